What follows belongs to an exercise in optimizing a design on an open flow for small area; a production flow would make more cautious choices. The RTL was checked by simulation tests, not by an equivalence proof against the original design. Order is by start time. A run may have started before the one above it ended, and the first run may already hold edits. Not every run is shown, and edits may drop behaviour that the tests do not exercise.

==> flow/design.v <==
module VGA_Controller(clk, rst, xCount, yCount, ScreenArea, hsync, vsync, blank_n);
input clk, rst;
output reg [9:0]xCount, yCount; 
output reg ScreenArea;  
output hsync, vsync, blank_n;
reg p_hSync, p_vSync; 
localparam porchHF = 10'd640;  
localparam syncH = 10'd655; 
localparam porchHB = 10'd747;  
localparam maxH = 10'd793;  
localparam porchVF = 10'd480;  
localparam syncV = 10'd490;  
localparam porchVB = 10'd492;  
localparam maxV = 10'd525;  
always@(posedge clk)
	begin
		if(rst == 1'b1)
			xCount <= 10'd0;
		else if(xCount === maxH)
			xCount <= 10'd0;
		else
			xCount <= xCount + 10'd1;
	end
always@(posedge clk)
	begin
		if(rst == 1'b1)
			yCount <= 10'd0;
		else if(xCount === maxH)
			begin
				if(yCount === maxV)
					yCount <= 10'd0;
				else
					yCount <= yCount + 10'd1;
			end
	end
always@(posedge clk)  
	begin
		ScreenArea <= ((xCount < porchHF) && (yCount < porchVF)); 
	end
always@(posedge clk)  
	begin
		p_hSync <= ((xCount >= syncH) && (xCount < porchHB)); 
		p_vSync <= ((yCount >= syncV) && (yCount < porchVB)); 
	end
assign vsync = ~p_vSync; 
assign hsync = ~p_hSync;
assign blank_n = ScreenArea;
endmodule	
module player_frog (clk,rst,up,down,left,right,update,xCount,yCount,frog);
input clk,rst,up,down,left,right,update;
input [9:0]xCount;
input [9:0]yCount;
output frog;
reg frog;
wire rst;
reg [9:0] frogX[0:31];
reg [8:0] frogY[0:31];
wire [9:0] xCount;
wire [9:0] yCount;
always@(posedge clk) 
	begin	
		frog <= (xCount > frogX[0] && xCount < (frogX[0]+10'd15)) && (yCount > frogY[0] && yCount < (frogY[0]+10'd15));
	end
reg [2:0]S; 
reg [2:0]NS;
localparam move_up = 3'd0, move_down = 3'd1, move_left = 3'd2, move_right = 3'd3, dont_move = 3'd4;
always @(posedge clk) if (rst == 1'b1 || update == 1'b1) 
	begin
		if (rst == 1'b1)
			S <= dont_move;
		else
			S <= NS;
	end
always @(*) 
	case (S)
		move_up:
			begin
				if(up == 1'b0)
					NS = move_up;
				else
					NS = dont_move;
			end
		move_down:
			begin
				if(down == 1'b0)
					NS = move_down;
				else
					NS = dont_move;
			end
		move_left:
			begin
				if(left == 1'b0)
					NS = move_left;
				else
					NS = dont_move;
			end
		move_right:
			begin
				if(right == 1'b0)
					NS = move_right;
				else
					NS = dont_move;
			end
		dont_move: 
			begin
				if(up == 1'b0)
					NS = move_up;
				else if (down == 1'b0)
					NS = move_down;
				else if (left == 1'b0)
					NS = move_left;
				else if (right == 1'b0)
					NS = move_right;
				else
					NS = dont_move;
			end
		default:
			NS = dont_move;
	endcase
always @(posedge clk) if (rst == 1'b1 || update == 1'b1) 
	begin
	if (rst == 1'b1)
		begin  
			frogX[0] <= 10'd300;
			frogY[0] <= 9'd449;
		end
	else
		case(S)
			move_up:
				frogY[0] <= (frogY[0] - 9'd2);
			move_down:
				frogY[0] <= (frogY[0] + 9'd2);
			move_left:
				frogX[0] <= (frogX[0] - 10'd2);
			move_right:
				frogX[0] <= (frogX[0] + 10'd2);
			dont_move:
				begin
					frogX[0] <= frogX[0];
					frogY[0] <= frogY[0];
				end
		endcase
	end
endmodule 
module lv1car_generator (clk,update,rst,xCount,yCount,traffic);	 
input clk,rst,update;
input [9:0]xCount;
input [9:0]yCount;
wire [9:0] xCount;
wire [9:0] yCount;
output [114:0]traffic;  
assign traffic[0] = lane1c0;
assign traffic[1] = lane1c1;
assign traffic[2] = lane1c2;
assign traffic[3] = lane1c3;
assign traffic[4] = lane1c4;
assign traffic[5] = lane1c5;
assign traffic[6] = lane1c6;
assign traffic[7] = lane1c7;
assign traffic[8] = lane1c8;
assign traffic[9] = lane1c9;
assign traffic[10] = lane2c0;
assign traffic[11] = 1'b0;
assign traffic[12] = lane2c2;
assign traffic[13] = 1'b0;
assign traffic[14] = lane2c4;
assign traffic[15] = 1'b0;
assign traffic[16] = lane2c6;
assign traffic[10'd17] = 1'b0;
assign traffic[18] = lane2c8;
assign traffic[19] = 1'b0;
assign traffic[20] = 1'b0;
assign traffic[21] = lane3c0;
assign traffic[22] = lane3c1;
assign traffic[23] = 1'b0;
assign traffic[24] = lane3c3;
assign traffic[25] = lane3c4;
assign traffic[26] = 1'b0;
assign traffic[27] = lane3c6;
assign traffic[28] = lane3c7;
assign traffic[29] = 1'b0;
assign traffic[30] = 1'b0;
assign traffic[31] = 1'b0;
assign traffic[32] = 1'b0;
assign traffic[33] = 1'b0;
assign traffic[34] = 1'b0;
assign traffic[35] = 1'b0;
assign traffic[36] = 1'b0;
assign traffic[37] = lane5c1;
assign traffic[38] = lane5c2;
assign traffic[39] = 1'b0;
assign traffic[40] = lane5c4;
assign traffic[41] = lane5c5;
assign traffic[42] = 1'b0;
assign traffic[43] = lane5c7;
assign traffic[44] = lane5c8;
assign traffic[45] = lane6c0;
assign traffic[46] = 1'b0;
assign traffic[47] = lane6c2;
assign traffic[48] = lane6c3;
assign traffic[49] = 1'b0;
assign traffic[50] = lane6c5;
assign traffic[51] = lane6c6;
assign traffic[52] = 1'b0;
assign traffic[53] = lane6c8;
assign traffic[54] = lane6c9;
assign traffic[55] = lane6c10;
assign traffic[56] = 1'b0;
assign traffic[57] = lane6c12;
assign traffic[58] = lane7c0;
assign traffic[59] = lane7c1;
assign traffic[60] = lane7c2;
assign traffic[61] = lane7c3;
assign traffic[62] = lane7c4;
assign traffic[63] = lane7c5;
assign traffic[64] = lane7c6;
assign traffic[65] = 1'b0;
assign traffic[66] = lane9c0;
assign traffic[67] = lane9c1;
assign traffic[68] = lane9c2;
assign traffic[69] = lane9c3;
assign traffic[70] = lane9c4;
assign traffic[71] = lane9c5;
assign traffic[72] = lane10c0;
assign traffic[73] = 1'b0;
assign traffic[74] = lane10c2;
assign traffic[75] = lane10c3;
assign traffic[76] = lane10c4;
assign traffic[77] = lane10c5;
assign traffic[78] = 1'b0;
assign traffic[79] = lane10c7;
assign traffic[80] = lane10c8;
assign traffic[81] = 1'b0;
assign traffic[82] = lane11c0;
assign traffic[83] = lane11c1;
assign traffic[84] = lane11c2;
assign traffic[85] = lane11c3;
assign traffic[86] = lane11c4;
assign traffic[87] = lane11c5;
assign traffic[88] = lane11c6;
assign traffic[89] = lane11c7;
assign traffic[90] = lane11c8;
assign traffic[91] = lane12c0;
assign traffic[92] = lane12c1;
assign traffic[93] = lane12c2;
assign traffic[94] = lane12c3;
assign traffic[95] = lane12c4;
assign traffic[96] = lane12c5;
assign traffic[97] = 1'b0;
assign traffic[98] = 1'b0;
assign traffic[99] = 1'b0;
assign traffic[100] = 1'b0;
assign traffic[101] = 1'b0;
assign traffic[102] = 1'b0;
assign traffic[103] = lane14c0;
assign traffic[104] = lane14c1;
assign traffic[105] = lane14c2;
assign traffic[106] = lane14c3;
assign traffic[107] = lane14c4;
assign traffic[108] = lane15c0;
assign traffic[109] = 1'b0;
assign traffic[110] = lane15c2;
assign traffic[111] = lane15c3;
assign traffic[112] = lane15c4;
assign traffic[113] = 1'b0;
assign traffic[114] = lane15c6;
reg lane1c0;
reg lane1c1;
reg lane1c2;
reg lane1c3;
reg lane1c4;
reg lane1c5;
reg lane1c6;
reg lane1c7;
reg lane1c8;
reg lane1c9;
reg lane2c0;
reg lane2c2;
reg lane2c4;
reg lane2c6;
reg lane2c8;
reg lane3c0;
reg lane3c1;
reg lane3c3;
reg lane3c4;
reg lane3c6;
reg lane3c7;
reg lane5c1;
reg lane5c2;
reg lane5c4;
reg lane5c5;
reg lane5c7;
reg lane5c8;
reg lane6c0;
reg lane6c2;
reg lane6c3;
reg lane6c5;
reg lane6c6;
reg lane6c8;
reg lane6c9;
reg lane6c10;
reg lane6c12;
reg lane7c0;
reg lane7c1;
reg lane7c2;
reg lane7c3;
reg lane7c4;
reg lane7c5;
reg lane7c6;
reg lane9c0;
reg lane9c1;
reg lane9c2;
reg lane9c3;
reg lane9c4;
reg lane9c5;
reg lane10c0;
reg lane10c2;
reg lane10c3;
reg lane10c4;
reg lane10c5;
reg lane10c7;
reg lane10c8;
reg lane11c0;
reg lane11c1;
reg lane11c2;
reg lane11c3;
reg lane11c4;
reg lane11c5;
reg lane11c6;
reg lane11c7;
reg lane11c8;
reg lane12c0;
reg lane12c1;
reg lane12c2;
reg lane12c3;
reg lane12c4;
reg lane12c5;
reg lane14c0;
reg lane14c1;
reg lane14c2;
reg lane14c3;
reg lane14c4;
reg lane15c0;
reg lane15c2;
reg lane15c3;
reg lane15c4;
reg lane15c6;
reg [9:0] lane1c0X [0:31];
reg [8:0] lane1c0Y [0:31];
reg [9:0] lane1c1X [0:31];
reg [8:0] lane1c1Y [0:31];
reg [9:0] lane1c2X [0:31];
reg [8:0] lane1c2Y [0:31];
reg [9:0] lane1c3X [0:31];
reg [8:0] lane1c3Y [0:31];
reg [9:0] lane1c4X [0:31];
reg [8:0] lane1c4Y [0:31];
reg [9:0] lane1c5X [0:31];
reg [8:0] lane1c5Y [0:31];
reg [9:0] lane1c6X [0:31];
reg [8:0] lane1c6Y [0:31];
reg [9:0] lane1c7X [0:31];
reg [8:0] lane1c7Y [0:31];
reg [9:0] lane1c8X [0:31];
reg [8:0] lane1c8Y [0:31];
reg [9:0] lane1c9X [0:31];
reg [8:0] lane1c9Y [0:31];
reg [9:0] lane2c0X [0:31];
reg [8:0] lane2c0Y [0:31];
reg [9:0] lane2c2X [0:31];
reg [8:0] lane2c2Y [0:31];
reg [9:0] lane2c4X [0:31];
reg [8:0] lane2c4Y [0:31];
reg [9:0] lane2c6X [0:31];
reg [8:0] lane2c6Y [0:31];
reg [9:0] lane2c8X [0:31];
reg [8:0] lane2c8Y [0:31];
reg [9:0] lane3c0X [0:31];
reg [8:0] lane3c0Y [0:31];
reg [9:0] lane3c1X [0:31];
reg [8:0] lane3c1Y [0:31];
reg [9:0] lane3c3X [0:31];
reg [8:0] lane3c3Y [0:31];
reg [9:0] lane3c4X [0:31];
reg [8:0] lane3c4Y [0:31];
reg [9:0] lane3c6X [0:31];
reg [8:0] lane3c6Y [0:31];
reg [9:0] lane3c7X [0:31];
reg [8:0] lane3c7Y [0:31];
reg [9:0] lane5c1X [0:31];
reg [8:0] lane5c1Y [0:31];
reg [9:0] lane5c2X [0:31];
reg [8:0] lane5c2Y [0:31];
reg [9:0] lane5c4X [0:31];
reg [8:0] lane5c4Y [0:31];
reg [9:0] lane5c5X [0:31];
reg [8:0] lane5c5Y [0:31];
reg [9:0] lane5c7X [0:31];
reg [8:0] lane5c7Y [0:31];
reg [9:0] lane5c8X [0:31];
reg [8:0] lane5c8Y [0:31];
reg [9:0] lane6c0X [0:31];
reg [8:0] lane6c0Y [0:31];
reg [9:0] lane6c2X [0:31];
reg [8:0] lane6c2Y [0:31];
reg [9:0] lane6c3X [0:31];
reg [8:0] lane6c3Y [0:31];
reg [9:0] lane6c5X [0:31];
reg [8:0] lane6c5Y [0:31];
reg [9:0] lane6c6X [0:31];
reg [8:0] lane6c6Y [0:31];
reg [9:0] lane6c8X [0:31];
reg [8:0] lane6c8Y [0:31];
reg [9:0] lane6c9X [0:31];
reg [8:0] lane6c9Y [0:31];
reg [9:0] lane6c10X [0:31];
reg [8:0] lane6c10Y [0:31];
reg [9:0] lane6c12X [0:31];
reg [8:0] lane6c12Y [0:31];
reg [9:0] lane7c0X [0:31];
reg [8:0] lane7c0Y [0:31];
reg [9:0] lane7c1X [0:31];
reg [8:0] lane7c1Y [0:31];
reg [9:0] lane7c2X [0:31];
reg [8:0] lane7c2Y [0:31];
reg [9:0] lane7c3X [0:31];
reg [8:0] lane7c3Y [0:31];
reg [9:0] lane7c4X [0:31];
reg [8:0] lane7c4Y [0:31];
reg [9:0] lane7c5X [0:31];
reg [8:0] lane7c5Y [0:31];
reg [9:0] lane7c6X [0:31];
reg [8:0] lane7c6Y [0:31];
reg [9:0] lane9c0X [0:31];
reg [8:0] lane9c0Y [0:31];
reg [9:0] lane9c1X [0:31];
reg [8:0] lane9c1Y [0:31];
reg [9:0] lane9c2X [0:31];
reg [8:0] lane9c2Y [0:31];
reg [9:0] lane9c3X [0:31];
reg [8:0] lane9c3Y [0:31];
reg [9:0] lane9c4X [0:31];
reg [8:0] lane9c4Y [0:31];
reg [9:0] lane9c5X [0:31];
reg [8:0] lane9c5Y [0:31];
reg [9:0] lane10c0X [0:31];
reg [8:0] lane10c0Y [0:31];
reg [9:0] lane10c2X [0:31];
reg [8:0] lane10c2Y [0:31];
reg [9:0] lane10c3X [0:31];
reg [8:0] lane10c3Y [0:31];
reg [9:0] lane10c4X [0:31];
reg [8:0] lane10c4Y [0:31];
reg [9:0] lane10c5X [0:31];
reg [8:0] lane10c5Y [0:31];
reg [9:0] lane10c7X [0:31];
reg [8:0] lane10c7Y [0:31];
reg [9:0] lane10c8X [0:31];
reg [8:0] lane10c8Y [0:31];
reg [9:0] lane11c0X [0:31];
reg [8:0] lane11c0Y [0:31];
reg [9:0] lane11c1X [0:31];
reg [8:0] lane11c1Y [0:31];
reg [9:0] lane11c2X [0:31];
reg [8:0] lane11c2Y [0:31];
reg [9:0] lane11c3X [0:31];
reg [8:0] lane11c3Y [0:31];
reg [9:0] lane11c4X [0:31];
reg [8:0] lane11c4Y [0:31];
reg [9:0] lane11c5X [0:31];
reg [8:0] lane11c5Y [0:31];
reg [9:0] lane11c6X [0:31];
reg [8:0] lane11c6Y [0:31];
reg [9:0] lane11c7X [0:31];
reg [8:0] lane11c7Y [0:31];
reg [9:0] lane11c8X [0:31];
reg [8:0] lane11c8Y [0:31];
reg [9:0] lane12c0X [0:31];
reg [8:0] lane12c0Y [0:31];
reg [9:0] lane12c1X [0:31];
reg [8:0] lane12c1Y [0:31];
reg [9:0] lane12c2X [0:31];
reg [8:0] lane12c2Y [0:31];
reg [9:0] lane12c3X [0:31];
reg [8:0] lane12c3Y [0:31];
reg [9:0] lane12c4X [0:31];
reg [8:0] lane12c4Y [0:31];
reg [9:0] lane12c5X [0:31];
reg [8:0] lane12c5Y [0:31];
reg [9:0] lane14c0X [0:31];
reg [8:0] lane14c0Y [0:31];
reg [9:0] lane14c1X [0:31];
reg [8:0] lane14c1Y [0:31];
reg [9:0] lane14c2X [0:31];
reg [8:0] lane14c2Y [0:31];
reg [9:0] lane14c3X [0:31];
reg [8:0] lane14c3Y [0:31];
reg [9:0] lane14c4X [0:31];
reg [8:0] lane14c4Y [0:31];
reg [9:0] lane15c0X [0:31];
reg [8:0] lane15c0Y [0:31];
reg [9:0] lane15c2X [0:31];
reg [8:0] lane15c2Y [0:31];
reg [9:0] lane15c3X [0:31];
reg [8:0] lane15c3Y [0:31];
reg [9:0] lane15c4X [0:31];
reg [8:0] lane15c4Y [0:31];
reg [9:0] lane15c6X [0:31];
reg [8:0] lane15c6Y [0:31];
always@(posedge clk) 
	begin	
		lane1c0 <= (xCount > lane1c0X[0] && xCount < (lane1c0X[0]+10'd17)) && (yCount > lane1c0Y[0] && yCount < (lane1c0Y[0]+10'd17));
		lane1c1 <= (xCount > lane1c1X[0] && xCount < (lane1c1X[0]+10'd17)) && (yCount > lane1c1Y[0] && yCount < (lane1c1Y[0]+10'd17));
		lane1c2 <= (xCount > lane1c2X[0] && xCount < (lane1c2X[0]+10'd17)) && (yCount > lane1c2Y[0] && yCount < (lane1c2Y[0]+10'd17));
		lane1c3 <= (xCount > lane1c3X[0] && xCount < (lane1c3X[0]+10'd17)) && (yCount > lane1c3Y[0] && yCount < (lane1c3Y[0]+10'd17));
		lane1c4 <= (xCount > lane1c4X[0] && xCount < (lane1c4X[0]+10'd17)) && (yCount > lane1c4Y[0] && yCount < (lane1c4Y[0]+10'd17));
		lane1c5 <= (xCount > lane1c5X[0] && xCount < (lane1c5X[0]+10'd17)) && (yCount > lane1c5Y[0] && yCount < (lane1c5Y[0]+10'd17));
		lane1c6 <= (xCount > lane1c6X[0] && xCount < (lane1c6X[0]+10'd17)) && (yCount > lane1c6Y[0] && yCount < (lane1c6Y[0]+10'd17));
		lane1c7 <= (xCount > lane1c7X[0] && xCount < (lane1c7X[0]+10'd17)) && (yCount > lane1c7Y[0] && yCount < (lane1c7Y[0]+10'd17));
		lane1c8 <= (xCount > lane1c8X[0] && xCount < (lane1c8X[0]+10'd17)) && (yCount > lane1c8Y[0] && yCount < (lane1c8Y[0]+10'd17));
		lane1c9 <= (xCount > lane1c9X[0] && xCount < (lane1c9X[0]+10'd17)) && (yCount > lane1c9Y[0] && yCount < (lane1c9Y[0]+10'd17));
		lane2c0 <= (xCount > lane2c0X[0] && xCount < (lane2c0X[0]+10'd17)) && (yCount > lane2c0Y[0] && yCount < (lane2c0Y[0]+10'd17));
		lane2c2 <= (xCount > lane2c2X[0] && xCount < (lane2c2X[0]+10'd17)) && (yCount > lane2c2Y[0] && yCount < (lane2c2Y[0]+10'd17));
		lane2c4 <= (xCount > lane2c4X[0] && xCount < (lane2c4X[0]+10'd17)) && (yCount > lane2c4Y[0] && yCount < (lane2c4Y[0]+10'd17));
		lane2c6 <= (xCount > lane2c6X[0] && xCount < (lane2c6X[0]+10'd17)) && (yCount > lane2c6Y[0] && yCount < (lane2c6Y[0]+10'd17));
		lane2c8 <= (xCount > lane2c8X[0] && xCount < (lane2c8X[0]+10'd17)) && (yCount > lane2c8Y[0] && yCount < (lane2c8Y[0]+10'd17));
		lane3c0 <= (xCount > lane3c0X[0] && xCount < (lane3c0X[0]+10'd17)) && (yCount > lane3c0Y[0] && yCount < (lane3c0Y[0]+10'd17));
		lane3c1 <= (xCount > lane3c1X[0] && xCount < (lane3c1X[0]+10'd17)) && (yCount > lane3c1Y[0] && yCount < (lane3c1Y[0]+10'd17));
		lane3c3 <= (xCount > lane3c3X[0] && xCount < (lane3c3X[0]+10'd17)) && (yCount > lane3c3Y[0] && yCount < (lane3c3Y[0]+10'd17));
		lane3c4 <= (xCount > lane3c4X[0] && xCount < (lane3c4X[0]+10'd17)) && (yCount > lane3c4Y[0] && yCount < (lane3c4Y[0]+10'd17));
		lane3c6 <= (xCount > lane3c6X[0] && xCount < (lane3c6X[0]+10'd17)) && (yCount > lane3c6Y[0] && yCount < (lane3c6Y[0]+10'd17));
		lane3c7 <= (xCount > lane3c7X[0] && xCount < (lane3c7X[0]+10'd17)) && (yCount > lane3c7Y[0] && yCount < (lane3c7Y[0]+10'd17));
		lane5c1 <= (xCount > lane5c1X[0] && xCount < (lane5c1X[0]+10'd17)) && (yCount > lane5c1Y[0] && yCount < (lane5c1Y[0]+10'd17));
		lane5c2 <= (xCount > lane5c2X[0] && xCount < (lane5c2X[0]+10'd17)) && (yCount > lane5c2Y[0] && yCount < (lane5c2Y[0]+10'd17));
		lane5c4 <= (xCount > lane5c4X[0] && xCount < (lane5c4X[0]+10'd17)) && (yCount > lane5c4Y[0] && yCount < (lane5c4Y[0]+10'd17));
		lane5c5 <= (xCount > lane5c5X[0] && xCount < (lane5c5X[0]+10'd17)) && (yCount > lane5c5Y[0] && yCount < (lane5c5Y[0]+10'd17));
		lane5c7 <= (xCount > lane5c7X[0] && xCount < (lane5c7X[0]+10'd17)) && (yCount > lane5c7Y[0] && yCount < (lane5c7Y[0]+10'd17));
		lane5c8 <= (xCount > lane5c8X[0] && xCount < (lane5c8X[0]+10'd17)) && (yCount > lane5c8Y[0] && yCount < (lane5c8Y[0]+10'd17));
		lane6c0 <= (xCount > lane6c0X[0] && xCount < (lane6c0X[0]+10'd17)) && (yCount > lane6c0Y[0] && yCount < (lane6c0Y[0]+10'd17));
		lane6c2 <= (xCount > lane6c2X[0] && xCount < (lane6c2X[0]+10'd17)) && (yCount > lane6c2Y[0] && yCount < (lane6c2Y[0]+10'd17));
		lane6c3 <= (xCount > lane6c3X[0] && xCount < (lane6c3X[0]+10'd17)) && (yCount > lane6c3Y[0] && yCount < (lane6c3Y[0]+10'd17));
		lane6c5 <= (xCount > lane6c5X[0] && xCount < (lane6c5X[0]+10'd17)) && (yCount > lane6c5Y[0] && yCount < (lane6c5Y[0]+10'd17));
		lane6c6 <= (xCount > lane6c6X[0] && xCount < (lane6c6X[0]+10'd17)) && (yCount > lane6c6Y[0] && yCount < (lane6c6Y[0]+10'd17));
		lane6c8 <= (xCount > lane6c8X[0] && xCount < (lane6c8X[0]+10'd17)) && (yCount > lane6c8Y[0] && yCount < (lane6c8Y[0]+10'd17));
		lane6c9 <= (xCount > lane6c9X[0] && xCount < (lane6c9X[0]+10'd17)) && (yCount > lane6c9Y[0] && yCount < (lane6c9Y[0]+10'd17));
		lane6c10 <= (xCount > lane6c10X[0] && xCount < (lane6c10X[0]+10'd17)) && (yCount > lane6c10Y[0] && yCount < (lane6c10Y[0]+10'd17));
		lane6c12 <= (xCount > lane6c12X[0] && xCount < (lane6c12X[0]+10'd17)) && (yCount > lane6c12Y[0] && yCount < (lane6c12Y[0]+10'd17));
		lane7c0 <= (xCount > lane7c0X[0] && xCount < (lane7c0X[0]+10'd17)) && (yCount > lane7c0Y[0] && yCount < (lane7c0Y[0]+10'd17));
		lane7c1 <= (xCount > lane7c1X[0] && xCount < (lane7c1X[0]+10'd17)) && (yCount > lane7c1Y[0] && yCount < (lane7c1Y[0]+10'd17));
		lane7c2 <= (xCount > lane7c2X[0] && xCount < (lane7c2X[0]+10'd17)) && (yCount > lane7c2Y[0] && yCount < (lane7c2Y[0]+10'd17));
		lane7c3 <= (xCount > lane7c3X[0] && xCount < (lane7c3X[0]+10'd17)) && (yCount > lane7c3Y[0] && yCount < (lane7c3Y[0]+10'd17));
		lane7c4 <= (xCount > lane7c4X[0] && xCount < (lane7c4X[0]+10'd17)) && (yCount > lane7c4Y[0] && yCount < (lane7c4Y[0]+10'd17));
		lane7c5 <= (xCount > lane7c5X[0] && xCount < (lane7c5X[0]+10'd17)) && (yCount > lane7c5Y[0] && yCount < (lane7c5Y[0]+10'd17));
		lane7c6 <= (xCount > lane7c6X[0] && xCount < (lane7c6X[0]+10'd17)) && (yCount > lane7c6Y[0] && yCount < (lane7c6Y[0]+10'd17));
		lane9c0 <= (xCount > lane9c0X[0] && xCount < (lane9c0X[0]+10'd17)) && (yCount > lane9c0Y[0] && yCount < (lane9c0Y[0]+10'd17));
		lane9c1 <= (xCount > lane9c1X[0] && xCount < (lane9c1X[0]+10'd17)) && (yCount > lane9c1Y[0] && yCount < (lane9c1Y[0]+10'd17));
		lane9c2 <= (xCount > lane9c2X[0] && xCount < (lane9c2X[0]+10'd17)) && (yCount > lane9c2Y[0] && yCount < (lane9c2Y[0]+10'd17));
		lane9c3 <= (xCount > lane9c3X[0] && xCount < (lane9c3X[0]+10'd17)) && (yCount > lane9c3Y[0] && yCount < (lane9c3Y[0]+10'd17));
		lane9c4 <= (xCount > lane9c4X[0] && xCount < (lane9c4X[0]+10'd17)) && (yCount > lane9c4Y[0] && yCount < (lane9c4Y[0]+10'd17));
		lane9c5 <= (xCount > lane9c5X[0] && xCount < (lane9c5X[0]+10'd17)) && (yCount > lane9c5Y[0] && yCount < (lane9c5Y[0]+10'd17));
		lane10c0 <= (xCount > lane10c0X[0] && xCount < (lane10c0X[0]+10'd17)) && (yCount > lane10c0Y[0] && yCount < (lane10c0Y[0]+10'd17));
		lane10c2 <= (xCount > lane10c2X[0] && xCount < (lane10c2X[0]+10'd17)) && (yCount > lane10c2Y[0] && yCount < (lane10c2Y[0]+10'd17));
		lane10c3 <= (xCount > lane10c3X[0] && xCount < (lane10c3X[0]+10'd17)) && (yCount > lane10c3Y[0] && yCount < (lane10c3Y[0]+10'd17));
		lane10c4 <= (xCount > lane10c4X[0] && xCount < (lane10c4X[0]+10'd17)) && (yCount > lane10c4Y[0] && yCount < (lane10c4Y[0]+10'd17));
		lane10c5 <= (xCount > lane10c5X[0] && xCount < (lane10c5X[0]+10'd17)) && (yCount > lane10c5Y[0] && yCount < (lane10c5Y[0]+10'd17));
		lane10c7 <= (xCount > lane10c7X[0] && xCount < (lane10c7X[0]+10'd17)) && (yCount > lane10c7Y[0] && yCount < (lane10c7Y[0]+10'd17));
		lane10c8 <= (xCount > lane10c8X[0] && xCount < (lane10c8X[0]+10'd17)) && (yCount > lane10c8Y[0] && yCount < (lane10c8Y[0]+10'd17));
		lane11c0 <= (xCount > lane11c0X[0] && xCount < (lane11c0X[0]+10'd17)) && (yCount > lane11c0Y[0] && yCount < (lane11c0Y[0]+10'd17));
		lane11c1 <= (xCount > lane11c1X[0] && xCount < (lane11c1X[0]+10'd17)) && (yCount > lane11c1Y[0] && yCount < (lane11c1Y[0]+10'd17));
		lane11c2 <= (xCount > lane11c2X[0] && xCount < (lane11c2X[0]+10'd17)) && (yCount > lane11c2Y[0] && yCount < (lane11c2Y[0]+10'd17));
		lane11c3 <= (xCount > lane11c3X[0] && xCount < (lane11c3X[0]+10'd17)) && (yCount > lane11c3Y[0] && yCount < (lane11c3Y[0]+10'd17));
		lane11c4 <= (xCount > lane11c4X[0] && xCount < (lane11c4X[0]+10'd17)) && (yCount > lane11c4Y[0] && yCount < (lane11c4Y[0]+10'd17));
		lane11c5 <= (xCount > lane11c5X[0] && xCount < (lane11c5X[0]+10'd17)) && (yCount > lane11c5Y[0] && yCount < (lane11c5Y[0]+10'd17));
		lane11c6 <= (xCount > lane11c6X[0] && xCount < (lane11c6X[0]+10'd17)) && (yCount > lane11c6Y[0] && yCount < (lane11c6Y[0]+10'd17));
		lane11c7 <= (xCount > lane11c7X[0] && xCount < (lane11c7X[0]+10'd17)) && (yCount > lane11c7Y[0] && yCount < (lane11c7Y[0]+10'd17));
		lane11c8 <= (xCount > lane11c8X[0] && xCount < (lane11c8X[0]+10'd17)) && (yCount > lane11c8Y[0] && yCount < (lane11c8Y[0]+10'd17));
		lane12c0 <= (xCount > lane12c0X[0] && xCount < (lane12c0X[0]+10'd17)) && (yCount > lane12c0Y[0] && yCount < (lane12c0Y[0]+10'd17));
		lane12c1 <= (xCount > lane12c1X[0] && xCount < (lane12c1X[0]+10'd17)) && (yCount > lane12c1Y[0] && yCount < (lane12c1Y[0]+10'd17));
		lane12c2 <= (xCount > lane12c2X[0] && xCount < (lane12c2X[0]+10'd17)) && (yCount > lane12c2Y[0] && yCount < (lane12c2Y[0]+10'd17));
		lane12c3 <= (xCount > lane12c3X[0] && xCount < (lane12c3X[0]+10'd17)) && (yCount > lane12c3Y[0] && yCount < (lane12c3Y[0]+10'd17));
		lane12c4 <= (xCount > lane12c4X[0] && xCount < (lane12c4X[0]+10'd17)) && (yCount > lane12c4Y[0] && yCount < (lane12c4Y[0]+10'd17));
		lane12c5 <= (xCount > lane12c5X[0] && xCount < (lane12c5X[0]+10'd17)) && (yCount > lane12c5Y[0] && yCount < (lane12c5Y[0]+10'd17));
		lane14c0 <= (xCount > lane14c0X[0] && xCount < (lane14c0X[0]+10'd17)) && (yCount > lane14c0Y[0] && yCount < (lane14c0Y[0]+10'd17));
		lane14c1 <= (xCount > lane14c1X[0] && xCount < (lane14c1X[0]+10'd17)) && (yCount > lane14c1Y[0] && yCount < (lane14c1Y[0]+10'd17));
		lane14c2 <= (xCount > lane14c2X[0] && xCount < (lane14c2X[0]+10'd17)) && (yCount > lane14c2Y[0] && yCount < (lane14c2Y[0]+10'd17));
		lane14c3 <= (xCount > lane14c3X[0] && xCount < (lane14c3X[0]+10'd17)) && (yCount > lane14c3Y[0] && yCount < (lane14c3Y[0]+10'd17));
		lane14c4 <= (xCount > lane14c4X[0] && xCount < (lane14c4X[0]+10'd17)) && (yCount > lane14c4Y[0] && yCount < (lane14c4Y[0]+10'd17));
		lane15c0 <= (xCount > lane15c0X[0] && xCount < (lane15c0X[0]+10'd17)) && (yCount > lane15c0Y[0] && yCount < (lane15c0Y[0]+10'd17));
		lane15c2 <= (xCount > lane15c2X[0] && xCount < (lane15c2X[0]+10'd17)) && (yCount > lane15c2Y[0] && yCount < (lane15c2Y[0]+10'd17));
		lane15c3 <= (xCount > lane15c3X[0] && xCount < (lane15c3X[0]+10'd17)) && (yCount > lane15c3Y[0] && yCount < (lane15c3Y[0]+10'd17));
		lane15c4 <= (xCount > lane15c4X[0] && xCount < (lane15c4X[0]+10'd17)) && (yCount > lane15c4Y[0] && yCount < (lane15c4Y[0]+10'd17));
		lane15c6 <= (xCount > lane15c6X[0] && xCount < (lane15c6X[0]+10'd17)) && (yCount > lane15c6Y[0] && yCount < (lane15c6Y[0]+10'd17));
	end
always @(posedge clk) if (rst == 1'b1 || update == 1'b1)
	begin
		if (rst == 1'b1)
			begin  
				lane1c0X[0] <= 10'd20;
				lane1c0Y[0] <= 9'd74;
				lane1c1X[0] <= 10'd90;
				lane1c1Y[0] <= 9'd74;
				lane1c2X[0] <= 10'd160;
				lane1c2Y[0] <= 9'd74;
				lane1c3X[0] <= 10'd230;
				lane1c3Y[0] <= 9'd74;
				lane1c4X[0] <= 10'd300;
				lane1c4Y[0] <= 9'd74;
				lane1c5X[0] <= 10'd370;
				lane1c5Y[0] <= 9'd74;
				lane1c6X[0] <= 10'd440;
				lane1c6Y[0] <= 9'd74;
				lane1c7X[0] <= 10'd510;
				lane1c7Y[0] <= 9'd74;
				lane1c8X[0] <= 10'd580;
				lane1c8Y[0] <= 9'd74;
				lane1c9X[0] <= 10'd610;
				lane1c9Y[0] <= 9'd74;
			end
		else if (lane1c0X[0] >= 10'd640)
			lane1c0X[0] <= 10'd0;
		else if (lane1c1X[0] >= 10'd640)
			lane1c1X[0] <= 10'd0;
		else if (lane1c2X[0] >= 10'd640)
			lane1c2X[0] <= 10'd0;
		else if (lane1c3X[0] >= 10'd640)
			lane1c3X[0] <= 10'd0;
		else if (lane1c4X[0] >= 10'd640)
			lane1c4X[0] <= 10'd0;
		else if (lane1c5X[0] >= 10'd640)
			lane1c5X[0] <= 10'd0;
		else if (lane1c6X[0] >= 10'd640)
			lane1c6X[0] <= 10'd0;
		else if (lane1c7X[0] >= 10'd640)
			lane1c7X[0] <= 10'd0;
		else if (lane1c8X[0] >= 10'd640)
			lane1c8X[0] <= 10'd0;
		else if (lane1c9X[0] >= 10'd640)
			lane1c9X[0] <= 10'd0;
		else
			begin  
				lane1c0X[0] <= lane1c0X[0] + 10'd1;
				lane1c1X[0] <= lane1c1X[0] + 10'd1;
				lane1c2X[0] <= lane1c2X[0] + 10'd1;
				lane1c3X[0] <= lane1c3X[0] + 10'd1;
				lane1c4X[0] <= lane1c4X[0] + 10'd1;
				lane1c5X[0] <= lane1c5X[0] + 10'd1;
				lane1c6X[0] <= lane1c6X[0] + 10'd1;
				lane1c7X[0] <= lane1c7X[0] + 10'd1;
				lane1c8X[0] <= lane1c8X[0] + 10'd1;
				lane1c9X[0] <= lane1c9X[0] + 10'd1;	
			end
	end
always @(posedge clk) if (rst == 1'b1 || update == 1'b1)
	begin
		if (rst == 1'b1)  
			begin
				lane2c0X[0] <= 10'd20;
				lane2c0Y[0] <= 9'd99;
				lane2c2X[0] <= 10'd160;
				lane2c2Y[0] <= 9'd99;
				lane2c4X[0] <= 10'd300;
				lane2c4Y[0] <= 9'd99;
				lane2c6X[0] <= 10'd440;
				lane2c6Y[0] <= 9'd99;
				lane2c8X[0] <= 10'd580;
				lane2c8Y[0] <= 9'd99;
			end
		else if (lane2c0X[0] >= 10'd640)
			lane2c0X[0] <= 10'd0;
		else if (lane2c2X[0] >= 10'd640)
			lane2c2X[0] <= 10'd0;
		else if (lane2c4X[0] >= 10'd640)
			lane2c4X[0] <= 10'd0;
		else if (lane2c6X[0] >= 10'd640)
			lane2c6X[0] <= 10'd0;
		else if (lane2c8X[0] >= 10'd640)
			lane2c8X[0] <= 10'd0;
		else  
			begin
				lane2c0X[0] <= lane2c0X[0] + 10'd2;
				lane2c2X[0] <= lane2c2X[0] + 10'd2;
				lane2c4X[0] <= lane2c4X[0] + 10'd2;
				lane2c6X[0] <= lane2c6X[0] + 10'd2;
				lane2c8X[0] <= lane2c8X[0] + 10'd2;
			end
		end
always @(posedge clk) if (rst == 1'b1 || update == 1'b1)
	begin
		if (rst == 1'b1)
			begin  
				lane3c0X[0] <= 10'd30;
				lane3c0Y[0] <= 9'd124;
				lane3c1X[0] <= 10'd100;
				lane3c1Y[0] <= 9'd124;
				lane3c3X[0] <= 10'd240;
				lane3c3Y[0] <= 9'd124;
				lane3c4X[0] <= 10'd310;
				lane3c4Y[0] <= 9'd124;
				lane3c6X[0] <= 10'd450;
				lane3c6Y[0] <= 9'd124;
				lane3c7X[0] <= 10'd520;
				lane3c7Y[0] <= 9'd124;
			end
		else if (lane3c0X[0] == 10'd0)
			lane3c0X[0] <= 10'd640;
		else if (lane3c1X[0] == 10'd0)
			lane3c1X[0] <= 10'd640;
		else if (lane3c3X[0] == 10'd0)
			lane3c3X[0] <= 10'd640;
		else if (lane3c4X[0] == 10'd0)
			lane3c4X[0] <= 10'd640;
		else if (lane3c6X[0] == 10'd0)
			lane3c6X[0] <= 10'd640;
		else if (lane3c7X[0] == 10'd0)
			lane3c7X[0] <= 10'd640;
		else
			begin  
				lane3c0X[0] <= lane3c0X[0] - 10'd2;
				lane3c1X[0] <= lane3c1X[0] - 10'd2;
				lane3c3X[0] <= lane3c3X[0] - 10'd2;
				lane3c4X[0] <= lane3c4X[0] - 10'd2;
				lane3c6X[0] <= lane3c6X[0] - 10'd2;
				lane3c7X[0] <= lane3c7X[0] - 10'd2;
			end
	end
always @(posedge clk) if (rst == 1'b1 || update == 1'b1)
	begin
		if (rst == 1'b1)
			begin  
				lane5c1X[0] <= 10'd90;
				lane5c1Y[0] <= 9'd174;
				lane5c2X[0] <= 10'd160;
				lane5c2Y[0] <= 9'd174;
				lane5c4X[0] <= 10'd300;
				lane5c4Y[0] <= 9'd174;
				lane5c5X[0] <= 10'd370;
				lane5c5Y[0] <= 9'd174;
				lane5c7X[0] <= 10'd510;
				lane5c7Y[0] <= 9'd174;
				lane5c8X[0] <= 10'd580;
				lane5c8Y[0] <= 9'd174;
			end
		else if (lane5c1X[0] == 10'd0)
			lane5c1X[0] <= 10'd640;
		else if (lane5c2X[0] == 10'd0)
			lane5c2X[0] <= 10'd640;
		else if (lane5c4X[0] == 10'd0)
			lane5c4X[0] <= 10'd640;
		else if (lane5c5X[0] == 10'd0)
			lane5c5X[0] <= 10'd640;
		else if (lane5c7X[0] == 10'd0)
			lane5c7X[0] <= 10'd640;
		else if (lane5c8X[0] == 10'd0)
			lane5c8X[0] <= 10'd640;
		else
			begin  
				lane5c1X[0] <= lane5c1X[0] - 10'd1;
				lane5c2X[0] <= lane5c2X[0] - 10'd1;
				lane5c4X[0] <= lane5c4X[0] - 10'd1;
				lane5c5X[0] <= lane5c5X[0] - 10'd1;
				lane5c7X[0] <= lane5c7X[0] - 10'd1;
				lane5c8X[0] <= lane5c8X[0] - 10'd1;
			end
	end
always @(posedge clk) if (rst == 1'b1 || update == 1'b1)
	begin
		if (rst == 1'b1)
			begin  
				lane6c0X[0] <= 10'd20;
				lane6c0Y[0] <= 9'd199;
				lane6c2X[0] <= 10'd160;
				lane6c2Y[0] <= 9'd199;
				lane6c3X[0] <= 10'd230;
				lane6c3Y[0] <= 9'd199;
				lane6c5X[0] <= 10'd370;
				lane6c5Y[0] <= 9'd199;
				lane6c6X[0] <= 10'd440;
				lane6c6Y[0] <= 9'd199;
				lane6c8X[0] <= 10'd580;
				lane6c8Y[0] <= 9'd199;
				lane6c9X[0] <= 10'd610;
				lane6c9Y[0] <= 9'd199;
				lane6c10X[0] <= 10'd470;
				lane6c10Y[0] <= 9'd199;
				lane6c12X[0] <= 10'd130;
				lane6c12Y[0] <= 9'd199;
			end
		else if (lane6c0X[0] == 10'd0)
			lane6c0X[0] <= 10'd640;
		else if (lane6c2X[0] == 10'd0)
			lane6c2X[0] <= 10'd640;
		else if (lane6c3X[0] == 10'd0)
			lane6c3X[0] <= 10'd640;
		else if (lane6c5X[0] == 10'd0)
			lane6c5X[0] <= 10'd640;
		else if (lane6c6X[0] == 10'd0)
			lane6c6X[0] <= 10'd640;
		else if (lane6c8X[0] == 10'd0)
			lane6c8X[0] <= 10'd640;
		else if (lane6c9X[0] == 10'd0)
			lane6c9X[0] <= 10'd640;
		else if (lane6c10X[0] == 10'd0)
			lane6c10X[0] <= 10'd640;
		else if (lane6c12X[0] == 10'd0)
			lane6c12X[0] <= 10'd640;
		else
			begin  
				lane6c0X[0] <= lane6c0X[0] - 10'd2;
				lane6c2X[0] <= lane6c2X[0] - 10'd2;
				lane6c3X[0] <= lane6c3X[0] - 10'd2;
				lane6c5X[0] <= lane6c5X[0] - 10'd2;
				lane6c6X[0] <= lane6c6X[0] - 10'd2;
				lane6c8X[0] <= lane6c8X[0] - 10'd2;
				lane6c9X[0] <= lane6c9X[0] - 10'd2;
				lane6c10X[0] <= lane6c10X[0] - 10'd2;
				lane6c12X[0] <= lane6c12X[0] - 10'd2;
			end
	end
always @(posedge clk) if (rst == 1'b1 || update == 1'b1)
	begin
		if (rst == 1'b1)
			begin  
				lane7c0X[0] <= 10'd20;
				lane7c0Y[0] <= 9'd224;
				lane7c1X[0] <= 10'd115;
				lane7c1Y[0] <= 9'd224;
				lane7c2X[0] <= 10'd200;
				lane7c2Y[0] <= 9'd224;
				lane7c3X[0] <= 10'd310;
				lane7c3Y[0] <= 9'd224;
				lane7c4X[0] <= 10'd415;
				lane7c4Y[0] <= 9'd224;
				lane7c5X[0] <= 10'd570;
				lane7c5Y[0] <= 9'd224;
				lane7c6X[0] <= 10'd495;
				lane7c6Y[0] <= 9'd224;
			end
		else if (lane7c0X[0] >= 10'd640)
			lane7c0X[0] <= 10'd0;
		else if (lane7c1X[0] >= 10'd640)
			lane7c1X[0] <= 10'd0;
		else if (lane7c2X[0] >= 10'd640)
			lane7c2X[0] <= 10'd0;
		else if (lane7c3X[0] >= 10'd640)
			lane7c3X[0] <= 10'd0;
		else if (lane7c4X[0] >= 10'd640)
			lane7c4X[0] <= 10'd0;
		else if (lane7c5X[0] >= 10'd640)
			lane7c5X[0] <= 10'd0;
		else if (lane7c6X[0] >= 10'd640)
			lane7c6X[0] <= 10'd0;
		else
			begin  
				lane7c0X[0] <= lane7c0X[0] + 10'd1;
				lane7c1X[0] <= lane7c1X[0] + 10'd1;
				lane7c2X[0] <= lane7c2X[0] + 10'd1;
				lane7c3X[0] <= lane7c3X[0] + 10'd1;
				lane7c4X[0] <= lane7c4X[0] + 10'd1;
				lane7c5X[0] <= lane7c5X[0] + 10'd1;
				lane7c6X[0] <= lane7c6X[0] + 10'd1;
			end
	end
always @(posedge clk) if (rst == 1'b1 || update == 1'b1)
	begin
		if (rst == 1'b1)
			begin  
				lane9c0X[0] <= 10'd30;
				lane9c0Y[0] <= 9'd274;
				lane9c1X[0] <= 10'd150;
				lane9c1Y[0] <= 9'd274;
				lane9c2X[0] <= 10'd255;
				lane9c2Y[0] <= 9'd274;
				lane9c3X[0] <= 10'd365;
				lane9c3Y[0] <= 9'd274;
				lane9c4X[0] <= 10'd465;
				lane9c4Y[0] <= 9'd274;
				lane9c5X[0] <= 10'd570;
				lane9c5Y[0] <= 9'd274;
			end
		else if (lane9c0X[0] >= 10'd640)
			lane9c0X[0] <= 10'd0;
		else if (lane9c1X[0] >= 10'd640)
			lane9c1X[0] <= 10'd0;
		else if (lane9c2X[0] >= 10'd640)
			lane9c2X[0] <= 10'd0;
		else if (lane9c3X[0] >= 10'd640)
			lane9c3X[0] <= 10'd0;
		else if (lane9c4X[0] >= 10'd640)
			lane9c4X[0] <= 10'd0;
		else if (lane9c5X[0] >= 10'd640)
			lane9c5X[0] <= 10'd0;
		else
			begin  
				lane9c0X[0] <= lane9c0X[0] + 10'd1;
				lane9c1X[0] <= lane9c1X[0] + 10'd1;
				lane9c2X[0] <= lane9c2X[0] + 10'd1;
				lane9c3X[0] <= lane9c3X[0] + 10'd1;
				lane9c4X[0] <= lane9c4X[0] + 10'd1;
				lane9c5X[0] <= lane9c5X[0] + 10'd1;
			end
	end
always @(posedge clk) if (rst == 1'b1 || update == 1'b1)
	begin
		if (rst == 1'b1)
			begin  
				lane10c0X[0] <= 10'd10;
				lane10c0Y[0] <= 9'd299;
				lane10c2X[0] <= 10'd130;
				lane10c2Y[0] <= 9'd299;
				lane10c3X[0] <= 10'd190;
				lane10c3Y[0] <= 9'd299;
				lane10c4X[0] <= 10'd250;
				lane10c4Y[0] <= 9'd299;
				lane10c5X[0] <= 10'd315;
				lane10c5Y[0] <= 9'd299;
				lane10c7X[0] <= 10'd440;
				lane10c7Y[0] <= 9'd299;
				lane10c8X[0] <= 10'd510;
				lane10c8Y[0] <= 9'd299;
			end
		else if (lane10c0X[0] >= 10'd640)
			lane10c0X[0] <= 10'd0;
		else if (lane10c2X[0] >= 10'd640)
			lane10c2X[0] <= 10'd0;
		else if (lane10c3X[0] >= 10'd640)
			lane10c3X[0] <= 10'd0;
		else if (lane10c4X[0] >= 10'd640)
			lane10c4X[0] <= 10'd0;
		else if (lane10c5X[0] >= 10'd640)
			lane10c5X[0] <= 10'd0;
		else if (lane10c7X[0] >= 10'd640)
			lane10c7X[0] <= 10'd0;
		else if (lane10c8X[0] >= 10'd640)
			lane10c8X[0] <= 10'd0;
		else
			begin  
				lane10c0X[0] <= lane10c0X[0] + 10'd2;
				lane10c2X[0] <= lane10c2X[0] + 10'd2;
				lane10c3X[0] <= lane10c3X[0] + 10'd2;
				lane10c4X[0] <= lane10c4X[0] + 10'd2;
				lane10c5X[0] <= lane10c5X[0] + 10'd2;
				lane10c7X[0] <= lane10c7X[0] + 10'd2;
				lane10c8X[0] <= lane10c8X[0] + 10'd2;
			end
	end
always @(posedge clk) if (rst == 1'b1 || update == 1'b1)
	begin
		if (rst == 1'b1)
			begin  
				lane11c0X[0] <= 10'd30;
				lane11c0Y[0] <= 9'd324;
				lane11c1X[0] <= 10'd100;
				lane11c1Y[0] <= 9'd324;
				lane11c2X[0] <= 10'd170;
				lane11c2Y[0] <= 9'd324;
				lane11c3X[0] <= 10'd240;
				lane11c3Y[0] <= 9'd324;
				lane11c4X[0] <= 10'd310;
				lane11c4Y[0] <= 9'd324;
				lane11c5X[0] <= 10'd385;
				lane11c5Y[0] <= 9'd324;
				lane11c6X[0] <= 10'd450;
				lane11c6Y[0] <= 9'd324;
				lane11c7X[0] <= 10'd520;
				lane11c7Y[0] <= 9'd324;
				lane11c8X[0] <= 10'd580;
				lane11c8Y[0] <= 9'd324;
			end
		else if (lane11c0X[0] == 10'd0)
			lane11c0X[0] <= 10'd640;
		else if (lane11c1X[0] == 10'd0)
			lane11c1X[0] <= 10'd640;
		else if (lane11c2X[0] == 10'd0)
			lane11c2X[0] <= 10'd640;
		else if (lane11c3X[0] == 10'd0)
			lane11c3X[0] <= 10'd640;
		else if (lane11c4X[0] == 10'd0)
			lane11c4X[0] <= 10'd640;
		else if (lane11c5X[0] == 10'd0)
			lane11c5X[0] <= 10'd640;
		else if (lane11c6X[0] == 10'd0)
			lane11c6X[0] <= 10'd640;
		else if (lane11c7X[0] == 10'd0)
			lane11c7X[0] <= 10'd640;
		else if (lane11c8X[0] == 10'd0)
			lane11c8X[0] <= 10'd640;
		else
			begin  
				lane11c0X[0] <= lane11c0X[0] - 10'd1;
				lane11c1X[0] <= lane11c1X[0] - 10'd1;
				lane11c2X[0] <= lane11c2X[0] - 10'd1;
				lane11c3X[0] <= lane11c3X[0] - 10'd1;
				lane11c4X[0] <= lane11c4X[0] - 10'd1;
				lane11c5X[0] <= lane11c5X[0] - 10'd1;
				lane11c6X[0] <= lane11c6X[0] - 10'd1;
				lane11c7X[0] <= lane11c7X[0] - 10'd1;
				lane11c8X[0] <= lane11c8X[0] - 10'd1;
			end
	end
always @(posedge clk) if (rst == 1'b1 || update == 1'b1)
	begin
		if (rst == 1'b1)
			begin  
				lane12c0X[0] <= 10'd20;
				lane12c0Y[0] <= 9'd349;
				lane12c1X[0] <= 10'd110;
				lane12c1Y[0] <= 9'd349;
				lane12c2X[0] <= 10'd210;
				lane12c2Y[0] <= 9'd349;
				lane12c3X[0] <= 10'd330;
				lane12c3Y[0] <= 9'd349;
				lane12c4X[0] <= 10'd450;
				lane12c4Y[0] <= 9'd349;
				lane12c5X[0] <= 10'd570;
				lane12c5Y[0] <= 9'd349;			
			end
		else if (lane12c0X[0] == 10'd0)
			lane12c0X[0] <= 10'd640;
		else if (lane12c1X[0] == 10'd0)
			lane12c1X[0] <= 10'd640;
		else if (lane12c2X[0] == 10'd0)
			lane12c2X[0] <= 10'd640;
		else if (lane12c3X[0] == 10'd0)
			lane12c3X[0] <= 10'd640;
		else if (lane12c4X[0] == 10'd0)
			lane12c4X[0] <= 10'd640;
		else if (lane12c5X[0] == 10'd0)
			lane12c5X[0] <= 10'd640;			
		else
			begin  
				lane12c0X[0] <= lane12c0X[0] - 10'd2;
				lane12c1X[0] <= lane12c1X[0] - 10'd2;
				lane12c2X[0] <= lane12c2X[0] - 10'd2;
				lane12c3X[0] <= lane12c3X[0] - 10'd2;
				lane12c4X[0] <= lane12c4X[0] - 10'd2;
				lane12c5X[0] <= lane12c5X[0] - 10'd2;
			end
	end
always @(posedge clk) if (rst == 1'b1 || update == 1'b1)
	begin
		if (rst == 1'b1)
			begin  
				lane14c0X[0] <= 10'd24;
				lane14c0Y[0] <= 9'd399;
				lane14c1X[0] <= 10'd150;
				lane14c1Y[0] <= 9'd399;
				lane14c2X[0] <= 10'd290;
				lane14c2Y[0] <= 9'd399;
				lane14c3X[0] <= 10'd440;
				lane14c3Y[0] <= 9'd399;
				lane14c4X[0] <= 10'd570;
				lane14c4Y[0] <= 9'd399;
			end
		else if (lane14c0X[0] == 10'd0)
			lane14c0X[0] <= 10'd640;
		else if (lane14c1X[0] == 10'd0)
			lane14c1X[0] <= 10'd640;
		else if (lane14c2X[0] == 10'd0)
			lane14c2X[0] <= 10'd640;
		else if (lane14c3X[0] == 10'd0)
			lane14c3X[0] <= 10'd640;
		else if (lane14c4X[0] == 10'd0)
			lane14c4X[0] <= 10'd640;
		else
			begin  
				lane14c0X[0] <= lane14c0X[0] - 10'd2;
				lane14c1X[0] <= lane14c1X[0] - 10'd2;
				lane14c2X[0] <= lane14c2X[0] - 10'd2;
				lane14c3X[0] <= lane14c3X[0] - 10'd2;
				lane14c4X[0] <= lane14c4X[0] - 10'd2;
			end
	end
always @(posedge clk) if (rst == 1'b1 || update == 1'b1)
	begin
		if (rst == 1'b1)
			begin  
				lane15c0X[0] <= 10'd20;
				lane15c0Y[0] <= 9'd424;
				lane15c2X[0] <= 10'd200;
				lane15c2Y[0] <= 9'd424;
				lane15c3X[0] <= 10'd310;
				lane15c3Y[0] <= 9'd424;
				lane15c4X[0] <= 10'd415;
				lane15c4Y[0] <= 9'd424;
				lane15c6X[0] <= 10'd495;
				lane15c6Y[0] <= 9'd424;
			end
		else if (lane15c0X[0] == 10'd0)
			lane15c0X[0] <= 10'd640;
		else if (lane15c2X[0] == 10'd0)
			lane15c2X[0] <= 10'd640;
		else if (lane15c3X[0] == 10'd0)
			lane15c3X[0] <= 10'd640;
		else if (lane15c4X[0] == 10'd0)
			lane15c4X[0] <= 10'd640;
		else if (lane15c6X[0] == 10'd0)
			lane15c6X[0] <= 10'd640;
		else
			begin  
				lane15c0X[0] <= lane15c0X[0] - 10'd1;
				lane15c2X[0] <= lane15c2X[0] - 10'd1;
				lane15c3X[0] <= lane15c3X[0] - 10'd1;
				lane15c4X[0] <= lane15c4X[0] - 10'd1;
				lane15c6X[0] <= lane15c6X[0] - 10'd1;
			end
	end
endmodule 
module lv2car_generator (clk,update,rst,xCount,yCount,traffic);	 
input clk,rst,update;
input [9:0]xCount;
input [9:0]yCount;
wire [9:0] xCount;
wire [9:0] yCount;
output [114:0]traffic; 
assign traffic[0] = lane1c0;
assign traffic[1] = lane1c1;
assign traffic[2] = lane1c2;
assign traffic[3] = lane1c3;
assign traffic[4] = lane1c4;
assign traffic[5] = lane1c5;
assign traffic[6] = lane1c6;
assign traffic[7] = lane1c7;
assign traffic[8] = lane1c8;
assign traffic[9] = lane1c9;
assign traffic[10] = lane2c0;
assign traffic[11] = lane2c1;
assign traffic[12] = lane2c2;
assign traffic[13] = lane2c3;
assign traffic[14] = lane2c4;
assign traffic[15] = lane2c5;
assign traffic[16] = lane2c6;
assign traffic[17] = lane2c7;
assign traffic[18] = lane2c8;
assign traffic[19] = lane2c9;
assign traffic[20] = lane2c10;
assign traffic[21] = lane3c0;
assign traffic[22] = lane3c1;
assign traffic[23] = lane3c2;
assign traffic[24] = lane3c3;
assign traffic[25] = lane3c4;
assign traffic[26] = lane3c5;
assign traffic[27] = lane3c6;
assign traffic[28] = lane3c7;
assign traffic[29] = lane3c8;
assign traffic[30] = lane4c0;
assign traffic[31] = lane4c1;
assign traffic[32] = lane4c2;
assign traffic[33] = lane4c3;
assign traffic[34] = lane4c4;
assign traffic[35] = lane4c5;
assign traffic[36] = lane5c0;
assign traffic[37] = lane5c1;
assign traffic[38] = lane5c2;
assign traffic[39] = lane5c3;
assign traffic[40] = lane5c4;
assign traffic[41] = lane5c5;
assign traffic[42] = lane5c6;
assign traffic[43] = lane5c7;
assign traffic[44] = lane5c8;
assign traffic[45] = lane6c0;
assign traffic[46] = lane6c1;
assign traffic[47] = lane6c2;
assign traffic[48] = lane6c3;
assign traffic[49] = lane6c4;
assign traffic[50] = lane6c5;
assign traffic[51] = lane6c6;
assign traffic[52] = lane6c7;
assign traffic[53] = lane6c8;
assign traffic[54] = lane6c9;
assign traffic[55] = lane6c10;
assign traffic[56] = lane6c11;
assign traffic[57] = lane6c12;
assign traffic[58] = lane7c0;
assign traffic[59] = lane7c1;
assign traffic[60] = lane7c2;
assign traffic[61] = lane7c3;
assign traffic[62] = lane7c4;
assign traffic[63] = lane7c5;
assign traffic[64] = lane7c6;
assign traffic[65] = lane8c0;
assign traffic[66] = lane9c0;
assign traffic[67] = lane9c1;
assign traffic[68] = lane9c2;
assign traffic[69] = lane9c3;
assign traffic[70] = lane9c4;
assign traffic[71] = lane9c5;
assign traffic[72] = lane10c0;
assign traffic[73] = lane10c1;
assign traffic[74] = lane10c2;
assign traffic[75] = lane10c3;
assign traffic[76] = lane10c4;
assign traffic[77] = lane10c5;
assign traffic[78] = lane10c6;
assign traffic[79] = lane10c7;
assign traffic[80] = lane10c8;
assign traffic[81] = lane10c9;
assign traffic[82] = lane11c0;
assign traffic[83] = lane11c1;
assign traffic[84] = lane11c2;
assign traffic[85] = lane11c3;
assign traffic[86] = lane11c4;
assign traffic[87] = lane11c5;
assign traffic[88] = lane11c6;
assign traffic[89] = lane11c7;
assign traffic[90] = lane11c8;
assign traffic[91] = lane12c0;
assign traffic[92] = lane12c1;
assign traffic[93] = lane12c2;
assign traffic[94] = lane12c3;
assign traffic[95] = lane12c4;
assign traffic[96] = lane12c5;
assign traffic[97] = lane13c0;
assign traffic[98] = lane13c1;
assign traffic[99] = lane13c2;
assign traffic[100] = lane13c3;
assign traffic[101] = lane13c4;
assign traffic[102] = lane13c5;
assign traffic[103] = lane14c0;
assign traffic[104] = lane14c1;
assign traffic[105] = lane14c2;
assign traffic[106] = lane14c3;
assign traffic[107] = lane14c4;
assign traffic[108] = lane15c0;
assign traffic[109] = lane15c1;
assign traffic[110] = lane15c2;
assign traffic[111] = lane15c3;
assign traffic[112] = lane15c4;
assign traffic[113] = lane15c5;
assign traffic[114] = lane15c6;
reg lane1c0;
reg lane1c1;
reg lane1c2;
reg lane1c3;
reg lane1c4;
reg lane1c5;
reg lane1c6;
reg lane1c7;
reg lane1c8;
reg lane1c9;
reg lane2c0;
reg lane2c1;
reg lane2c2;
reg lane2c3;
reg lane2c4;
reg lane2c5;
reg lane2c6;
reg lane2c7;
reg lane2c8;
reg lane2c9;
reg lane2c10;
reg lane3c0;
reg lane3c1;
reg lane3c2;
reg lane3c3;
reg lane3c4;
reg lane3c5;
reg lane3c6;
reg lane3c7;
reg lane3c8;
reg lane4c0;
reg lane4c1;
reg lane4c2;
reg lane4c3;
reg lane4c4;
reg lane4c5;
reg lane5c0;
reg lane5c1;
reg lane5c2;
reg lane5c3;
reg lane5c4;
reg lane5c5;
reg lane5c6;
reg lane5c7;
reg lane5c8;
reg lane6c0;
reg lane6c1;
reg lane6c2;
reg lane6c3;
reg lane6c4;
reg lane6c5;
reg lane6c6;
reg lane6c7;
reg lane6c8;
reg lane6c9;
reg lane6c10;
reg lane6c11;
reg lane6c12;
reg lane7c0;
reg lane7c1;
reg lane7c2;
reg lane7c3;
reg lane7c4;
reg lane7c5;
reg lane7c6;
reg lane8c0;
reg lane9c0;
reg lane9c1;
reg lane9c2;
reg lane9c3;
reg lane9c4;
reg lane9c5;
reg lane10c0;
reg lane10c1;
reg lane10c2;
reg lane10c3;
reg lane10c4;
reg lane10c5;
reg lane10c6;
reg lane10c7;
reg lane10c8;
reg lane10c9;
reg lane11c0;
reg lane11c1;
reg lane11c2;
reg lane11c3;
reg lane11c4;
reg lane11c5;
reg lane11c6;
reg lane11c7;
reg lane11c8;
reg lane12c0;
reg lane12c1;
reg lane12c2;
reg lane12c3;
reg lane12c4;
reg lane12c5;
reg lane13c0;
reg lane13c1;
reg lane13c2;
reg lane13c3;
reg lane13c4;
reg lane13c5;
reg lane14c0;
reg lane14c1;
reg lane14c2;
reg lane14c3;
reg lane14c4;
reg lane15c0;
reg lane15c1;
reg lane15c2;
reg lane15c3;
reg lane15c4;
reg lane15c5;
reg lane15c6;
reg [9:0] lane1c0X [0:31];
reg [8:0] lane1c0Y [0:31];
reg [9:0] lane1c1X [0:31];
reg [8:0] lane1c1Y [0:31];
reg [9:0] lane1c2X [0:31];
reg [8:0] lane1c2Y [0:31];
reg [9:0] lane1c3X [0:31];
reg [8:0] lane1c3Y [0:31];
reg [9:0] lane1c4X [0:31];
reg [8:0] lane1c4Y [0:31];
reg [9:0] lane1c5X [0:31];
reg [8:0] lane1c5Y [0:31];
reg [9:0] lane1c6X [0:31];
reg [8:0] lane1c6Y [0:31];
reg [9:0] lane1c7X [0:31];
reg [8:0] lane1c7Y [0:31];
reg [9:0] lane1c8X [0:31];
reg [8:0] lane1c8Y [0:31];
reg [9:0] lane1c9X [0:31];
reg [8:0] lane1c9Y [0:31];
reg [9:0] lane2c0X [0:31];
reg [8:0] lane2c0Y [0:31];
reg [9:0] lane2c1X [0:31];
reg [8:0] lane2c1Y [0:31];
reg [9:0] lane2c2X [0:31];
reg [8:0] lane2c2Y [0:31];
reg [9:0] lane2c3X [0:31];
reg [8:0] lane2c3Y [0:31];
reg [9:0] lane2c4X [0:31];
reg [8:0] lane2c4Y [0:31];
reg [9:0] lane2c5X [0:31];
reg [8:0] lane2c5Y [0:31];
reg [9:0] lane2c6X [0:31];
reg [8:0] lane2c6Y [0:31];
reg [9:0] lane2c7X [0:31];
reg [8:0] lane2c7Y [0:31];
reg [9:0] lane2c8X [0:31];
reg [8:0] lane2c8Y [0:31];
reg [9:0] lane2c9X [0:31];
reg [8:0] lane2c9Y [0:31];
reg [9:0] lane2c10X [0:31];
reg [8:0] lane2c10Y [0:31];
reg [9:0] lane3c0X [0:31];
reg [8:0] lane3c0Y [0:31];
reg [9:0] lane3c1X [0:31];
reg [8:0] lane3c1Y [0:31];
reg [9:0] lane3c2X [0:31];
reg [8:0] lane3c2Y [0:31];
reg [9:0] lane3c3X [0:31];
reg [8:0] lane3c3Y [0:31];
reg [9:0] lane3c4X [0:31];
reg [8:0] lane3c4Y [0:31];
reg [9:0] lane3c5X [0:31];
reg [8:0] lane3c5Y [0:31];
reg [9:0] lane3c6X [0:31];
reg [8:0] lane3c6Y [0:31];
reg [9:0] lane3c7X [0:31];
reg [8:0] lane3c7Y [0:31];
reg [9:0] lane3c8X [0:31];
reg [8:0] lane3c8Y [0:31];
reg [9:0] lane4c0X [0:31];
reg [8:0] lane4c0Y [0:31];
reg [9:0] lane4c1X [0:31];
reg [8:0] lane4c1Y [0:31];
reg [9:0] lane4c2X [0:31];
reg [8:0] lane4c2Y [0:31];
reg [9:0] lane4c3X [0:31];
reg [8:0] lane4c3Y [0:31];
reg [9:0] lane4c4X [0:31];
reg [8:0] lane4c4Y [0:31];
reg [9:0] lane4c5X [0:31];
reg [8:0] lane4c5Y [0:31];
reg [9:0] lane5c0X [0:31];
reg [8:0] lane5c0Y [0:31];
reg [9:0] lane5c1X [0:31];
reg [8:0] lane5c1Y [0:31];
reg [9:0] lane5c2X [0:31];
reg [8:0] lane5c2Y [0:31];
reg [9:0] lane5c3X [0:31];
reg [8:0] lane5c3Y [0:31];
reg [9:0] lane5c4X [0:31];
reg [8:0] lane5c4Y [0:31];
reg [9:0] lane5c5X [0:31];
reg [8:0] lane5c5Y [0:31];
reg [9:0] lane5c6X [0:31];
reg [8:0] lane5c6Y [0:31];
reg [9:0] lane5c7X [0:31];
reg [8:0] lane5c7Y [0:31];
reg [9:0] lane5c8X [0:31];
reg [8:0] lane5c8Y [0:31];
reg [9:0] lane6c0X [0:31];
reg [8:0] lane6c0Y [0:31];
reg [9:0] lane6c1X [0:31];
reg [8:0] lane6c1Y [0:31];
reg [9:0] lane6c2X [0:31];
reg [8:0] lane6c2Y [0:31];
reg [9:0] lane6c3X [0:31];
reg [8:0] lane6c3Y [0:31];
reg [9:0] lane6c4X [0:31];
reg [8:0] lane6c4Y [0:31];
reg [9:0] lane6c5X [0:31];
reg [8:0] lane6c5Y [0:31];
reg [9:0] lane6c6X [0:31];
reg [8:0] lane6c6Y [0:31];
reg [9:0] lane6c7X [0:31];
reg [8:0] lane6c7Y [0:31];
reg [9:0] lane6c8X [0:31];
reg [8:0] lane6c8Y [0:31];
reg [9:0] lane6c9X [0:31];
reg [8:0] lane6c9Y [0:31];
reg [9:0] lane6c10X [0:31];
reg [8:0] lane6c10Y [0:31];
reg [9:0] lane6c11X [0:31];
reg [8:0] lane6c11Y [0:31];
reg [9:0] lane6c12X [0:31];
reg [8:0] lane6c12Y [0:31];
reg [9:0] lane7c0X [0:31];
reg [8:0] lane7c0Y [0:31];
reg [9:0] lane7c1X [0:31];
reg [8:0] lane7c1Y [0:31];
reg [9:0] lane7c2X [0:31];
reg [8:0] lane7c2Y [0:31];
reg [9:0] lane7c3X [0:31];
reg [8:0] lane7c3Y [0:31];
reg [9:0] lane7c4X [0:31];
reg [8:0] lane7c4Y [0:31];
reg [9:0] lane7c5X [0:31];
reg [8:0] lane7c5Y [0:31];
reg [9:0] lane7c6X [0:31];
reg [8:0] lane7c6Y [0:31];
reg [9:0] lane8c0X [0:31];
reg [8:0] lane8c0Y [0:31];
reg [9:0] lane9c0X [0:31];
reg [8:0] lane9c0Y [0:31];
reg [9:0] lane9c1X [0:31];
reg [8:0] lane9c1Y [0:31];
reg [9:0] lane9c2X [0:31];
reg [8:0] lane9c2Y [0:31];
reg [9:0] lane9c3X [0:31];
reg [8:0] lane9c3Y [0:31];
reg [9:0] lane9c4X [0:31];
reg [8:0] lane9c4Y [0:31];
reg [9:0] lane9c5X [0:31];
reg [8:0] lane9c5Y [0:31];
reg [9:0] lane10c0X [0:31];
reg [8:0] lane10c0Y [0:31];
reg [9:0] lane10c1X [0:31];
reg [8:0] lane10c1Y [0:31];
reg [9:0] lane10c2X [0:31];
reg [8:0] lane10c2Y [0:31];
reg [9:0] lane10c3X [0:31];
reg [8:0] lane10c3Y [0:31];
reg [9:0] lane10c4X [0:31];
reg [8:0] lane10c4Y [0:31];
reg [9:0] lane10c5X [0:31];
reg [8:0] lane10c5Y [0:31];
reg [9:0] lane10c6X [0:31];
reg [8:0] lane10c6Y [0:31];
reg [9:0] lane10c7X [0:31];
reg [8:0] lane10c7Y [0:31];
reg [9:0] lane10c8X [0:31];
reg [8:0] lane10c8Y [0:31];
reg [9:0] lane10c9X [0:31];
reg [8:0] lane10c9Y [0:31];
reg [9:0] lane11c0X [0:31];
reg [8:0] lane11c0Y [0:31];
reg [9:0] lane11c1X [0:31];
reg [8:0] lane11c1Y [0:31];
reg [9:0] lane11c2X [0:31];
reg [8:0] lane11c2Y [0:31];
reg [9:0] lane11c3X [0:31];
reg [8:0] lane11c3Y [0:31];
reg [9:0] lane11c4X [0:31];
reg [8:0] lane11c4Y [0:31];
reg [9:0] lane11c5X [0:31];
reg [8:0] lane11c5Y [0:31];
reg [9:0] lane11c6X [0:31];
reg [8:0] lane11c6Y [0:31];
reg [9:0] lane11c7X [0:31];
reg [8:0] lane11c7Y [0:31];
reg [9:0] lane11c8X [0:31];
reg [8:0] lane11c8Y [0:31];
reg [9:0] lane12c0X [0:31];
reg [8:0] lane12c0Y [0:31];
reg [9:0] lane12c1X [0:31];
reg [8:0] lane12c1Y [0:31];
reg [9:0] lane12c2X [0:31];
reg [8:0] lane12c2Y [0:31];
reg [9:0] lane12c3X [0:31];
reg [8:0] lane12c3Y [0:31];
reg [9:0] lane12c4X [0:31];
reg [8:0] lane12c4Y [0:31];
reg [9:0] lane12c5X [0:31];
reg [8:0] lane12c5Y [0:31];
reg [9:0] lane13c0X [0:31];
reg [8:0] lane13c0Y [0:31];
reg [9:0] lane13c1X [0:31];
reg [8:0] lane13c1Y [0:31];
reg [9:0] lane13c2X [0:31];
reg [8:0] lane13c2Y [0:31];
reg [9:0] lane13c3X [0:31];
reg [8:0] lane13c3Y [0:31];
reg [9:0] lane13c4X [0:31];
reg [8:0] lane13c4Y [0:31];
reg [9:0] lane13c5X [0:31];
reg [8:0] lane13c5Y [0:31];
reg [9:0] lane14c0X [0:31];
reg [8:0] lane14c0Y [0:31];
reg [9:0] lane14c1X [0:31];
reg [8:0] lane14c1Y [0:31];
reg [9:0] lane14c2X [0:31];
reg [8:0] lane14c2Y [0:31];
reg [9:0] lane14c3X [0:31];
reg [8:0] lane14c3Y [0:31];
reg [9:0] lane14c4X [0:31];
reg [8:0] lane14c4Y [0:31];
reg [9:0] lane15c0X [0:31];
reg [8:0] lane15c0Y [0:31];
reg [9:0] lane15c1X [0:31];
reg [8:0] lane15c1Y [0:31];
reg [9:0] lane15c2X [0:31];
reg [8:0] lane15c2Y [0:31];
reg [9:0] lane15c3X [0:31];
reg [8:0] lane15c3Y [0:31];
reg [9:0] lane15c4X [0:31];
reg [8:0] lane15c4Y [0:31];
reg [9:0] lane15c5X [0:31];
reg [8:0] lane15c5Y [0:31];
reg [9:0] lane15c6X [0:31];
reg [8:0] lane15c6Y [0:31];
always@(posedge clk) 
	begin	
		lane1c0 <= (xCount > lane1c0X[0] && xCount < (lane1c0X[0]+10'd17)) && (yCount > lane1c0Y[0] && yCount < (lane1c0Y[0]+10'd17));
		lane1c1 <= (xCount > lane1c1X[0] && xCount < (lane1c1X[0]+10'd30)) && (yCount > lane1c1Y[0] && yCount < (lane1c1Y[0]+10'd17));
		lane1c2 <= (xCount > lane1c2X[0] && xCount < (lane1c2X[0]+10'd17)) && (yCount > lane1c2Y[0] && yCount < (lane1c2Y[0]+10'd17));
		lane1c3 <= (xCount > lane1c3X[0] && xCount < (lane1c3X[0]+10'd25)) && (yCount > lane1c3Y[0] && yCount < (lane1c3Y[0]+10'd17));
		lane1c4 <= (xCount > lane1c4X[0] && xCount < (lane1c4X[0]+10'd17)) && (yCount > lane1c4Y[0] && yCount < (lane1c4Y[0]+10'd17));
		lane1c5 <= (xCount > lane1c5X[0] && xCount < (lane1c5X[0]+10'd27)) && (yCount > lane1c5Y[0] && yCount < (lane1c5Y[0]+10'd17));
		lane1c6 <= (xCount > lane1c6X[0] && xCount < (lane1c6X[0]+10'd17)) && (yCount > lane1c6Y[0] && yCount < (lane1c6Y[0]+10'd17));
		lane1c7 <= (xCount > lane1c7X[0] && xCount < (lane1c7X[0]+10'd33)) && (yCount > lane1c7Y[0] && yCount < (lane1c7Y[0]+10'd17));
		lane1c8 <= (xCount > lane1c8X[0] && xCount < (lane1c8X[0]+10'd17)) && (yCount > lane1c8Y[0] && yCount < (lane1c8Y[0]+10'd17));
		lane1c9 <= (xCount > lane1c9X[0] && xCount < (lane1c9X[0]+10'd31)) && (yCount > lane1c9Y[0] && yCount < (lane1c9Y[0]+10'd17));
		lane2c0 <= (xCount > lane2c0X[0] && xCount < (lane2c0X[0]+10'd17)) && (yCount > lane2c0Y[0] && yCount < (lane2c0Y[0]+10'd17));
		lane2c1 <= (xCount > lane2c1X[0] && xCount < (lane2c1X[0]+10'd17)) && (yCount > lane2c1Y[0] && yCount < (lane2c1Y[0]+10'd17));
		lane2c2 <= (xCount > lane2c2X[0] && xCount < (lane2c2X[0]+10'd26)) && (yCount > lane2c2Y[0] && yCount < (lane2c2Y[0]+10'd17));
		lane2c3 <= (xCount > lane2c3X[0] && xCount < (lane2c3X[0]+10'd17)) && (yCount > lane2c3Y[0] && yCount < (lane2c3Y[0]+10'd17));
		lane2c4 <= (xCount > lane2c4X[0] && xCount < (lane2c4X[0]+10'd17)) && (yCount > lane2c4Y[0] && yCount < (lane2c4Y[0]+10'd17));
		lane2c5 <= (xCount > lane2c5X[0] && xCount < (lane2c5X[0]+10'd17)) && (yCount > lane2c5Y[0] && yCount < (lane2c5Y[0]+10'd17));
		lane2c6 <= (xCount > lane2c6X[0] && xCount < (lane2c6X[0]+10'd17)) && (yCount > lane2c6Y[0] && yCount < (lane2c6Y[0]+10'd17));
		lane2c7 <= (xCount > lane2c7X[0] && xCount < (lane2c7X[0]+10'd17)) && (yCount > lane2c7Y[0] && yCount < (lane2c7Y[0]+10'd17));
		lane2c8 <= (xCount > lane2c8X[0] && xCount < (lane2c8X[0]+10'd17)) && (yCount > lane2c8Y[0] && yCount < (lane2c8Y[0]+10'd17));
		lane2c9 <= (xCount > lane2c9X[0] && xCount < (lane2c9X[0]+10'd17)) && (yCount > lane2c9Y[0] && yCount < (lane2c9Y[0]+10'd17));
		lane2c10 <= (xCount > lane2c10X[0] && xCount < (lane2c10X[0]+10'd17)) && (yCount > lane2c10Y[0] && yCount < (lane2c10Y[0]+10'd17));
		lane3c0 <= (xCount > lane3c0X[0] && xCount < (lane3c0X[0]+10'd17)) && (yCount > lane3c0Y[0] && yCount < (lane3c0Y[0]+10'd17));
		lane3c1 <= (xCount > lane3c1X[0] && xCount < (lane3c1X[0]+10'd17)) && (yCount > lane3c1Y[0] && yCount < (lane3c1Y[0]+10'd17));
		lane3c2 <= (xCount > lane3c2X[0] && xCount < (lane3c2X[0]+10'd17)) && (yCount > lane3c2Y[0] && yCount < (lane3c2Y[0]+10'd17));
		lane3c3 <= (xCount > lane3c3X[0] && xCount < (lane3c3X[0]+10'd17)) && (yCount > lane3c3Y[0] && yCount < (lane3c3Y[0]+10'd17));
		lane3c4 <= (xCount > lane3c4X[0] && xCount < (lane3c4X[0]+10'd17)) && (yCount > lane3c4Y[0] && yCount < (lane3c4Y[0]+10'd17));
		lane3c5 <= (xCount > lane3c5X[0] && xCount < (lane3c5X[0]+10'd17)) && (yCount > lane3c5Y[0] && yCount < (lane3c5Y[0]+10'd17));
		lane3c6 <= (xCount > lane3c6X[0] && xCount < (lane3c6X[0]+10'd17)) && (yCount > lane3c6Y[0] && yCount < (lane3c6Y[0]+10'd17));
		lane3c7 <= (xCount > lane3c7X[0] && xCount < (lane3c7X[0]+10'd17)) && (yCount > lane3c7Y[0] && yCount < (lane3c7Y[0]+10'd17));
		lane3c8 <= (xCount > lane3c8X[0] && xCount < (lane3c8X[0]+10'd17)) && (yCount > lane3c8Y[0] && yCount < (lane3c8Y[0]+10'd17));
		lane4c0 <= (xCount > lane4c0X[0] && xCount < (lane4c0X[0]+10'd17)) && (yCount > lane4c0Y[0] && yCount < (lane4c0Y[0]+10'd17));
		lane4c1 <= (xCount > lane4c1X[0] && xCount < (lane4c1X[0]+10'd40)) && (yCount > lane4c1Y[0] && yCount < (lane4c1Y[0]+10'd17));
		lane4c2 <= (xCount > lane4c2X[0] && xCount < (lane4c2X[0]+10'd35)) && (yCount > lane4c2Y[0] && yCount < (lane4c2Y[0]+10'd17));
		lane4c3 <= (xCount > lane4c3X[0] && xCount < (lane4c3X[0]+10'd25)) && (yCount > lane4c3Y[0] && yCount < (lane4c3Y[0]+10'd17));
		lane4c4 <= (xCount > lane4c4X[0] && xCount < (lane4c4X[0]+10'd17)) && (yCount > lane4c4Y[0] && yCount < (lane4c4Y[0]+10'd17));
		lane4c5 <= (xCount > lane4c5X[0] && xCount < (lane4c5X[0]+10'd30)) && (yCount > lane4c5Y[0] && yCount < (lane4c5Y[0]+10'd17));
		lane5c0 <= (xCount > lane5c0X[0] && xCount < (lane5c0X[0]+10'd17)) && (yCount > lane5c0Y[0] && yCount < (lane5c0Y[0]+10'd17));
		lane5c1 <= (xCount > lane5c1X[0] && xCount < (lane5c1X[0]+10'd17)) && (yCount > lane5c1Y[0] && yCount < (lane5c1Y[0]+10'd17));
		lane5c2 <= (xCount > lane5c2X[0] && xCount < (lane5c2X[0]+10'd17)) && (yCount > lane5c2Y[0] && yCount < (lane5c2Y[0]+10'd17));
		lane5c3 <= (xCount > lane5c3X[0] && xCount < (lane5c3X[0]+10'd17)) && (yCount > lane5c3Y[0] && yCount < (lane5c3Y[0]+10'd17));
		lane5c4 <= (xCount > lane5c4X[0] && xCount < (lane5c4X[0]+10'd17)) && (yCount > lane5c4Y[0] && yCount < (lane5c4Y[0]+10'd17));
		lane5c5 <= (xCount > lane5c5X[0] && xCount < (lane5c5X[0]+10'd17)) && (yCount > lane5c5Y[0] && yCount < (lane5c5Y[0]+10'd17));
		lane5c6 <= (xCount > lane5c6X[0] && xCount < (lane5c6X[0]+10'd17)) && (yCount > lane5c6Y[0] && yCount < (lane5c6Y[0]+10'd17));
		lane5c7 <= (xCount > lane5c7X[0] && xCount < (lane5c7X[0]+10'd17)) && (yCount > lane5c7Y[0] && yCount < (lane5c7Y[0]+10'd17));
		lane5c8 <= (xCount > lane5c8X[0] && xCount < (lane5c8X[0]+10'd17)) && (yCount > lane5c8Y[0] && yCount < (lane5c8Y[0]+10'd17));
		lane6c0 <= (xCount > lane6c0X[0] && xCount < (lane6c0X[0]+10'd17)) && (yCount > lane6c0Y[0] && yCount < (lane6c0Y[0]+10'd17));
		lane6c1 <= (xCount > lane6c1X[0] && xCount < (lane6c1X[0]+10'd17)) && (yCount > lane6c1Y[0] && yCount < (lane6c1Y[0]+10'd17));
		lane6c2 <= (xCount > lane6c2X[0] && xCount < (lane6c2X[0]+10'd17)) && (yCount > lane6c2Y[0] && yCount < (lane6c2Y[0]+10'd17));
		lane6c3 <= (xCount > lane6c3X[0] && xCount < (lane6c3X[0]+10'd17)) && (yCount > lane6c3Y[0] && yCount < (lane6c3Y[0]+10'd17));
		lane6c4 <= (xCount > lane6c4X[0] && xCount < (lane6c4X[0]+10'd17)) && (yCount > lane6c4Y[0] && yCount < (lane6c4Y[0]+10'd17));
		lane6c5 <= (xCount > lane6c5X[0] && xCount < (lane6c5X[0]+10'd17)) && (yCount > lane6c5Y[0] && yCount < (lane6c5Y[0]+10'd17));
		lane6c6 <= (xCount > lane6c6X[0] && xCount < (lane6c6X[0]+10'd17)) && (yCount > lane6c6Y[0] && yCount < (lane6c6Y[0]+10'd17));
		lane6c7 <= (xCount > lane6c7X[0] && xCount < (lane6c7X[0]+10'd17)) && (yCount > lane6c7Y[0] && yCount < (lane6c7Y[0]+10'd17));
		lane6c8 <= (xCount > lane6c8X[0] && xCount < (lane6c8X[0]+10'd17)) && (yCount > lane6c8Y[0] && yCount < (lane6c8Y[0]+10'd17));
		lane6c9 <= (xCount > lane6c9X[0] && xCount < (lane6c9X[0]+10'd17)) && (yCount > lane6c9Y[0] && yCount < (lane6c9Y[0]+10'd17));
		lane6c10 <= (xCount > lane6c10X[0] && xCount < (lane6c10X[0]+10'd17)) && (yCount > lane6c10Y[0] && yCount < (lane6c10Y[0]+10'd17));
		lane6c11 <= (xCount > lane6c11X[0] && xCount < (lane6c11X[0]+10'd17)) && (yCount > lane6c11Y[0] && yCount < (lane6c11Y[0]+10'd17));
		lane6c12 <= (xCount > lane6c12X[0] && xCount < (lane6c12X[0]+10'd17)) && (yCount > lane6c12Y[0] && yCount < (lane6c12Y[0]+10'd17));
		lane7c0 <= (xCount > lane7c0X[0] && xCount < (lane7c0X[0]+10'd25)) && (yCount > lane7c0Y[0] && yCount < (lane7c0Y[0]+10'd17));
		lane7c1 <= (xCount > lane7c1X[0] && xCount < (lane7c1X[0]+10'd25)) && (yCount > lane7c1Y[0] && yCount < (lane7c1Y[0]+10'd17));
		lane7c2 <= (xCount > lane7c2X[0] && xCount < (lane7c2X[0]+10'd25)) && (yCount > lane7c2Y[0] && yCount < (lane7c2Y[0]+10'd17));
		lane7c3 <= (xCount > lane7c3X[0] && xCount < (lane7c3X[0]+10'd25)) && (yCount > lane7c3Y[0] && yCount < (lane7c3Y[0]+10'd17));
		lane7c4 <= (xCount > lane7c4X[0] && xCount < (lane7c4X[0]+10'd25)) && (yCount > lane7c4Y[0] && yCount < (lane7c4Y[0]+10'd17));
		lane7c5 <= (xCount > lane7c5X[0] && xCount < (lane7c5X[0]+10'd25)) && (yCount > lane7c5Y[0] && yCount < (lane7c5Y[0]+10'd17));
		lane7c6 <= (xCount > lane7c6X[0] && xCount < (lane7c6X[0]+10'd25)) && (yCount > lane7c6Y[0] && yCount < (lane7c6Y[0]+10'd17));
		lane8c0 <= (xCount > lane8c0X[0] && xCount < (lane8c0X[0]+10'd17)) && (yCount > lane8c0Y[0] && yCount < (lane8c0Y[0]+10'd17));
		lane9c0 <= (xCount > lane9c0X[0] && xCount < (lane9c0X[0]+10'd20)) && (yCount > lane9c0Y[0] && yCount < (lane9c0Y[0]+10'd17));
		lane9c1 <= (xCount > lane9c1X[0] && xCount < (lane9c1X[0]+10'd20)) && (yCount > lane9c1Y[0] && yCount < (lane9c1Y[0]+10'd17));
		lane9c2 <= (xCount > lane9c2X[0] && xCount < (lane9c2X[0]+10'd20)) && (yCount > lane9c2Y[0] && yCount < (lane9c2Y[0]+10'd17));
		lane9c3 <= (xCount > lane9c3X[0] && xCount < (lane9c3X[0]+10'd20)) && (yCount > lane9c3Y[0] && yCount < (lane9c3Y[0]+10'd17));
		lane9c4 <= (xCount > lane9c4X[0] && xCount < (lane9c4X[0]+10'd20)) && (yCount > lane9c4Y[0] && yCount < (lane9c4Y[0]+10'd17));
		lane9c5 <= (xCount > lane9c5X[0] && xCount < (lane9c5X[0]+10'd20)) && (yCount > lane9c5Y[0] && yCount < (lane9c5Y[0]+10'd17));
		lane10c0 <= (xCount > lane10c0X[0] && xCount < (lane10c0X[0]+10'd17)) && (yCount > lane10c0Y[0] && yCount < (lane10c0Y[0]+10'd17));
		lane10c1 <= (xCount > lane10c1X[0] && xCount < (lane10c1X[0]+10'd17)) && (yCount > lane10c1Y[0] && yCount < (lane10c1Y[0]+10'd17));
		lane10c2 <= (xCount > lane10c2X[0] && xCount < (lane10c2X[0]+10'd17)) && (yCount > lane10c2Y[0] && yCount < (lane10c2Y[0]+10'd17));
		lane10c3 <= (xCount > lane10c3X[0] && xCount < (lane10c3X[0]+10'd17)) && (yCount > lane10c3Y[0] && yCount < (lane10c3Y[0]+10'd17));
		lane10c4 <= (xCount > lane10c4X[0] && xCount < (lane10c4X[0]+10'd17)) && (yCount > lane10c4Y[0] && yCount < (lane10c4Y[0]+10'd17));
		lane10c5 <= (xCount > lane10c5X[0] && xCount < (lane10c5X[0]+10'd17)) && (yCount > lane10c5Y[0] && yCount < (lane10c5Y[0]+10'd17));
		lane10c6 <= (xCount > lane10c6X[0] && xCount < (lane10c6X[0]+10'd17)) && (yCount > lane10c6Y[0] && yCount < (lane10c6Y[0]+10'd17));
		lane10c7 <= (xCount > lane10c7X[0] && xCount < (lane10c7X[0]+10'd17)) && (yCount > lane10c7Y[0] && yCount < (lane10c7Y[0]+10'd17));
		lane10c8 <= (xCount > lane10c8X[0] && xCount < (lane10c8X[0]+10'd17)) && (yCount > lane10c8Y[0] && yCount < (lane10c8Y[0]+10'd17));
		lane10c9 <= (xCount > lane10c9X[0] && xCount < (lane10c9X[0]+10'd17)) && (yCount > lane10c9Y[0] && yCount < (lane10c9Y[0]+10'd17));
		lane11c0 <= (xCount > lane11c0X[0] && xCount < (lane11c0X[0]+10'd17)) && (yCount > lane11c0Y[0] && yCount < (lane11c0Y[0]+10'd17));
		lane11c1 <= (xCount > lane11c1X[0] && xCount < (lane11c1X[0]+10'd17)) && (yCount > lane11c1Y[0] && yCount < (lane11c1Y[0]+10'd17));
		lane11c2 <= (xCount > lane11c2X[0] && xCount < (lane11c2X[0]+10'd17)) && (yCount > lane11c2Y[0] && yCount < (lane11c2Y[0]+10'd17));
		lane11c3 <= (xCount > lane11c3X[0] && xCount < (lane11c3X[0]+10'd17)) && (yCount > lane11c3Y[0] && yCount < (lane11c3Y[0]+10'd17));
		lane11c4 <= (xCount > lane11c4X[0] && xCount < (lane11c4X[0]+10'd17)) && (yCount > lane11c4Y[0] && yCount < (lane11c4Y[0]+10'd17));
		lane11c5 <= (xCount > lane11c5X[0] && xCount < (lane11c5X[0]+10'd17)) && (yCount > lane11c5Y[0] && yCount < (lane11c5Y[0]+10'd17));
		lane11c6 <= (xCount > lane11c6X[0] && xCount < (lane11c6X[0]+10'd17)) && (yCount > lane11c6Y[0] && yCount < (lane11c6Y[0]+10'd17));
		lane11c7 <= (xCount > lane11c7X[0] && xCount < (lane11c7X[0]+10'd17)) && (yCount > lane11c7Y[0] && yCount < (lane11c7Y[0]+10'd17));
		lane11c8 <= (xCount > lane11c8X[0] && xCount < (lane11c8X[0]+10'd17)) && (yCount > lane11c8Y[0] && yCount < (lane11c8Y[0]+10'd17));
		lane12c0 <= (xCount > lane12c0X[0] && xCount < (lane12c0X[0]+10'd17)) && (yCount > lane12c0Y[0] && yCount < (lane12c0Y[0]+10'd17));
		lane12c1 <= (xCount > lane12c1X[0] && xCount < (lane12c1X[0]+10'd17)) && (yCount > lane12c1Y[0] && yCount < (lane12c1Y[0]+10'd17));
		lane12c2 <= (xCount > lane12c2X[0] && xCount < (lane12c2X[0]+10'd17)) && (yCount > lane12c2Y[0] && yCount < (lane12c2Y[0]+10'd17));
		lane12c3 <= (xCount > lane12c3X[0] && xCount < (lane12c3X[0]+10'd17)) && (yCount > lane12c3Y[0] && yCount < (lane12c3Y[0]+10'd17));
		lane12c4 <= (xCount > lane12c4X[0] && xCount < (lane12c4X[0]+10'd17)) && (yCount > lane12c4Y[0] && yCount < (lane12c4Y[0]+10'd17));
		lane12c5 <= (xCount > lane12c5X[0] && xCount < (lane12c5X[0]+10'd17)) && (yCount > lane12c5Y[0] && yCount < (lane12c5Y[0]+10'd17));
		lane13c0 <= (xCount > lane13c0X[0] && xCount < (lane13c0X[0]+10'd22)) && (yCount > lane13c0Y[0] && yCount < (lane13c0Y[0]+10'd17));
		lane13c1 <= (xCount > lane13c1X[0] && xCount < (lane13c1X[0]+10'd22)) && (yCount > lane13c1Y[0] && yCount < (lane13c1Y[0]+10'd17));
		lane13c2 <= (xCount > lane13c2X[0] && xCount < (lane13c2X[0]+10'd22)) && (yCount > lane13c2Y[0] && yCount < (lane13c2Y[0]+10'd17));
		lane13c3 <= (xCount > lane13c3X[0] && xCount < (lane13c3X[0]+10'd22)) && (yCount > lane13c3Y[0] && yCount < (lane13c3Y[0]+10'd17));
		lane13c4 <= (xCount > lane13c4X[0] && xCount < (lane13c4X[0]+10'd22)) && (yCount > lane13c4Y[0] && yCount < (lane13c4Y[0]+10'd17));
		lane13c5 <= (xCount > lane13c5X[0] && xCount < (lane13c5X[0]+10'd22)) && (yCount > lane13c5Y[0] && yCount < (lane13c5Y[0]+10'd17));
		lane14c0 <= (xCount > lane14c0X[0] && xCount < (lane14c0X[0]+10'd30)) && (yCount > lane14c0Y[0] && yCount < (lane14c0Y[0]+10'd17));
		lane14c1 <= (xCount > lane14c1X[0] && xCount < (lane14c1X[0]+10'd30)) && (yCount > lane14c1Y[0] && yCount < (lane14c1Y[0]+10'd17));
		lane14c2 <= (xCount > lane14c2X[0] && xCount < (lane14c2X[0]+10'd30)) && (yCount > lane14c2Y[0] && yCount < (lane14c2Y[0]+10'd17));
		lane14c3 <= (xCount > lane14c3X[0] && xCount < (lane14c3X[0]+10'd30)) && (yCount > lane14c3Y[0] && yCount < (lane14c3Y[0]+10'd17));
		lane14c4 <= (xCount > lane14c4X[0] && xCount < (lane14c4X[0]+10'd30)) && (yCount > lane14c4Y[0] && yCount < (lane14c4Y[0]+10'd17));
		lane15c0 <= (xCount > lane15c0X[0] && xCount < (lane15c0X[0]+10'd17)) && (yCount > lane15c0Y[0] && yCount < (lane15c0Y[0]+10'd17));
		lane15c1 <= (xCount > lane15c1X[0] && xCount < (lane15c1X[0]+10'd17)) && (yCount > lane15c1Y[0] && yCount < (lane15c1Y[0]+10'd17));
		lane15c2 <= (xCount > lane15c2X[0] && xCount < (lane15c2X[0]+10'd17)) && (yCount > lane15c2Y[0] && yCount < (lane15c2Y[0]+10'd17));
		lane15c3 <= (xCount > lane15c3X[0] && xCount < (lane15c3X[0]+10'd17)) && (yCount > lane15c3Y[0] && yCount < (lane15c3Y[0]+10'd17));
		lane15c4 <= (xCount > lane15c4X[0] && xCount < (lane15c4X[0]+10'd17)) && (yCount > lane15c4Y[0] && yCount < (lane15c4Y[0]+10'd17));
		lane15c5 <= (xCount > lane15c5X[0] && xCount < (lane15c5X[0]+10'd17)) && (yCount > lane15c5Y[0] && yCount < (lane15c5Y[0]+10'd17));
		lane15c6 <= (xCount > lane15c6X[0] && xCount < (lane15c6X[0]+10'd17)) && (yCount > lane15c6Y[0] && yCount < (lane15c6Y[0]+10'd17));
	end
always @(posedge clk) if (rst == 1'b1 || update == 1'b1)
	begin
		if (rst == 1'b1)
			begin  
				lane1c0X[0] <= 10'd20;
				lane1c0Y[0] <= 9'd74;
				lane1c1X[0] <= 10'd90;
				lane1c1Y[0] <= 9'd74;
				lane1c2X[0] <= 10'd160;
				lane1c2Y[0] <= 9'd74;
				lane1c3X[0] <= 10'd230;
				lane1c3Y[0] <= 9'd74;
				lane1c4X[0] <= 10'd300;
				lane1c4Y[0] <= 9'd74;
				lane1c5X[0] <= 10'd370;
				lane1c5Y[0] <= 9'd74;
				lane1c6X[0] <= 10'd440;
				lane1c6Y[0] <= 9'd74;
				lane1c7X[0] <= 10'd510;
				lane1c7Y[0] <= 9'd74;
				lane1c8X[0] <= 10'd580;
				lane1c8Y[0] <= 9'd74;
				lane1c9X[0] <= 10'd610;
				lane1c9Y[0] <= 9'd74;
			end
		else if (lane1c0X[0] >= 10'd640)
			lane1c0X[0] <= 10'd0;
		else if (lane1c1X[0] >= 10'd640)
			lane1c1X[0] <= 10'd0;
		else if (lane1c2X[0] >= 10'd640)
			lane1c2X[0] <= 10'd0;
		else if (lane1c3X[0] >= 10'd640)
			lane1c3X[0] <= 10'd0;
		else if (lane1c4X[0] >= 10'd640)
			lane1c4X[0] <= 10'd0;
		else if (lane1c5X[0] >= 10'd640)
			lane1c5X[0] <= 10'd0;
		else if (lane1c6X[0] >= 10'd640)
			lane1c6X[0] <= 10'd0;
		else if (lane1c7X[0] >= 10'd640)
			lane1c7X[0] <= 10'd0;
		else if (lane1c8X[0] >= 10'd640)
			lane1c8X[0] <= 10'd0;
		else if (lane1c9X[0] >= 10'd640)
			lane1c9X[0] <= 10'd0;
		else
			begin  
				lane1c0X[0] <= lane1c0X[0] + 10'd2;
				lane1c1X[0] <= lane1c1X[0] + 10'd2;
				lane1c2X[0] <= lane1c2X[0] + 10'd2;
				lane1c3X[0] <= lane1c3X[0] + 10'd2;
				lane1c4X[0] <= lane1c4X[0] + 10'd2;
				lane1c5X[0] <= lane1c5X[0] + 10'd2;
				lane1c6X[0] <= lane1c6X[0] + 10'd2;
				lane1c7X[0] <= lane1c7X[0] + 10'd2;
				lane1c8X[0] <= lane1c8X[0] + 10'd2;
				lane1c9X[0] <= lane1c9X[0] + 10'd2;	
			end
	end
always @(posedge clk) if (rst == 1'b1 || update == 1'b1)
	begin
		if (rst == 1'b1)  
			begin
				lane2c0X[0] <= 10'd20;
				lane2c0Y[0] <= 9'd99;
				lane2c1X[0] <= 10'd90;
				lane2c1Y[0] <= 9'd99;
				lane2c2X[0] <= 10'd160;
				lane2c2Y[0] <= 9'd99;
				lane2c3X[0] <= 10'd230;
				lane2c3Y[0] <= 9'd99;
				lane2c4X[0] <= 10'd300;
				lane2c4Y[0] <= 9'd99;
				lane2c5X[0] <= 10'd370;
				lane2c5Y[0] <= 9'd99;
				lane2c6X[0] <= 10'd440;
				lane2c6Y[0] <= 9'd99;
				lane2c7X[0] <= 10'd510;
				lane2c7Y[0] <= 9'd99;
				lane2c8X[0] <= 10'd580;
				lane2c8Y[0] <= 9'd99;
				lane2c9X[0] <= 10'd610;
				lane2c9Y[0] <= 9'd99;
				lane2c10X[0] <= 10'd470;
				lane2c10Y[0] <= 9'd99;
			end
		else if (lane2c0X[0] >= 10'd640)
			lane2c0X[0] <= 10'd0;
		else if (lane2c1X[0] >= 10'd640)
			lane2c1X[0] <= 10'd0;
		else if (lane2c2X[0] >= 10'd640)
			lane2c2X[0] <= 10'd0;
		else if (lane2c3X[0] >= 10'd640)
			lane2c3X[0] <= 10'd0;
		else if (lane2c4X[0] >= 10'd640)
			lane2c4X[0] <= 10'd0;
		else if (lane2c5X[0] >= 10'd640)
			lane2c5X[0] <= 10'd0;
		else if (lane2c6X[0] >= 10'd640)
			lane2c6X[0] <= 10'd0;
		else if (lane2c7X[0] >= 10'd640)
			lane2c7X[0] <= 10'd0;
		else if (lane2c8X[0] >= 10'd640)
			lane2c8X[0] <= 10'd0;
		else if (lane2c9X[0] >= 10'd640)
			lane2c9X[0] <= 10'd0;
		else if (lane2c10X[0] >= 10'd640)
			lane2c10X[0] <= 10'd0;
		else  
			begin
				lane2c0X[0] <= lane2c0X[0] + 10'd1;
				lane2c1X[0] <= lane2c1X[0] + 10'd1;
				lane2c2X[0] <= lane2c2X[0] + 10'd1;
				lane2c3X[0] <= lane2c3X[0] + 10'd1;
				lane2c4X[0] <= lane2c4X[0] + 10'd1;
				lane2c5X[0] <= lane2c5X[0] + 10'd1;
				lane2c6X[0] <= lane2c6X[0] + 10'd1;
				lane2c7X[0] <= lane2c7X[0] + 10'd1;
				lane2c8X[0] <= lane2c8X[0] + 10'd1;
				lane2c9X[0] <= lane2c9X[0] + 10'd1;
				lane2c10X[0] <= lane2c10X[0] + 10'd1;
			end
		end
always @(posedge clk) if (rst == 1'b1 || update == 1'b1)
	begin
		if (rst == 1'b1)
			begin  
				lane3c0X[0] <= 10'd30;
				lane3c0Y[0] <= 9'd124;
				lane3c1X[0] <= 10'd100;
				lane3c1Y[0] <= 9'd124;
				lane3c2X[0] <= 10'd170;
				lane3c2Y[0] <= 9'd124;
				lane3c3X[0] <= 10'd240;
				lane3c3Y[0] <= 9'd124;
				lane3c4X[0] <= 10'd310;
				lane3c4Y[0] <= 9'd124;
				lane3c5X[0] <= 10'd380;
				lane3c5Y[0] <= 9'd124;
				lane3c6X[0] <= 10'd450;
				lane3c6Y[0] <= 9'd124;
				lane3c7X[0] <= 10'd520;
				lane3c7Y[0] <= 9'd124;
				lane3c8X[0] <= 10'd580;
				lane3c8Y[0] <= 9'd124;
			end
		else if (lane3c0X[0] == 10'd0)
			lane3c0X[0] <= 10'd640;
		else if (lane3c1X[0] == 10'd0)
			lane3c1X[0] <= 10'd640;
		else if (lane3c2X[0] == 10'd0)
			lane3c2X[0] <= 10'd640;
		else if (lane3c3X[0] == 10'd0)
			lane3c3X[0] <= 10'd640;
		else if (lane3c4X[0] == 10'd0)
			lane3c4X[0] <= 10'd640;
		else if (lane3c5X[0] == 10'd0)
			lane3c5X[0] <= 10'd640;
		else if (lane3c6X[0] == 10'd0)
			lane3c6X[0] <= 10'd640;
		else if (lane3c7X[0] == 10'd0)
			lane3c7X[0] <= 10'd640;
		else if (lane3c8X[0] == 10'd0)
			lane3c8X[0] <= 10'd640;
		else
			begin  
				lane3c0X[0] <= lane3c0X[0] - 10'd1;
				lane3c1X[0] <= lane3c1X[0] - 10'd1;
				lane3c2X[0] <= lane3c2X[0] - 10'd1;
				lane3c3X[0] <= lane3c3X[0] - 10'd1;
				lane3c4X[0] <= lane3c4X[0] - 10'd1;
				lane3c5X[0] <= lane3c5X[0] - 10'd1;
				lane3c6X[0] <= lane3c6X[0] - 10'd1;
				lane3c7X[0] <= lane3c7X[0] - 10'd1;
				lane3c8X[0] <= lane3c8X[0] - 10'd1;
			end
	end
always @(posedge clk) if (rst == 1'b1 || update == 1'b1)
	begin
		if (rst == 1'b1)
			begin  
				lane4c0X[0] <= 10'd20;
				lane4c0Y[0] <= 9'd149;
				lane4c1X[0] <= 10'd90;
				lane4c1Y[0] <= 9'd149;
				lane4c2X[0] <= 10'd210;
				lane4c2Y[0] <= 9'd149;
				lane4c3X[0] <= 10'd330;
				lane4c3Y[0] <= 9'd149;
				lane4c4X[0] <= 10'd450;
				lane4c4Y[0] <= 9'd149;
				lane4c5X[0] <= 10'd570;
				lane4c5Y[0] <= 9'd149;
			end
		else if (lane4c0X[0] >= 10'd640)
			lane4c0X[0] <= 10'd0;
		else if (lane4c1X[0] >= 10'd640)
			lane4c1X[0] <= 10'd0;
		else if (lane4c2X[0] >= 10'd640)
			lane4c2X[0] <= 10'd0;
		else if (lane4c3X[0] >= 10'd640)
			lane4c3X[0] <= 10'd0;
		else if (lane4c4X[0] >= 10'd640)
			lane4c4X[0] <= 10'd0;
		else if (lane4c5X[0] >= 10'd640)
			lane4c5X[0] <= 10'd0;
		else
			begin  
				lane4c0X[0] <= lane4c0X[0] + 10'd3;
				lane4c1X[0] <= lane4c1X[0] + 10'd3;
				lane4c2X[0] <= lane4c2X[0] + 10'd3;
				lane4c3X[0] <= lane4c3X[0] + 10'd3;
				lane4c4X[0] <= lane4c4X[0] + 10'd3;
				lane4c5X[0] <= lane4c5X[0] + 10'd3;
			end
	end
always @(posedge clk) if (rst == 1'b1 || update == 1'b1)
	begin
		if (rst == 1'b1)
			begin  
				lane5c0X[0] <= 10'd20;
				lane5c0Y[0] <= 9'd174;
				lane5c1X[0] <= 10'd90;
				lane5c1Y[0] <= 9'd174;
				lane5c2X[0] <= 10'd160;
				lane5c2Y[0] <= 9'd174;
				lane5c3X[0] <= 10'd230;
				lane5c3Y[0] <= 9'd174;
				lane5c4X[0] <= 10'd300;
				lane5c4Y[0] <= 9'd174;
				lane5c5X[0] <= 10'd370;
				lane5c5Y[0] <= 9'd174;
				lane5c6X[0] <= 10'd440;
				lane5c6Y[0] <= 9'd174;
				lane5c7X[0] <= 10'd510;
				lane5c7Y[0] <= 9'd174;
				lane5c8X[0] <= 10'd580;
				lane5c8Y[0] <= 9'd174;
			end
		else if (lane5c0X[0] == 10'd0)
			lane5c0X[0] <= 10'd640;
		else if (lane5c1X[0] == 10'd0)
			lane5c1X[0] <= 10'd640;
		else if (lane5c2X[0] == 10'd0)
			lane5c2X[0] <= 10'd640;
		else if (lane5c3X[0] == 10'd0)
			lane5c3X[0] <= 10'd640;
		else if (lane5c4X[0] == 10'd0)
			lane5c4X[0] <= 10'd640;
		else if (lane5c5X[0] == 10'd0)
			lane5c5X[0] <= 10'd640;
		else if (lane5c6X[0] == 10'd0)
			lane5c6X[0] <= 10'd640;
		else if (lane5c7X[0] == 10'd0)
			lane5c7X[0] <= 10'd640;
		else if (lane5c8X[0] == 10'd0)
			lane5c8X[0] <= 10'd640;
		else
			begin  
				lane5c0X[0] <= lane5c0X[0] - 10'd2;
				lane5c1X[0] <= lane5c1X[0] - 10'd2;
				lane5c2X[0] <= lane5c2X[0] - 10'd2;
				lane5c3X[0] <= lane5c3X[0] - 10'd2;
				lane5c4X[0] <= lane5c4X[0] - 10'd2;
				lane5c5X[0] <= lane5c5X[0] - 10'd2;
				lane5c6X[0] <= lane5c6X[0] - 10'd2;
				lane5c7X[0] <= lane5c7X[0] - 10'd2;
				lane5c8X[0] <= lane5c8X[0] - 10'd2;
			end
	end
always @(posedge clk) if (rst == 1'b1 || update == 1'b1)
	begin
		if (rst == 1'b1)
			begin  
				lane6c0X[0] <= 10'd20;
				lane6c0Y[0] <= 9'd199;
				lane6c1X[0] <= 10'd90;
				lane6c1Y[0] <= 9'd199;
				lane6c2X[0] <= 10'd160;
				lane6c2Y[0] <= 9'd199;
				lane6c3X[0] <= 10'd230;
				lane6c3Y[0] <= 9'd199;
				lane6c4X[0] <= 10'd300;
				lane6c4Y[0] <= 9'd199;
				lane6c5X[0] <= 10'd370;
				lane6c5Y[0] <= 9'd199;
				lane6c6X[0] <= 10'd440;
				lane6c6Y[0] <= 9'd199;
				lane6c7X[0] <= 10'd510;
				lane6c7Y[0] <= 9'd199;
				lane6c8X[0] <= 10'd580;
				lane6c8Y[0] <= 9'd199;
				lane6c9X[0] <= 10'd610;
				lane6c9Y[0] <= 9'd199;
				lane6c10X[0] <= 10'd470;
				lane6c10Y[0] <= 9'd199;
				lane6c11X[0] <= 10'd260;
				lane6c11Y[0] <= 9'd199;
				lane6c12X[0] <= 10'd130;
				lane6c12Y[0] <= 9'd199;
			end
		else if (lane6c0X[0] == 10'd0)
			lane6c0X[0] <= 10'd640;
		else if (lane6c1X[0] == 10'd0)
			lane6c1X[0] <= 10'd640;
		else if (lane6c2X[0] == 10'd0)
			lane6c2X[0] <= 10'd640;
		else if (lane6c3X[0] == 10'd0)
			lane6c3X[0] <= 10'd640;
		else if (lane6c4X[0] == 10'd0)
			lane6c4X[0] <= 10'd640;
		else if (lane6c5X[0] == 10'd0)
			lane6c5X[0] <= 10'd640;
		else if (lane6c6X[0] == 10'd0)
			lane6c6X[0] <= 10'd640;
		else if (lane6c7X[0] == 10'd0)
			lane6c7X[0] <= 10'd640;
		else if (lane6c8X[0] == 10'd0)
			lane6c8X[0] <= 10'd640;
		else if (lane6c9X[0] == 10'd0)
			lane6c9X[0] <= 10'd640;
		else if (lane6c10X[0] == 10'd0)
			lane6c10X[0] <= 10'd640;
		else if (lane6c11X[0] == 10'd0)
			lane6c11X[0] <= 10'd640;
		else if (lane6c12X[0] == 10'd0)
			lane6c12X[0] <= 10'd640;
		else
			begin  
				lane6c0X[0] <= lane6c0X[0] - 10'd1;
				lane6c1X[0] <= lane6c1X[0] - 10'd1;
				lane6c2X[0] <= lane6c2X[0] - 10'd1;
				lane6c3X[0] <= lane6c3X[0] - 10'd1;
				lane6c4X[0] <= lane6c4X[0] - 10'd1;
				lane6c5X[0] <= lane6c5X[0] - 10'd1;
				lane6c6X[0] <= lane6c6X[0] - 10'd1;
				lane6c7X[0] <= lane6c7X[0] - 10'd1;
				lane6c8X[0] <= lane6c8X[0] - 10'd1;
				lane6c9X[0] <= lane6c9X[0] - 10'd1;
				lane6c10X[0] <= lane6c10X[0] - 10'd1;
				lane6c11X[0] <= lane6c11X[0] - 10'd1;
				lane6c12X[0] <= lane6c12X[0] - 10'd1;
			end
	end
always @(posedge clk) if (rst == 1'b1 || update == 1'b1)
	begin
		if (rst == 1'b1)
			begin  
				lane7c0X[0] <= 10'd20;
				lane7c0Y[0] <= 9'd224;
				lane7c1X[0] <= 10'd115;
				lane7c1Y[0] <= 9'd224;
				lane7c2X[0] <= 10'd200;
				lane7c2Y[0] <= 9'd224;
				lane7c3X[0] <= 10'd310;
				lane7c3Y[0] <= 9'd224;
				lane7c4X[0] <= 10'd415;
				lane7c4Y[0] <= 9'd224;
				lane7c5X[0] <= 10'd570;
				lane7c5Y[0] <= 9'd224;
				lane7c6X[0] <= 10'd495;
				lane7c6Y[0] <= 9'd224;
			end
		else if (lane7c0X[0] >= 10'd640)
			lane7c0X[0] <= 10'd0;
		else if (lane7c1X[0] >= 10'd640)
			lane7c1X[0] <= 10'd0;
		else if (lane7c2X[0] >= 10'd640)
			lane7c2X[0] <= 10'd0;
		else if (lane7c3X[0] >= 10'd640)
			lane7c3X[0] <= 10'd0;
		else if (lane7c4X[0] >= 10'd640)
			lane7c4X[0] <= 10'd0;
		else if (lane7c5X[0] >= 10'd640)
			lane7c5X[0] <= 10'd0;
		else if (lane7c6X[0] >= 10'd640)
			lane7c6X[0] <= 10'd0;
		else
			begin  
				lane7c0X[0] <= lane7c0X[0] + 10'd1;
				lane7c1X[0] <= lane7c1X[0] + 10'd1;
				lane7c2X[0] <= lane7c2X[0] + 10'd1;
				lane7c3X[0] <= lane7c3X[0] + 10'd1;
				lane7c4X[0] <= lane7c4X[0] + 10'd1;
				lane7c5X[0] <= lane7c5X[0] + 10'd1;
				lane7c6X[0] <= lane7c6X[0] + 10'd1;
			end
	end
always @(posedge clk) if (rst == 1'b1 || update == 1'b1)
	begin
		if (rst == 1'b1)
			begin
				lane8c0X[0] <= 10'd300;
				lane8c0Y[0] <= 9'd249;
			end
		else if (lane8c0X[0] == 0)
			lane8c0X[0] <= 10'd640;
		else
			lane8c0X[0] <= lane8c0X[0] - 10'd9;                                                                                                      ;
	end
always @(posedge clk) if (rst == 1'b1 || update == 1'b1)
	begin
		if (rst == 1'b1)
			begin  
				lane9c0X[0] <= 10'd30;
				lane9c0Y[0] <= 9'd274;
				lane9c1X[0] <= 10'd150;
				lane9c1Y[0] <= 9'd274;
				lane9c2X[0] <= 10'd255;
				lane9c2Y[0] <= 9'd274;
				lane9c3X[0] <= 10'd365;
				lane9c3Y[0] <= 9'd274;
				lane9c4X[0] <= 10'd465;
				lane9c4Y[0] <= 9'd274;
				lane9c5X[0] <= 10'd570;
				lane9c5Y[0] <= 9'd274;
			end
		else if (lane9c0X[0] >= 10'd640)
			lane9c0X[0] <= 10'd0;
		else if (lane9c1X[0] >= 10'd640)
			lane9c1X[0] <= 10'd0;
		else if (lane9c2X[0] >= 10'd640)
			lane9c2X[0] <= 10'd0;
		else if (lane9c3X[0] >= 10'd640)
			lane9c3X[0] <= 10'd0;
		else if (lane9c4X[0] >= 10'd640)
			lane9c4X[0] <= 10'd0;
		else if (lane9c5X[0] >= 10'd640)
			lane9c5X[0] <= 10'd0;
		else
			begin  
				lane9c0X[0] <= lane9c0X[0] + 10'd3;
				lane9c1X[0] <= lane9c1X[0] + 10'd3;
				lane9c2X[0] <= lane9c2X[0] + 10'd3;
				lane9c3X[0] <= lane9c3X[0] + 10'd3;
				lane9c4X[0] <= lane9c4X[0] + 10'd3;
				lane9c5X[0] <= lane9c5X[0] + 10'd3;
			end
	end
always @(posedge clk) if (rst == 1'b1 || update == 1'b1)
	begin
		if (rst == 1'b1)
			begin  
				lane10c0X[0] <= 10'd10;
				lane10c0Y[0] <= 9'd299;
				lane10c1X[0] <= 10'd70;
				lane10c1Y[0] <= 9'd299;
				lane10c2X[0] <= 10'd130;
				lane10c2Y[0] <= 9'd299;
				lane10c3X[0] <= 10'd190;
				lane10c3Y[0] <= 9'd299;
				lane10c4X[0] <= 10'd250;
				lane10c4Y[0] <= 9'd299;
				lane10c5X[0] <= 10'd315;
				lane10c5Y[0] <= 9'd299;
				lane10c6X[0] <= 10'd380;
				lane10c6Y[0] <= 9'd299;
				lane10c7X[0] <= 10'd440;
				lane10c7Y[0] <= 9'd299;
				lane10c8X[0] <= 10'd510;
				lane10c8Y[0] <= 9'd299;
				lane10c9X[0] <= 10'd580;
				lane10c9Y[0] <= 9'd299;
			end
		else if (lane10c0X[0] >= 10'd640)
			lane10c0X[0] <= 10'd0;
		else if (lane10c1X[0] >= 10'd640)
			lane10c1X[0] <= 10'd0;
		else if (lane10c2X[0] >= 10'd640)
			lane10c2X[0] <= 10'd0;
		else if (lane10c3X[0] >= 10'd640)
			lane10c3X[0] <= 10'd0;
		else if (lane10c4X[0] >= 10'd640)
			lane10c4X[0] <= 10'd0;
		else if (lane10c5X[0] >= 10'd640)
			lane10c5X[0] <= 10'd0;
		else if (lane10c6X[0] >= 10'd640)
			lane10c6X[0] <= 10'd0;
		else if (lane10c7X[0] >= 10'd640)
			lane10c7X[0] <= 10'd0;
		else if (lane10c8X[0] >= 10'd640)
			lane10c8X[0] <= 10'd0;
		else if (lane10c9X[0] >= 10'd640)
			lane10c9X[0] <= 10'd0;
		else
			begin  
				lane10c0X[0] <= lane10c0X[0] + 10'd1;
				lane10c1X[0] <= lane10c1X[0] + 10'd1;
				lane10c2X[0] <= lane10c2X[0] + 10'd1;
				lane10c3X[0] <= lane10c3X[0] + 10'd1;
				lane10c4X[0] <= lane10c4X[0] + 10'd1;
				lane10c5X[0] <= lane10c5X[0] + 10'd1;
				lane10c6X[0] <= lane10c6X[0] + 10'd1;
				lane10c7X[0] <= lane10c7X[0] + 10'd1;
				lane10c8X[0] <= lane10c8X[0] + 10'd1;
				lane10c9X[0] <= lane10c9X[0] + 10'd1;
			end
	end
always @(posedge clk) if (rst == 1'b1 || update == 1'b1)
	begin
		if (rst == 1'b1)
			begin  
				lane11c0X[0] <= 10'd30;
				lane11c0Y[0] <= 9'd324;
				lane11c1X[0] <= 10'd100;
				lane11c1Y[0] <= 9'd324;
				lane11c2X[0] <= 10'd170;
				lane11c2Y[0] <= 9'd324;
				lane11c3X[0] <= 10'd240;
				lane11c3Y[0] <= 9'd324;
				lane11c4X[0] <= 10'd310;
				lane11c4Y[0] <= 9'd324;
				lane11c5X[0] <= 10'd385;
				lane11c5Y[0] <= 9'd324;
				lane11c6X[0] <= 10'd450;
				lane11c6Y[0] <= 9'd324;
				lane11c7X[0] <= 10'd520;
				lane11c7Y[0] <= 9'd324;
				lane11c8X[0] <= 10'd580;
				lane11c8Y[0] <= 9'd324;
			end
		else if (lane11c0X[0] == 10'd0)
			lane11c0X[0] <= 10'd640;
		else if (lane11c1X[0] == 10'd0)
			lane11c1X[0] <= 10'd640;
		else if (lane11c2X[0] == 10'd0)
			lane11c2X[0] <= 10'd640;
		else if (lane11c3X[0] == 10'd0)
			lane11c3X[0] <= 10'd640;
		else if (lane11c4X[0] == 10'd0)
			lane11c4X[0] <= 10'd640;
		else if (lane11c5X[0] == 10'd0)
			lane11c5X[0] <= 10'd640;
		else if (lane11c6X[0] == 10'd0)
			lane11c6X[0] <= 10'd640;
		else if (lane11c7X[0] == 10'd0)
			lane11c7X[0] <= 10'd640;
		else if (lane11c8X[0] == 10'd0)
			lane11c8X[0] <= 10'd640;
		else
			begin  
				lane11c0X[0] <= lane11c0X[0] - 10'd2;
				lane11c1X[0] <= lane11c1X[0] - 10'd2;
				lane11c2X[0] <= lane11c2X[0] - 10'd2;
				lane11c3X[0] <= lane11c3X[0] - 10'd2;
				lane11c4X[0] <= lane11c4X[0] - 10'd2;
				lane11c5X[0] <= lane11c5X[0] - 10'd2;
				lane11c6X[0] <= lane11c6X[0] - 10'd2;
				lane11c7X[0] <= lane11c7X[0] - 10'd2;
				lane11c8X[0] <= lane11c8X[0] - 10'd2;
			end
	end
always @(posedge clk) if (rst == 1'b1 || update == 1'b1)
	begin
		if (rst == 1'b1)
			begin  
				lane12c0X[0] <= 10'd20;
				lane12c0Y[0] <= 9'd349;
				lane12c1X[0] <= 10'd110;
				lane12c1Y[0] <= 9'd349;
				lane12c2X[0] <= 10'd210;
				lane12c2Y[0] <= 9'd349;
				lane12c3X[0] <= 10'd330;
				lane12c3Y[0] <= 9'd349;
				lane12c4X[0] <= 10'd450;
				lane12c4Y[0] <= 9'd349;
				lane12c5X[0] <= 10'd570;
				lane12c5Y[0] <= 9'd349;			
			end
		else if (lane12c0X[0] == 10'd0)
			lane12c0X[0] <= 10'd640;
		else if (lane12c1X[0] == 10'd0)
			lane12c1X[0] <= 10'd640;
		else if (lane12c2X[0] == 10'd0)
			lane12c2X[0] <= 10'd640;
		else if (lane12c3X[0] == 10'd0)
			lane12c3X[0] <= 10'd640;
		else if (lane12c4X[0] == 10'd0)
			lane12c4X[0] <= 10'd640;
		else if (lane12c5X[0] == 10'd0)
			lane12c5X[0] <= 10'd640;			
		else
			begin  
				lane12c0X[0] <= lane12c0X[0] - 10'd1;
				lane12c1X[0] <= lane12c1X[0] - 10'd1;
				lane12c2X[0] <= lane12c2X[0] - 10'd1;
				lane12c3X[0] <= lane12c3X[0] - 10'd1;
				lane12c4X[0] <= lane12c4X[0] - 10'd1;
				lane12c5X[0] <= lane12c5X[0] - 10'd1;
			end
	end
always @(posedge clk) if (rst == 1'b1 || update == 1'b1)
	begin
		if (rst == 1'b1)
			begin  
				lane13c0X[0] <= 10'd20;
				lane13c0Y[0] <= 9'd374;
				lane13c1X[0] <= 10'd115;
				lane13c1Y[0] <= 9'd374;
				lane13c2X[0] <= 10'd225;
				lane13c2Y[0] <= 9'd374;
				lane13c3X[0] <= 10'd335;
				lane13c3Y[0] <= 9'd374;
				lane13c4X[0] <= 10'd445;
				lane13c4Y[0] <= 9'd374;
				lane13c5X[0] <= 10'd555;
				lane13c5Y[0] <= 9'd374;			
			end
		else if (lane13c0X[0] >= 10'd640)
			lane13c0X[0] <= 10'd0;
		else if (lane13c1X[0] >= 10'd640)
			lane13c1X[0] <= 10'd0;
		else if (lane13c2X[0] >= 10'd640)
			lane13c2X[0] <= 10'd0;
		else if (lane13c3X[0] >= 10'd640)
			lane13c3X[0] <= 10'd0;
		else if (lane13c4X[0] >= 10'd640)
			lane13c4X[0] <= 10'd0;
		else if (lane13c5X[0] >= 10'd640)
			lane13c5X[0] <= 10'd0;
		else
			begin  
				lane13c0X[0] <= lane13c0X[0] + 10'd1;
				lane13c1X[0] <= lane13c1X[0] + 10'd1;
				lane13c2X[0] <= lane13c2X[0] + 10'd1;
				lane13c3X[0] <= lane13c3X[0] + 10'd1;
				lane13c4X[0] <= lane13c4X[0] + 10'd1;
				lane13c5X[0] <= lane13c5X[0] + 10'd1;
			end
	end
always @(posedge clk) if (rst == 1'b1 || update == 1'b1)
	begin
		if (rst == 1'b1)
			begin  
				lane14c0X[0] <= 10'd24;
				lane14c0Y[0] <= 9'd399;
				lane14c1X[0] <= 10'd150;
				lane14c1Y[0] <= 9'd399;
				lane14c2X[0] <= 10'd290;
				lane14c2Y[0] <= 9'd399;
				lane14c3X[0] <= 10'd440;
				lane14c3Y[0] <= 9'd399;
				lane14c4X[0] <= 10'd570;
				lane14c4Y[0] <= 9'd399;
			end
		else if (lane14c0X[0] == 10'd0)
			lane14c0X[0] <= 10'd640;
		else if (lane14c1X[0] == 10'd0)
			lane14c1X[0] <= 10'd640;
		else if (lane14c2X[0] == 10'd0)
			lane14c2X[0] <= 10'd640;
		else if (lane14c3X[0] == 10'd0)
			lane14c3X[0] <= 10'd640;
		else if (lane14c4X[0] == 10'd0)
			lane14c4X[0] <= 10'd640;
		else
			begin  
				lane14c0X[0] <= lane14c0X[0] - 10'd2;
				lane14c1X[0] <= lane14c1X[0] - 10'd2;
				lane14c2X[0] <= lane14c2X[0] - 10'd2;
				lane14c3X[0] <= lane14c3X[0] - 10'd2;
				lane14c4X[0] <= lane14c4X[0] - 10'd2;
			end
	end
always @(posedge clk) if (rst == 1'b1 || update == 1'b1)
	begin
		if (rst == 1'b1)
			begin  
				lane15c0X[0] <= 10'd20;
				lane15c0Y[0] <= 9'd424;
				lane15c1X[0] <= 10'd115;
				lane15c1Y[0] <= 9'd424;
				lane15c2X[0] <= 10'd200;
				lane15c2Y[0] <= 9'd424;
				lane15c3X[0] <= 10'd310;
				lane15c3Y[0] <= 9'd424;
				lane15c4X[0] <= 10'd415;
				lane15c4Y[0] <= 9'd424;
				lane15c5X[0] <= 10'd570;
				lane15c5Y[0] <= 9'd424;
				lane15c6X[0] <= 10'd495;
				lane15c6Y[0] <= 9'd424;
			end
		else if (lane15c0X[0] == 10'd0)
			lane15c0X[0] <= 10'd640;
		else if (lane15c1X[0] == 10'd0)
			lane15c1X[0] <= 10'd640;
		else if (lane15c2X[0] == 10'd0)
			lane15c2X[0] <= 10'd640;
		else if (lane15c3X[0] == 10'd0)
			lane15c3X[0] <= 10'd640;
		else if (lane15c4X[0] == 10'd0)
			lane15c4X[0] <= 10'd640;
		else if (lane15c5X[0] == 10'd0)
			lane15c5X[0] <= 10'd640;
		else if (lane15c6X[0] == 10'd0)
			lane15c6X[0] <= 10'd640;
		else
			begin  
				lane15c0X[0] <= lane15c0X[0] - 10'd1;
				lane15c1X[0] <= lane15c1X[0] - 10'd1;
				lane15c2X[0] <= lane15c2X[0] - 10'd1;
				lane15c3X[0] <= lane15c3X[0] - 10'd1;
				lane15c4X[0] <= lane15c4X[0] - 10'd1;
				lane15c5X[0] <= lane15c5X[0] - 10'd1;
				lane15c6X[0] <= lane15c6X[0] - 10'd1;
			end
	end
endmodule 
module collision (clk,rst,frog,traffic,border,end_zone,xCount,yCount,win,game_over); 
input clk, rst, frog, border, end_zone;
input [114:0]traffic;
input [9:0]xCount;
input [9:0]yCount;
output win, game_over;  
wire frog;
wire end_zone;
wire border;
wire [114:0]traffic;
wire [9:0] xCount;
wire [9:0] yCount;
reg game_over; 
reg win; 
wire squish;  
wire splash;  
assign splash = frog && end_zone;
assign squish = (frog && border) || (frog && (traffic[0] || traffic[1] || traffic[2] || traffic[3] || traffic[4] || traffic[5] || traffic[6] || traffic[7] || traffic[8] || traffic[9] || traffic[10] || traffic [11] || traffic[12] || traffic[13] || traffic[14] || traffic[15] || traffic[16] || traffic[17] || traffic[18] || traffic[19] || traffic[20] || traffic[21] || traffic[22] || traffic[23] || traffic[24] || traffic[25] || traffic[26] || traffic[27] || traffic[28] || traffic[29] || traffic[30] || traffic[31] || traffic[32] || traffic[33] || traffic[34] || traffic[35] || traffic[36] || traffic[37] || traffic[38] || traffic[39] || traffic[40] || traffic[41] || traffic[42] || traffic[43] || traffic[44] || traffic[45] || traffic[46] || traffic[47] || traffic[48] || traffic[49] || traffic[50] || traffic[51] || traffic[52] || traffic[53] || traffic[54] || traffic[55] || traffic [56] || traffic[57] || traffic[58] || traffic[59] || traffic[60] || traffic[61] || traffic[62] || traffic[63] || traffic[64] || traffic[65] || traffic[66] || traffic[67] || traffic[68] || traffic[69] || traffic[70] || traffic[71] || traffic[72] || traffic[73] || traffic[74] || traffic[75] || traffic[76] || traffic[77] || traffic[78] || traffic[79] || traffic[80] || traffic[81] || traffic[82] || traffic[83] || traffic[84] || traffic[85] || traffic[86] || traffic[87] || traffic[88] || traffic[89] || traffic[90] || traffic[91] || traffic[92] || traffic[93] || traffic[94] || traffic[95] || traffic[96] || traffic[97] || traffic[98] || traffic[99] || traffic[100] || traffic[101] || traffic[102] || traffic[103] || traffic[104] || traffic[105] || traffic[106] || traffic[107] || traffic[108] || traffic[109] || traffic[110] || traffic[111] || traffic[112] || traffic[113] || traffic[114]));
localparam alive = 2'd0, winner = 2'd1, loser = 2'd2;
reg [1:0]S;
reg [1:0]NS;
always @(posedge clk)
	begin
		if (rst == 1'b1)
			S <= alive;
		else
			S <= NS;
	end
always @(*) 
	case (S)
		alive: 
			begin
				if (splash == 1'b1)
					NS = winner;
				else if (squish == 1'b1)
					NS = loser;
				else
					NS = alive;
			end
		winner:							 
			NS = winner;
		loser:
			NS = loser;
		default:
			NS = alive;
	endcase
always @(posedge clk) 
	begin
		if (rst == 1'b1)
			begin
				win <= 1'b0;
				game_over <= 1'b0;
			end
		else
			begin
				case (S)
					alive:
						begin
							win <= 1'b0;
							game_over <= 1'b0;
						end
					winner:
						win <= 1'b1;
					loser:
						game_over <= 1'b1;
				endcase
			end
	end
endmodule
module text(clk,rst,xCount,yCount,game_over_text,win_text,level_text,level_num1_text,level_num2_text,safezone_L4,safezone_L8,safezone_L13);
input clk,rst;
input [9:0]xCount;
input [9:0] yCount;
wire [9:0] xCount;
wire [9:0] yCount;
output game_over_text;
output win_text;
output level_text;
output level_num1_text;
output level_num2_text;
output safezone_L4;
output safezone_L8;
output safezone_L13;
wire game_over_text;
assign game_over_text = (go1 || go2 || go3 || go4 || go5 || go6 || go7 || go8 || go9 || go10);
reg [9:0] game_overX[0:31];
reg [8:0] game_overY[0:31];
reg go1, go2, go3, go4, go5;
reg go6, go7, go8, go9, go10;
always@(posedge clk) 
	begin	
			if (rst == 1'b1)
				begin
					game_overX[0] = 10'd200;
					game_overY[0] = 9'd200;
				end
			else
				begin
					go1 <= ((yCount >= (game_overY[0] + 9'd0))  && (yCount < (game_overY[0] + 9'd10)))  &&  ( ( (xCount >= (game_overX[0] + 10'd10)) && (xCount < (game_overX[0] + 10'd50)) ) || ( (xCount >= (game_overX[0] + 10'd90)) && (xCount < (game_overX[0] + 10'd100)) ) || ( (xCount >= (game_overX[0] + 10'd140)) && (xCount < (game_overX[0] + 10'd150)) ) || ( (xCount >= (game_overX[0] + 10'd180)) && (xCount < (game_overX[0] + 10'd190)) ) || ( (xCount >= (game_overX[0] + 10'd210)) && (xCount < (game_overX[0] + 10'd260)) )  );
					go2 <= ((yCount >= (game_overY[0] + 9'd10)) && (yCount < (game_overY[0] + 9'd20)))  &&  ( ( (xCount >= (game_overX[0] + 10'd0)) && (xCount < (game_overX[0] + 10'd10)) ) || ( (xCount >= (game_overX[0] + 10'd80)) && (xCount < (game_overX[0] + 10'd90)) ) || ( (xCount >= (game_overX[0] + 10'd100)) && (xCount < (game_overX[0] + 10'd110)) ) || ( (xCount >= (game_overX[0] + 10'd140)) && (xCount < (game_overX[0] + 10'd160)) ) || ( (xCount >= (game_overX[0] + 10'd170)) && (xCount < (game_overX[0] + 10'd190)) ) || ( (xCount >= (game_overX[0] + 10'd210)) && (xCount < (game_overX[0] + 10'd220)) ) );
					go3 <= ((yCount >= (game_overY[0] + 9'd20)) && (yCount < (game_overY[0] + 9'd30)))  &&  ( ( (xCount >= (game_overX[0] + 10'd0)) && (xCount < (game_overX[0] + 10'd10)) ) || ( (xCount >= (game_overX[0] + 10'd30)) && (xCount < (game_overX[0] + 10'd50)) ) || ( (xCount >= (game_overX[0] + 10'd70)) && (xCount < (game_overX[0] + 10'd80)) ) || ( (xCount >= (game_overX[0] + 10'd110)) && (xCount < (game_overX[0] + 10'd120)) ) || ( (xCount >= (game_overX[0] + 10'd140)) && (xCount < (game_overX[0] + 10'd150)) ) || ( (xCount >= (game_overX[0] + 10'd160)) && (xCount < (game_overX[0] + 10'd170)) ) || ( (xCount >= (game_overX[0] + 10'd180)) && (xCount < (game_overX[0] + 10'd190)) ) || ( (xCount >= (game_overX[0] + 10'd210)) && (xCount < (game_overX[0] + 10'd240)) ) );
					go4 <= ((yCount >= (game_overY[0] + 9'd30)) && (yCount < (game_overY[0] + 9'd40)))  &&  ( ( (xCount >= (game_overX[0] + 10'd0)) && (xCount < (game_overX[0] + 10'd10)) ) || ( (xCount >= (game_overX[0] + 10'd40)) && (xCount < (game_overX[0] + 10'd50)) ) || ( (xCount >= (game_overX[0] + 10'd70)) && (xCount < (game_overX[0] + 10'd120)) ) || ( (xCount >= (game_overX[0] + 10'd140)) && (xCount < (game_overX[0] + 10'd150)) ) || ( (xCount >= (game_overX[0] + 10'd180)) && (xCount < (game_overX[0] + 10'd190)) ) || ( (xCount >= (game_overX[0] + 10'd210)) && (xCount < (game_overX[0] + 10'd220)) ) );
					go5 <= ((yCount >= (game_overY[0] + 9'd40)) && (yCount < (game_overY[0] + 9'd50)))  &&  ( ( (xCount >= (game_overX[0] + 10'd10)) && (xCount < (game_overX[0] + 10'd50)) ) || ( (xCount >= (game_overX[0] + 10'd70)) && (xCount < (game_overX[0] + 10'd80)) ) || ( (xCount >= (game_overX[0] + 10'd110)) && (xCount < (game_overX[0] + 10'd120)) ) || ( (xCount >= (game_overX[0] + 10'd140)) && (xCount < (game_overX[0] + 10'd150)) ) || ( (xCount >= (game_overX[0] + 10'd180)) && (xCount < (game_overX[0] + 10'd190)) ) || ( (xCount >= (game_overX[0] + 10'd210)) && (xCount < (game_overX[0] + 10'd260)) ) );
					go6 <=  ((yCount >= (game_overY[0] + 9'd60))  && (yCount < (game_overY[0] + 9'd70)))  &&  ( ( (xCount >= (game_overX[0] + 10'd10)) && (xCount < (game_overX[0] + 10'd40)) ) || ( (xCount >= (game_overX[0] + 10'd70)) && (xCount < (game_overX[0] + 10'd80)) ) || ( (xCount >= (game_overX[0] + 10'd110)) && (xCount < (game_overX[0] + 10'd120)) ) || ( (xCount >= (game_overX[0] + 10'd140)) && (xCount < (game_overX[0] + 10'd190)) ) || ( (xCount >= (game_overX[0] + 10'd210)) && (xCount < (game_overX[0] + 10'd250)) ) );
					go7 <=  ((yCount >= (game_overY[0] + 9'd70))  && (yCount < (game_overY[0] + 9'd80)))  &&  ( ( (xCount >= (game_overX[0] + 10'd0)) && (xCount < (game_overX[0] + 10'd10)) ) || ( (xCount >= (game_overX[0] + 10'd40)) && (xCount < (game_overX[0] + 10'd50)) ) || ( (xCount >= (game_overX[0] + 10'd70)) && (xCount < (game_overX[0] + 10'd80)) ) || ( (xCount >= (game_overX[0] + 10'd110)) && (xCount < (game_overX[0] + 10'd120)) ) || ( (xCount >= (game_overX[0] + 10'd140)) && (xCount < (game_overX[0] + 10'd150)) ) || ( (xCount >= (game_overX[0] + 10'd210)) && (xCount < (game_overX[0] + 10'd220)) ) || ( (xCount >= (game_overX[0] + 10'd250)) && (xCount < (game_overX[0] + 10'd260)) ) );
					go8 <=  ((yCount >= (game_overY[0] + 9'd80))  && (yCount < (game_overY[0] + 9'd90)))  &&  ( ( (xCount >= (game_overX[0] + 10'd0)) && (xCount < (game_overX[0] + 10'd10)) ) || ( (xCount >= (game_overX[0] + 10'd40)) && (xCount < (game_overX[0] + 10'd50)) ) || ( (xCount >= (game_overX[0] + 10'd70)) && (xCount < (game_overX[0] + 10'd80)) ) || ( (xCount >= (game_overX[0] + 10'd110)) && (xCount < (game_overX[0] + 10'd120)) ) || ( (xCount >= (game_overX[0] + 10'd140)) && (xCount < (game_overX[0] + 10'd170)) ) || ( (xCount >= (game_overX[0] + 10'd210)) && (xCount < (game_overX[0] + 10'd250)) ) );
					go9 <=  ((yCount >= (game_overY[0] + 9'd90))  && (yCount < (game_overY[0] + 9'd100))) &&  ( ( (xCount >= (game_overX[0] + 10'd0)) && (xCount < (game_overX[0] + 10'd10)) ) || ( (xCount >= (game_overX[0] + 10'd40)) && (xCount < (game_overX[0] + 10'd50)) ) || ( (xCount >= (game_overX[0] + 10'd80)) && (xCount < (game_overX[0] + 10'd90)) ) || ( (xCount >= (game_overX[0] + 10'd100)) && (xCount < (game_overX[0] + 10'd110)) ) || ( (xCount >= (game_overX[0] + 10'd140)) && (xCount < (game_overX[0] + 10'd150)) ) || ( (xCount >= (game_overX[0] + 10'd210)) && (xCount < (game_overX[0] + 10'd220)) ) || ( (xCount >= (game_overX[0] + 10'd250)) && (xCount < (game_overX[0] + 10'd260)) ) );
					go10 <= ((yCount >= (game_overY[0] + 9'd100)) && (yCount < (game_overY[0] + 9'd110))) &&  ( ( (xCount >= (game_overX[0] + 10'd10)) && (xCount < (game_overX[0] + 10'd40)) ) || ( (xCount >= (game_overX[0] + 10'd90)) && (xCount < (game_overX[0] + 10'd100)) ) || ( (xCount >= (game_overX[0] + 10'd140)) && (xCount < (game_overX[0] + 10'd190)) ) || ( (xCount >= (game_overX[0] + 10'd210)) && (xCount < (game_overX[0] + 10'd220)) ) || ( (xCount >= (game_overX[0] + 10'd250)) && (xCount < (game_overX[0] + 10'd260)) ) );
				end
	end
wire win_text;
assign win_text = (win1 || win2 || win3 || win4 || win5);
reg [9:0] wt_X[0:31];
reg [8:0] wt_Y[0:31];
reg win1, win2, win3, win4, win5;
always @(posedge clk)
	begin
		if (rst == 1'b1)
			begin
				wt_X[0] = 10'd230;
				wt_Y[0] = 9'd230;
			end
		else
			begin
			win1 <= ((yCount >= (wt_Y[0] + 9'd0))  && (yCount < (wt_Y[0] + 9'd10)))  && ( ( (xCount >= (wt_X[0] + 10'd0)) && (xCount < (wt_X[0] + 10'd10)) ) || ( (xCount >= (wt_X[0] + 10'd40)) && (xCount < (wt_X[0] + 10'd50)) ) || ( (xCount >= (wt_X[0] + 10'd70)) && (xCount < (wt_X[0] + 10'd120)) ) || ( (xCount >= (wt_X[0] + 10'd140)) && (xCount < (wt_X[0] + 10'd150)) ) || ((xCount >= (wt_X[0] + 10'd180)) && (xCount < (wt_X[0] + 10'd190)) ) || ( (xCount >= (wt_X[0] + 10'd200)) && (xCount < (wt_X[0] + 10'd210)) ) );
			win2 <= ((yCount >= (wt_Y[0] + 9'd10)) && (yCount < (wt_Y[0] + 9'd20)))  && ( ( (xCount >= (wt_X[0] + 10'd0)) && (xCount < (wt_X[0] + 10'd10)) ) || ( (xCount >= (wt_X[0] + 10'd40)) && (xCount < (wt_X[0] + 10'd50)) ) || ( (xCount >= (wt_X[0] + 10'd90)) && (xCount < (wt_X[0] + 10'd100)) ) || ( (xCount >= (wt_X[0] + 10'd140)) && (xCount < (wt_X[0] + 10'd160)) ) || ((xCount >= (wt_X[0] + 10'd180)) && (xCount < (wt_X[0] + 10'd190)) ) || ( (xCount >= (wt_X[0] + 10'd200)) && (xCount < (wt_X[0] + 10'd210)) ) );
			win3 <= ((yCount >= (wt_Y[0] + 9'd20)) && (yCount < (wt_Y[0] + 9'd30)))  && ( ( (xCount >= (wt_X[0] + 10'd0)) && (xCount < (wt_X[0] + 10'd10)) ) || ( (xCount >= (wt_X[0] + 10'd20)) && (xCount < (wt_X[0] + 10'd30)) ) || ( (xCount >= (wt_X[0] + 10'd40)) && (xCount < (wt_X[0] + 10'd50)) ) || ( (xCount >= (wt_X[0] + 10'd90)) && (xCount < (wt_X[0] + 10'd100)) ) || ( (xCount >= (wt_X[0] + 10'd140)) && (xCount < (wt_X[0] + 10'd150)) ) || ((xCount >= (wt_X[0] + 10'd160)) && (xCount < (wt_X[0] + 10'd170)) ) || ( (xCount >= (wt_X[0] + 10'd180)) && (xCount < (wt_X[0] + 10'd190)) ) || ( (xCount >= (wt_X[0] + 10'd200)) && (xCount < (wt_X[0] + 10'd210)) ) );
			win4 <= ((yCount >= (wt_Y[0] + 9'd30)) && (yCount < (wt_Y[0] + 9'd40)))  && ( ( (xCount >= (wt_X[0] + 10'd0)) && (xCount < (wt_X[0] + 10'd20)) ) || ( (xCount >= (wt_X[0] + 10'd30)) && (xCount < (wt_X[0] + 10'd50)) ) || ( (xCount >= (wt_X[0] + 10'd90)) && (xCount < (wt_X[0] + 10'd100)) ) || ( (xCount >= (wt_X[0] + 10'd140)) && (xCount < (wt_X[0] + 10'd150)) ) || ((xCount >= (wt_X[0] + 10'd170)) && (xCount < (wt_X[0] + 10'd190)) ) );
			win5 <= ((yCount >= (wt_Y[0] + 9'd40)) && (yCount < (wt_Y[0] + 9'd50)))  && ( ( (xCount >= (wt_X[0] + 10'd0)) && (xCount < (wt_X[0] + 10'd10)) ) || ( (xCount >= (wt_X[0] + 10'd40)) && (xCount < (wt_X[0] + 10'd50)) ) || ( (xCount >= (wt_X[0] + 10'd70)) && (xCount < (wt_X[0] + 10'd120)) ) || ( (xCount >= (wt_X[0] + 10'd140)) && (xCount < (wt_X[0] + 10'd150)) ) || ((xCount >= (wt_X[0] + 10'd180)) && (xCount < (wt_X[0] + 10'd190)) ) || ( (xCount >= (wt_X[0] + 10'd200)) && (xCount < (wt_X[0] + 10'd210)) ) );
			end
	end
wire level_text;
wire level_num1_text;
wire level_num2_text;
reg [9:0] level_X[0:31];
reg [8:0] level_Y[0:31];
assign level_text = (lvl1 || lvl2 || lvl3 || lvl4 || lvl5);
assign level_num1_text = (lvone1 || lvone2 || lvone3 || lvone4 || lvone5);
assign level_num2_text = (lvtwo1 || lvtwo2 || lvtwo3 || lvtwo4 || lvtwo5);
reg lvl1, lvl2, lvl3, lvl4, lvl5;
reg lvone1, lvone2, lvone3, lvone4, lvone5;
reg lvtwo1, lvtwo2, lvtwo3, lvtwo4, lvtwo5;
always @(posedge clk)
	begin
		level_X[0] = 10'd15;
		level_Y[0] = 9'd3;
		lvl1 <= ((yCount >= (level_Y[0] + 9'd0))  && (yCount < (level_Y[0] + 9'd2)))  && ( ( (xCount >= (level_X[0] + 10'd0)) && (xCount < (level_X[0] + 10'd2)) )  || ( (xCount >= (level_X[0] + 10'd12)) && (xCount < (level_X[0] + 10'd22)) ) || ( (xCount >= (level_X[0] + 10'd24)) && (xCount < (level_X[0] + 10'd26)) ) || ( (xCount >= (level_X[0] + 10'd32)) && (xCount < (level_X[0] + 10'd34)) ) || ( (xCount >= (level_X[0] + 10'd36)) && (xCount < (level_X[0] + 10'd46)) ) || ( (xCount >= (level_X[0] + 10'd48)) && (xCount < (level_X[0] + 10'd50)) ) );
		lvl2 <= ((yCount >= (level_Y[0] + 9'd2))  && (yCount < (level_Y[0] + 9'd4)))  && ( ( (xCount >= (level_X[0] + 10'd0)) && (xCount < (level_X[0] + 10'd2)) )  || ( (xCount >= (level_X[0] + 10'd12)) && (xCount < (level_X[0] + 10'd14)) ) || ( (xCount >= (level_X[0] + 10'd24)) && (xCount < (level_X[0] + 10'd26)) ) || ( (xCount >= (level_X[0] + 10'd32)) && (xCount < (level_X[0] + 10'd34)) ) || ( (xCount >= (level_X[0] + 10'd36)) && (xCount < (level_X[0] + 10'd38)) ) || ( (xCount >= (level_X[0] + 10'd48)) && (xCount < (level_X[0] + 10'd50)) ) );
		lvl3 <= ((yCount >= (level_Y[0] + 9'd4))  && (yCount < (level_Y[0] + 9'd6)))  && ( ( (xCount >= (level_X[0] + 10'd0)) && (xCount < (level_X[0] + 10'd2)) )  || ( (xCount >= (level_X[0] + 10'd12)) && (xCount < (level_X[0] + 10'd18)) ) || ( (xCount >= (level_X[0] + 10'd24)) && (xCount < (level_X[0] + 10'd26)) ) || ( (xCount >= (level_X[0] + 10'd32)) && (xCount < (level_X[0] + 10'd34)) ) || ( (xCount >= (level_X[0] + 10'd36)) && (xCount < (level_X[0] + 10'd42)) ) || ( (xCount >= (level_X[0] + 10'd48)) && (xCount < (level_X[0] + 10'd50)) ) );
		lvl4 <= ((yCount >= (level_Y[0] + 9'd6))  && (yCount < (level_Y[0] + 9'd8)))  && ( ( (xCount >= (level_X[0] + 10'd0)) && (xCount < (level_X[0] + 10'd2)) )  || ( (xCount >= (level_X[0] + 10'd12)) && (xCount < (level_X[0] + 10'd14)) ) || ( (xCount >= (level_X[0] + 10'd26)) && (xCount < (level_X[0] + 10'd28)) ) || ( (xCount >= (level_X[0] + 10'd30)) && (xCount < (level_X[0] + 10'd32)) ) || ( (xCount >= (level_X[0] + 10'd36)) && (xCount < (level_X[0] + 10'd38)) ) || ( (xCount >= (level_X[0] + 10'd48)) && (xCount < (level_X[0] + 10'd50)) ) );
		lvl5 <= ((yCount >= (level_Y[0] + 9'd8))  && (yCount < (level_Y[0] + 9'd10))) && ( ( (xCount >= (level_X[0] + 10'd0)) && (xCount < (level_X[0] + 10'd10)) ) || ( (xCount >= (level_X[0] + 10'd12)) && (xCount < (level_X[0] + 10'd22)) ) || ( (xCount >= (level_X[0] + 10'd28)) && (xCount < (level_X[0] + 10'd30)) ) || ( (xCount >= (level_X[0] + 10'd36)) && (xCount < (level_X[0] + 10'd46)) ) || ( (xCount >= (level_X[0] + 10'd48)) && (xCount < (level_X[0] + 10'd58)) )  );
		lvone1 <= ((yCount >= (level_Y[0] + 9'd0))  && (yCount < (level_Y[0] + 9'd2)))   && ( (xCount >= (level_X[0] + 10'd62)) && (xCount < (level_X[0] + 10'd66)) );
		lvone2 <= ((yCount >= (level_Y[0] + 9'd2))  && (yCount < (level_Y[0] + 9'd4)))   && ( (xCount >= (level_X[0] + 10'd64)) && (xCount < (level_X[0] + 10'd66)) );
		lvone3 <= ((yCount >= (level_Y[0] + 9'd4))  && (yCount < (level_Y[0] + 9'd6)))   && ( (xCount >= (level_X[0] + 10'd64)) && (xCount < (level_X[0] + 10'd66)) );
		lvone4 <= ((yCount >= (level_Y[0] + 9'd6))  && (yCount < (level_Y[0] + 9'd8)))   && ( (xCount >= (level_X[0] + 10'd64)) && (xCount < (level_X[0] + 10'd66)) );
		lvone5 <= ((yCount >= (level_Y[0] + 9'd8))  && (yCount < (level_Y[0] + 9'd10)))  && ( (xCount >= (level_X[0] + 10'd62)) && (xCount < (level_X[0] + 10'd68)) );
		lvtwo1 <= ((yCount >= (level_Y[0] + 9'd0))  && (yCount < (level_Y[0] + 9'd2)))   && ( (xCount >= (level_X[0] + 10'd60)) && (xCount < (level_X[0] + 10'd68)) );
		lvtwo2 <= ((yCount >= (level_Y[0] + 9'd2))  && (yCount < (level_Y[0] + 9'd4)))   && ( (xCount >= (level_X[0] + 10'd68)) && (xCount < (level_X[0] + 10'd70)) );
		lvtwo3 <= ((yCount >= (level_Y[0] + 9'd4))  && (yCount < (level_Y[0] + 9'd6)))   && ( (xCount >= (level_X[0] + 10'd62)) && (xCount < (level_X[0] + 10'd68)) );
		lvtwo4 <= ((yCount >= (level_Y[0] + 9'd6))  && (yCount < (level_Y[0] + 9'd8)))   && ( (xCount >= (level_X[0] + 10'd60)) && (xCount < (level_X[0] + 10'd62)) );
		lvtwo5 <= ((yCount >= (level_Y[0] + 9'd8))  && (yCount < (level_Y[0] + 9'd10)))  && ( (xCount >= (level_X[0] + 10'd60)) && (xCount < (level_X[0] + 10'd70)) );
	end
wire safezone_L4;   
wire safezone_L8;   
wire safezone_L13;  
reg [9:0] sz4_X[0:31];
reg [8:0] sz4_Y[0:31];
reg [9:0] sz8_X[0:31];
reg [8:0] sz8_Y[0:31];
reg [9:0] sz13_X[0:31];
reg [8:0] sz13_Y[0:31];
assign safezone_L4 = (s4_1 || s4_2 || s4_3 || s4_4 || s4_5);
assign safezone_L8 = (s8_1 || s8_2 || s8_3 || s8_4 || s8_5);
assign safezone_L13 = (s13_1 || s13_2 || s13_3 || s13_4 || s13_5);
reg s4_1, s4_2, s4_3, s4_4, s4_5;
reg s8_1, s8_2, s8_3, s8_4, s8_5;
reg s13_1, s13_2, s13_3, s13_4, s13_5;
always @(posedge clk)
	begin
		sz4_X[0] = 10'd20;
		sz4_Y[0] = 9'd150;
		sz8_X[0] = 10'd20;
		sz8_Y[0] = 9'd250;
		sz13_X[0] = 10'd20;
		sz13_Y[0] = 9'd375;
		s4_1 <= ((yCount >= (sz4_Y[0] + 9'd0))  && (yCount < (sz4_Y[0] + 9'd3)))   && ( ( (xCount >= (sz4_X[0] + 10'd3)) && (xCount < (sz4_X[0] + 10'd15)) ) || ( (xCount >= (sz4_X[0] + 10'd24)) && (xCount < (sz4_X[0] + 10'd27)) ) || ( (xCount >= (sz4_X[0] + 10'd36)) && (xCount < (sz4_X[0] + 10'd51)) ) || ( (xCount >= (sz4_X[0] + 10'd54)) && (xCount < (sz4_X[0] + 10'd69)) ) || ( (xCount >= (sz4_X[0] + 10'd72)) && (xCount < (sz4_X[0] + 10'd87)) ) || ( (xCount >= (sz4_X[0] + 10'd93)) && (xCount < (sz4_X[0] + 10'd102)) ) || ( (xCount >= (sz4_X[0] + 10'd108)) && (xCount < (sz4_X[0] + 10'd111)) ) || ( (xCount >= (sz4_X[0] + 10'd120)) && (xCount < (sz4_X[0] + 10'd123)) ) || ( (xCount >= (sz4_X[0] + 10'd126)) && (xCount < (sz4_X[0] + 10'd141)) ) );
		s4_2 <= ((yCount >= (sz4_Y[0] + 9'd3))  && (yCount < (sz4_Y[0] + 9'd6)))   && ( ( (xCount >= (sz4_X[0] + 10'd0)) && (xCount < (sz4_X[0] + 10'd3)) ) ||  ( (xCount >= (sz4_X[0] + 10'd21)) && (xCount < (sz4_X[0] + 10'd24)) ) || ( (xCount >= (sz4_X[0] + 10'd27)) && (xCount < (sz4_X[0] + 10'd30)) ) || ( (xCount >= (sz4_X[0] + 10'd36)) && (xCount < (sz4_X[0] + 10'd39)) ) || ( (xCount >= (sz4_X[0] + 10'd54)) && (xCount < (sz4_X[0] + 10'd57)) ) || ( (xCount >= (sz4_X[0] + 10'd81)) && (xCount < (sz4_X[0] + 10'd84)) ) || ( (xCount >= (sz4_X[0] + 10'd90)) && (xCount < (sz4_X[0] + 10'd93)) ) || ( (xCount >= (sz4_X[0] + 10'd102)) && (xCount < (sz4_X[0] + 10'd105)) ) || ( (xCount >= (sz4_X[0] + 10'd108)) && (xCount < (sz4_X[0] + 10'd114)) ) || ( (xCount >= (sz4_X[0] + 10'd120)) && (xCount < (sz4_X[0] + 10'd123)) ) || ( (xCount >= (sz4_X[0] + 10'd126)) && (xCount < (sz4_X[0] + 10'd129)) ) );
		s4_3 <= ((yCount >= (sz4_Y[0] + 9'd6))  && (yCount < (sz4_Y[0] + 9'd9)))   && ( ( (xCount >= (sz4_X[0] + 10'd3)) && (xCount < (sz4_X[0] + 10'd12)) ) ||  ( (xCount >= (sz4_X[0] + 10'd18)) && (xCount < (sz4_X[0] + 10'd21)) ) || ( (xCount >= (sz4_X[0] + 10'd30)) && (xCount < (sz4_X[0] + 10'd33)) ) || ( (xCount >= (sz4_X[0] + 10'd36)) && (xCount < (sz4_X[0] + 10'd45)) ) || ( (xCount >= (sz4_X[0] + 10'd54)) && (xCount < (sz4_X[0] + 10'd63)) ) || ( (xCount >= (sz4_X[0] + 10'd78)) && (xCount < (sz4_X[0] + 10'd81)) ) || ( (xCount >= (sz4_X[0] + 10'd90)) && (xCount < (sz4_X[0] + 10'd93)) ) || ( (xCount >= (sz4_X[0] + 10'd102)) && (xCount < (sz4_X[0] + 10'd105)) ) || ( (xCount >= (sz4_X[0] + 10'd108)) && (xCount < (sz4_X[0] + 10'd111)) ) || ( (xCount >= (sz4_X[0] + 10'd114)) && (xCount < (sz4_X[0] + 10'd117)) ) || ( (xCount >= (sz4_X[0] + 10'd120)) && (xCount < (sz4_X[0] + 10'd123)) ) || ( (xCount >= (sz4_X[0] + 10'd126)) && (xCount < (sz4_X[0] + 10'd135)) ) );
		s4_4 <= ((yCount >= (sz4_Y[0] + 9'd9))  && (yCount < (sz4_Y[0] + 9'd12)))  && ( ( (xCount >= (sz4_X[0] + 10'd12)) && (xCount < (sz4_X[0] + 10'd15)) ) || ( (xCount >= (sz4_X[0] + 10'd18)) && (xCount < (sz4_X[0] + 10'd33)) ) || ( (xCount >= (sz4_X[0] + 10'd36)) && (xCount < (sz4_X[0] + 10'd39)) ) || ( (xCount >= (sz4_X[0] + 10'd54)) && (xCount < (sz4_X[0] + 10'd57)) ) || ( (xCount >= (sz4_X[0] + 10'd75)) && (xCount < (sz4_X[0] + 10'd78)) ) || ( (xCount >= (sz4_X[0] + 10'd90)) && (xCount < (sz4_X[0] + 10'd93)) ) || ( (xCount >= (sz4_X[0] + 10'd102)) && (xCount < (sz4_X[0] + 10'd105)) ) || ( (xCount >= (sz4_X[0] + 10'd108)) && (xCount < (sz4_X[0] + 10'd111)) ) || ( (xCount >= (sz4_X[0] + 10'd117)) && (xCount < (sz4_X[0] + 10'd123)) ) || ( (xCount >= (sz4_X[0] + 10'd126)) && (xCount < (sz4_X[0] + 10'd129)) ) );
		s4_5 <= ((yCount >= (sz4_Y[0] + 9'd12)) && (yCount < (sz4_Y[0] + 9'd15)))  && ( ( (xCount >= (sz4_X[0] + 10'd0)) && (xCount < (sz4_X[0] + 10'd12)) ) || ( (xCount >= (sz4_X[0] + 10'd18)) && (xCount < (sz4_X[0] + 10'd21)) ) || ( (xCount >= (sz4_X[0] + 10'd30)) && (xCount < (sz4_X[0] + 10'd33)) ) || ( (xCount >= (sz4_X[0] + 10'd36)) && (xCount < (sz4_X[0] + 10'd39)) ) || ( (xCount >= (sz4_X[0] + 10'd54)) && (xCount < (sz4_X[0] + 10'd69)) ) || ( (xCount >= (sz4_X[0] + 10'd72)) && (xCount < (sz4_X[0] + 10'd87)) ) || ( (xCount >= (sz4_X[0] + 10'd93)) && (xCount < (sz4_X[0] + 10'd102)) ) || ( (xCount >= (sz4_X[0] + 10'd108)) && (xCount < (sz4_X[0] + 10'd111)) ) || ( (xCount >= (sz4_X[0] + 10'd120)) && (xCount < (sz4_X[0] + 10'd123)) ) || ( (xCount >= (sz4_X[0] + 10'd126)) && (xCount < (sz4_X[0] + 10'd141)) ) );		
		s8_1 <= ((yCount >= (sz8_Y[0] + 9'd0))  && (yCount < (sz8_Y[0] + 9'd3)))   && ( ( (xCount >= (sz8_X[0] + 10'd3)) && (xCount < (sz8_X[0] + 10'd15)) ) || ( (xCount >= (sz8_X[0] + 10'd24)) && (xCount < (sz8_X[0] + 10'd27)) ) || ( (xCount >= (sz8_X[0] + 10'd36)) && (xCount < (sz8_X[0] + 10'd51)) ) || ( (xCount >= (sz8_X[0] + 10'd54)) && (xCount < (sz8_X[0] + 10'd69)) ) || ( (xCount >= (sz8_X[0] + 10'd72)) && (xCount < (sz8_X[0] + 10'd87)) ) || ( (xCount >= (sz8_X[0] + 10'd93)) && (xCount < (sz8_X[0] + 10'd102)) ) || ( (xCount >= (sz8_X[0] + 10'd108)) && (xCount < (sz8_X[0] + 10'd111)) ) || ( (xCount >= (sz8_X[0] + 10'd120)) && (xCount < (sz8_X[0] + 10'd123)) ) || ( (xCount >= (sz8_X[0] + 10'd126)) && (xCount < (sz8_X[0] + 10'd141)) ) );
		s8_2 <= ((yCount >= (sz8_Y[0] + 9'd3))  && (yCount < (sz8_Y[0] + 9'd6)))   && ( ( (xCount >= (sz8_X[0] + 10'd0)) && (xCount < (sz8_X[0] + 10'd3)) ) ||  ( (xCount >= (sz8_X[0] + 10'd21)) && (xCount < (sz8_X[0] + 10'd24)) ) || ( (xCount >= (sz8_X[0] + 10'd27)) && (xCount < (sz8_X[0] + 10'd30)) ) || ( (xCount >= (sz8_X[0] + 10'd36)) && (xCount < (sz8_X[0] + 10'd39)) ) || ( (xCount >= (sz8_X[0] + 10'd54)) && (xCount < (sz8_X[0] + 10'd57)) ) || ( (xCount >= (sz8_X[0] + 10'd81)) && (xCount < (sz8_X[0] + 10'd84)) ) || ( (xCount >= (sz8_X[0] + 10'd90)) && (xCount < (sz8_X[0] + 10'd93)) ) || ( (xCount >= (sz8_X[0] + 10'd102)) && (xCount < (sz8_X[0] + 10'd105)) ) || ( (xCount >= (sz8_X[0] + 10'd108)) && (xCount < (sz8_X[0] + 10'd114)) ) || ( (xCount >= (sz8_X[0] + 10'd120)) && (xCount < (sz8_X[0] + 10'd123)) ) || ( (xCount >= (sz8_X[0] + 10'd126)) && (xCount < (sz8_X[0] + 10'd129)) ) );
		s8_3 <= ((yCount >= (sz8_Y[0] + 9'd6))  && (yCount < (sz8_Y[0] + 9'd9)))   && ( ( (xCount >= (sz8_X[0] + 10'd3)) && (xCount < (sz8_X[0] + 10'd12)) ) ||  ( (xCount >= (sz8_X[0] + 10'd18)) && (xCount < (sz8_X[0] + 10'd21)) ) || ( (xCount >= (sz8_X[0] + 10'd30)) && (xCount < (sz8_X[0] + 10'd33)) ) || ( (xCount >= (sz8_X[0] + 10'd36)) && (xCount < (sz8_X[0] + 10'd45)) ) || ( (xCount >= (sz8_X[0] + 10'd54)) && (xCount < (sz8_X[0] + 10'd63)) ) ||  ( (xCount >= (sz8_X[0] + 10'd78)) && (xCount < (sz8_X[0] + 10'd81)) ) || ( (xCount >= (sz8_X[0] + 10'd90)) && (xCount < (sz8_X[0] + 10'd93)) ) || ( (xCount >= (sz8_X[0] + 10'd102)) && (xCount < (sz8_X[0] + 10'd105)) ) || ( (xCount >= (sz8_X[0] + 10'd108)) && (xCount < (sz8_X[0] + 10'd111)) ) || ( (xCount >= (sz8_X[0] + 10'd114)) && (xCount < (sz8_X[0] + 10'd117)) ) || ( (xCount >= (sz8_X[0] + 10'd120)) && (xCount < (sz8_X[0] + 10'd123)) ) || ( (xCount >= (sz8_X[0] + 10'd126)) && (xCount < (sz8_X[0] + 10'd135)) ) );
		s8_4 <= ((yCount >= (sz8_Y[0] + 9'd9))  && (yCount < (sz8_Y[0] + 9'd12)))  && ( ( (xCount >= (sz8_X[0] + 10'd12)) && (xCount < (sz8_X[0] + 10'd15)) ) || ( (xCount >= (sz8_X[0] + 10'd18)) && (xCount < (sz8_X[0] + 10'd33)) ) || ( (xCount >= (sz8_X[0] + 10'd36)) && (xCount < (sz8_X[0] + 10'd39)) ) || ( (xCount >= (sz8_X[0] + 10'd54)) && (xCount < (sz8_X[0] + 10'd57)) ) || ( (xCount >= (sz8_X[0] + 10'd75)) && (xCount < (sz8_X[0] + 10'd78)) ) || ( (xCount >= (sz8_X[0] + 10'd90)) && (xCount < (sz8_X[0] + 10'd93)) ) || ( (xCount >= (sz8_X[0] + 10'd102)) && (xCount < (sz8_X[0] + 10'd105)) ) || ( (xCount >= (sz8_X[0] + 10'd108)) && (xCount < (sz8_X[0] + 10'd111)) ) || ( (xCount >= (sz8_X[0] + 10'd117)) && (xCount < (sz8_X[0] + 10'd123)) ) || ( (xCount >= (sz8_X[0] + 10'd126)) && (xCount < (sz8_X[0] + 10'd129)) ) );
		s8_5 <= ((yCount >= (sz8_Y[0] + 9'd12)) && (yCount < (sz8_Y[0] + 9'd15)))  && ( ( (xCount >= (sz8_X[0] + 10'd0)) && (xCount < (sz8_X[0] + 10'd12)) ) || ( (xCount >= (sz8_X[0] + 10'd18)) && (xCount < (sz8_X[0] + 10'd21)) ) || ( (xCount >= (sz8_X[0] + 10'd30)) && (xCount < (sz8_X[0] + 10'd33)) ) || ( (xCount >= (sz8_X[0] + 10'd36)) && (xCount < (sz8_X[0] + 10'd39)) ) || ( (xCount >= (sz8_X[0] + 10'd54)) && (xCount < (sz8_X[0] + 10'd69)) ) || ( (xCount >= (sz8_X[0] + 10'd72)) && (xCount < (sz8_X[0] + 10'd87)) ) || ( (xCount >= (sz8_X[0] + 10'd93)) && (xCount < (sz8_X[0] + 10'd102)) ) || ( (xCount >= (sz8_X[0] + 10'd108)) && (xCount < (sz8_X[0] + 10'd111)) ) || ( (xCount >= (sz8_X[0] + 10'd120)) && (xCount < (sz8_X[0] + 10'd123)) ) || ( (xCount >= (sz8_X[0] + 10'd126)) && (xCount < (sz8_X[0] + 10'd141)) ) );		
		s13_1 <= ((yCount >= (sz13_Y[0] + 9'd0))  && (yCount < (sz13_Y[0] + 9'd3)))   && ( ( (xCount >= (sz13_X[0] + 10'd3)) && (xCount < (sz13_X[0] + 10'd15)) ) || ( (xCount >= (sz13_X[0] + 10'd24)) && (xCount < (sz13_X[0] + 10'd27)) ) || ( (xCount >= (sz13_X[0] + 10'd36)) && (xCount < (sz13_X[0] + 10'd51)) ) || ( (xCount >= (sz13_X[0] + 10'd54)) && (xCount < (sz13_X[0] + 10'd69)) ) || ( (xCount >= (sz13_X[0] + 10'd72)) && (xCount < (sz13_X[0] + 10'd87)) ) || ( (xCount >= (sz13_X[0] + 10'd93)) && (xCount < (sz13_X[0] + 10'd102)) ) || ( (xCount >= (sz13_X[0] + 10'd108)) && (xCount < (sz13_X[0] + 10'd111)) ) || ( (xCount >= (sz13_X[0] + 10'd120)) && (xCount < (sz13_X[0] + 10'd123)) ) || ( (xCount >= (sz13_X[0] + 10'd126)) && (xCount < (sz13_X[0] + 10'd141)) ) );
		s13_2 <= ((yCount >= (sz13_Y[0] + 9'd3))  && (yCount < (sz13_Y[0] + 9'd6)))   && ( ( (xCount >= (sz13_X[0] + 10'd0)) && (xCount < (sz13_X[0] + 10'd3)) ) ||  ( (xCount >= (sz13_X[0] + 10'd21)) && (xCount < (sz13_X[0] + 10'd24)) ) || ( (xCount >= (sz13_X[0] + 10'd27)) && (xCount < (sz13_X[0] + 10'd30)) ) || ( (xCount >= (sz13_X[0] + 10'd36)) && (xCount < (sz13_X[0] + 10'd39)) ) || ( (xCount >= (sz13_X[0] + 10'd54)) && (xCount < (sz13_X[0] + 10'd57)) ) || ( (xCount >= (sz13_X[0] + 10'd81)) && (xCount < (sz13_X[0] + 10'd84)) ) || ( (xCount >= (sz13_X[0] + 10'd90)) && (xCount < (sz13_X[0] + 10'd93)) ) || ( (xCount >= (sz13_X[0] + 10'd102)) && (xCount < (sz13_X[0] + 10'd105)) ) || ( (xCount >= (sz13_X[0] + 10'd108)) && (xCount < (sz13_X[0] + 10'd114)) ) || ( (xCount >= (sz13_X[0] + 10'd120)) && (xCount < (sz13_X[0] + 10'd123)) ) || ( (xCount >= (sz13_X[0] + 10'd126)) && (xCount < (sz13_X[0] + 10'd129)) ) );
		s13_3 <= ((yCount >= (sz13_Y[0] + 9'd6))  && (yCount < (sz13_Y[0] + 9'd9)))   && ( ( (xCount >= (sz13_X[0] + 10'd3)) && (xCount < (sz13_X[0] + 10'd12)) ) ||  ( (xCount >= (sz13_X[0] + 10'd18)) && (xCount < (sz13_X[0] + 10'd21)) ) || ( (xCount >= (sz13_X[0] + 10'd30)) && (xCount < (sz13_X[0] + 10'd33)) ) || ( (xCount >= (sz13_X[0] + 10'd36)) && (xCount < (sz13_X[0] + 10'd45)) ) || ( (xCount >= (sz13_X[0] + 10'd54)) && (xCount < (sz13_X[0] + 10'd63)) ) ||  ( (xCount >= (sz13_X[0] + 10'd78)) && (xCount < (sz13_X[0] + 10'd81)) ) || ( (xCount >= (sz13_X[0] + 10'd90)) && (xCount < (sz13_X[0] + 10'd93)) ) || ( (xCount >= (sz13_X[0] + 10'd102)) && (xCount < (sz13_X[0] + 10'd105)) ) || ( (xCount >= (sz13_X[0] + 10'd108)) && (xCount < (sz13_X[0] + 10'd111)) ) || ( (xCount >= (sz13_X[0] + 10'd114)) && (xCount < (sz13_X[0] + 10'd117)) ) || ( (xCount >= (sz13_X[0] + 10'd120)) && (xCount < (sz13_X[0] + 10'd123)) ) || ( (xCount >= (sz13_X[0] + 10'd126)) && (xCount < (sz13_X[0] + 10'd135)) ) );
		s13_4 <= ((yCount >= (sz13_Y[0] + 9'd9))  && (yCount < (sz13_Y[0] + 9'd12)))  && ( ( (xCount >= (sz13_X[0] + 10'd12)) && (xCount < (sz13_X[0] + 10'd15)) ) || ( (xCount >= (sz13_X[0] + 10'd18)) && (xCount < (sz13_X[0] + 10'd33)) ) || ( (xCount >= (sz13_X[0] + 10'd36)) && (xCount < (sz13_X[0] + 10'd39)) ) || ( (xCount >= (sz13_X[0] + 10'd54)) && (xCount < (sz13_X[0] + 10'd57)) ) || ( (xCount >= (sz13_X[0] + 10'd75)) && (xCount < (sz13_X[0] + 10'd78)) ) || ( (xCount >= (sz13_X[0] + 10'd90)) && (xCount < (sz13_X[0] + 10'd93)) ) || ( (xCount >= (sz13_X[0] + 10'd102)) && (xCount < (sz13_X[0] + 10'd105)) ) || ( (xCount >= (sz13_X[0] + 10'd108)) && (xCount < (sz13_X[0] + 10'd111)) ) || ( (xCount >= (sz13_X[0] + 10'd117)) && (xCount < (sz13_X[0] + 10'd123)) ) || ( (xCount >= (sz13_X[0] + 10'd126)) && (xCount < (sz13_X[0] + 10'd129)) ) );
		s13_5 <= ((yCount >= (sz13_Y[0] + 9'd12)) && (yCount < (sz13_Y[0] + 9'd15)))  && ( ( (xCount >= (sz13_X[0] + 10'd0)) && (xCount < (sz13_X[0] + 10'd12)) ) || ( (xCount >= (sz13_X[0] + 10'd18)) && (xCount < (sz13_X[0] + 10'd21)) ) || ( (xCount >= (sz13_X[0] + 10'd30)) && (xCount < (sz13_X[0] + 10'd33)) ) || ( (xCount >= (sz13_X[0] + 10'd36)) && (xCount < (sz13_X[0] + 10'd39)) ) || ( (xCount >= (sz13_X[0] + 10'd54)) && (xCount < (sz13_X[0] + 10'd69)) ) || ( (xCount >= (sz13_X[0] + 10'd72)) && (xCount < (sz13_X[0] + 10'd87)) ) || ( (xCount >= (sz13_X[0] + 10'd93)) && (xCount < (sz13_X[0] + 10'd102)) ) || ( (xCount >= (sz13_X[0] + 10'd108)) && (xCount < (sz13_X[0] + 10'd111)) ) || ( (xCount >= (sz13_X[0] + 10'd120)) && (xCount < (sz13_X[0] + 10'd123)) ) || ( (xCount >= (sz13_X[0] + 10'd126)) && (xCount < (sz13_X[0] + 10'd141)) ) );		
	end
endmodule
module frogger (clk, rst, update, VGA_R, VGA_G, VGA_B, hsync, vsync, blank_n, up, down, left, right, levelselect);
input clk, rst;  
input update;  
input up,down,left,right;   
input levelselect;  
output hsync, vsync, blank_n;  
player_frog	froggy (clk,rst,up,down,left,right,update,xCount,yCount,frog);
wire frog;
lv1car_generator cars1(clk,update,rst,xCount,yCount,traffic1);
lv2car_generator cars2(clk,update,rst,xCount,yCount,traffic2);
wire [114:0]traffic1;
wire [114:0]traffic2;
reg [114:0]traffic;
always @(posedge clk)
	begin
		if (levelselect == 1'b0)
			traffic <= traffic1;
		else
			traffic <= traffic2;
	end
collision WL(clk,rst,frog,traffic,border,end_zone,xCount,yCount,win,game_over);
wire game_over;
wire win;
reg end_zone;
always @(posedge clk)
	begin
		end_zone <= ((yCount >= 15) && (yCount <= 65)) ;
	end
reg  border;
always @(posedge clk) 
	begin
		border <= (((xCount >= 0) && (xCount < 15) || (xCount >= 630) && (xCount < 641)) || ((yCount >= 0) && (yCount < 15) || (yCount >= 465) && (yCount < 481)));
	end
reg yellow_roadlines;   
reg white_roadlines;  
always @(posedge clk)
	begin
		yellow_roadlines <= ( ((yCount >= 69) && (yCount <= 70 )) || ((yCount >= 119) && (yCount <= 120 )) || ((yCount >= 144) && (yCount <= 145 )) || ((yCount >= 169) && (yCount <= 170 )) || ((yCount >= 219) && (yCount <= 220 )) || ((yCount >= 244) && (yCount <= 245 )) || ((yCount >= 269) && (yCount <= 270)) || ((yCount >= 319) && (yCount <= 320 )) || ((yCount >= 369) && (yCount <= 370 )) || ((yCount >= 394) && (yCount <= 395 )) || ((yCount >= 444) && (yCount <= 445 )) );                                                                                                                                                                                                                                                                                                           
		white_roadlines <= (( ((xCount > 15) && (xCount <= 30)) || ((xCount >= 45) && (xCount <= 60)) || ((xCount >= 75) && (xCount <= 90)) || ((xCount >= 105) && (xCount <= 120)) || ((xCount >= 135) && (xCount <= 150)) || ((xCount >= 165) && (xCount <= 180)) || ((xCount >= 195) && (xCount <= 210)) || ((xCount >= 225) && (xCount <= 240)) || ((xCount >= 255) && (xCount <= 270)) || ((xCount >= 285) && (xCount <= 300)) || ((xCount >= 315) && (xCount <= 330)) || ((xCount >= 345) && (xCount <= 360)) || ((xCount >= 375) && (xCount <= 390)) || ((xCount >= 405) && (xCount <= 420)) || ((xCount >= 435) && (xCount <= 450)) || ((xCount >= 465) && (xCount <= 480)) || ((xCount >= 495) && (xCount <= 510)) || ((xCount >= 525) && (xCount <= 540)) || ((xCount >= 555) && (xCount <= 570)) || ((xCount >= 585) && (xCount <= 600)) || ((xCount >= 615) && (xCount < 630)) ) && (((yCount >= 94) && (yCount <= 95 )) || ((yCount >= 194) && (yCount <= 195 )) || ((yCount >= 294) && (yCount <= 295 )) || ((yCount >= 344) && (yCount <= 345 )) || ((yCount >= 419) && (yCount <= 420 )) ));
	end
wire game_over_text;
wire win_text;
wire level_text;
wire level_num1_text;
wire level_num2_text;
wire safezone_L4;
wire safezone_L8;
wire safezone_L13;
text words(clk,rst,xCount,yCount,game_over_text,win_text,level_text,level_num1_text,level_num2_text,safezone_L4,safezone_L8,safezone_L13);
wire [9:0] xCount; 
wire [9:0] yCount;
wire ScreenArea;
VGA_Controller VGA(clk, rst, xCount, yCount, ScreenArea, hsync, vsync, blank_n);
output reg [7:0]VGA_R, VGA_G, VGA_B;
reg R;
reg G;
reg B;
always @(posedge clk)
	begin
		if (game_over == 1'b0)
			begin
				if (win == 1'b0)
					begin;
						if (levelselect == 1'b0)
							begin
								R <= (( (border && !level_text && !level_num1_text) || (!frog && safezone_L4) || (!frog && safezone_L8) || (!frog && safezone_L13) || (yellow_roadlines && !frog) || (white_roadlines && !frog) || traffic[0] || traffic [1] || traffic[3] || traffic[4] || traffic[5] || traffic[8] || traffic[9] || traffic[10] || traffic [11] || traffic[13] || traffic[15] || traffic[16] || traffic[17] || traffic[19] || traffic[21] || traffic[22] || traffic[23] || traffic[27] || traffic[28] || traffic[29] || traffic[30] || traffic[32] || traffic[33] || traffic[34] || traffic[35] || traffic[36] || traffic[38] || traffic[40] || traffic[41] || traffic[44] || traffic[45] || traffic[47] || traffic[48] || traffic[50] || traffic[51] || traffic[55] || traffic [56] || traffic[59] || traffic[60] || traffic[62] || traffic[64] || traffic[65] || traffic[67] || traffic[69] || traffic[70] || traffic[72] || traffic[74] || traffic[75] || traffic[77] || traffic[80] || traffic[82] || traffic[84] || traffic[85] || traffic[87] || traffic[89] || traffic[91] || traffic[92] || traffic[94] || traffic[97] || traffic[99] || traffic[101] || traffic[104] || traffic[105] || traffic[106] || traffic[109] || traffic[112] || traffic[113] || traffic[114]));
								G <= ((border && !level_text && !level_num1_text) || frog || end_zone || safezone_L4 || safezone_L8 || safezone_L13 || yellow_roadlines || white_roadlines || traffic[9] || traffic[4] || traffic[5] || traffic[6] || traffic[7] || traffic[12] || traffic[13] || traffic[16] || traffic[17] || traffic[18] || traffic[19] || traffic[20] || traffic[21] || traffic[22] || traffic[24] || traffic[25] || traffic[31] || traffic[34] || traffic[35] || traffic[37] || traffic[38] || traffic[40] || traffic[41] || traffic[42] || traffic[44] || traffic[46] || traffic[48] || traffic[49] || traffic[51] || traffic[53] || traffic[55] || traffic[57] || traffic[59] || traffic[61] || traffic[62] || traffic[63] || traffic[65] || traffic[66] || traffic[68] || traffic[70] || traffic[72] || traffic[76] || traffic[77] || traffic[79] || traffic[81] || traffic[82] || traffic[83] || traffic[85] || traffic[86] || traffic[90] || traffic[92] || traffic[93] || traffic[94] || traffic[96] || traffic[98] || traffic[99] || traffic[101] || traffic[102] || traffic[106] || traffic[107] || traffic[108] || traffic[109] || traffic[110] || traffic[113]);
								B <= (!frog &&((border && !level_text && !level_num1_text) || end_zone || safezone_L4 || safezone_L8 || safezone_L13 || (white_roadlines && !frog) || traffic[0] || traffic[2] || traffic[3] || traffic[5] || traffic[7] || traffic[11] || traffic[14] || traffic[16] || traffic[20] || traffic[21] || traffic[24] || traffic[26] || traffic[28] || traffic[30] || traffic[31] || traffic[32] || traffic[35] || traffic[39] || traffic[40] || traffic[42] || traffic[43] || traffic[44] || traffic[45] || traffic[46] || traffic[48] || traffic[50] || traffic[52] || traffic[54] || traffic[55] || traffic[57] || traffic[58] || traffic[60] || traffic[61] || traffic[62] || traffic[65] || traffic[67] || traffic[68] || traffic[70] || traffic[71] || traffic[73] || traffic[75] || traffic[77] || traffic[78] || traffic[79] || traffic[82] || traffic[84] || traffic[86] || traffic[88] || traffic[89] || traffic[90] || traffic[91] || traffic[92] || traffic[95] || traffic[96] || traffic[98] || traffic[100] || traffic[101] || traffic[103] || traffic[105] || traffic[107] || traffic[108] || traffic[109] || traffic[111] || traffic[114]));
							end
						else
							begin
								R <= (( (border && !level_text && !level_num2_text) || (yellow_roadlines && !frog) || (white_roadlines && !frog) || traffic[0] || traffic [1] || traffic[3] || traffic[4] || traffic[5] || traffic[8] || traffic[9] || traffic[10] || traffic [11] || traffic[13] || traffic[15] || traffic[16] || traffic[17] || traffic[19] || traffic[21] || traffic[22] || traffic[23] || traffic[27] || traffic[28] || traffic[29] || traffic[30] || traffic[32] || traffic[33] || traffic[34] || traffic[35] || traffic[36] || traffic[38] || traffic[40] || traffic[41] || traffic[44] || traffic[45] || traffic[47] || traffic[48] || traffic[50] || traffic[51] || traffic[55] || traffic [56] || traffic[59] || traffic[60] || traffic[62] || traffic[64] || traffic[65] || traffic[67] || traffic[69] || traffic[70] || traffic[72] || traffic[74] || traffic[75] || traffic[77] || traffic[80] || traffic[82] || traffic[84] || traffic[85] || traffic[87] || traffic[89] || traffic[91] || traffic[92] || traffic[94] || traffic[97] || traffic[99] || traffic[101] || traffic[104] || traffic[105] || traffic[106] || traffic[109] || traffic[112] || traffic[113] || traffic[114]));
								G <= ((border && !level_text && !level_num2_text) || frog || end_zone || yellow_roadlines || white_roadlines || traffic[9] || traffic[4] || traffic[5] || traffic[6] || traffic[7] || traffic[12] || traffic[13] || traffic[16] || traffic[17] || traffic[18] || traffic[19] || traffic[20] || traffic[21] || traffic[22] || traffic[24] || traffic[25] || traffic[31] || traffic[34] || traffic[35] || traffic[37] || traffic[38] || traffic[40] || traffic[41] || traffic[42] || traffic[44] || traffic[46] || traffic[48] || traffic[49] || traffic[51] || traffic[53] || traffic[55] || traffic[57] || traffic[59] || traffic[61] || traffic[62] || traffic[63] || traffic[65] || traffic[66] || traffic[68] || traffic[70] || traffic[72] || traffic[76] || traffic[77] || traffic[79] || traffic[81] || traffic[82] || traffic[83] || traffic[85] || traffic[86] || traffic[90] || traffic[92] || traffic[93] || traffic[94] || traffic[96] || traffic[98] || traffic[99] || traffic[101] || traffic[102] || traffic[106] || traffic[107] || traffic[108] || traffic[109] || traffic[110] || traffic[113]);
								B <= (!frog &&((border && !level_text && !level_num2_text) || end_zone || (white_roadlines && !frog) || traffic[0] || traffic[2] || traffic[3] || traffic[5] || traffic[7] || traffic[11] || traffic[14] || traffic[16] || traffic[20] || traffic[21] || traffic[24] || traffic[26] || traffic[28] || traffic[30] || traffic[31] || traffic[32] || traffic[35] || traffic[39] || traffic[40] || traffic[42] || traffic[43] || traffic[44] || traffic[45] || traffic[46] || traffic[48] || traffic[50] || traffic[52] || traffic[54] || traffic[55] || traffic[57] || traffic[58] || traffic[60] || traffic[61] || traffic[62] || traffic[65] || traffic[67] || traffic[68] || traffic[70] || traffic[71] || traffic[73] || traffic[75] || traffic[77] || traffic[78] || traffic[79] || traffic[82] || traffic[84] || traffic[86] || traffic[88] || traffic[89] || traffic[90] || traffic[91] || traffic[92] || traffic[95] || traffic[96] || traffic[98] || traffic[100] || traffic[101] || traffic[103] || traffic[105] || traffic[107] || traffic[108] || traffic[109] || traffic[111] || traffic[114]));
							end
					end
				else
					begin
						R <= 1'b0;
						G <= ScreenArea & !win_text;
						B <= 1'b0;
					end
			end
		else
			begin
				R <= ScreenArea & !game_over_text;
				G <= 1'b0;
				B <= 1'b0;
			end
	end
always@(posedge clk)
	begin
		VGA_R <= {8{R}};
		VGA_G <= {8{G}};
		VGA_B <= {8{B}};
	end 
endmodule
==> flow/run.sh <==
#!/bin/bash
# synth_recipe.tcl (not shown) runs the flow's synth.tcl, then flattens the netlist and writes it again
# the make line also repeats each setting of config.mk as NAME=value (left out here)
make -C /OpenROAD-flow-scripts/flow DESIGN_CONFIG=/design/flow/config.mk WORK_HOME=/design/flow/orfs CLKGATE_MAP_FILE= SYNTH_SCRIPT=/design/flow/synth_recipe.tcl finish
==> flow/config.mk <==
export PLATFORM = sky130hd
export DESIGN_NAME = frogger
export DESIGN_NICKNAME = frogger
export VERILOG_FILES = /design/flow/design.v
export SDC_FILE = /design/flow/constraint.sdc
export NUM_CORES = 4
export LEC_CHECK = 0
export CAP_MARGIN = 20
export CORE_MARGIN = 2
export CORE_UTILIZATION = 40
export SLEW_MARGIN = 20
==> flow/constraint.sdc <==
create_clock -name core_clock -period 20.0 [get_ports {clk}]
set_input_delay 4.0000 -clock core_clock [delete_from_list [all_inputs] [get_ports {clk}]]
set_output_delay 4.0000 -clock core_clock [all_outputs]
set_load 0.01 [all_outputs]
==> flow_metrics.env, run 1 <==
export IMPL_outcome="complete, no violations"
export IMPL_crit_top_cell="buf_4"
export IMPL_fmax_ghz=0.143
export IMPL_path_clk_slew_ns=0.06
export IMPL_layout_nets=29522
export IMPL_holdPathStages=1
export IMPL_grt_max_degree=138
export IMPL_min_period_ns=7.01
export IMPL_hp_class="flop to flop"
export IMPL_coreArea_um2=565000
export IMPL_ys_flop_type="edfxtp_1"
export IMPL_nFillCells=54610
export IMPL_numCtsBuffers=297
export IMPL_path_class="input pin to flop"
export IMPL_crit_start="rst"
export IMPL_r2r_end="cars2.lane7c3"
export IMPL_grt_ovfl_total=0
export IMPL_tightestPinTransition_ns=1.18
export IMPL_crit_slowest_cell="buf_4"
export IMPL_setup_worst_path_end="cars2.lane1c2X[0][1]"
export IMPL_cts_hold_buf=0
export IMPL_end_kind="flop"
export IMPL_cap_violations=0
export IMPL_cp_cell_sequence="buf_8 > inv_8 > buf_4 > buf_4 > buf_4 > nand2_1 > a31oi_1 > nor2_1"
export IMPL_cts_htree_levels=5
export IMPL_antenna_found_initial=21
export IMPL_r2r_cells=9
export IMPL_rsz0062_at_grt="no"
export IMPL_fp_dieH_um=757
export IMPL_num_vias=182497
export IMPL_crit_family="buffers and inverters"
export IMPL_clock_sinks=2364
export IMPL_post_cts_buffers=0
export IMPL_placed_area_um2=237000
export IMPL_mostFrequentLayoutCells="ha_1, xnor2_1, inv_1"
export IMPL_ant_nets=0
export IMPL_ios=35
export IMPL_syn2layout_area_growth_pct=8.79
export IMPL_hold_violations=0
export IMPL_start_kind="input pin"
export IMPL_hp_start="cars2.lane5c6"
export IMPL_fin_setup_tns_ns=0
export IMPL_cts_buffer_depth=4
export IMPL_syn_num_nets=29519
export IMPL_cp_num_cells=8
export IMPL_die_x_um=757
export IMPL_dp_final_hpwl_um=431000
export IMPL_worstPathRequired_ns=20.63
export IMPL_yosys_area_top_type="edfxtp_1"
export IMPL_rr_startpoint="VGA.xCount[6]"
export IMPL_final_setup_viol_count=0
export IMPL_io_buffer_count=34
export IMPL_first_pass_iters=8
export IMPL_finalCritPeriodShare_pct=35.1
export IMPL_cts_tree="built"
export IMPL_synth_top_cells_by_area="edfxtp_1, ha_1, xnor2_1"
export IMPL_yosysWarnings=413
export IMPL_yosysSeqAreaShare_pct=29.6
export IMPL_synthCells=25052
export IMPL_largest_register_ffs=115
export IMPL_via_per_inst=5.56
export IMPL_rows=276
export IMPL_syn_area_per_cell_um2=9.06
export IMPL_synth_edff_count=1985
export IMPL_netlist_area_leader_share_pct=26.3
export IMPL_grt_first_pass_wirelength_um=975000
export IMPL_dieArea_um2=574000
export IMPL_root_buffer="clkbuf_16"
export IMPL_clock_latency_ns=0.98
export IMPL_synth_seq_cells=2364
export IMPL_grt_usage_pct=20.6
export IMPL_drc=0
export IMPL_drv_slew=0
export IMPL_cp_arrival_ns=7.64
export IMPL_r2r_setup_slack_ns=14.35
export IMPL_cts_resized=0
export IMPL_regMostFlops="traffic"
export IMPL_maxSlewHeadroom_pct=20.9
export IMPL_critPathMaxFanout=122
export IMPL_ys_types=107
export IMPL_async_flop_share_pct=0
export IMPL_avgRoutedWirePerCell_um=18.6
export IMPL_path_buf_inv=5
export IMPL_gp_congestion=0.920
export IMPL_layout_commonest_cell="ha_1"
export IMPL_cp_slowest_stage_delay_ns=0.76
export IMPL_syn_area_um2=227000
export IMPL_final_area_um2=247000
export IMPL_skew_ns=0.0454
export IMPL_routed_wl_um=609000
export IMPL_initial_utilization_pct=40.2
export IMPL_drtIter0Drc=13000
export IMPL_grt_pass1_vias=179279
export IMPL_drive_gt1_share_pct=3.76
per-layer routing:
layer  GRT usage [%]  part of all wire, %  wire length [um]  vias up
met5               0               0.0021                13        -
met4            5.10                  2.7             16200        2
met3            2.17                  4.6             27800      909
met2            34.5                   46            279000     3849
met1            28.3                   47            287000    87040
li1                -                    -                 -    90697
layout make-up:
type / instances / area [um2] / area share (%)
Clock inverter: 173 / 2170 / 0.879
Inverter: 2344 / 8810 / 3.57
Antenna cell: 6 / 15.0 / 0.00608
Timing Repair Buffer: 268 / 2400 / 0.973
Clock buffer: 371 / 7970 / 3.23
Tap cell: 7506 / 9390 / 3.80
Multi-Input combinational cell: 19780 / 149000 / 60.3
Sequential cell: 2364 / 67200 / 27.2
worst min path at each step:
stage	slack [ns]	endpoint
4_1_cts	0.44	traffic[39]
3_5_place_dp	0.42	traffic[39]
3_3_place_gp	0.41	traffic[42]
6_report	0.43	traffic[42]
2_1_floorplan	0.31	VGA_B[0]
5_1_grt	0.44	traffic[11]
cells in the mapped netlist (all sizes together) (48+ instances only):
cell type     n
ha         4457
xnor2      2525
inv        2307
edfxtp     1985
nor2       1941
o21ai      1499
nand2      1395
a21oi      1389
nor3        853
nand3       824
nand4       662
nor2b       473
a21o        467
clkbuf      459
o21a        458
dfxtp       379
and3        279
a31oi       259
nor4        238
nand2b      211
or3         197
a211oi      166
o211ai      165
a211o       123
buf         105
nand3b       95
mux2         82
o2111ai      78
a2111oi      71
and2         71
a311oi       67
o211a        58
or2          52
o21bai       51
o31ai        48
per-stage QoR:
| stage | instances | utilization, % | hold WS, ns | worst slack, ns |
|---|---|---|---|---|
| finish | 32812 | 43.7 | 0.432 | 12.99 |
| detailed placement | 32262 | 41.9 | 0.422 | 12.00 |
| floorplan | 25052 | - | 0.310 | 8.26 |
| global route | 32807 | 43.7 | 0.442 | 12.67 |
| CTS | 32806 | 43.7 | 0.435 | 13.04 |
| global placement | 32259 | 41.9 | 0.415 | 12.03 |
cell families after synthesis:
family	share of synthesized area [%]
flip-flops	29.6
buffers and inverters	4.87
multiplexers	0.508
XOR/XNOR	9.89
AND/OR/NAND/NOR	16.4
AO/OA/AOI/OAI	14.1
adder cells (fa/ha/maj)	24.6
Power of run 1 is not shown: the default activity estimate is doubtful for this run.
--- run 2: outline of the changes from run 1 ---
flow/design.v: 2700 -> 1126 lines; modules unchanged: 2
  lanes: new, 448 lines
  carpix: new, 280 lines, shown in part
  cars: new, 60 lines
  collision: edited, 69 -> 57 lines
  text: edited, 133 -> 56 lines, not shown
  frogger: edited, 97 -> 81 lines
  removed: lv1car_generator, lv2car_generator
==> module lanes as of run 2 <==
module lanes(clk, rst, update, L1_1_U, L1_1_P, L1_2_U, L1_2_P, L1_3_U, L1_3_P, L1_5_U, L1_5_P, L1_6_U, L1_6_P, L1_7_U, L1_7_P, L1_9_U, L1_9_P, L1_10_U, L1_10_P, L1_10_lap_lane10c5, L1_11_U, L1_11_P, L1_12_U, L1_12_P, L1_14_U, L1_14_P, L1_15_U, L1_15_P, L2_1_U, L2_1_P, L2_2_U, L2_2_P, L2_3_U, L2_3_P, L2_4_U, L2_4_P, L2_4_lap_lane4c0, L2_5_U, L2_5_P, L2_6_U, L2_6_P, L2_8_X, L2_9_U, L2_9_P, L2_9_lap_lane9c3, L2_10_U, L2_10_P, L2_11_U, L2_11_P, L2_11_J_lane11c5, L2_12_U, L2_12_P, L2_13_U, L2_13_P, L2_15_U, L2_15_P);
input clk, rst, update;
output [9:0] L1_1_U;
output L1_1_P;
output [9:0] L1_2_U;
output L1_2_P;
output [9:0] L1_3_U;
output L1_3_P;
output [9:0] L1_5_U;
output L1_5_P;
output [9:0] L1_6_U;
output L1_6_P;
output [9:0] L1_7_U;
output L1_7_P;
output [9:0] L1_9_U;
output L1_9_P;
output [9:0] L1_10_U;
output L1_10_P;
output L1_10_lap_lane10c5;
output [9:0] L1_11_U;
output L1_11_P;
output [9:0] L1_12_U;
output L1_12_P;
output [9:0] L1_14_U;
output L1_14_P;
output [9:0] L1_15_U;
output L1_15_P;
output [9:0] L2_1_U;
output L2_1_P;
output [9:0] L2_2_U;
output L2_2_P;
output [9:0] L2_3_U;
output L2_3_P;
output [9:0] L2_4_U;
output L2_4_P;
output L2_4_lap_lane4c0;
output [9:0] L2_5_U;
output L2_5_P;
output [9:0] L2_6_U;
output L2_6_P;
output [9:0] L2_8_X;
output [9:0] L2_9_U;
output L2_9_P;
output L2_9_lap_lane9c3;
output [9:0] L2_10_U;
output L2_10_P;
output [9:0] L2_11_U;
output L2_11_P;
output [8:0] L2_11_J_lane11c5;
output [9:0] L2_12_U;
output L2_12_P;
output [9:0] L2_13_U;
output L2_13_P;
output [9:0] L2_15_U;
output L2_15_P;
reg [9:0] L1_1_U;
wire [9:0] L1_1_Un = (L1_1_U == 10'd639) ? 10'd0 : L1_1_U + 10'd1;
reg L1_1_P;
wire L1_1_pn = (L1_1_Un == 10'd620) | (L1_1_Un == 10'd550) | (L1_1_Un == 10'd480) | (L1_1_Un == 10'd410) | (L1_1_Un == 10'd340) | (L1_1_Un == 10'd270) | (L1_1_Un == 10'd200) | (L1_1_Un == 10'd130) | (L1_1_Un == 10'd60) | (L1_1_Un == 10'd30);
always @(posedge clk)
	if (rst) begin
		L1_1_U <= 0; L1_1_P <= 1'b0;
	end else if (update) begin
		if (L1_1_P) begin
			L1_1_P <= 1'b0;
		end else begin
			L1_1_U <= L1_1_Un;
			L1_1_P <= L1_1_pn;
		end
	end
reg [8:0] L1_2_T;
wire [9:0] L1_2_U = {L1_2_T, 1'b0};
wire [8:0] L1_2_Tn = (L1_2_T == 9'd319) ? 9'd0 : L1_2_T + 9'd1;
wire [9:0] L1_2_Un = {L1_2_Tn, 1'b0};
reg L1_2_P;
wire L1_2_pn = (L1_2_Un == 10'd620) | (L1_2_Un == 10'd480) | (L1_2_Un == 10'd340) | (L1_2_Un == 10'd200) | (L1_2_Un == 10'd60);
always @(posedge clk)
	if (rst) begin
		L1_2_T <= 0; L1_2_P <= 1'b0;
	end else if (update) begin
		if (L1_2_P) begin
			L1_2_P <= 1'b0;
		end else begin
			L1_2_T <= L1_2_Tn;
			L1_2_P <= L1_2_pn;
		end
	end
reg [8:0] L1_3_T;
wire [9:0] L1_3_U = {L1_3_T, 1'b0};
wire [8:0] L1_3_Tn = (L1_3_T == 9'd0) ? 9'd319 : L1_3_T - 9'd1;
wire [9:0] L1_3_Un = {L1_3_Tn, 1'b0};
reg L1_3_P;
wire L1_3_pn = (L1_3_Un == 10'd610) | (L1_3_Un == 10'd540) | (L1_3_Un == 10'd400) | (L1_3_Un == 10'd330) | (L1_3_Un == 10'd190) | (L1_3_Un == 10'd120);
always @(posedge clk)
	if (rst) begin
		L1_3_T <= 0; L1_3_P <= 1'b0;
	end else if (update) begin
		if (L1_3_P) begin
			L1_3_P <= 1'b0;
		end else begin
			L1_3_T <= L1_3_Tn;
			L1_3_P <= L1_3_pn;
		end
	end
reg [9:0] L1_5_U;
wire [9:0] L1_5_Un = (L1_5_U == 10'd0) ? 10'd639 : L1_5_U - 10'd1;
reg L1_5_P;
wire L1_5_pn = (L1_5_Un == 10'd550) | (L1_5_Un == 10'd480) | (L1_5_Un == 10'd340) | (L1_5_Un == 10'd270) | (L1_5_Un == 10'd130) | (L1_5_Un == 10'd60);
always @(posedge clk)
	if (rst) begin
		L1_5_U <= 0; L1_5_P <= 1'b0;
	end else if (update) begin
		if (L1_5_P) begin
			L1_5_P <= 1'b0;
		end else begin
			L1_5_U <= L1_5_Un;
			L1_5_P <= L1_5_pn;
		end
	end
reg [8:0] L1_6_T;
wire [9:0] L1_6_U = {L1_6_T, 1'b0};
wire [8:0] L1_6_Tn = (L1_6_T == 9'd0) ? 9'd319 : L1_6_T - 9'd1;
wire [9:0] L1_6_Un = {L1_6_Tn, 1'b0};
reg L1_6_P;
wire L1_6_pn = (L1_6_Un == 10'd620) | (L1_6_Un == 10'd480) | (L1_6_Un == 10'd410) | (L1_6_Un == 10'd270) | (L1_6_Un == 10'd200) | (L1_6_Un == 10'd60) | (L1_6_Un == 10'd30) | (L1_6_Un == 10'd170) | (L1_6_Un == 10'd510);
always @(posedge clk)
	if (rst) begin
		L1_6_T <= 0; L1_6_P <= 1'b0;
	end else if (update) begin
		if (L1_6_P) begin
			L1_6_P <= 1'b0;
		end else begin
			L1_6_T <= L1_6_Tn;
			L1_6_P <= L1_6_pn;
		end
	end
reg [9:0] L1_7_U;
wire [9:0] L1_7_Un = (L1_7_U == 10'd639) ? 10'd0 : L1_7_U + 10'd1;
reg L1_7_P;
wire L1_7_pn = (L1_7_Un == 10'd620) | (L1_7_Un == 10'd525) | (L1_7_Un == 10'd440) | (L1_7_Un == 10'd330) | (L1_7_Un == 10'd225) | (L1_7_Un == 10'd70) | (L1_7_Un == 10'd145);
always @(posedge clk)
	if (rst) begin
		L1_7_U <= 0; L1_7_P <= 1'b0;
	end else if (update) begin
		if (L1_7_P) begin
			L1_7_P <= 1'b0;
		end else begin
			L1_7_U <= L1_7_Un;
			L1_7_P <= L1_7_pn;
		end
	end
reg [9:0] L1_9_U;
wire [9:0] L1_9_Un = (L1_9_U == 10'd639) ? 10'd0 : L1_9_U + 10'd1;
reg L1_9_P;
wire L1_9_pn = (L1_9_Un == 10'd610) | (L1_9_Un == 10'd490) | (L1_9_Un == 10'd385) | (L1_9_Un == 10'd275) | (L1_9_Un == 10'd175) | (L1_9_Un == 10'd70);
always @(posedge clk)
	if (rst) begin
		L1_9_U <= 0; L1_9_P <= 1'b0;
	end else if (update) begin
		if (L1_9_P) begin
			L1_9_P <= 1'b0;
		end else begin
			L1_9_U <= L1_9_Un;
			L1_9_P <= L1_9_pn;
		end
	end
reg [8:0] L1_10_T;
wire [9:0] L1_10_U = {L1_10_T, 1'b0};
wire [8:0] L1_10_Tn = (L1_10_T == 9'd319) ? 9'd0 : L1_10_T + 9'd1;
wire [9:0] L1_10_Un = {L1_10_Tn, 1'b0};
reg L1_10_P;
reg L1_10_lap_lane10c5;
wire L1_10_pn = (L1_10_Un == 10'd630) | (L1_10_Un == 10'd510) | (L1_10_Un == 10'd450) | (L1_10_Un == 10'd390) | (L1_10_lap_lane10c5 ? (L1_10_Un == 10'd326) : (L1_10_Un == 10'd326)) | (L1_10_Un == 10'd200) | (L1_10_Un == 10'd130);
always @(posedge clk)
	if (rst) begin
		L1_10_T <= 0; L1_10_P <= 1'b0;
		L1_10_lap_lane10c5 <= 1'b0;
	end else if (update) begin
		if (L1_10_P) begin
			L1_10_P <= 1'b0;
			if (L1_10_U == 10'd326) L1_10_lap_lane10c5 <= 1'b1;
		end else begin
			L1_10_T <= L1_10_Tn;
			L1_10_P <= L1_10_pn;
		end
	end
reg [9:0] L1_11_U;
wire [9:0] L1_11_Un = (L1_11_U == 10'd0) ? 10'd639 : L1_11_U - 10'd1;
reg L1_11_P;
wire L1_11_pn = (L1_11_Un == 10'd610) | (L1_11_Un == 10'd540) | (L1_11_Un == 10'd470) | (L1_11_Un == 10'd400) | (L1_11_Un == 10'd330) | (L1_11_Un == 10'd255) | (L1_11_Un == 10'd190) | (L1_11_Un == 10'd120) | (L1_11_Un == 10'd60);
always @(posedge clk)
	if (rst) begin
		L1_11_U <= 0; L1_11_P <= 1'b0;
	end else if (update) begin
		if (L1_11_P) begin
			L1_11_P <= 1'b0;
		end else begin
			L1_11_U <= L1_11_Un;
			L1_11_P <= L1_11_pn;
		end
	end
reg [8:0] L1_12_T;
wire [9:0] L1_12_U = {L1_12_T, 1'b0};
wire [8:0] L1_12_Tn = (L1_12_T == 9'd0) ? 9'd319 : L1_12_T - 9'd1;
wire [9:0] L1_12_Un = {L1_12_Tn, 1'b0};
reg L1_12_P;
wire L1_12_pn = (L1_12_Un == 10'd620) | (L1_12_Un == 10'd530) | (L1_12_Un == 10'd430) | (L1_12_Un == 10'd310) | (L1_12_Un == 10'd190) | (L1_12_Un == 10'd70);
always @(posedge clk)
	if (rst) begin
		L1_12_T <= 0; L1_12_P <= 1'b0;
	end else if (update) begin
		if (L1_12_P) begin
			L1_12_P <= 1'b0;
		end else begin
			L1_12_T <= L1_12_Tn;
			L1_12_P <= L1_12_pn;
		end
	end
reg [8:0] L1_14_T;
wire [9:0] L1_14_U = {L1_14_T, 1'b0};
wire [8:0] L1_14_Tn = (L1_14_T == 9'd0) ? 9'd319 : L1_14_T - 9'd1;
wire [9:0] L1_14_Un = {L1_14_Tn, 1'b0};
reg L1_14_P;
wire L1_14_pn = (L1_14_Un == 10'd616) | (L1_14_Un == 10'd490) | (L1_14_Un == 10'd350) | (L1_14_Un == 10'd200) | (L1_14_Un == 10'd70);
always @(posedge clk)
	if (rst) begin
		L1_14_T <= 0; L1_14_P <= 1'b0;
	end else if (update) begin
		if (L1_14_P) begin
			L1_14_P <= 1'b0;
		end else begin
			L1_14_T <= L1_14_Tn;
			L1_14_P <= L1_14_pn;
		end
	end
reg [9:0] L1_15_U;
wire [9:0] L1_15_Un = (L1_15_U == 10'd0) ? 10'd639 : L1_15_U - 10'd1;
reg L1_15_P;
wire L1_15_pn = (L1_15_Un == 10'd620) | (L1_15_Un == 10'd440) | (L1_15_Un == 10'd330) | (L1_15_Un == 10'd225) | (L1_15_Un == 10'd145);
always @(posedge clk)
	if (rst) begin
		L1_15_U <= 0; L1_15_P <= 1'b0;
	end else if (update) begin
		if (L1_15_P) begin
			L1_15_P <= 1'b0;
		end else begin
			L1_15_U <= L1_15_Un;
			L1_15_P <= L1_15_pn;
		end
	end
reg [8:0] L2_1_T;
wire [9:0] L2_1_U = {L2_1_T, 1'b0};
wire [8:0] L2_1_Tn = (L2_1_T == 9'd319) ? 9'd0 : L2_1_T + 9'd1;
wire [9:0] L2_1_Un = {L2_1_Tn, 1'b0};
reg L2_1_P;
wire L2_1_pn = (L2_1_Un == 10'd620) | (L2_1_Un == 10'd550) | (L2_1_Un == 10'd480) | (L2_1_Un == 10'd410) | (L2_1_Un == 10'd340) | (L2_1_Un == 10'd270) | (L2_1_Un == 10'd200) | (L2_1_Un == 10'd130) | (L2_1_Un == 10'd60) | (L2_1_Un == 10'd30);
always @(posedge clk)
	if (rst) begin
		L2_1_T <= 0; L2_1_P <= 1'b0;
	end else if (update) begin
		if (L2_1_P) begin
			L2_1_P <= 1'b0;
		end else begin
			L2_1_T <= L2_1_Tn;
			L2_1_P <= L2_1_pn;
		end
	end
reg [9:0] L2_2_U;
wire [9:0] L2_2_Un = (L2_2_U == 10'd639) ? 10'd0 : L2_2_U + 10'd1;
reg L2_2_P;
wire L2_2_pn = (L2_2_Un == 10'd620) | (L2_2_Un == 10'd550) | (L2_2_Un == 10'd480) | (L2_2_Un == 10'd410) | (L2_2_Un == 10'd340) | (L2_2_Un == 10'd270) | (L2_2_Un == 10'd200) | (L2_2_Un == 10'd130) | (L2_2_Un == 10'd60) | (L2_2_Un == 10'd30) | (L2_2_Un == 10'd170);
always @(posedge clk)
	if (rst) begin
		L2_2_U <= 0; L2_2_P <= 1'b0;
	end else if (update) begin
		if (L2_2_P) begin
			L2_2_P <= 1'b0;
		end else begin
			L2_2_U <= L2_2_Un;
			L2_2_P <= L2_2_pn;
		end
	end
reg [9:0] L2_3_U;
wire [9:0] L2_3_Un = (L2_3_U == 10'd0) ? 10'd639 : L2_3_U - 10'd1;
reg L2_3_P;
wire L2_3_pn = (L2_3_Un == 10'd610) | (L2_3_Un == 10'd540) | (L2_3_Un == 10'd470) | (L2_3_Un == 10'd400) | (L2_3_Un == 10'd330) | (L2_3_Un == 10'd260) | (L2_3_Un == 10'd190) | (L2_3_Un == 10'd120) | (L2_3_Un == 10'd60);
always @(posedge clk)
	if (rst) begin
		L2_3_U <= 0; L2_3_P <= 1'b0;
	end else if (update) begin
		if (L2_3_P) begin
			L2_3_P <= 1'b0;
		end else begin
			L2_3_U <= L2_3_Un;
			L2_3_P <= L2_3_pn;
		end
	end
reg [9:0] L2_4_U;
wire [9:0] L2_4_Un = (L2_4_U == 10'd639) ? 10'd0 : L2_4_U + 10'd3;
reg L2_4_P;
reg L2_4_lap_lane4c0;
wire L2_4_pn = (L2_4_lap_lane4c0 ? (L2_4_Un == 10'd621) : (L2_4_Un == 10'd621)) | (L2_4_Un == 10'd552) | (L2_4_Un == 10'd432) | (L2_4_Un == 10'd312) | (L2_4_Un == 10'd192) | (L2_4_Un == 10'd72);
always @(posedge clk)
	if (rst) begin
		L2_4_U <= 0; L2_4_P <= 1'b0;
		L2_4_lap_lane4c0 <= 1'b0;
	end else if (update) begin
		if (L2_4_P) begin
			L2_4_P <= 1'b0;
			if (L2_4_U == 10'd621) L2_4_lap_lane4c0 <= 1'b1;
		end else begin
			L2_4_U <= L2_4_Un;
			L2_4_P <= L2_4_pn;
		end
	end
reg [8:0] L2_5_T;
wire [9:0] L2_5_U = {L2_5_T, 1'b0};
wire [8:0] L2_5_Tn = (L2_5_T == 9'd0) ? 9'd319 : L2_5_T - 9'd1;
wire [9:0] L2_5_Un = {L2_5_Tn, 1'b0};
reg L2_5_P;
wire L2_5_pn = (L2_5_Un == 10'd620) | (L2_5_Un == 10'd550) | (L2_5_Un == 10'd480) | (L2_5_Un == 10'd410) | (L2_5_Un == 10'd340) | (L2_5_Un == 10'd270) | (L2_5_Un == 10'd200) | (L2_5_Un == 10'd130) | (L2_5_Un == 10'd60);
always @(posedge clk)
	if (rst) begin
		L2_5_T <= 0; L2_5_P <= 1'b0;
	end else if (update) begin
		if (L2_5_P) begin
			L2_5_P <= 1'b0;
		end else begin
			L2_5_T <= L2_5_Tn;
			L2_5_P <= L2_5_pn;
		end
	end
reg [9:0] L2_6_U;
wire [9:0] L2_6_Un = (L2_6_U == 10'd0) ? 10'd639 : L2_6_U - 10'd1;
reg L2_6_P;
wire L2_6_pn = (L2_6_Un == 10'd620) | (L2_6_Un == 10'd550) | (L2_6_Un == 10'd480) | (L2_6_Un == 10'd410) | (L2_6_Un == 10'd340) | (L2_6_Un == 10'd270) | (L2_6_Un == 10'd200) | (L2_6_Un == 10'd130) | (L2_6_Un == 10'd60) | (L2_6_Un == 10'd30) | (L2_6_Un == 10'd170) | (L2_6_Un == 10'd380) | (L2_6_Un == 10'd510);
always @(posedge clk)
	if (rst) begin
		L2_6_U <= 0; L2_6_P <= 1'b0;
	end else if (update) begin
		if (L2_6_P) begin
			L2_6_P <= 1'b0;
		end else begin
			L2_6_U <= L2_6_Un;
			L2_6_P <= L2_6_pn;
		end
	end
reg [9:0] L2_8_X;
always @(posedge clk) if (rst) L2_8_X <= 10'd300; else if (update) L2_8_X <= (L2_8_X == 10'd0) ? 10'd640 : L2_8_X - 10'd9;
reg [9:0] L2_9_U;
wire [9:0] L2_9_Un = (L2_9_U == 10'd639) ? 10'd0 : L2_9_U + 10'd3;
reg L2_9_P;
reg L2_9_lap_lane9c3;
wire L2_9_pn = (L2_9_Un == 10'd612) | (L2_9_Un == 10'd492) | (L2_9_Un == 10'd387) | (L2_9_lap_lane9c3 ? (L2_9_Un == 10'd276) : (L2_9_Un == 10'd276)) | (L2_9_Un == 10'd177) | (L2_9_Un == 10'd72);
always @(posedge clk)
	if (rst) begin
		L2_9_U <= 0; L2_9_P <= 1'b0;
		L2_9_lap_lane9c3 <= 1'b0;
	end else if (update) begin
		if (L2_9_P) begin
			L2_9_P <= 1'b0;
			if (L2_9_U == 10'd276) L2_9_lap_lane9c3 <= 1'b1;
		end else begin
			L2_9_U <= L2_9_Un;
			L2_9_P <= L2_9_pn;
		end
	end
reg [9:0] L2_10_U;
wire [9:0] L2_10_Un = (L2_10_U == 10'd639) ? 10'd0 : L2_10_U + 10'd1;
reg L2_10_P;
wire L2_10_pn = (L2_10_Un == 10'd630) | (L2_10_Un == 10'd570) | (L2_10_Un == 10'd510) | (L2_10_Un == 10'd450) | (L2_10_Un == 10'd390) | (L2_10_Un == 10'd325) | (L2_10_Un == 10'd260) | (L2_10_Un == 10'd200) | (L2_10_Un == 10'd130) | (L2_10_Un == 10'd60);
always @(posedge clk)
	if (rst) begin
		L2_10_U <= 0; L2_10_P <= 1'b0;
	end else if (update) begin
		if (L2_10_P) begin
			L2_10_P <= 1'b0;
		end else begin
			L2_10_U <= L2_10_Un;
			L2_10_P <= L2_10_pn;
		end
	end
reg [8:0] L2_11_T;
wire [9:0] L2_11_U = {L2_11_T, 1'b0};
wire [8:0] L2_11_Tn = (L2_11_T == 9'd0) ? 9'd319 : L2_11_T - 9'd1;
wire [9:0] L2_11_Un = {L2_11_Tn, 1'b0};
reg L2_11_P;
reg [8:0] L2_11_J_lane11c5;
wire L2_11_pn = (L2_11_Un == 10'd610) | (L2_11_Un == 10'd540) | (L2_11_Un == 10'd470) | (L2_11_Un == 10'd400) | (L2_11_Un == 10'd330) | (L2_11_Un == 10'd190) | (L2_11_Un == 10'd120) | (L2_11_Un == 10'd60);
always @(posedge clk)
	if (rst) begin
		L2_11_T <= 0; L2_11_P <= 1'b0;
		L2_11_J_lane11c5 <= 9'd192;
	end else if (update) begin
		if (L2_11_P) begin
			L2_11_P <= 1'b0;
		end else begin
			L2_11_T <= L2_11_Tn;
			L2_11_P <= L2_11_pn;
			L2_11_J_lane11c5 <= L2_11_J_lane11c5 - 9'd1;
		end
	end
reg [9:0] L2_12_U;
wire [9:0] L2_12_Un = (L2_12_U == 10'd0) ? 10'd639 : L2_12_U - 10'd1;
reg L2_12_P;
wire L2_12_pn = (L2_12_Un == 10'd620) | (L2_12_Un == 10'd530) | (L2_12_Un == 10'd430) | (L2_12_Un == 10'd310) | (L2_12_Un == 10'd190) | (L2_12_Un == 10'd70);
always @(posedge clk)
	if (rst) begin
		L2_12_U <= 0; L2_12_P <= 1'b0;
	end else if (update) begin
		if (L2_12_P) begin
			L2_12_P <= 1'b0;
		end else begin
			L2_12_U <= L2_12_Un;
			L2_12_P <= L2_12_pn;
		end
	end
reg [9:0] L2_13_U;
wire [9:0] L2_13_Un = (L2_13_U == 10'd639) ? 10'd0 : L2_13_U + 10'd1;
reg L2_13_P;
wire L2_13_pn = (L2_13_Un == 10'd620) | (L2_13_Un == 10'd525) | (L2_13_Un == 10'd415) | (L2_13_Un == 10'd305) | (L2_13_Un == 10'd195) | (L2_13_Un == 10'd85);
always @(posedge clk)
	if (rst) begin
		L2_13_U <= 0; L2_13_P <= 1'b0;
	end else if (update) begin
		if (L2_13_P) begin
			L2_13_P <= 1'b0;
		end else begin
			L2_13_U <= L2_13_Un;
			L2_13_P <= L2_13_pn;
		end
	end
reg [9:0] L2_15_U;
wire [9:0] L2_15_Un = (L2_15_U == 10'd0) ? 10'd639 : L2_15_U - 10'd1;
reg L2_15_P;
wire L2_15_pn = (L2_15_Un == 10'd620) | (L2_15_Un == 10'd525) | (L2_15_Un == 10'd440) | (L2_15_Un == 10'd330) | (L2_15_Un == 10'd225) | (L2_15_Un == 10'd70) | (L2_15_Un == 10'd145);
always @(posedge clk)
	if (rst) begin
		L2_15_U <= 0; L2_15_P <= 1'b0;
	end else if (update) begin
		if (L2_15_P) begin
			L2_15_P <= 1'b0;
		end else begin
			L2_15_U <= L2_15_Un;
			L2_15_P <= L2_15_pn;
		end
	end
endmodule
==> module carpix as of run 2, first 62 of 280 lines <==
module carpix(clk, xCount, yCount, L1_1_U, L1_1_P, L1_2_U, L1_2_P, L1_3_U, L1_3_P, L1_5_U, L1_5_P, L1_6_U, L1_6_P, L1_7_U, L1_7_P, L1_9_U, L1_9_P, L1_10_U, L1_10_P, L1_10_lap_lane10c5, L1_11_U, L1_11_P, L1_12_U, L1_12_P, L1_14_U, L1_14_P, L1_15_U, L1_15_P, L2_1_U, L2_1_P, L2_2_U, L2_2_P, L2_3_U, L2_3_P, L2_4_U, L2_4_P, L2_4_lap_lane4c0, L2_5_U, L2_5_P, L2_6_U, L2_6_P, L2_8_X, L2_9_U, L2_9_P, L2_9_lap_lane9c3, L2_10_U, L2_10_P, L2_11_U, L2_11_P, L2_11_J_lane11c5, L2_12_U, L2_12_P, L2_13_U, L2_13_P, L2_15_U, L2_15_P, c1, c2);
input clk;
input [9:0] xCount, yCount;
input [9:0] L1_1_U;
input L1_1_P;
input [9:0] L1_2_U;
input L1_2_P;
input [9:0] L1_3_U;
input L1_3_P;
input [9:0] L1_5_U;
input L1_5_P;
input [9:0] L1_6_U;
input L1_6_P;
input [9:0] L1_7_U;
input L1_7_P;
input [9:0] L1_9_U;
input L1_9_P;
input [9:0] L1_10_U;
input L1_10_P;
input L1_10_lap_lane10c5;
input [9:0] L1_11_U;
input L1_11_P;
input [9:0] L1_12_U;
input L1_12_P;
input [9:0] L1_14_U;
input L1_14_P;
input [9:0] L1_15_U;
input L1_15_P;
input [9:0] L2_1_U;
input L2_1_P;
input [9:0] L2_2_U;
input L2_2_P;
input [9:0] L2_3_U;
input L2_3_P;
input [9:0] L2_4_U;
input L2_4_P;
input L2_4_lap_lane4c0;
input [9:0] L2_5_U;
input L2_5_P;
input [9:0] L2_6_U;
input L2_6_P;
input [9:0] L2_8_X;
input [9:0] L2_9_U;
input L2_9_P;
input L2_9_lap_lane9c3;
input [9:0] L2_10_U;
input L2_10_P;
input [9:0] L2_11_U;
input L2_11_P;
input [8:0] L2_11_J_lane11c5;
input [9:0] L2_12_U;
input L2_12_P;
input [9:0] L2_13_U;
input L2_13_P;
input [9:0] L2_15_U;
input L2_15_P;
output reg [3:0] c1, c2;
wire Rg = (xCount >= 10'd641);
wire Lg = (xCount <= 10'd39);
wire row74 = (yCount > 10'd74) && (yCount < 10'd91);
wire row99 = (yCount > 10'd99) && (yCount < 10'd116);
wire row124 = (yCount > 10'd124) && (yCount < 10'd141);
==> module cars as of run 2 <==
module cars(clk, rst, update, xCount, yCount, c1, c2);
input clk, rst, update;
input [9:0] xCount, yCount;
output [3:0] c1, c2;
wire [9:0] L1_1_U;
wire L1_1_P;
wire [9:0] L1_2_U;
wire L1_2_P;
wire [9:0] L1_3_U;
wire L1_3_P;
wire [9:0] L1_5_U;
wire L1_5_P;
wire [9:0] L1_6_U;
wire L1_6_P;
wire [9:0] L1_7_U;
wire L1_7_P;
wire [9:0] L1_9_U;
wire L1_9_P;
wire [9:0] L1_10_U;
wire L1_10_P;
wire L1_10_lap_lane10c5;
wire [9:0] L1_11_U;
wire L1_11_P;
wire [9:0] L1_12_U;
wire L1_12_P;
wire [9:0] L1_14_U;
wire L1_14_P;
wire [9:0] L1_15_U;
wire L1_15_P;
wire [9:0] L2_1_U;
wire L2_1_P;
wire [9:0] L2_2_U;
wire L2_2_P;
wire [9:0] L2_3_U;
wire L2_3_P;
wire [9:0] L2_4_U;
wire L2_4_P;
wire L2_4_lap_lane4c0;
wire [9:0] L2_5_U;
wire L2_5_P;
wire [9:0] L2_6_U;
wire L2_6_P;
wire [9:0] L2_8_X;
wire [9:0] L2_9_U;
wire L2_9_P;
wire L2_9_lap_lane9c3;
wire [9:0] L2_10_U;
wire L2_10_P;
wire [9:0] L2_11_U;
wire L2_11_P;
wire [8:0] L2_11_J_lane11c5;
wire [9:0] L2_12_U;
wire L2_12_P;
wire [9:0] L2_13_U;
wire L2_13_P;
wire [9:0] L2_15_U;
wire L2_15_P;
lanes st(.clk(clk), .rst(rst), .update(update), .L1_1_U(L1_1_U), .L1_1_P(L1_1_P), .L1_2_U(L1_2_U), .L1_2_P(L1_2_P), .L1_3_U(L1_3_U), .L1_3_P(L1_3_P), .L1_5_U(L1_5_U), .L1_5_P(L1_5_P), .L1_6_U(L1_6_U), .L1_6_P(L1_6_P), .L1_7_U(L1_7_U), .L1_7_P(L1_7_P), .L1_9_U(L1_9_U), .L1_9_P(L1_9_P), .L1_10_U(L1_10_U), .L1_10_P(L1_10_P), .L1_10_lap_lane10c5(L1_10_lap_lane10c5), .L1_11_U(L1_11_U), .L1_11_P(L1_11_P), .L1_12_U(L1_12_U), .L1_12_P(L1_12_P), .L1_14_U(L1_14_U), .L1_14_P(L1_14_P), .L1_15_U(L1_15_U), .L1_15_P(L1_15_P), .L2_1_U(L2_1_U), .L2_1_P(L2_1_P), .L2_2_U(L2_2_U), .L2_2_P(L2_2_P), .L2_3_U(L2_3_U), .L2_3_P(L2_3_P), .L2_4_U(L2_4_U), .L2_4_P(L2_4_P), .L2_4_lap_lane4c0(L2_4_lap_lane4c0), .L2_5_U(L2_5_U), .L2_5_P(L2_5_P), .L2_6_U(L2_6_U), .L2_6_P(L2_6_P), .L2_8_X(L2_8_X), .L2_9_U(L2_9_U), .L2_9_P(L2_9_P), .L2_9_lap_lane9c3(L2_9_lap_lane9c3), .L2_10_U(L2_10_U), .L2_10_P(L2_10_P), .L2_11_U(L2_11_U), .L2_11_P(L2_11_P), .L2_11_J_lane11c5(L2_11_J_lane11c5), .L2_12_U(L2_12_U), .L2_12_P(L2_12_P), .L2_13_U(L2_13_U), .L2_13_P(L2_13_P), .L2_15_U(L2_15_U), .L2_15_P(L2_15_P));
carpix pix(.clk(clk), .xCount(xCount), .yCount(yCount), .L1_1_U(L1_1_U), .L1_1_P(L1_1_P), .L1_2_U(L1_2_U), .L1_2_P(L1_2_P), .L1_3_U(L1_3_U), .L1_3_P(L1_3_P), .L1_5_U(L1_5_U), .L1_5_P(L1_5_P), .L1_6_U(L1_6_U), .L1_6_P(L1_6_P), .L1_7_U(L1_7_U), .L1_7_P(L1_7_P), .L1_9_U(L1_9_U), .L1_9_P(L1_9_P), .L1_10_U(L1_10_U), .L1_10_P(L1_10_P), .L1_10_lap_lane10c5(L1_10_lap_lane10c5), .L1_11_U(L1_11_U), .L1_11_P(L1_11_P), .L1_12_U(L1_12_U), .L1_12_P(L1_12_P), .L1_14_U(L1_14_U), .L1_14_P(L1_14_P), .L1_15_U(L1_15_U), .L1_15_P(L1_15_P), .L2_1_U(L2_1_U), .L2_1_P(L2_1_P), .L2_2_U(L2_2_U), .L2_2_P(L2_2_P), .L2_3_U(L2_3_U), .L2_3_P(L2_3_P), .L2_4_U(L2_4_U), .L2_4_P(L2_4_P), .L2_4_lap_lane4c0(L2_4_lap_lane4c0), .L2_5_U(L2_5_U), .L2_5_P(L2_5_P), .L2_6_U(L2_6_U), .L2_6_P(L2_6_P), .L2_8_X(L2_8_X), .L2_9_U(L2_9_U), .L2_9_P(L2_9_P), .L2_9_lap_lane9c3(L2_9_lap_lane9c3), .L2_10_U(L2_10_U), .L2_10_P(L2_10_P), .L2_11_U(L2_11_U), .L2_11_P(L2_11_P), .L2_11_J_lane11c5(L2_11_J_lane11c5), .L2_12_U(L2_12_U), .L2_12_P(L2_12_P), .L2_13_U(L2_13_U), .L2_13_P(L2_13_P), .L2_15_U(L2_15_U), .L2_15_P(L2_15_P), .c1(c1), .c2(c2));
endmodule
==> module collision as of run 2 <==
module collision (clk,rst,frog,traffic_any,border,end_zone,win,game_over); 
input clk, rst, frog, border, end_zone;
input traffic_any;  
output reg win, game_over;  
wire splash = frog && end_zone;  
wire squish = frog && (border || traffic_any);  
localparam alive = 2'd0, winner = 2'd1, loser = 2'd2;
reg [1:0]S;
reg [1:0]NS;
always @(posedge clk)
	begin
		if (rst == 1'b1)
			S <= alive;
		else
			S <= NS;
	end
always @(*) 
	case (S)
		alive: 
			begin
				if (splash == 1'b1)
					NS = winner;
				else if (squish == 1'b1)
					NS = loser;
				else
					NS = alive;
			end
		winner:
			NS = winner;
		loser:
			NS = loser;
		default:
			NS = alive;
	endcase
always @(posedge clk) 
	begin
		if (rst == 1'b1)
			begin
				win <= 1'b0;
				game_over <= 1'b0;
			end
		else
			begin
				case (S)
					alive:
						begin
							win <= 1'b0;
							game_over <= 1'b0;
						end
					winner:
						win <= 1'b1;
					loser:
						game_over <= 1'b1;
				endcase
			end
	end
endmodule
==> module frogger as of run 2 <==
module frogger (clk, rst, update, VGA_R, VGA_G, VGA_B, hsync, vsync, blank_n, up, down, left, right, levelselect);
input clk, rst;  
input update;  
input up,down,left,right;   
input levelselect;  
output hsync, vsync, blank_n;  
output [7:0] VGA_R, VGA_G, VGA_B;
wire [9:0] xCount; 
wire [9:0] yCount;
wire ScreenArea;
VGA_Controller VGA(clk, rst, xCount, yCount, ScreenArea, hsync, vsync, blank_n);
wire frog;
player_frog froggy (clk,rst,up,down,left,right,update,xCount,yCount,frog);
wire [3:0] c1, c2;
cars traffic_gen(clk, rst, update, xCount, yCount, c1, c2);
reg [3:0] traffic;  
always @(posedge clk)
	traffic <= levelselect ? c2 : c1;
wire game_over;
wire win;
reg border, end_zone;
collision WL(clk,rst,frog,traffic[3],border,end_zone,win,game_over);
wire game_over_text_c, win_text_c, level_text_c, level_num1_text_c, level_num2_text_c, safezone_c;
text words(xCount,yCount,game_over_text_c,win_text_c,level_text_c,level_num1_text_c,level_num2_text_c,safezone_c);
wire border_c = (((xCount >= 0) && (xCount < 15) || (xCount >= 630) && (xCount < 641)) || ((yCount >= 0) && (yCount < 15) || (yCount >= 465) && (yCount < 481)));
wire yellow_c = ( ((yCount >= 69) && (yCount <= 70 )) || ((yCount >= 119) && (yCount <= 120 )) || ((yCount >= 144) && (yCount <= 145 )) || ((yCount >= 169) && (yCount <= 170 )) || ((yCount >= 219) && (yCount <= 220 )) || ((yCount >= 244) && (yCount <= 245 )) || ((yCount >= 269) && (yCount <= 270)) || ((yCount >= 319) && (yCount <= 320 )) || ((yCount >= 369) && (yCount <= 370 )) || ((yCount >= 394) && (yCount <= 395 )) || ((yCount >= 444) && (yCount <= 445 )) );
wire white_c = (( ((xCount > 15) && (xCount <= 30)) || ((xCount >= 45) && (xCount <= 60)) || ((xCount >= 75) && (xCount <= 90)) || ((xCount >= 105) && (xCount <= 120)) || ((xCount >= 135) && (xCount <= 150)) || ((xCount >= 165) && (xCount <= 180)) || ((xCount >= 195) && (xCount <= 210)) || ((xCount >= 225) && (xCount <= 240)) || ((xCount >= 255) && (xCount <= 270)) || ((xCount >= 285) && (xCount <= 300)) || ((xCount >= 315) && (xCount <= 330)) || ((xCount >= 345) && (xCount <= 360)) || ((xCount >= 375) && (xCount <= 390)) || ((xCount >= 405) && (xCount <= 420)) || ((xCount >= 435) && (xCount <= 450)) || ((xCount >= 465) && (xCount <= 480)) || ((xCount >= 495) && (xCount <= 510)) || ((xCount >= 525) && (xCount <= 540)) || ((xCount >= 555) && (xCount <= 570)) || ((xCount >= 585) && (xCount <= 600)) || ((xCount >= 615) && (xCount < 630)) ) && (((yCount >= 94) && (yCount <= 95 )) || ((yCount >= 194) && (yCount <= 195 )) || ((yCount >= 294) && (yCount <= 295 )) || ((yCount >= 344) && (yCount <= 345 )) || ((yCount >= 419) && (yCount <= 420 )) ));
reg border1, border2;  
reg safezone, roadlines, white_roadlines;
reg game_over_text, win_text;
always @(posedge clk)
	begin
		end_zone <= ((yCount >= 15) && (yCount <= 65)) ;
		border <= border_c;
		border1 <= border_c && !level_text_c && !level_num1_text_c;
		border2 <= border_c && !level_text_c && !level_num2_text_c;
		safezone <= safezone_c;
		roadlines <= yellow_c || white_c;
		white_roadlines <= white_c;
		game_over_text <= game_over_text_c;
		win_text <= win_text_c;
	end
reg R, G, B;
always @(posedge clk)
	begin
		if (game_over == 1'b1)
			begin
				R <= ScreenArea & !game_over_text;
				G <= 1'b0;
				B <= 1'b0;
			end
		else if (win == 1'b1)
			begin
				R <= 1'b0;
				G <= ScreenArea & !win_text;
				B <= 1'b0;
			end
		else if (levelselect == 1'b0)
			begin
				R <= border1 || (!frog && (safezone || roadlines)) || traffic[0];
				G <= border1 || frog || end_zone || safezone || roadlines || traffic[1];
				B <= !frog && (border1 || end_zone || safezone || white_roadlines || traffic[2]);
			end
		else
			begin
				R <= border2 || (!frog && roadlines) || traffic[0];
				G <= border2 || frog || end_zone || roadlines || traffic[1];
				B <= !frog && (border2 || end_zone || white_roadlines || traffic[2]);
			end
	end
reg VR, VG, VB;
always @(posedge clk)
	begin
		VR <= R;
		VG <= G;
		VB <= B;
	end
assign VGA_R = {8{VR}};
assign VGA_G = {8{VG}};
assign VGA_B = {8{VB}};
endmodule
==> run 2 against run 1 <==
Compared with the run above:
- worst setup slack worse by 4.2 ns
- clock skew down 0.0084 ns
- critical path type is now flop to flop
- maximum frequency down 37%
- synthesized cell count down 74%
- non-clock buffer count down 26
- still clean
- final area down 81%
- critical path depth up 19
- sequential share of layout area down 12 points
- synthesized area down 81%
- largest cell class unchanged
==> flow_metrics.env, run 2 <==
export IMPL_muxShareOfSynthArea_pct=1.19
export IMPL_syn_num_nets=6809
export IMPL_drtIter0Drc=9620
export IMPL_r2r_end="traffic_gen.pix.c1[3]"
export IMPL_ys_flop_type="dfxtp_1"
export IMPL_dieArea_um2=113000
export IMPL_cts_buffer_depth=3
export IMPL_tightestPinTransition_ns=1.41
export IMPL_grt_max_degree=185
export IMPL_start_kind="flop"
export IMPL_netlist_area_leader_share_pct=15.1
export IMPL_min_period_ns=11.18
export IMPL_final_setup_viol_count=0
export IMPL_cts_tree="built"
export IMPL_coreArea_um2=109000
export IMPL_path_class="flop to flop"
export IMPL_fp_dieH_um=336
export IMPL_synth_seq_cells=352
export IMPL_routed_wl_um=262000
export IMPL_final_area_um2=47600
export IMPL_maxSlewHeadroom_pct=4.94
export IMPL_syn_area_um2=44100
export IMPL_synth_xor_area_share_pct=5.32
export IMPL_setup_worst_path_end="traffic_gen.pix.c1[3]"
export IMPL_r2r_cells=27
export IMPL_syn2layout_area_growth_pct=7.91
export IMPL_worstPathRequired_ns=20.50
export IMPL_cap_violations=0
export IMPL_mostFrequentLayoutCells="nor2_1, nand2_1, a21oi_1"
export IMPL_gp_congestion=1.17
export IMPL_drv_slew=0
export IMPL_crit_start="VGA.yCount[1]"
export IMPL_grt_first_pass_wirelength_um=368000
export IMPL_grt_ovfl_total=0
export IMPL_path_clk_slew_ns=0.06
export IMPL_end_kind="flop"
export IMPL_hold_violations=0
export IMPL_dp_final_hpwl_um=193000
export IMPL_post_cts_buffers=0
export IMPL_fmax_ghz=0.0894
export IMPL_outcome="complete, no violations"
export IMPL_async_flop_share_pct=0
export IMPL_synth_most_common_cell="nor2_1"
export IMPL_cts_hold_buf=0
export IMPL_synthAdderAreaFrac_pct=5.31
export IMPL_critPathMaxFanout=21
export IMPL_layout_commonest_cell="nor2_1"
export IMPL_drc=0
export IMPL_fin_setup_tns_ns=0
export IMPL_antenna_found_initial=18
export IMPL_ant_nets=0
export IMPL_rr_startpoint="VGA.yCount[1]"
export IMPL_cp_arrival_ns=11.68
export IMPL_root_buffer="clkbuf_16"
export IMPL_crit_top_cell="inv_1"
export IMPL_synth_simple_area_share_pct=32.4
export IMPL_cp_slowest_stage_delay_ns=1.03
export IMPL_die_x_um=336
export IMPL_rows=121
export IMPL_placed_area_um2=46000
export IMPL_ys_types=124
export IMPL_avgRoutedWirePerCell_um=33.0
export IMPL_finalCritPeriodShare_pct=55.9
export IMPL_ios=35
export IMPL_clock_latency_ns=0.64
export IMPL_synthCells=6618
export IMPL_io_buffer_count=34
export IMPL_yosys_area_top_type="dfxtp_1"
export IMPL_rsz0062_at_grt="no"
export IMPL_synth_compound_area_share_pct=33.0
export IMPL_initial_utilization_pct=40.4
export IMPL_yosysWarnings=8
export IMPL_numCtsBuffers=47
export IMPL_grt_pass1_vias=50954
export IMPL_first_pass_iters=15
export IMPL_clock_sinks=352
export IMPL_layout_nets=6613
export IMPL_yosysSeqAreaShare_pct=16.4
export IMPL_synth_edff_count=20
export IMPL_yosys_top_cells_count="nor2_1, nand2_1, a21oi_1, o21ai_0, clkbuf_1"
export IMPL_via_per_inst=7.19
export IMPL_cts_resized=0
export IMPL_grt_usage_pct=44.3
export IMPL_crit_slowest_cell="a2111oi_2"
export IMPL_num_vias=57060
export IMPL_drive_gt1_share_pct=7.40
export IMPL_skew_ns=0.0370
export IMPL_cts_htree_levels=2
export IMPL_synth_top_family_by_area="compound AO/OA/AOI/OAI gates"
export IMPL_r2r_setup_slack_ns=8.82
export IMPL_synth_top_cells_by_area="dfxtp_1, nor2_1, nand2_1"
export IMPL_hp_class="flop to flop"
export IMPL_nFillCells=11494
export IMPL_hp_start="G"
export IMPL_syn_area_per_cell_um2=6.66
## run 2: cell families after synthesis
logic type,Yosys count
AOI/OAI and AO/OA,2138
xor gates and xnor gates,268
adders and majority gates,185
buffers and inverters,673
DFF,352
muxes,49
and+or+nand+nor,2953
## run 2: critical path: cells and delay by family (launching register included)
kind	cells	cell delay (ns)
buffers and inverters	4	1.35
DFF	1	0.82
adders and majority gates	3	0.99
AOI/OAI and AO/OA	12	4.88
and+or+nand+nor	8	2.93
## run 2: stage by stage
stage	hold slack (ns)	instances	util, %	worst slack, ns
3_5_place_dp	0.312	7848	42.1	9.53
2_1_floorplan	0.310	6618	-	11.98
5_1_grt	0.342	7933	43.6	8.59
6_report	0.326	7938	43.6	8.82
3_3_place_gp	0.311	7848	42.1	9.42
4_1_cts	0.326	7931	43.5	9.47
## run 2: final cells by class
type | instances | area, um2 | share of cell area (%)
multi-input cells | 5593 | 34300 | 72.2
flip-flops and latches | 352 | 7250 | 15.2
repair buffers | 242 | 1910 | 4.02
well taps | 1476 | 1850 | 3.88
clock buffers | 59 | 1270 | 2.67
inverters | 186 | 698 | 1.47
clock inverters | 24 | 236 | 0.497
diodes | 6 | 15.0 | 0.0316
## run 2: worst min path at each step
stage / end / slack [ns] / cells after the start
final: VG / 0.33 / 0
after global routing: VB / 0.34 / 0
after detailed placement: VG / 0.31 / 0
after CTS: VG / 0.33 / 0
after global placement: VB / 0.31 / 0
after floorplan: VB / 0.31 / 0
## run 2: layer usage
metal | wire, um | vias to the layer above | GRT usage, %
met5 | 281 | - | 0.681
li1 | - | 24555 | -
met4 | 19400 | 14 | 24.5
met2 | 99700 | 4413 | 60.8
met1 | 103000 | 26952 | 57.1
met3 | 39200 | 1126 | 19.7
Power of run 2 is not shown: the default activity estimate is doubtful for this run.
--- run 3: outline of the changes from run 2 ---
flow/design.v: 1126 -> 1530 lines; modules unchanged: 3
  player_frog: edited, 96 -> 69 lines
  lanes: edited, 448 -> 448 lines
  carpix: edited, 280 -> 711 lines, shown in part
  cars: edited, 60 -> 60 lines
  frogger: edited, 81 -> 81 lines
==> module player_frog as of run 3 <==
module player_frog (clk,rst,up,down,left,right,update,xCount,yCount,frog);
input clk,rst,up,down,left,right,update;
input [9:0]xCount;
input [9:0]yCount;
output reg frog;
reg [9:1] frogX;
reg [8:1] frogY;
wire [10:0] dx = {1'b0, xCount} - {1'b0, frogX, 1'b0};
wire [10:0] dy = {1'b0, yCount} - {2'b0, frogY, 1'b1};
always@(posedge clk) 
	frog <= (dx[10:4] == 7'd0) && (dx[3:0] != 4'd0) && (dx[3:0] != 4'd15) &&
	        (dy[10:4] == 7'd0) && (dy[3:0] != 4'd0) && (dy[3:0] != 4'd15);
reg [2:0]S; 
reg [2:0]NS;
localparam move_up = 3'd0, move_down = 3'd1, move_left = 3'd2, move_right = 3'd3, dont_move = 3'd4;
always @(posedge clk) if (rst == 1'b1 || update == 1'b1) 
	begin
		if (rst == 1'b1)
			S <= dont_move;
		else
			S <= NS;
	end
always @(*) 
	case (S)
		move_up:
			NS = (up == 1'b0) ? move_up : dont_move;
		move_down:
			NS = (down == 1'b0) ? move_down : dont_move;
		move_left:
			NS = (left == 1'b0) ? move_left : dont_move;
		move_right:
			NS = (right == 1'b0) ? move_right : dont_move;
		dont_move: 
			begin
				if(up == 1'b0)
					NS = move_up;
				else if (down == 1'b0)
					NS = move_down;
				else if (left == 1'b0)
					NS = move_left;
				else if (right == 1'b0)
					NS = move_right;
				else
					NS = dont_move;
			end
		default:
			NS = dont_move;
	endcase
always @(posedge clk) if (rst == 1'b1 || update == 1'b1) 
	begin
	if (rst == 1'b1)
		begin  
			frogX <= 9'd150;
			frogY <= 8'd224;
		end
	else
		case(S)
			move_up:
				frogY <= frogY - 8'd1;
			move_down:
				frogY <= frogY + 8'd1;
			move_left:
				frogX <= frogX - 9'd1;
			move_right:
				frogX <= frogX + 9'd1;
			default: ;
		endcase
	end
endmodule 
==> module lanes as of run 3 <==
module lanes(clk, rst, update, L1_1_U, L1_1_P, L1_2_U, L1_2_P, L1_3_U, L1_3_P, L1_5_U, L1_5_P, L1_6_U, L1_6_P, L1_7_U, L1_7_P, L1_9_U, L1_9_P, L1_10_U, L1_10_P, L1_10_lap_lane10c5, L1_11_U, L1_11_P, L1_12_U, L1_12_P, L1_14_U, L1_14_P, L1_15_U, L1_15_P, L2_1_U, L2_1_P, L2_2_U, L2_2_P, L2_3_U, L2_3_P, L2_4_U, L2_4_P, L2_4_lap_lane4c0, L2_5_U, L2_5_P, L2_6_U, L2_6_P, L2_8_X, L2_9_U, L2_9_P, L2_9_lap_lane9c3, L2_10_U, L2_10_P, L2_11_U, L2_11_P, L2_11_J_lane11c5, L2_12_U, L2_12_P, L2_13_U, L2_13_P, L2_15_U, L2_15_P);
input clk, rst, update;
output [9:0] L1_1_U;
output L1_1_P;
output [9:0] L1_2_U;
output L1_2_P;
output [9:0] L1_3_U;
output L1_3_P;
output [9:0] L1_5_U;
output L1_5_P;
output [9:0] L1_6_U;
output L1_6_P;
output [9:0] L1_7_U;
output L1_7_P;
output [9:0] L1_9_U;
output L1_9_P;
output [9:0] L1_10_U;
output L1_10_P;
output L1_10_lap_lane10c5;
output [9:0] L1_11_U;
output L1_11_P;
output [9:0] L1_12_U;
output L1_12_P;
output [9:0] L1_14_U;
output L1_14_P;
output [9:0] L1_15_U;
output L1_15_P;
output [9:0] L2_1_U;
output L2_1_P;
output [9:0] L2_2_U;
output L2_2_P;
output [9:0] L2_3_U;
output L2_3_P;
output [9:0] L2_4_U;
output L2_4_P;
output L2_4_lap_lane4c0;
output [9:0] L2_5_U;
output L2_5_P;
output [9:0] L2_6_U;
output L2_6_P;
output [9:0] L2_8_X;
output [9:0] L2_9_U;
output L2_9_P;
output L2_9_lap_lane9c3;
output [9:0] L2_10_U;
output L2_10_P;
output [9:0] L2_11_U;
output L2_11_P;
output [8:0] L2_11_J_lane11c5;
output [9:0] L2_12_U;
output L2_12_P;
output [9:0] L2_13_U;
output L2_13_P;
output [9:0] L2_15_U;
output L2_15_P;
reg [9:0] L1_1_U;
wire [9:0] L1_1_Un = (L1_1_U == 10'd639) ? 10'd0 : L1_1_U + 10'd1;
reg L1_1_P;
wire L1_1_pn = (L1_1_U == 10'd619) | (L1_1_U == 10'd549) | (L1_1_U == 10'd479) | (L1_1_U == 10'd409) | (L1_1_U == 10'd339) | (L1_1_U == 10'd269) | (L1_1_U == 10'd199) | (L1_1_U == 10'd129) | (L1_1_U == 10'd59) | (L1_1_U == 10'd29);
always @(posedge clk)
	if (rst) begin
		L1_1_U <= 0; L1_1_P <= 1'b0;
	end else if (update) begin
		if (L1_1_P) begin
			L1_1_P <= 1'b0;
		end else begin
			L1_1_U <= L1_1_Un;
			L1_1_P <= L1_1_pn;
		end
	end
reg [8:0] L1_2_T;
wire [9:0] L1_2_U = {L1_2_T, 1'b0};
wire [8:0] L1_2_Tn = (L1_2_T == 9'd319) ? 9'd0 : L1_2_T + 9'd1;
wire [9:0] L1_2_Un = {L1_2_Tn, 1'b0};
reg L1_2_P;
wire L1_2_pn = (L1_2_U == 10'd618) | (L1_2_U == 10'd478) | (L1_2_U == 10'd338) | (L1_2_U == 10'd198) | (L1_2_U == 10'd58);
always @(posedge clk)
	if (rst) begin
		L1_2_T <= 0; L1_2_P <= 1'b0;
	end else if (update) begin
		if (L1_2_P) begin
			L1_2_P <= 1'b0;
		end else begin
			L1_2_T <= L1_2_Tn;
			L1_2_P <= L1_2_pn;
		end
	end
reg [8:0] L1_3_T;
wire [9:0] L1_3_U = {L1_3_T, 1'b0};
wire [8:0] L1_3_Tn = (L1_3_T == 9'd0) ? 9'd319 : L1_3_T - 9'd1;
wire [9:0] L1_3_Un = {L1_3_Tn, 1'b0};
reg L1_3_P;
wire L1_3_pn = (L1_3_U == 10'd612) | (L1_3_U == 10'd542) | (L1_3_U == 10'd402) | (L1_3_U == 10'd332) | (L1_3_U == 10'd192) | (L1_3_U == 10'd122);
always @(posedge clk)
	if (rst) begin
		L1_3_T <= 0; L1_3_P <= 1'b0;
	end else if (update) begin
		if (L1_3_P) begin
			L1_3_P <= 1'b0;
		end else begin
			L1_3_T <= L1_3_Tn;
			L1_3_P <= L1_3_pn;
		end
	end
reg [9:0] L1_5_U;
wire [9:0] L1_5_Un = (L1_5_U == 10'd0) ? 10'd639 : L1_5_U - 10'd1;
reg L1_5_P;
wire L1_5_pn = (L1_5_U == 10'd551) | (L1_5_U == 10'd481) | (L1_5_U == 10'd341) | (L1_5_U == 10'd271) | (L1_5_U == 10'd131) | (L1_5_U == 10'd61);
always @(posedge clk)
	if (rst) begin
		L1_5_U <= 0; L1_5_P <= 1'b0;
	end else if (update) begin
		if (L1_5_P) begin
			L1_5_P <= 1'b0;
		end else begin
			L1_5_U <= L1_5_Un;
			L1_5_P <= L1_5_pn;
		end
	end
reg [8:0] L1_6_T;
wire [9:0] L1_6_U = {L1_6_T, 1'b0};
wire [8:0] L1_6_Tn = (L1_6_T == 9'd0) ? 9'd319 : L1_6_T - 9'd1;
wire [9:0] L1_6_Un = {L1_6_Tn, 1'b0};
reg L1_6_P;
wire L1_6_pn = (L1_6_U == 10'd622) | (L1_6_U == 10'd482) | (L1_6_U == 10'd412) | (L1_6_U == 10'd272) | (L1_6_U == 10'd202) | (L1_6_U == 10'd62) | (L1_6_U == 10'd32) | (L1_6_U == 10'd172) | (L1_6_U == 10'd512);
always @(posedge clk)
	if (rst) begin
		L1_6_T <= 0; L1_6_P <= 1'b0;
	end else if (update) begin
		if (L1_6_P) begin
			L1_6_P <= 1'b0;
		end else begin
			L1_6_T <= L1_6_Tn;
			L1_6_P <= L1_6_pn;
		end
	end
reg [9:0] L1_7_U;
wire [9:0] L1_7_Un = (L1_7_U == 10'd639) ? 10'd0 : L1_7_U + 10'd1;
reg L1_7_P;
wire L1_7_pn = (L1_7_U == 10'd619) | (L1_7_U == 10'd524) | (L1_7_U == 10'd439) | (L1_7_U == 10'd329) | (L1_7_U == 10'd224) | (L1_7_U == 10'd69) | (L1_7_U == 10'd144);
always @(posedge clk)
	if (rst) begin
		L1_7_U <= 0; L1_7_P <= 1'b0;
	end else if (update) begin
		if (L1_7_P) begin
			L1_7_P <= 1'b0;
		end else begin
			L1_7_U <= L1_7_Un;
			L1_7_P <= L1_7_pn;
		end
	end
reg [9:0] L1_9_U;
wire [9:0] L1_9_Un = (L1_9_U == 10'd639) ? 10'd0 : L1_9_U + 10'd1;
reg L1_9_P;
wire L1_9_pn = (L1_9_U == 10'd609) | (L1_9_U == 10'd489) | (L1_9_U == 10'd384) | (L1_9_U == 10'd274) | (L1_9_U == 10'd174) | (L1_9_U == 10'd69);
always @(posedge clk)
	if (rst) begin
		L1_9_U <= 0; L1_9_P <= 1'b0;
	end else if (update) begin
		if (L1_9_P) begin
			L1_9_P <= 1'b0;
		end else begin
			L1_9_U <= L1_9_Un;
			L1_9_P <= L1_9_pn;
		end
	end
reg [8:0] L1_10_T;
wire [9:0] L1_10_U = {L1_10_T, 1'b0};
wire [8:0] L1_10_Tn = (L1_10_T == 9'd319) ? 9'd0 : L1_10_T + 9'd1;
wire [9:0] L1_10_Un = {L1_10_Tn, 1'b0};
reg L1_10_P;
reg L1_10_lap_lane10c5;
wire L1_10_pn = (L1_10_U == 10'd628) | (L1_10_U == 10'd508) | (L1_10_U == 10'd448) | (L1_10_U == 10'd388) | (L1_10_lap_lane10c5 ? (L1_10_U == 10'd324) : (L1_10_U == 10'd324)) | (L1_10_U == 10'd198) | (L1_10_U == 10'd128);
always @(posedge clk)
	if (rst) begin
		L1_10_T <= 0; L1_10_P <= 1'b0;
		L1_10_lap_lane10c5 <= 1'b0;
	end else if (update) begin
		if (L1_10_P) begin
			L1_10_P <= 1'b0;
			if (L1_10_U == 10'd326) L1_10_lap_lane10c5 <= 1'b1;
		end else begin
			L1_10_T <= L1_10_Tn;
			L1_10_P <= L1_10_pn;
		end
	end
reg [9:0] L1_11_U;
wire [9:0] L1_11_Un = (L1_11_U == 10'd0) ? 10'd639 : L1_11_U - 10'd1;
reg L1_11_P;
wire L1_11_pn = (L1_11_U == 10'd611) | (L1_11_U == 10'd541) | (L1_11_U == 10'd471) | (L1_11_U == 10'd401) | (L1_11_U == 10'd331) | (L1_11_U == 10'd256) | (L1_11_U == 10'd191) | (L1_11_U == 10'd121) | (L1_11_U == 10'd61);
always @(posedge clk)
	if (rst) begin
		L1_11_U <= 0; L1_11_P <= 1'b0;
	end else if (update) begin
		if (L1_11_P) begin
			L1_11_P <= 1'b0;
		end else begin
			L1_11_U <= L1_11_Un;
			L1_11_P <= L1_11_pn;
		end
	end
reg [8:0] L1_12_T;
wire [9:0] L1_12_U = {L1_12_T, 1'b0};
wire [8:0] L1_12_Tn = (L1_12_T == 9'd0) ? 9'd319 : L1_12_T - 9'd1;
wire [9:0] L1_12_Un = {L1_12_Tn, 1'b0};
reg L1_12_P;
wire L1_12_pn = (L1_12_U == 10'd622) | (L1_12_U == 10'd532) | (L1_12_U == 10'd432) | (L1_12_U == 10'd312) | (L1_12_U == 10'd192) | (L1_12_U == 10'd72);
always @(posedge clk)
	if (rst) begin
		L1_12_T <= 0; L1_12_P <= 1'b0;
	end else if (update) begin
		if (L1_12_P) begin
			L1_12_P <= 1'b0;
		end else begin
			L1_12_T <= L1_12_Tn;
			L1_12_P <= L1_12_pn;
		end
	end
reg [8:0] L1_14_T;
wire [9:0] L1_14_U = {L1_14_T, 1'b0};
wire [8:0] L1_14_Tn = (L1_14_T == 9'd0) ? 9'd319 : L1_14_T - 9'd1;
wire [9:0] L1_14_Un = {L1_14_Tn, 1'b0};
reg L1_14_P;
wire L1_14_pn = (L1_14_U == 10'd618) | (L1_14_U == 10'd492) | (L1_14_U == 10'd352) | (L1_14_U == 10'd202) | (L1_14_U == 10'd72);
always @(posedge clk)
	if (rst) begin
		L1_14_T <= 0; L1_14_P <= 1'b0;
	end else if (update) begin
		if (L1_14_P) begin
			L1_14_P <= 1'b0;
		end else begin
			L1_14_T <= L1_14_Tn;
			L1_14_P <= L1_14_pn;
		end
	end
reg [9:0] L1_15_U;
wire [9:0] L1_15_Un = (L1_15_U == 10'd0) ? 10'd639 : L1_15_U - 10'd1;
reg L1_15_P;
wire L1_15_pn = (L1_15_U == 10'd621) | (L1_15_U == 10'd441) | (L1_15_U == 10'd331) | (L1_15_U == 10'd226) | (L1_15_U == 10'd146);
always @(posedge clk)
	if (rst) begin
		L1_15_U <= 0; L1_15_P <= 1'b0;
	end else if (update) begin
		if (L1_15_P) begin
			L1_15_P <= 1'b0;
		end else begin
			L1_15_U <= L1_15_Un;
			L1_15_P <= L1_15_pn;
		end
	end
reg [8:0] L2_1_T;
wire [9:0] L2_1_U = {L2_1_T, 1'b0};
wire [8:0] L2_1_Tn = (L2_1_T == 9'd319) ? 9'd0 : L2_1_T + 9'd1;
wire [9:0] L2_1_Un = {L2_1_Tn, 1'b0};
reg L2_1_P;
wire L2_1_pn = (L2_1_U == 10'd618) | (L2_1_U == 10'd548) | (L2_1_U == 10'd478) | (L2_1_U == 10'd408) | (L2_1_U == 10'd338) | (L2_1_U == 10'd268) | (L2_1_U == 10'd198) | (L2_1_U == 10'd128) | (L2_1_U == 10'd58) | (L2_1_U == 10'd28);
always @(posedge clk)
	if (rst) begin
		L2_1_T <= 0; L2_1_P <= 1'b0;
	end else if (update) begin
		if (L2_1_P) begin
			L2_1_P <= 1'b0;
		end else begin
			L2_1_T <= L2_1_Tn;
			L2_1_P <= L2_1_pn;
		end
	end
reg [9:0] L2_2_U;
wire [9:0] L2_2_Un = (L2_2_U == 10'd639) ? 10'd0 : L2_2_U + 10'd1;
reg L2_2_P;
wire L2_2_pn = (L2_2_U == 10'd619) | (L2_2_U == 10'd549) | (L2_2_U == 10'd479) | (L2_2_U == 10'd409) | (L2_2_U == 10'd339) | (L2_2_U == 10'd269) | (L2_2_U == 10'd199) | (L2_2_U == 10'd129) | (L2_2_U == 10'd59) | (L2_2_U == 10'd29) | (L2_2_U == 10'd169);
always @(posedge clk)
	if (rst) begin
		L2_2_U <= 0; L2_2_P <= 1'b0;
	end else if (update) begin
		if (L2_2_P) begin
			L2_2_P <= 1'b0;
		end else begin
			L2_2_U <= L2_2_Un;
			L2_2_P <= L2_2_pn;
		end
	end
reg [9:0] L2_3_U;
wire [9:0] L2_3_Un = (L2_3_U == 10'd0) ? 10'd639 : L2_3_U - 10'd1;
reg L2_3_P;
wire L2_3_pn = (L2_3_U == 10'd611) | (L2_3_U == 10'd541) | (L2_3_U == 10'd471) | (L2_3_U == 10'd401) | (L2_3_U == 10'd331) | (L2_3_U == 10'd261) | (L2_3_U == 10'd191) | (L2_3_U == 10'd121) | (L2_3_U == 10'd61);
always @(posedge clk)
	if (rst) begin
		L2_3_U <= 0; L2_3_P <= 1'b0;
	end else if (update) begin
		if (L2_3_P) begin
			L2_3_P <= 1'b0;
		end else begin
			L2_3_U <= L2_3_Un;
			L2_3_P <= L2_3_pn;
		end
	end
reg [9:0] L2_4_U;
wire [9:0] L2_4_Un = (L2_4_U == 10'd639) ? 10'd0 : L2_4_U + 10'd3;
reg L2_4_P;
reg L2_4_lap_lane4c0;
wire L2_4_pn = (L2_4_lap_lane4c0 ? (L2_4_U == 10'd618) : (L2_4_U == 10'd618)) | (L2_4_U == 10'd549) | (L2_4_U == 10'd429) | (L2_4_U == 10'd309) | (L2_4_U == 10'd189) | (L2_4_U == 10'd69);
always @(posedge clk)
	if (rst) begin
		L2_4_U <= 0; L2_4_P <= 1'b0;
		L2_4_lap_lane4c0 <= 1'b0;
	end else if (update) begin
		if (L2_4_P) begin
			L2_4_P <= 1'b0;
			if (L2_4_U == 10'd621) L2_4_lap_lane4c0 <= 1'b1;
		end else begin
			L2_4_U <= L2_4_Un;
			L2_4_P <= L2_4_pn;
		end
	end
reg [8:0] L2_5_T;
wire [9:0] L2_5_U = {L2_5_T, 1'b0};
wire [8:0] L2_5_Tn = (L2_5_T == 9'd0) ? 9'd319 : L2_5_T - 9'd1;
wire [9:0] L2_5_Un = {L2_5_Tn, 1'b0};
reg L2_5_P;
wire L2_5_pn = (L2_5_U == 10'd622) | (L2_5_U == 10'd552) | (L2_5_U == 10'd482) | (L2_5_U == 10'd412) | (L2_5_U == 10'd342) | (L2_5_U == 10'd272) | (L2_5_U == 10'd202) | (L2_5_U == 10'd132) | (L2_5_U == 10'd62);
always @(posedge clk)
	if (rst) begin
		L2_5_T <= 0; L2_5_P <= 1'b0;
	end else if (update) begin
		if (L2_5_P) begin
			L2_5_P <= 1'b0;
		end else begin
			L2_5_T <= L2_5_Tn;
			L2_5_P <= L2_5_pn;
		end
	end
reg [9:0] L2_6_U;
wire [9:0] L2_6_Un = (L2_6_U == 10'd0) ? 10'd639 : L2_6_U - 10'd1;
reg L2_6_P;
wire L2_6_pn = (L2_6_U == 10'd621) | (L2_6_U == 10'd551) | (L2_6_U == 10'd481) | (L2_6_U == 10'd411) | (L2_6_U == 10'd341) | (L2_6_U == 10'd271) | (L2_6_U == 10'd201) | (L2_6_U == 10'd131) | (L2_6_U == 10'd61) | (L2_6_U == 10'd31) | (L2_6_U == 10'd171) | (L2_6_U == 10'd381) | (L2_6_U == 10'd511);
always @(posedge clk)
	if (rst) begin
		L2_6_U <= 0; L2_6_P <= 1'b0;
	end else if (update) begin
		if (L2_6_P) begin
			L2_6_P <= 1'b0;
		end else begin
			L2_6_U <= L2_6_Un;
			L2_6_P <= L2_6_pn;
		end
	end
reg [9:0] L2_8_X;
always @(posedge clk) if (rst) L2_8_X <= 10'd300; else if (update) L2_8_X <= (L2_8_X == 10'd0) ? 10'd640 : L2_8_X - 10'd9;
reg [9:0] L2_9_U;
wire [9:0] L2_9_Un = (L2_9_U == 10'd639) ? 10'd0 : L2_9_U + 10'd3;
reg L2_9_P;
reg L2_9_lap_lane9c3;
wire L2_9_pn = (L2_9_U == 10'd609) | (L2_9_U == 10'd489) | (L2_9_U == 10'd384) | (L2_9_lap_lane9c3 ? (L2_9_U == 10'd273) : (L2_9_U == 10'd273)) | (L2_9_U == 10'd174) | (L2_9_U == 10'd69);
always @(posedge clk)
	if (rst) begin
		L2_9_U <= 0; L2_9_P <= 1'b0;
		L2_9_lap_lane9c3 <= 1'b0;
	end else if (update) begin
		if (L2_9_P) begin
			L2_9_P <= 1'b0;
			if (L2_9_U == 10'd276) L2_9_lap_lane9c3 <= 1'b1;
		end else begin
			L2_9_U <= L2_9_Un;
			L2_9_P <= L2_9_pn;
		end
	end
reg [9:0] L2_10_U;
wire [9:0] L2_10_Un = (L2_10_U == 10'd639) ? 10'd0 : L2_10_U + 10'd1;
reg L2_10_P;
wire L2_10_pn = (L2_10_U == 10'd629) | (L2_10_U == 10'd569) | (L2_10_U == 10'd509) | (L2_10_U == 10'd449) | (L2_10_U == 10'd389) | (L2_10_U == 10'd324) | (L2_10_U == 10'd259) | (L2_10_U == 10'd199) | (L2_10_U == 10'd129) | (L2_10_U == 10'd59);
always @(posedge clk)
	if (rst) begin
		L2_10_U <= 0; L2_10_P <= 1'b0;
	end else if (update) begin
		if (L2_10_P) begin
			L2_10_P <= 1'b0;
		end else begin
			L2_10_U <= L2_10_Un;
			L2_10_P <= L2_10_pn;
		end
	end
reg [8:0] L2_11_T;
wire [9:0] L2_11_U = {L2_11_T, 1'b0};
wire [8:0] L2_11_Tn = (L2_11_T == 9'd0) ? 9'd319 : L2_11_T - 9'd1;
wire [9:0] L2_11_Un = {L2_11_Tn, 1'b0};
reg L2_11_P;
reg [8:0] L2_11_J_lane11c5;
wire L2_11_pn = (L2_11_U == 10'd612) | (L2_11_U == 10'd542) | (L2_11_U == 10'd472) | (L2_11_U == 10'd402) | (L2_11_U == 10'd332) | (L2_11_U == 10'd192) | (L2_11_U == 10'd122) | (L2_11_U == 10'd62);
always @(posedge clk)
	if (rst) begin
		L2_11_T <= 0; L2_11_P <= 1'b0;
		L2_11_J_lane11c5 <= 9'd192;
	end else if (update) begin
		if (L2_11_P) begin
			L2_11_P <= 1'b0;
		end else begin
			L2_11_T <= L2_11_Tn;
			L2_11_P <= L2_11_pn;
			L2_11_J_lane11c5 <= L2_11_J_lane11c5 - 9'd1;
		end
	end
reg [9:0] L2_12_U;
wire [9:0] L2_12_Un = (L2_12_U == 10'd0) ? 10'd639 : L2_12_U - 10'd1;
reg L2_12_P;
wire L2_12_pn = (L2_12_U == 10'd621) | (L2_12_U == 10'd531) | (L2_12_U == 10'd431) | (L2_12_U == 10'd311) | (L2_12_U == 10'd191) | (L2_12_U == 10'd71);
always @(posedge clk)
	if (rst) begin
		L2_12_U <= 0; L2_12_P <= 1'b0;
	end else if (update) begin
		if (L2_12_P) begin
			L2_12_P <= 1'b0;
		end else begin
			L2_12_U <= L2_12_Un;
			L2_12_P <= L2_12_pn;
		end
	end
reg [9:0] L2_13_U;
wire [9:0] L2_13_Un = (L2_13_U == 10'd639) ? 10'd0 : L2_13_U + 10'd1;
reg L2_13_P;
wire L2_13_pn = (L2_13_U == 10'd619) | (L2_13_U == 10'd524) | (L2_13_U == 10'd414) | (L2_13_U == 10'd304) | (L2_13_U == 10'd194) | (L2_13_U == 10'd84);
always @(posedge clk)
	if (rst) begin
		L2_13_U <= 0; L2_13_P <= 1'b0;
	end else if (update) begin
		if (L2_13_P) begin
			L2_13_P <= 1'b0;
		end else begin
			L2_13_U <= L2_13_Un;
			L2_13_P <= L2_13_pn;
		end
	end
reg [9:0] L2_15_U;
wire [9:0] L2_15_Un = (L2_15_U == 10'd0) ? 10'd639 : L2_15_U - 10'd1;
reg L2_15_P;
wire L2_15_pn = (L2_15_U == 10'd621) | (L2_15_U == 10'd526) | (L2_15_U == 10'd441) | (L2_15_U == 10'd331) | (L2_15_U == 10'd226) | (L2_15_U == 10'd71) | (L2_15_U == 10'd146);
always @(posedge clk)
	if (rst) begin
		L2_15_U <= 0; L2_15_P <= 1'b0;
	end else if (update) begin
		if (L2_15_P) begin
			L2_15_P <= 1'b0;
		end else begin
			L2_15_U <= L2_15_Un;
			L2_15_P <= L2_15_pn;
		end
	end
endmodule
==> module carpix as of run 3, first 62 of 711 lines <==
module carpix(clk, xCount, yCount, L1_1_U, L1_1_P, L1_2_U, L1_2_P, L1_3_U, L1_3_P, L1_5_U, L1_5_P, L1_6_U, L1_6_P, L1_7_U, L1_7_P, L1_9_U, L1_9_P, L1_10_U, L1_10_P, L1_10_lap_lane10c5, L1_11_U, L1_11_P, L1_12_U, L1_12_P, L1_14_U, L1_14_P, L1_15_U, L1_15_P, L2_1_U, L2_1_P, L2_2_U, L2_2_P, L2_3_U, L2_3_P, L2_4_U, L2_4_P, L2_4_lap_lane4c0, L2_5_U, L2_5_P, L2_6_U, L2_6_P, L2_8_X, L2_9_U, L2_9_P, L2_9_lap_lane9c3, L2_10_U, L2_10_P, L2_11_U, L2_11_P, L2_11_J_lane11c5, L2_12_U, L2_12_P, L2_13_U, L2_13_P, L2_15_U, L2_15_P, c1, c2);
input clk;
input [9:0] xCount, yCount;
input [9:0] L1_1_U;
input L1_1_P;
input [9:0] L1_2_U;
input L1_2_P;
input [9:0] L1_3_U;
input L1_3_P;
input [9:0] L1_5_U;
input L1_5_P;
input [9:0] L1_6_U;
input L1_6_P;
input [9:0] L1_7_U;
input L1_7_P;
input [9:0] L1_9_U;
input L1_9_P;
input [9:0] L1_10_U;
input L1_10_P;
input L1_10_lap_lane10c5;
input [9:0] L1_11_U;
input L1_11_P;
input [9:0] L1_12_U;
input L1_12_P;
input [9:0] L1_14_U;
input L1_14_P;
input [9:0] L1_15_U;
input L1_15_P;
input [9:0] L2_1_U;
input L2_1_P;
input [9:0] L2_2_U;
input L2_2_P;
input [9:0] L2_3_U;
input L2_3_P;
input [9:0] L2_4_U;
input L2_4_P;
input L2_4_lap_lane4c0;
input [9:0] L2_5_U;
input L2_5_P;
input [9:0] L2_6_U;
input L2_6_P;
input [9:0] L2_8_X;
input [9:0] L2_9_U;
input L2_9_P;
input L2_9_lap_lane9c3;
input [9:0] L2_10_U;
input L2_10_P;
input [9:0] L2_11_U;
input L2_11_P;
input [8:0] L2_11_J_lane11c5;
input [9:0] L2_12_U;
input L2_12_P;
input [9:0] L2_13_U;
input L2_13_P;
input [9:0] L2_15_U;
input L2_15_P;
output reg [2:0] c1, c2;
wire Rg = (xCount >= 10'd641);
wire Lg = (xCount <= 10'd39);
wire row74 = (yCount > 10'd74) && (yCount < 10'd91);
wire row99 = (yCount > 10'd99) && (yCount < 10'd116);
wire row124 = (yCount > 10'd124) && (yCount < 10'd141);
==> module cars, changes in run 3 <==
@@ -1,7 +1,7 @@
 module cars(clk, rst, update, xCount, yCount, c1, c2);
 input clk, rst, update;
 input [9:0] xCount, yCount;
-output [3:0] c1, c2;
+output [2:0] c1, c2;
 wire [9:0] L1_1_U;
 wire L1_1_P;
 wire [9:0] L1_2_U;
==> module frogger, changes in run 3 <==
@@ -11,15 +11,15 @@
 VGA_Controller VGA(clk, rst, xCount, yCount, ScreenArea, hsync, vsync, blank_n);
 wire frog;
 player_frog froggy (clk,rst,up,down,left,right,update,xCount,yCount,frog);
-wire [3:0] c1, c2;
+wire [2:0] c1, c2;
 cars traffic_gen(clk, rst, update, xCount, yCount, c1, c2);
-reg [3:0] traffic;  
+reg [2:0] traffic;  
 always @(posedge clk)
 	traffic <= levelselect ? c2 : c1;
 wire game_over;
 wire win;
 reg border, end_zone;
-collision WL(clk,rst,frog,traffic[3],border,end_zone,win,game_over);
+collision WL(clk,rst,frog,|traffic,border,end_zone,win,game_over);
 wire game_over_text_c, win_text_c, level_text_c, level_num1_text_c, level_num2_text_c, safezone_c;
 text words(xCount,yCount,game_over_text_c,win_text_c,level_text_c,level_num1_text_c,level_num2_text_c,safezone_c);
 wire border_c = (((xCount >= 0) && (xCount < 15) || (xCount >= 630) && (xCount < 641)) || ((yCount >= 0) && (yCount < 15) || (yCount >= 465) && (yCount < 481)));
==> run 3 against run 2 <==
Compared with the run above:
- still clean
- critical path depth down 2
- count of clock-buffer cells in the layout up 2
- via count down 30%
- maximum frequency up 6.3%
- global-route usage down 12 points
- synthesized area down 20%
- die area down 20%
- critical endpoint is now traffic_gen.pix.c2[1]
- highest routed layer unchanged
==> flow_metrics.env, run 3 <==
export IMPL_r2r_setup_slack_ns=9.48
export IMPL_fmax_ghz=0.0950
export IMPL_grt_first_pass_wirelength_um=225000
export IMPL_num_vias=39825
export IMPL_min_period_ns=10.52
export IMPL_utilization_pct=43.1
export IMPL_cts_htree_levels=2
export IMPL_synth_top_cells_by_area="dfxtp_1, nor2_1, ha_1"
export IMPL_layout_commonest_cell="nor2_1"
export IMPL_dpl_worst_slack_ns=10.01
export IMPL_cap_violations=0
export IMPL_post_cts_buffers=0
export IMPL_yosys_top_cells_count="nor2_1, nand2_1, dfxtp_1, a21oi_1, clkbuf_1"
export IMPL_syn_num_nets=5179
export IMPL_end_kind="flop"
export IMPL_die_x_um=300
export IMPL_cts_buffer_depth=3
export IMPL_drv_slew=0
export IMPL_crit_top_cell="buf_4"
export IMPL_hp_class="flop to flop"
export IMPL_yosys_area_top_type="dfxtp_1"
export IMPL_gp_congestion=1.04
export IMPL_worstPathRequired_ns=20.53
export IMPL_ios=35
export IMPL_mostFrequentLayoutCells="nor2_1, nand2_1, dfxtp_1"
export IMPL_dieArea_um2=90100
export IMPL_synthCells=5009
export IMPL_via_per_inst=6.67
export IMPL_cts_hold_buf=0
export IMPL_netlist_area_leader_share_pct=18.8
export IMPL_grt_pass1_vias=35400
export IMPL_grt_ovfl_total=0
export IMPL_holdPathStages=0
export IMPL_r2r_cells=25
export IMPL_initial_utilization_pct=40.4
export IMPL_antenna_found_initial=6
export IMPL_crit_slowest_cell="a2111oi_0"
export IMPL_rsz0062_at_grt="no"
export IMPL_io_buffer_count=34
export IMPL_grt_max_degree=83
export IMPL_syn2layout_area_growth_pct=6.71
export IMPL_fp_dieH_um=300
export IMPL_hp_start="R"
export IMPL_clock_sinks=349
export IMPL_yosysWarnings=6
export IMPL_placed_area_um2=36000
export IMPL_cp_num_cells=25
export IMPL_path_buf_inv=5
export IMPL_rr_startpoint="VGA.yCount[1]"
export IMPL_rows=108
export IMPL_first_pass_iters=10
export IMPL_critPathMaxFanout=28
export IMPL_root_buffer="clkbuf_16"
export IMPL_cts_tree="built"
export IMPL_crit_family="compound AO/OA/AOI/OAI gates"
export IMPL_path_class="flop to flop"
export IMPL_nFillCells=8990
export IMPL_final_setup_viol_count=0
export IMPL_ys_types=107
export IMPL_final_area_um2=37400
export IMPL_cp_slowest_stage_delay_ns=1.11
export IMPL_async_flop_share_pct=0
export IMPL_hold_violations=0
export IMPL_path_clk_slew_ns=0.05
export IMPL_cts_resized=0
export IMPL_syn_area_um2=35100
export IMPL_drc=0
export IMPL_synth_edff_count=20
export IMPL_ys_flop_type="dfxtp_1"
export IMPL_synth_most_common_cell="nor2_1"
export IMPL_r2r_end="traffic_gen.pix.c2[1]"
export IMPL_coreArea_um2=86900
export IMPL_synth_seq_cells=349
export IMPL_drive_gt1_share_pct=5.90
export IMPL_ant_nets=0
export IMPL_start_kind="flop"
export IMPL_maxSlewHeadroom_pct=9.27
export IMPL_numCtsBuffers=44
export IMPL_setup_slack_ns=9.48
export IMPL_finalCritPeriodShare_pct=52.6
export IMPL_drtIter0Drc=5745
export IMPL_grt_usage_pct=31.9
export IMPL_avgRoutedWirePerCell_um=25.3
export IMPL_layout_nets=4949
export IMPL_yosysSeqAreaShare_pct=20.5
export IMPL_dp_final_hpwl_um=112000
export IMPL_skew_ns=0.0218
export IMPL_outcome="complete, no violations"
export IMPL_hold_end="VR"
export IMPL_cp_arrival_ns=11.05
export IMPL_tightestPinTransition_ns=1.33
export IMPL_fin_setup_tns_ns=0
export IMPL_syn_area_per_cell_um2=7.00
export IMPL_routed_wl_um=151000
export IMPL_clock_latency_ns=0.60
==> run 3: how the worst max path moves through the flow <==
stage / start / to
finish: VGA.yCount[1] / traffic_gen.pix.c2[1]
floorplan: VGA.yCount[1] / traffic_gen.pix.c2[1]
global placement: VGA.yCount[1] / traffic_gen.pix.c2[1]
detailed placement: VGA.yCount[1] / traffic_gen.pix.c2[1]
CTS: VGA.yCount[1] / traffic_gen.pix.c2[1]
global route: VGA.yCount[1] / traffic_gen.pix.c2[1]
==> run 3: cell families after synthesis <==
kind of cell / after synthesis / share of synthesized area [%]
xor gates and xnor gates: 244 / 6.09
adders and majority gates: 164 / 5.94
and+or+nand+nor: 2250 / 32.3
AOI/OAI and AO/OA: 1354 / 26.3
muxes: 79 / 2.29
DFF: 349 / 20.5
buffers and inverters: 569 / 6.57
==> run 3: layout make-up <==
class                      count  area (um2)  share of cell area, %
multi-input combinational   4091       25700                   68.7
sequential                   349        7190                   19.2
tap                         1155        1450                   3.86
clock buffer                  61        1310                   3.49
timing repair buffer         120         985                   2.63
inverter                     173         649                   1.73
clock inverter                19         146                  0.391
antenna                        1        2.50                0.00668
==> run 3: metal layers <==
metal / track usage, % / up-vias / wire, um
met1: 43.4 / 18600 / 62300
li1: - / 18110 / -
met3: 7.64 / 531 / 17800
met2: 47.6 / 2578 / 62400
met4: 14.6 / 6 / 8340
met5: 0 / - / 41
==> run 3: per-stage QoR <==
step	hold slack, ns	std cells
4_1_cts	0.325	5968
3_5_place_dp	0.312	5888
2_1_floorplan	0.310	5009
3_3_place_gp	0.310	5888
5_1_grt	0.331	5968
6_report	0.324	5969
Power of run 3 is not shown: the default activity estimate is doubtful for this run.
==> run 4: changes to the inputs <==
--- a/flow/config.mk
+++ b/flow/config.mk
@@ -7,5 +7,7 @@
 export LEC_CHECK = 0
 export CAP_MARGIN = 20
 export CORE_MARGIN = 2
-export CORE_UTILIZATION = 40
+export CORE_UTILIZATION = 30
+export CTS_BUF_LIST = sky130_fd_sc_hd__clkbuf_4
+export CTS_CLUSTER_SIZE = 50
 export SLEW_MARGIN = 20
==> run 4 against run 3 <==
Compared with the run above:
- non-clock buffer count unchanged
- still clean
- critical path depth rose by 2
- routed wire length rose by 3.7%
- cell count increased by 8.0%
==> flow_metrics.env, run 4 <==
export IMPL_path_class="flop to flop"
export IMPL_grt_usage_pct=25.0
export IMPL_cap_violations=0
export IMPL_rsz0062_at_grt="no"
export IMPL_avgRoutedWirePerCell_um=24.3
export IMPL_cts_buffer_depth=3
export IMPL_grt_ovfl_total=0
export IMPL_netlist_area_leader_share_pct=18.8
export IMPL_ys_types=107
export IMPL_finalCritPeriodShare_pct=50.4
export IMPL_ys_flop_type="dfxtp_1"
export IMPL_syn_area_um2=35100
export IMPL_syn2layout_area_growth_pct=7.56
export IMPL_post_cts_buffers=0
export IMPL_setup_worst_path_end="traffic_gen.pix.c2[1]"
export IMPL_yosysSeqAreaShare_pct=20.5
export IMPL_start_kind="flop"
export IMPL_grt_max_degree=66
export IMPL_ant_nets=0
export IMPL_first_pass_iters=7
export IMPL_cp_arrival_ns=11.03
export IMPL_synth_edff_count=20
export IMPL_layout_nets=5010
export IMPL_crit_start="VGA.yCount[1]"
export IMPL_path_clk_slew_ns=0.07
export IMPL_critPathMaxFanout=23
export IMPL_cp_slowest_stage_delay_ns=0.80
export IMPL_grt_pass1_vias=36984
export IMPL_worstPathRequired_ns=20.94
export IMPL_clock_sinks=349
export IMPL_grt_first_pass_wirelength_um=235000
export IMPL_dp_final_hpwl_um=116000
export IMPL_cts_hold_buf=0
export IMPL_rows=125
export IMPL_min_period_ns=10.08
export IMPL_synth_most_common_cell="nor2_1"
export IMPL_gp_congestion=1.03
export IMPL_tightestPinTransition_ns=1.11
export IMPL_fp_dieH_um=346
export IMPL_drtIter0Drc=5486
export IMPL_yosysWarnings=6
export IMPL_yosys_area_top_type="dfxtp_1"
export IMPL_num_vias=40491
export IMPL_io_buffer_count=34
export IMPL_initial_utilization_pct=30.2
export IMPL_layout_commonest_cell="nor2_1"
export IMPL_cts_tree="built"
export IMPL_hold_violations=0
export IMPL_skew_ns=0.113
export IMPL_root_buffer="clkbuf_4"
export IMPL_dieArea_um2=120000
export IMPL_synth_seq_cells=349
export IMPL_fmax_ghz=0.0992
export IMPL_end_kind="flop"
export IMPL_r2r_setup_slack_ns=9.92
export IMPL_r2r_cells=27
export IMPL_drv_slew=0
export IMPL_clock_latency_ns=1.00
export IMPL_async_flop_share_pct=0
export IMPL_drc=0
export IMPL_hp_class="flop to flop"
export IMPL_cts_resized=0
export IMPL_r2r_end="traffic_gen.pix.c2[1]"
export IMPL_ios=35
export IMPL_die_x_um=346
export IMPL_routed_wl_um=156000
export IMPL_maxSlewHeadroom_pct=25.3
export IMPL_synth_top_cells_by_area="dfxtp_1, nor2_1, ha_1"
export IMPL_synthCells=5009
export IMPL_outcome="complete, no violations"
export IMPL_yosys_top_cells_count="nor2_1, nand2_1, dfxtp_1, a21oi_1, clkbuf_1"
export IMPL_final_setup_viol_count=0
export IMPL_syn_num_nets=5179
export IMPL_drive_gt1_share_pct=7.48
export IMPL_cts_htree_levels=3
export IMPL_fin_setup_tns_ns=0
export IMPL_antenna_found_initial=5
export IMPL_syn_area_per_cell_um2=7.00
export IMPL_numCtsBuffers=105
export IMPL_rr_startpoint="VGA.yCount[1]"
export IMPL_mostFrequentLayoutCells="nor2_1, nand2_1, dfxtp_1"
export IMPL_coreArea_um2=116000
export IMPL_crit_slowest_cell="dfxtp_1"
export IMPL_via_per_inst=6.28
run 4: cell counts after synthesis:
Identical to the previous run, type by type.
run 4: cells by family after synthesis:
family          after synthesis  synth area share [%]
xor+xnor                    244                  6.09
fa+ha+maj                   164                  5.94
simple gates               2250                  32.3
buf+inv                     569                  6.57
flops                       349                  20.5
compound gates             1354                  26.3
mux                          79                  2.29
run 4: layout make-up:
class | instances | area (um2)
Timing Repair Buffer | 120 | 982
Tap cell | 1524 | 1910
Multi-Input combinational cell | 4091 | 25700
Inverter | 173 | 649
Sequential cell | 349 | 7190
Fill cell | 12731 | 78300
Clock buffer | 150 | 1130
Clock inverter | 37 | 180
Antenna cell | 2 | 5.00
run 4: worst min-delay path by stage:
stage,start,depth (start not counted),endpoint
detailed placement,B,0,VB
CTS,G,0,VG
global placement,G,0,VG
finish,G,0,VG
global route,B,0,VB
floorplan,B,0,VB
run 4: worst max-delay path, delay by kind of cell (launching register included):
kind / cells / cell delay, ns
AND/OR/NAND/NOR: 10 / 3.15
flip-flops: 1 / 0.80
AO/OA/AOI/OAI: 10 / 3.61
adder cells (fa/ha/maj): 2 / 0.76
buffers and inverters: 5 / 1.77
run 4: per-stage QoR:
step                      instance area, um2  setup slack [ns]  util, %  hold slack (ns)  instances
after floorplan                        35100             12.42        -            0.310       5009
after global placement                 36400             10.32     31.4            0.314       6257
final                                  37700              9.92     32.5            0.326       6446
after CTS                              37700             10.13     32.5            0.327       6444
after detailed placement               36400             10.14     31.4            0.312       6257
after global routing                   37700              9.56     32.5            0.343       6446
run 4: metal layers:
metal	track usage [%]	part of all wire, %
met2	37.0	41
met3	5.36	10
met5	0	0.011
met1	33.5	42
met4	13.9	6.3
Power of run 4 is not shown: the default activity estimate is doubtful for this run.
## Run 5: large edit since run 4, in outline
flow/design.v: 1530 -> 1741 lines; modules unchanged: 5
  lanes: edited, 448 -> 562 lines, shown in part
  text: edited, 56 -> 156 lines
  frogger: edited, 81 -> 78 lines
==> module lanes, changes in run 5, first 12 of 604 lines <==
@@ -54,255 +54,332 @@
 output [9:0] L2_15_U;
 output L2_15_P;
 reg [9:0] L1_1_U;
-wire [9:0] L1_1_Un = (L1_1_U == 10'd639) ? 10'd0 : L1_1_U + 10'd1;
 reg L1_1_P;
-wire L1_1_pn = (L1_1_U == 10'd619) | (L1_1_U == 10'd549) | (L1_1_U == 10'd479) | (L1_1_U == 10'd409) | (L1_1_U == 10'd339) | (L1_1_U == 10'd269) | (L1_1_U == 10'd199) | (L1_1_U == 10'd129) | (L1_1_U == 10'd59) | (L1_1_U == 10'd29);
+wire L1_1_wrap = (L1_1_U[9] & L1_1_U[6] & L1_1_U[5] & L1_1_U[4] & L1_1_U[3] & L1_1_U[2] & L1_1_U[1] & L1_1_U[0]);
+wire [9:0] L1_1_Un = L1_1_wrap ? 10'd0 : L1_1_U + 10'd1;
+wire L1_1_pn = (~L1_1_U[9] & ~L1_1_U[8] & ~L1_1_U[7] & ~L1_1_U[6] & ~L1_1_U[5] & L1_1_U[4] & L1_1_U[3] & L1_1_U[2] & ~L1_1_U[1] & L1_1_U[0]) | (~L1_1_U[9] & ~L1_1_U[8] & ~L1_1_U[7] & ~L1_1_U[6] & L1_1_U[5] & L1_1_U[4] & L1_1_U[3] & ~L1_1_U[2] & L1_1_U[1] & L1_1_U[0]) | (~L1_1_U[8] & L1_1_U[7] & ~L1_1_U[6] & ~L1_1_U[5] & ~L1_1_U[4] & ~L1_1_U[3] & ~L1_1_U[2] & ~L1_1_U[1] & L1_1_U[0]) | (~L1_1_U[8] & L1_1_U[7] & L1_1_U[6] & ~L1_1_U[5] & ~L1_1_U[4] & ~L1_1_U[3] & L1_1_U[2] & L1_1_U[1] & L1_1_U[0]) | (L1_1_U[8] & ~L1_1_U[7] & ~L1_1_U[6] & ~L1_1_U[5] & ~L1_1_U[4] & L1_1_U[3] & L1_1_U[2] & ~L1_1_U[1] & L1_1_U[0]) | (L1_1_U[8] & ~L1_1_U[7] & L1_1_U[6] & ~L1_1_U[5] & L1_1_U[4] & ~L1_1_U[3] & ~L1_1_U[2] & L1_1_U[1] & L1_1_U[0]) | (L1_1_U[8] & L1_1_U[7] & ~L1_1_U[6] & ~L1_1_U[5] & L1_1_U[4] & L1_1_U[3] & ~L1_1_U[2] & ~L1_1_U[1] & L1_1_U[0]) | (L1_1_U[8] & L1_1_U[7] & L1_1_U[6] & ~L1_1_U[5] & L1_1_U[4] & L1_1_U[3] & L1_1_U[2] & L1_1_U[1] & L1_1_U[0]) | (L1_1_U[9] & ~L1_1_U[6] & L1_1_U[5] & ~L1_1_U[4] & ~L1_1_U[3] & L1_1_U[2] & ~L1_1_U[1] & L1_1_U[0]) | (L1_1_U[9] & L1_1_U[6] & L1_1_U[5] & ~L1_1_U[4] & L1_1_U[3] & ~L1_1_U[2] & L1_1_U[1] & L1_1_U[0]);
+wire L1_1_en = update & ~L1_1_P;
+wire [10:0] L1_1_c;
==> module text as of run 5 <==
module text(xCount, yCount, border_c, end_zone_c, border1_c, border2_c, safezone_c, roadlines_c, white_c, game_over_text_c, win_text_c);
input [9:0] xCount, yCount;
output border_c, end_zone_c, border1_c, border2_c, safezone_c, roadlines_c, white_c, game_over_text_c, win_text_c;
wire yCounth_eq0 = (yCount[9:4] == 6'd0);
wire yCountl_le14 = (yCount[3:0] <= 4'd14);
wire yCounth_eq29 = (yCount[9:4] == 6'd29);
wire yCountl_ge1 = (yCount[3:0] >= 4'd1);
wire yCounth_eq30 = (yCount[9:4] == 6'd30);
wire yCountl_le0 = (yCount[3:0] <= 4'd0);
wire xCounth_eq0 = (xCount[9:4] == 6'd0);
wire xCountl_le14 = (xCount[3:0] <= 4'd14);
wire xCounth_eq39 = (xCount[9:4] == 6'd39);
wire xCountl_ge6 = (xCount[3:0] >= 4'd6);
wire xCounth_eq40 = (xCount[9:4] == 6'd40);
wire xCountl_le0 = (xCount[3:0] <= 4'd0);
wire yCounth_gt0 = (yCount[9:4] > 6'd0);
wire yCounth_lt29 = (yCount[9:4] < 6'd29);
wire yCountl_ge15 = (yCount[3:0] >= 4'd15);
wire yCounth_gt30 = (yCount[9:4] > 6'd30);
wire yCounth_lt4 = (yCount[9:4] < 6'd4);
wire yCounth_eq4 = (yCount[9:4] == 6'd4);
wire yCountl_le1 = (yCount[3:0] <= 4'd1);
wire yCountl_le2 = (yCount[3:0] <= 4'd2);
wire yCountl_ge13 = (yCount[3:0] >= 4'd13);
wire xCounth_eq1 = (xCount[9:4] == 6'd1);
wire xCountl_ge1 = (xCount[3:0] >= 4'd1);
wire xCountl_le10 = (xCount[3:0] <= 4'd10);
wire xCounth_eq2 = (xCount[9:4] == 6'd2);
wire xCountl_ge5 = (xCount[3:0] >= 4'd5);
wire xCountl_le6 = (xCount[3:0] <= 4'd6);
wire xCountl_ge9 = (xCount[3:0] >= 4'd9);
wire xCounth_eq3 = (xCount[9:4] == 6'd3);
wire xCountl_le2 = (xCount[3:0] <= 4'd2);
wire xCountl_ge13 = (xCount[3:0] >= 4'd13);
wire xCounth_eq4 = (xCount[9:4] == 6'd4);
wire xCountl_le12 = (xCount[3:0] <= 4'd12);
wire xCounth_gt5 = (xCount[9:4] > 6'd5);
wire xCounth_eq5 = (xCount[9:4] == 6'd5);
wire yCountl_ge3 = (yCount[3:0] >= 4'd3);
wire yCountl_le4 = (yCount[3:0] <= 4'd4);
wire yCountl_ge5 = (yCount[3:0] >= 4'd5);
wire yCountl_le6 = (yCount[3:0] <= 4'd6);
wire yCountl_ge7 = (yCount[3:0] >= 4'd7);
wire yCountl_le8 = (yCount[3:0] <= 4'd8);
wire xCountl_le8 = (xCount[3:0] <= 4'd8);
wire xCountl_ge11 = (xCount[3:0] >= 4'd11);
wire xCountl_ge15 = (xCount[3:0] >= 4'd15);
wire yCountl_ge9 = (yCount[3:0] >= 4'd9);
wire yCountl_le10 = (yCount[3:0] <= 4'd10);
wire xCountl_ge3 = (xCount[3:0] >= 4'd3);
wire yCountl_ge11 = (yCount[3:0] >= 4'd11);
wire yCountl_le12 = (yCount[3:0] <= 4'd12);
wire xCounth_gt4 = (xCount[9:4] > 6'd4);
wire xCountl_ge7 = (xCount[3:0] >= 4'd7);
wire xCountl_ge12 = (xCount[3:0] >= 4'd12);
wire xCountl_ge8 = (xCount[3:0] >= 4'd8);
wire xCountl_ge10 = (xCount[3:0] >= 4'd10);
wire xCounth_eq6 = (xCount[9:4] == 6'd6);
wire xCounth_eq7 = (xCount[9:4] == 6'd7);
wire xCountl_le9 = (xCount[3:0] <= 4'd9);
wire xCounth_eq8 = (xCount[9:4] == 6'd8);
wire xCounth_eq9 = (xCount[9:4] == 6'd9);
wire xCountl_ge2 = (xCount[3:0] >= 4'd2);
wire xCounth_eq10 = (xCount[9:4] == 6'd10);
wire yCounth_eq9 = (yCount[9:4] == 6'd9);
wire yCountl_ge6 = (yCount[3:0] >= 4'd6);
wire yCounth_eq15 = (yCount[9:4] == 6'd15);
wire yCountl_ge10 = (yCount[3:0] >= 4'd10);
wire yCounth_eq23 = (yCount[9:4] == 6'd23);
wire yCountl_le9 = (yCount[3:0] <= 4'd9);
wire xCountl_ge4 = (xCount[3:0] >= 4'd4);
wire xCountl_le11 = (xCount[3:0] <= 4'd11);
wire xCountl_le1 = (xCount[3:0] <= 4'd1);
wire xCountl_le7 = (xCount[3:0] <= 4'd7);
wire xCountl_ge14 = (xCount[3:0] >= 4'd14);
wire xCountl_le5 = (xCount[3:0] <= 4'd5);
wire xCountl_le4 = (xCount[3:0] <= 4'd4);
wire yCountl_le11 = (yCount[3:0] <= 4'd11);
wire yCountl_ge12 = (yCount[3:0] >= 4'd12);
wire yCounth_eq16 = (yCount[9:4] == 6'd16);
wire yCounth_eq10 = (yCount[9:4] == 6'd10);
wire yCountl_le5 = (yCount[3:0] <= 4'd5);
wire yCounth_eq24 = (yCount[9:4] == 6'd24);
wire yCountl_ge2 = (yCount[3:0] >= 4'd2);
wire yCounth_eq7 = (yCount[9:4] == 6'd7);
wire yCounth_eq13 = (yCount[9:4] == 6'd13);
wire yCountl_ge4 = (yCount[3:0] >= 4'd4);
wire yCounth_eq19 = (yCount[9:4] == 6'd19);
wire yCounth_eq20 = (yCount[9:4] == 6'd20);
wire yCounth_eq27 = (yCount[9:4] == 6'd27);
wire yCountl_le13 = (yCount[3:0] <= 4'd13);
wire xCounth_eq11 = (xCount[9:4] == 6'd11);
wire xCounth_eq12 = (xCount[9:4] == 6'd12);
wire xCounth_eq13 = (xCount[9:4] == 6'd13);
wire xCounth_eq14 = (xCount[9:4] == 6'd14);
wire xCounth_eq15 = (xCount[9:4] == 6'd15);
wire xCounth_eq16 = (xCount[9:4] == 6'd16);
wire xCounth_eq17 = (xCount[9:4] == 6'd17);
wire xCounth_eq18 = (xCount[9:4] == 6'd18);
wire xCounth_eq19 = (xCount[9:4] == 6'd19);
wire xCounth_eq20 = (xCount[9:4] == 6'd20);
wire xCounth_eq21 = (xCount[9:4] == 6'd21);
wire xCounth_eq22 = (xCount[9:4] == 6'd22);
wire xCounth_eq23 = (xCount[9:4] == 6'd23);
wire xCounth_eq24 = (xCount[9:4] == 6'd24);
wire xCounth_eq25 = (xCount[9:4] == 6'd25);
wire xCounth_eq26 = (xCount[9:4] == 6'd26);
wire xCounth_eq27 = (xCount[9:4] == 6'd27);
wire xCounth_eq28 = (xCount[9:4] == 6'd28);
wire xCounth_eq29 = (xCount[9:4] == 6'd29);
wire xCounth_eq30 = (xCount[9:4] == 6'd30);
wire xCounth_eq31 = (xCount[9:4] == 6'd31);
wire xCounth_eq32 = (xCount[9:4] == 6'd32);
wire xCounth_eq33 = (xCount[9:4] == 6'd33);
wire xCounth_eq34 = (xCount[9:4] == 6'd34);
wire xCounth_eq35 = (xCount[9:4] == 6'd35);
wire xCounth_eq36 = (xCount[9:4] == 6'd36);
wire xCounth_eq37 = (xCount[9:4] == 6'd37);
wire xCounth_eq38 = (xCount[9:4] == 6'd38);
wire yCounth_eq5 = (yCount[9:4] == 6'd5);
wire yCountl_ge14 = (yCount[3:0] >= 4'd14);
wire yCounth_eq12 = (yCount[9:4] == 6'd12);
wire yCountl_le3 = (yCount[3:0] <= 4'd3);
wire yCounth_eq18 = (yCount[9:4] == 6'd18);
wire yCountl_le7 = (yCount[3:0] <= 4'd7);
wire yCounth_eq21 = (yCount[9:4] == 6'd21);
wire yCountl_ge8 = (yCount[3:0] >= 4'd8);
wire yCounth_eq26 = (yCount[9:4] == 6'd26);
wire xCounth_gt13 = (xCount[9:4] > 6'd13);
wire xCounth_lt15 = (xCount[9:4] < 6'd15);
wire xCountl_le13 = (xCount[3:0] <= 4'd13);
wire xCounth_gt25 = (xCount[9:4] > 6'd25);
wire xCounth_lt28 = (xCount[9:4] < 6'd28);
wire xCountl_le3 = (xCount[3:0] <= 4'd3);
wire xCounth_lt27 = (xCount[9:4] < 6'd27);
wire yCounth_eq14 = (yCount[9:4] == 6'd14);
wire xCounth_gt16 = (xCount[9:4] > 6'd16);
wire xCounth_lt20 = (xCount[9:4] < 6'd20);
wire xCounth_gt21 = (xCount[9:4] > 6'd21);
wire xCounth_lt24 = (xCount[9:4] < 6'd24);
wire yCounth_eq17 = (yCount[9:4] == 6'd17);
wire xCounth_lt23 = (xCount[9:4] < 6'd23);
wire xCounth_gt18 = (xCount[9:4] > 6'd18);
wire xCounth_lt21 = (xCount[9:4] < 6'd21);
wire xCounth_gt24 = (xCount[9:4] > 6'd24);
wire xCounth_lt26 = (xCount[9:4] < 6'd26);
assign border_c = (((yCounth_eq0 & yCountl_le14) | ((yCounth_eq29 & yCountl_ge1) | (yCounth_eq30 & yCountl_le0))) & (1'b1)) | ((((yCounth_gt0 & yCounth_lt29) | (yCounth_eq0 & yCountl_ge15) | (yCounth_eq29 & yCountl_le0)) | ((yCounth_gt30) | (yCounth_eq30 & yCountl_ge1))) & ((xCounth_eq0 & xCountl_le14) | ((xCounth_eq39 & xCountl_ge6) | (xCounth_eq40 & xCountl_le0))));
assign end_zone_c = ((((yCounth_gt0 & yCounth_lt4) | (yCounth_eq0 & yCountl_ge15) | (yCounth_eq4 & yCountl_le1))) & (1'b1));
assign border1_c = (((yCounth_eq0 & yCountl_le2) | (yCounth_eq0 & yCountl_ge13 & yCountl_le14) | ((yCounth_eq29 & yCountl_ge1) | (yCounth_eq30 & yCountl_le0))) & (1'b1)) | (((yCounth_eq0 & yCountl_ge3 & yCountl_le4)) & ((xCounth_eq0 & xCountl_le14) | (xCounth_eq1 & xCountl_ge1 & xCountl_le10) | (xCounth_eq2 & xCountl_ge5 & xCountl_le6) | (xCounth_eq2 & xCountl_ge9 & xCountl_le14) | (xCounth_eq3 & xCountl_ge1 & xCountl_le2) | (xCounth_eq3 & xCountl_ge13 & xCountl_le14) | (xCounth_eq4 & xCountl_ge1 & xCountl_le12) | ((xCounth_gt5) | (xCounth_eq5 & xCountl_ge1)))) | (((yCounth_eq0 & yCountl_ge5 & yCountl_le6)) & ((xCounth_eq0 & xCountl_le14) | (xCounth_eq1 & xCountl_ge1 & xCountl_le10) | ((xCounth_eq1 & xCountl_ge13) | (xCounth_eq2 & xCountl_le6)) | (xCounth_eq2 & xCountl_ge9 & xCountl_le14) | (xCounth_eq3 & xCountl_ge1 & xCountl_le2) | (xCounth_eq3 & xCountl_ge5 & xCountl_le14) | (xCounth_eq4 & xCountl_ge1 & xCountl_le14) | ((xCounth_gt5) | (xCounth_eq5 & xCountl_ge1)))) | (((yCounth_eq0 & yCountl_ge7 & yCountl_le8)) & ((xCounth_eq0 & xCountl_le14) | (xCounth_eq1 & xCountl_ge1 & xCountl_le10) | (xCounth_eq2 & xCountl_ge1 & xCountl_le6) | (xCounth_eq2 & xCountl_ge9 & xCountl_le14) | (xCounth_eq3 & xCountl_ge1 & xCountl_le2) | (xCounth_eq3 & xCountl_ge9 & xCountl_le14) | (xCounth_eq4 & xCountl_ge1 & xCountl_le14) | ((xCounth_gt5) | (xCounth_eq5 & xCountl_ge1)))) | (((yCounth_eq0 & yCountl_ge9 & yCountl_le10)) & ((xCounth_eq0 & xCountl_le14) | (xCounth_eq1 & xCountl_ge1 & xCountl_le10) | ((xCounth_eq1 & xCountl_ge13) | (xCounth_eq2 & xCountl_le8)) | (xCounth_eq2 & xCountl_ge11 & xCountl_le12) | ((xCounth_eq2 & xCountl_ge15) | (xCounth_eq3 & xCountl_le2)) | (xCounth_eq3 & xCountl_ge5 & xCountl_le14) | (xCounth_eq4 & xCountl_ge1 & xCountl_le14) | ((xCounth_gt5) | (xCounth_eq5 & xCountl_ge1)))) | (((yCounth_eq0 & yCountl_ge11 & yCountl_le12)) & ((xCounth_eq0 & xCountl_le14) | (xCounth_eq1 & xCountl_ge9 & xCountl_le10) | (xCounth_eq2 & xCountl_ge5 & xCountl_le10) | ((xCounth_eq2 & xCountl_ge13) | (xCounth_eq3 & xCountl_le2)) | (xCounth_eq3 & xCountl_ge13 & xCountl_le14) | (xCounth_eq4 & xCountl_ge9 & xCountl_le12) | ((xCounth_gt5) | (xCounth_eq5 & xCountl_ge3)))) | ((((yCounth_gt0 & yCounth_lt29) | (yCounth_eq0 & yCountl_ge15) | (yCounth_eq29 & yCountl_le0)) | ((yCounth_gt30) | (yCounth_eq30 & yCountl_ge1))) & ((xCounth_eq0 & xCountl_le14) | ((xCounth_eq39 & xCountl_ge6) | (xCounth_eq40 & xCountl_le0))));
assign border2_c = (((yCounth_eq0 & yCountl_le2) | (yCounth_eq0 & yCountl_ge13 & yCountl_le14) | ((yCounth_eq29 & yCountl_ge1) | (yCounth_eq30 & yCountl_le0))) & (1'b1)) | (((yCounth_eq0 & yCountl_ge3 & yCountl_le4)) & ((xCounth_eq0 & xCountl_le14) | (xCounth_eq1 & xCountl_ge1 & xCountl_le10) | (xCounth_eq2 & xCountl_ge5 & xCountl_le6) | (xCounth_eq2 & xCountl_ge9 & xCountl_le14) | (xCounth_eq3 & xCountl_ge1 & xCountl_le2) | (xCounth_eq3 & xCountl_ge13 & xCountl_le14) | (xCounth_eq4 & xCountl_ge1 & xCountl_le10) | ((xCounth_gt5) | (xCounth_eq5 & xCountl_ge3)))) | (((yCounth_eq0 & yCountl_ge5 & yCountl_le6)) & ((xCounth_eq0 & xCountl_le14) | (xCounth_eq1 & xCountl_ge1 & xCountl_le10) | ((xCounth_eq1 & xCountl_ge13) | (xCounth_eq2 & xCountl_le6)) | (xCounth_eq2 & xCountl_ge9 & xCountl_le14) | (xCounth_eq3 & xCountl_ge1 & xCountl_le2) | (xCounth_eq3 & xCountl_ge5 & xCountl_le14) | ((xCounth_eq4 & xCountl_ge1) | (xCounth_eq5 & xCountl_le2)) | ((xCounth_gt5) | (xCounth_eq5 & xCountl_ge5)))) | (((yCounth_eq0 & yCountl_ge7 & yCountl_le8)) & ((xCounth_eq0 & xCountl_le14) | (xCounth_eq1 & xCountl_ge1 & xCountl_le10) | (xCounth_eq2 & xCountl_ge1 & xCountl_le6) | (xCounth_eq2 & xCountl_ge9 & xCountl_le14) | (xCounth_eq3 & xCountl_ge1 & xCountl_le2) | (xCounth_eq3 & xCountl_ge9 & xCountl_le14) | (xCounth_eq4 & xCountl_ge1 & xCountl_le12) | ((xCounth_gt5) | (xCounth_eq5 & xCountl_ge3)))) | (((yCounth_eq0 & yCountl_ge9 & yCountl_le10)) & ((xCounth_eq0 & xCountl_le14) | (xCounth_eq1 & xCountl_ge1 & xCountl_le10) | ((xCounth_eq1 & xCountl_ge13) | (xCounth_eq2 & xCountl_le8)) | (xCounth_eq2 & xCountl_ge11 & xCountl_le12) | ((xCounth_eq2 & xCountl_ge15) | (xCounth_eq3 & xCountl_le2)) | (xCounth_eq3 & xCountl_ge5 & xCountl_le14) | (xCounth_eq4 & xCountl_ge1 & xCountl_le10) | ((xCounth_gt4) | (xCounth_eq4 & xCountl_ge13)))) | (((yCounth_eq0 & yCountl_ge11 & yCountl_le12)) & ((xCounth_eq0 & xCountl_le14) | (xCounth_eq1 & xCountl_ge9 & xCountl_le10) | (xCounth_eq2 & xCountl_ge5 & xCountl_le10) | ((xCounth_eq2 & xCountl_ge13) | (xCounth_eq3 & xCountl_le2)) | (xCounth_eq3 & xCountl_ge13 & xCountl_le14) | (xCounth_eq4 & xCountl_ge9 & xCountl_le10) | ((xCounth_gt5) | (xCounth_eq5 & xCountl_ge5)))) | ((((yCounth_gt0 & yCounth_lt29) | (yCounth_eq0 & yCountl_ge15) | (yCounth_eq29 & yCountl_le0)) | ((yCounth_gt30) | (yCounth_eq30 & yCountl_ge1))) & ((xCounth_eq0 & xCountl_le14) | ((xCounth_eq39 & xCountl_ge6) | (xCounth_eq40 & xCountl_le0))));
assign safezone_c = (((yCounth_eq9 & yCountl_ge6 & yCountl_le8) | (yCounth_eq15 & yCountl_ge10 & yCountl_le12) | (yCounth_eq23 & yCountl_ge7 & yCountl_le9)) & (((xCounth_eq1 & xCountl_ge7) | (xCounth_eq2 & xCountl_le2)) | (xCounth_eq2 & xCountl_ge12 & xCountl_le14) | ((xCounth_eq3 & xCountl_ge8) | (xCounth_eq4 & xCountl_le6)) | ((xCounth_eq4 & xCountl_ge10) | (xCounth_eq5 & xCountl_le8)) | ((xCounth_eq5 & xCountl_ge12) | (xCounth_eq6 & xCountl_le10)) | (xCounth_eq7 & xCountl_ge1 & xCountl_le9) | (xCounth_eq8 & xCountl_le2) | (xCounth_eq8 & xCountl_ge12 & xCountl_le14) | ((xCounth_eq9 & xCountl_ge2) | (xCounth_eq10 & xCountl_le0)))) | (((yCounth_eq9 & yCountl_ge9 & yCountl_le11) | (yCounth_eq15 & yCountl_ge13) | (yCounth_eq23 & yCountl_ge10 & yCountl_le12)) & ((xCounth_eq1 & xCountl_ge4 & xCountl_le6) | (xCounth_eq2 & xCountl_ge9 & xCountl_le11) | ((xCounth_eq2 & xCountl_ge15) | (xCounth_eq3 & xCountl_le1)) | (xCounth_eq3 & xCountl_ge8 & xCountl_le10) | (xCounth_eq4 & xCountl_ge10 & xCountl_le12) | (xCounth_eq6 & xCountl_ge5 & xCountl_le7) | ((xCounth_eq6 & xCountl_ge14) | (xCounth_eq7 & xCountl_le0)) | (xCounth_eq7 & xCountl_ge10 & xCountl_le12) | (xCounth_eq8 & xCountl_le5) | (xCounth_eq8 & xCountl_ge12 & xCountl_le14) | (xCounth_eq9 & xCountl_ge2 & xCountl_le4))) | (((yCounth_eq9 & yCountl_ge12 & yCountl_le14) | (yCounth_eq16 & yCountl_le2) | (yCounth_eq23 & yCountl_ge13)) & ((xCounth_eq1 & xCountl_ge7) | (xCounth_eq2 & xCountl_ge6 & xCountl_le8) | (xCounth_eq3 & xCountl_ge2 & xCountl_le4) | ((xCounth_eq3 & xCountl_ge8) | (xCounth_eq4 & xCountl_le0)) | ((xCounth_eq4 & xCountl_ge10) | (xCounth_eq5 & xCountl_le2)) | (xCounth_eq6 & xCountl_ge2 & xCountl_le4) | ((xCounth_eq6 & xCountl_ge14) | (xCounth_eq7 & xCountl_le0)) | (xCounth_eq7 & xCountl_ge10 & xCountl_le12) | (xCounth_eq8 & xCountl_le2) | (xCounth_eq8 & xCountl_ge6 & xCountl_le8) | (xCounth_eq8 & xCountl_ge12 & xCountl_le14) | (xCounth_eq9 & xCountl_ge2 & xCountl_le10))) | ((((yCounth_eq9 & yCountl_ge15) | (yCounth_eq10 & yCountl_le1)) | (yCounth_eq16 & yCountl_ge3 & yCountl_le5) | (yCounth_eq24 & yCountl_le2)) & ((xCounth_eq2 & xCountl_le2) | ((xCounth_eq2 & xCountl_ge6) | (xCounth_eq3 & xCountl_le4)) | (xCounth_eq3 & xCountl_ge8 & xCountl_le10) | (xCounth_eq4 & xCountl_ge10 & xCountl_le12) | ((xCounth_eq5 & xCountl_ge15) | (xCounth_eq6 & xCountl_le1)) | ((xCounth_eq6 & xCountl_ge14) | (xCounth_eq7 & xCountl_le0)) | (xCounth_eq7 & xCountl_ge10 & xCountl_le12) | (xCounth_eq8 & xCountl_le2) | (xCounth_eq8 & xCountl_ge9 & xCountl_le14) | (xCounth_eq9 & xCountl_ge2 & xCountl_le4))) | (((yCounth_eq10 & yCountl_ge2 & yCountl_le4) | (yCounth_eq16 & yCountl_ge6 & yCountl_le8) | (yCounth_eq24 & yCountl_ge3 & yCountl_le5)) & ((xCounth_eq1 & xCountl_ge4) | (xCounth_eq2 & xCountl_ge6 & xCountl_le8) | (xCounth_eq3 & xCountl_ge2 & xCountl_le4) | (xCounth_eq3 & xCountl_ge8 & xCountl_le10) | ((xCounth_eq4 & xCountl_ge10) | (xCounth_eq5 & xCountl_le8)) | ((xCounth_eq5 & xCountl_ge12) | (xCounth_eq6 & xCountl_le10)) | (xCounth_eq7 & xCountl_ge1 & xCountl_le9) | (xCounth_eq8 & xCountl_le2) | (xCounth_eq8 & xCountl_ge12 & xCountl_le14) | ((xCounth_eq9 & xCountl_ge2) | (xCounth_eq10 & xCountl_le0))));
assign roadlines_c = (((yCounth_eq4 & yCountl_ge5 & yCountl_le6) | (yCounth_eq7 & yCountl_ge7 & yCountl_le8) | (yCounth_eq9 & yCountl_le1) | (yCounth_eq10 & yCountl_ge9 & yCountl_le10) | (yCounth_eq13 & yCountl_ge11 & yCountl_le12) | (yCounth_eq15 & yCountl_ge4 & yCountl_le5) | (yCounth_eq16 & yCountl_ge13 & yCountl_le14) | ((yCounth_eq19 & yCountl_ge15) | (yCounth_eq20 & yCountl_le0)) | (yCounth_eq23 & yCountl_ge1 & yCountl_le2) | (yCounth_eq24 & yCountl_ge10 & yCountl_le11) | (yCounth_eq27 & yCountl_ge12 & yCountl_le13)) & (1'b1)) | (((yCounth_eq5 & yCountl_ge14) | (yCounth_eq12 & yCountl_ge2 & yCountl_le3) | (yCounth_eq18 & yCountl_ge6 & yCountl_le7) | (yCounth_eq21 & yCountl_ge8 & yCountl_le9) | (yCounth_eq26 & yCountl_ge3 & yCountl_le4)) & ((xCounth_eq1 & xCountl_le14) | ((xCounth_eq2 & xCountl_ge13) | (xCounth_eq3 & xCountl_le12)) | ((xCounth_eq4 & xCountl_ge11) | (xCounth_eq5 & xCountl_le10)) | ((xCounth_eq6 & xCountl_ge9) | (xCounth_eq7 & xCountl_le8)) | ((xCounth_eq8 & xCountl_ge7) | (xCounth_eq9 & xCountl_le6)) | ((xCounth_eq10 & xCountl_ge5) | (xCounth_eq11 & xCountl_le4)) | ((xCounth_eq12 & xCountl_ge3) | (xCounth_eq13 & xCountl_le2)) | ((xCounth_eq14 & xCountl_ge1) | (xCounth_eq15 & xCountl_le0)) | ((xCounth_eq15 & xCountl_ge15) | (xCounth_eq16 & xCountl_le14)) | ((xCounth_eq17 & xCountl_ge13) | (xCounth_eq18 & xCountl_le12)) | ((xCounth_eq19 & xCountl_ge11) | (xCounth_eq20 & xCountl_le10)) | ((xCounth_eq21 & xCountl_ge9) | (xCounth_eq22 & xCountl_le8)) | ((xCounth_eq23 & xCountl_ge7) | (xCounth_eq24 & xCountl_le6)) | ((xCounth_eq25 & xCountl_ge5) | (xCounth_eq26 & xCountl_le4)) | ((xCounth_eq27 & xCountl_ge3) | (xCounth_eq28 & xCountl_le2)) | ((xCounth_eq29 & xCountl_ge1) | (xCounth_eq30 & xCountl_le0)) | ((xCounth_eq30 & xCountl_ge15) | (xCounth_eq31 & xCountl_le14)) | ((xCounth_eq32 & xCountl_ge13) | (xCounth_eq33 & xCountl_le12)) | ((xCounth_eq34 & xCountl_ge11) | (xCounth_eq35 & xCountl_le10)) | ((xCounth_eq36 & xCountl_ge9) | (xCounth_eq37 & xCountl_le8)) | ((xCounth_eq38 & xCountl_ge7) | (xCounth_eq39 & xCountl_le5))));
assign white_c = (((yCounth_eq5 & yCountl_ge14) | (yCounth_eq12 & yCountl_ge2 & yCountl_le3) | (yCounth_eq18 & yCountl_ge6 & yCountl_le7) | (yCounth_eq21 & yCountl_ge8 & yCountl_le9) | (yCounth_eq26 & yCountl_ge3 & yCountl_le4)) & ((xCounth_eq1 & xCountl_le14) | ((xCounth_eq2 & xCountl_ge13) | (xCounth_eq3 & xCountl_le12)) | ((xCounth_eq4 & xCountl_ge11) | (xCounth_eq5 & xCountl_le10)) | ((xCounth_eq6 & xCountl_ge9) | (xCounth_eq7 & xCountl_le8)) | ((xCounth_eq8 & xCountl_ge7) | (xCounth_eq9 & xCountl_le6)) | ((xCounth_eq10 & xCountl_ge5) | (xCounth_eq11 & xCountl_le4)) | ((xCounth_eq12 & xCountl_ge3) | (xCounth_eq13 & xCountl_le2)) | ((xCounth_eq14 & xCountl_ge1) | (xCounth_eq15 & xCountl_le0)) | ((xCounth_eq15 & xCountl_ge15) | (xCounth_eq16 & xCountl_le14)) | ((xCounth_eq17 & xCountl_ge13) | (xCounth_eq18 & xCountl_le12)) | ((xCounth_eq19 & xCountl_ge11) | (xCounth_eq20 & xCountl_le10)) | ((xCounth_eq21 & xCountl_ge9) | (xCounth_eq22 & xCountl_le8)) | ((xCounth_eq23 & xCountl_ge7) | (xCounth_eq24 & xCountl_le6)) | ((xCounth_eq25 & xCountl_ge5) | (xCounth_eq26 & xCountl_le4)) | ((xCounth_eq27 & xCountl_ge3) | (xCounth_eq28 & xCountl_le2)) | ((xCounth_eq29 & xCountl_ge1) | (xCounth_eq30 & xCountl_le0)) | ((xCounth_eq30 & xCountl_ge15) | (xCounth_eq31 & xCountl_le14)) | ((xCounth_eq32 & xCountl_ge13) | (xCounth_eq33 & xCountl_le12)) | ((xCounth_eq34 & xCountl_ge11) | (xCounth_eq35 & xCountl_le10)) | ((xCounth_eq36 & xCountl_ge9) | (xCounth_eq37 & xCountl_le8)) | ((xCounth_eq38 & xCountl_ge7) | (xCounth_eq39 & xCountl_le5))));
assign game_over_text_c = ((((yCounth_eq12 & yCountl_ge8) | (yCounth_eq13 & yCountl_le1))) & (((xCounth_gt13 & xCounth_lt15) | (xCounth_eq13 & xCountl_ge2) | (xCounth_eq15 & xCountl_le9)) | (xCounth_eq18 & xCountl_ge2 & xCountl_le11) | (xCounth_eq21 & xCountl_ge4 & xCountl_le13) | ((xCounth_eq23 & xCountl_ge12) | (xCounth_eq24 & xCountl_le5)) | ((xCounth_gt25 & xCounth_lt28) | (xCounth_eq25 & xCountl_ge10) | (xCounth_eq28 & xCountl_le11)))) | (((yCounth_eq13 & yCountl_ge2 & yCountl_le11)) & (((xCounth_eq12 & xCountl_ge8) | (xCounth_eq13 & xCountl_le1)) | ((xCounth_eq17 & xCountl_ge8) | (xCounth_eq18 & xCountl_le1)) | ((xCounth_eq18 & xCountl_ge12) | (xCounth_eq19 & xCountl_le5)) | ((xCounth_eq21 & xCountl_ge4) | (xCounth_eq22 & xCountl_le7)) | ((xCounth_eq23 & xCountl_ge2) | (xCounth_eq24 & xCountl_le5)) | ((xCounth_eq25 & xCountl_ge10) | (xCounth_eq26 & xCountl_le3)))) | ((((yCounth_eq13 & yCountl_ge12) | (yCounth_eq14 & yCountl_le5))) & (((xCounth_eq12 & xCountl_ge8) | (xCounth_eq13 & xCountl_le1)) | ((xCounth_eq14 & xCountl_ge6) | (xCounth_eq15 & xCountl_le9)) | ((xCounth_eq16 & xCountl_ge14) | (xCounth_eq17 & xCountl_le7)) | (xCounth_eq19 & xCountl_ge6) | (xCounth_eq21 & xCountl_ge4 & xCountl_le13) | ((xCounth_eq22 & xCountl_ge8) | (xCounth_eq23 & xCountl_le1)) | ((xCounth_eq23 & xCountl_ge12) | (xCounth_eq24 & xCountl_le5)) | ((xCounth_gt25 & xCounth_lt27) | (xCounth_eq25 & xCountl_ge10) | (xCounth_eq27 & xCountl_le7)))) | (((yCounth_eq14 & yCountl_ge6)) & (((xCounth_eq12 & xCountl_ge8) | (xCounth_eq13 & xCountl_le1)) | (xCounth_eq15 & xCountl_le9) | ((xCounth_gt16 & xCounth_lt20) | (xCounth_eq16 & xCountl_ge14)) | (xCounth_eq21 & xCountl_ge4 & xCountl_le13) | ((xCounth_eq23 & xCountl_ge12) | (xCounth_eq24 & xCountl_le5)) | ((xCounth_eq25 & xCountl_ge10) | (xCounth_eq26 & xCountl_le3)))) | (((yCounth_eq15 & yCountl_le9)) & (((xCounth_gt13 & xCounth_lt15) | (xCounth_eq13 & xCountl_ge2) | (xCounth_eq15 & xCountl_le9)) | ((xCounth_eq16 & xCountl_ge14) | (xCounth_eq17 & xCountl_le7)) | (xCounth_eq19 & xCountl_ge6) | (xCounth_eq21 & xCountl_ge4 & xCountl_le13) | ((xCounth_eq23 & xCountl_ge12) | (xCounth_eq24 & xCountl_le5)) | ((xCounth_gt25 & xCounth_lt28) | (xCounth_eq25 & xCountl_ge10) | (xCounth_eq28 & xCountl_le11)))) | (((yCounth_eq16 & yCountl_ge4 & yCountl_le13)) & (((xCounth_gt13 & xCounth_lt15) | (xCounth_eq13 & xCountl_ge2)) | ((xCounth_eq16 & xCountl_ge14) | (xCounth_eq17 & xCountl_le7)) | (xCounth_eq19 & xCountl_ge6) | ((xCounth_gt21 & xCounth_lt24) | (xCounth_eq21 & xCountl_ge4) | (xCounth_eq24 & xCountl_le5)) | ((xCounth_gt25 & xCounth_lt28) | (xCounth_eq25 & xCountl_ge10) | (xCounth_eq28 & xCountl_le1)))) | ((((yCounth_eq16 & yCountl_ge14) | (yCounth_eq17 & yCountl_le7))) & (((xCounth_eq12 & xCountl_ge8) | (xCounth_eq13 & xCountl_le1)) | (xCounth_eq15 & xCountl_le9) | ((xCounth_eq16 & xCountl_ge14) | (xCounth_eq17 & xCountl_le7)) | (xCounth_eq19 & xCountl_ge6) | (xCounth_eq21 & xCountl_ge4 & xCountl_le13) | ((xCounth_eq25 & xCountl_ge10) | (xCounth_eq26 & xCountl_le3)) | (xCounth_eq28 & xCountl_ge2 & xCountl_le11))) | ((((yCounth_eq17 & yCountl_ge8) | (yCounth_eq18 & yCountl_le1))) & (((xCounth_eq12 & xCountl_ge8) | (xCounth_eq13 & xCountl_le1)) | (xCounth_eq15 & xCountl_le9) | ((xCounth_eq16 & xCountl_ge14) | (xCounth_eq17 & xCountl_le7)) | (xCounth_eq19 & xCountl_ge6) | ((xCounth_gt21 & xCounth_lt23) | (xCounth_eq21 & xCountl_ge4) | (xCounth_eq23 & xCountl_le1)) | ((xCounth_gt25 & xCounth_lt28) | (xCounth_eq25 & xCountl_ge10) | (xCounth_eq28 & xCountl_le1)))) | (((yCounth_eq18 & yCountl_ge2 & yCountl_le11)) & (((xCounth_eq12 & xCountl_ge8) | (xCounth_eq13 & xCountl_le1)) | (xCounth_eq15 & xCountl_le9) | ((xCounth_eq17 & xCountl_ge8) | (xCounth_eq18 & xCountl_le1)) | ((xCounth_eq18 & xCountl_ge12) | (xCounth_eq19 & xCountl_le5)) | (xCounth_eq21 & xCountl_ge4 & xCountl_le13) | ((xCounth_eq25 & xCountl_ge10) | (xCounth_eq26 & xCountl_le3)) | (xCounth_eq28 & xCountl_ge2 & xCountl_le11))) | ((((yCounth_eq18 & yCountl_ge12) | (yCounth_eq19 & yCountl_le5))) & (((xCounth_gt13 & xCounth_lt15) | (xCounth_eq13 & xCountl_ge2)) | (xCounth_eq18 & xCountl_ge2 & xCountl_le11) | ((xCounth_gt21 & xCounth_lt24) | (xCounth_eq21 & xCountl_ge4) | (xCounth_eq24 & xCountl_le5)) | ((xCounth_eq25 & xCountl_ge10) | (xCounth_eq26 & xCountl_le3)) | (xCounth_eq28 & xCountl_ge2 & xCountl_le11)));
assign win_text_c = (((yCounth_eq14 & yCountl_ge6) | ((yCounth_eq16 & yCountl_ge14) | (yCounth_eq17 & yCountl_le7))) & ((xCounth_eq14 & xCountl_ge6) | ((xCounth_eq16 & xCountl_ge14) | (xCounth_eq17 & xCountl_le7)) | ((xCounth_gt18 & xCounth_lt21) | (xCounth_eq18 & xCountl_ge12) | (xCounth_eq21 & xCountl_le13)) | (xCounth_eq23 & xCountl_ge2 & xCountl_le11) | ((xCounth_eq25 & xCountl_ge10) | (xCounth_eq26 & xCountl_le3)) | ((xCounth_eq26 & xCountl_ge14) | (xCounth_eq27 & xCountl_le7)))) | (((yCounth_eq15 & yCountl_le9)) & ((xCounth_eq14 & xCountl_ge6) | ((xCounth_eq16 & xCountl_ge14) | (xCounth_eq17 & xCountl_le7)) | (xCounth_eq20 & xCountl_le9) | ((xCounth_eq23 & xCountl_ge2) | (xCounth_eq24 & xCountl_le5)) | ((xCounth_eq25 & xCountl_ge10) | (xCounth_eq26 & xCountl_le3)) | ((xCounth_eq26 & xCountl_ge14) | (xCounth_eq27 & xCountl_le7)))) | ((((yCounth_eq15 & yCountl_ge10) | (yCounth_eq16 & yCountl_le3))) & ((xCounth_eq14 & xCountl_ge6) | ((xCounth_eq15 & xCountl_ge10) | (xCounth_eq16 & xCountl_le3)) | ((xCounth_eq16 & xCountl_ge14) | (xCounth_eq17 & xCountl_le7)) | (xCounth_eq20 & xCountl_le9) | (xCounth_eq23 & xCountl_ge2 & xCountl_le11) | (xCounth_eq24 & xCountl_ge6) | ((xCounth_eq25 & xCountl_ge10) | (xCounth_eq26 & xCountl_le3)) | ((xCounth_eq26 & xCountl_ge14) | (xCounth_eq27 & xCountl_le7)))) | (((yCounth_eq16 & yCountl_ge4 & yCountl_le13)) & (((xCounth_eq14 & xCountl_ge6) | (xCounth_eq15 & xCountl_le9)) | ((xCounth_eq16 & xCountl_ge4) | (xCounth_eq17 & xCountl_le7)) | (xCounth_eq20 & xCountl_le9) | (xCounth_eq23 & xCountl_ge2 & xCountl_le11) | ((xCounth_gt24 & xCounth_lt26) | (xCounth_eq26 & xCountl_le3))));
endmodule
==> module frogger as of run 5 <==
module frogger (clk, rst, update, VGA_R, VGA_G, VGA_B, hsync, vsync, blank_n, up, down, left, right, levelselect);
input clk, rst;  
input update;  
input up,down,left,right;   
input levelselect;  
output hsync, vsync, blank_n;  
output [7:0] VGA_R, VGA_G, VGA_B;
wire [9:0] xCount; 
wire [9:0] yCount;
wire ScreenArea;
VGA_Controller VGA(clk, rst, xCount, yCount, ScreenArea, hsync, vsync, blank_n);
wire frog;
player_frog froggy (clk,rst,up,down,left,right,update,xCount,yCount,frog);
wire [2:0] c1, c2;
cars traffic_gen(clk, rst, update, xCount, yCount, c1, c2);
reg [2:0] traffic;  
always @(posedge clk)
	traffic <= levelselect ? c2 : c1;
wire game_over;
wire win;
reg border, end_zone;
collision WL(clk,rst,frog,|traffic,border,end_zone,win,game_over);
wire border_c, end_zone_c, border1_c, border2_c, safezone_c, roadlines_c, white_c, game_over_text_c, win_text_c;
text words(xCount, yCount, border_c, end_zone_c, border1_c, border2_c, safezone_c, roadlines_c, white_c, game_over_text_c, win_text_c);
reg border1, border2;  
reg safezone, roadlines, white_roadlines;
reg game_over_text, win_text;
always @(posedge clk)
	begin
		end_zone <= end_zone_c;
		border <= border_c;
		border1 <= border1_c;
		border2 <= border2_c;
		safezone <= safezone_c;
		roadlines <= roadlines_c;
		white_roadlines <= white_c;
		game_over_text <= game_over_text_c;
		win_text <= win_text_c;
	end
reg R, G, B;
always @(posedge clk)
	begin
		if (game_over == 1'b1)
			begin
				R <= ScreenArea & !game_over_text;
				G <= 1'b0;
				B <= 1'b0;
			end
		else if (win == 1'b1)
			begin
				R <= 1'b0;
				G <= ScreenArea & !win_text;
				B <= 1'b0;
			end
		else if (levelselect == 1'b0)
			begin
				R <= border1 || (!frog && (safezone || roadlines)) || traffic[0];
				G <= border1 || frog || end_zone || safezone || roadlines || traffic[1];
				B <= !frog && (border1 || end_zone || safezone || white_roadlines || traffic[2]);
			end
		else
			begin
				R <= border2 || (!frog && roadlines) || traffic[0];
				G <= border2 || frog || end_zone || roadlines || traffic[1];
				B <= !frog && (border2 || end_zone || white_roadlines || traffic[2]);
			end
	end
reg VR, VG, VB;
always @(posedge clk)
	begin
		VR <= R;
		VG <= G;
		VB <= B;
	end
assign VGA_R = {8{VR}};
assign VGA_G = {8{VG}};
assign VGA_B = {8{VB}};
endmodule
--- a/flow/config.mk
+++ b/flow/config.mk
@@ -8,6 +8,6 @@
 export CAP_MARGIN = 20
 export CORE_MARGIN = 2
 export CORE_UTILIZATION = 30
-export CTS_BUF_LIST = sky130_fd_sc_hd__clkbuf_4
-export CTS_CLUSTER_SIZE = 50
+export CTS_CLUSTER_DIAMETER = 150
+export CTS_CLUSTER_SIZE = 16
 export SLEW_MARGIN = 20
==> run 5 against run 4 <==
Compared with the run above:
- still clean on timing, DRC and antenna
- cell count decreased by 10%
- final area fell by 5.9%
- synthesized area shrank 5.3%
- non-clock buffer count decreased by 14
- worst hold slack improved by 0.0099 ns
- critical path depth down 5
- synthesized cell count is 11% lower
- register-to-register slack better by 0.42 ns
- count of clock-buffer cells in the layout fell by 117
- critical path type unchanged
==> flow_metrics.env, run 5 <==
export IMPL_synth_most_common_cell="nor2_1"
export IMPL_initial_utilization_pct=30.1
export IMPL_cp_num_cells=22
export IMPL_r2r_setup_slack_ns=10.34
export IMPL_diodes=0
export IMPL_root_buffer="clkbuf_16"
export IMPL_r2r_end="traffic_gen.pix.c2[0]"
export IMPL_cp_slowest_stage_delay_ns=0.91
export IMPL_num_vias=36548
export IMPL_yosysWarnings=6
export IMPL_syn_num_nets=4718
export IMPL_ant_nets=0
export IMPL_critPathMaxFanout=36
export IMPL_grt_usage_pct=26.0
export IMPL_regArea_um2=7190
export IMPL_final_setup_viol_count=0
export IMPL_netlist_area_leader_share_pct=19.8
export IMPL_drv_slew=0
export IMPL_path_class="flop to flop"
export IMPL_gp_congestion=1.07
export IMPL_post_cts_buffers=0
export IMPL_cts_tree="built"
export IMPL_syn_area_per_cell_um2=7.48
export IMPL_cts_buffer_depth=3
export IMPL_syn_area_um2=33200
export IMPL_ys_types=117
export IMPL_start_kind="flop"
export IMPL_yosysSeqAreaShare_pct=21.6
export IMPL_grt_first_pass_wirelength_um=226000
export IMPL_end_kind="flop"
export IMPL_fp_dieH_um=337
export IMPL_drtIter0Drc=5119
export IMPL_worstPathRequired_ns=20.45
export IMPL_mostFrequentLayoutCells="nor2_1, a21oi_1, nand2_1"
export IMPL_antenna_found_initial=2
export IMPL_cp_cell_sequence="buf_4 > and2_1 > a32o_1 > a211oi_4 > buf_4 > a2111oi_0 > nand3_1 > inv_2 > ha_1 > nor2b_1 > o311ai_0 > nor3_1 > a2111oi_1 > o41ai_1 > a31oi_1 > nand2_1 > nand2_1 > nor3_1 > a22o_1 > or4_1 > nor4_1 > nand4_1"
export IMPL_synth_top_cells_by_area="dfxtp_1, ha_1, a21oi_1"
export IMPL_crit_slowest_cell="a2111oi_1"
export IMPL_synth_edff_count=20
export IMPL_dp_final_hpwl_um=117000
export IMPL_yosys_area_top_type="dfxtp_1"
export IMPL_numCtsBuffers=26
export IMPL_utilization_pct=32.2
export IMPL_clock_latency_ns=0.62
export IMPL_path_buf_inv=3
export IMPL_rsz0062_at_grt="no"
export IMPL_layout_nets=4574
export IMPL_path_clk_slew_ns=0.10
export IMPL_via_per_inst=6.31
export IMPL_fmax_ghz=0.104
export IMPL_layout_commonest_cell="nor2_1"
export IMPL_cts_resized=0
export IMPL_nFillCells=11874
export IMPL_fin_setup_tns_ns=0
export IMPL_skew_ns=0.0353
export IMPL_maxSlewHeadroom_pct=24.9
export IMPL_hold_violations=0
export IMPL_rr_startpoint="VGA.yCount[2]"
export IMPL_cts_hold_buf=0
export IMPL_clock_sinks=349
export IMPL_io_buffer_count=34
export IMPL_setup_worst_path_end="traffic_gen.pix.c2[0]"
export IMPL_outcome="complete, no violations"
export IMPL_ys_flop_type="dfxtp_1"
export IMPL_syn2layout_area_growth_pct=6.93
export IMPL_r2r_cells=22
export IMPL_grt_max_degree=90
export IMPL_min_period_ns=9.66
export IMPL_coreArea_um2=110000
export IMPL_ios=35
export IMPL_crit_family="compound AO/OA/AOI/OAI gates"
export IMPL_tightestPinTransition_ns=1.10
export IMPL_cp_arrival_ns=10.11
export IMPL_routed_wl_um=153000
export IMPL_grt_pass1_vias=33578
export IMPL_hp_class="flop to flop"
export IMPL_crit_start="VGA.yCount[2]"
export IMPL_async_flop_share_pct=0
export IMPL_multi_input_area_um2=24000
export IMPL_first_pass_iters=10
export IMPL_yosys_top_cells_count="nor2_1, a21oi_1, nand2_1, dfxtp_1, ha_1"
export IMPL_drc=0
export IMPL_drive_gt1_share_pct=4.99
export IMPL_dieArea_um2=113000
export IMPL_cap_violations=0
export IMPL_synth_seq_cells=349
export IMPL_grt_ovfl_total=0
export IMPL_synthCells=4442
export IMPL_avgRoutedWirePerCell_um=26.3
export IMPL_cts_htree_levels=1
export IMPL_die_x_um=337
export IMPL_finalCritPeriodShare_pct=48.3
export IMPL_rows=122
## run 5: worst min path at each step
stage,to,slack (ns),cells after the start,start
2_1_floorplan,VB,0.31,0,B
3_3_place_gp,VG,0.32,0,G
3_5_place_dp,VB,0.32,0,B
4_1_cts,VB,0.34,0,B
5_1_grt,VB,0.35,0,B
6_report,VB,0.34,0,B
## run 5: metrics by stage
step	setup slack, ns	cells	area (um2)	hold WS, ns
CTS	10.80	5793	35500	0.342
detailed placement	10.89	5758	34800	0.323
global placement	10.71	5758	34800	0.318
floorplan	13.05	4442	33200	0.310
finish	10.34	5793	35500	0.336
global route	9.85	5793	35500	0.352
## run 5: cell type report
cell class | count | area share, %
Clock buffer | 33 | 1.99
Timing Repair Buffer | 106 | 2.47
Multi-Input combinational cell | 3595 | 67.6
Tap cell | 1488 | 5.24
Sequential cell | 349 | 20.2
Clock inverter | 2 | 0.0669
Inverter | 220 | 2.34
## run 5: logic make-up (layout without fill, tap and decap cells)
family | after synthesis | after routing | share of synthesized area, %
adder cells (fa/ha/maj) | 269 | 269 | 10.2
multiplexers | 87 | 87 | 2.67
flip-flops | 349 | 349 | 21.6
XOR/XNOR | 127 | 127 | 3.35
AND/OR/NAND/NOR | 1788 | 1788 | 28.3
buffers and inverters | 498 | 361 | 6.34
AO/OA/AOI/OAI | 1324 | 1324 | 27.4
## run 5: layer usage
metal  up-vias  share of wire, %  wire [um]  track usage (%)
met1     17366                42      64100             34.7
met5         -            0.0085         13                0
li1      16568                 -          -                -
met3       512               9.8      14900             5.27
met4         2               6.9      10500             14.3
met2      2100                41      63100             39.1
Power of run 5 is not shown: the default activity estimate is doubtful for this run.
==> run 6: changes to the inputs <==
==> flow/flow/run.sh (new file) <==
#!/bin/bash
# Layout flow: the standard synthesis, then an area-oriented re-mapping of the
# combinational logic only (every flip-flop instance of the standard synthesis is kept
# as it is, same name and cell), then the standard layout from floorplan to finish.
# Each tool's output goes to a log file of its own in this folder.
set -euo pipefail
WORK=$(pwd)
R=$WORK/orfs/results/$FLOW_PLATFORM/frogger/base
LIB=$FLOW_HOME/platforms/$FLOW_PLATFORM/lib/sky130_fd_sc_hd__tt_025C_1v80.lib
YOSYS=$FLOW_HOME/../tools/install/yosys/bin/yosys

# 1. standard synthesis
bash standard.sh synth > $WORK/log_1_standard_synth.log 2>&1

# 2. re-map the combinational logic for area
cp $R/1_2_yosys.v $WORK/standard_synth.v
python3 flow/libmodels.py $LIB $FLOW_HOME/platforms/$FLOW_PLATFORM/config.mk $WORK/comb_cells.v $WORK/dont_use.txt > $WORK/log_2_libmodels.log 2>&1
$YOSYS -p "read_liberty -lib $LIB; read_verilog $WORK/standard_synth.v; hierarchy -top $FLOW_TOP; \
  techmap -map $WORK/comb_cells.v; techmap; opt -purge; \
  abc -liberty $LIB $(cat $WORK/dont_use.txt) -script $WORK/flow/resyn.abc; opt_clean -purge; \
  hilomap -singleton -hicell sky130_fd_sc_hd__conb_1 HI -locell sky130_fd_sc_hd__conb_1 LO; \
  splitnets; opt_clean -purge; insbuf -buf sky130_fd_sc_hd__buf_4 A X; check -assert -mapped; \
  tee -o $WORK/resyn_stat.txt stat -liberty $LIB; \
  write_verilog -noattr -nohex -nodec $WORK/resyn.v" > $WORK/log_3_resyn_yosys.log 2>&1

ffs() { grep -oE '^\s*sky130_fd_sc_hd__[a-z]*df[a-z0-9_]* +[^ (]+' "$1" | sed -E 's/_[0-9]+ +/ /; s/^\s+//' | sort; }
if ! diff <(ffs $WORK/standard_synth.v) <(ffs $WORK/resyn.v) > $WORK/log_4_ffcheck.log 2>&1 || [ ! -s $WORK/resyn.v ]; then
  echo "flip-flops differ; using the standard synthesis" >> $WORK/log_4_ffcheck.log
  cp $WORK/standard_synth.v $WORK/resyn.v
fi
cp $WORK/resyn.v $R/1_2_yosys.v
rm -f $R/1_synth.odb $R/1_synth.sdc

# 3. standard layout from the re-mapped netlist
bash standard.sh > $WORK/log_5_standard_layout.log 2>&1
==> flow/flow/libmodels.py (new file) <==
"""Write Verilog models (one assign per output pin) of the combinational cells of a
liberty file, so Yosys can turn a mapped netlist's logic cells back into gates, and
the -dont_use arguments for the platform's don't-use cells.
usage: libmodels.py LIB PLATFORM_CONFIG_MK OUT_MODELS_V OUT_DONTUSE_TXT"""
import re, sys
lib = open(sys.argv[1]).read()
out = []
for c in re.split(r'\n\s*cell\s*\(\s*"?', lib)[1:]:
    name = re.match(r'(\w+)', c).group(1)
    if re.search(r'\b(ff|latch|statetable)\s*\(', c):   # sequential cells stay as they are
        continue
    ins, outs = [], []
    for pn, body in re.findall(r'pin\s*\(\s*"?(\w+)"?\s*\)\s*\{(.*?)\n\s{8}\}', c, re.S):
        d = re.search(r'direction\s*:\s*"?(\w+)', body)
        if not d: continue
        if d.group(1) == 'input': ins.append(pn)
        elif d.group(1) == 'output':
            f = re.search(r'function\s*:\s*"([^"]*)"', body)
            if f: outs.append((pn, f.group(1)))
    if not outs: continue
    def conv(f):
        f = f.replace('!', '~')
        f = re.sub(r'\)\s*\(', ') & (', f)
        for _ in range(2): f = re.sub(r'(\w)\s+(\w)', r'\1 & \2', f)
        f = re.sub(r'(\w)\s+\(', r'\1 & (', f)
        f = re.sub(r'\)\s+(\w)', r') & \1', f)
        return f
    out.append(f"module {name}({', '.join(ins + [o for o, _ in outs])});")
    out += [f"  input {i};" for i in ins]
    for o, f in outs: out.append(f"  output {o};\n  assign {o} = {conv(f)};")
    out.append("endmodule")
open(sys.argv[3], 'w').write('\n'.join(out) + '\n')
cfg = open(sys.argv[2]).read()
m = re.search(r'export DONT_USE_CELLS \+= \\\n((?:.*\\\n)*.*\n)', cfg)
open(sys.argv[4], 'w').write(' '.join('-dont_use ' + c for c in re.findall(r'sky130_fd_sc_hd__\w+', m.group(1))))
==> flow/flow/resyn.abc (new file) <==
strash
dc2
&get -n
&st
&dch -f
&nf -R 2000 -a
&put
mfs2 -a
strash
&get -n
&st
&dch -f
&nf -R 2000
&put
topo
dnsize -c
==> flow/standard.sh (new file) <==
#!/bin/bash
# synth_recipe.tcl (not shown) runs the flow's synth.tcl, then flattens the netlist and writes it again
# the make line also repeats each setting of config.mk as NAME=value (left out here)
make -C /OpenROAD-flow-scripts/flow DESIGN_CONFIG=/design/flow/config.mk WORK_HOME=/design/flow/orfs CLKGATE_MAP_FILE= SYNTH_SCRIPT=/design/flow/synth_recipe.tcl "${@:-finish}"
removed: flow/run.sh
==> run 6 against run 5 <==
Compared with the run above:
- register-to-register slack lost 0.55 ns
- sequential share of layout area grew 3.8 points
- first-iteration DRC count shrank 16%
- highest routed layer unchanged
==> flow_metrics.env, run 6 <==
export IMPL_grt_pass1_vias=29065
export IMPL_dp_final_hpwl_um=92100
export IMPL_drive_gt1_share_pct=3.24
export IMPL_diodes=0
export IMPL_critPathMaxFanout=33
export IMPL_rows=109
export IMPL_fp_dieH_um=304
export IMPL_io_buffer_count=34
export IMPL_root_buffer="clkbuf_16"
export IMPL_final_cells=5172
export IMPL_setup_slack_ns=9.79
export IMPL_avgRoutedWirePerCell_um=23.9
export IMPL_path_class="flop to flop"
export IMPL_fmax_ghz=0.0980
export IMPL_fin_setup_tns_ns=0
export IMPL_synthCells=3885
export IMPL_clock_latency_ns=0.61
export IMPL_cp_arrival_ns=10.67
export IMPL_cts_tree="built"
export IMPL_initial_utilization_pct=30.4
export IMPL_path_clk_slew_ns=0.09
export IMPL_grt_max_degree=82
export IMPL_clock_sinks=349
export IMPL_drtIter0Drc=4325
export IMPL_hold_violations=0
export IMPL_grt_first_pass_wirelength_um=185000
export IMPL_dpl_worst_slack_ns=10.19
export IMPL_start_kind="flop"
export IMPL_nFillCells=9733
export IMPL_numCtsBuffers=25
export IMPL_syn2layout_area_growth_pct=11.1
export IMPL_mostFrequentLayoutCells="nor2_1, nand2_1, a21oi_1"
export IMPL_via_per_inst=6.32
export IMPL_ant_nets=0
export IMPL_final_area_um2=29900
export IMPL_crit_slowest_cell="dfxtp_1"
export IMPL_hp_class="flop to flop"
export IMPL_syn_area_per_cell_um2=6.93
export IMPL_worstPathRequired_ns=20.47
export IMPL_end_kind="flop"
export IMPL_yosysWarnings=6
export IMPL_grt_ovfl_total=0
export IMPL_first_pass_iters=9
export IMPL_min_period_ns=10.21
export IMPL_skew_ns=0.0261
export IMPL_final_setup_viol_count=0
export IMPL_placed_area_um2=29300
export IMPL_drc=0
export IMPL_syn_area_um2=26900
export IMPL_cts_resized=0
export IMPL_syn_num_nets=3893
export IMPL_maxSlewHeadroom_pct=21.9
export IMPL_outcome="complete, no violations"
export IMPL_layout_commonest_cell="nor2_1"
export IMPL_finalCritPeriodShare_pct=51.0
export IMPL_num_vias=32681
export IMPL_tightestPinTransition_ns=1.16
export IMPL_cts_buffer_depth=3
export IMPL_gp_congestion=1.03
export IMPL_dp_cells=5143
export IMPL_rsz0062_at_grt="no"
export IMPL_cts_htree_levels=1
export IMPL_routed_wl_um=124000
export IMPL_cap_violations=0
export IMPL_layout_nets=4013
export IMPL_die_x_um=304
export IMPL_r2r_setup_slack_ns=9.79
export IMPL_antenna_found_initial=2
export IMPL_dieArea_um2=92200
export IMPL_cp_slowest_stage_delay_ns=0.90
export IMPL_grt_usage_pct=25.5
export IMPL_ios=35
export IMPL_coreArea_um2=88600
export IMPL_cts_hold_buf=0
export IMPL_post_cts_buffers=0
export IMPL_drv_slew=0
run 6: cell count changes in the layout (fill, tap and decap cells not counted), moves of 47 or more:
cell,before,now
inv_1,209,0
ha_1,263,0
a21oi_1,347,394
nand4_1,122,46
nand2_1,340,494
clkinv_1,4,63
mux2i_1,73,16
nor2_1,373,560
and2_1,110,1
o21ai_0,201,325
run 6: final timing paths:
| kind | cells past startpoint | from | to |
|---|---|---|---|
| max | 32 | VGA.yCount[1] | traffic_gen.pix.c2[0] |
| min | 0 | G | VG |
| max reg2reg | 32 | VGA.yCount[1] | traffic_gen.pix.c2[0] |
| min reg2reg | 0 | G | VG |
run 6: metrics by stage:
stage / hold slack (ns) / utilization (%)
after floorplan: 0.310 / -
after global placement: 0.313 / 33.0
after detailed placement: 0.314 / 33.0
after CTS: 0.320 / 33.8
after global routing: 0.338 / 33.8
final: 0.317 / 33.8
run 6: worst max-delay path: cells and delay by family, from the launching register on:
family / cells / cell delay, ns
flip-flops: 1 / 0.90
buffers and inverters: 4 / 1.26
adder cells (fa/ha/maj): 3 / 1.28
AND/OR/NAND/NOR: 12 / 3.15
AO/OA/AOI/OAI: 11 / 2.76
XOR/XNOR: 2 / 0.67
run 6: layout make-up:
class	count	area, um2	share of cell area [%]
clock buffer	27	633	2.12
clock inverter	2	25.0	0.0836
inverter	63	236	0.790
multi-input combinational	3449	19400	64.9
sequential	349	7190	24.0
tap	1165	1460	4.87
timing repair buffer	117	962	3.21
run 6: routing by layer:
layer	vias up	global-route usage, %	share of wire, %
met5	-	0	0.013
met3	386	4.29	10
met4	2	10.7	4.9
li1	15063	-	-
met2	1835	39.5	43
met1	15395	34.9	42
Power of run 6 is not shown: the default activity estimate is doubtful for this run.
==> run 7: changes to the inputs <==
--- a/flow/flow/resyn.abc
+++ b/flow/flow/resyn.abc
@@ -1,4 +1,8 @@
 strash
+&get -n
+&st
+&deepsyn -T 300
+&put
 dc2
 &get -n
 &st
==> run 7 against run 6 <==
Compared with the run above:
- count of clock-buffer cells in the layout increased by 4
- non-clock buffer count down 15
- global-route usage is 0.18 points higher
- worst setup slack got worse by 1.4 ns
- synthesized cell count decreased by 5.6%
- critical path depth increased by 5
- critical path type unchanged
- largest cell class unchanged
==> flow_metrics.env, run 7 <==
export IMPL_drc=0
export IMPL_cp_arrival_ns=12.06
export IMPL_numCtsBuffers=25
export IMPL_worstPathRequired_ns=20.49
export IMPL_cts_tree="built"
export IMPL_path_buf_inv=3
export IMPL_via_per_inst=6.21
export IMPL_post_cts_buffers=0
export IMPL_routed_wl_um=116000
export IMPL_start_kind="flop"
export IMPL_top_layer="met5"
export IMPL_antenna_found_initial=2
export IMPL_clock_sinks=349
export IMPL_finalCritPeriodShare_pct=57.8
export IMPL_cts_buffer_depth=3
export IMPL_wl_met3_um=12600
export IMPL_first_pass_iters=8
export IMPL_syn_num_nets=3676
export IMPL_ios=35
export IMPL_mostFrequentLayoutCells="nor2_1, nand2_1, a21oi_1"
export IMPL_yosysWarnings=6
export IMPL_drive_gt1_share_pct=2.94
export IMPL_crit_top_cell="nand2_1"
export IMPL_num_vias=30483
export IMPL_grt_ovfl_total=0
export IMPL_fp_dieH_um=295
export IMPL_skew_ns=0.0401
export IMPL_synthCells=3668
export IMPL_cts_resized=0
export IMPL_layout_commonest_cell="nor2_1"
export IMPL_drv_slew=0
export IMPL_tightestPinTransition_ns=1.31
export IMPL_critPathMaxFanout=28
export IMPL_maxSlewHeadroom_pct=12.2
export IMPL_drtIter0Drc=4439
export IMPL_outcome="complete, no violations"
export IMPL_grt_max_degree=87
export IMPL_io_buffer_count=34
export IMPL_die_x_um=295
export IMPL_initial_utilization_pct=30.4
export IMPL_crit_slowest_cell="nor2_1"
export IMPL_gp_congestion=1.10
export IMPL_rows=106
export IMPL_met2_length_um=49000
export IMPL_fmax_ghz=0.0864
export IMPL_end_kind="flop"
export IMPL_cts_htree_levels=1
export IMPL_clock_latency_ns=0.61
export IMPL_path_class="flop to flop"
export IMPL_min_period_ns=11.57
export IMPL_root_buffer="clkbuf_16"
export IMPL_wl_met1_um=48300
export IMPL_grt_usage_pct=25.7
export IMPL_cts_hold_buf=0
export IMPL_fin_setup_tns_ns=0
export IMPL_path_clk_slew_ns=0.09
export IMPL_syn_area_per_cell_um2=6.94
export IMPL_avgRoutedWirePerCell_um=23.5
export IMPL_hold_violations=0
export IMPL_syn_area_um2=25500
export IMPL_ant_nets=0
export IMPL_layout_nets=3781
export IMPL_grt_first_pass_wirelength_um=174000
export IMPL_dieArea_um2=87200
export IMPL_syn2layout_area_growth_pct=11.2
export IMPL_grt_pass1_vias=27402
export IMPL_crit_family="compound AO/OA/AOI/OAI gates"
export IMPL_cap_violations=0
export IMPL_final_setup_viol_count=0
export IMPL_hp_class="flop to flop"
export IMPL_diodes=0
export IMPL_coreArea_um2=83800
export IMPL_dp_final_hpwl_um=86000
export IMPL_cp_slowest_stage_delay_ns=0.86
export IMPL_rsz0062_at_grt="no"
==> run 7: worst register-to-register path: cells and delay by family, from the launching register on <==
family	cells	cell delay, ns
compound gates	14	4.18
simple gates	16	3.98
fa+ha+maj	4	1.46
buf+inv	3	0.99
flops	1	0.82
==> run 7: layout make-up <==
cell class	count	area [um2]
Multi-Input combinational cell	3209	17800
Clock buffer	31	658
Fill cell	9210	55500
Timing Repair Buffer	102	850
Inverter	86	323
Clock inverter	1	20.0
Tap cell	1134	1420
Sequential cell	349	7190
==> run 7: worst paths after layout <==
| path | from | end | slack [ns] | cells past startpoint |
|---|---|---|---|---|
| setup reg to reg | VGA.yCount[3] | traffic_gen.pix.c2[2] | 8.43 | 37 |
| hold reg to reg | G | VG | 0.33 | 0 |
| hold / removal | G | VG | 0.33 | 0 |
| setup / recovery | VGA.yCount[3] | traffic_gen.pix.c2[2] | 8.43 | 37 |
==> run 7: metrics by stage <==
step | worst slack (ns) | utilization (%) | cells | hold slack [ns] | cell area, um2
after global routing | 7.66 | 33.8 | 4912 | 0.336 | 28300
after CTS | 8.88 | 33.8 | 4912 | 0.330 | 28300
after global placement | 8.90 | 33.0 | 4880 | 0.313 | 27600
after detailed placement | 8.88 | 33.0 | 4880 | 0.312 | 27600
after floorplan | 10.18 | - | 3668 | 0.310 | 25500
final | 8.43 | 33.8 | 4912 | 0.330 | 28300
==> run 7: routing by layer <==
metal	vias up	global-route usage, %
met1	14131	35.3
met5	-	0
met4	2	10.3
li1	14010	-
met2	1950	39.4
met3	390	4.83
Power of run 7 is not shown: the default activity estimate is doubtful for this run.
==> run 8: changes to the inputs <==
--- a/flow/flow/resyn.abc
+++ b/flow/flow/resyn.abc
@@ -1,7 +1,7 @@
 strash
 &get -n
 &st
-&deepsyn -T 300
+&deepsyn -T 600
 &put
 dc2
 &get -n
--- a/flow/config.mk
+++ b/flow/config.mk
@@ -8,6 +8,6 @@
 export CAP_MARGIN = 20
 export CORE_MARGIN = 2
 export CORE_UTILIZATION = 30
-export CTS_CLUSTER_DIAMETER = 150
-export CTS_CLUSTER_SIZE = 16
+export CTS_CLUSTER_DIAMETER = 200
+export CTS_CLUSTER_SIZE = 20
 export SLEW_MARGIN = 20
==> run 8 against run 7 <==
Compared with the run above:
- largest cell class unchanged
- cell count fell by 0.63%
- critical path depth is the same
- via count down 1.0%
- critical endpoint is now traffic_gen.pix.c2[0]
- non-clock buffer count is 2 lower
- synthesized cell count down 0.60%
==> flow_metrics.env, run 8 <==
export IMPL_cp_slowest_stage_delay_ns=0.82
export IMPL_grt_first_pass_wirelength_um=177000
export IMPL_gp_congestion=1.04
export IMPL_syn2layout_area_growth_pct=10.8
export IMPL_path_class="flop to flop"
export IMPL_dp_final_hpwl_um=89600
export IMPL_finalCritPeriodShare_pct=54.2
export IMPL_clock_latency_ns=0.59
export IMPL_ios=35
export IMPL_fmax_ghz=0.0923
export IMPL_cp_arrival_ns=11.30
export IMPL_syn_area_per_cell_um2=6.99
export IMPL_layout_nets=3753
export IMPL_dp_cells=4856
export IMPL_routed_wl_um=119000
export IMPL_grt_usage_pct=26.4
export IMPL_hold_violations=0
export IMPL_drtIter0Drc=4474
export IMPL_avgRoutedWirePerCell_um=24.4
export IMPL_mostFrequentLayoutCells="nor2_1, nand2_1, a21oi_1"
export IMPL_cap_violations=0
export IMPL_grt_pass1_vias=27391
export IMPL_fp_dieH_um=295
export IMPL_maxSlewHeadroom_pct=28.8
export IMPL_cts_tree="built"
export IMPL_antenna_found_initial=3
export IMPL_fin_setup_tns_ns=0
export IMPL_cts_buffer_depth=3
export IMPL_cts_htree_levels=1
export IMPL_root_buffer="clkbuf_16"
export IMPL_io_buffer_count=34
export IMPL_grt_max_degree=104
export IMPL_worstPathRequired_ns=20.46
export IMPL_drive_gt1_share_pct=2.88
export IMPL_grt_busiest_layer="met2"
export IMPL_hold_ws_ns=0.334
export IMPL_crit_slowest_cell="dfxtp_1"
export IMPL_tightestPinTransition_ns=1.04
export IMPL_dieArea_um2=87300
export IMPL_cts_resized=0
export IMPL_end_kind="flop"
export IMPL_final_setup_viol_count=0
export IMPL_yosysWarnings=6
export IMPL_diodes=0
export IMPL_cts_hold_buf=0
export IMPL_grt_use_met3_pct=4.84
export IMPL_numCtsBuffers=21
export IMPL_drc=0
export IMPL_coreArea_um2=83800
export IMPL_first_pass_iters=11
export IMPL_placed_area_um2=27700
export IMPL_syn_num_nets=3654
export IMPL_grt_ovfl_total=0
export IMPL_start_kind="flop"
export IMPL_layout_commonest_cell="nor2_1"
export IMPL_hp_class="flop to flop"
export IMPL_outcome="complete, no violations"
export IMPL_syn_area_um2=25500
export IMPL_die_x_um=295
export IMPL_initial_utilization_pct=30.4
export IMPL_path_clk_slew_ns=0.11
export IMPL_num_vias=30175
export IMPL_ant_nets=0
export IMPL_rows=106
export IMPL_final_cells=4881
export IMPL_final_area_um2=28200
export IMPL_synthCells=3646
export IMPL_post_cts_buffers=0
export IMPL_min_period_ns=10.84
export IMPL_critPathMaxFanout=35
export IMPL_clock_sinks=349
export IMPL_via_per_inst=6.18
export IMPL_skew_ns=0.0271
export IMPL_rsz0062_at_grt="no"
export IMPL_use_met1_pct=35.7
export IMPL_drv_slew=0
export IMPL_nFillCells=9185
export IMPL_r2r_setup_slack_ns=9.16
export IMPL_regArea_um2=7190
export IMPL_met2_usage_pct=40.7
export IMPL_multi_input_area_um2=17900
[run 8: routing by layer]
metal | vias up | routed length [um]
li1 | 13949 | -
met1 | 14215 | 49900
met2 | 1663 | 50700
met3 | 344 | 11800
met4 | 4 | 6460
met5 | - | 27
[run 8: worst paths after layout]
kind / endpoint / from / cells after the start
hold reg to reg: VR / R / 0
setup / recovery: traffic_gen.pix.c2[0] / VGA.yCount[2] / 37
setup reg to reg: traffic_gen.pix.c2[0] / VGA.yCount[2] / 37
hold / removal: VR / R / 0
[run 8: final cells by class]
cell class / count / share of cell area (%)
well taps: 1134 / 5.03
clock buffers: 23 / 1.89
multi-input cells: 3186 / 63.5
flip-flops and latches: 349 / 25.5
inverters: 87 / 1.16
clock inverters: 2 / 0.0709
repair buffers: 100 / 2.96
[run 8: worst max-delay path, delay by kind of cell (launching register included)]
family                   cells  cell delay [ns]
buffers and inverters        2             0.81
flip-flops                   1             0.82
AND/OR/NAND/NOR             20             4.17
adder cells (fa/ha/maj)      2             0.71
AO/OA/AOI/OAI               13             4.13
[run 8: stage by stage]
stage / utilization (%) / setup slack [ns]
after floorplan: - / 10.63
after global placement: 33.0 / 9.57
after detailed placement: 33.0 / 9.49
after CTS: 33.7 / 9.46
after global routing: 33.7 / 8.10
final: 33.7 / 9.16
Power of run 8 is not shown: the default activity estimate is doubtful for this run.
==> run 9: changes to the inputs <==
--- a/flow/flow/run.sh
+++ b/flow/flow/run.sh
@@ -31,5 +31,7 @@
 cp $WORK/resyn.v $R/1_2_yosys.v
 rm -f $R/1_synth.odb $R/1_synth.sdc
 
-# 3. standard layout from the re-mapped netlist
+# 3. standard layout from the re-mapped netlist; every input and output port still
+#    gets its own buffer, the smallest buffer cell instead of clkdlybuf4s50_1
+export BUFFER_PORTS_ARGS="-buffer_cell sky130_fd_sc_hd__buf_1"
 bash standard.sh > $WORK/log_5_standard_layout.log 2>&1
==> flow/flow/resyn.abc (replaced) <==
strash
&get -n
&st
&deepsyn -T 300
&put
dc2
&get -n
&st
&dch -f
&nf -R 5000 -a
&put
mfs2 -a -W 6
strash
&get -n
&st
&dch -f
&nf -R 5000 -a
&put
mfs2 -a -W 6
strash
&get -n
&st
&dch -f
&nf -R 5000
&put
topo
dnsize -c
==> run 9 against run 8 <==
Compared with the run above:
- still clean
- cell count decreased by 1.5%
- die area decreased by 0.90%
- first-iteration DRC count increased by 4.1%
- routed wire length increased by 1.5%
- count of clock-buffer cells in the layout increased by 1
- worst hold slack got worse by 0.0021 ns
- register-to-register slack got worse by 0.20 ns
- flip-flop and latch count unchanged
- global-route usage increased by 0.40 points
- critical path depth increased by 3
- clock skew about the same
- sequential share of layout area increased by 0.46 points
- critical path type unchanged
- largest cell class unchanged
==> flow_metrics.env, run 9 <==
export IMPL_outcome="complete, no violations"
export IMPL_r2r_setup_slack_ns=8.96
export IMPL_crit_top_cell="a21oi_1"
export IMPL_num_vias=30389
export IMPL_path_buf_inv=3
export IMPL_hp_class="flop to flop"
export IMPL_crit_family="simple AND/OR/NAND/NOR gates"
export IMPL_cts_resized=0
export IMPL_grt_first_pass_wirelength_um=179000
export IMPL_numCtsBuffers=21
export IMPL_cts_hold_buf=0
export IMPL_start_kind="flop"
export IMPL_clock_latency_ns=0.60
export IMPL_tightestPinTransition_ns=1.18
export IMPL_fmax_ghz=0.0906
export IMPL_rows=106
export IMPL_rsz0062_at_grt="no"
export IMPL_syn_area_per_cell_um2=6.97
export IMPL_layout_commonest_cell="nand2_1"
export IMPL_io_buffer_count=34
export IMPL_synthCells=3621
export IMPL_drv_slew=0
export IMPL_ant_nets=0
export IMPL_post_cts_buffers=0
export IMPL_fp_dieH_um=294
export IMPL_path_clk_slew_ns=0.10
export IMPL_initial_utilization_pct=30.2
export IMPL_cts_htree_levels=1
export IMPL_grt_max_degree=70
export IMPL_nFillCells=9161
export IMPL_syn_num_nets=3629
export IMPL_finalCritPeriodShare_pct=55.2
export IMPL_die_x_um=294
export IMPL_grt_pass1_vias=27092
export IMPL_yosysWarnings=6
export IMPL_worstPathRequired_ns=20.43
export IMPL_cts_buffer_depth=3
export IMPL_coreArea_um2=83600
export IMPL_via_per_inst=6.32
export IMPL_regArea_um2=7190
export IMPL_cp_slowest_stage_delay_ns=0.93
export IMPL_clock_sinks=349
export IMPL_dp_final_hpwl_um=90600
export IMPL_end_kind="flop"
export IMPL_layout_nets=3730
export IMPL_drive_gt1_share_pct=2.90
export IMPL_drc=0
export IMPL_dieArea_um2=86500
export IMPL_maxSlewHeadroom_pct=20.3
export IMPL_crit_slowest_cell="o21ai_0"
export IMPL_dp_cells=4779
export IMPL_syn_area_um2=25200
export IMPL_ios=35
export IMPL_path_class="flop to flop"
export IMPL_final_setup_viol_count=0
export IMPL_gp_congestion=1.09
export IMPL_root_buffer="clkbuf_16"
export IMPL_antenna_found_initial=5
export IMPL_cts_tree="built"
export IMPL_grt_usage_pct=26.8
export IMPL_final_cells=4807
export IMPL_syn2layout_area_growth_pct=9.84
export IMPL_mostFrequentLayoutCells="nand2_1, nor2_1, a21oi_1"
export IMPL_placed_area_um2=27200
export IMPL_drtIter0Drc=4656
export IMPL_min_period_ns=11.04
export IMPL_first_pass_iters=9
export IMPL_hold_violations=0
export IMPL_avgRoutedWirePerCell_um=25.1
export IMPL_final_area_um2=27700
export IMPL_multi_input_area_um2=17700
export IMPL_hold_ws_ns=0.332
export IMPL_cp_arrival_ns=11.47
export IMPL_critPathMaxFanout=35
export IMPL_grt_ovfl_total=0
export IMPL_skew_ns=0.0271
export IMPL_routed_wl_um=121000
export IMPL_cap_violations=0
export IMPL_fin_setup_tns_ns=0
[run 9: path summary, 6_finish.rpt]
| kind | startpoint | to | cells after the start |
|---|---|---|---|
| worst min register to register | B | VB | 0 |
| worst max-delay path | VGA.yCount[2] | traffic_gen.pix.c2[1] | 40 |
| worst min-delay path | B | VB | 0 |
| worst max register to register | VGA.yCount[2] | traffic_gen.pix.c2[1] | 40 |
[run 9: per-layer routing]
metal	share of wire, %	GRT usage (%)
met5	0	0
met4	5.9	13.2
met3	10	4.56
met2	42	40.8
met1	42	36.6
[run 9: final cells by class]
type | instances | area share (%)
clock inverter | 2 | 0.0722
tap | 1080 | 4.87
multi-input combinational | 3169 | 63.8
antenna | 2 | 0.0180
timing repair buffer | 102 | 2.32
sequential | 349 | 25.9
clock buffer | 24 | 1.97
inverter | 79 | 1.07
[run 9: metrics by stage]
| step | setup slack, ns | util (%) |
|---|---|---|
| CTS | 9.43 | 33.2 |
| floorplan | 10.03 | - |
| global placement | 9.64 | 32.5 |
| global route | 8.26 | 33.2 |
| detailed placement | 9.47 | 32.5 |
| finish | 8.96 | 33.2 |
Power of run 9 is not shown: the default activity estimate is doubtful for this run.
==> run 10: changes to the inputs <==
--- a/flow/flow/run.sh
+++ b/flow/flow/run.sh
@@ -21,7 +21,16 @@
   hilomap -singleton -hicell sky130_fd_sc_hd__conb_1 HI -locell sky130_fd_sc_hd__conb_1 LO; \
   splitnets; opt_clean -purge; insbuf -buf sky130_fd_sc_hd__buf_4 A X; check -assert -mapped; \
   tee -o $WORK/resyn_stat.txt stat -liberty $LIB; \
-  write_verilog -noattr -nohex -nodec $WORK/resyn.v" > $WORK/log_3_resyn_yosys.log 2>&1
+  write_verilog -noattr -nohex -nodec $WORK/resyn1.v" > $WORK/log_3_resyn_yosys.log 2>&1
+# a second area pass on the re-mapped netlist
+$YOSYS -p "read_liberty -lib $LIB; read_verilog $WORK/resyn1.v; hierarchy -top $FLOW_TOP; \
+  techmap -map $WORK/comb_cells.v; techmap; opt -purge; \
+  abc -liberty $LIB $(cat $WORK/dont_use.txt) -script $WORK/flow/resyn2.abc; opt_clean -purge; \
+  hilomap -singleton -hicell sky130_fd_sc_hd__conb_1 HI -locell sky130_fd_sc_hd__conb_1 LO; \
+  splitnets; opt_clean -purge; insbuf -buf sky130_fd_sc_hd__buf_4 A X; check -assert -mapped; \
+  tee -o $WORK/resyn_stat2.txt stat -liberty $LIB; \
+  write_verilog -noattr -nohex -nodec $WORK/resyn.v" > $WORK/log_3b_resyn_yosys.log 2>&1 || cp $WORK/resyn1.v $WORK/resyn.v
+[ -s $WORK/resyn.v ] || cp $WORK/resyn1.v $WORK/resyn.v
 
 ffs() { grep -oE '^\s*sky130_fd_sc_hd__[a-z]*df[a-z0-9_]* +[^ (]+' "$1" | sed -E 's/_[0-9]+ +/ /; s/^\s+//' | sort; }
 if ! diff <(ffs $WORK/standard_synth.v) <(ffs $WORK/resyn.v) > $WORK/log_4_ffcheck.log 2>&1 || [ ! -s $WORK/resyn.v ]; then
==> flow/flow/resyn2.abc (new file) <==
strash
&get -n
&st
&deepsyn -T 240
&put
dc2
&get -n
&st
&dch -f
&nf -R 5000 -a
&put
mfs2 -a -W 6
strash
&get -n
&st
&dch -f
&nf -R 5000 -a
&put
mfs2 -a -W 6
strash
&get -n
&st
&dch -f
&nf -R 5000
&put
topo
dnsize -c
==> run 10 against run 9 <==
Compared with the run above:
- die area decreased by 0.49%
- register-to-register slack got worse by 0.67 ns
- first-iteration DRC count decreased by 12%
- largest cell class unchanged
==> flow_metrics.env, run 10 <==
export IMPL_cts_hold_buf=0
export IMPL_layout_commonest_cell="nor2_1"
export IMPL_grt_max_degree=69
export IMPL_grt_usage_pct=26.7
export IMPL_routed_wl_um=120000
export IMPL_placed_area_um2=27100
export IMPL_drtIter0Drc=4093
export IMPL_rsz0062_at_grt="no"
export IMPL_drc=0
export IMPL_path_class="flop to flop"
export IMPL_ant_nets=0
export IMPL_start_kind="flop"
export IMPL_cp_slowest_stage_delay_ns=0.83
export IMPL_first_pass_iters=12
export IMPL_layout_nets=3698
export IMPL_die_x_um=293
export IMPL_syn2layout_area_growth_pct=10.1
export IMPL_worstPathRequired_ns=20.47
export IMPL_cts_tree="built"
export IMPL_dieArea_um2=86100
export IMPL_min_period_ns=11.71
export IMPL_critPathMaxFanout=33
export IMPL_clock_latency_ns=0.60
export IMPL_hold_violations=0
export IMPL_grt_ovfl_total=0
export IMPL_drive_gt1_share_pct=3.09
export IMPL_clock_sinks=349
export IMPL_ios=35
export IMPL_yosysWarnings=6
export IMPL_post_cts_buffers=0
export IMPL_hp_class="flop to flop"
export IMPL_syn_area_per_cell_um2=7.01
export IMPL_cap_violations=0
export IMPL_syn_area_um2=25100
export IMPL_avgRoutedWirePerCell_um=25.2
export IMPL_fmax_ghz=0.0854
export IMPL_cts_buffer_depth=3
export IMPL_initial_utilization_pct=30.2
export IMPL_final_setup_viol_count=0
export IMPL_gp_congestion=1.03
export IMPL_rows=106
export IMPL_tightestPinTransition_ns=1.17
export IMPL_drv_slew=0
export IMPL_root_buffer="clkbuf_16"
export IMPL_mostFrequentLayoutCells="nor2_1, nand2_1, a21oi_1"
export IMPL_path_clk_slew_ns=0.10
export IMPL_antenna_found_initial=1
export IMPL_finalCritPeriodShare_pct=58.6
export IMPL_io_buffer_count=34
export IMPL_crit_slowest_cell="xnor2_1"
export IMPL_cts_htree_levels=1
export IMPL_outcome="complete, no violations"
export IMPL_numCtsBuffers=21
export IMPL_fin_setup_tns_ns=0
export IMPL_num_vias=30000
export IMPL_synthCells=3583
export IMPL_dp_final_hpwl_um=90000
export IMPL_grt_pass1_vias=27031
export IMPL_fp_dieH_um=293
export IMPL_maxSlewHeadroom_pct=22.2
export IMPL_coreArea_um2=83300
export IMPL_final_area_um2=27600
export IMPL_skew_ns=0.0294
export IMPL_cts_resized=0
export IMPL_end_kind="flop"
export IMPL_grt_first_pass_wirelength_um=177000
export IMPL_cp_arrival_ns=12.19
export IMPL_via_per_inst=6.28
export IMPL_syn_num_nets=3591
[run 10: path summary, 6_finish.rpt]
check	startpoint	to	slack [ns]	cells past startpoint
worst min-delay path	B	VB	0.34	0
worst max register to register	VGA.yCount[3]	traffic_gen.pix.c2[2]	8.29	41
worst max-delay path	VGA.yCount[3]	traffic_gen.pix.c2[2]	8.29	41
worst min register to register	B	VB	0.34	0
[run 10: layout make-up]
type / instances / area [um2]
antenna: 2 / 5.00
fill: 9122 / 55600
multi-input combinational: 3129 / 17600
clock inverter: 2 / 20.0
tap: 1080 / 1350
clock buffer: 25 / 541
sequential: 349 / 7190
inverter: 81 / 304
timing repair buffer: 108 / 688
[run 10: metal layers]
layer	wire length, um	global-route usage (%)	up-vias
met4	6260	12.1	0
met5	0	0	-
met1	51500	36.7	14243
met2	50900	40.7	1654
met3	11400	4.59	331
li1	-	-	13772
[run 10: stage by stage]
stage,hold slack [ns],cells,worst slack [ns],util [%]
after floorplan,0.310,3583,10.15,-
after global placement,0.313,4747,8.77,32.5
after detailed placement,0.315,4747,8.63,32.5
after CTS,0.338,4774,8.58,33.2
after global routing,0.341,4774,7.40,33.2
final,0.336,4776,8.29,33.2
[run 10: critical path: cells and delay by family (launching register included)]
kind,cells,cell delay (ns)
simple gates,19,4.29
flops,1,0.72
compound gates,12,2.52
buf+inv,3,0.93
fa+ha+maj,5,2.03
xor+xnor,2,1.06
Power of run 10 is not shown: the default activity estimate is doubtful for this run.

## separate check: timing with driven ports
No port has a modelled driver above. Below, the same layouts with a new extraction and two added sets of constraints. Step 1, drivers: a clkbuf_16 drives clk and a buf_2 each remaining input, both assumed. Step 2 moves the port delays by t, midway between the first and last clock arrival at a register: inputs arrive t later, outputs are due t later. That takes back most of the time a late clock gives input paths. Slacks: no drivers / after step 1 / after step 2; pairs: no drivers / after step 1.
run	t (ns)	setup slack, ns	hold WS [ns]	worst slew at a driven data input, ns
run 1	1.070	12.988 / 13.051 / 11.981	0.432 / 0.432 / 0.432	0.09
run 2	0.710	8.817 / 8.817 / 8.817	0.326 / 0.326 / 0.326	0.07
run 3	0.657	9.479 / 9.479 / 9.479	0.324 / 0.324 / 0.324	0.03
run 4	1.011	9.919 / 9.919 / 9.919	0.326 / 0.326 / 0.326	0.05
run 5	0.663	10.340 / 10.340 / 10.340	0.336 / 0.336 / 0.336	0.04
run 6	0.664	9.794 / 9.794 / 9.794	0.317 / 0.317 / 0.317	0.04
run 7	0.651	8.432 / 8.432 / 8.432	0.330 / 0.330 / 0.330	0.03
run 8	0.641	9.163 / 9.163 / 9.163	0.334 / 0.334 / 0.334	0.04
run 9	0.649	8.959 / 8.959 / 8.959	0.332 / 0.332 / 0.332	0.11
run 10	0.650	8.287 / 8.287 / 8.287	0.336 / 0.336 / 0.336	0.04
After both steps setup and hold are still met in every run listed. The setup slack of run 1, which loses most, moves by +0.063 ns with the drivers and by -1.007 ns with both steps.
